Background: an optimization exercise with open tools, aiming at small area, a short achievable clock period and few clock cycles per item. Do not read the settings as production practice. RTL that was checked went through simulation tests only; none was proved equivalent to the original. Order is by start time. A run may have started before the one above it ended, and the first run may already hold edits. Some runs may be left out. An edit can pass the tests and still lose a function that they never use. No functional check of the RTL was part of runs 3 to 8, 16, 19, 22, 25 and 33. Power figures rest on the tool's default switching activity, not on a simulated workload.

## config.mk

```make
export PLATFORM = sky130hd
export DESIGN_NAME = muldiv
export DESIGN_NICKNAME = muldiv
export VERILOG_FILES = /design/flow/design.v
export SDC_FILE = /design/flow/constraint.sdc
export NUM_CORES = 4
export LEC_CHECK = 0
export CAP_MARGIN = 20
export CORE_MARGIN = 2
export CORE_UTILIZATION = 40
export PLACE_DENSITY = 0.6
export SLEW_MARGIN = 20
```

## constraint.sdc

```tcl
create_clock -name core_clock -period 5.0 [get_ports {clk_i}]
set_input_delay 1.0000 -clock core_clock [delete_from_list [all_inputs] [get_ports {clk_i}]]
set_output_delay 1.0000 -clock core_clock [all_outputs]
set_load 0.01 [all_outputs]
```

## design.v

```verilog
`timescale 1ns / 1ps
module muldiv#(parameter DATA_WIDTH = 32)
(
    input                         clk_i,
    input                         rst_i,
    input                         stall_i,
    input  [DATA_WIDTH-1 : 0]     a_i,
    input  [DATA_WIDTH-1 : 0]     b_i,
    input                         req_i,
    input  [ 2 : 0]               operation_sel_i,
    output reg [DATA_WIDTH-1 : 0] muldiv_result_o,
    output reg                    ready_o
);
function [DATA_WIDTH-1 : 0] abs;
    input [DATA_WIDTH-1 : 0] num;
    abs = num[DATA_WIDTH-1] ? -num : num;
endfunction
wire operation_mul, operation_mulh, operation_mulhsu, operation_mulhu,
     operation_div, operation_divu, operation_rem, operation_remu;
assign operation_mul = (operation_sel_i == 3'b000);
assign operation_mulh = (operation_sel_i == 3'b001);
assign operation_mulhsu = (operation_sel_i == 3'b010);
assign operation_mulhu = (operation_sel_i == 3'b011);
assign operation_div = (operation_sel_i == 3'b100);
assign operation_divu = (operation_sel_i == 3'b101);
assign operation_rem = (operation_sel_i == 3'b110);
assign operation_remu = (operation_sel_i == 3'b111);
wire is_divider, is_a_zero, is_b_zero,
     is_a_neg, is_b_neg, signed_adjust, mul_overflow;
assign is_divider = operation_sel_i[2];
assign is_a_zero = (a_i == 32'b0);
assign is_b_zero = (b_i == 32'b0);
assign is_a_neg  = a_i[31] & (operation_mulh | operation_mulhsu | operation_div | operation_rem);
assign is_b_neg  = b_i[31] & (operation_mulh | operation_div | operation_rem);
assign signed_adjust = is_a_neg ^ is_b_neg;
assign mul_overflow   = (is_a_neg & (a_i[30: 0] == 31'b0));
wire [DATA_WIDTH-1 : 0] op_a, op_b;
assign op_a = ( | is_a_neg)? abs(a_i) : a_i;
assign op_b = ( | is_b_neg)? abs(b_i) : b_i;
wire                    is_calc_done;
reg  [DATA_WIDTH-1 : 0] reg32;
reg  [DATA_WIDTH*2 : 0] result;        
reg  [ 5 : 0]           cnt;
assign is_calc_done = ~|cnt;
wire [DATA_WIDTH-1 : 0] mull, mulh, quotient, remainder;
assign mull = result[31: 0];
assign mulh = result[63: 32];
assign quotient = result[31: 0];
assign remainder = result[64: 33];
localparam S_IDLE        = 3'b000,
           S_CALC        = 3'b001,
           S_SIGN_ADJUST = 3'b010,
           S_DONE        = 3'b011,
           S_STALL       = 3'b100;
reg [2 : 0] S, S_nxt;
always @(posedge clk_i)
begin
    if (rst_i)
        S <= S_IDLE;
    else
        S <= S_nxt;
end
always @(*)
begin
    case (S)
        S_IDLE:
            S_nxt = (| req_i)? (is_a_zero | is_b_zero)? S_DONE : S_CALC : S_IDLE;
        S_CALC:
            S_nxt = ( | is_calc_done)? S_SIGN_ADJUST : S_CALC;
        S_SIGN_ADJUST:
            S_nxt = S_DONE;
        S_DONE:
            S_nxt = (stall_i)? S_STALL : S_IDLE;
        S_STALL:
            S_nxt = (stall_i)? S_STALL : S_IDLE;
        default:
            S_nxt = S_IDLE;
    endcase
end
wire mul_add = ( | result[0]);
wire div_sub = (result[63: 32] >= reg32);
wire [32 : 0] adder_opa, adder_opb;
assign adder_opa = is_divider ? -reg32 : reg32;
assign adder_opb = result[63: 32];
wire [32 : 0] adder_tmp = adder_opa + adder_opb;
wire [64 : 0] result_tmp = {adder_tmp, result[31: 0]};
always @(posedge clk_i)
begin
    if ( (S == S_IDLE) & req_i)
    begin
        if ( | is_divider)
        begin                    
            if (is_b_zero)
            begin                    
                result[64: 33] <= a_i;
                result[32]  <= 1'b0;
                result[31: 0] <= {32{1'b1}};
            end
            else
            begin
                cnt <= 'd32;
                reg32 <= op_b;
                result <= {1'b0, 32'b0, op_a};   
            end
        end
        else
        begin                                
            if (is_a_zero | is_b_zero)
            begin
                result <= 65'b0;
            end
            else
            begin
                cnt <= 'd31;
                reg32 <= op_a;
                result <= {1'b0, 32'b0, op_b};   
            end
        end
    end
    else if (S == S_CALC)
    begin
        cnt <= cnt - 'd1;
        if ( | is_divider)
        begin
            result <= ( | div_sub)? {result_tmp[63 : 0], 1'b1} : {result[63 : 0], 1'b0};
        end
        else
        begin
            result <= ( | mul_add)? {1'b0, result_tmp[64 : 1]} : {1'b0, result[64 : 1]};
        end
    end
    else if (S == S_SIGN_ADJUST)
    begin
        if ( | is_divider)
        begin
            result[64: 33] <= ( | is_a_neg)? -remainder : remainder;
            result[31: 0] <= ( | signed_adjust)? -quotient : quotient;
        end
        else
        begin
            result <= (operation_mulh | operation_mulhu)? ( | signed_adjust)? -result : result
       : ( | operation_mulhsu)? ( | is_a_neg)? -result : result
       : result;
        end
    end
end
always @(posedge clk_i)
begin
    if (S == S_DONE || S == S_STALL)
        ready_o <= 1;
    else
        ready_o <= 0;
end
always @(posedge clk_i)
begin
    if (S == S_DONE)
        muldiv_result_o <= ( {32{operation_mul}} & mull)
                      | ( {32{operation_mulh | operation_mulhsu | operation_mulhu}} & mulh)
                      | ( {32{operation_div | operation_divu}} & quotient)
                      | ( {32{operation_rem | operation_remu}} & remainder)
                      ;
    else
        muldiv_result_o <= muldiv_result_o;
end
endmodule    
```

## run.sh

```bash
#!/bin/bash
# synth_recipe.tcl (not shown) runs the flow's synth.tcl, then flattens the netlist and writes it again
# the make line also repeats each setting of config.mk as NAME=value (left out here)
make -C /OpenROAD-flow-scripts/flow DESIGN_CONFIG=/design/flow/config.mk WORK_HOME=/design/flow/orfs CLKGATE_MAP_FILE= SYNTH_SCRIPT=/design/flow/synth_recipe.tcl finish
```

==> flow_metrics.tcl, run 1 <==
set metrics [dict create \
    design.core.area_sq_um 35300 \
    run_status "complete, no violations" \
    peakVddDrop_uv 281 \
    arr_time_crit_path_ps 4950 \
    synth_sequential_area_ratio_pct 29.0 \
    slew_headroom_pct 33.8 \
    worstSetupPathType "reg2reg" \
    place_inst 2179 \
    layout.nets 1884 \
    crit_chain "inv_2 -> nand4_1 -> or4_4 -> or3_1 -> nand2b_1 -> or4_4 -> nand2_1 -> xnor2_1 -> ha_1 -> buf_4 -> a21o_1 -> a211o_1 -> a211oi_1 -> a31oi_2 -> or3_1 -> a31oi_1 -> a211oi_1" \
    final_layout_size_suffix_gt1_share_pct 7.24 \
    asyncSetResetFlopFracSynth_pct 0 \
    dpl_cell_area_sq_um 15700 \
    fp.dieArea_sq_um 37000 \
    route.vias.total 14329 \
    antenna_left 0 \
    worst_path_dominant_cell_family "simple AND/OR/NAND/NOR gates" \
    setup_viols_final 0 \
    row_count 69 \
    syn_inst_count 1697 \
    final.setup_skew_ps 11.3 \
    synth_area_leader_cell "sky130_fd_sc_hd__edfxtp_1" \
    post_synth_num_cell_types 73 \
    fin_crit_sh_pct 95.5 \
    grt_antenna_before_repair 0 \
    maximum_clock_path_buffer_count 2 \
    rsz0062_at_grt "true" \
    num_io_pins 104 \
    postCtsHoldBufs 0 \
    post-dp-hpwl_um 41500 \
    global_route_usage_over_all_layers_pct 30.1 \
    synth_top_cell_area_share_pct 28.3 \
    maxClockFrequency_mhz 209 \
    htreeDepth 4 \
    diodes 0 \
    cts_made_buffers 17 \
    synth_top_cells_by_area "sky130_fd_sc_hd__edfxtp_1, sky130_fd_sc_hd__xnor2_1, sky130_fd_sc_hd__a21oi_1" \
    drt_pass1_iterations 6 \
    gp_congestion 0.969 \
    wirelength_um 55400 \
    timing.critical_path.fanout_max 6 \
    critical_path_buf_inv_count 2 \
    hold_violations 0 \
    avgViaCountPerCell 6.47 \
    yosys_most_used_dff "sky130_fd_sc_hd__edfxtp_1" \
    max_slew.worst_pin.slew_ps 990 \
    die_height_um 192 \
    critical_path.max_stage_delay_ps 560 \
    layout.cells.most_common_list "sky130_fd_sc_hd__a21oi_1, sky130_fd_sc_hd__nor2_1, sky130_fd_sc_hd__edfxtp_1" \
    floorplan.initialDensity_pct 40.2 \
    finalNonFillerCells 2215 \
    hold_path.class "reg2reg" \
    first_global_vias 13209 \
    clk-insertion-delay-late_ps 440 \
    leading_cell_type_in_the_layout_fill_and_taps_excluded "sky130_fd_sc_hd__a21oi_1" \
    drt_iter0_drc 1995 \
    critPathCaptureType "flop" \
    drc 0 \
    grt_remaining_overflow 0 \
    maxCapViolations 0 \
    die_x_um 192 \
    mapped_area_sq_um 14200 \
    area_growth_syn_to_layout_pct 15.5 \
    net_count_after_synthesis 1840 \
    io_buffer_count 103 \
    grt_first_pass_wirelength_um 82300 \
    cts_num_sinks 139 \
    final.fill_count 3416 \
    worstPathRequired_ps 5180 \
    fin_area_sq_um 16400 \
    average_cell_area_after_synthesis_sq_um 8.37 \
    cts_tree "done" \
    yosysWarnings 1 \
    setup-tns-final_ps 0 \
    leakagePower_nw 6.02 \
    synth-edff-count 134 \
    cts.reportedPaths.clkPinSlew_ps 70 \
    critical_path.slowest_cell "sky130_fd_sc_hd__or4_4" \
    clock-root-buffer "sky130_fd_sc_hd__clkbuf_16" \
    crit_path_start_kind "flop" \
    postSynthRegisterBits 139 \
    post_drt_wl_per_cell_um 25.0 \
    post-layout-total-power_w 0.00564 \
    drv_slew 0 \
    pwr_density_cell_nw_per_um2 344 \
    grt_max_degree 83 \
    layout_min_cycle_time_ps 4780 \
]
==> cells in the mapped netlist (19+ instances only) <==
| cell type | count |
|---|---|
| sky130_fd_sc_hd__a21oi_1 | 183 |
| sky130_fd_sc_hd__nor2_1 | 137 |
| sky130_fd_sc_hd__edfxtp_1 | 134 |
| sky130_fd_sc_hd__clkbuf_1 | 115 |
| sky130_fd_sc_hd__nand2_1 | 112 |
| sky130_fd_sc_hd__xnor2_1 | 112 |
| sky130_fd_sc_hd__o21ai_0 | 92 |
| sky130_fd_sc_hd__mux2i_1 | 90 |
| sky130_fd_sc_hd__ha_1 | 71 |
| sky130_fd_sc_hd__xor2_1 | 59 |
| sky130_fd_sc_hd__inv_1 | 54 |
| sky130_fd_sc_hd__nor3_1 | 50 |
| sky130_fd_sc_hd__o22ai_1 | 36 |
| sky130_fd_sc_hd__a211oi_1 | 34 |
| sky130_fd_sc_hd__a21o_1 | 28 |
| sky130_fd_sc_hd__or3_1 | 27 |
| sky130_fd_sc_hd__o31ai_1 | 26 |
| sky130_fd_sc_hd__nor4_1 | 25 |
| sky130_fd_sc_hd__o211ai_1 | 23 |
| sky130_fd_sc_hd__nand3_1 | 19 |
==> metal layers <==
metal | routed length [um] | track usage (%) | up-vias
met5 | 0 | 0 | -
met4 | 2770 | 14.7 | 0
met3 | 4770 | 4.44 | 118
met2 | 24300 | 46.0 | 823
met1 | 23600 | 41.5 | 6906
li1 | - | - | 6482
==> per-stage QoR <==
| stage | hold WS [ps] | util [%] | setup WS (ps) |
|---|---|---|---|
| floorplan | 573 | - | 11.7 |
| global placement | 594 | 44.6 | 131 |
| detailed placement | 598 | 44.6 | 52.9 |
| CTS | 605 | 46.2 | 29.1 |
| global route | 664 | 46.5 | -30.0 |
| finish | 605 | 46.5 | 223 |
==> path summary, 6_finish.rpt <==
| check | from | endpoint | slack, ps | depth (start not counted) |
|---|---|---|---|---|
| setup / recovery | reg32[3] | result[60] | 220 | 17 |
| hold / removal | cnt[0] | cnt[0] | 610 | 1 |
| setup reg to reg | reg32[3] | result[60] | 220 | 17 |
| hold reg to reg | cnt[0] | cnt[0] | 610 | 1 |
==> kinds of logic (layout without fill, tap and decap cells) <==
kind of cell | after synthesis | count (layout) | share of synthesized area (%)
compound gates | 549 | 549 | 24.7
xor+xnor | 171 | 171 | 10.5
fa+ha+maj | 72 | 72 | 6.39
buf+inv | 186 | 243 | 4.93
flops | 139 | 139 | 29.0
mux | 99 | 99 | 7.05
simple gates | 481 | 481 | 17.3
==> power by group <==
group	internal, W	switching (W)	total [W]
sequential	0.00149	0.000346	0.00184
clock	0.000744	0.000540	0.00128
combinational	0.00101	0.00151	0.00252
==> sequential cells by signal, summed over array words and instances (netlist names) <==
register and count:
result 65, muldiv_result_o 32, reg32 32, cnt 6, S 3, ready_o 1
==> cell type report <==
class	count	area, sq um	share of cell area (%)
inverter	55	206	1.26
multi-input combinational	1372	9450	57.6
timing repair buffer	156	1480	9.01
sequential	139	4120	25.1
clock buffer	20	447	2.72
tap	461	577	3.52
clock inverter	12	125	0.763
==> repair_timing <==
action	4_1_cts	5_1_grt
setup endpoints to repair	0	10
resized for setup	0	10
buffers inserted	0	2
Testbench counts, summed over its fixed seeds: cycles 70,150, ops 2,048.
==> run 2: changes to the inputs <==
==> design.v (replaced) <==
`timescale 1ns / 1ps
module muldiv#(parameter DATA_WIDTH = 32)
(
    input                         clk_i,
    input                         rst_i,
    input                         stall_i,
    input  [DATA_WIDTH-1 : 0]     a_i,
    input  [DATA_WIDTH-1 : 0]     b_i,
    input                         req_i,
    input  [ 2 : 0]               operation_sel_i,
    output reg [DATA_WIDTH-1 : 0] muldiv_result_o,
    output reg                    ready_o
);
wire is_div   = operation_sel_i[2];
wire is_rem   = operation_sel_i[2] & operation_sel_i[1];
wire a_signed = ~operation_sel_i[0] | (operation_sel_i == 3'b001);
wire b_signed = (operation_sel_i == 3'b000) | (operation_sel_i == 3'b001)
              | (operation_sel_i == 3'b100) | (operation_sel_i == 3'b110);
wire sa = a_i[31] & a_signed;
wire sb = b_i[31] & b_signed;
wire [31:0] ua = sa ? -a_i : a_i;
wire [31:0] ub = sb ? -b_i : b_i;
wire b_zero = ~|b_i;
reg  [4:0] lead;
integer i;
always @(*) begin
    lead = 5'd0;
    for (i = 0; i < 32; i = i + 1)
        if (ua[i]) lead = i;
end
wire a_zero    = ~|a_i;
wire div_zero  = is_div & b_zero;
wire [4:0] top = div_zero ? 5'd31 : lead;
reg  [31:0] R, Q;
reg  [4:0]  cnt;
reg         busy, ps;
reg         f_selq, f_neg, f_mh;
wire start = req_i & ~busy & ~ready_o;
wire bit_i = busy ? ua[cnt] : (div_zero ? ua[31] : 1'b1);
wire [32:0] rs   = {R, bit_i};
wire [33:0] dsub = {1'b0, rs} - {2'b0, ub};
wire        ge   = ~dsub[33];
wire [32:0] msum = {1'b0, R[30:0], 1'b0} + {1'b0, ub};
wire [31:0] qsh  = {Q[30:0], is_div ? ge : R[31]};
wire [31:0] qinc = qsh + 32'd1;
wire [31:0] R_step = is_div ? (ge ? dsub[31:0] : rs[31:0])
                            : (bit_i ? msum[31:0] : {R[30:0], 1'b0});
wire [31:0] Q_step = (~is_div & bit_i & msum[32]) ? qinc : qsh;
wire nz     = ~a_zero | div_zero;
wire step   = (start & nz) | busy;
wire finish = (start & (~nz | top == 5'd0)) | (busy & cnt == 5'd0);
always @(posedge clk_i)
begin
    ps <= stall_i;
    if (rst_i) begin
        busy    <= 1'b0;
        ready_o <= 1'b0;
    end else begin
        busy    <= (start & nz & top != 5'd0) | (busy & cnt != 5'd0);
        ready_o <= finish | (ready_o & ps);
    end
    if (start)
        cnt <= top - 5'd1;
    else if (busy)
        cnt <= cnt - 5'd1;
    if (step) begin
        R <= R_step;
        Q <= Q_step;
    end else if (~(ready_o & ps)) begin
        R <= 32'd0;
        Q <= 32'd0;
    end
    if (start) begin
        f_selq <= is_div ? ~is_rem : (operation_sel_i[1:0] != 2'b00);
        f_neg  <= is_rem ? sa : ((sa ^ sb) & ~div_zero);
        f_mh   <= ~is_div & (operation_sel_i[1:0] != 2'b00);
    end
end
wire [31:0] res_x = f_selq ? Q : R;
wire        res_c = f_mh ? (R == 32'd0) : 1'b1;
always @(*)
    muldiv_result_o = f_neg ? (~res_x + {31'd0, res_c}) : res_x;
endmodule    
==> run 2 against run 1 <==
  * The layout now fails its checks (setup timing)
  * Highest routed layer unchanged
  * Combinational power rose to 2.6 times the previous value
  * Utilization up 16 points
  * Final area rose by 17%
  * Sequential power fell by 46%
==> flow_metrics.tcl, run 2 <==
set metrics [dict create \
    synth_sequential_area_ratio_pct 18.0 \
    average_cell_area_after_synthesis_sq_um 7.37 \
    asyncSetResetFlopFracSynth_pct 0 \
    detailedPlace.worstSlack_ps -2930 \
    grt_max_degree 65 \
    num_io_pins 104 \
    drc 0 \
    route.vias.total 15588 \
    drt_iter0_drc 1180 \
    dpl_cell_area_sq_um 17600 \
    cts_tree "done" \
    post_synth_num_cell_types 89 \
    fp.dieArea_sq_um 32400 \
    biggestRegsByFlops "Q (32), R (32), cnt (5)" \
    io_buffer_count 103 \
    ys_top_cells_by_count "sky130_fd_sc_hd__nor2_1, sky130_fd_sc_hd__nand2_1, sky130_fd_sc_hd__a21oi_1" \
    htreeDepth 3 \
    worstPathRequired_ps 5110 \
    failed_layout_checks "setup timing" \
    die_x_um 180 \
    layout_min_cycle_time_ps 6850 \
    leakagePower_nw 8.34 \
    maxCapViolations 0 \
    cts_made_buffers 9 \
    worstSetupPathType "in2reg" \
    post-layout-total-power_w 0.00823 \
    wirelength_um 52500 \
    clk-insertion-delay-late_ps 360 \
    cts_num_sinks 75 \
    synth-edff-count 72 \
    fin_area_sq_um 19100 \
    peakVddDrop_uv 242 \
    slew_headroom_pct 30.7 \
    maxClockFrequency_mhz 146 \
    timing.critical_path.fanout_max 6 \
    post_drt_wl_per_cell_um 19.9 \
    critical_path.slowest_cell "sky130_fd_sc_hd__or4_4" \
    critical_path.max_stage_delay_ps 580 \
    drt_pass1_iterations 6 \
    grt_first_pass_wirelength_um 80100 \
    finished_core_util_pct 62.7 \
    max_slew.worst_pin.slew_ps 1040 \
    postLayoutSetupSlackWorst_ps -1850 \
    global_route_usage_over_all_layers_pct 30.9 \
    crit_path_start_kind "primary input" \
    net_count_after_synthesis 1822 \
    floorplan.initialDensity_pct 40.6 \
    synth_area_leader_cell "sky130_fd_sc_hd__edfxtp_1" \
    yosysWarnings 1 \
    hold_violations 0 \
    critPathCaptureType "flop" \
    drv_slew 0 \
    postSynthRegisterBits 75 \
    syn_inst_count 1679 \
    layout.cells.most_common_list "sky130_fd_sc_hd__buf_4, sky130_fd_sc_hd__nor2_1, sky130_fd_sc_hd__nand2_1" \
    layout.nets 2379 \
    rsz0062_at_grt "true" \
    avgViaCountPerCell 5.91 \
    mapped_area_sq_um 12400 \
    maximum_clock_path_buffer_count 2 \
    gp_congestion 0.957 \
    grt_antenna_before_repair 1 \
    design.core.area_sq_um 30500 \
    arr_time_crit_path_ps 6960 \
    first_global_vias 14681 \
    die_height_um 180 \
    antenna_left 0 \
    clock-root-buffer "sky130_fd_sc_hd__clkbuf_16" \
    synth_top_cell_area_share_pct 17.5 \
    cts.reportedPaths.clkPinSlew_ps 70 \
    setup_viols_final 64 \
    grt_remaining_overflow 0 \
    cp_common_cell "sky130_fd_sc_hd__or4_4" \
    synth.most_common_cell "sky130_fd_sc_hd__nor2_1" \
    run_status "failed layout checks" \
    post-dp-hpwl_um 40600 \
    hold_path.class "reg2reg" \
    pwr_density_cell_nw_per_um2 430 \
    final.setup_skew_ps 12.3 \
    area_growth_syn_to_layout_pct 54.5 \
    leading_cell_type_in_the_layout_fill_and_taps_excluded "sky130_fd_sc_hd__buf_4" \
    final_layout_size_suffix_gt1_share_pct 33.9 \
    synth_top_cells_by_area "sky130_fd_sc_hd__edfxtp_1, sky130_fd_sc_hd__ha_1, sky130_fd_sc_hd__xnor2_1" \
    yosys_most_used_dff "sky130_fd_sc_hd__edfxtp_1" \
    row_count 64 \
    fin_crit_sh_pct 137 \
    setup-tns-final_ps -87450 \
]
## run 2: cell types whose count changed in the layout (fill, tap and decap cells not counted), sizes merged, moves of 33 or more
| cell | before | now |
|---|---|---|
| buf | 55 | 555 |
| a21oi | 183 | 115 |
| edfxtp | 134 | 72 |
| clkdlybuf4s50 | 101 | 60 |
| mux2i | 90 | 49 |
| nand3 | 19 | 58 |
| nor2 | 137 | 171 |
| inv | 55 | 88 |
## run 2: report_power, final
group	switching, W	internal, W	total [W]
registers	0.000124	0.000876	0.000999
clock network	0.000300	0.000393	0.000693
logic	0.00345	0.00308	0.00654
## run 2: area by class of cell
class	count	area (sq um)
diodes	1	2.50
clock buffers	10	229
clock inverters	6	72.6
fillers	2735	11400
inverters	87	329
multi-input cells	1408	10400
flip-flops and latches	75	2220
well taps	396	495
repair buffers	655	5420
## run 2: timing repair
action	CTS	global route
endpoints found under the setup margin	74	73
gates cloned	1	3
pin swaps	54	74
setup buffers	36	18
resized for setup	124	132
hold buffers	0	0
hold endpoints to repair	0	0
## run 2: worst paths after layout
check             depth (start not counted)  slack [ps]      end  startpoint
hold / removal                            4         670  ready_o          ps
setup reg to reg                         25        -790    Q[10]      cnt[0]
hold reg to reg                           4         670  ready_o          ps
setup / recovery                         26       -1850    Q[10]      a_i[3]
## run 2: cell families (layout without fill, tap and decap cells)
| logic type | after synthesis | in the layout | synth area share (%) |
|---|---|---|---|
| compound gates | 480 | 480 | 26.6 |
| xor+xnor | 135 | 135 | 9.55 |
| fa+ha+maj | 72 | 72 | 7.40 |
| buf+inv | 196 | 758 | 6.24 |
| flops | 75 | 75 | 18.0 |
| mux | 54 | 54 | 4.42 |
| other cells | 0 | 1 | 0 |
| simple gates | 667 | 667 | 27.8 |
## run 2: metrics by stage
step	cells	hold slack, ps
finish	2638	669
floorplan	1679	548
detailed placement	2577	649
global route	2637	700
global placement	2577	637
CTS	2629	664
## run 2: metal layers
layer / up-vias / track usage (%) / part of all wire (%)
met5: - / 0 / 0
met4: 0 / 13.0 / 4.1
met3: 124 / 5.33 / 8.4
met2: 695 / 49.0 / 45
met1: 7333 / 41.3 / 43
li1: 7436 / - / -
## run 2: critical path, delay by kind of cell
| kind | cells | cell delay (ps) |
|---|---|---|
| adders and majority gates | 2 | 300 |
| buffers and inverters | 5 | 480 |
| AOI/OAI and AO/OA | 8 | 2190 |
| and+or+nand+nor | 11 | 2980 |
Testbench counts for the RTL of run 2, summed over its fixed seeds: cycles 33,944, ops 2,048.
==> run 3: changes to the inputs <==
==> design.v (replaced) <==
`timescale 1ns / 1ps
module muldiv#(parameter DATA_WIDTH = 32)
(
    input                         clk_i,
    input                         rst_i,
    input                         stall_i,
    input  [DATA_WIDTH-1 : 0]     a_i,
    input  [DATA_WIDTH-1 : 0]     b_i,
    input                         req_i,
    input  [ 2 : 0]               operation_sel_i,
    output reg [DATA_WIDTH-1 : 0] muldiv_result_o,
    output reg                    ready_o
);
wire is_div   = operation_sel_i[2];
wire is_rem   = operation_sel_i[2] & operation_sel_i[1];
wire b_zero   = ~|b_i;
wire a_zero   = ~|a_i;
wire div_zero = is_div & b_zero;
wire a_signed = (~operation_sel_i[0] | (operation_sel_i == 3'b001)) & ~div_zero;
wire b_signed = (operation_sel_i == 3'b000) | (operation_sel_i == 3'b001)
              | (operation_sel_i == 3'b100) | (operation_sel_i == 3'b110);
wire sa = a_i[31] & a_signed;
wire sb = b_i[31] & b_signed;
reg  [31:0] ua;
reg         low_nz;
integer i;
always @(*) begin
    low_nz = 1'b0;
    for (i = 0; i < 32; i = i + 1) begin
        ua[i]  = a_i[i] ^ (sa & low_nz);
        low_nz = low_nz | a_i[i];
    end
end
reg  [4:0] lead;
always @(*) begin
    lead = 5'd0;
    for (i = 0; i < 32; i = i + 1)
        if (ua[i]) lead = i;
    if (div_zero) lead = 5'd31;
end
reg  [31:0] R, Q;
reg  [4:0]  cnt;
reg         busy, ps, nb;
reg         f_selq, f_neg, f_mh;
wire start = req_i & ~busy & ~ready_o;
wire bit_i = busy ? nb : (div_zero ? a_i[31] : 1'b1);
wire        inv  = sb ^ is_div;
wire [31:0] Rg   = R & {32{busy}};
wire [31:0] Qg   = Q & {32{busy}};
wire [33:0] opa  = {1'b0, Rg, is_div & bit_i};
wire [33:0] opb  = {is_div, is_div, b_i ^ {32{inv}}};
wire [33:0] sum  = opa + opb + {33'd0, inv};
wire        ge   = ~sum[33];
wire [31:0] R_div = ge ? sum[31:0] : {Rg[30:0], bit_i};
wire [31:0] R_mul = bit_i ? sum[31:0] : {Rg[30:0], 1'b0};
wire        q_in  = is_div ? ge : (bit_i ? sum[32] : Rg[31]);
wire [31:0] qsh   = {Qg[30:0], q_in};
wire [31:0] Q_mul = {Qg[30:0] + {30'd0, bit_i & sum[33]}, q_in};
wire step   = (start & (~a_zero | div_zero)) | busy;
wire [4:0] idx = busy ? cnt : lead;
wire last   = (idx == 5'd0);
wire [32:0] ua_sh = {ua, 1'b0};
always @(posedge clk_i)
begin
    ps <= stall_i;
    if (rst_i) begin
        busy    <= 1'b0;
        ready_o <= 1'b0;
    end else begin
        busy    <= step & ~last;
        ready_o <= (start & ~step) | (step & last) | (ready_o & ps);
    end
    if (step) begin
        cnt <= idx - 5'd1;
        nb  <= ua_sh[idx];
        R   <= is_div ? R_div : R_mul;
        Q   <= is_div ? qsh : Q_mul;
    end else if (start) begin
        R   <= 32'd0;
        Q   <= 32'd0;
    end
    if (start) begin
        f_selq <= is_div ? ~is_rem : (operation_sel_i[1:0] != 2'b00);
        f_neg  <= is_rem ? sa : ((sa ^ sb) & ~div_zero);
        f_mh   <= ~is_div & (operation_sel_i[1:0] != 2'b00);
    end
end
wire [31:0] res_x = f_selq ? Q : R;
wire        r_nz  = f_mh & (|R);
reg  [31:0] res;
reg         x_nz;
always @(*) begin
    x_nz = r_nz;
    for (i = 0; i < 32; i = i + 1) begin
        res[i] = res_x[i] ^ (f_neg & x_nz);
        x_nz   = x_nz | res_x[i];
    end
    muldiv_result_o = res;
end
endmodule    
==> run 3 against run 2 <==
  * The layout still fails its checks (setup timing)
  * Die area is 25% lower
  * Global-route usage is 6.0 points lower
  * Hold slack worse by 170 ps
  * Worst setup slack better by 1600 ps
  * Routed wire length is 43% lower
  * Critical endpoint is now Q[27]
  * Largest power group unchanged
==> flow_metrics.tcl, run 3 <==
set metrics [dict create \
    synth_top_cell_area_share_pct 23.8 \
    wirelength_um 30000 \
    critical_path.reg2reg.endpoint "Q[27]" \
    slew_headroom_pct 48.7 \
    syn_inst_count 1206 \
    synth_sequential_area_ratio_pct 24.4 \
    global_route_usage_over_all_layers_pct 24.8 \
    clk-insertion-delay-late_ps 350 \
    cts_made_buffers 9 \
    yosys_most_used_dff "sky130_fd_sc_hd__edfxtp_1" \
    diodes 0 \
    net_count_after_synthesis 1314 \
    place_inst 1819 \
    cts_tree "done" \
    fp.dieArea_sq_um 24300 \
    worstSetupPathType "in2reg" \
    num_io_pins 104 \
    antenna_left 0 \
    yosysWarnings 1 \
    r2r.worst_path.cells 27 \
    ys_top_cells_by_count "sky130_fd_sc_hd__nand2_1, sky130_fd_sc_hd__nor2_1, sky130_fd_sc_hd__xnor2_1" \
    clock-root-buffer "sky130_fd_sc_hd__clkbuf_16" \
    hold_violations 0 \
    synth_area_leader_cell "sky130_fd_sc_hd__edfxtp_1" \
    pwr_density_cell_nw_per_um2 245 \
    failed_layout_checks "setup timing" \
    postLayoutSetupSlackWorst_ps -215 \
    setup.worst_path.end "Q[27]" \
    timing.critical_path.fanout_max 5 \
    drt_pass1_iterations 5 \
    peakVddDrop_uv 184 \
    crit_start "operation_sel_i[2]" \
    synth_top_cells_by_area "sky130_fd_sc_hd__edfxtp_1, sky130_fd_sc_hd__xnor2_1, sky130_fd_sc_hd__nand2_1" \
    worstPathRequired_ps 5090 \
    arr_time_crit_path_ps 5310 \
    critPathCaptureType "flop" \
    htreeDepth 3 \
    area_growth_syn_to_layout_pct 48.7 \
    drt_iter0_drc 614 \
    finalNonFillerCells 1876 \
    drv_slew 0 \
    grt_remaining_overflow 0 \
    synth-edff-count 73 \
    maxClockFrequency_mhz 192 \
    final_layout_size_suffix_gt1_share_pct 29.0 \
    layout.nets 1694 \
    floorplan.initialDensity_pct 40.8 \
    leading_cell_type_in_the_layout_fill_and_taps_excluded "sky130_fd_sc_hd__buf_4" \
    crit_path_start_kind "primary input" \
    post_synth_num_cell_types 80 \
    layout.cells.most_common_list "sky130_fd_sc_hd__buf_4, sky130_fd_sc_hd__nand2_1, sky130_fd_sc_hd__nor2_1" \
    post-dp-hpwl_um 23700 \
    avgViaCountPerCell 5.48 \
    reg2reg_from "R[0]" \
    gp_congestion 0.929 \
    postCtsHoldBufs 0 \
    maximum_clock_path_buffer_count 2 \
    average_cell_area_after_synthesis_sq_um 7.65 \
    final.setup_skew_ps 10.2 \
    mapped_area_sq_um 9230 \
    cts.reportedPaths.clkPinSlew_ps 60 \
    first_global_vias 9943 \
    io_buffer_count 103 \
    rsz0062_at_grt "true" \
    drc 0 \
    cts_num_sinks 76 \
    grt_max_degree 37 \
    min-delay-start "ps" \
    grt_antenna_before_repair 0 \
    grt_first_pass_wirelength_um 48600 \
    biggestRegsByFlops "Q (32), R (32), cnt (5)" \
    post_drt_wl_per_cell_um 16.0 \
    die_height_um 156 \
    design.core.area_sq_um 22600 \
    fin_crit_sh_pct 104 \
    route.vias.total 10286 \
    max_slew.worst_pin.slew_ps 766 \
    hold_path.class "reg2reg" \
    maxCapViolations 0 \
    row_count 55 \
    leakagePower_nw 6.12 \
    r2r_slack_ps 330 \
    asyncSetResetFlopFracSynth_pct 0 \
    synth.most_common_cell "sky130_fd_sc_hd__nand2_1" \
    layout_min_cycle_time_ps 5220 \
    run_status "failed layout checks" \
    setup_viols_final 13 \
    die_x_um 156 \
    detailedPlace.worstSlack_ps -1110 \
    postSynthRegisterBits 76 \
]
[run 3: stage by stage]
stage	area, sq um	total power, W	hold slack, ps	utilization, %	setup TNS [ps]
detailed placement	12800	0.00256	488	56.4	-27290
finish	13700	0.00336	500	60.6	-1110
global route	13700	0.00355	561	60.6	-5990
floorplan	9360	0.00179	461	-	-4330
global placement	12800	0.00254	467	56.4	-24690
CTS	13600	0.00333	503	59.9	-409
[run 3: area by class of cell]
type	count	area (sq um)
Fill cell	2058	8920
Multi-Input combinational cell	989	6810
Timing Repair Buffer	445	3740
Sequential cell	76	2250
Tap cell	285	357
Inverter	65	244
Clock buffer	9	225
Clock inverter	7	90.1
[run 3: worst min-delay path by stage]
stage / to / slack, ps / cells past startpoint
floorplan: ready_o / 460 / 2
global route: ready_o / 560 / 2
detailed placement: ready_o / 490 / 2
CTS: ready_o / 500 / 2
finish: ready_o / 500 / 2
global placement: ready_o / 470 / 2
[run 3: critical path, stage by stage]
cell and delay, ps:
sky130_fd_sc_hd__buf_8 100, sky130_fd_sc_hd__buf_6 110, sky130_fd_sc_hd__o22ai_4 220, sky130_fd_sc_hd__buf_12 170
sky130_fd_sc_hd__xnor2_2 60, sky130_fd_sc_hd__ha_1 340, sky130_fd_sc_hd__a21o_1 170, sky130_fd_sc_hd__a21oi_1 210
sky130_fd_sc_hd__nand3_2 120, sky130_fd_sc_hd__a211o_1 310, sky130_fd_sc_hd__nor2_1 120, sky130_fd_sc_hd__o21ai_2 100
sky130_fd_sc_hd__a21oi_2 150, sky130_fd_sc_hd__o211ai_1 90, sky130_fd_sc_hd__o21a_1 150, sky130_fd_sc_hd__o21ai_1 140
sky130_fd_sc_hd__ha_2 230, sky130_fd_sc_hd__ha_4 140, sky130_fd_sc_hd__nand3_2 80, sky130_fd_sc_hd__or3_4 390
sky130_fd_sc_hd__nor2_4 130, sky130_fd_sc_hd__nand2_2 90, sky130_fd_sc_hd__nor2_4 110, sky130_fd_sc_hd__and4_4 250
sky130_fd_sc_hd__nand4_1 100, sky130_fd_sc_hd__xor2_1 160, sky130_fd_sc_hd__nor2_1 60
[run 3: cell families (layout without fill, tap and decap cells)]
family | Yosys count | in the layout | synth area share, %
AND/OR/NAND/NOR | 483 | 483 | 26.2
XOR/XNOR | 133 | 133 | 12.6
buffers and inverters | 141 | 526 | 6.24
multiplexers | 49 | 49 | 5.44
AO/OA/AOI/OAI | 287 | 287 | 20.0
flip-flops | 76 | 76 | 24.4
adder cells (fa/ha/maj) | 37 | 37 | 5.10
[run 3: per-layer routing]
layer / up-vias / global-route usage, % / wire [um]
met5: - / 0 / 0
met4: 0 / 10.5 / 1100
met3: 55 / 1.83 / 1030
met2: 257 / 44.9 / 15000
met1: 4823 / 30.4 / 12900
li1: 5151 / - / -
[run 3: timing repair]
action / CTS / global route
gates resized for setup: 118 / 32
pin swaps: 61 / 23
buffers inserted: 30 / 13
cloned: 1 / 0
endpoints found under the setup margin: 44 / 40
[run 3: power by group]
group	total, W	internal, W	switching [W]
Sequential	0.000909	0.000829	0.0000799
Combinational	0.00173	0.000883	0.000846
Clock	0.000717	0.000436	0.000282
Total	0.00336	0.00215	0.00121
==> run 4: changes to the inputs <==
--- a/design.v
+++ b/design.v
@@ -38,28 +38,28 @@
         if (ua[i]) lead = i;
     if (div_zero) lead = 5'd31;
 end
-reg  [31:0] R, Q;
+reg  [31:0] R, Q, B;
 reg  [4:0]  cnt;
 reg         busy, ps, nb;
+reg         f_div, f_inv;
 reg         f_selq, f_neg, f_mh;
 wire start = req_i & ~busy & ~ready_o;
-wire bit_i = busy ? nb : (div_zero ? a_i[31] : 1'b1);
 wire        inv  = sb ^ is_div;
-wire [31:0] Rg   = R & {32{busy}};
-wire [31:0] Qg   = Q & {32{busy}};
-wire [33:0] opa  = {1'b0, Rg, is_div & bit_i};
-wire [33:0] opb  = {is_div, is_div, b_i ^ {32{inv}}};
-wire [33:0] sum  = opa + opb + {33'd0, inv};
-wire        ge   = ~sum[33];
-wire [31:0] R_div = ge ? sum[31:0] : {Rg[30:0], bit_i};
-wire [31:0] R_mul = bit_i ? sum[31:0] : {Rg[30:0], 1'b0};
-wire        q_in  = is_div ? ge : (bit_i ? sum[32] : Rg[31]);
-wire [31:0] qsh   = {Qg[30:0], q_in};
-wire [31:0] Q_mul = {Qg[30:0] + {30'd0, bit_i & sum[33]}, q_in};
-wire step   = (start & (~a_zero | div_zero)) | busy;
-wire [4:0] idx = busy ? cnt : lead;
-wire last   = (idx == 5'd0);
+wire [33:0] opa  = {1'b0, R, f_div & nb};
+wire [33:0] opb  = {f_div, f_div, B};
+wire [33:0] sum  = opa + opb + {33'd0, f_inv};
+wire        take  = f_div ? ~sum[33] : nb;
+wire [31:0] R_nxt = take ? sum[31:0] : {R[30:0], nb};
+wire        c_hi  = ~f_div & nb & sum[33];
+wire [30:0] q_inc = Q[30:0] + 31'd1;
+wire        q_in  = f_div ? ~sum[33] : (nb ? sum[32] : R[31]);
+wire [31:0] Q_nxt = {c_hi ? q_inc : Q[30:0], q_in};
+wire bit0   = div_zero ? a_i[31] : ~a_zero;
+wire b_one  = (b_i == 32'd1) | (sb & (&b_i));
+wire ge0    = b_zero | (b_one & bit0);
 wire [32:0] ua_sh = {ua, 1'b0};
+wire        last  = (cnt == 5'd0);
+wire        nz    = ~a_zero | div_zero;
 always @(posedge clk_i)
 begin
     ps <= stall_i;
@@ -67,22 +67,32 @@
         busy    <= 1'b0;
         ready_o <= 1'b0;
     end else begin
-        busy    <= step & ~last;
-        ready_o <= (start & ~step) | (step & last) | (ready_o & ps);
-    end
-    if (step) begin
-        cnt <= idx - 5'd1;
-        nb  <= ua_sh[idx];
-        R   <= is_div ? R_div : R_mul;
-        Q   <= is_div ? qsh : Q_mul;
-    end else if (start) begin
-        R   <= 32'd0;
-        Q   <= 32'd0;
+        busy    <= (start & nz & ~(is_div & lead == 5'd0)) | (busy & ~last);
+        ready_o <= (start & (~nz | (is_div & lead == 5'd0))) | (busy & last) | (ready_o & ps);
     end
     if (start) begin
+        B      <= b_i ^ {32{inv}};
+        f_div  <= is_div;
+        f_inv  <= inv;
         f_selq <= is_div ? ~is_rem : (operation_sel_i[1:0] != 2'b00);
         f_neg  <= is_rem ? sa : ((sa ^ sb) & ~div_zero);
         f_mh   <= ~is_div & (operation_sel_i[1:0] != 2'b00);
+        if (is_div) begin
+            R   <= {31'd0, bit0 & ~b_one};
+            Q   <= {31'd0, ge0};
+            cnt <= lead - 5'd1;
+            nb  <= ua_sh[lead];
+        end else begin
+            R   <= 32'd0;
+            Q   <= 32'd0;
+            cnt <= lead;
+            nb  <= 1'b1;
+        end
+    end else if (busy) begin
+        R   <= R_nxt;
+        Q   <= Q_nxt;
+        cnt <= cnt - 5'd1;
+        nb  <= ua_sh[cnt];
     end
 end
 wire [31:0] res_x = f_selq ? Q : R;
==> run 4 against run 3 <==
  * Now clean on timing, DRC and antenna
  * Power rose by 49%
  * Utilization fell by 7.1 points
  * Hold slack got worse by 28 ps
  * Critical path depth fell by 10
  * Critical path type unchanged
  * Critical endpoint is now nb
  * Largest cell class unchanged
  * Largest power group unchanged
  * Highest routed layer unchanged
==> flow_metrics.tcl, run 4 <==
set metrics [dict create \
    run_status "complete, no violations" \
    p_comb_share_pct 57.1 \
    grt_remaining_overflow 0 \
    finished_core_util_pct 53.5 \
    first_global_vias 10211 \
    fin_crit_sh_pct 97.0 \
    hold_violations 0 \
    asyncSetResetFlopFracSynth_pct 0 \
    layout_min_cycle_time_ps 4850 \
    share_seq_of_total_power_pct 28.9 \
    clock-root-buffer "sky130_fd_sc_hd__clkbuf_16" \
    synth_area_leader_cell "sky130_fd_sc_hd__edfxtp_1" \
    post_synth_num_cell_types 87 \
    cts.reportedPaths.clkPinSlew_ps 70 \
    worstPathRequired_ps 5100 \
    slew_headroom_pct 37.4 \
    yosysWarnings 1 \
    layout.cells.most_common_list "sky130_fd_sc_hd__buf_4, sky130_fd_sc_hd__nand2_1, sky130_fd_sc_hd__edfxtp_1" \
    critPathCaptureType "flop" \
    avgViaCountPerCell 5.73 \
    ys_top_cells_by_count "sky130_fd_sc_hd__nand2_1, sky130_fd_sc_hd__edfxtp_1, sky130_fd_sc_hd__a21oi_1" \
    final.setup_skew_ps 12.2 \
    cts_num_sinks 110 \
    layout.nets 1696 \
    pwr_density_cell_nw_per_um2 349 \
    biggestRegsByFlops "B (32), Q (32), R (32)" \
    switching_share_pct 41.4 \
    floorplan.initialDensity_pct 40.7 \
    maxClockFrequency_mhz 206 \
    max_slew.worst_pin.slew_ps 939 \
    timing.critical_path.fanout_max 14 \
    arr_time_crit_path_ps 4950 \
    mapped_area_sq_um 10900 \
    final_layout_size_suffix_gt1_share_pct 21.5 \
    average_cell_area_after_synthesis_sq_um 8.44 \
    cts_made_buffers 9 \
    design.core.area_sq_um 26900 \
    worstSetupPathType "in2reg" \
    rsz0062_at_grt "true" \
    post_drt_wl_per_cell_um 18.0 \
    power.switching_w 0.00208 \
    grt_first_pass_wirelength_um 54700 \
    post-dp-hpwl_um 27500 \
    synth_sequential_area_ratio_pct 29.9 \
    cts_tree "done" \
    yosys_most_used_dff "sky130_fd_sc_hd__edfxtp_1" \
    antenna_left 0 \
    synth_top_cells_by_area "sky130_fd_sc_hd__edfxtp_1, sky130_fd_sc_hd__xnor2_1, sky130_fd_sc_hd__nand2_1" \
    setup_viols_final 0 \
    synth_top_cell_area_share_pct 29.4 \
    postSynthRegisterBits 110 \
    critical_path.reg2reg.endpoint "R[31]" \
    row_count 60 \
    fin_area_sq_um 14400 \
    drv_slew 0 \
    grt_antenna_before_repair 0 \
    diodes 0 \
    whs_path_depth 2 \
    net_count_after_synthesis 1406 \
    fp.dieArea_sq_um 28700 \
    dpl_cell_area_sq_um 13900 \
    wirelength_um 34900 \
    clockPowerShare_pct 14.1 \
    gp_congestion 0.920 \
    crit_path_start_kind "primary input" \
    die_height_um 169 \
    maxCapViolations 0 \
    grt_max_degree 71 \
    drt_iter0_drc 1098 \
    syn_inst_count 1297 \
    r2r.worst_path.cells 16 \
    leading_cell_type_in_the_layout_fill_and_taps_excluded "sky130_fd_sc_hd__buf_4" \
    reg2reg_from "nb" \
    peakVddDrop_uv 220 \
    hold_path.class "reg2reg" \
    synth-edff-count 107 \
    route.vias.total 11083 \
    leakagePower_nw 5.61 \
    io_buffer_count 103 \
    die_x_um 169 \
    post-layout-total-power_w 0.00501 \
    r2r_slack_ps 550 \
    htreeDepth 3 \
    num_io_pins 104 \
    min-delay-start "ps" \
    timing.hold.worst_endpoint "ready_o" \
    area_growth_syn_to_layout_pct 31.3 \
    synth.most_common_cell "sky130_fd_sc_hd__nand2_1" \
    internal-power_w 0.00294 \
    maximum_clock_path_buffer_count 2 \
    drc 0 \
    postCtsHoldBufs 0 \
    global_route_usage_over_all_layers_pct 23.9 \
    drt_pass1_iterations 5 \
    clk-insertion-delay-late_ps 360 \
]
[run 4: cell types whose count changed in the layout (fill, tap and decap cells not counted), moves of 21 or more]
cell / delta
sky130_fd_sc_hd__clkdlybuf4s50_1: +29
sky130_fd_sc_hd__a21oi_1: +36
sky130_fd_sc_hd__edfxtp_1: +34
sky130_fd_sc_hd__inv_1: -30
sky130_fd_sc_hd__dlygate4sd2_1: -21
sky130_fd_sc_hd__nand3_1: -23
sky130_fd_sc_hd__buf_4: -73
[run 4: worst max path at each step]
stage | from | endpoint | slack (ps) | depth (start not counted)
2_1_floorplan | f_selq | muldiv_result_o[28] | 410 | 13
3_3_place_gp | b_i[2] | nb | -270 | 19
3_5_place_dp | b_i[2] | nb | -340 | 19
4_1_cts | b_i[2] | nb | 20 | 19
5_1_grt | b_i[2] | nb | -110 | 16
6_report | b_i[2] | nb | 150 | 17
[run 4: layout make-up]
type	instances	area, sq um
timing repair buffer	358	2930
multi-input combinational	1071	7310
tap	341	427
sequential	110	3270
inverter	37	139
clock buffer	10	229
clock inverter	6	57.6
fill	2542	12500
[run 4: through the flow]
step / worst slack, ps / std cells / hold slack (ps) / TNS (ps)
after floorplan: 407 / 1297 / 440 / 0
after global placement: -271 / 1905 / 460 / -779
after detailed placement: -344 / 1905 / 468 / -1110
after CTS: 15.2 / 1927 / 473 / 0
after global routing: -115 / 1933 / 492 / -338
final: 149 / 1933 / 473 / 0
[run 4: kinds of logic after synthesis]
logic type / share of synthesized area (%)
adders and majority gates: 4.48
DFF: 29.9
buffers and inverters: 4.41
xor gates and xnor gates: 10.1
and+or+nand+nor: 23.7
muxes: 5.92
AOI/OAI and AO/OA: 21.5
[run 4: critical path, cell delays in order]
cell and delay [ps]:
sky130_fd_sc_hd__clkdlybuf4s50_1 430, sky130_fd_sc_hd__nor4_2 340, sky130_fd_sc_hd__buf_4 170, sky130_fd_sc_hd__nand4_1 140, sky130_fd_sc_hd__o31a_2 540, sky130_fd_sc_hd__buf_4 220, sky130_fd_sc_hd__o32ai_1 280, sky130_fd_sc_hd__a21oi_1 130
sky130_fd_sc_hd__buf_4 170, sky130_fd_sc_hd__o31ai_4 350, sky130_fd_sc_hd__nor2_4 120, sky130_fd_sc_hd__buf_4 170, sky130_fd_sc_hd__buf_4 140, sky130_fd_sc_hd__nand2_1 50, sky130_fd_sc_hd__o221ai_1 110, sky130_fd_sc_hd__a2111oi_1 450
sky130_fd_sc_hd__a21oi_1 120
[run 4: power groups by stage]
| stage | Clock, W | Sequential, W | Combinational [W] |
|---|---|---|---|
| after floorplan | 0 | 0.00144 | 0.00169 |
| after global placement | 0 | 0.00145 | 0.00277 |
| after detailed placement | 0 | 0.00146 | 0.00280 |
| after CTS | 0.000714 | 0.00144 | 0.00280 |
| after global routing | 0.000742 | 0.00147 | 0.00313 |
| final | 0.000706 | 0.00145 | 0.00286 |
[run 4: what timing repair did]
action                     in CTS  in global routing
pin swaps                       2                  6
gates resized for setup        19                 32
cloned                          0                  1
setup endpoints to repair       8                 16
buffers inserted                6                  5
[run 4: per-layer routing]
metal / up-vias / share of wire [%] / global-route usage, %
li1: 5501 / - / -
met1: 5146 / 48 / 35.9
met2: 395 / 44 / 37.0
met3: 41 / 6.3 / 2.45
met4: 0 / 1.7 / 5.28
met5: - / 0 / 0
==> run 5: changes to the inputs <==
--- a/design.v
+++ b/design.v
@@ -16,7 +16,7 @@
 wire b_zero   = ~|b_i;
 wire a_zero   = ~|a_i;
 wire div_zero = is_div & b_zero;
-wire a_signed = (~operation_sel_i[0] | (operation_sel_i == 3'b001)) & ~div_zero;
+wire a_signed = ~operation_sel_i[0] | (operation_sel_i == 3'b001);
 wire b_signed = (operation_sel_i == 3'b000) | (operation_sel_i == 3'b001)
               | (operation_sel_i == 3'b100) | (operation_sel_i == 3'b110);
 wire sa = a_i[31] & a_signed;
@@ -54,9 +54,6 @@
 wire [30:0] q_inc = Q[30:0] + 31'd1;
 wire        q_in  = f_div ? ~sum[33] : (nb ? sum[32] : R[31]);
 wire [31:0] Q_nxt = {c_hi ? q_inc : Q[30:0], q_in};
-wire bit0   = div_zero ? a_i[31] : ~a_zero;
-wire b_one  = (b_i == 32'd1) | (sb & (&b_i));
-wire ge0    = b_zero | (b_one & bit0);
 wire [32:0] ua_sh = {ua, 1'b0};
 wire        last  = (cnt == 5'd0);
 wire        nz    = ~a_zero | div_zero;
@@ -67,8 +64,8 @@
         busy    <= 1'b0;
         ready_o <= 1'b0;
     end else begin
-        busy    <= (start & nz & ~(is_div & lead == 5'd0)) | (busy & ~last);
-        ready_o <= (start & (~nz | (is_div & lead == 5'd0))) | (busy & last) | (ready_o & ps);
+        busy    <= (start & nz) | (busy & ~last);
+        ready_o <= (start & ~nz) | (busy & last) | (ready_o & ps);
     end
     if (start) begin
         B      <= b_i ^ {32{inv}};
@@ -77,17 +74,10 @@
         f_selq <= is_div ? ~is_rem : (operation_sel_i[1:0] != 2'b00);
         f_neg  <= is_rem ? sa : ((sa ^ sb) & ~div_zero);
         f_mh   <= ~is_div & (operation_sel_i[1:0] != 2'b00);
-        if (is_div) begin
-            R   <= {31'd0, bit0 & ~b_one};
-            Q   <= {31'd0, ge0};
-            cnt <= lead - 5'd1;
-            nb  <= ua_sh[lead];
-        end else begin
-            R   <= 32'd0;
-            Q   <= 32'd0;
-            cnt <= lead;
-            nb  <= 1'b1;
-        end
+        R      <= 32'd0;
+        Q      <= 32'd0;
+        cnt    <= lead;
+        nb     <= ~div_zero | ua[31];
     end else if (busy) begin
         R   <= R_nxt;
         Q   <= Q_nxt;
--- a/config.mk
+++ b/config.mk
@@ -9,4 +9,5 @@
 export CORE_MARGIN = 2
 export CORE_UTILIZATION = 40
 export PLACE_DENSITY = 0.6
+export SETUP_SLACK_MARGIN = 1.5
 export SLEW_MARGIN = 20
==> run 5 against run 4 <==
  * Clock power rose by 3%
  * Synthesized area fell by 8.4%
  * Clock-buffer cell count rose by 1
  * Worst setup slack improved by 530 ps
  * Power fell by 17%
  * Hold slack improved by 14 ps
  * Sequential power fell by 16%
  * Die area fell by 8.2%
  * Critical path depth fell by 7
  * Combinational power fell by 23%
  * Sequential share of layout area fell by 1.7 points
  * Critical path type is now reg2out
  * Register-to-register slack improved by 1100 ps
==> flow_metrics.tcl, run 5 <==
set metrics [dict create \
    rsz0062_at_grt "true" \
    maxCapViolations 0 \
    hold_violations 0 \
    cts_num_sinks 110 \
    grt_first_pass_wirelength_um 49600 \
    synth.most_common_cell "sky130_fd_sc_hd__xnor2_1" \
    route.vias.total 9942 \
    fin_crit_sh_pct 86.3 \
    setup-tns-final_ps 0 \
    clock-root-buffer "sky130_fd_sc_hd__clkbuf_16" \
    seqCellArea_sq_um 2650 \
    num_io_pins 104 \
    p_comb_share_pct 53.0 \
    wirelength_um 31800 \
    worstSetupPathType "reg2out" \
    post_drt_wl_per_cell_um 19.3 \
    leakagePower_nw 4.85 \
    row_count 57 \
    leading_cell_type_in_the_layout_fill_and_taps_excluded "sky130_fd_sc_hd__xnor2_1" \
    final.setup_skew_ps 7.87 \
    antenna_left 0 \
    cts_tree "done" \
    average_cell_area_after_synthesis_sq_um 8.26 \
    cts_made_buffers 9 \
    yosys_most_used_dff "sky130_fd_sc_hd__dfxtp_1" \
    drv_slew 0 \
    grt_antenna_before_repair 0 \
    synth_top_cell_area_share_pct 13.4 \
    max_slew.worst_pin.slew_ps 1020 \
    drt_iter0_drc 874 \
    die_height_um 162 \
    global_route_usage_over_all_layers_pct 23.3 \
    synth-edff-count 43 \
    synth_area_leader_cell "sky130_fd_sc_hd__dfxtp_1" \
    avgViaCountPerCell 6.04 \
    postSynthRegisterBits 110 \
    critPathCaptureType "output pin" \
    arr_time_crit_path_ps 3320 \
    drc 0 \
    maximum_clock_path_buffer_count 2 \
    biggestRegsByFlops "B (32), Q (32), R (32)" \
    io_buffer_count 103 \
    layout.cells.most_common_list "sky130_fd_sc_hd__xnor2_1, sky130_fd_sc_hd__nand2_1, sky130_fd_sc_hd__buf_4" \
    slew_headroom_pct 31.8 \
    floorplan.initialDensity_pct 41.0 \
    grt_max_degree 76 \
    post-dp-hpwl_um 22500 \
    crit_path_start_kind "flop" \
    drt_pass1_iterations 5 \
    internal-power_w 0.00242 \
    clk-insertion-delay-late_ps 360 \
    post_synth_num_cell_types 87 \
    die_x_um 162 \
    synth_sequential_area_ratio_pct 26.3 \
    fp.dieArea_sq_um 26300 \
    peakVddDrop_uv 219 \
    htreeDepth 3 \
    yosysWarnings 1 \
    hold_path.class "reg2reg" \
    asyncSetResetFlopFracSynth_pct 0 \
    timing.critical_path.fanout_max 5 \
    first_global_vias 9192 \
    grt_remaining_overflow 0 \
    final_layout_size_suffix_gt1_share_pct 22.3 \
    worstPathRequired_ps 4000 \
    syn_inst_count 1213 \
    share_seq_of_total_power_pct 29.5 \
    ys_top_cells_by_count "sky130_fd_sc_hd__xnor2_1, sky130_fd_sc_hd__nand2_1, sky130_fd_sc_hd__o21ai_0" \
    run_status "complete, no violations" \
    layout_min_cycle_time_ps 4320 \
    design.core.area_sq_um 24500 \
    post-layout-total-power_w 0.00415 \
    switching_share_pct 41.5 \
    mapped_area_sq_um 10000 \
    layout.nets 1424 \
    area_growth_syn_to_layout_pct 25.7 \
    multi_input_area_sq_um 7580 \
    cts.reportedPaths.clkPinSlew_ps 80 \
    gp_congestion 0.915 \
    net_count_after_synthesis 1321 \
    final.fill_count 2270 \
    diodes 0 \
    synth_top_cells_by_area "sky130_fd_sc_hd__dfxtp_1, sky130_fd_sc_hd__edfxtp_1, sky130_fd_sc_hd__xnor2_1" \
    maxClockFrequency_mhz 232 \
    setup_viols_final 0 \
    power.switching_w 0.00172 \
    pwr_density_cell_nw_per_um2 329 \
    clockPowerShare_pct 17.5 \
]
==> run 5: cell types whose count changed in the layout (fill, tap and decap cells not counted), moves of 16 or more <==
cell	before	now
sky130_fd_sc_hd__edfxtp_1	107	43
sky130_fd_sc_hd__buf_2	0	32
sky130_fd_sc_hd__nor2_1	83	61
sky130_fd_sc_hd__nand2_1	142	87
sky130_fd_sc_hd__clkdlybuf4s50_1	91	54
sky130_fd_sc_hd__o21ai_0	70	54
sky130_fd_sc_hd__nand4_1	36	16
sky130_fd_sc_hd__dfxtp_1	3	55
sky130_fd_sc_hd__xor2_1	45	20
sky130_fd_sc_hd__or4_1	18	1
sky130_fd_sc_hd__a21oi_1	94	56
sky130_fd_sc_hd__a22o_1	2	50
sky130_fd_sc_hd__buf_4	253	67
==> run 5: cells by family (layout without fill, tap and decap cells) <==
logic type | count (synthesis) | in the layout | share of synthesized area [%]
buffers and inverters | 129 | 237 | 5.23
AO/OA/AOI/OAI | 392 | 392 | 27.8
adder cells (fa/ha/maj) | 37 | 37 | 4.77
multiplexers | 54 | 54 | 5.64
XOR/XNOR | 129 | 129 | 11.3
flip-flops | 110 | 110 | 26.3
AND/OR/NAND/NOR | 362 | 362 | 19.0
==> run 5: cell type report <==
class	instances	area share, %
clock buffer	11	2.02
clock inverter	5	0.238
inverter	38	1.13
multi-input combinational	974	60.2
sequential	110	21.1
tap	324	3.22
timing repair buffer	183	12.1
==> run 5: critical path: stages, from the launching register on <==
cell and delay [ps]:
sky130_fd_sc_hd__dfxtp_4 350, sky130_fd_sc_hd__or4_4 550, sky130_fd_sc_hd__o41ai_4 350, sky130_fd_sc_hd__and4_1 270, sky130_fd_sc_hd__nand4_1 160, sky130_fd_sc_hd__buf_4 200
sky130_fd_sc_hd__or2_4 290, sky130_fd_sc_hd__nor2_4 110, sky130_fd_sc_hd__a31o_2 180, sky130_fd_sc_hd__xor2_2 200, sky130_fd_sc_hd__dlygate4sd2_1 290
==> run 5: layer usage <==
layer  vias to the layer above  track usage, %  share of wire [%]
met5                         -               0                  0
met4                         0            5.43                1.7
met3                        38            2.94                5.4
met2                       301            37.7                 46
met1                      4779            33.2                 47
li1                       4824               -                  -
==> run 5: timing repair <==
| item | 4_1_cts | 5_1_grt |
|---|---|---|
| gates resized for setup | 234 | 106 |
| buffers inserted | 18 | 20 |
| endpoints found under the setup margin | 104 | 66 |
| hold buffers | 0 | 0 |
| pin swaps | 36 | 57 |
==> run 5: final timing paths <==
path	from	endpoint	slack, ps	cells after the start
setup / recovery	R[19]	muldiv_result_o[25]	680	10
hold / removal	Q[31]	Q[31]	490	1
setup reg to reg	nb	R[16]	1620	12
hold reg to reg	Q[31]	Q[31]	490	1
==> run 5: stage by stage <==
step	hold slack [ps]	utilization [%]	instances	instance area, sq um	setup slack [ps]
after detailed placement	470	47.2	1591	11500	387
after CTS	489	49.7	1625	12200	740
after global routing	502	51.5	1645	12600	583
after floorplan	449	-	1213	10100	1140
final	487	51.5	1645	12600	683
after global placement	463	47.2	1591	11500	445
==> run 5: power by group through the flow <==
stage                     Sequential, W  Combinational (W)  Clock, W
final                           0.00122            0.00220  0.000725
after global routing            0.00124            0.00239  0.000767
after CTS                       0.00122            0.00205  0.000735
after detailed placement        0.00123            0.00196         0
after global placement          0.00123            0.00195         0
after floorplan                 0.00117            0.00133         0
==> run 6: changes to the inputs <==
--- a/config.mk
+++ b/config.mk
@@ -9,5 +9,4 @@
 export CORE_MARGIN = 2
 export CORE_UTILIZATION = 40
 export PLACE_DENSITY = 0.6
-export SETUP_SLACK_MARGIN = 1.5
 export SLEW_MARGIN = 20
==> run 6 against run 5 <==
  * Clock-buffer cell count stayed put
  * Die area unchanged
  * Via count fell by 3.2%
  * Critical endpoint is now muldiv_result_o[30]
  * Highest routed layer unchanged
  * Sequential share of layout area rose by 1.2 points
  * Synthesized area did not move
==> flow_metrics.tcl, run 6 <==
set metrics [dict create \
    setup_viols_final 0 \
    design.core.area_sq_um 24500 \
    critical_path.slowest_cell "sky130_fd_sc_hd__or4_4" \
    synth_top_cells_by_area "sky130_fd_sc_hd__dfxtp_1, sky130_fd_sc_hd__edfxtp_1, sky130_fd_sc_hd__xnor2_1" \
    cts_num_sinks 110 \
    route.vias.total 9625 \
    io_buffer_count 103 \
    mapped_area_sq_um 10000 \
    cts_tree "done" \
    grt_remaining_overflow 0 \
    crit_chain "or4_4 -> o41ai_4 -> and4_1 -> nand4_1 -> or4_1 -> nand2b_2 -> o31ai_2 -> xnor2_1 -> clkdlybuf4s50_1" \
    maxCapViolations 0 \
    grt_antenna_before_repair 0 \
    final_layout_size_suffix_gt1_share_pct 8.48 \
    layout.nets 1388 \
    grt_max_degree 75 \
    leakagePower_nw 4.46 \
    clock-root-buffer "sky130_fd_sc_hd__clkbuf_16" \
    timing.critical_path.fanout_max 6 \
    synth.most_common_cell "sky130_fd_sc_hd__xnor2_1" \
    leading_cell_type_in_the_layout_fill_and_taps_excluded "sky130_fd_sc_hd__xnor2_1" \
    ys_top_cells_by_count "sky130_fd_sc_hd__xnor2_1, sky130_fd_sc_hd__nand2_1, sky130_fd_sc_hd__o21ai_0" \
    pwr_density_cell_nw_per_um2 334 \
    synth_compound_area_share_pct 27.8 \
    critPathCaptureType "output pin" \
    worstPathRequired_ps 4000 \
    die_x_um 162 \
    clk-insertion-delay-late_ps 370 \
    detailedPlace.worstSlack_ps 263 \
    floorplan.initialDensity_pct 41.0 \
    yosysWarnings 1 \
    asyncSetResetFlopFracSynth_pct 0 \
    synth_top_cell_area_share_pct 13.4 \
    hold_path.class "reg2reg" \
    fp.dieArea_sq_um 26300 \
    htreeDepth 3 \
    hold_violations 0 \
    drt_iter0_drc 715 \
    yosys_most_used_dff "sky130_fd_sc_hd__dfxtp_1" \
    syn_inst_count 1213 \
    net_count_after_synthesis 1321 \
    post_synth_num_cell_types 87 \
    gp_congestion 0.898 \
    post_drt_wl_per_cell_um 18.8 \
    peakVddDrop_uv 185 \
    postCtsHoldBufs 0 \
    postSynthRegisterBits 110 \
    biggestRegsByFlops "B (32), Q (32), R (32)" \
    critical_path.max_stage_delay_ps 580 \
    first_global_vias 9093 \
    synth_sequential_area_ratio_pct 26.3 \
    cts.reportedPaths.clkPinSlew_ps 80 \
    diodes 0 \
    fin_crit_sh_pct 97.8 \
    max_slew.worst_pin.slew_ps 1090 \
    synth_area_leader_cell "sky130_fd_sc_hd__dfxtp_1" \
    maxClockFrequency_mhz 204 \
    rsz0062_at_grt "false" \
    synth_top_family_by_area "compound AO/OA/AOI/OAI gates" \
    average_cell_area_after_synthesis_sq_um 8.26 \
    row_count 57 \
    avgViaCountPerCell 5.98 \
    crit_path_start_kind "flop" \
    grt_first_pass_wirelength_um 48500 \
    finished_core_util_pct 48.3 \
    yosys.area_share.xor_xnor_pct 11.3 \
    arr_time_crit_path_ps 3890 \
    synth-edff-count 43 \
    worstSetupPathType "reg2out" \
    num_io_pins 104 \
    postLayoutSetupSlackWorst_ps 110 \
    drt_pass1_iterations 5 \
    maximum_clock_path_buffer_count 2 \
    post-dp-hpwl_um 22500 \
    layout.cells.most_common_list "sky130_fd_sc_hd__xnor2_1, sky130_fd_sc_hd__clkdlybuf4s50_1, sky130_fd_sc_hd__nand2_1" \
    die_height_um 162 \
    slew_headroom_pct 27.2 \
    wirelength_um 30200 \
    run_status "complete, no violations" \
    global_route_usage_over_all_layers_pct 22.9 \
    antenna_left 0 \
    area_growth_syn_to_layout_pct 17.8 \
    synthSimpleGateAreaFrac_pct 19.0 \
    yosys.area_share.adder_pct 4.77 \
    drv_slew 0 \
    drc 0 \
    layout_min_cycle_time_ps 4890 \
    muxShareOfSynthArea_pct 5.64 \
    setup-tns-final_ps 0 \
    cts_made_buffers 9 \
    final.setup_skew_ps 9.36 \
]
[run 6: changes by cell type in the layout (fill, tap and decap cells not counted), sizes merged]
cell	change
buf	-72
clkinv	-3
clkdlybuf4s50	+48
inv	+2
dlymetal6s2s	-1
dlygate4sd2	-4
bufinv	+1
clkdlybuf4s15	-3
clkbuf	-4
[run 6: final timing paths]
kind                            startpoint             endpoint  slack, ps  cells after the start
worst max-delay path                 R[18]  muldiv_result_o[30]        110                      9
worst min register to register       Q[31]                Q[31]        490                      1
worst min-delay path                 Q[31]                Q[31]        490                      1
worst max register to register       f_div                R[16]        550                     12
[run 6: final cells by class]
type                       count  area (sq um)
clock buffer                  11           243
multi-input combinational    974          6940
sequential                   110          2630
inverter                      38           143
tap                          324           405
timing repair buffer         147          1390
fill                        2370         12700
clock inverter                 5          55.1
[run 6: cell families after synthesis]
kind of cell / count (synthesis)
AOI/OAI and AO/OA: 392
muxes: 54
xor gates and xnor gates: 129
and+or+nand+nor: 362
buffers and inverters: 129
DFF: 110
adders and majority gates: 37
[run 6: what timing repair did]
action | 4_1_cts | 5_1_grt
setup buffers | 0 | 1
resized for setup | 2 | 7
hold endpoints to repair | 0 | 0
setup endpoints to repair | 1 | 4
pin swaps | 5 | 3
[run 6: power by group]
group          leakage (nW)  switching [W]  internal (W)
clock network         0.152       0.000351      0.000404
logic                  3.36        0.00105      0.000919
registers             0.953       0.000160       0.00106
total                  4.46        0.00156       0.00238
[run 6: layer usage]
metal	up-vias	share of wire [%]	track usage, %
li1	4756	-	-
met1	4561	48	32.9
met2	277	44	36.3
met3	31	5.8	3.32
met4	0	1.6	5.31
met5	-	0	0
[run 6: stage by stage]
stage | total power, W | hold slack, ps | area [sq um] | instances
6_report | 0.00394 | 493 | 11800 | 1609
5_1_grt | 0.00420 | 519 | 11800 | 1609
4_1_cts | 0.00391 | 493 | 11800 | 1608
3_5_place_dp | 0.00315 | 470 | 11500 | 1592
3_3_place_gp | 0.00313 | 466 | 11500 | 1592
2_1_floorplan | 0.00247 | 449 | 10000 | 1213
[run 6: critical path: cells and delay by family, from the launching register on]
| kind | cells | cell delay (ps) |
|---|---|---|
| xor+xnor | 1 | 140 |
| buf+inv | 1 | 550 |
| compound gates | 2 | 670 |
| flops | 1 | 380 |
| simple gates | 5 | 1780 |
==> run 7: changes to the inputs <==
--- a/design.v
+++ b/design.v
@@ -11,6 +11,37 @@
     output reg [DATA_WIDTH-1 : 0] muldiv_result_o,
     output reg                    ready_o
 );
+function [31:0] prefix_or;
+    input [31:0] x;
+    integer l, k;
+    begin
+        prefix_or = x;
+        for (l = 0; l < 5; l = l + 1)
+            for (k = 0; k < 32; k = k + 1)
+                if (k[l])
+                    prefix_or[k] = prefix_or[k] | prefix_or[((k >> l) << l) - 1];
+    end
+endfunction
+function [33:0] add34;
+    input [33:0] x, y;
+    input        ci;
+    reg   [33:0] p, g, gg, pp;
+    integer l, k;
+    begin
+        p = x ^ y;
+        g = x & y;
+        g[0] = g[0] | (p[0] & ci);
+        gg = g;
+        pp = p;
+        for (l = 0; l < 6; l = l + 1)
+            for (k = 0; k < 34; k = k + 1)
+                if (k[l]) begin
+                    gg[k] = gg[k] | (pp[k] & gg[((k >> l) << l) - 1]);
+                    pp[k] = pp[k] & pp[((k >> l) << l) - 1];
+                end
+        add34 = p ^ {gg[32:0], ci};
+    end
+endfunction
 wire is_div   = operation_sel_i[2];
 wire is_rem   = operation_sel_i[2] & operation_sel_i[1];
 wire b_zero   = ~|b_i;
@@ -21,21 +52,32 @@
               | (operation_sel_i == 3'b100) | (operation_sel_i == 3'b110);
 wire sa = a_i[31] & a_signed;
 wire sb = b_i[31] & b_signed;
-reg  [31:0] ua;
-reg         low_nz;
-integer i;
+wire [31:0] a_pre = prefix_or(a_i);
+wire [31:0] ua    = a_i ^ ({32{sa}} & {a_pre[30:0], 1'b0});
+reg  [15:0] v1; reg [15:0] e1;
+reg  [7:0]  v2; reg [15:0] e2;
+reg  [3:0]  v3; reg [11:0] e3;
+reg  [1:0]  v4; reg [7:0]  e4;
+reg  [4:0]  lead;
+integer j;
 always @(*) begin
-    low_nz = 1'b0;
-    for (i = 0; i < 32; i = i + 1) begin
-        ua[i]  = a_i[i] ^ (sa & low_nz);
-        low_nz = low_nz | a_i[i];
+    for (j = 0; j < 16; j = j + 1) begin
+        v1[j] = ua[2*j+1] | ua[2*j];
+        e1[j] = ua[2*j+1];
     end
-end
-reg  [4:0] lead;
-always @(*) begin
-    lead = 5'd0;
-    for (i = 0; i < 32; i = i + 1)
-        if (ua[i]) lead = i;
+    for (j = 0; j < 8; j = j + 1) begin
+        v2[j]         = v1[2*j+1] | v1[2*j];
+        e2[2*j+:2]    = v1[2*j+1] ? {1'b1, e1[2*j+1]} : {1'b0, e1[2*j]};
+    end
+    for (j = 0; j < 4; j = j + 1) begin
+        v3[j]         = v2[2*j+1] | v2[2*j];
+        e3[3*j+:3]    = v2[2*j+1] ? {1'b1, e2[4*j+2+:2]} : {1'b0, e2[4*j+:2]};
+    end
+    for (j = 0; j < 2; j = j + 1) begin
+        v4[j]         = v3[2*j+1] | v3[2*j];
+        e4[4*j+:4]    = v3[2*j+1] ? {1'b1, e3[6*j+3+:3]} : {1'b0, e3[6*j+:3]};
+    end
+    lead = v4[1] ? {1'b1, e4[7:4]} : {1'b0, e4[3:0]};
     if (div_zero) lead = 5'd31;
 end
 reg  [31:0] R, Q, B;
@@ -45,9 +87,7 @@
 reg         f_selq, f_neg, f_mh;
 wire start = req_i & ~busy & ~ready_o;
 wire        inv  = sb ^ is_div;
-wire [33:0] opa  = {1'b0, R, f_div & nb};
-wire [33:0] opb  = {f_div, f_div, B};
-wire [33:0] sum  = opa + opb + {33'd0, f_inv};
+wire [33:0] sum  = add34({1'b0, R, f_div & nb}, {f_div, f_div, B}, f_inv);
 wire        take  = f_div ? ~sum[33] : nb;
 wire [31:0] R_nxt = take ? sum[31:0] : {R[30:0], nb};
 wire        c_hi  = ~f_div & nb & sum[33];
@@ -87,14 +127,7 @@
 end
 wire [31:0] res_x = f_selq ? Q : R;
 wire        r_nz  = f_mh & (|R);
-reg  [31:0] res;
-reg         x_nz;
-always @(*) begin
-    x_nz = r_nz;
-    for (i = 0; i < 32; i = i + 1) begin
-        res[i] = res_x[i] ^ (f_neg & x_nz);
-        x_nz   = x_nz | res_x[i];
-    end
-    muldiv_result_o = res;
-end
+wire [31:0] x_pre = prefix_or(res_x);
+always @(*)
+    muldiv_result_o = res_x ^ ({32{f_neg}} & ({x_pre[30:0], 1'b0} | {32{r_nz}}));
 endmodule    
--- a/config.mk
+++ b/config.mk
@@ -9,4 +9,5 @@
 export CORE_MARGIN = 2
 export CORE_UTILIZATION = 40
 export PLACE_DENSITY = 0.6
+export SETUP_SLACK_MARGIN = 1.0
 export SLEW_MARGIN = 20
==> run 7 against run 6 <==
  * Sequential share of layout area is 0.20 points lower
  * Combinational power fell by 16%
  * Critical endpoint is now Q[24]
  * First-iteration DRC count fell by 8.3%
  * Die area is 6.2% lower
  * Fmax grew 18%
  * Sequential cell count unchanged
  * Synthesized cell count down 3.4%
  * Via count down 5.8%
  * Register-to-register slack better by 290 ps
==> flow_metrics.tcl, run 7 <==
set metrics [dict create \
    run_status "complete, no violations" \
    gp_congestion 0.911 \
    worst_path_dominant_cell_family "simple AND/OR/NAND/NOR gates" \
    wirelength_um 28000 \
    drt_pass1_iterations 8 \
    hold_path.class "reg2reg" \
    synth.most_common_cell "sky130_fd_sc_hd__nand2_1" \
    post-dp-hpwl_um 20200 \
    fin_worst_hold_slack_ps 472 \
    place_inst 1538 \
    postSynthRegisterBits 110 \
    clk-insertion-delay-late_ps 360 \
    post_synth_num_cell_types 74 \
    global_route_usage_over_all_layers_pct 22.4 \
    critical_path.max_stage_delay_ps 410 \
    drc 0 \
    row_count 56 \
    muxShareOfSynthArea_pct 5.04 \
    fin_crit_sh_pct 83.2 \
    critical_path.slowest_cell "sky130_fd_sc_hd__edfxtp_1" \
    postCtsHoldBufs 0 \
    maxClockFrequency_mhz 240 \
    hold_violations 0 \
    leading_cell_type_in_the_layout_fill_and_taps_excluded "sky130_fd_sc_hd__nand2_1" \
    ys_top_cells_by_count "sky130_fd_sc_hd__nand2_1, sky130_fd_sc_hd__o21ai_0, sky130_fd_sc_hd__xnor2_1" \
    gr-usage-met2_pct 40.4 \
    yosys.area_share.adder_pct 5.89 \
    floorplan.initialDensity_pct 40.4 \
    die_x_um 157 \
    maximum_clock_path_buffer_count 2 \
    finalNonFillerCells 1602 \
    setup_viols_final 0 \
    biggestRegsByFlops "B (32), Q (32), R (32)" \
    layout.cells.most_common_list "sky130_fd_sc_hd__nand2_1, sky130_fd_sc_hd__xnor2_1, sky130_fd_sc_hd__nor2_1" \
    synthSimpleGateAreaFrac_pct 21.9 \
    clock-root-buffer "sky130_fd_sc_hd__clkbuf_16" \
    r2r.worst_path.cells 21 \
    grt_max_degree 97 \
    setup-tns-final_ps 0 \
    crit_chain "nand2_2 -> fa_2 -> inv_2 -> fa_2 -> a211oi_2 -> o211ai_1 -> a31o_2 -> nand3_2 -> a21oi_2 -> o31ai_2 -> a21boi_2 -> or2_4 -> fa_2 -> nand4b_1 -> nor3_4 -> and3_4 -> and3_4 -> and3_4 -> xor2_1 -> nand2_1 -> o21ai_1" \
    io_buffer_count 103 \
    groute.layer.met3.usage_pct 2.20 \
    grt_antenna_before_repair 1 \
    synth_sequential_area_ratio_pct 28.0 \
    antenna_left 0 \
    cts.reportedPaths.clkPinSlew_ps 80 \
    final.fill_count 2254 \
    yosys.area_share.xor_xnor_pct 11.9 \
    postLayoutSetupSlackWorst_ps 839 \
    cts_tree "done" \
    fp.dieArea_sq_um 24700 \
    cp_num_cells 21 \
    worstSetupPathType "reg2reg" \
    yosysWarnings 1 \
    worstPathRequired_ps 5220 \
    critical_path_buf_inv_count 1 \
    avgViaCountPerCell 5.66 \
    pwr_density_cell_nw_per_um2 309 \
    die_height_um 157 \
    htreeDepth 3 \
    globalRoute.busiestLayer "met2" \
    synth_compound_area_share_pct 22.4 \
    drv_slew 0 \
    crit_path_start_kind "flop" \
    arr_time_crit_path_ps 4380 \
    grt_remaining_overflow 0 \
    synth-edff-count 43 \
    met1_usage_pct 28.8 \
    drt_iter0_drc 656 \
    final_layout_size_suffix_gt1_share_pct 15.2 \
    whs_path_depth 2 \
    syn_inst_count 1172 \
    area_growth_syn_to_layout_pct 27.0 \
    synth_top_cell_area_share_pct 14.3 \
    finished_core_util_pct 51.2 \
    cts_made_buffers 9 \
    rsz0062_at_grt "true" \
    final.setup_skew_ps 12.6 \
    layout.nets 1389 \
    asyncSetResetFlopFracSynth_pct 0 \
    route.vias.total 9068 \
    peakVddDrop_uv 186 \
    timing.critical_path.fanout_max 6 \
    average_cell_area_after_synthesis_sq_um 8.01 \
    synth_top_family_by_area "compound AO/OA/AOI/OAI gates" \
    net_count_after_synthesis 1283 \
    layout_min_cycle_time_ps 4160 \
    mapped_area_sq_um 9390 \
    synth_area_leader_cell "sky130_fd_sc_hd__dfxtp_1" \
    post_drt_wl_per_cell_um 17.5 \
    grt_first_pass_wirelength_um 44100 \
    first_global_vias 8323 \
    critPathCaptureType "flop" \
    slew_headroom_pct 36.0 \
    cts_num_sinks 110 \
    synth_top_cells_by_area "sky130_fd_sc_hd__dfxtp_1, sky130_fd_sc_hd__edfxtp_1, sky130_fd_sc_hd__xnor2_1" \
    num_io_pins 104 \
    leakagePower_nw 4.69 \
    diodes 0 \
    yosys_most_used_dff "sky130_fd_sc_hd__dfxtp_1" \
    detailedPlace.worstSlack_ps 301 \
    maxCapViolations 0 \
    max_slew.worst_pin.slew_ps 959 \
    design.core.area_sq_um 23300 \
]
-- run 7: where the power goes --
| part | leakage (nW) | total (W) | switching [W] | internal (W) |
|---|---|---|---|---|
| registers | 0.956 | 0.00125 | 0.000192 | 0.00106 |
| clock network | 0.154 | 0.000769 | 0.000349 | 0.000420 |
| logic | 3.58 | 0.00166 | 0.000862 | 0.000801 |
-- run 7: logic make-up (layout without fill, tap and decap cells) --
group           count (synthesis)  after routing
xor+xnor                      128            128
fa+ha+maj                      40             40
simple gates                  416            416
flops                         110            110
mux                            46             46
compound gates                318            318
buf+inv                       114            225
-- run 7: final cells by class --
cell class              count  area (sq um)  area share (%)
inverters                  31           116           0.976
repair buffers            178          1750            14.7
flip-flops and latches    110          2640            22.1
multi-input cells         948          6710            56.3
well taps                 319           399            3.35
clock buffers              12           256            2.15
clock inverters             4          53.8           0.451
-- run 7: tightest hold or removal path, cell delays in order, from the launching register on --
cell                      delay [ps]
sky130_fd_sc_hd__dfxtp_1         330
sky130_fd_sc_hd__nand2_1          60
sky130_fd_sc_hd__o21ai_1          50
-- run 7: path summary, 6_finish.rpt --
| check | start | endpoint | slack [ps] |
|---|---|---|---|
| hold / removal | Q[29] | Q[29] | 470 |
| setup reg to reg | nb | Q[24] | 840 |
| hold reg to reg | Q[29] | Q[29] | 470 |
| setup / recovery | nb | Q[24] | 840 |
-- run 7: metal layers --
layer	routed length [um]	up-vias
li1	-	4522
met1	12000	4267
met2	14500	251
met3	1200	26
met4	359	2
met5	11	-
-- run 7: stage by stage --
stage                     instance area, sq um  power [W]
after floorplan                           9410    0.00221
after global placement                   10700    0.00272
after detailed placement                 10700    0.00273
after CTS                                11500    0.00357
after global routing                     11900    0.00391
final                                    11900    0.00368
-- run 7: repair_timing --
| item | CTS | global route |
|---|---|---|
| resized for setup | 85 | 80 |
| endpoints found under the setup margin | 86 | 87 |
| pin swaps | 23 | 33 |
| gates cloned | 2 | 2 |
| setup buffers | 21 | 23 |
==> run 8: changes to the inputs <==
--- a/config.mk
+++ b/config.mk
@@ -9,5 +9,5 @@
 export CORE_MARGIN = 2
 export CORE_UTILIZATION = 40
 export PLACE_DENSITY = 0.6
-export SETUP_SLACK_MARGIN = 1.0
+export SETUP_SLACK_MARGIN = 2.0
 export SLEW_MARGIN = 20
==> run 8 against run 7 <==
  * Hold slack worse by 0.77 ps
  * Power up 5.3%
  * Final area up 8.1%
  * Still clean
  * Sequential share of layout area down 1.5 points
  * Critical endpoint is now Q[26]
  * Highest routed layer is now met4
==> flow_metrics.tcl, run 8 <==
set metrics [dict create \
    io_buffer_count 103 \
    pwr_density_cell_nw_per_um2 301 \
    yosysWarnings 1 \
    yosys_most_used_dff "sky130_fd_sc_hd__dfxtp_1" \
    final.setup_skew_ps 13.1 \
    setup-tns-final_ps 0 \
    die_height_um 157 \
    cp_common_cell "sky130_fd_sc_hd__fa_2" \
    postSynthRegisterBits 110 \
    finished_core_util_pct 55.4 \
    floorplan.initialDensity_pct 40.4 \
    post-dp-hpwl_um 19900 \
    synth_area_leader_cell "sky130_fd_sc_hd__dfxtp_1" \
    syn_inst_count 1172 \
    drv_slew 0 \
    worstPathRequired_ps 5260 \
    gp_congestion 0.870 \
    min-delay-start "Q[29]" \
    critical_path.slowest_cell "sky130_fd_sc_hd__edfxtp_1" \
    multi_input_area_sq_um 7220 \
    clock-root-buffer "sky130_fd_sc_hd__clkbuf_16" \
    peakVddDrop_uv 180 \
    slew_headroom_pct 33.1 \
    ys_top_cells_by_count "sky130_fd_sc_hd__nand2_1, sky130_fd_sc_hd__o21ai_0, sky130_fd_sc_hd__xnor2_1" \
    die_x_um 157 \
    cts_made_buffers 9 \
    drt_pass1_iterations 5 \
    final_layout_size_suffix_gt1_share_pct 27.7 \
    reg2reg_from "nb" \
    timing.critical_path.fanout_max 6 \
    wirelength_um 29500 \
    biggestRegsByFlops "B (32), Q (32), R (32)" \
    mapped_area_sq_um 9390 \
    post_drt_wl_per_cell_um 17.6 \
    maximum_clock_path_buffer_count 2 \
    crit_chain "nand2_2 -> fa_2 -> inv_2 -> fa_2 -> a211oi_2 -> o211ai_1 -> a31o_2 -> nand3_2 -> a21oi_2 -> o31ai_2 -> a21boi_1 -> or2_4 -> fa_2 -> nand4b_1 -> nor3_4 -> and3_4 -> and3_4 -> and3_1 -> xor2_1 -> a22o_1" \
    place_inst 1540 \
    leading_cell_type_in_the_layout_fill_and_taps_excluded "sky130_fd_sc_hd__nand2_1" \
    antenna_left 0 \
    row_count 56 \
    cts_num_sinks 110 \
    cts.reportedPaths.clkPinSlew_ps 80 \
    diodes 0 \
    drt_iter0_drc 635 \
    avgViaCountPerCell 5.67 \
    layout.cells.most_common_list "sky130_fd_sc_hd__nand2_1, sky130_fd_sc_hd__buf_4, sky130_fd_sc_hd__xnor2_1" \
    num_io_pins 104 \
    setup_viols_final 0 \
    critPathCaptureType "flop" \
    area_growth_syn_to_layout_pct 37.3 \
    fin_worst_hold_slack_ps 472 \
    synth_top_cells_by_area "sky130_fd_sc_hd__dfxtp_1, sky130_fd_sc_hd__edfxtp_1, sky130_fd_sc_hd__xnor2_1" \
    layout.nets 1463 \
    dpl_cell_area_sq_um 10800 \
    finalNonFillerCells 1676 \
    fin_crit_sh_pct 83.9 \
    clk-insertion-delay-late_ps 360 \
    cts_tree "done" \
    grt_max_degree 97 \
    leakagePower_nw 5.07 \
    asyncSetResetFlopFracSynth_pct 0 \
    synth_top_cell_area_share_pct 14.3 \
    r2r_slack_ps 800 \
    hold_path.class "reg2reg" \
    timing.hold.worst_endpoint "Q[29]" \
    maxClockFrequency_mhz 238 \
    synth.most_common_cell "sky130_fd_sc_hd__nand2_1" \
    synth-edff-count 43 \
    layout_min_cycle_time_ps 4200 \
    whs_path_depth 2 \
    worst_path_dominant_cell_family "simple AND/OR/NAND/NOR gates" \
    route.vias.total 9511 \
    grt_antenna_before_repair 0 \
    max_slew.worst_pin.slew_ps 1000 \
    grt_first_pass_wirelength_um 45800 \
    average_cell_area_after_synthesis_sq_um 8.01 \
    drc 0 \
    design.core.area_sq_um 23300 \
    critical_path_buf_inv_count 1 \
    run_status "complete, no violations" \
    final.fill_count 2136 \
    global_route_usage_over_all_layers_pct 23.3 \
    maxCapViolations 0 \
    synth_sequential_area_ratio_pct 28.0 \
    post_synth_num_cell_types 74 \
    rsz0062_at_grt "true" \
    hold_violations 0 \
    fp.dieArea_sq_um 24700 \
    net_count_after_synthesis 1283 \
    seqCellArea_sq_um 2650 \
    fin_area_sq_um 12900 \
    arr_time_crit_path_ps 4450 \
    critical_path.reg2reg.endpoint "Q[26]" \
    r2r.worst_path.cells 20 \
    worstSetupPathType "reg2reg" \
    critical_path.max_stage_delay_ps 450 \
    grt_remaining_overflow 0 \
    htreeDepth 3 \
    first_global_vias 8767 \
    crit_path_start_kind "flop" \
    crit_start "nb" \
]
[run 8: cell counts after synthesis]
No cell type changed its count.
[run 8: worst reg2reg max path, delay by kind of cell (launching register included)]
family	cells	cell delay [ps]
buffers and inverters	1	40
AOI/OAI and AO/OA	7	1280
DFF	1	450
xor gates and xnor gates	1	140
adders and majority gates	3	920
and+or+nand+nor	8	1290
[run 8: cell type report]
| cell class | count | area share, % |
|---|---|---|
| Clock buffer | 12 | 2.00 |
| Multi-Input combinational cell | 948 | 56.0 |
| Timing Repair Buffer | 252 | 17.2 |
| Clock inverter | 4 | 0.165 |
| Sequential cell | 110 | 20.6 |
| Tap cell | 319 | 3.10 |
| Inverter | 31 | 0.903 |
[run 8: worst max path at each step]
stage | end | slack, ps | depth (start not counted)
floorplan | Q[26] | 920 | 20
global placement | cnt[1] | 410 | 9
detailed placement | Q[31] | 340 | 20
CTS | Q[24] | 900 | 21
global route | Q[23] | 560 | 21
finish | Q[26] | 800 | 20
[run 8: metrics by stage]
step	power (W)	setup slack, ps
final	0.00388	804
after global routing	0.00412	564
after CTS	0.00367	905
after detailed placement	0.00277	337
after global placement	0.00275	411
after floorplan	0.00225	922
[run 8: cells by family after synthesis]
| family | count (synthesis) | synth area share [%] |
|---|---|---|
| buf+inv | 114 | 4.75 |
| mux | 46 | 5.04 |
| compound gates | 318 | 22.4 |
| simple gates | 416 | 21.9 |
| fa+ha+maj | 40 | 5.89 |
| xor+xnor | 128 | 11.9 |
| flops | 110 | 28.0 |
[run 8: power breakdown]
group	leakage (nW)	total, W	internal, W	switching, W
Combinational	3.97	0.00192	0.000936	0.000986
Sequential	0.960	0.00125	0.00106	0.000188
Clock	0.142	0.000706	0.000368	0.000338
Total	5.07	0.00388	0.00237	0.00151
[run 8: repair_timing]
item | CTS | global route
endpoints found under the setup margin | 104 | 103
resized for setup | 344 | 104
endpoints found under the hold margin | 0 | 0
hold buffers | 0 | 0
gates cloned | 2 | 0
pin swaps | 78 | 61
buffers inserted | 79 | 39
[run 8: layer usage]
| layer | part of all wire (%) | GRT usage (%) | wire (um) | vias up |
|---|---|---|---|---|
| li1 | - | - | - | 4650 |
| met1 | 44 | 31.5 | 13100 | 4535 |
| met2 | 49 | 39.3 | 14500 | 290 |
| met4 | 1.9 | 7.36 | 546 | 0 |
| met5 | 0 | 0 | 0 | - |
| met3 | 4.5 | 2.26 | 1320 | 36 |
==> run 9: changes to the inputs <==
--- a/design.v
+++ b/design.v
@@ -22,24 +22,28 @@
                     prefix_or[k] = prefix_or[k] | prefix_or[((k >> l) << l) - 1];
     end
 endfunction
-function [33:0] add34;
-    input [33:0] x, y;
+function [33:0] add33;
+    input [32:0] x, y;
     input        ci;
-    reg   [33:0] p, g, gg, pp;
+    reg   [32:0] p, g, gg, pp, c;
+    reg          g0;
     integer l, k;
     begin
-        p = x ^ y;
-        g = x & y;
-        g[0] = g[0] | (p[0] & ci);
+        p  = x ^ y;
+        g  = x & y;
+        g0 = g[0] | (p[0] & ci);
         gg = g;
         pp = p;
-        for (l = 0; l < 6; l = l + 1)
-            for (k = 0; k < 34; k = k + 1)
-                if (k[l]) begin
-                    gg[k] = gg[k] | (pp[k] & gg[((k >> l) << l) - 1]);
-                    pp[k] = pp[k] & pp[((k >> l) << l) - 1];
+        for (l = 0; l < 5; l = l + 1)
+            for (k = 1; k < 33; k = k + 1)
+                if ((k - 1) & (1 << l)) begin
+                    gg[k] = gg[k] | (pp[k] & gg[(((k - 1) >> l) << l)]);
+                    pp[k] = pp[k] & pp[(((k - 1) >> l) << l)];
                 end
-        add34 = p ^ {gg[32:0], ci};
+        c[0] = g0;
+        for (k = 1; k < 33; k = k + 1)
+            c[k] = gg[k] | (pp[k] & g0);
+        add33 = {c[32], p ^ {c[31:0], ci}};
     end
 endfunction
 wire is_div   = operation_sel_i[2];
@@ -87,12 +91,12 @@
 reg         f_selq, f_neg, f_mh;
 wire start = req_i & ~busy & ~ready_o;
 wire        inv  = sb ^ is_div;
-wire [33:0] sum  = add34({1'b0, R, f_div & nb}, {f_div, f_div, B}, f_inv);
-wire        take  = f_div ? ~sum[33] : nb;
+wire [33:0] sum  = add33({R, f_div & nb}, {f_div, B}, f_inv);
+wire        take  = f_div ? sum[33] : nb;
 wire [31:0] R_nxt = take ? sum[31:0] : {R[30:0], nb};
 wire        c_hi  = ~f_div & nb & sum[33];
 wire [30:0] q_inc = Q[30:0] + 31'd1;
-wire        q_in  = f_div ? ~sum[33] : (nb ? sum[32] : R[31]);
+wire        q_in  = f_div ? sum[33] : (nb ? sum[32] : R[31]);
 wire [31:0] Q_nxt = {c_hi ? q_inc : Q[30:0], q_in};
 wire [32:0] ua_sh = {ua, 1'b0};
 wire        last  = (cnt == 5'd0);
--- a/config.mk
+++ b/config.mk
@@ -9,5 +9,4 @@
 export CORE_MARGIN = 2
 export CORE_UTILIZATION = 40
 export PLACE_DENSITY = 0.6
-export SETUP_SLACK_MARGIN = 2.0
 export SLEW_MARGIN = 20
==> run 9 against run 8 <==
  * Still clean on timing, DRC and antenna
  * Synthesized cell count is 0.17% higher
  * Worst setup slack got worse by 420 ps
  * Clock power about the same
  * Routed wire length down 4.6%
  * Synthesized area rose by 6.6%
  * Die area is 6.4% higher
  * Sequential share of layout area increased by 2.6 points
  * Clock skew is 6.2 ps lower
  * Hold slack got worse by 2.0 ps
  * Utilization down 8.9 points
  * Final area shrank 12%
  * Largest power group unchanged
==> flow_metrics.tcl, run 9 <==
set metrics [dict create \
    run_status "complete, no violations" \
    reg2reg_from "f_div" \
    crit_path_start_kind "flop" \
    synth_area_leader_cell "sky130_fd_sc_hd__dfxtp_1" \
    max_slew.worst_pin.slew_ps 1150 \
    cts.reportedPaths.clkPinSlew_ps 70 \
    maximum_clock_path_buffer_count 2 \
    fin_worst_hold_slack_ps 470 \
    layout.nets 1326 \
    pwr_density_cell_nw_per_um2 338 \
    leading_cell_type_in_the_layout_fill_and_taps_excluded "sky130_fd_sc_hd__clkdlybuf4s50_1" \
    min-delay-start "ps" \
    post_synth_num_cell_types 100 \
    design.core.area_sq_um 24500 \
    grt_remaining_overflow 0 \
    postCtsSetupRepairBufs 0 \
    num_io_pins 104 \
    synth_top_cells_by_area "sky130_fd_sc_hd__dfxtp_1, sky130_fd_sc_hd__edfxtp_1, sky130_fd_sc_hd__xnor2_1" \
    cts_tree "done" \
    seqCellArea_sq_um 2630 \
    synth_top_cell_area_share_pct 13.4 \
    worstSetupPathType "reg2out" \
    layout_min_cycle_time_ps 4620 \
    hold_violations 0 \
    crit_start "f_selq" \
    maxClockFrequency_mhz 217 \
    grt_first_pass_wirelength_um 45800 \
    post_drt_wl_per_cell_um 18.2 \
    leakagePower_nw 3.94 \
    diodes 0 \
    timing.critical_path.fanout_max 14 \
    r2r_slack_ps 1290 \
    antenna_left 0 \
    asyncSetResetFlopFracSynth_pct 0 \
    grt_antenna_before_repair 0 \
    post-dp-hpwl_um 20900 \
    final_layout_size_suffix_gt1_share_pct 8.75 \
    first_global_vias 8580 \
    setup-tns-final_ps 0 \
    biggestRegsByFlops "B (32), Q (32), R (32)" \
    final.fill_count 2374 \
    critical_path.slowest_cell "sky130_fd_sc_hd__edfxtp_1" \
    maxCapViolations 0 \
    slew_headroom_pct 23.4 \
    hold_path.class "reg2reg" \
    drc 0 \
    gp_congestion 0.862 \
    syn_inst_count 1174 \
    clk-insertion-delay-late_ps 360 \
    io_buffer_count 103 \
    critical_path.max_stage_delay_ps 750 \
    global_route_usage_over_all_layers_pct 21.3 \
    drt_pass1_iterations 5 \
    average_cell_area_after_synthesis_sq_um 8.52 \
    avgViaCountPerCell 6.00 \
    row_count 57 \
    cts_made_buffers 9 \
    synth_sequential_area_ratio_pct 26.3 \
    postCtsHoldBufs 0 \
    grt_max_degree 64 \
    wirelength_um 28100 \
    net_count_after_synthesis 1282 \
    yosys_most_used_dff "sky130_fd_sc_hd__dfxtp_1" \
    setup_viols_final 0 \
    synth.most_common_cell "sky130_fd_sc_hd__nand2_1" \
    critPathCaptureType "output pin" \
    floorplan.initialDensity_pct 40.9 \
    layout.cells.most_common_list "sky130_fd_sc_hd__clkdlybuf4s50_1, sky130_fd_sc_hd__nand2_1, sky130_fd_sc_hd__xnor2_1" \
    postSynthRegisterBits 110 \
    final.setup_skew_ps 6.86 \
    yosysWarnings 1 \
    fin_crit_sh_pct 92.3 \
    cp_common_cell "sky130_fd_sc_hd__nand3_1" \
    arr_time_crit_path_ps 3620 \
    drv_slew 0 \
    mapped_area_sq_um 10000 \
    area_growth_syn_to_layout_pct 13.7 \
    post-layout-total-power_w 0.00384 \
    worstPathRequired_ps 4000 \
    multi_input_area_sq_um 6770 \
    drt_iter0_drc 686 \
    peakVddDrop_uv 195 \
    fp.dieArea_sq_um 26300 \
    cts_repair_resize_count 0 \
    ys_top_cells_by_count "sky130_fd_sc_hd__nand2_1, sky130_fd_sc_hd__xnor2_1, sky130_fd_sc_hd__o21ai_0" \
    die_height_um 162 \
    cts_num_sinks 110 \
    clock-root-buffer "sky130_fd_sc_hd__clkbuf_16" \
    rsz0062_at_grt "false" \
    route.vias.total 9277 \
    crit_chain "buf_4 -> mux2i_1 -> nand3_1 -> nor2_1 -> nand3_1 -> nor4_4 -> nand3_1 -> o31ai_1 -> xor2_1 -> clkdlybuf4s50_1" \
    synth-edff-count 43 \
    die_x_um 162 \
    htreeDepth 3 \
]
[run 9: cell count changes after synthesis, sizes merged, moves of 11 or more]
| cell | before | now |
|---|---|---|
| a32oi | 4 | 22 |
| a22o | 20 | 1 |
| nor3 | 29 | 45 |
| nor4 | 18 | 29 |
| nand2 | 154 | 89 |
| a221o | 2 | 19 |
[run 9: metal layers]
metal,global-route usage (%),vias to the layer above,wire [um]
met2,32.3,300,12300
met4,4.75,0,342
met5,0,-,0
li1,-,4558,-
met1,32.2,4389,14100
met3,2.40,30,1390
[run 9: final cells by class]
| cell class | instances | share of cell area (%) |
|---|---|---|
| multi-input cells | 943 | 59.5 |
| flip-flops and latches | 110 | 23.2 |
| repair buffers | 120 | 10.2 |
| well taps | 324 | 3.56 |
| clock buffers | 12 | 2.17 |
| inverters | 34 | 1.12 |
| clock inverters | 4 | 0.297 |
[run 9: per-stage QoR]
step / cells / worst slack (ps) / utilization, % / area, sq um
after detailed placement: 1531 / 671 / 45.3 / 11100
after global routing: 1547 / 84.3 / 46.5 / 11400
after floorplan: 1174 / 1680 / - / 10000
after global placement: 1531 / 661 / 45.3 / 11100
after CTS: 1547 / 353 / 46.5 / 11400
final: 1547 / 384 / 46.5 / 11400
[run 9: kinds of logic after synthesis]
logic type      share of synthesized area, %
buf+inv                                 6.18
mux                                     5.52
flops                                   26.3
xor+xnor                                10.2
simple gates                            22.4
compound gates                          24.7
fa+ha+maj                               4.78
[run 9: critical path: cells and delay by family, from the launching register on]
family / cells / cell delay (ps)
buf+inv: 2 / 850
flops: 1 / 750
compound gates: 1 / 290
simple gates: 5 / 860
xor+xnor: 1 / 170
mux: 1 / 330
[run 9: path summary, 6_finish.rpt]
path	to	cells past startpoint
hold reg to reg	ready_o	2
setup / recovery	muldiv_result_o[29]	10
hold / removal	ready_o	2
setup reg to reg	Q[26]	10
[run 9: power by group]
group          switching, W  internal (W)  leakage, nW
sequential         0.000239       0.00108        0.952
combinational      0.000981      0.000839         2.86
clock              0.000350      0.000357        0.127
total               0.00157       0.00227         3.94
Testbench counts for the RTL of run 9, summed over its fixed seeds: cycles 35,912, ops 2,048.
==> run 10: changes to the inputs <==
--- a/config.mk
+++ b/config.mk
@@ -9,4 +9,5 @@
 export CORE_MARGIN = 2
 export CORE_UTILIZATION = 40
 export PLACE_DENSITY = 0.6
+export SETUP_SLACK_MARGIN = 1.5
 export SLEW_MARGIN = 20
==> run 10 against run 9 <==
  * Still clean
  * Fmax is 20% higher
  * Clock power increased by 0.6%
  * Synthesized cell count is the same
  * Largest cell class unchanged
==> flow_metrics.tcl, run 10 <==
set metrics [dict create \
    yosysWarnings 1 \
    route.vias.total 9578 \
    yosys_most_used_dff "sky130_fd_sc_hd__dfxtp_1" \
    max_slew.worst_pin.slew_ps 1100 \
    synthSimpleGateAreaFrac_pct 22.4 \
    asyncSetResetFlopFracSynth_pct 0 \
    htreeDepth 3 \
    synth_top_cell_area_share_pct 13.4 \
    setup_viols_final 0 \
    cts_made_buffers 9 \
    drt_iter0_drc 794 \
    maximum_clock_path_buffer_count 2 \
    setup-tns-final_ps 0 \
    worstSetupPathType "reg2out" \
    mapped_area_sq_um 10000 \
    synth_sequential_area_ratio_pct 26.3 \
    layout.nets 1381 \
    worstPathRequired_ps 4000 \
    grt_max_degree 64 \
    leading_cell_type_in_the_layout_fill_and_taps_excluded "sky130_fd_sc_hd__nand2_1" \
    synth-edff-count 43 \
    die_height_um 162 \
    io_buffer_count 103 \
    timing.critical_path.fanout_max 4 \
    wirelength_um 29800 \
    postSynthRegisterBits 110 \
    critPathCaptureType "output pin" \
    maxClockFrequency_mhz 260 \
    post_synth_num_cell_types 100 \
    biggestRegsByFlops "B (32), Q (32), R (32)" \
    syn_inst_count 1174 \
    postCtsHoldBufs 0 \
    drc 0 \
    net_count_after_synthesis 1282 \
    arr_time_crit_path_ps 2840 \
    design.core.area_sq_um 24500 \
    crit_path_start_kind "flop" \
    fp.dieArea_sq_um 26300 \
    clock-root-buffer "sky130_fd_sc_hd__clkbuf_16" \
    avgViaCountPerCell 5.98 \
    cts_tree "done" \
    synth_compound_area_share_pct 24.7 \
    cts.reportedPaths.clkPinSlew_ps 70 \
    drt_pass1_iterations 5 \
    dpl_cell_area_sq_um 11100 \
    synth_top_family_by_area "compound AO/OA/AOI/OAI gates" \
    hold_path.class "reg2reg" \
    grt_first_pass_wirelength_um 47000 \
    post-layout-total-power_w 0.00412 \
    antenna_left 0 \
    floorplan.initialDensity_pct 40.9 \
    fin_area_sq_um 12200 \
    layout_min_cycle_time_ps 3840 \
    fin_worst_hold_slack_ps 470 \
    synth_top_cells_by_area "sky130_fd_sc_hd__dfxtp_1, sky130_fd_sc_hd__edfxtp_1, sky130_fd_sc_hd__xnor2_1" \
    global_route_usage_over_all_layers_pct 21.9 \
    finished_core_util_pct 50.0 \
    slew_headroom_pct 26.9 \
    die_x_um 162 \
    final.fill_count 2308 \
    ys_top_cells_by_count "sky130_fd_sc_hd__nand2_1, sky130_fd_sc_hd__xnor2_1, sky130_fd_sc_hd__o21ai_0" \
    final.setup_skew_ps 8.57 \
    num_io_pins 104 \
    diodes 0 \
    clk-insertion-delay-late_ps 370 \
    maxCapViolations 0 \
    yosys.area_share.adder_pct 4.78 \
    hold_violations 0 \
    run_status "complete, no violations" \
    synth_area_leader_cell "sky130_fd_sc_hd__dfxtp_1" \
    area_growth_syn_to_layout_pct 22.3 \
    fin_crit_sh_pct 76.9 \
    rsz0062_at_grt "true" \
    yosys.area_share.xor_xnor_pct 10.2 \
    post-dp-hpwl_um 20900 \
    row_count 57 \
    post_drt_wl_per_cell_um 18.6 \
    gp_congestion 0.862 \
    leakagePower_nw 4.49 \
    pwr_density_cell_nw_per_um2 337 \
    drv_slew 0 \
    peakVddDrop_uv 193 \
    average_cell_area_after_synthesis_sq_um 8.52 \
    cts_num_sinks 110 \
    muxShareOfSynthArea_pct 5.52 \
    synth.most_common_cell "sky130_fd_sc_hd__nand2_1" \
    layout.cells.most_common_list "sky130_fd_sc_hd__nand2_1, sky130_fd_sc_hd__xnor2_1, sky130_fd_sc_hd__buf_4" \
    grt_remaining_overflow 0 \
    grt_antenna_before_repair 0 \
    first_global_vias 8769 \
    final_layout_size_suffix_gt1_share_pct 21.4 \
]
run 10: cell counts after synthesis:
No cell type changed its count.
run 10: worst paths after layout:
kind	slack, ps	depth (start not counted)	from	end
max	1160	10	R[28]	muldiv_result_o[5]
min	470	2	ps	ready_o
max reg2reg	1680	9	B[26]	Q[22]
min reg2reg	470	2	ps	ready_o
run 10: metrics by stage:
| step | std cells | setup WS [ps] |
|---|---|---|
| after CTS | 1568 | 1210 |
| after floorplan | 1174 | 1680 |
| final | 1602 | 1160 |
| after global routing | 1602 | 1040 |
| after detailed placement | 1531 | 671 |
| after global placement | 1531 | 661 |
run 10: critical path, stage by stage, from the launching register on:
cell	delay (ps)
sky130_fd_sc_hd__dfxtp_4	360
sky130_fd_sc_hd__nor4_4	300
sky130_fd_sc_hd__nand4_1	180
sky130_fd_sc_hd__o31ai_4	320
sky130_fd_sc_hd__buf_4	170
sky130_fd_sc_hd__buf_6	100
sky130_fd_sc_hd__nand2_2	80
sky130_fd_sc_hd__or2_4	310
sky130_fd_sc_hd__o31ai_2	260
sky130_fd_sc_hd__xor2_1	170
sky130_fd_sc_hd__clkdlybuf4s15_2	240
run 10: layout make-up:
cell class	instances	area [sq um]	area share, %
Clock inverter	4	33.8	0.276
Clock buffer	12	246	2.01
Timing Repair Buffer	174	1500	12.2
Tap cell	324	405	3.31
Sequential cell	110	2670	21.8
Multi-Input combinational cell	944	7250	59.3
Inverter	34	128	1.04
run 10: logic make-up after synthesis:
| logic type | Yosys count |
|---|---|
| simple gates | 399 |
| compound gates | 339 |
| buf+inv | 121 |
| xor+xnor | 116 |
| flops | 110 |
| mux | 52 |
| fa+ha+maj | 37 |
run 10: where the power goes:
part / internal [W] / switching [W]
sequential: 0.00109 / 0.000247
combinational: 0.000938 / 0.00113
clock: 0.000356 / 0.000354
run 10: what timing repair did:
item,in CTS,in global routing
pin swaps,31,36
setup endpoints to repair,61,73
resized for setup,172,104
setup buffers,21,33
endpoints found under the hold margin,0,0
cloned,0,1
run 10: per-layer routing:
layer | wire length (um) | part of all wire, % | vias up | GRT usage (%)
met5 | 0 | 0 | - | 0
met4 | 273 | 0.92 | 0 | 4.71
met3 | 1770 | 6.0 | 24 | 3.06
met2 | 13300 | 45 | 316 | 33.7
met1 | 14400 | 48 | 4571 | 32.6
li1 | - | - | 4667 | -
==> run 11: changes to the inputs <==
--- a/design.v
+++ b/design.v
@@ -84,14 +84,14 @@
     lead = v4[1] ? {1'b1, e4[7:4]} : {1'b0, e4[3:0]};
     if (div_zero) lead = 5'd31;
 end
-reg  [31:0] R, Q, B;
+reg  [31:0] R, Q;
 reg  [4:0]  cnt;
 reg         busy, ps, nb;
 reg         f_div, f_inv;
 reg         f_selq, f_neg, f_mh;
 wire start = req_i & ~busy & ~ready_o;
 wire        inv  = sb ^ is_div;
-wire [33:0] sum  = add33({R, f_div & nb}, {f_div, B}, f_inv);
+wire [33:0] sum  = add33({R, f_div & nb}, {f_div, b_i ^ {32{f_inv}}}, f_inv);
 wire        take  = f_div ? sum[33] : nb;
 wire [31:0] R_nxt = take ? sum[31:0] : {R[30:0], nb};
 wire        c_hi  = ~f_div & nb & sum[33];
@@ -112,7 +112,6 @@
         ready_o <= (start & ~nz) | (busy & last) | (ready_o & ps);
     end
     if (start) begin
-        B      <= b_i ^ {32{inv}};
         f_div  <= is_div;
         f_inv  <= inv;
         f_selq <= is_div ? ~is_rem : (operation_sel_i[1:0] != 2'b00);
==> run 11 against run 10 <==
  * Still clean
  * Sequential power shrank 28%
  * Final area rose by 1.8%
  * Sequential cell count decreased by 32
  * Via count is 7.9% higher
  * Synthesized cell count grew 2.0%
  * Combinational power increased by 19%
  * Register-to-register slack worse by 350 ps
  * Critical path depth increased by 2
  * Critical endpoint is now muldiv_result_o[31]
  * Largest cell class unchanged
  * Highest routed layer unchanged
==> flow_metrics.tcl, run 11 <==
set metrics [dict create \
    timing.critical_path.fanout_max 5 \
    die_height_um 152 \
    maxCapViolations 0 \
    r2r_slack_ps 1330 \
    maximum_clock_path_buffer_count 2 \
    synth_sequential_area_ratio_pct 19.2 \
    synth_top_cells_by_area "sky130_fd_sc_hd__dfxtp_1, sky130_fd_sc_hd__xor2_1, sky130_fd_sc_hd__nand2_1" \
    maxClockFrequency_mhz 235 \
    clk-insertion-delay-late_ps 360 \
    rsz0062_at_grt "true" \
    worstSetupPathType "reg2out" \
    average_cell_area_after_synthesis_sq_um 7.28 \
    fin_crit_sh_pct 85.1 \
    critPathCaptureType "output pin" \
    grt_first_pass_wirelength_um 49300 \
    setup-tns-final_ps 0 \
    cts_made_buffers 9 \
    row_count 53 \
    synth_top_cell_area_share_pct 15.4 \
    drc 0 \
    leading_cell_type_in_the_layout_fill_and_taps_excluded "sky130_fd_sc_hd__nand2_1" \
    final.setup_skew_ps 13.4 \
    floorplan.initialDensity_pct 41.0 \
    asyncSetResetFlopFracSynth_pct 0 \
    synth-edff-count 11 \
    slew_headroom_pct 42.0 \
    drt_pass1_iterations 7 \
    die_x_um 152 \
    drt_iter0_drc 809 \
    gp_congestion 0.914 \
    crit_start "R[26]" \
    finalNonFillerCells 1666 \
    critical_path.reg2reg.endpoint "R[4]" \
    ys_top_cells_by_count "sky130_fd_sc_hd__nand2_1, sky130_fd_sc_hd__a21oi_1, sky130_fd_sc_hd__o21ai_0" \
    fin_worst_hold_slack_ps 506 \
    leakagePower_nw 4.88 \
    grt_max_degree 65 \
    layout.nets 1493 \
    io_buffer_count 103 \
    mapped_area_sq_um 8710 \
    r2r.worst_path.cells 19 \
    cts_tree "done" \
    cts.reportedPaths.clkPinSlew_ps 70 \
    synth_area_leader_cell "sky130_fd_sc_hd__dfxtp_1" \
    syn_inst_count 1197 \
    design.core.area_sq_um 21200 \
    fp.dieArea_sq_um 23000 \
    route.vias.total 10332 \
    crit_path_start_kind "flop" \
    drv_slew 0 \
    first_global_vias 9320 \
    run_status "complete, no violations" \
    grt_antenna_before_repair 0 \
    layout_min_cycle_time_ps 4260 \
    post-dp-hpwl_um 21700 \
    postSynthRegisterBits 78 \
    setup.worst_path.end "muldiv_result_o[31]" \
    min-delay-start "Q[31]" \
    whs_path_depth 1 \
    arr_time_crit_path_ps 3260 \
    net_count_after_synthesis 1304 \
    clock-root-buffer "sky130_fd_sc_hd__clkbuf_16" \
    grt_remaining_overflow 0 \
    diodes 0 \
    layout.cells.most_common_list "sky130_fd_sc_hd__nand2_1, sky130_fd_sc_hd__buf_4, sky130_fd_sc_hd__xor2_1, sky130_fd_sc_hd__a21oi_1, sky130_fd_sc_hd__dfxtp_1" \
    biggestRegsByFlops "Q (32), R (32), cnt (5)" \
    reg2reg_from "f_inv" \
    yosys_most_used_dff "sky130_fd_sc_hd__dfxtp_1" \
    place_inst 1521 \
    post_drt_wl_per_cell_um 19.8 \
    num_io_pins 104 \
    post_synth_num_cell_types 82 \
    htreeDepth 3 \
    antenna_left 0 \
    setup_viols_final 0 \
    synth.most_common_cell "sky130_fd_sc_hd__nand2_1" \
    area_growth_syn_to_layout_pct 43.0 \
    worstPathRequired_ps 4000 \
    wirelength_um 32900 \
    pwr_density_cell_nw_per_um2 330 \
    global_route_usage_over_all_layers_pct 27.0 \
    cts_num_sinks 78 \
    max_slew.worst_pin.slew_ps 869 \
    peakVddDrop_uv 173 \
    final_layout_size_suffix_gt1_share_pct 30.9 \
    finished_core_util_pct 58.7 \
    yosysWarnings 1 \
    hold_path.class "reg2reg" \
    hold_violations 0 \
    avgViaCountPerCell 6.20 \
]
run 11: cell count changes after synthesis, moves of 12 or more:
cell and change:
sky130_fd_sc_hd__nand2_1 +66, sky130_fd_sc_hd__edfxtp_1 -32, sky130_fd_sc_hd__xor2_1 +30, sky130_fd_sc_hd__a21oi_1 +29, sky130_fd_sc_hd__xnor2_1 -27, sky130_fd_sc_hd__o311ai_0 +23, sky130_fd_sc_hd__a32oi_1 -17, sky130_fd_sc_hd__clkbuf_1 +16
sky130_fd_sc_hd__nand4_1 +14, sky130_fd_sc_hd__o21ai_1 -13, sky130_fd_sc_hd__a221o_1 -12
run 11: area by class of cell:
cell class	instances	area [sq um]
clock buffers	10	250
repair buffers	268	2380
clock inverters	6	47.5
inverters	31	116
multi-input cells	998	7630
fillers	1883	8760
well taps	275	344
flip-flops and latches	78	1690
run 11: worst min path at each step:
stage / to
floorplan: Q[25]
global placement: Q[31]
detailed placement: Q[31]
CTS: Q[31]
global route: Q[31]
finish: Q[31]
run 11: kinds of logic (layout without fill, tap and decap cells):
kind of cell | after synthesis | in the layout | share of synthesized area [%]
XOR/XNOR | 119 | 119 | 12.0
AND/OR/NAND/NOR | 469 | 469 | 27.1
multiplexers | 38 | 38 | 4.51
adder cells (fa/ha/maj) | 36 | 36 | 5.26
buffers and inverters | 121 | 315 | 5.69
flip-flops | 78 | 78 | 19.2
AO/OA/AOI/OAI | 336 | 336 | 26.3
run 11: timing repair:
item,4_1_cts,5_1_grt
setup endpoints to repair,101,98
resized for setup,292,209
pin swaps,89,88
hold buffers,0,0
setup buffers,95,28
cloned,3,2
run 11: stage by stage:
stage          worst slack (ps)  total power, W  area (sq um)
5_1_grt                     651         0.00433         12500
6_report                    743         0.00412         12500
2_1_floorplan              1360         0.00205          8830
3_3_place_gp                502         0.00267         10100
3_5_place_dp                438         0.00268         10100
4_1_cts                     982         0.00375         11600
run 11: report_power, final:
part	leakage (nW)	internal (W)	total (W)	switching, W
Clock	0.145	0.000373	0.000681	0.000309
Sequential	0.652	0.000742	0.000962	0.000220
Combinational	4.08	0.00118	0.00247	0.00129
run 11: worst max-delay path: stages, from the launching register on:
cell and delay [ps]:
sky130_fd_sc_hd__dfxtp_1 400, sky130_fd_sc_hd__nor4_2 370, sky130_fd_sc_hd__nand4_1 190, sky130_fd_sc_hd__o21a_1 250
sky130_fd_sc_hd__nor4b_2 240, sky130_fd_sc_hd__buf_4 190, sky130_fd_sc_hd__nand4_1 210, sky130_fd_sc_hd__nor3_2 290
sky130_fd_sc_hd__buf_4 170, sky130_fd_sc_hd__nand3_4 90, sky130_fd_sc_hd__o21a_1 230, sky130_fd_sc_hd__xnor2_2 130
sky130_fd_sc_hd__buf_2 140
run 11: layer usage:
layer	vias to the layer above	track usage, %	wire, um
li1	4858	-	-
met1	4882	36.4	14100
met2	497	41.9	14700
met3	95	6.44	2950
met4	0	10.3	1120
met5	-	0	0
Testbench counts for the RTL of run 11, summed over its fixed seeds: cycles 35,912, ops 2,048.
==> run 12: changes to the inputs <==
--- a/config.mk
+++ b/config.mk
@@ -9,5 +9,5 @@
 export CORE_MARGIN = 2
 export CORE_UTILIZATION = 40
 export PLACE_DENSITY = 0.6
-export SETUP_SLACK_MARGIN = 1.5
+export SETUP_SLACK_MARGIN = 1.0
 export SLEW_MARGIN = 20
==> run 12 against run 11 <==
  * Fmax up 3.8%
  * Global-route usage down 1.8 points
  * Sequential power up 0.4%
  * Largest cell class unchanged
  * Still clean on timing, DRC and antenna
  * Power down 10%
  * Sequential cell count unchanged
==> flow_metrics.tcl, run 12 <==
set metrics [dict create \
    hold_path.class "reg2reg" \
    asyncSetResetFlopFracSynth_pct 0 \
    cts_made_buffers 9 \
    critical_path.slowest_cell "sky130_fd_sc_hd__or3_1" \
    design.core.area_sq_um 21200 \
    synth_sequential_area_ratio_pct 19.2 \
    fin_worst_hold_slack_ps 511 \
    crit_chain "nor4_4 -> nand4_1 -> o21a_1 -> nor4b_2 -> buf_4 -> nand3_2 -> or3_1 -> o21ai_2 -> xor2_1 -> clkdlybuf4s15_2" \
    grt_antenna_before_repair 0 \
    maximum_clock_path_buffer_count 2 \
    worstSetupPathType "reg2out" \
    clk-insertion-delay-late_ps 350 \
    cts_num_sinks 78 \
    synth.most_common_cell "sky130_fd_sc_hd__nand2_1" \
    drt_iter0_drc 792 \
    grt_max_degree 58 \
    peakVddDrop_uv 148 \
    pwr_density_cell_nw_per_um2 334 \
    die_height_um 152 \
    crit_path_start_kind "flop" \
    post_synth_num_cell_types 82 \
    fp.dieArea_sq_um 23000 \
    antenna_left 0 \
    cts.reportedPaths.clkPinSlew_ps 70 \
    worstPathRequired_ps 4000 \
    slew_headroom_pct 48.2 \
    mapped_area_sq_um 8710 \
    drt_pass1_iterations 5 \
    die_x_um 152 \
    arr_time_crit_path_ps 3100 \
    cts_tree "done" \
    diodes 0 \
    final_layout_size_suffix_gt1_share_pct 16.1 \
    synth_area_leader_cell "sky130_fd_sc_hd__dfxtp_1" \
    run_status "complete, no violations" \
    row_count 53 \
    layout.cells.most_common_list "sky130_fd_sc_hd__nand2_1, sky130_fd_sc_hd__a21oi_1, sky130_fd_sc_hd__nor2_1" \
    rsz0062_at_grt "true" \
    setup-tns-final_ps 0 \
    leading_cell_type_in_the_layout_fill_and_taps_excluded "sky130_fd_sc_hd__nand2_1" \
    final.setup_skew_ps 11.2 \
    first_global_vias 8574 \
    fin_crit_sh_pct 82.0 \
    htreeDepth 3 \
    postSynthRegisterBits 78 \
    layout.nets 1403 \
    worst_path_dominant_cell_family "simple AND/OR/NAND/NOR gates" \
    drc 0 \
    leakagePower_nw 4.24 \
    biggestRegsByFlops "Q (32), R (32), cnt (5)" \
    grt_first_pass_wirelength_um 46000 \
    area_growth_syn_to_layout_pct 27.4 \
    hold_violations 0 \
    clock-root-buffer "sky130_fd_sc_hd__clkbuf_16" \
    syn_inst_count 1197 \
    ys_top_cells_by_count "sky130_fd_sc_hd__nand2_1, sky130_fd_sc_hd__a21oi_1, sky130_fd_sc_hd__o21ai_0" \
    net_count_after_synthesis 1304 \
    io_buffer_count 103 \
    synth_top_cell_area_share_pct 15.4 \
    grt_remaining_overflow 0 \
    critical_path_buf_inv_count 2 \
    wirelength_um 30000 \
    maxCapViolations 0 \
    critPathCaptureType "output pin" \
    critical_path.max_stage_delay_ps 410 \
    yosysWarnings 1 \
    average_cell_area_after_synthesis_sq_um 7.28 \
    place_inst 1526 \
    drv_slew 0 \
    post-dp-hpwl_um 21400 \
    global_route_usage_over_all_layers_pct 25.3 \
    timing.critical_path.fanout_max 7 \
    synth_top_cells_by_area "sky130_fd_sc_hd__dfxtp_1, sky130_fd_sc_hd__xor2_1, sky130_fd_sc_hd__nand2_1" \
    num_io_pins 104 \
    layout_min_cycle_time_ps 4100 \
    postCtsHoldBufs 0 \
    post_drt_wl_per_cell_um 19.1 \
    floorplan.initialDensity_pct 41.0 \
    maxClockFrequency_mhz 244 \
    gp_congestion 0.909 \
    max_slew.worst_pin.slew_ps 771 \
    finalNonFillerCells 1576 \
    setup_viols_final 0 \
    route.vias.total 9544 \
    avgViaCountPerCell 6.06 \
    synth-edff-count 11 \
    yosys_most_used_dff "sky130_fd_sc_hd__dfxtp_1" \
]
==> run 12: cell counts after synthesis <==
No cell type changed its count.
==> run 12: logic make-up after synthesis <==
group	share of synthesized area, %
buffers and inverters	5.69
flip-flops	19.2
AND/OR/NAND/NOR	27.1
AO/OA/AOI/OAI	26.3
XOR/XNOR	12.0
adder cells (fa/ha/maj)	5.26
multiplexers	4.51
==> run 12: routing by layer <==
| layer | up-vias | global-route usage [%] | wire [um] |
|---|---|---|---|
| met3 | 44 | 3.77 | 1830 |
| met4 | 0 | 6.76 | 644 |
| met5 | - | 0 | 0 |
| li1 | 4684 | - | - |
| met2 | 323 | 39.0 | 13300 |
| met1 | 4493 | 36.6 | 14200 |
==> run 12: path summary, 6_finish.rpt <==
kind | endpoint | depth (start not counted) | slack, ps | start
worst max-delay path | muldiv_result_o[20] | 10 | 900 | R[22]
worst max register to register | R[27] | 13 | 1370 | f_inv
worst min register to register | Q[31] | 1 | 510 | Q[31]
worst min-delay path | Q[31] | 1 | 510 | Q[31]
==> run 12: where the power goes <==
| part | switching [W] | internal, W |
|---|---|---|
| Combinational | 0.00106 | 0.000880 |
| Clock | 0.000291 | 0.000503 |
| Sequential | 0.000223 | 0.000742 |
| Total | 0.00158 | 0.00213 |
==> run 12: layout make-up <==
class	count	area [sq um]
clock inverters	5	106
multi-input cells	998	6940
repair buffers	178	1660
inverters	31	116
fillers	2033	10100
well taps	275	344
clock buffers	11	243
flip-flops and latches	78	1690
==> run 12: repair_timing <==
| item | CTS | global route |
|---|---|---|
| endpoints found under the setup margin | 79 | 83 |
| pin swaps | 18 | 33 |
| resized for setup | 97 | 94 |
| gates cloned | 2 | 2 |
| setup buffers | 13 | 17 |
==> run 12: stage by stage <==
stage / setup slack [ps] / area (sq um) / power, W / util (%)
after floorplan: 1310 / 8710 / 0.00200 / -
after global placement: 447 / 10000 / 0.00262 / 47.3
after detailed placement: 394 / 10000 / 0.00264 / 47.3
after CTS: 882 / 10700 / 0.00352 / 50.5
after global routing: 783 / 11100 / 0.00390 / 52.3
final: 900 / 11100 / 0.00370 / 52.3
==> run 13: changes to the inputs <==
==> flow/run.sh (new file) <==
#!/bin/bash
# The standard layout, with the ports buffered by sky130_fd_sc_hd__buf_4
# instead of the flow's default pick (a slow delay buffer).
set -e
bash standard.sh synth > synth.log 2>&1
bash standard.sh "BUFFER_PORTS_ARGS=-buffer_cell sky130_fd_sc_hd__buf_4" finish > layout.log 2>&1
==> standard.sh (new file) <==
#!/bin/bash
# synth_recipe.tcl (not shown) runs the flow's synth.tcl, then flattens the netlist and writes it again
# the make line also repeats each setting of config.mk as NAME=value (left out here)
make -C /OpenROAD-flow-scripts/flow DESIGN_CONFIG=/design/flow/config.mk WORK_HOME=/design/flow/orfs CLKGATE_MAP_FILE= SYNTH_SCRIPT=/design/flow/synth_recipe.tcl "${@:-finish}"
removed: run.sh
==> run 13 against run 12 <==
  * Non-clock buffer count down 33
  * Utilization down 4.0 points
  * First-iteration DRC count up 8.6%
==> flow_metrics.tcl, run 13 <==
set metrics [dict create \
    grt_antenna_before_repair 0 \
    post-dp-hpwl_um 21000 \
    slew_headroom_pct 28.1 \
    synth_sequential_area_ratio_pct 19.2 \
    antenna_left 0 \
    setup.worst_path.end "muldiv_result_o[31]" \
    design.core.area_sq_um 21200 \
    clk-insertion-delay-late_ps 360 \
    timing.critical_path.fanout_max 4 \
    area_growth_syn_to_layout_pct 17.7 \
    synth-edff-count 11 \
    synth_top_cell_area_share_pct 15.4 \
    final_layout_size_suffix_gt1_share_pct 17.7 \
    setup_viols_final 0 \
    grt_remaining_overflow 0 \
    critical_path.reg2reg.endpoint "R[27]" \
    average_cell_area_after_synthesis_sq_um 7.28 \
    final.setup_skew_ps 8.62 \
    drv_slew 0 \
    max_slew.worst_pin.slew_ps 1080 \
    yosys.area_share.adder_pct 5.26 \
    drc 0 \
    avgViaCountPerCell 6.06 \
    num_io_pins 104 \
    postCtsHoldBufs 0 \
    leading_cell_type_in_the_layout_fill_and_taps_excluded "sky130_fd_sc_hd__nand2_1" \
    mapped_area_sq_um 8710 \
    muxShareOfSynthArea_pct 4.51 \
    rsz0062_at_grt "true" \
    reg2reg_from "f_inv" \
    yosys.area_share.xor_xnor_pct 12.0 \
    row_count 53 \
    dpl_cell_area_sq_um 9640 \
    fp.dieArea_sq_um 23000 \
    die_x_um 152 \
    crit_path_start_kind "flop" \
    run_status "complete, no violations" \
    layout.cells.most_common_list "sky130_fd_sc_hd__nand2_1, sky130_fd_sc_hd__buf_4, sky130_fd_sc_hd__a21oi_1" \
    drt_iter0_drc 860 \
    ys_top_cells_by_count "sky130_fd_sc_hd__nand2_1, sky130_fd_sc_hd__a21oi_1, sky130_fd_sc_hd__o21ai_0" \
    layout.nets 1370 \
    cts_made_buffers 9 \
    asyncSetResetFlopFracSynth_pct 0 \
    peakVddDrop_uv 165 \
    global_route_usage_over_all_layers_pct 24.8 \
    maxCapViolations 0 \
    synth_area_leader_cell "sky130_fd_sc_hd__dfxtp_1" \
    finished_core_util_pct 48.3 \
    worstSetupPathType "reg2out" \
    r2r.worst_path.cells 13 \
    hold_path.class "reg2reg" \
    fin_area_sq_um 10200 \
    syn_inst_count 1197 \
    fin_crit_sh_pct 81.9 \
    clock-root-buffer "sky130_fd_sc_hd__clkbuf_16" \
    pwr_density_cell_nw_per_um2 326 \
    synth_top_family_by_area "simple AND/OR/NAND/NOR gates" \
    diodes 0 \
    drt_pass1_iterations 6 \
    r2r_slack_ps 1280 \
    io_buffer_count 103 \
    fin_worst_hold_slack_ps 502 \
    floorplan.initialDensity_pct 41.0 \
    net_count_after_synthesis 1304 \
    grt_max_degree 63 \
    hold_violations 0 \
    cts.reportedPaths.clkPinSlew_ps 60 \
    synthSimpleGateAreaFrac_pct 27.1 \
    crit_start "R[22]" \
    critPathCaptureType "output pin" \
    wirelength_um 28700 \
    leakagePower_nw 3.90 \
    synth_compound_area_share_pct 26.3 \
    gp_congestion 0.905 \
    maximum_clock_path_buffer_count 2 \
    first_global_vias 8350 \
    post_drt_wl_per_cell_um 18.6 \
    htreeDepth 3 \
    cts_tree "done" \
    grt_first_pass_wirelength_um 45200 \
    biggestRegsByFlops "Q (32), R (32), cnt (5)" \
    arr_time_crit_path_ps 3090 \
    worstPathRequired_ps 4000 \
    layout_min_cycle_time_ps 4090 \
    postSynthRegisterBits 78 \
    synth.most_common_cell "sky130_fd_sc_hd__nand2_1" \
    yosys_most_used_dff "sky130_fd_sc_hd__dfxtp_1" \
    die_height_um 152 \
    synth_top_cells_by_area "sky130_fd_sc_hd__dfxtp_1, sky130_fd_sc_hd__xor2_1, sky130_fd_sc_hd__nand2_1" \
    yosysWarnings 1 \
    cts_num_sinks 78 \
    maxClockFrequency_mhz 244 \
    route.vias.total 9349 \
    setup-tns-final_ps 0 \
    post_synth_num_cell_types 82 \
]
## run 13: changes by cell type in the layout (fill, tap and decap cells not counted), moves of 7 or more
cell,delta
sky130_fd_sc_hd__dlygate4sd2_1,-9
sky130_fd_sc_hd__clkdlybuf4s50_1,-64
sky130_fd_sc_hd__buf_4,+74
sky130_fd_sc_hd__buf_2,-9
sky130_fd_sc_hd__o21ai_1,-10
sky130_fd_sc_hd__dlymetal6s2s_1,-17
sky130_fd_sc_hd__nor4_1,+7
sky130_fd_sc_hd__o21ai_0,+16
## run 13: worst min path at each step
stage | startpoint | depth (start not counted) | end | slack (ps)
4_1_cts | Q[31] | 1 | Q[31] | 500
2_1_floorplan | Q[31] | 1 | Q[31] | 460
5_1_grt | Q[31] | 1 | Q[31] | 530
3_5_place_dp | Q[31] | 1 | Q[31] | 470
3_3_place_gp | Q[31] | 1 | Q[31] | 490
6_report | Q[31] | 1 | Q[31] | 500
## run 13: where the power goes
part | total (W) | internal, W | leakage [nW] | switching, W
Sequential | 0.000939 | 0.000741 | 0.651 | 0.000198
Clock | 0.000650 | 0.000353 | 0.139 | 0.000297
Combinational | 0.00175 | 0.000766 | 3.11 | 0.000981
## run 13: kinds of logic after synthesis
logic type               after synthesis
buffers and inverters                121
flip-flops                            78
XOR/XNOR                             119
AND/OR/NAND/NOR                      469
AO/OA/AOI/OAI                        336
adder cells (fa/ha/maj)               36
multiplexers                          38
## run 13: critical path: stages, from the launching register on
cell and delay [ps]:
sky130_fd_sc_hd__dfxtp_4 360, sky130_fd_sc_hd__nor4_4 360, sky130_fd_sc_hd__nand4_1 200, sky130_fd_sc_hd__o21a_1 280, sky130_fd_sc_hd__nor4b_4 310, sky130_fd_sc_hd__nand4_1 280
sky130_fd_sc_hd__nor3_4 280, sky130_fd_sc_hd__nand3_2 140, sky130_fd_sc_hd__o21a_1 220, sky130_fd_sc_hd__xnor2_1 160, sky130_fd_sc_hd__buf_4 150
## run 13: area by class of cell
type	instances	area (sq um)
multi-input cells	998	6680
inverters	31	116
repair buffers	145	1140
fillers	2134	11000
clock buffers	10	239
clock inverters	6	45.0
flip-flops and latches	78	1680
well taps	275	344
## run 13: through the flow
| step | setup WS, ps | total power, W | instances |
|---|---|---|---|
| detailed placement | 462 | 0.00255 | 1509 |
| CTS | 963 | 0.00329 | 1539 |
| finish | 905 | 0.00334 | 1543 |
| global placement | 616 | 0.00253 | 1509 |
| floorplan | 1310 | 0.00200 | 1197 |
| global route | 774 | 0.00355 | 1543 |
## run 13: what timing repair did
action / 4_1_cts / 5_1_grt
pin swaps: 14 / 14
setup endpoints to repair: 47 / 24
gates resized for setup: 31 / 15
setup buffers: 14 / 4
## run 13: per-layer routing
metal  routed length, um  track usage [%]  up-vias  share of wire [%]
met4                 446             6.06        0                1.6
met1               13400             35.7     4359                 47
met3                2060             4.43       36                7.2
met5                   0                0        -                  0
met2               12800             38.4      336                 45
li1                    -                -     4618                  -
==> run 14: changes to the inputs <==
==> flow/run.sh (replaced) <==
#!/bin/bash
# The standard layout, with the ports buffered by sky130_fd_sc_hd__buf_2
# instead of the flow's default pick (a slow delay buffer).
set -e
bash standard.sh synth > synth.log 2>&1
bash standard.sh "BUFFER_PORTS_ARGS=-buffer_cell sky130_fd_sc_hd__buf_2" finish > layout.log 2>&1
==> run 14 against run 13 <==
  * Still clean
  * Power is 1.4% higher
  * Sequential cell count stayed put
  * Critical path depth stayed put
  * Sequential share of layout area is 0.24 points higher
  * Clock-buffer cell count is 1 higher
  * Cell count is 0.13% lower
  * Fmax is 0.12% lower
  * Combinational power hardly changed
  * Critical path type unchanged
  * Highest routed layer unchanged
==> flow_metrics.tcl, run 14 <==
set metrics [dict create \
    run_status "complete, no violations" \
    slew_headroom_pct 29.9 \
    grt_remaining_overflow 0 \
    die_x_um 152 \
    synth_compound_area_share_pct 26.3 \
    ys_top_cells_by_count "sky130_fd_sc_hd__nand2_1, sky130_fd_sc_hd__a21oi_1, sky130_fd_sc_hd__o21ai_0" \
    layout.cells.most_common_list "sky130_fd_sc_hd__nand2_1, sky130_fd_sc_hd__buf_2, sky130_fd_sc_hd__a21oi_1" \
    pwr_density_cell_nw_per_um2 335 \
    cts_tree "done" \
    crit_path_start_kind "flop" \
    drt_pass1_iterations 7 \
    drv_slew 0 \
    avgViaCountPerCell 6.08 \
    maxCapViolations 0 \
    finished_core_util_pct 47.5 \
    diodes 0 \
    global_route_usage_over_all_layers_pct 24.5 \
    grt_max_degree 63 \
    yosys.area_share.xor_xnor_pct 12.0 \
    maximum_clock_path_buffer_count 2 \
    area_growth_syn_to_layout_pct 15.8 \
    leakagePower_nw 3.82 \
    setup-tns-final_ps 0 \
    mapped_area_sq_um 8710 \
    postLayoutSetupSlackWorst_ps 900 \
    yosysWarnings 1 \
    hold_path.class "reg2reg" \
    layout_min_cycle_time_ps 4100 \
    seqCellArea_sq_um 1680 \
    synth-edff-count 11 \
    maxClockFrequency_mhz 244 \
    timing.critical_path.fanout_max 5 \
    final_layout_size_suffix_gt1_share_pct 18.3 \
    grt_antenna_before_repair 0 \
    fin_crit_sh_pct 82.0 \
    post-dp-hpwl_um 20800 \
    cts.reportedPaths.clkPinSlew_ps 70 \
    wirelength_um 28600 \
    die_height_um 152 \
    net_count_after_synthesis 1304 \
    fin_worst_hold_slack_ps 512 \
    setup_viols_final 0 \
    postCtsHoldBufs 0 \
    arr_time_crit_path_ps 3100 \
    detailedPlace.worstSlack_ps 626 \
    muxShareOfSynthArea_pct 4.51 \
    biggestRegsByFlops "Q (32), R (32), cnt (5)" \
    num_io_pins 104 \
    row_count 53 \
    hold_violations 0 \
    yosys.area_share.adder_pct 5.26 \
    htreeDepth 3 \
    synth.most_common_cell "sky130_fd_sc_hd__nand2_1" \
    post_drt_wl_per_cell_um 18.6 \
    final.setup_skew_ps 15.1 \
    gp_congestion 0.920 \
    post_synth_num_cell_types 82 \
    design.core.area_sq_um 21200 \
    r2r_slack_ps 1210 \
    peakVddDrop_uv 184 \
    yosys_most_used_dff "sky130_fd_sc_hd__dfxtp_1" \
    drt_iter0_drc 834 \
    average_cell_area_after_synthesis_sq_um 7.28 \
    clk-insertion-delay-late_ps 360 \
    rsz0062_at_grt "true" \
    cts_made_buffers 9 \
    synthSimpleGateAreaFrac_pct 27.1 \
    critical_path.max_stage_delay_ps 400 \
    floorplan.initialDensity_pct 41.0 \
    synth_top_cells_by_area "sky130_fd_sc_hd__dfxtp_1, sky130_fd_sc_hd__xor2_1, sky130_fd_sc_hd__nand2_1" \
    max_slew.worst_pin.slew_ps 1040 \
    critPathCaptureType "output pin" \
    first_global_vias 8449 \
    grt_first_pass_wirelength_um 44900 \
    fp.dieArea_sq_um 23000 \
    synth_top_cell_area_share_pct 15.4 \
    route.vias.total 9376 \
    leading_cell_type_in_the_layout_fill_and_taps_excluded "sky130_fd_sc_hd__nand2_1" \
    cts_num_sinks 78 \
    antenna_left 0 \
    io_buffer_count 103 \
    asyncSetResetFlopFracSynth_pct 0 \
    drc 0 \
    synth_sequential_area_ratio_pct 19.2 \
    synth_area_leader_cell "sky130_fd_sc_hd__dfxtp_1" \
    syn_inst_count 1197 \
    crit_chain "nor4_2 -> nand4_1 -> o21a_1 -> nor4b_4 -> nand4_1 -> nor3_4 -> nand3_2 -> o21a_1 -> xnor2_1 -> buf_2" \
    synth_top_family_by_area "simple AND/OR/NAND/NOR gates" \
    critical_path.slowest_cell "sky130_fd_sc_hd__dfxtp_1" \
    final.fill_count 2135 \
    layout.nets 1368 \
    postSynthRegisterBits 78 \
    clock-root-buffer "sky130_fd_sc_hd__clkbuf_16" \
    multi_input_area_sq_um 6750 \
    worstPathRequired_ps 4000 \
    worstSetupPathType "reg2out" \
]
## run 14: final cells by class
cell class,instances,area share (%)
clock buffer,11,2.51
clock inverter,5,0.633
inverter,31,1.15
multi-input combinational,998,67.0
sequential,78,16.7
tap,275,3.41
timing repair buffer,143,8.65
## run 14: report_power, final
group          internal [W]  total, W  leakage (nW)  switching, W
clock              0.000419  0.000713         0.153      0.000295
sequential         0.000740  0.000947         0.651      0.000207
combinational      0.000728   0.00172          3.02      0.000994
## run 14: final timing paths
check	startpoint	end	cells past startpoint
max	R[26]	muldiv_result_o[31]	10
min	Q[31]	Q[31]	1
max reg2reg	f_inv	Q[28]	13
min reg2reg	Q[31]	Q[31]	1
## run 14: layer usage
metal	vias to the layer above	GRT usage, %	routed length (um)
li1	4602	-	-
met5	-	0	0
met2	356	38.1	12700
met3	33	3.86	2050
met1	4385	35.3	13400
met4	0	6.25	437
## run 14: kinds of logic (layout without fill, tap and decap cells)
kind of cell / after synthesis / in the layout
mux: 38 / 38
xor+xnor: 119 / 119
fa+ha+maj: 36 / 36
compound gates: 336 / 336
simple gates: 469 / 469
flops: 78 / 78
buf+inv: 121 / 190
## run 14: timing repair
action                                  4_1_cts  5_1_grt
pin swaps                                     8        5
gates resized for setup                      26       26
gates cloned                                  1        0
buffers inserted                             10        5
endpoints found under the setup margin       24       20
## run 14: worst max-delay path, delay by kind of cell (launching register included)
family | cells | cell delay, ps
AOI/OAI and AO/OA | 2 | 470
xor gates and xnor gates | 1 | 120
buffers and inverters | 1 | 150
DFF | 1 | 400
and+or+nand+nor | 6 | 1610
## run 14: per-stage QoR
stage	area, sq um	std cells	total power, W
after floorplan	8710	1197	0.00200
after global placement	9380	1509	0.00249
after detailed placement	9380	1509	0.00251
after CTS	9930	1536	0.00329
after global routing	10100	1541	0.00359
final	10100	1541	0.00338
==> run 15: changes to the inputs <==
--- a/config.mk
+++ b/config.mk
@@ -7,7 +7,7 @@
 export LEC_CHECK = 0
 export CAP_MARGIN = 20
 export CORE_MARGIN = 2
-export CORE_UTILIZATION = 40
-export PLACE_DENSITY = 0.6
+export CORE_UTILIZATION = 60
+export PLACE_DENSITY = 0.75
 export SETUP_SLACK_MARGIN = 1.0
 export SLEW_MARGIN = 20
==> run 15 against run 14 <==
  * Synthesized area did not move
  * Synthesized cell count unchanged
  * Final area down 1.8%
  * Register-to-register slack gained 70 ps
  * First-iteration DRC count is 18% higher
  * Clock-buffer cell count is 2 lower
  * Clock skew decreased by 3.0 ps
  * Sequential cell count is the same
  * Largest cell class unchanged
  * Critical endpoint unchanged
  * Highest routed layer unchanged
  * Clock power shrank 4.2%
  * Sequential share of layout area grew 0.22 points
  * Hold slack worse by 17 ps
==> flow_metrics.tcl, run 15 <==
set metrics [dict create \
    synth_top_cells_by_area "sky130_fd_sc_hd__dfxtp_1, sky130_fd_sc_hd__xor2_1, sky130_fd_sc_hd__nand2_1" \
    p_comb_share_pct 49.5 \
    finalNonFillerCells 1450 \
    cts_made_buffers 9 \
    cts_num_sinks 78 \
    crit_path_start_kind "flop" \
    share_seq_of_total_power_pct 29.5 \
    syn_inst_count 1197 \
    worstPathRequired_ps 4000 \
    post-dp-hpwl_um 19100 \
    diodes 0 \
    global_route_usage_over_all_layers_pct 33.0 \
    arr_time_crit_path_ps 3240 \
    gp_congestion 0.916 \
    route.vias.total 9522 \
    finished_core_util_pct 68.9 \
    wirelength_um 26700 \
    yosys_most_used_dff "sky130_fd_sc_hd__dfxtp_1" \
    final.setup_skew_ps 12.1 \
    grt_antenna_before_repair 0 \
    synth_compound_area_share_pct 26.3 \
    postSynthRegisterBits 78 \
    postCtsHoldBufs 0 \
    first_global_vias 8494 \
    max_slew.worst_pin.slew_ps 1020 \
    layout.cells.most_common_list "sky130_fd_sc_hd__nand2_1, sky130_fd_sc_hd__buf_2, sky130_fd_sc_hd__a21oi_1" \
    setup-tns-final_ps 0 \
    biggestRegsByFlops "Q (32), R (32), cnt (5)" \
    drv_slew 0 \
    yosys.area_share.xor_xnor_pct 12.0 \
    synth.most_common_cell "sky130_fd_sc_hd__nand2_1" \
    ys_top_cells_by_count "sky130_fd_sc_hd__nand2_1, sky130_fd_sc_hd__a21oi_1, sky130_fd_sc_hd__o21ai_0" \
    fin_worst_hold_slack_ps 495 \
    synth_area_leader_cell "sky130_fd_sc_hd__dfxtp_1" \
    layout_min_cycle_time_ps 4240 \
    cts_tree "done" \
    synth_sequential_area_ratio_pct 19.2 \
    place_inst 1413 \
    grt_max_degree 65 \
    pwr_density_cell_nw_per_um2 328 \
    clockPowerShare_pct 21.0 \
    switching_share_pct 44.0 \
    design.core.area_sq_um 14400 \
    internal-power_w 0.00182 \
    layout.nets 1368 \
    met1_usage_pct 47.8 \
    drc 0 \
    muxShareOfSynthArea_pct 4.51 \
    r2r_slack_ps 1280 \
    io_buffer_count 103 \
    final_layout_size_suffix_gt1_share_pct 17.1 \
    power.switching_w 0.00143 \
    critPathCaptureType "output pin" \
    floorplan.initialDensity_pct 60.6 \
    net_count_after_synthesis 1304 \
    clk-insertion-delay-late_ps 350 \
    synth_top_cell_area_share_pct 15.4 \
    hold_path.class "reg2reg" \
    rsz0062_at_grt "true" \
    leading_cell_type_in_the_layout_fill_and_taps_excluded "sky130_fd_sc_hd__nand2_1" \
    die_height_um 124 \
    peakVddDrop_uv 218 \
    groute.layer.met3.usage_pct 4.90 \
    maxClockFrequency_mhz 236 \
    drt_iter0_drc 986 \
    yosysWarnings 1 \
    avgViaCountPerCell 6.57 \
    leakagePower_nw 3.80 \
    fp.dieArea_sq_um 15500 \
    globalRoute.busiestLayer "met2" \
    worstSetupPathType "reg2out" \
    mapped_area_sq_um 8710 \
    maximum_clock_path_buffer_count 2 \
    run_status "complete, no violations" \
    post_drt_wl_per_cell_um 18.4 \
    antenna_left 0 \
    area_growth_syn_to_layout_pct 13.7 \
    gr-usage-met2_pct 50.8 \
    grt_remaining_overflow 0 \
    hold_violations 0 \
    cts.reportedPaths.clkPinSlew_ps 60 \
    die_x_um 124 \
    clock-root-buffer "sky130_fd_sc_hd__clkbuf_16" \
    num_io_pins 104 \
    setup_viols_final 0 \
    synth-edff-count 11 \
    average_cell_area_after_synthesis_sq_um 7.28 \
    row_count 44 \
    grt_first_pass_wirelength_um 42800 \
    slew_headroom_pct 31.9 \
    synthSimpleGateAreaFrac_pct 27.1 \
    post_synth_num_cell_types 82 \
    yosys.area_share.adder_pct 5.26 \
    asyncSetResetFlopFracSynth_pct 0 \
    maxCapViolations 0 \
    htreeDepth 3 \
    synth_top_family_by_area "simple AND/OR/NAND/NOR gates" \
    drt_pass1_iterations 6 \
    timing.critical_path.fanout_max 5 \
    fin_crit_sh_pct 84.8 \
]
==> run 15: final timing paths <==
path	cells past startpoint	startpoint	to
setup / recovery	11	f_selq	muldiv_result_o[31]
hold / removal	1	Q[31]	Q[31]
setup reg to reg	15	f_inv	Q[28]
hold reg to reg	1	Q[31]	Q[31]
==> run 15: area by class of cell <==
| cell class | instances | area (sq um) |
|---|---|---|
| multi-input combinational | 998 | 6680 |
| fill | 1251 | 4470 |
| sequential | 78 | 1670 |
| timing repair buffer | 143 | 900 |
| tap | 184 | 230 |
| clock buffer | 9 | 225 |
| inverter | 31 | 116 |
| clock inverter | 7 | 77.6 |
==> run 15: timing repair <==
action                                  in CTS  in global routing
pin swaps                                    2                 11
endpoints found under the hold margin        0                  0
buffers inserted                            11                  9
gates resized for setup                     12                 21
endpoints found under the setup margin      79                 27
gates cloned                                 0                  1
==> run 15: power groups by stage <==
stage	logic [W]	registers (W)	clock network (W)
after floorplan	0.00116	0.000839	0
after global placement	0.00145	0.000951	0
final	0.00161	0.000957	0.000683
after CTS	0.00154	0.000939	0.000683
after detailed placement	0.00148	0.000956	0
after global routing	0.00176	0.000967	0.000706
==> run 15: critical path, cell delays in order (launching register included) <==
cell                       delay, ps
sky130_fd_sc_hd__edfxtp_1        520
sky130_fd_sc_hd__buf_12          180
sky130_fd_sc_hd__nor3b_1         360
sky130_fd_sc_hd__o21ai_1         150
sky130_fd_sc_hd__or3_4           370
sky130_fd_sc_hd__nor3_4          120
sky130_fd_sc_hd__nand4_1         230
sky130_fd_sc_hd__nor3_2          320
sky130_fd_sc_hd__nand3_2         150
sky130_fd_sc_hd__o21a_1          210
sky130_fd_sc_hd__xnor2_1         140
sky130_fd_sc_hd__buf_2           140
==> run 15: layer usage <==
layer	part of all wire, %	wire length, um
met5	0	0
met4	1.9	520
met3	8.7	2320
met2	44	11900
met1	45	12000
==> run 15: stage by stage <==
step                instance area [sq um]  worst slack (ps)  power [W]
finish                               9900               762    0.00325
global route                         9900               642    0.00343
CTS                                  9730               997    0.00316
detailed placement                   9240               510    0.00243
global placement                     9240               616    0.00240
floorplan                            8710              1310    0.00200
==> run 15: kinds of logic (layout without fill, tap and decap cells) <==
logic type,Yosys count,in the layout
AND/OR/NAND/NOR,469,469
AO/OA/AOI/OAI,336,336
buffers and inverters,121,190
XOR/XNOR,119,119
flip-flops,78,78
multiplexers,38,38
adder cells (fa/ha/maj),36,36
==> run 16: changes to the inputs <==
--- a/design.v
+++ b/design.v
@@ -22,10 +22,10 @@
                     prefix_or[k] = prefix_or[k] | prefix_or[((k >> l) << l) - 1];
     end
 endfunction
-function [33:0] add33;
-    input [32:0] x, y;
+function [34:0] add35;
+    input [34:0] x, y;
     input        ci;
-    reg   [32:0] p, g, gg, pp, c;
+    reg   [34:0] p, g, gg, pp, c;
     reg          g0;
     integer l, k;
     begin
@@ -34,16 +34,16 @@
         g0 = g[0] | (p[0] & ci);
         gg = g;
         pp = p;
-        for (l = 0; l < 5; l = l + 1)
-            for (k = 1; k < 33; k = k + 1)
+        for (l = 0; l < 6; l = l + 1)
+            for (k = 1; k < 35; k = k + 1)
                 if ((k - 1) & (1 << l)) begin
                     gg[k] = gg[k] | (pp[k] & gg[(((k - 1) >> l) << l)]);
                     pp[k] = pp[k] & pp[(((k - 1) >> l) << l)];
                 end
         c[0] = g0;
-        for (k = 1; k < 33; k = k + 1)
+        for (k = 1; k < 35; k = k + 1)
             c[k] = gg[k] | (pp[k] & g0);
-        add33 = {c[32], p ^ {c[31:0], ci}};
+        add35 = p ^ {c[33:0], ci};
     end
 endfunction
 wire is_div   = operation_sel_i[2];
@@ -87,17 +87,22 @@
 reg  [31:0] R, Q;
 reg  [4:0]  cnt;
 reg         busy, ps, nb;
-reg         f_div, f_inv;
-reg         f_selq, f_neg, f_mh;
+reg         f_div, f_inv, f_s, f_nq;
+reg         f_selq, f_neg;
 wire start = req_i & ~busy & ~ready_o;
-wire        inv  = sb ^ is_div;
-wire [33:0] sum  = add33({R, f_div & nb}, {f_div, b_i ^ {32{f_inv}}}, f_inv);
-wire        take  = f_div ? sum[33] : nb;
+wire        inv  = is_div ? ~sb : sa;
+wire [34:0] sum  = add35({2'b00, R, f_div & nb},
+                         {~f_div & f_s, ~f_div & f_s, f_div | f_s, b_i ^ {32{f_inv}}},
+                         f_inv);
+wire        ge    = sum[33];
+wire        take  = f_div ? ge : nb;
 wire [31:0] R_nxt = take ? sum[31:0] : {R[30:0], nb};
-wire        c_hi  = ~f_div & nb & sum[33];
+wire        q_in  = f_div ? ge : (nb ? sum[32] : R[31]);
+wire        q_up  = ~f_div & nb & ~sum[34] & sum[33];
+wire        q_dn  = f_div ? (f_nq & ge) : (nb & sum[34]);
 wire [30:0] q_inc = Q[30:0] + 31'd1;
-wire        q_in  = f_div ? sum[33] : (nb ? sum[32] : R[31]);
-wire [31:0] Q_nxt = {c_hi ? q_inc : Q[30:0], q_in};
+wire [30:0] q_dec = Q[30:0] - 31'd1;
+wire [31:0] Q_nxt = {q_up ? q_inc : (q_dn ? q_dec : Q[30:0]), q_in};
 wire [32:0] ua_sh = {ua, 1'b0};
 wire        last  = (cnt == 5'd0);
 wire        nz    = ~a_zero | div_zero;
@@ -114,9 +119,10 @@
     if (start) begin
         f_div  <= is_div;
         f_inv  <= inv;
+        f_s    <= sa ^ sb;
+        f_nq   <= (sa ^ sb) & ~div_zero;
         f_selq <= is_div ? ~is_rem : (operation_sel_i[1:0] != 2'b00);
-        f_neg  <= is_rem ? sa : ((sa ^ sb) & ~div_zero);
-        f_mh   <= ~is_div & (operation_sel_i[1:0] != 2'b00);
+        f_neg  <= is_rem & sa;
         R      <= 32'd0;
         Q      <= 32'd0;
         cnt    <= lead;
@@ -128,9 +134,8 @@
         nb  <= ua_sh[cnt];
     end
 end
-wire [31:0] res_x = f_selq ? Q : R;
-wire        r_nz  = f_mh & (|R);
-wire [31:0] x_pre = prefix_or(res_x);
+wire [31:0] r_pre = prefix_or(R);
+wire [31:0] res_r = R ^ ({32{f_neg}} & {r_pre[30:0], 1'b0});
 always @(*)
-    muldiv_result_o = res_x ^ ({32{f_neg}} & ({x_pre[30:0], 1'b0} | {32{r_nz}}));
+    muldiv_result_o = f_selq ? Q : res_r;
 endmodule    
--- a/config.mk
+++ b/config.mk
@@ -5,9 +5,10 @@
 export SDC_FILE = /design/flow/constraint.sdc
 export NUM_CORES = 4
 export LEC_CHECK = 0
+export ABC_AREA = 1
 export CAP_MARGIN = 20
 export CORE_MARGIN = 2
-export CORE_UTILIZATION = 60
-export PLACE_DENSITY = 0.75
+export CORE_UTILIZATION = 40
+export PLACE_DENSITY = 0.6
 export SETUP_SLACK_MARGIN = 1.0
 export SLEW_MARGIN = 20
==> run 16 against run 15 <==
  * Clock skew fell by 4.8 ps
  * Synthesized cell count rose by 49%
  * Critical endpoint is now muldiv_result_o[30]
  * Hold slack got worse by 42 ps
  * Power rose by 15%
  * Register-to-register slack improved by 100 ps
  * Non-clock buffer count fell by 27
  * Die area rose by 70%
  * Routed wire length rose by 22%
  * First-iteration DRC count fell by 17%
  * Largest power group unchanged
  * Final area rose by 11%
  * Combinational power rose by 29%
  * Largest cell class unchanged
  * Worst setup slack improved by 490 ps
==> flow_metrics.tcl, run 16 <==
set metrics [dict create \
    setup-tns-final_ps 0 \
    whs_path_depth 2 \
    cts.reportedPaths.clkPinSlew_ps 60 \
    maximum_clock_path_buffer_count 2 \
    htreeDepth 3 \
    leakagePower_nw 5.44 \
    synth_area_leader_cell "sky130_fd_sc_hd__nand2_1" \
    mapped_area_sq_um 10000 \
    worst_path_dominant_cell_family "simple AND/OR/NAND/NOR gates" \
    grt_antenna_before_repair 0 \
    biggestRegsByFlops "Q (32), R (32), cnt (5)" \
    average_cell_area_after_synthesis_sq_um 5.62 \
    final.fill_count 2722 \
    gp_congestion 0.935 \
    synth_sequential_area_ratio_pct 17.0 \
    post_synth_num_cell_types 47 \
    leading_cell_type_in_the_layout_fill_and_taps_excluded "sky130_fd_sc_hd__nand2_1" \
    first_global_vias 10330 \
    r2r_slack_ps 1380 \
    fin_worst_hold_slack_ps 453 \
    wirelength_um 32600 \
    num_io_pins 104 \
    diodes 0 \
    critical_path_buf_inv_count 1 \
    finalNonFillerCells 2167 \
    timing.critical_path.fanout_max 9 \
    floorplan.initialDensity_pct 41.0 \
    ys_top_cells_by_count "sky130_fd_sc_hd__nand2_1, sky130_fd_sc_hd__nand3_1, sky130_fd_sc_hd__inv_1" \
    min-delay-start "Q[31]" \
    syn_inst_count 1785 \
    max_slew.worst_pin.slew_ps 1030 \
    cp_common_cell "sky130_fd_sc_hd__nor2_4" \
    synth-edff-count 12 \
    drv_slew 0 \
    hold_path.class "reg2reg" \
    antenna_left 0 \
    synth_top_cell_area_share_pct 20.3 \
    worstSetupPathType "reg2out" \
    asyncSetResetFlopFracSynth_pct 0 \
    global_route_usage_over_all_layers_pct 24.4 \
    layout.cells.most_common_list "sky130_fd_sc_hd__nand2_1, sky130_fd_sc_hd__nand3_1, sky130_fd_sc_hd__inv_1" \
    arr_time_crit_path_ps 2750 \
    synth.most_common_cell "sky130_fd_sc_hd__nand2_1" \
    cts_tree "done" \
    finished_core_util_pct 45.1 \
    drc 0 \
    postCtsHoldBufs 0 \
    pwr_density_cell_nw_per_um2 339 \
    reg2reg_from "f_inv" \
    final.setup_skew_ps 7.28 \
    detailedPlace.worstSlack_ps 642 \
    maxClockFrequency_mhz 267 \
    yosysWarnings 1 \
    cts_made_buffers 9 \
    critical_path.max_stage_delay_ps 370 \
    layout_min_cycle_time_ps 3750 \
    synth_top_cells_by_area "sky130_fd_sc_hd__nand2_1, sky130_fd_sc_hd__dfxtp_1, sky130_fd_sc_hd__nand3_1" \
    critPathCaptureType "output pin" \
    layout.nets 1946 \
    post_drt_wl_per_cell_um 15.0 \
    maxCapViolations 0 \
    net_count_after_synthesis 1893 \
    run_status "complete, no violations" \
    die_height_um 162 \
    avgViaCountPerCell 5.25 \
    crit_path_start_kind "flop" \
    yosys_most_used_dff "sky130_fd_sc_hd__dfxtp_1" \
    grt_max_degree 63 \
    row_count 57 \
    fin_crit_sh_pct 74.9 \
    setup_viols_final 0 \
    peakVddDrop_uv 179 \
    crit_chain "nor2_2 -> nand2_1 -> nor2_4 -> nand3_1 -> nor2_4 -> nand3_4 -> nor2_4 -> nand3_2 -> o21ai_4 -> or2_2 -> nand3_1 -> o21ai_0 -> buf_2" \
    final_layout_size_suffix_gt1_share_pct 10.7 \
    timing.hold.worst_endpoint "Q[31]" \
    route.vias.total 11384 \
    worstPathRequired_ps 4000 \
    critical_path.slowest_cell "sky130_fd_sc_hd__dfxtp_1" \
    design.core.area_sq_um 24500 \
    place_inst 2148 \
    grt_first_pass_wirelength_um 52000 \
    fp.dieArea_sq_um 26400 \
    grt_remaining_overflow 0 \
    area_growth_syn_to_layout_pct 9.93 \
    clk-insertion-delay-late_ps 360 \
    r2r.worst_path.cells 15 \
    critical_path.reg2reg.endpoint "R[11]" \
    slew_headroom_pct 31.5 \
    clock-root-buffer "sky130_fd_sc_hd__clkbuf_16" \
    cts_num_sinks 79 \
    post-dp-hpwl_um 24900 \
    hold_violations 0 \
    drt_iter0_drc 816 \
    rsz0062_at_grt "false" \
    drt_pass1_iterations 5 \
    postLayoutSetupSlackWorst_ps 1250 \
    io_buffer_count 103 \
    postSynthRegisterBits 79 \
    die_x_um 162 \
]
## run 16: area by class of cell
class	count	area [sq um]	area share, %
repair buffers	116	623	5.65
multi-input cells	1405	7140	64.7
flip-flops and latches	79	1700	15.4
well taps	324	405	3.67
clock buffers	11	264	2.39
inverters	227	861	7.80
clock inverters	5	40.0	0.363
## run 16: where the power goes
| group | leakage [nW] | total [W] | internal, W | switching (W) |
|---|---|---|---|---|
| clock | 0.139 | 0.000688 | 0.000382 | 0.000305 |
| combinational | 4.64 | 0.00208 | 0.000724 | 0.00136 |
| sequential | 0.661 | 0.000967 | 0.000759 | 0.000208 |
| total | 5.44 | 0.00374 | 0.00187 | 0.00187 |
## run 16: metrics by stage
stage	instance area, sq um	power (W)
CTS	11000	0.00370
detailed placement	10700	0.00301
floorplan	10000	0.00248
global placement	10700	0.00298
finish	11000	0.00374
global route	11000	0.00407
## run 16: what timing repair did
item / 4_1_cts / 5_1_grt
resized for setup: 1 / 8
setup buffers: 0 / 3
setup endpoints to repair: 6 / 46
pin swaps: 0 / 3
## run 16: layer usage
layer / vias up / GRT usage, % / part of all wire (%)
li1: 5919 / - / -
met4: 0 / 4.02 / 1.0
met2: 279 / 42.1 / 47
met1: 5162 / 32.4 / 47
met5: - / 0 / 0
met3: 24 / 4.15 / 5.5
## run 16: cell families after synthesis
group | count (synthesis) | share of synthesized area [%]
AND/OR/NAND/NOR | 1042 | 46.3
buffers and inverters | 301 | 12.3
AO/OA/AOI/OAI | 255 | 13.6
flip-flops | 79 | 17.0
XOR/XNOR | 71 | 6.20
adder cells (fa/ha/maj) | 37 | 4.69
## run 16: worst max-delay path by stage
stage | depth (start not counted) | from | endpoint | slack [ps]
final | 13 | R[0] | muldiv_result_o[30] | 1250
after global routing | 14 | R[0] | muldiv_result_o[31] | 1010
after CTS | 7 | f_neg | muldiv_result_o[12] | 1080
after detailed placement | 15 | b_i[14] | Q[21] | 640
after global placement | 15 | b_i[14] | Q[19] | 780
after floorplan | 16 | b_i[19] | R[23] | 1940
## run 16: tightest hold or removal path, stage by stage, from the launching register on
cell and delay [ps]:
sky130_fd_sc_hd__dfxtp_1 310, sky130_fd_sc_hd__nand2_1 60, sky130_fd_sc_hd__nand2_1 40
==> run 17: changes to the inputs <==
==> design.v: back to that of run 11 <==
==> run 17 against run 16 <==
  * Cell count down 1.9%
  * Sequential power down 18%
  * Highest routed layer is now met5
  * Largest power group unchanged
  * Hold slack better by 2.9 ps
  * Largest cell class unchanged
==> flow_metrics.tcl, run 17 <==
set metrics [dict create \
    avgViaCountPerCell 5.23 \
    switching_share_pct 43.7 \
    critical_path.slowest_cell "sky130_fd_sc_hd__edfxtp_1" \
    maxClockFrequency_mhz 260 \
    postLayoutSetupSlackWorst_ps 1160 \
    route.vias.total 11124 \
    synth_sequential_area_ratio_pct 17.1 \
    floorplan.initialDensity_pct 40.4 \
    power.switching_w 0.00129 \
    clk-insertion-delay-late_ps 350 \
    ys_top_cells_by_count "sky130_fd_sc_hd__nand2_1, sky130_fd_sc_hd__nand3_1, sky130_fd_sc_hd__inv_1" \
    drt_iter0_drc 729 \
    post-dp-hpwl_um 24200 \
    rsz0062_at_grt "false" \
    postSynthRegisterBits 78 \
    clockPowerShare_pct 24.9 \
    grt_first_pass_wirelength_um 49800 \
    r2r_slack_ps 1420 \
    drv_slew 0 \
    num_io_pins 104 \
    setup_viols_final 0 \
    first_global_vias 10053 \
    leakagePower_nw 5.37 \
    synth_area_leader_cell "sky130_fd_sc_hd__nand2_1" \
    syn_inst_count 1716 \
    peakVddDrop_uv 172 \
    antenna_left 0 \
    p_comb_share_pct 48.2 \
    slew_headroom_pct 29.3 \
    pwr_density_cell_nw_per_um2 267 \
    synth_top_cells_by_area "sky130_fd_sc_hd__nand2_1, sky130_fd_sc_hd__dfxtp_1, sky130_fd_sc_hd__nand3_1" \
    cp_common_cell "sky130_fd_sc_hd__nand2_1" \
    leading_cell_type_in_the_layout_fill_and_taps_excluded "sky130_fd_sc_hd__nand2_1" \
    grt_antenna_before_repair 2 \
    net_count_after_synthesis 1823 \
    crit_path_start_kind "flop" \
    worstSetupPathType "reg2out" \
    grt_remaining_overflow 0 \
    finished_core_util_pct 45.6 \
    layout.nets 1902 \
    critPathCaptureType "output pin" \
    yosys_most_used_dff "sky130_fd_sc_hd__dfxtp_1" \
    layout_min_cycle_time_ps 3840 \
    wirelength_um 31200 \
    die_x_um 160 \
    run_status "complete, no violations" \
    synth.most_common_cell "sky130_fd_sc_hd__nand2_1" \
    hold_path.class "reg2reg" \
    mapped_area_sq_um 9780 \
    r2r.worst_path.cells 16 \
    reg2reg_from "f_inv" \
    cts.reportedPaths.clkPinSlew_ps 70 \
    final.setup_skew_ps 9.29 \
    share_seq_of_total_power_pct 26.9 \
    maxCapViolations 0 \
    post_drt_wl_per_cell_um 14.7 \
    setup-tns-final_ps 0 \
    asyncSetResetFlopFracSynth_pct 0 \
    row_count 57 \
    detailedPlace.worstSlack_ps 858 \
    area_growth_syn_to_layout_pct 12.8 \
    design.core.area_sq_um 24200 \
    hold_violations 0 \
    cts_made_buffers 9 \
    drc 0 \
    internal-power_w 0.00166 \
    fp.dieArea_sq_um 25700 \
    io_buffer_count 103 \
    arr_time_crit_path_ps 2840 \
    grt_max_degree 66 \
    maximum_clock_path_buffer_count 2 \
    layout.cells.most_common_list "sky130_fd_sc_hd__nand2_1, sky130_fd_sc_hd__nand3_1, sky130_fd_sc_hd__inv_1" \
    drt_pass1_iterations 5 \
    gp_congestion 0.901 \
    worstPathRequired_ps 4000 \
    crit_chain "buf_4 -> buf_12 -> nand2_1 -> o21ai_2 -> nor2_1 -> buf_4 -> nand2_1 -> nor3_2 -> and2_4 -> nand2_2 -> inv_4 -> nand2_4 -> nor2_4 -> nand2_1 -> nand2_1 -> xor2_1 -> buf_2" \
    biggestRegsByFlops "Q (32), R (32), cnt (5)" \
    cts_num_sinks 78 \
    synth_top_cell_area_share_pct 18.7 \
    final_layout_size_suffix_gt1_share_pct 11.8 \
    cts_tree "done" \
    critical_path.max_stage_delay_ps 360 \
    crit_start "f_selq" \
    critical_path.reg2reg.endpoint "R[22]" \
    yosysWarnings 1 \
    die_height_um 160 \
    global_route_usage_over_all_layers_pct 23.5 \
    clock-root-buffer "sky130_fd_sc_hd__clkbuf_16" \
    average_cell_area_after_synthesis_sq_um 5.70 \
    synth-edff-count 11 \
    setup.worst_path.end "muldiv_result_o[26]" \
    post_synth_num_cell_types 46 \
    timing.critical_path.fanout_max 8 \
    htreeDepth 3 \
    max_slew.worst_pin.slew_ps 1060 \
    fin_crit_sh_pct 76.8 \
]
## run 17: cell types whose count changed in the layout (fill, tap and decap cells not counted), moves of 7 or more
cell and delta:
sky130_fd_sc_hd__o21ai_1 +26, sky130_fd_sc_hd__buf_4 +10, sky130_fd_sc_hd__xor2_1 +13, sky130_fd_sc_hd__o21ai_0 -15, sky130_fd_sc_hd__a21oi_1 -44, sky130_fd_sc_hd__inv_1 -16
sky130_fd_sc_hd__nand4_1 +8, sky130_fd_sc_hd__nand3_1 +43, sky130_fd_sc_hd__o211ai_1 -14, sky130_fd_sc_hd__or2_1 -7, sky130_fd_sc_hd__nand2_1 -57
## run 17: through the flow
step	instances	instance area, sq um	hold WS (ps)	power [W]
after global routing	2124	11000	486	0.00316
final	2125	11000	455	0.00294
after global placement	2094	10500	447	0.00216
after CTS	2110	10800	460	0.00291
after detailed placement	2094	10500	453	0.00218
after floorplan	1716	9780	432	0.00179
## run 17: worst min-delay path by stage
stage               start      end  slack [ps]  cells past startpoint
floorplan              ps  ready_o         430                      2
global placement       ps  ready_o         450                      2
global route           ps  ready_o         490                      2
CTS                    ps  ready_o         460                      2
detailed placement     ps  ready_o         450                      2
finish                 ps  ready_o         460                      2
## run 17: cell families (layout without fill, tap and decap cells)
| family | after synthesis | in the layout | share of synthesized area (%) |
|---|---|---|---|
| DFF | 78 | 78 | 17.1 |
| and+or+nand+nor | 1023 | 1023 | 47.1 |
| adders and majority gates | 36 | 36 | 4.68 |
| buffers and inverters | 277 | 361 | 11.7 |
| other | 0 | 1 | 0 |
| AOI/OAI and AO/OA | 214 | 214 | 11.6 |
| xor gates and xnor gates | 88 | 88 | 7.88 |
## run 17: routing by layer
layer | part of all wire, % | track usage [%] | vias up
li1 | - | - | 5763
met1 | 45 | 30.2 | 5060
met2 | 48 | 40.8 | 263
met3 | 5.0 | 2.97 | 36
met4 | 2.4 | 7.49 | 2
met5 | 0.042 | 0 | -
## run 17: cell type report
cell class | instances | area, sq um
clock buffers | 11 | 264
flip-flops and latches | 78 | 1670
multi-input cells | 1361 | 6980
repair buffers | 132 | 842
inverters | 213 | 802
diodes | 1 | 2.50
well taps | 324 | 405
fillers | 2573 | 13100
clock inverters | 5 | 63.8
## run 17: critical path: cells and delay by family, from the launching register on
family / cells / cell delay [ps]
AND/OR/NAND/NOR: 10 / 1110
buffers and inverters: 5 / 730
flip-flops: 1 / 360
XOR/XNOR: 1 / 170
AO/OA/AOI/OAI: 1 / 100
## run 17: what timing repair did
item                                    CTS  global route
setup buffers                             0            11
pin swaps                                 0             3
endpoints found under the setup margin   13            61
hold buffers                              0             0
gates cloned                              0             2
gates resized for setup                   6            10
## run 17: power groups by stage
stage	clock network (W)	logic, W	registers (W)
2_1_floorplan	0	0.00104	0.000753
3_3_place_gp	0	0.00135	0.000810
3_5_place_dp	0	0.00136	0.000810
4_1_cts	0.000737	0.00137	0.000796
5_1_grt	0.000762	0.00160	0.000801
6_report	0.000733	0.00142	0.000793
Testbench counts for the RTL of run 17, summed over its fixed seeds: cycles 35,912, ops 2,048.
==> run 18: changes to the inputs <==
--- a/config.mk
+++ b/config.mk
@@ -10,5 +10,5 @@
 export CORE_MARGIN = 2
 export CORE_UTILIZATION = 40
 export PLACE_DENSITY = 0.6
-export SETUP_SLACK_MARGIN = 1.0
+export SETUP_SLACK_MARGIN = 0.5
 export SLEW_MARGIN = 20
==> run 18 against run 17 <==
  * Critical path depth is 1 lower
  * Global-route usage hardly changed
  * Fmax is 9.4% lower
  * Critical path type unchanged
  * Largest power group unchanged
  * Largest cell class unchanged
  * Sequential share of layout area is 0.27 points higher
  * Sequential power is 0.5% higher
==> flow_metrics.tcl, run 18 <==
set metrics [dict create \
    postCtsHoldBufs 0 \
    hold_violations 0 \
    cts_tree "done" \
    final.fill_count 2596 \
    cts_num_sinks 78 \
    yosys.area_share.xor_xnor_pct 7.88 \
    layout_min_cycle_time_ps 4240 \
    crit_path_start_kind "flop" \
    post_synth_num_cell_types 46 \
    arr_time_crit_path_ps 3240 \
    synth-edff-count 11 \
    setup-tns-final_ps 0 \
    run_status "complete, no violations" \
    drt_iter0_drc 714 \
    worstSetupPathType "reg2out" \
    num_io_pins 104 \
    net_count_after_synthesis 1823 \
    grt_remaining_overflow 0 \
    max_slew.worst_pin.slew_ps 1040 \
    critPathCaptureType "output pin" \
    pwr_density_cell_nw_per_um2 268 \
    maxClockFrequency_mhz 236 \
    first_global_vias 10044 \
    fin_crit_sh_pct 84.7 \
    avgViaCountPerCell 5.20 \
    clock-root-buffer "sky130_fd_sc_hd__clkbuf_16" \
    setup_viols_final 0 \
    synth_top_cells_by_area "sky130_fd_sc_hd__nand2_1, sky130_fd_sc_hd__dfxtp_1, sky130_fd_sc_hd__nand3_1" \
    clk-insertion-delay-late_ps 350 \
    ys_top_cells_by_count "sky130_fd_sc_hd__nand2_1, sky130_fd_sc_hd__nand3_1, sky130_fd_sc_hd__inv_1" \
    drc 0 \
    crit_start "f_selq" \
    synth_area_leader_cell "sky130_fd_sc_hd__nand2_1" \
    synth_sequential_area_ratio_pct 17.1 \
    yosysWarnings 1 \
    area_growth_syn_to_layout_pct 10.8 \
    biggestRegsByFlops "Q (32), R (32), cnt (5)" \
    cts.reportedPaths.clkPinSlew_ps 60 \
    synth.most_common_cell "sky130_fd_sc_hd__nand2_1" \
    htreeDepth 3 \
    groute.layer.met3.usage_pct 2.97 \
    peakVddDrop_uv 173 \
    leading_cell_type_in_the_layout_fill_and_taps_excluded "sky130_fd_sc_hd__nand2_1" \
    layout.nets 1889 \
    postSynthRegisterBits 78 \
    cts_repair_resize_count 0 \
    rsz0062_at_grt "false" \
    reg2reg_from "f_inv" \
    synth_top_family_by_area "simple AND/OR/NAND/NOR gates" \
    synth_compound_area_share_pct 11.6 \
    gr-usage-met2_pct 40.7 \
    gp_congestion 0.901 \
    design.core.area_sq_um 24200 \
    hold_path.class "reg2reg" \
    postCtsSetupRepairBufs 0 \
    die_x_um 160 \
    grt_antenna_before_repair 2 \
    io_buffer_count 103 \
    r2r_slack_ps 1110 \
    slew_headroom_pct 30.8 \
    fp.dieArea_sq_um 25700 \
    wirelength_um 30600 \
    mapped_area_sq_um 9780 \
    timing.critical_path.fanout_max 33 \
    fin_worst_hold_slack_ps 456 \
    worstPathRequired_ps 4000 \
    post-dp-hpwl_um 24200 \
    syn_inst_count 1716 \
    drt_pass1_iterations 5 \
    met1_usage_pct 30.2 \
    globalRoute.busiestLayer "met2" \
    cts_made_buffers 9 \
    final_layout_size_suffix_gt1_share_pct 10.9 \
    final.setup_skew_ps 7.90 \
    min-delay-start "ps" \
    grt_max_degree 66 \
    synth_top_cell_area_share_pct 18.7 \
    asyncSetResetFlopFracSynth_pct 0 \
    die_height_um 160 \
    grt_first_pass_wirelength_um 49700 \
    muxShareOfSynthArea_pct 0 \
    maxCapViolations 0 \
    global_route_usage_over_all_layers_pct 23.4 \
    floorplan.initialDensity_pct 40.4 \
    yosys_most_used_dff "sky130_fd_sc_hd__dfxtp_1" \
    row_count 57 \
    maximum_clock_path_buffer_count 2 \
    antenna_left 0 \
    yosys.area_share.adder_pct 4.68 \
    average_cell_area_after_synthesis_sq_um 5.70 \
    leakagePower_nw 5.26 \
    layout.cells.most_common_list "sky130_fd_sc_hd__nand2_1, sky130_fd_sc_hd__nand3_1, sky130_fd_sc_hd__inv_1" \
    post_drt_wl_per_cell_um 14.5 \
    route.vias.total 10985 \
    synthSimpleGateAreaFrac_pct 47.1 \
    drv_slew 0 \
]
-- run 18: cell counts after synthesis --
No cell type changed its count.
-- run 18: logic make-up (layout without fill, tap and decap cells) --
family | count (synthesis) | count (layout)
AND/OR/NAND/NOR | 1023 | 1023
XOR/XNOR | 88 | 88
buffers and inverters | 277 | 348
other | 0 | 1
adder cells (fa/ha/maj) | 36 | 36
flip-flops | 78 | 78
AO/OA/AOI/OAI | 214 | 214
-- run 18: path summary, 6_finish.rpt --
kind | cells past startpoint | end
setup / recovery | 16 | muldiv_result_o[28]
hold / removal | 2 | ready_o
setup reg to reg | 12 | R[10]
hold reg to reg | 2 | ready_o
-- run 18: critical path, cell delays in order, from the launching register on --
cell and delay (ps):
sky130_fd_sc_hd__edfxtp_1 480, sky130_fd_sc_hd__buf_4 280, sky130_fd_sc_hd__nand2_1 100, sky130_fd_sc_hd__o21ai_0 220, sky130_fd_sc_hd__nor2_1 150, sky130_fd_sc_hd__buf_4 150, sky130_fd_sc_hd__nand2_1 60, sky130_fd_sc_hd__nor3_2 120
sky130_fd_sc_hd__and2_2 220, sky130_fd_sc_hd__nand2_1 180, sky130_fd_sc_hd__inv_2 130, sky130_fd_sc_hd__nand2_2 130, sky130_fd_sc_hd__nor2_4 180, sky130_fd_sc_hd__nand2_1 70, sky130_fd_sc_hd__nand2_1 70, sky130_fd_sc_hd__xor2_1 170
sky130_fd_sc_hd__buf_2 150
-- run 18: cell type report --
class                   instances  area [sq um]  share of cell area [%]
multi-input cells            1361          6960                    64.2
flip-flops and latches         78          1670                    15.4
inverters                     213           800                    7.38
repair buffers                119           668                    6.16
well taps                     324           405                    3.74
clock buffers                  11           264                    2.44
clock inverters                 5          63.8                   0.589
diodes                          1          2.50                  0.0231
-- run 18: stage by stage --
| step | total power, W | setup slack (ps) | cell area, sq um | utilization (%) | cells |
|---|---|---|---|---|---|
| after floorplan | 0.00179 | 1980 | 9780 | - | 1716 |
| after global placement | 0.00216 | 956 | 10500 | 43.3 | 2094 |
| after detailed placement | 0.00218 | 858 | 10500 | 43.3 | 2094 |
| after CTS | 0.00290 | 778 | 10800 | 44.7 | 2110 |
| after global routing | 0.00313 | 515 | 10800 | 44.8 | 2111 |
| final | 0.00291 | 764 | 10800 | 44.8 | 2112 |
-- run 18: where the power goes --
group	switching (W)	total [W]	internal (W)
clock	0.000296	0.000731	0.000435
sequential	0.0000993	0.000797	0.000698
combinational	0.000881	0.00138	0.000500
total	0.00128	0.00291	0.00163
-- run 18: per-layer routing --
metal  vias to the layer above  routed length, um
met5                         -                 13
met4                         2                785
met3                        41               1480
met2                       265              14400
met1                      4934              14000
li1                       5743                  -
==> run 19: changes to the inputs <==
==> design.v: back to that of run 16 <==
--- a/config.mk
+++ b/config.mk
@@ -5,10 +5,9 @@
 export SDC_FILE = /design/flow/constraint.sdc
 export NUM_CORES = 4
 export LEC_CHECK = 0
-export ABC_AREA = 1
 export CAP_MARGIN = 20
 export CORE_MARGIN = 2
 export CORE_UTILIZATION = 40
 export PLACE_DENSITY = 0.6
-export SETUP_SLACK_MARGIN = 0.5
+export SETUP_SLACK_MARGIN = 1.0
 export SLEW_MARGIN = 20
==> run 19 against run 18 <==
  * Via count down 8.0%
  * Largest cell class unchanged
  * Final area down 4.2%
  * Clock-buffer cell count up 3
  * Still clean
  * Largest power group unchanged
  * Fmax up 2.2%
  * Sequential share of layout area up 1.0 points
  * Hold slack better by 38 ps
==> flow_metrics.tcl, run 19 <==
set metrics [dict create \
    cts_made_buffers 9 \
    hold_path.class "reg2reg" \
    area_growth_syn_to_layout_pct 13.9 \
    floorplan.initialDensity_pct 40.5 \
    syn_inst_count 1279 \
    critical_path.slowest_cell "sky130_fd_sc_hd__or4_4" \
    maxCapViolations 0 \
    post_synth_num_cell_types 79 \
    slew_headroom_pct 26.6 \
    cp_common_cell "sky130_fd_sc_hd__or4_4" \
    route.vias.total 10111 \
    fin_crit_sh_pct 82.9 \
    layout_min_cycle_time_ps 4140 \
    setup_viols_final 0 \
    multi_input_area_sq_um 7100 \
    cts_num_sinks 79 \
    postSynthRegisterBits 79 \
    final.fill_count 2297 \
    grt_antenna_before_repair 0 \
    peakVddDrop_uv 217 \
    grt_max_degree 60 \
    crit_path_start_kind "flop" \
    first_global_vias 9212 \
    synth_sequential_area_ratio_pct 18.7 \
    diodes 0 \
    cts_tree "done" \
    layout.cells.most_common_list "sky130_fd_sc_hd__nand2_1, sky130_fd_sc_hd__o21ai_0, sky130_fd_sc_hd__buf_2" \
    grt_first_pass_wirelength_um 49100 \
    cts.reportedPaths.clkPinSlew_ps 70 \
    fp.dieArea_sq_um 24000 \
    drt_pass1_iterations 5 \
    rsz0062_at_grt "true" \
    final.setup_skew_ps 15.7 \
    postCtsHoldBufs 0 \
    row_count 55 \
    post-dp-hpwl_um 21900 \
    clock-root-buffer "sky130_fd_sc_hd__clkbuf_16" \
    die_height_um 155 \
    crit_chain "buf_4 -> or4_4 -> or3_4 -> or4_4 -> o31ai_1 -> xnor2_1 -> mux2_2 -> buf_2" \
    design.core.area_sq_um 22500 \
    maxClockFrequency_mhz 241 \
    leading_cell_type_in_the_layout_fill_and_taps_excluded "sky130_fd_sc_hd__nand2_1" \
    critical_path.max_stage_delay_ps 540 \
    synth_area_leader_cell "sky130_fd_sc_hd__dfxtp_1" \
    yosysWarnings 1 \
    synth_compound_area_share_pct 31.0 \
    antenna_left 0 \
    synthSimpleGateAreaFrac_pct 27.8 \
    final_layout_size_suffix_gt1_share_pct 16.3 \
    timing.critical_path.fanout_max 6 \
    synth_top_cells_by_area "sky130_fd_sc_hd__dfxtp_1, sky130_fd_sc_hd__o21ai_0, sky130_fd_sc_hd__xor2_1" \
    num_io_pins 104 \
    ys_top_cells_by_count "sky130_fd_sc_hd__nand2_1, sky130_fd_sc_hd__o21ai_0, sky130_fd_sc_hd__clkbuf_1" \
    drv_slew 0 \
    setup-tns-final_ps 0 \
    htreeDepth 3 \
    finalNonFillerCells 1619 \
    average_cell_area_after_synthesis_sq_um 7.13 \
    hold_violations 0 \
    clk-insertion-delay-late_ps 360 \
    leakagePower_nw 4.00 \
    biggestRegsByFlops "Q (32), R (32), cnt (5)" \
    critPathCaptureType "output pin" \
    gp_congestion 0.872 \
    net_count_after_synthesis 1387 \
    yosys.area_share.adder_pct 5.16 \
    grt_remaining_overflow 0 \
    synth_top_cell_area_share_pct 14.7 \
    worstSetupPathType "reg2out" \
    avgViaCountPerCell 6.25 \
    yosys_most_used_dff "sky130_fd_sc_hd__dfxtp_1" \
    synth_top_family_by_area "compound AO/OA/AOI/OAI gates" \
    synth.most_common_cell "sky130_fd_sc_hd__nand2_1" \
    drc 0 \
    seqCellArea_sq_um 1710 \
    asyncSetResetFlopFracSynth_pct 0 \
    pwr_density_cell_nw_per_um2 475 \
    arr_time_crit_path_ps 3140 \
    critical_path_buf_inv_count 2 \
    worst_path_dominant_cell_family "simple AND/OR/NAND/NOR gates" \
    place_inst 1588 \
    muxShareOfSynthArea_pct 1.96 \
    drt_iter0_drc 883 \
    run_status "complete, no violations" \
    worstPathRequired_ps 4000 \
    global_route_usage_over_all_layers_pct 25.0 \
    maximum_clock_path_buffer_count 2 \
    io_buffer_count 103 \
    layout.nets 1437 \
    wirelength_um 30800 \
    mapped_area_sq_um 9120 \
    die_x_um 155 \
    synth-edff-count 12 \
    max_slew.worst_pin.slew_ps 1100 \
    yosys.area_share.xor_xnor_pct 9.70 \
    post_drt_wl_per_cell_um 19.0 \
]
## run 19: cell count changes after synthesis, sizes merged, moves of 19 or more
cell    change
nand2b     +20
nand2     -369
nor2       -70
inv       -186
or4        +19
or3        +25
clkbuf     +64
buf        -25
nand3     -229
o31ai      +26
## run 19: worst paths after layout
path	startpoint	endpoint	slack (ps)	cells after the start
setup / recovery	R[18]	muldiv_result_o[26]	860	8
hold / removal	Q[31]	Q[31]	490	2
setup reg to reg	f_inv	Q[29]	1060	13
hold reg to reg	Q[31]	Q[31]	490	2
## run 19: report_power, final
group	leakage (nW)	internal (W)	total, W	switching (W)
Combinational	3.20	0.00125	0.00298	0.00173
Clock	0.143	0.000378	0.000657	0.000278
Sequential	0.662	0.000859	0.00130	0.000437
Total	4.00	0.00249	0.00493	0.00244
## run 19: through the flow
step	hold slack [ps]	setup slack, ps	total power [W]	cell area, sq um	util (%)
2_1_floorplan	452	1020	0.00320	9130	-
3_3_place_gp	486	391	0.00400	9800	43.5
3_5_place_dp	486	268	0.00402	9800	43.5
4_1_cts	506	957	0.00478	10200	45.2
5_1_grt	529	798	0.00533	10400	46.1
6_report	493	856	0.00493	10400	46.1
## run 19: layout make-up
| type | instances | area share [%] |
|---|---|---|
| Clock buffer | 14 | 2.64 |
| Clock inverter | 2 | 0.133 |
| Inverter | 30 | 1.08 |
| Multi-Input combinational cell | 1067 | 68.4 |
| Sequential cell | 79 | 16.4 |
| Tap cell | 285 | 3.43 |
| Timing Repair Buffer | 142 | 7.90 |
## run 19: kinds of logic (layout without fill, tap and decap cells)
kind of cell | after synthesis | in the layout
simple gates | 489 | 489
mux | 17 | 17
fa+ha+maj | 37 | 37
flops | 79 | 79
compound gates | 423 | 423
buf+inv | 133 | 188
xor+xnor | 101 | 101
## run 19: timing repair
item                                    CTS  global route
pin swaps                                 4             5
setup buffers                             3            12
gates resized for setup                  21            30
cloned                                    0             0
endpoints found under the setup margin   27            29
## run 19: worst reg2reg max path, delay by kind of cell (launching register included)
kind	cells	cell delay, ps
AO/OA/AOI/OAI	6	1950
AND/OR/NAND/NOR	3	350
adder cells (fa/ha/maj)	1	350
flip-flops	1	410
buffers and inverters	2	430
XOR/XNOR	1	350
## run 19: metal layers
metal	GRT usage, %	vias to the layer above	wire length [um]
li1	-	4942	-
met1	34.0	4746	13900
met2	40.6	365	14000
met3	3.37	58	1920
met4	8.77	0	884
met5	0	-	0
==> run 20: changes to the inputs <==
==> design.v: back to that of run 9 <==
==> run 20 against run 19 <==
  * Combinational power is 41% lower
  * Largest power group unchanged
  * Power is 22% lower
  * Synthesized cell count down 8.2%
  * Highest routed layer unchanged
  * Utilization shrank 1.0 points
  * Final area increased by 6.3%
  * Synthesized area grew 9.7%
  * Hold slack got worse by 22 ps
  * Clock-buffer cell count down 5
==> flow_metrics.tcl, run 20 <==
set metrics [dict create \
    die_x_um 162 \
    syn_inst_count 1174 \
    diodes 0 \
    pwr_density_cell_nw_per_um2 347 \
    cts_tree "done" \
    post_drt_wl_per_cell_um 18.1 \
    antenna_left 0 \
    post-layout-total-power_w 0.00384 \
    hold_violations 0 \
    rsz0062_at_grt "true" \
    maximum_clock_path_buffer_count 2 \
    first_global_vias 8234 \
    crit_path_start_kind "flop" \
    route.vias.total 9223 \
    drc 0 \
    post-dp-hpwl_um 20500 \
    average_cell_area_after_synthesis_sq_um 8.52 \
    leading_cell_type_in_the_layout_fill_and_taps_excluded "sky130_fd_sc_hd__buf_2" \
    layout_min_cycle_time_ps 3910 \
    grt_remaining_overflow 0 \
    design.core.area_sq_um 24500 \
    drv_slew 0 \
    asyncSetResetFlopFracSynth_pct 0 \
    maxCapViolations 0 \
    arr_time_crit_path_ps 2910 \
    floorplan.initialDensity_pct 40.9 \
    setup_viols_final 0 \
    final_layout_size_suffix_gt1_share_pct 19.1 \
    fp.dieArea_sq_um 26300 \
    cts_made_buffers 9 \
    slew_headroom_pct 26.6 \
    synth_top_cells_by_area "sky130_fd_sc_hd__dfxtp_1, sky130_fd_sc_hd__edfxtp_1, sky130_fd_sc_hd__xnor2_1" \
    mapped_area_sq_um 10000 \
    clk-insertion-delay-late_ps 360 \
    layout.nets 1326 \
    global_route_usage_over_all_layers_pct 21.2 \
    die_height_um 162 \
    synth_area_leader_cell "sky130_fd_sc_hd__dfxtp_1" \
    synth_sequential_area_ratio_pct 26.3 \
    synth-edff-count 43 \
    setup-tns-final_ps 0 \
    max_slew.worst_pin.slew_ps 1100 \
    area_growth_syn_to_layout_pct 10.4 \
    drt_pass1_iterations 5 \
    ys_top_cells_by_count "sky130_fd_sc_hd__nand2_1, sky130_fd_sc_hd__xnor2_1, sky130_fd_sc_hd__o21ai_0" \
    peakVddDrop_uv 177 \
    row_count 57 \
    postSynthRegisterBits 110 \
    hold_path.class "reg2reg" \
    postCtsHoldBufs 0 \
    drt_iter0_drc 687 \
    net_count_after_synthesis 1282 \
    layout.cells.most_common_list "sky130_fd_sc_hd__buf_2, sky130_fd_sc_hd__nand2_1, sky130_fd_sc_hd__xnor2_1" \
    timing.critical_path.fanout_max 5 \
    clock-root-buffer "sky130_fd_sc_hd__clkbuf_16" \
    num_io_pins 104 \
    avgViaCountPerCell 5.96 \
    biggestRegsByFlops "B (32), Q (32), R (32)" \
    dpl_cell_area_sq_um 10500 \
    yosysWarnings 1 \
    worstSetupPathType "reg2out" \
    leakagePower_nw 4.00 \
    io_buffer_count 103 \
    run_status "complete, no violations" \
    post_synth_num_cell_types 100 \
    cts.reportedPaths.clkPinSlew_ps 80 \
    wirelength_um 28000 \
    htreeDepth 3 \
    postLayoutSetupSlackWorst_ps 1090 \
    maxClockFrequency_mhz 256 \
    critPathCaptureType "output pin" \
    cts_num_sinks 110 \
    synth.most_common_cell "sky130_fd_sc_hd__nand2_1" \
    grt_max_degree 64 \
    gp_congestion 0.899 \
    fin_area_sq_um 11000 \
    grt_antenna_before_repair 0 \
    fin_crit_sh_pct 78.2 \
    yosys_most_used_dff "sky130_fd_sc_hd__dfxtp_1" \
    final.setup_skew_ps 8.96 \
    worstPathRequired_ps 4000 \
    detailedPlace.worstSlack_ps 1270 \
    synth_top_cell_area_share_pct 13.4 \
    grt_first_pass_wirelength_um 45400 \
]
-- run 20: kinds of logic after synthesis --
logic type	after synthesis	share of synthesized area, %
xor gates and xnor gates	116	10.2
adders and majority gates	37	4.78
buffers and inverters	121	6.18
and+or+nand+nor	399	22.4
AOI/OAI and AO/OA	339	24.7
muxes	52	5.52
DFF	110	26.3
-- run 20: worst max-delay path: stages, from the launching register on --
cell and delay, ps:
sky130_fd_sc_hd__dfxtp_1 390, sky130_fd_sc_hd__nor4_1 370, sky130_fd_sc_hd__nand3_1 170, sky130_fd_sc_hd__o31ai_4 300, sky130_fd_sc_hd__nand4_4 140, sky130_fd_sc_hd__or3_4 410, sky130_fd_sc_hd__nand3b_4 200, sky130_fd_sc_hd__o31ai_4 250
sky130_fd_sc_hd__xor2_1 170, sky130_fd_sc_hd__buf_2 150
-- run 20: final cells by class --
class / instances / area (sq um)
well taps: 324 / 405
repair buffers: 120 / 681
flip-flops and latches: 110 / 2650
inverters: 34 / 128
clock buffers: 9 / 225
multi-input cells: 943 / 6880
clock inverters: 7 / 72.6
fillers: 2418 / 13400
-- run 20: metal layers --
metal  wire [um]  vias up  track usage [%]
met2       12400      289             31.9
met3        1440       13             2.02
met4         241        0             3.70
met5           0        -                0
li1            -     4567                -
met1       13900     4354             32.9
-- run 20: final timing paths --
check	from	endpoint	slack (ps)	depth (start not counted)
setup / recovery	R[17]	muldiv_result_o[21]	1090	9
hold / removal	ps	ready_o	470	2
setup reg to reg	f_div	Q[31]	1350	11
hold reg to reg	ps	ready_o	470	2
-- run 20: timing repair --
item                                    in CTS  in global routing
endpoints found under the setup margin       4                 14
cloned                                       0                  1
pin swaps                                    1                  6
gates resized for setup                      3                 32
buffers inserted                             1                  3
-- run 20: power by group --
| group | internal (W) | switching (W) |
|---|---|---|
| Sequential | 0.00108 | 0.000253 |
| Clock | 0.000390 | 0.000351 |
| Combinational | 0.000761 | 0.00100 |
-- run 20: metrics by stage --
step	hold WS (ps)	cells	utilization [%]
6_report	471	1547	45.1
5_1_grt	496	1547	45.1
4_1_cts	486	1543	44.4
3_5_place_dp	468	1526	43.1
3_3_place_gp	470	1526	43.1
2_1_floorplan	432	1174	-
Testbench counts for the RTL of run 20, summed over its fixed seeds: cycles 35,912, ops 2,048.
==> run 21: changes to the inputs <==
--- a/config.mk
+++ b/config.mk
@@ -9,5 +9,5 @@
 export CORE_MARGIN = 2
 export CORE_UTILIZATION = 40
 export PLACE_DENSITY = 0.6
-export SETUP_SLACK_MARGIN = 1.0
+export SETUP_SLACK_MARGIN = 1.5
 export SLEW_MARGIN = 20
==> run 21 against run 20 <==
  * Utilization grew 1.8 points
  * Synthesized cell count unchanged
  * Synthesized area stayed put
  * Fmax up 3.4%
  * Register-to-register slack better by 350 ps
  * Clock skew grew 3.3 ps
  * Cell count rose by 1.6%
  * Critical path depth did not move
  * Critical path type unchanged
  * Critical endpoint unchanged
  * Largest power group unchanged
==> flow_metrics.tcl, run 21 <==
set metrics [dict create \
    cts_tree "done" \
    net_count_after_synthesis 1282 \
    maxCapViolations 0 \
    min-delay-start "ps" \
    asyncSetResetFlopFracSynth_pct 0 \
    hold_violations 0 \
    hold_path.class "reg2reg" \
    die_x_um 162 \
    rsz0062_at_grt "true" \
    layout.nets 1351 \
    setup_viols_final 0 \
    row_count 57 \
    post-layout-total-power_w 0.00403 \
    num_io_pins 104 \
    run_status "complete, no violations" \
    crit_start "R[28]" \
    leakagePower_nw 4.18 \
    wirelength_um 28600 \
    fp.dieArea_sq_um 26300 \
    gp_congestion 0.899 \
    worstPathRequired_ps 4000 \
    synth_sequential_area_ratio_pct 26.3 \
    synth_area_leader_cell "sky130_fd_sc_hd__dfxtp_1" \
    average_cell_area_after_synthesis_sq_um 8.52 \
    syn_inst_count 1174 \
    layout_min_cycle_time_ps 3780 \
    layout.cells.most_common_list "sky130_fd_sc_hd__buf_2, sky130_fd_sc_hd__nand2_1, sky130_fd_sc_hd__xnor2_1" \
    drt_iter0_drc 766 \
    antenna_left 0 \
    clk-insertion-delay-late_ps 360 \
    cp_common_cell "sky130_fd_sc_hd__o31ai_4" \
    final.setup_skew_ps 12.2 \
    clock-root-buffer "sky130_fd_sc_hd__clkbuf_16" \
    synth.most_common_cell "sky130_fd_sc_hd__nand2_1" \
    mapped_area_sq_um 10000 \
    grt_max_degree 64 \
    critPathCaptureType "output pin" \
    drv_slew 0 \
    grt_first_pass_wirelength_um 46400 \
    maximum_clock_path_buffer_count 2 \
    worstSetupPathType "reg2out" \
    timing.critical_path.fanout_max 5 \
    crit_chain "nor4_4 -> nand4_1 -> o31ai_4 -> nand4_4 -> or3_4 -> nand3b_4 -> o31ai_4 -> xor2_1 -> buf_2" \
    synth-edff-count 43 \
    pwr_density_cell_nw_per_um2 351 \
    cts_made_buffers 9 \
    fin_worst_hold_slack_ps 470 \
    cts.reportedPaths.clkPinSlew_ps 80 \
    die_height_um 162 \
    diodes 0 \
    post_synth_num_cell_types 100 \
    maxClockFrequency_mhz 264 \
    synth_top_cell_area_share_pct 13.4 \
    design.core.area_sq_um 24500 \
    avgViaCountPerCell 5.96 \
    peakVddDrop_uv 164 \
    global_route_usage_over_all_layers_pct 21.7 \
    leading_cell_type_in_the_layout_fill_and_taps_excluded "sky130_fd_sc_hd__buf_2" \
    yosys_most_used_dff "sky130_fd_sc_hd__dfxtp_1" \
    reg2reg_from "nb" \
    final_layout_size_suffix_gt1_share_pct 23.3 \
    critical_path.max_stage_delay_ps 410 \
    grt_antenna_before_repair 0 \
    postSynthRegisterBits 110 \
    io_buffer_count 103 \
    max_slew.worst_pin.slew_ps 999 \
    setup-tns-final_ps 0 \
    arr_time_crit_path_ps 2780 \
    drt_pass1_iterations 5 \
    first_global_vias 8484 \
    htreeDepth 3 \
    crit_path_start_kind "flop" \
    floorplan.initialDensity_pct 40.9 \
    biggestRegsByFlops "B (32), Q (32), R (32)" \
    route.vias.total 9370 \
    post-dp-hpwl_um 20500 \
    critical_path.slowest_cell "sky130_fd_sc_hd__or3_4" \
    yosysWarnings 1 \
    drc 0 \
    post_drt_wl_per_cell_um 18.2 \
    grt_remaining_overflow 0 \
    synth_top_cells_by_area "sky130_fd_sc_hd__dfxtp_1, sky130_fd_sc_hd__edfxtp_1, sky130_fd_sc_hd__xnor2_1" \
    cts_num_sinks 110 \
    fin_crit_sh_pct 75.7 \
    area_growth_syn_to_layout_pct 14.8 \
    ys_top_cells_by_count "sky130_fd_sc_hd__nand2_1, sky130_fd_sc_hd__xnor2_1, sky130_fd_sc_hd__o21ai_0" \
    slew_headroom_pct 33.4 \
]
[run 21: final cells by class]
class | instances | area (sq um)
clock buffer | 9 | 225
inverter | 34 | 128
fill | 2368 | 13000
multi-input combinational | 943 | 7090
sequential | 110 | 2660
timing repair buffer | 145 | 900
tap | 324 | 405
clock inverter | 7 | 72.6
[run 21: cell families after synthesis]
logic type                 synth area share, %
DFF                                       26.3
buffers and inverters                     6.18
xor gates and xnor gates                  10.2
adders and majority gates                 4.78
muxes                                     5.52
and+or+nand+nor                           22.4
AOI/OAI and AO/OA                         24.7
[run 21: per-layer routing]
layer / up-vias / GRT usage [%] / share of wire [%]
met4: 0 / 4.59 / 1.2
met2: 306 / 32.8 / 44
met1: 4400 / 33.2 / 49
li1: 4640 / - / -
met3: 24 / 2.04 / 5.3
met5: - / 0 / 0
[run 21: path summary, 6_finish.rpt]
check | end | slack, ps | depth (start not counted)
setup reg to reg | Q[26] | 1700 | 11
setup / recovery | muldiv_result_o[21] | 1220 | 9
hold reg to reg | ready_o | 470 | 2
hold / removal | ready_o | 470 | 2
[run 21: stage by stage]
stage,cells,setup WS (ps),instance area [sq um],util [%]
6_report,1572,1220,11500,46.9
3_3_place_gp,1526,1290,10500,43.1
5_1_grt,1572,1120,11500,46.9
4_1_cts,1559,1240,11300,46.2
2_1_floorplan,1174,1680,10000,-
3_5_place_dp,1526,1270,10500,43.1
[run 21: report_power, final]
part	internal, W	switching [W]	total, W
combinational	0.000864	0.00108	0.00194
sequential	0.00109	0.000259	0.00135
clock	0.000390	0.000353	0.000743
[run 21: worst max-delay path, delay by kind of cell (launching register included)]
family                 cells  cell delay, ps
buffers and inverters      1             150
AND/OR/NAND/NOR            5            1240
AO/OA/AOI/OAI              2             530
flip-flops                 1             360
XOR/XNOR                   1             170
[run 21: timing repair]
action,in CTS,in global routing
hold buffers,0,0
buffers inserted,16,12
cloned,1,0
resized for setup,78,14
setup endpoints to repair,47,53
pin swaps,20,13
hold endpoints to repair,0,0
==> run 22: changes to the inputs <==
==> design.v: back to that of run 16 <==
--- a/config.mk
+++ b/config.mk
@@ -8,6 +8,7 @@
 export CAP_MARGIN = 20
 export CORE_MARGIN = 2
 export CORE_UTILIZATION = 40
+export CTS_BUF_LIST = sky130_fd_sc_hd__clkbuf_8
 export PLACE_DENSITY = 0.6
-export SETUP_SLACK_MARGIN = 1.5
+export SETUP_SLACK_MARGIN = 1.0
 export SLEW_MARGIN = 20
==> run 22 against run 21 <==
  * Synthesized area is 8.8% lower
  * Sequential cell count is 31 lower
  * Non-clock buffer count is 4 lower
  * Still clean
  * Cell count is 2.9% higher
  * Routed wire length is 6.6% higher
  * Sequential power is 4% lower
  * Critical endpoint is now muldiv_result_o[27]
  * Register-to-register slack worse by 600 ps
  * Clock power is 36% lower
  * Utilization is 1.3 points lower
  * Clock skew is 8.5 ps higher
  * Combinational power is 54% higher
==> flow_metrics.tcl, run 22 <==
set metrics [dict create \
    crit_path_start_kind "flop" \
    max_slew.worst_pin.slew_ps 1120 \
    synth-edff-count 12 \
    net_count_after_synthesis 1387 \
    area_growth_syn_to_layout_pct 12.6 \
    hold_violations 0 \
    post-dp-hpwl_um 21900 \
    layout.nets 1436 \
    grt_first_pass_wirelength_um 49100 \
    syn_inst_count 1279 \
    leading_cell_type_in_the_layout_fill_and_taps_excluded "sky130_fd_sc_hd__nand2_1" \
    htreeDepth 3 \
    finished_core_util_pct 45.6 \
    route.vias.total 10096 \
    cp_common_cell "sky130_fd_sc_hd__or4_4" \
    timing.critical_path.fanout_max 4 \
    clock-root-buffer "sky130_fd_sc_hd__clkbuf_8" \
    arr_time_crit_path_ps 3260 \
    drv_slew 0 \
    postSynthRegisterBits 79 \
    critical_path.max_stage_delay_ps 590 \
    biggestRegsByFlops "Q (32), R (32), cnt (5)" \
    critical_path.slowest_cell "sky130_fd_sc_hd__or4_4" \
    maxCapViolations 0 \
    fin_crit_sh_pct 85.3 \
    peakVddDrop_uv 166 \
    maximum_clock_path_buffer_count 2 \
    synth.most_common_cell "sky130_fd_sc_hd__nand2_1" \
    grt_max_degree 60 \
    postCtsHoldBufs 0 \
    asyncSetResetFlopFracSynth_pct 0 \
    ys_top_cells_by_count "sky130_fd_sc_hd__nand2_1, sky130_fd_sc_hd__o21ai_0, sky130_fd_sc_hd__clkbuf_1" \
    worstPathRequired_ps 4000 \
    slew_headroom_pct 25.0 \
    layout.cells.most_common_list "sky130_fd_sc_hd__nand2_1, sky130_fd_sc_hd__o21ai_0, sky130_fd_sc_hd__buf_2" \
    clk-insertion-delay-late_ps 390 \
    drt_pass1_iterations 6 \
    yosysWarnings 1 \
    cts.reportedPaths.clkPinSlew_ps 90 \
    crit_chain "or4_4 -> nor4_4 -> nand4b_1 -> or4_4 -> o41ai_1 -> xnor2_1 -> mux2_2 -> buf_2" \
    avgViaCountPerCell 6.24 \
    yosys_most_used_dff "sky130_fd_sc_hd__dfxtp_1" \
    cts_tree "done" \
    cts_made_buffers 9 \
    grt_remaining_overflow 0 \
    layout_min_cycle_time_ps 4260 \
    first_global_vias 9197 \
    grt_antenna_before_repair 0 \
    synth_area_leader_cell "sky130_fd_sc_hd__dfxtp_1" \
    synth_top_cells_by_area "sky130_fd_sc_hd__dfxtp_1, sky130_fd_sc_hd__o21ai_0, sky130_fd_sc_hd__xor2_1" \
    run_status "complete, no violations" \
    hold_path.class "reg2reg" \
    leakagePower_nw 3.92 \
    post_synth_num_cell_types 79 \
    die_x_um 155 \
    cts_num_sinks 79 \
    pwr_density_cell_nw_per_um2 464 \
    num_io_pins 104 \
    wirelength_um 30500 \
    synth_sequential_area_ratio_pct 18.7 \
    setup-tns-final_ps 0 \
    worstSetupPathType "reg2out" \
    rsz0062_at_grt "true" \
    average_cell_area_after_synthesis_sq_um 7.13 \
    synth_top_cell_area_share_pct 14.7 \
    antenna_left 0 \
    die_height_um 155 \
    drt_iter0_drc 849 \
    final_layout_size_suffix_gt1_share_pct 16.1 \
    fp.dieArea_sq_um 24000 \
    io_buffer_count 103 \
    floorplan.initialDensity_pct 40.5 \
    global_route_usage_over_all_layers_pct 25.0 \
    maxClockFrequency_mhz 235 \
    drc 0 \
    critPathCaptureType "output pin" \
    setup_viols_final 0 \
    design.core.area_sq_um 22500 \
    final.setup_skew_ps 20.8 \
    gp_congestion 0.872 \
    row_count 55 \
    mapped_area_sq_um 9120 \
    post_drt_wl_per_cell_um 18.9 \
    diodes 0 \
]
run 22: final timing paths:
| check | start | to | slack, ps | cells after the start |
|---|---|---|---|---|
| max | R[2] | muldiv_result_o[27] | 740 | 8 |
| min | Q[31] | Q[31] | 500 | 2 |
| max reg2reg | f_inv | Q[29] | 1100 | 13 |
| min reg2reg | Q[31] | Q[31] | 500 | 2 |
run 22: power breakdown:
part / switching, W / internal (W)
clock network: 0.000259 / 0.000218
registers: 0.000440 / 0.000858
logic: 0.00172 / 0.00126
total: 0.00242 / 0.00234
run 22: kinds of logic (layout without fill, tap and decap cells):
kind of cell	count (synthesis)	count (layout)	synth area share, %
simple gates	489	489	27.8
compound gates	423	423	31.0
buf+inv	133	187	5.72
xor+xnor	101	101	9.70
flops	79	79	18.7
fa+ha+maj	37	37	5.16
mux	17	17	1.96
run 22: layout make-up:
cell class	count	area (sq um)
clock buffer	12	165
clock inverter	4	21.3
fill	2304	12200
inverter	30	113
multi-input combinational	1067	7080
sequential	79	1710
tap	285	357
timing repair buffer	141	823
run 22: worst max-delay path: cells and delay by family (launching register included):
family                    cells  cell delay [ps]
xor gates and xnor gates      1              130
buffers and inverters         1              150
muxes                         1              310
DFF                           1              320
AOI/OAI and AO/OA             1              390
and+or+nand+nor               4             1570
run 22: repair_timing:
action	4_1_cts	5_1_grt
cloned	0	0
setup endpoints to repair	26	28
pin swaps	4	7
buffers inserted	5	9
resized for setup	21	29
hold endpoints to repair	0	0
run 22: per-layer routing:
metal	vias up	track usage (%)	part of all wire [%]
met4	0	9.08	2.9
met1	4728	34.2	46
li1	4951	-	-
met5	-	0	0
met2	360	40.4	46
met3	57	3.26	6.0
run 22: metrics by stage:
stage / total power (W) / hold slack, ps / cells / instance area, sq um / setup WS [ps]
after floorplan: 0.00320 / 452 / 1279 / 9130 / 1020
after global placement: 0.00400 / 486 / 1588 / 9800 / 391
after detailed placement: 0.00402 / 486 / 1588 / 9800 / 268
after CTS: 0.00460 / 512 / 1609 / 10100 / 892
after global routing: 0.00515 / 530 / 1618 / 10300 / 682
final: 0.00476 / 500 / 1618 / 10300 / 737
==> run 23: changes to the inputs <==
==> design.v: back to that of run 11 <==
==> run 23 against run 22 <==
  * Combinational power fell by 42%
  * Worst setup slack improved by 230 ps
  * Cell count fell by 4.7%
  * Critical path depth rose by 3
==> flow_metrics.tcl, run 23 <==
set metrics [dict create \
    clk-insertion-delay-late_ps 390 \
    syn_inst_count 1197 \
    leading_cell_type_in_the_layout_fill_and_taps_excluded "sky130_fd_sc_hd__nand2_1" \
    post-dp-hpwl_um 20800 \
    hold_violations 0 \
    synth.most_common_cell "sky130_fd_sc_hd__nand2_1" \
    asyncSetResetFlopFracSynth_pct 0 \
    peakVddDrop_uv 158 \
    critical_path.slowest_cell "sky130_fd_sc_hd__edfxtp_1" \
    rsz0062_at_grt "true" \
    maxClockFrequency_mhz 248 \
    fp.dieArea_sq_um 23000 \
    layout_min_cycle_time_ps 4030 \
    r2r.worst_path.cells 14 \
    layout.nets 1369 \
    setup.worst_path.end "muldiv_result_o[31]" \
    diodes 0 \
    design.core.area_sq_um 21200 \
    seqCellArea_sq_um 1690 \
    muxShareOfSynthArea_pct 4.51 \
    cts.reportedPaths.clkPinSlew_ps 90 \
    slew_headroom_pct 27.6 \
    htreeDepth 3 \
    floorplan.initialDensity_pct 41.0 \
    max_slew.worst_pin.slew_ps 1080 \
    synth_area_leader_cell "sky130_fd_sc_hd__dfxtp_1" \
    post_synth_num_cell_types 82 \
    cts_tree "done" \
    mapped_area_sq_um 8710 \
    worstPathRequired_ps 4000 \
    crit_start "f_selq" \
    yosys.area_share.xor_xnor_pct 12.0 \
    global_route_usage_over_all_layers_pct 24.4 \
    synth_sequential_area_ratio_pct 19.2 \
    num_io_pins 104 \
    fin_crit_sh_pct 80.6 \
    drt_pass1_iterations 5 \
    wirelength_um 28600 \
    maxCapViolations 0 \
    synth_top_family_by_area "simple AND/OR/NAND/NOR gates" \
    pwr_density_cell_nw_per_um2 322 \
    yosys.area_share.adder_pct 5.26 \
    crit_path_start_kind "flop" \
    cts_num_sinks 78 \
    critical_path.reg2reg.endpoint "Q[28]" \
    clock-root-buffer "sky130_fd_sc_hd__clkbuf_8" \
    synthSimpleGateAreaFrac_pct 27.1 \
    route.vias.total 9350 \
    hold_path.class "reg2reg" \
    antenna_left 0 \
    post_drt_wl_per_cell_um 18.5 \
    yosys_most_used_dff "sky130_fd_sc_hd__dfxtp_1" \
    run_status "complete, no violations" \
    place_inst 1509 \
    finalNonFillerCells 1542 \
    timing.critical_path.fanout_max 11 \
    yosysWarnings 1 \
    grt_first_pass_wirelength_um 44800 \
    ys_top_cells_by_count "sky130_fd_sc_hd__nand2_1, sky130_fd_sc_hd__a21oi_1, sky130_fd_sc_hd__o21ai_0" \
    drt_iter0_drc 773 \
    drv_slew 0 \
    arr_time_crit_path_ps 3030 \
    grt_remaining_overflow 0 \
    worstSetupPathType "reg2out" \
    cts_made_buffers 9 \
    area_growth_syn_to_layout_pct 15.0 \
    gp_congestion 0.920 \
    setup_viols_final 0 \
    io_buffer_count 103 \
    final.setup_skew_ps 20.4 \
    critical_path.max_stage_delay_ps 460 \
    net_count_after_synthesis 1304 \
    layout.cells.most_common_list "sky130_fd_sc_hd__nand2_1, sky130_fd_sc_hd__buf_2, sky130_fd_sc_hd__a21oi_1" \
    postSynthRegisterBits 78 \
    reg2reg_from "f_inv" \
    worst_path_dominant_cell_family "simple AND/OR/NAND/NOR gates" \
    average_cell_area_after_synthesis_sq_um 7.28 \
    biggestRegsByFlops "Q (32), R (32), cnt (5)" \
    crit_chain "buf_12 -> mux2_2 -> or3_4 -> nor3_2 -> nand4_1 -> buf_4 -> nor3_4 -> nand3_2 -> o21a_1 -> xnor2_1 -> buf_2" \
    r2r_slack_ps 1240 \
    critPathCaptureType "output pin" \
    final.fill_count 2135 \
    row_count 53 \
    first_global_vias 8393 \
    synth_top_cell_area_share_pct 15.4 \
    avgViaCountPerCell 6.06 \
    leakagePower_nw 3.79 \
    cp_num_cells 11 \
    critical_path_buf_inv_count 3 \
    setup-tns-final_ps 0 \
    die_height_um 152 \
    final_layout_size_suffix_gt1_share_pct 18.7 \
    multi_input_area_sq_um 6770 \
    drc 0 \
    grt_antenna_before_repair 0 \
    maximum_clock_path_buffer_count 2 \
    die_x_um 152 \
    synth-edff-count 11 \
    synth_top_cells_by_area "sky130_fd_sc_hd__dfxtp_1, sky130_fd_sc_hd__xor2_1, sky130_fd_sc_hd__nand2_1" \
    synth_compound_area_share_pct 26.3 \
    grt_max_degree 63 \
]
==> run 23: cell types whose count changed after synthesis, moves of 12 or more <==
cell / delta
sky130_fd_sc_hd__clkbuf_1: -22
sky130_fd_sc_hd__mux2i_1: +18
sky130_fd_sc_hd__a21o_1: +12
sky130_fd_sc_hd__or4_1: -13
sky130_fd_sc_hd__xnor2_1: +20
sky130_fd_sc_hd__nand2_1: +15
sky130_fd_sc_hd__o31ai_1: -14
sky130_fd_sc_hd__or3_1: -16
sky130_fd_sc_hd__o311ai_0: +20
sky130_fd_sc_hd__o21ai_0: -56
sky130_fd_sc_hd__a32oi_1: -12
==> run 23: layout make-up <==
cell class | instances | share of cell area (%)
timing repair buffer | 144 | 8.78
tap | 275 | 3.44
multi-input combinational | 998 | 67.6
clock buffer | 11 | 1.51
inverter | 31 | 1.16
clock inverter | 5 | 0.637
sequential | 78 | 16.9
==> run 23: metal layers <==
layer  part of all wire, %  vias to the layer above  global-route usage [%]
li1                      -                     4606                       -
met1                    47                     4362                    35.6
met2                    45                      347                    38.3
met3                   6.8                       35                    3.23
met4                   1.2                        0                    5.05
met5                     0                        -                       0
==> run 23: where the power goes <==
group	switching (W)	leakage (nW)	internal (W)
registers	0.000210	0.653	0.000742
logic	0.000996	3.03	0.000743
clock network	0.000269	0.107	0.000262
==> run 23: repair_timing <==
action / in CTS / in global routing
endpoints found under the setup margin: 23 / 21
cloned: 1 / 0
pin swaps: 9 / 6
hold buffers: 0 / 0
buffers inserted: 12 / 4
resized for setup: 35 / 25
==> run 23: worst min-delay path by stage <==
stage / slack, ps / end / cells past startpoint / startpoint
final: 510 / Q[31] / 1 / Q[31]
after global routing: 530 / Q[31] / 1 / Q[31]
after CTS: 510 / Q[31] / 1 / Q[31]
after detailed placement: 480 / Q[31] / 1 / Q[31]
after global placement: 480 / Q[31] / 1 / Q[31]
after floorplan: 460 / Q[31] / 1 / Q[31]
==> run 23: logic make-up after synthesis <==
group | after synthesis
adders and majority gates | 36
buffers and inverters | 121
muxes | 38
xor gates and xnor gates | 119
AOI/OAI and AO/OA | 336
and+or+nand+nor | 469
DFF | 78
==> run 23: per-stage QoR <==
| stage | cell area, sq um | hold slack [ps] | setup WS (ps) | util [%] | power [W] |
|---|---|---|---|---|---|
| 2_1_floorplan | 8710 | 456 | 1310 | - | 0.00200 |
| 3_3_place_gp | 9380 | 475 | 700 | 44.2 | 0.00249 |
| 3_5_place_dp | 9380 | 482 | 626 | 44.2 | 0.00251 |
| 4_1_cts | 9890 | 508 | 998 | 46.6 | 0.00313 |
| 5_1_grt | 10000 | 526 | 837 | 47.2 | 0.00344 |
| 6_report | 10000 | 513 | 968 | 47.2 | 0.00322 |
Testbench counts for the RTL of run 23, summed over its fixed seeds: cycles 35,912, ops 2,048.
==> run 24: changes to the inputs <==
--- a/design.v
+++ b/design.v
@@ -95,9 +95,9 @@
 wire        take  = f_div ? sum[33] : nb;
 wire [31:0] R_nxt = take ? sum[31:0] : {R[30:0], nb};
 wire        c_hi  = ~f_div & nb & sum[33];
-wire [30:0] q_inc = Q[30:0] + 31'd1;
 wire        q_in  = f_div ? sum[33] : (nb ? sum[32] : R[31]);
-wire [31:0] Q_nxt = {c_hi ? q_inc : Q[30:0], q_in};
+wire [31:0] q_all = ~prefix_or(~{1'b1, Q[30:0]});
+wire [31:0] Q_nxt = {Q[30:0] ^ ({31{c_hi}} & {q_all[29:0], 1'b1}), q_in};
 wire [32:0] ua_sh = {ua, 1'b0};
 wire        last  = (cnt == 5'd0);
 wire        nz    = ~a_zero | div_zero;
==> run 24 against run 23 <==
  * Highest routed layer unchanged
  * Still clean on timing, DRC and antenna
  * Clock skew shrank 12 ps
  * Largest power group unchanged
  * Sequential share of layout area up 0.23 points
  * Synthesized cell count fell by 5.8%
  * Critical path type unchanged
  * Global-route usage is 0.73 points lower
  * Non-clock buffer count down 11
  * Clock power decreased by about 10%
  * Largest cell class unchanged
==> flow_metrics.tcl, run 24 <==
set metrics [dict create \
    cts_tree "done" \
    maxCapViolations 0 \
    critical_path.max_stage_delay_ps 440 \
    post_synth_num_cell_types 89 \
    mapped_area_sq_um 8620 \
    floorplan.initialDensity_pct 40.9 \
    layout.nets 1300 \
    fp.dieArea_sq_um 22700 \
    asyncSetResetFlopFracSynth_pct 0 \
    run_status "complete, no violations" \
    wl_met1_um 12800 \
    crit_path_start_kind "flop" \
    cp_common_cell "sky130_fd_sc_hd__buf_12" \
    leading_cell_type_in_the_layout_fill_and_taps_excluded "sky130_fd_sc_hd__nand2_1" \
    timing.hold.worst_endpoint "ready_o" \
    pwr_density_cell_nw_per_um2 307 \
    die_height_um 151 \
    synth_sequential_area_ratio_pct 19.4 \
    route.vias.total 8752 \
    final_layout_size_suffix_gt1_share_pct 18.5 \
    r2r.worst_path.cells 11 \
    critPathCaptureType "output pin" \
    leakagePower_nw 3.68 \
    row_count 53 \
    biggestRegsByFlops "Q (32), R (32), cnt (5)" \
    highest_layer "met4" \
    cts.reportedPaths.clkPinSlew_ps 90 \
    crit_chain "buf_12 -> buf_4 -> buf_12 -> nand3b_1 -> a21oi_2 -> nand4_1 -> buf_6 -> or3_1 -> o21ai_1 -> xnor2_1 -> buf_2" \
    layout_min_cycle_time_ps 4050 \
    r2r_slack_ps 1210 \
    io_buffer_count 103 \
    min-delay-start "ps" \
    design.core.area_sq_um 21100 \
    grt_max_degree 56 \
    net_count_after_synthesis 1234 \
    average_cell_area_after_synthesis_sq_um 7.64 \
    dpl_cell_area_sq_um 9270 \
    synth_area_leader_cell "sky130_fd_sc_hd__dfxtp_1" \
    postSynthRegisterBits 78 \
    setup-tns-final_ps 0 \
    rsz0062_at_grt "true" \
    drc 0 \
    synth.most_common_cell "sky130_fd_sc_hd__nand2_1" \
    layout.cells.most_common_list "sky130_fd_sc_hd__nand2_1, sky130_fd_sc_hd__buf_2, sky130_fd_sc_hd__o21ai_0" \
    hold_violations 0 \
    avgViaCountPerCell 5.94 \
    area_growth_syn_to_layout_pct 13.5 \
    maximum_clock_path_buffer_count 2 \
    setup_viols_final 0 \
    grt_remaining_overflow 0 \
    htreeDepth 3 \
    wirelength_um 27500 \
    gp_congestion 0.898 \
    die_x_um 151 \
    fin_area_sq_um 9780 \
    peakVddDrop_uv 90.2 \
    antenna_left 0 \
    clk-insertion-delay-late_ps 380 \
    critical_path.slowest_cell "sky130_fd_sc_hd__edfxtp_1" \
    timing.critical_path.fanout_max 16 \
    worstPathRequired_ps 4000 \
    diodes 0 \
    synth-edff-count 11 \
    num_io_pins 104 \
    slew_headroom_pct 38.3 \
    drt_pass1_iterations 6 \
    synth_top_cell_area_share_pct 15.6 \
    worstSetupPathType "reg2out" \
    clock-root-buffer "sky130_fd_sc_hd__clkbuf_8" \
    critical_path.reg2reg.endpoint "Q[14]" \
    arr_time_crit_path_ps 3050 \
    crit_start "f_selq" \
    drt_iter0_drc 820 \
    syn_inst_count 1128 \
    post-dp-hpwl_um 19900 \
    grt_first_pass_wirelength_um 42800 \
    first_global_vias 7991 \
    global_route_usage_over_all_layers_pct 23.6 \
    max_slew.worst_pin.slew_ps 918 \
    fin_crit_sh_pct 80.9 \
    grt_antenna_before_repair 0 \
    post_drt_wl_per_cell_um 18.6 \
    maxClockFrequency_mhz 247 \
    reg2reg_from "f_inv" \
    finished_core_util_pct 46.4 \
    final.setup_skew_ps 8.06 \
    ys_top_cells_by_count "sky130_fd_sc_hd__nand2_1, sky130_fd_sc_hd__o21ai_0, sky130_fd_sc_hd__dfxtp_1" \
    met2_length_um 12700 \
    cts_num_sinks 78 \
    drv_slew 0 \
    postCtsHoldBufs 0 \
    detailroute.wirelength.met3_um 1300 \
    yosys_most_used_dff "sky130_fd_sc_hd__dfxtp_1" \
    whs_path_depth 2 \
    post-layout-total-power_w 0.00300 \
    cts_made_buffers 9 \
    hold_path.class "reg2reg" \
    yosysWarnings 1 \
    synth_top_cells_by_area "sky130_fd_sc_hd__dfxtp_1, sky130_fd_sc_hd__xnor2_1, sky130_fd_sc_hd__xor2_1" \
]
## run 24: cell families (layout without fill, tap and decap cells)
kind of cell,count (synthesis),in the layout,share of synthesized area [%]
muxes,60,60,7.10
and+or+nand+nor,396,396,23.2
buffers and inverters,110,180,5.18
xor gates and xnor gates,132,132,13.4
AOI/OAI and AO/OA,317,318,26.6
DFF,78,78,19.4
adders and majority gates,35,35,5.17
## run 24: power by group
part	switching (W)	internal, W	total, W
logic	0.000915	0.000694	0.00161
registers	0.000189	0.000729	0.000918
clock network	0.000278	0.000198	0.000476
total	0.00138	0.00162	0.00300
## run 24: how the worst max path moves through the flow
stage	slack [ps]	endpoint	depth (start not counted)
after global routing	850	muldiv_result_o[31]	12
after floorplan	1320	Q[1]	11
final	950	muldiv_result_o[23]	11
after detailed placement	640	muldiv_result_o[31]	8
after global placement	660	muldiv_result_o[31]	8
after CTS	970	muldiv_result_o[31]	10
## run 24: layout make-up
type	instances	area, sq um
inverter	31	116
clock buffer	10	138
tap	275	344
timing repair buffer	133	781
fill	2120	11300
clock inverter	6	43.8
sequential	78	1670
multi-input combinational	941	6690
## run 24: stage by stage
| step | hold WS [ps] | worst slack (ps) | std cells |
|---|---|---|---|
| floorplan | 453 | 1320 | 1128 |
| global placement | 476 | 665 | 1442 |
| detailed placement | 475 | 640 | 1442 |
| CTS | 494 | 971 | 1466 |
| global route | 542 | 848 | 1474 |
| finish | 499 | 955 | 1474 |
## run 24: timing repair
| action | CTS | global route |
|---|---|---|
| pin swaps | 10 | 12 |
| buffers inserted | 8 | 7 |
| endpoints found under the setup margin | 25 | 54 |
| resized for setup | 16 | 24 |
| gates cloned | 0 | 1 |
## run 24: critical path: cells and delay by family (launching register included)
family / cells / cell delay, ps
xor gates and xnor gates: 1 / 220
AOI/OAI and AO/OA: 2 / 390
buffers and inverters: 5 / 860
and+or+nand+nor: 3 / 750
DFF: 1 / 440
## run 24: routing by layer
| layer | vias up | global-route usage (%) |
|---|---|---|
| li1 | 4334 | - |
| met1 | 4147 | 32.7 |
| met2 | 236 | 38.9 |
| met3 | 35 | 1.90 |
| met4 | 0 | 7.90 |
| met5 | - | 0 |
Testbench counts for the RTL of run 24, summed over its fixed seeds: cycles 35,912, ops 2,048.
==> run 25: changes to the inputs <==
--- a/design.v
+++ b/design.v
@@ -56,8 +56,7 @@
               | (operation_sel_i == 3'b100) | (operation_sel_i == 3'b110);
 wire sa = a_i[31] & a_signed;
 wire sb = b_i[31] & b_signed;
-wire [31:0] a_pre = prefix_or(a_i);
-wire [31:0] ua    = a_i ^ ({32{sa}} & {a_pre[30:0], 1'b0});
+wire [31:0] ua    = sa ? -a_i : a_i;
 reg  [15:0] v1; reg [15:0] e1;
 reg  [7:0]  v2; reg [15:0] e2;
 reg  [3:0]  v3; reg [11:0] e3;
@@ -128,9 +127,11 @@
         nb  <= ua_sh[cnt];
     end
 end
-wire [31:0] res_x = f_selq ? Q : R;
-wire        r_nz  = f_mh & (|R);
-wire [31:0] x_pre = prefix_or(res_x);
+wire [31:0] r_pre = prefix_or(R);
+wire [31:0] q_pre = prefix_or(Q);
+wire        r_nz  = f_mh & r_pre[31];
+wire [31:0] res_r = R ^ ({32{f_neg}} & {r_pre[30:0], 1'b0});
+wire [31:0] res_q = Q ^ ({32{f_neg}} & ({q_pre[30:0], 1'b0} | {32{r_nz}}));
 always @(*)
-    muldiv_result_o = res_x ^ ({32{f_neg}} & ({x_pre[30:0], 1'b0} | {32{r_nz}}));
+    muldiv_result_o = f_selq ? res_q : res_r;
 endmodule    
==> run 25 against run 24 <==
  * Now fails the layout checks on setup timing
  * Synthesized area shrank 3.0%
  * Clock power shrank 2%
  * Worst setup slack lost 960 ps
  * Clock-buffer cell count grew 1
  * Routed wire length shrank 4.4%
  * Synthesized cell count grew 0.62%
  * Non-clock buffer count grew 23
  * First-iteration DRC count shrank 26%
  * Critical endpoint is now muldiv_result_o[28]
  * Largest cell class unchanged
  * Largest power group unchanged
==> flow_metrics.tcl, run 25 <==
set metrics [dict create \
    run_status "failed layout checks" \
    failed_layout_checks "setup timing" \
    htreeDepth 3 \
    synth_sequential_area_ratio_pct 20.0 \
    grt_max_degree 66 \
    rsz0062_at_grt "true" \
    hold_violations 0 \
    cts_tree "done" \
    crit_path_start_kind "flop" \
    synth-edff-count 11 \
    synth_top_cell_area_share_pct 16.0 \
    design.core.area_sq_um 20400 \
    clockPowerShare_pct 13.1 \
    drv_slew 0 \
    synth_area_leader_cell "sky130_fd_sc_hd__dfxtp_1" \
    post-layout-total-power_w 0.00355 \
    net_count_after_synthesis 1243 \
    layout.cells.most_common_list "sky130_fd_sc_hd__nand2_1, sky130_fd_sc_hd__buf_2, sky130_fd_sc_hd__xor2_1" \
    cts_made_buffers 9 \
    setup_viols_final 1 \
    critPathCaptureType "output pin" \
    internal-power_w 0.00191 \
    postSynthRegisterBits 78 \
    hold_path.class "reg2reg" \
    arr_time_crit_path_ps 4000 \
    max_slew.worst_pin.slew_ps 755 \
    biggestRegsByFlops "Q (32), R (32), cnt (5)" \
    post-dp-hpwl_um 19900 \
    clock-root-buffer "sky130_fd_sc_hd__clkbuf_8" \
    drt_pass1_iterations 5 \
    cts.reportedPaths.clkPinSlew_ps 80 \
    gp_congestion 0.895 \
    fin_crit_sh_pct 100 \
    yosys_most_used_dff "sky130_fd_sc_hd__dfxtp_1" \
    worstSetupPathType "reg2out" \
    leakagePower_nw 3.99 \
    wirelength_um 26300 \
    place_inst 1464 \
    area_growth_syn_to_layout_pct 18.3 \
    timing.critical_path.fanout_max 6 \
    final_layout_size_suffix_gt1_share_pct 21.2 \
    maxCapViolations 0 \
    grt_antenna_before_repair 0 \
    peakVddDrop_uv 161 \
    maximum_clock_path_buffer_count 2 \
    syn_inst_count 1135 \
    antenna_left 0 \
    grt_remaining_overflow 0 \
    setup-tns-final_ps -2.37 \
    post_synth_num_cell_types 75 \
    drt_iter0_drc 606 \
    floorplan.initialDensity_pct 41.0 \
    die_height_um 149 \
    ys_top_cells_by_count "sky130_fd_sc_hd__nand2_1, sky130_fd_sc_hd__xor2_1, sky130_fd_sc_hd__o21ai_0" \
    route.vias.total 8544 \
    asyncSetResetFlopFracSynth_pct 0 \
    clk-insertion-delay-late_ps 380 \
    postCtsHoldBufs 0 \
    maxClockFrequency_mhz 200 \
    layout.nets 1335 \
    fin_area_sq_um 9890 \
    io_buffer_count 103 \
    worstPathRequired_ps 4000 \
    diodes 0 \
    finalNonFillerCells 1502 \
    cts_num_sinks 78 \
    synth.most_common_cell "sky130_fd_sc_hd__nand2_1" \
    layout_min_cycle_time_ps 5000 \
    p_comb_share_pct 61.6 \
    leading_cell_type_in_the_layout_fill_and_taps_excluded "sky130_fd_sc_hd__nand2_1" \
    yosysWarnings 1 \
    slew_headroom_pct 49.7 \
    avgViaCountPerCell 5.69 \
    share_seq_of_total_power_pct 25.3 \
    switching_share_pct 46.2 \
    num_io_pins 104 \
    final.fill_count 2033 \
    power.switching_w 0.00164 \
    average_cell_area_after_synthesis_sq_um 7.36 \
    synth_top_cells_by_area "sky130_fd_sc_hd__dfxtp_1, sky130_fd_sc_hd__xor2_1, sky130_fd_sc_hd__xnor2_1" \
    global_route_usage_over_all_layers_pct 23.7 \
    fp.dieArea_sq_um 22100 \
    fin_worst_hold_slack_ps 498 \
    die_x_um 149 \
    grt_first_pass_wirelength_um 42100 \
    pwr_density_cell_nw_per_um2 359 \
    dpl_cell_area_sq_um 9240 \
    post_drt_wl_per_cell_um 17.5 \
    row_count 52 \
    mapped_area_sq_um 8360 \
    postLayoutSetupSlackWorst_ps -2.37 \
    drc 0 \
    final.setup_skew_ps 15.4 \
    first_global_vias 7837 \
]
==> run 25: cell count changes after synthesis, moves of 22 or more <==
cell	previous run	this run
sky130_fd_sc_hd__xor2_1	66	103
sky130_fd_sc_hd__nor2_1	58	85
sky130_fd_sc_hd__mux2i_1	51	24
sky130_fd_sc_hd__a21oi_1	46	79
sky130_fd_sc_hd__o21ai_0	70	92
sky130_fd_sc_hd__o21ai_1	24	1
==> run 25: worst max-delay path: stages (launching register included) <==
cell and delay [ps]:
sky130_fd_sc_hd__dfxtp_4 350, sky130_fd_sc_hd__or4_4 550, sky130_fd_sc_hd__nor4_4 180, sky130_fd_sc_hd__or4b_4 510, sky130_fd_sc_hd__o31a_1 280, sky130_fd_sc_hd__or4b_4 500, sky130_fd_sc_hd__nand2b_4 160, sky130_fd_sc_hd__or4_4 490
sky130_fd_sc_hd__o21ai_2 150, sky130_fd_sc_hd__xor2_1 230, sky130_fd_sc_hd__a21oi_2 80, sky130_fd_sc_hd__buf_2 160
==> run 25: layout make-up <==
cell class	count	area, sq um	area share (%)
multi-input combinational	951	6640	67.1
sequential	78	1680	17.0
timing repair buffer	156	931	9.41
tap	270	338	3.42
clock buffer	11	151	1.53
inverter	31	119	1.20
clock inverter	5	33.8	0.342
==> run 25: kinds of logic (layout without fill, tap and decap cells) <==
family | after synthesis | after routing | synth area share [%]
simple gates | 390 | 390 | 22.8
mux | 31 | 31 | 4.22
xor+xnor | 178 | 178 | 18.6
flops | 78 | 78 | 20.0
compound gates | 315 | 315 | 23.8
fa+ha+maj | 37 | 37 | 5.63
buf+inv | 106 | 203 | 4.92
==> run 25: timing repair <==
item / in CTS / in global routing
gates resized for setup: 38 / 29
gates cloned: 0 / 0
pin swaps: 19 / 15
endpoints found under the setup margin: 31 / 66
setup buffers: 11 / 11
==> run 25: power by group through the flow <==
stage                     Sequential [W]  Clock [W]  Combinational (W)
after floorplan                 0.000879          0            0.00143
after global placement          0.000908          0            0.00198
after detailed placement        0.000911          0            0.00199
after CTS                       0.000893   0.000473            0.00209
after global routing            0.000919   0.000499            0.00239
final                           0.000899   0.000465            0.00218
==> run 25: path summary, 6_finish.rpt <==
| check | cells past startpoint | slack, ps | to | startpoint |
|---|---|---|---|---|
| hold reg to reg | 2 | 500 | Q[31] | Q[31] |
| setup reg to reg | 15 | 1320 | R[9] | f_inv |
| hold / removal | 2 | 500 | Q[31] | Q[31] |
| setup / recovery | 11 | -2 | muldiv_result_o[28] | R[3] |
==> run 25: routing by layer <==
layer	global-route usage [%]	share of wire [%]	wire length (um)
met1	34.8	48	12600
met3	3.10	5.8	1520
met5	0	0	0
met2	36.5	44	11700
met4	6.57	2.0	526
==> run 25: per-stage QoR <==
| step | setup WS, ps | util (%) |
|---|---|---|
| 2_1_floorplan | 410 | - |
| 3_3_place_gp | 257 | 45.4 |
| 3_5_place_dp | 173 | 45.4 |
| 4_1_cts | 31.3 | 47.4 |
| 5_1_grt | -116 | 48.6 |
| 6_report | -2.37 | 48.6 |
==> run 26: changes to the inputs <==
--- a/design.v
+++ b/design.v
@@ -127,11 +127,9 @@
         nb  <= ua_sh[cnt];
     end
 end
-wire [31:0] r_pre = prefix_or(R);
-wire [31:0] q_pre = prefix_or(Q);
-wire        r_nz  = f_mh & r_pre[31];
-wire [31:0] res_r = R ^ ({32{f_neg}} & {r_pre[30:0], 1'b0});
-wire [31:0] res_q = Q ^ ({32{f_neg}} & ({q_pre[30:0], 1'b0} | {32{r_nz}}));
+wire [31:0] res_x = f_selq ? Q : R;
+wire        r_nz  = f_mh & (|R);
+wire [31:0] x_pre = prefix_or(res_x);
 always @(*)
-    muldiv_result_o = f_selq ? res_q : res_r;
+    muldiv_result_o = res_x ^ ({32{f_neg}} & ({x_pre[30:0], 1'b0} | {32{r_nz}}));
 endmodule    
==> run 26 against run 25 <==
  * Now clean on timing, DRC and antenna
  * Sequential cell count is the same
  * Synthesized area shrank 1.7%
  * Die area shrank 1.6%
  * Final area shrank 4.2%
  * Largest power group unchanged
  * Worst setup slack gained 990 ps
  * Via count shrank 3.1%
  * Clock skew shrank 3.1 ps
==> flow_metrics.tcl, run 26 <==
set metrics [dict create \
    layout.cells.most_common_list "sky130_fd_sc_hd__nand2_1, sky130_fd_sc_hd__buf_2, sky130_fd_sc_hd__xor2_1" \
    leakagePower_nw 3.78 \
    yosys_most_used_dff "sky130_fd_sc_hd__dfxtp_1" \
    yosysWarnings 1 \
    critical_path.slowest_cell "sky130_fd_sc_hd__or4_4" \
    synth_sequential_area_ratio_pct 20.3 \
    average_cell_area_after_synthesis_sq_um 7.81 \
    design.core.area_sq_um 20200 \
    multi_input_area_sq_um 6330 \
    clock-root-buffer "sky130_fd_sc_hd__clkbuf_8" \
    fin_crit_sh_pct 80.3 \
    synth_area_leader_cell "sky130_fd_sc_hd__dfxtp_1" \
    drt_iter0_drc 378 \
    synth.most_common_cell "sky130_fd_sc_hd__nand2_1" \
    pwr_density_cell_nw_per_um2 331 \
    timing.critical_path.fanout_max 5 \
    setup_viols_final 0 \
    rsz0062_at_grt "true" \
    io_buffer_count 103 \
    num_io_pins 104 \
    worstSetupPathType "reg2out" \
    final_layout_size_suffix_gt1_share_pct 19.7 \
    drc 0 \
    maxCapViolations 0 \
    hold_violations 0 \
    seqCellArea_sq_um 1690 \
    biggestRegsByFlops "Q (32), R (32), cnt (5)" \
    place_inst 1384 \
    critical_path_buf_inv_count 1 \
    area_growth_syn_to_layout_pct 15.3 \
    arr_time_crit_path_ps 3010 \
    net_count_after_synthesis 1161 \
    gp_congestion 0.940 \
    critical_path.max_stage_delay_ps 530 \
    global_route_usage_over_all_layers_pct 23.8 \
    grt_remaining_overflow 0 \
    diodes 0 \
    route.vias.total 8283 \
    post_synth_num_cell_types 94 \
    final.setup_skew_ps 12.2 \
    grt_antenna_before_repair 0 \
    grt_first_pass_wirelength_um 41300 \
    post-dp-hpwl_um 19300 \
    postLayoutSetupSlackWorst_ps 985 \
    crit_chain "or4_4 -> nor3_2 -> nand4_1 -> o21ai_2 -> nand3_4 -> nor3_4 -> nand4_4 -> o41ai_4 -> xor2_2 -> buf_2" \
    avgViaCountPerCell 5.86 \
    cts.reportedPaths.clkPinSlew_ps 80 \
    crit_path_start_kind "flop" \
    drv_slew 0 \
    floorplan.initialDensity_pct 40.8 \
    ys_top_cells_by_count "sky130_fd_sc_hd__nand2_1, sky130_fd_sc_hd__xor2_1, sky130_fd_sc_hd__o21ai_0" \
    clk-insertion-delay-late_ps 380 \
    die_x_um 147 \
    mapped_area_sq_um 8220 \
    slew_headroom_pct 28.9 \
    finalNonFillerCells 1414 \
    cts_made_buffers 9 \
    worst_path_dominant_cell_family "simple AND/OR/NAND/NOR gates" \
    max_slew.worst_pin.slew_ps 1070 \
    synth_top_cells_by_area "sky130_fd_sc_hd__dfxtp_1, sky130_fd_sc_hd__xor2_1, sky130_fd_sc_hd__xnor2_1" \
    asyncSetResetFlopFracSynth_pct 0 \
    postSynthRegisterBits 78 \
    critPathCaptureType "output pin" \
    antenna_left 0 \
    setup-tns-final_ps 0 \
    synth-edff-count 11 \
    detailedPlace.worstSlack_ps 611 \
    run_status "complete, no violations" \
    cts_tree "done" \
    syn_inst_count 1053 \
    drt_pass1_iterations 5 \
    wirelength_um 25900 \
    maximum_clock_path_buffer_count 2 \
    htreeDepth 3 \
    die_height_um 147 \
    maxClockFrequency_mhz 249 \
    peakVddDrop_uv 151 \
    worstPathRequired_ps 4000 \
    layout_min_cycle_time_ps 4010 \
    layout.nets 1247 \
    leading_cell_type_in_the_layout_fill_and_taps_excluded "sky130_fd_sc_hd__nand2_1" \
    hold_path.class "reg2reg" \
    fp.dieArea_sq_um 21700 \
    grt_max_degree 52 \
    cts_num_sinks 78 \
    post_drt_wl_per_cell_um 18.3 \
    final.fill_count 2063 \
    first_global_vias 7721 \
    synth_top_cell_area_share_pct 16.3 \
    row_count 52 \
]
-- run 26: what timing repair did --
action	4_1_cts	5_1_grt
resized for setup	28	16
hold buffers	0	0
cloned	2	0
buffers inserted	12	0
pin swaps	11	3
endpoints found under the setup margin	21	31
-- run 26: cells by family (layout without fill, tap and decap cells) --
family	count (synthesis)	count (layout)	share of synthesized area, %
fa+ha+maj	37	37	5.72
compound gates	304	304	25.3
buf+inv	87	178	4.55
xor+xnor	149	149	15.9
mux	43	43	5.84
simple gates	355	355	22.4
flops	78	78	20.3
-- run 26: power by group --
part	internal, W	total (W)	leakage [nW]	switching, W
clock	0.000218	0.000471	0.102	0.000253
sequential	0.000754	0.000944	0.655	0.000190
combinational	0.000744	0.00172	3.03	0.000978
total	0.00172	0.00314	3.78	0.00142
-- run 26: final timing paths --
kind / start / end / slack (ps) / cells after the start
worst min register to register: Q[31] / Q[31] / 470 / 2
worst max-delay path: R[10] / muldiv_result_o[31] / 990 / 10
worst min-delay path: Q[31] / Q[31] / 470 / 2
worst max register to register: f_inv / Q[20] / 1290 / 12
-- run 26: worst reg2reg max path, cell delays in order, from the launching register on --
cell                        delay, ps
sky130_fd_sc_hd__edfxtp_1         340
sky130_fd_sc_hd__buf_6            320
sky130_fd_sc_hd__xor2_1           170
sky130_fd_sc_hd__ha_1             380
sky130_fd_sc_hd__a21oi_1          100
sky130_fd_sc_hd__o21a_1           210
sky130_fd_sc_hd__a211oi_4         290
sky130_fd_sc_hd__o2111ai_2        260
sky130_fd_sc_hd__a211o_1          450
sky130_fd_sc_hd__a2111o_1         550
sky130_fd_sc_hd__nor3_1           270
sky130_fd_sc_hd__xnor2_1          150
sky130_fd_sc_hd__o22ai_1           90
-- run 26: layout make-up --
| cell class | instances | share of cell area, % |
|---|---|---|
| clock buffer | 12 | 1.74 |
| multi-input combinational | 888 | 66.8 |
| tap | 270 | 3.56 |
| inverter | 27 | 1.07 |
| clock inverter | 4 | 0.211 |
| sequential | 78 | 17.9 |
| timing repair buffer | 135 | 8.71 |
-- run 26: metrics by stage --
stage	hold slack [ps]	utilization [%]	total power (W)	instance area [sq um]
floorplan	425	-	0.00206	8220
CTS	472	46.7	0.00311	9410
detailed placement	452	44.4	0.00256	8960
global route	488	47.0	0.00336	9480
finish	466	47.0	0.00314	9480
global placement	442	44.4	0.00256	8960
-- run 26: layer usage --
layer	track usage [%]	wire [um]
met1	31.0	11400
met2	40.9	12400
met3	2.20	1320
met4	8.89	794
met5	0	0
Testbench counts for the RTL of run 26, summed over its fixed seeds: cycles 35,912, ops 2,048.
==> run 27: changes to the inputs <==
--- a/config.mk
+++ b/config.mk
@@ -10,5 +10,5 @@
 export CORE_UTILIZATION = 40
 export CTS_BUF_LIST = sky130_fd_sc_hd__clkbuf_8
 export PLACE_DENSITY = 0.6
-export SETUP_SLACK_MARGIN = 1.0
+export SETUP_SLACK_MARGIN = 1.3
 export SLEW_MARGIN = 20
==> run 27 against run 26 <==
  * Largest cell class unchanged
  * Fmax is 4.7% lower
  * Critical path type unchanged
  * Final area is 5.0% higher
  * Non-clock buffer count is 28 higher
==> flow_metrics.tcl, run 27 <==
set metrics [dict create \
    max_slew.worst_pin.slew_ps 958 \
    htreeDepth 3 \
    peakVddDrop_uv 143 \
    cts.reportedPaths.clkPinSlew_ps 90 \
    final.fill_count 2006 \
    global_route_usage_over_all_layers_pct 23.7 \
    yosys_most_used_dff "sky130_fd_sc_hd__dfxtp_1" \
    drc 0 \
    synth-edff-count 11 \
    critical_path.reg2reg.endpoint "Q[31]" \
    maxCapViolations 0 \
    place_inst 1387 \
    postSynthRegisterBits 78 \
    reg2reg_from "f_inv" \
    timing.hold.worst_endpoint "Q[31]" \
    r2r_slack_ps 1350 \
    grt_max_degree 52 \
    crit_path_start_kind "flop" \
    clk-insertion-delay-late_ps 380 \
    fin_worst_hold_slack_ps 475 \
    drv_slew 0 \
    layout.nets 1275 \
    drt_iter0_drc 502 \
    die_height_um 147 \
    mapped_area_sq_um 8220 \
    rsz0062_at_grt "true" \
    synth_sequential_area_ratio_pct 20.3 \
    worstSetupPathType "reg2out" \
    post-dp-hpwl_um 19400 \
    power.switching_w 0.00147 \
    io_buffer_count 103 \
    min-delay-start "Q[31]" \
    pwr_density_cell_nw_per_um2 329 \
    cts_tree "done" \
    setup_viols_final 0 \
    worstPathRequired_ps 4000 \
    layout_min_cycle_time_ps 4210 \
    route.vias.total 8460 \
    floorplan.initialDensity_pct 40.8 \
    maxClockFrequency_mhz 237 \
    clock-root-buffer "sky130_fd_sc_hd__clkbuf_8" \
    synth.most_common_cell "sky130_fd_sc_hd__nand2_1" \
    fin_crit_sh_pct 84.3 \
    ys_top_cells_by_count "sky130_fd_sc_hd__nand2_1, sky130_fd_sc_hd__xor2_1, sky130_fd_sc_hd__o21ai_0" \
    seqCellArea_sq_um 1690 \
    final.setup_skew_ps 10.1 \
    synth_top_cell_area_share_pct 16.3 \
    detailedPlace.worstSlack_ps 680 \
    slew_headroom_pct 36.0 \
    die_x_um 147 \
    final_layout_size_suffix_gt1_share_pct 24.5 \
    post_drt_wl_per_cell_um 18.5 \
    wirelength_um 26600 \
    hold_violations 0 \
    share_seq_of_total_power_pct 28.7 \
    p_comb_share_pct 55.2 \
    grt_antenna_before_repair 0 \
    row_count 52 \
    syn_inst_count 1053 \
    num_io_pins 104 \
    clockPowerShare_pct 16.0 \
    yosysWarnings 1 \
    cts_made_buffers 9 \
    fp.dieArea_sq_um 21700 \
    asyncSetResetFlopFracSynth_pct 0 \
    biggestRegsByFlops "Q (32), R (32), cnt (5)" \
    post_synth_num_cell_types 94 \
    hold_path.class "reg2reg" \
    design.core.area_sq_um 20200 \
    average_cell_area_after_synthesis_sq_um 7.81 \
    r2r.worst_path.cells 14 \
    run_status "complete, no violations" \
    grt_first_pass_wirelength_um 41500 \
    whs_path_depth 2 \
    leakagePower_nw 4.01 \
    area_growth_syn_to_layout_pct 21.0 \
    grt_remaining_overflow 0 \
    net_count_after_synthesis 1161 \
    diodes 0 \
    antenna_left 0 \
    leading_cell_type_in_the_layout_fill_and_taps_excluded "sky130_fd_sc_hd__buf_2" \
    multi_input_area_sq_um 6600 \
    timing.critical_path.fanout_max 3 \
    first_global_vias 7706 \
    gp_congestion 0.914 \
    postLayoutSetupSlackWorst_ps 786 \
    critPathCaptureType "output pin" \
    layout.cells.most_common_list "sky130_fd_sc_hd__buf_2, sky130_fd_sc_hd__nand2_1, sky130_fd_sc_hd__xor2_1" \
    post-layout-total-power_w 0.00328 \
    synth_top_cells_by_area "sky130_fd_sc_hd__dfxtp_1, sky130_fd_sc_hd__xor2_1, sky130_fd_sc_hd__xnor2_1" \
    synth_area_leader_cell "sky130_fd_sc_hd__dfxtp_1" \
    drt_pass1_iterations 5 \
    internal-power_w 0.00181 \
    switching_share_pct 44.8 \
    arr_time_crit_path_ps 3210 \
    avgViaCountPerCell 5.87 \
    maximum_clock_path_buffer_count 2 \
    cts_num_sinks 78 \
    setup-tns-final_ps 0 \
    finalNonFillerCells 1441 \
]
==> run 27: worst max-delay path by stage <==
stage	start	endpoint	slack (ps)	depth (start not counted)
floorplan	b_i[2]	Q[16]	1280	12
global placement	R[10]	muldiv_result_o[31]	620	10
detailed placement	a_i[0]	cnt[1]	680	12
CTS	R[10]	muldiv_result_o[31]	890	10
global route	R[31]	muldiv_result_o[31]	670	10
finish	R[17]	muldiv_result_o[31]	790	10
==> run 27: metrics by stage <==
stage               instance area (sq um)  util, %
detailed placement                   8990     44.6
CTS                                  9530     47.2
global route                         9950     49.3
floorplan                            8240        -
global placement                     8990     44.6
finish                               9950     49.3
==> run 27: cell families after synthesis <==
logic type | synth area share (%)
compound gates | 25.3
xor+xnor | 15.9
fa+ha+maj | 5.72
buf+inv | 4.55
flops | 20.3
mux | 5.84
simple gates | 22.4
==> run 27: critical path: stages (launching register included) <==
cell,delay (ps)
sky130_fd_sc_hd__dfxtp_4,360
sky130_fd_sc_hd__or4_4,540
sky130_fd_sc_hd__nor3_4,110
sky130_fd_sc_hd__nand4_1,120
sky130_fd_sc_hd__o21ai_2,240
sky130_fd_sc_hd__nand3_4,130
sky130_fd_sc_hd__nor3_4,300
sky130_fd_sc_hd__nand4_4,140
sky130_fd_sc_hd__o41ai_4,460
sky130_fd_sc_hd__xor2_2,240
sky130_fd_sc_hd__buf_2,170
==> run 27: area by class of cell <==
class                           instances  share of cell area, %
Sequential cell                        78                   17.0
Clock inverter                          3                  0.415
Multi-Input combinational cell        888                   66.3
Clock buffer                           12                   1.66
Tap cell                              270                   3.40
Timing Repair Buffer                  163                   10.2
Inverter                               27                   1.02
==> run 27: repair_timing <==
| action | 4_1_cts | 5_1_grt |
|---|---|---|
| setup buffers | 18 | 19 |
| resized for setup | 46 | 62 |
| pin swaps | 21 | 42 |
| endpoints found under the setup margin | 83 | 59 |
| hold buffers | 0 | 0 |
| gates cloned | 0 | 2 |
==> run 27: power groups by stage <==
stage	clock network (W)	registers (W)	logic [W]
floorplan	0	0.000853	0.00121
global placement	0	0.000955	0.00160
global route	0.000557	0.000955	0.00199
CTS	0.000530	0.000935	0.00170
finish	0.000526	0.000941	0.00181
detailed placement	0	0.000953	0.00160
==> run 27: layer usage <==
layer,track usage [%],wire (um),part of all wire [%],vias up
met3,2.33,1200,4.5,34
met2,41.1,13100,49,243
met1,31.4,11900,45,4044
met5,0,0,0,-
met4,6.78,471,1.8,0
li1,-,-,-,4139
==> run 28: changes to the inputs <==
--- a/config.mk
+++ b/config.mk
@@ -7,8 +7,8 @@
 export LEC_CHECK = 0
 export CAP_MARGIN = 20
 export CORE_MARGIN = 2
-export CORE_UTILIZATION = 40
+export CORE_UTILIZATION = 50
 export CTS_BUF_LIST = sky130_fd_sc_hd__clkbuf_8
-export PLACE_DENSITY = 0.6
-export SETUP_SLACK_MARGIN = 1.3
+export PLACE_DENSITY = 0.7
+export SETUP_SLACK_MARGIN = 1.0
 export SLEW_MARGIN = 20
==> run 28 against run 27 <==
  * Clock skew grew 1.4 ps
  * Die area fell by 19%
  * Final area decreased by 5.8%
  * Register-to-register slack lost 50 ps
  * First-iteration DRC count is 57% higher
  * Fmax rose by 4.3%
  * Sequential cell count unchanged
  * Utilization grew 9.2 points
  * Combinational power fell by 6%
  * Critical path type unchanged
  * Critical endpoint unchanged
==> flow_metrics.tcl, run 28 <==
set metrics [dict create \
    run_status "complete, no violations" \
    asyncSetResetFlopFracSynth_pct 0 \
    drv_slew 0 \
    maxClockFrequency_mhz 247 \
    synth_area_leader_cell "sky130_fd_sc_hd__dfxtp_1" \
    clock-root-buffer "sky130_fd_sc_hd__clkbuf_8" \
    worstPathRequired_ps 4000 \
    critPathCaptureType "output pin" \
    leading_cell_type_in_the_layout_fill_and_taps_excluded "sky130_fd_sc_hd__nand2_1" \
    synth-edff-count 11 \
    setup-tns-final_ps 0 \
    average_cell_area_after_synthesis_sq_um 7.81 \
    worst_path_dominant_cell_family "simple AND/OR/NAND/NOR gates" \
    grt_remaining_overflow 0 \
    biggestRegsByFlops "Q (32), R (32), cnt (5)" \
    synthSimpleGateAreaFrac_pct 22.4 \
    yosys.area_share.adder_pct 5.72 \
    clockPowerShare_pct 15.9 \
    synth_top_cells_by_area "sky130_fd_sc_hd__dfxtp_1, sky130_fd_sc_hd__xor2_1, sky130_fd_sc_hd__xnor2_1" \
    muxShareOfSynthArea_pct 5.84 \
    hold_path.class "reg2reg" \
    met2_length_um 11000 \
    peakVddDrop_uv 167 \
    synth_top_family_by_area "compound AO/OA/AOI/OAI gates" \
    drt_iter0_drc 788 \
    max_slew.worst_pin.slew_ps 977 \
    fp.dieArea_sq_um 17500 \
    slew_headroom_pct 34.9 \
    area_growth_syn_to_layout_pct 14.0 \
    post_synth_num_cell_types 94 \
    die_x_um 132 \
    post_drt_wl_per_cell_um 18.3 \
    crit_path_start_kind "flop" \
    whs_path_depth 2 \
    die_height_um 132 \
    post-layout-total-power_w 0.00316 \
    net_count_after_synthesis 1161 \
    grt_antenna_before_repair 0 \
    arr_time_crit_path_ps 3040 \
    synth_top_cell_area_share_pct 16.3 \
    synth_compound_area_share_pct 25.3 \
    route.vias.total 8531 \
    global_route_usage_over_all_layers_pct 27.4 \
    final_layout_size_suffix_gt1_share_pct 19.9 \
    io_buffer_count 103 \
    setup_viols_final 0 \
    worstSetupPathType "reg2out" \
    htreeDepth 3 \
    yosys_most_used_dff "sky130_fd_sc_hd__dfxtp_1" \
    row_count 46 \
    hold_violations 0 \
    cts_num_sinks 78 \
    ys_top_cells_by_count "sky130_fd_sc_hd__nand2_1, sky130_fd_sc_hd__xor2_1, sky130_fd_sc_hd__o21ai_0" \
    gp_congestion 0.904 \
    mapped_area_sq_um 8220 \
    clk-insertion-delay-late_ps 380 \
    synth_sequential_area_ratio_pct 20.3 \
    crit_chain "or4_4 -> nor2_4 -> nand4_1 -> o21ai_2 -> nand3_4 -> nor3_4 -> nand4_4 -> o41ai_2 -> xor2_1 -> buf_2" \
    internal-power_w 0.00175 \
    yosysWarnings 1 \
    cts.reportedPaths.clkPinSlew_ps 80 \
    layout.cells.most_common_list "sky130_fd_sc_hd__nand2_1, sky130_fd_sc_hd__buf_2, sky130_fd_sc_hd__xor2_1" \
    pwr_density_cell_nw_per_um2 338 \
    floorplan.initialDensity_pct 51.4 \
    wirelength_um 24900 \
    critical_path.slowest_cell "sky130_fd_sc_hd__or4_4" \
    critical_path.max_stage_delay_ps 540 \
    cts_tree "done" \
    critical_path_buf_inv_count 1 \
    p_comb_share_pct 53.7 \
    leakagePower_nw 3.75 \
    cp_num_cells 10 \
    wl_met1_um 11100 \
    syn_inst_count 1053 \
    rsz0062_at_grt "true" \
    power.switching_w 0.00142 \
    avgViaCountPerCell 6.26 \
    first_global_vias 7548 \
    grt_first_pass_wirelength_um 39400 \
    r2r_slack_ps 1300 \
    post-dp-hpwl_um 18900 \
    layout.nets 1250 \
    postSynthRegisterBits 78 \
    antenna_left 0 \
    synth.most_common_cell "sky130_fd_sc_hd__nand2_1" \
    diodes 0 \
    switching_share_pct 44.8 \
    maxCapViolations 0 \
    highest_layer "met4" \
    timing.critical_path.fanout_max 5 \
    detailroute.wirelength.met3_um 1930 \
    num_io_pins 104 \
    final.setup_skew_ps 11.4 \
    drt_pass1_iterations 5 \
    maximum_clock_path_buffer_count 2 \
    layout_min_cycle_time_ps 4040 \
    r2r.worst_path.cells 13 \
    cts_made_buffers 9 \
    grt_max_degree 52 \
    share_seq_of_total_power_pct 30.4 \
    design.core.area_sq_um 16000 \
    fin_crit_sh_pct 80.8 \
    drc 0 \
    yosys.area_share.xor_xnor_pct 15.9 \
]
## run 28: changes by cell type in the layout (fill, tap and decap cells not counted), sizes merged
cell / previous run / this run
clkbuf: 12 / 11
clkinv: 2 / 3
buf: 163 / 138
## run 28: per-layer routing
metal	up-vias	track usage, %
met1	3995	38.3
li1	4101	-
met3	65	4.27
met4	0	10.9
met5	-	0
met2	370	42.4
## run 28: path summary, 6_finish.rpt
path               from                  end
setup / recovery  R[19]  muldiv_result_o[31]
hold / removal    Q[31]                Q[31]
setup reg to reg  f_inv                Q[28]
hold reg to reg   Q[31]                Q[31]
## run 28: cell type report
| class | instances | area, sq um |
|---|---|---|
| Clock buffer | 11 | 151 |
| Clock inverter | 4 | 47.5 |
| Fill cell | 1518 | 6630 |
| Inverter | 27 | 101 |
| Multi-Input combinational cell | 888 | 6330 |
| Sequential cell | 78 | 1680 |
| Tap cell | 216 | 270 |
| Timing Repair Buffer | 138 | 790 |
## run 28: power groups by stage
stage | clock network, W | logic (W) | registers [W]
2_1_floorplan | 0 | 0.00121 | 0.000853
3_3_place_gp | 0 | 0.00155 | 0.000959
3_5_place_dp | 0 | 0.00156 | 0.000962
4_1_cts | 0.000506 | 0.00161 | 0.000946
5_1_grt | 0.000529 | 0.00186 | 0.000970
6_report | 0.000503 | 0.00170 | 0.000960
## run 28: timing repair
item	in CTS	in global routing
hold endpoints to repair	0	0
buffers inserted	8	8
resized for setup	15	28
setup endpoints to repair	21	11
hold buffers	0	0
pin swaps	8	8
## run 28: tightest hold or removal path, stage by stage (launching register included)
cell                      delay, ps
sky130_fd_sc_hd__dfxtp_1        330
sky130_fd_sc_hd__nand2_1         40
sky130_fd_sc_hd__o21ai_0         60
## run 28: kinds of logic after synthesis
kind of cell               Yosys count
DFF                                 78
and+or+nand+nor                    355
AOI/OAI and AO/OA                  304
muxes                               43
xor gates and xnor gates           149
adders and majority gates           37
buffers and inverters               87
## run 28: metrics by stage
stage          hold slack [ps]  setup WS, ps  instances  instance area (sq um)  util [%]
2_1_floorplan              425          1190       1053                   8220         -
3_3_place_gp               451           807       1331                   8890      55.5
3_5_place_dp               450           831       1331                   8890      55.5
4_1_cts                    469           987       1354                   9210      57.6
5_1_grt                    492           906       1362                   9370      58.5
6_report                   468           958       1362                   9370      58.5
==> run 29: changes to the inputs <==
==> flow/run.sh (replaced) <==
#!/bin/bash
# The standard layout, with the ports buffered by sky130_fd_sc_hd__buf_1
# instead of the flow's default pick (a slow delay buffer).
set -e
bash standard.sh synth > synth.log 2>&1
bash standard.sh "BUFFER_PORTS_ARGS=-buffer_cell sky130_fd_sc_hd__buf_1" finish > layout.log 2>&1
--- a/config.mk
+++ b/config.mk
@@ -7,8 +7,8 @@
 export LEC_CHECK = 0
 export CAP_MARGIN = 20
 export CORE_MARGIN = 2
-export CORE_UTILIZATION = 50
+export CORE_UTILIZATION = 40
 export CTS_BUF_LIST = sky130_fd_sc_hd__clkbuf_8
-export PLACE_DENSITY = 0.7
+export PLACE_DENSITY = 0.6
 export SETUP_SLACK_MARGIN = 1.0
 export SLEW_MARGIN = 20
==> run 29 against run 28 <==
  * Still clean on timing, DRC and antenna
  * Worst setup slack improved by 7.7 ps
  * Die area increased by 24%
  * Routed wire length increased by 6.3%
  * Sequential share of layout area decreased by 0.11 points
  * Register-to-register slack got worse by 40 ps
  * Sequential cell count unchanged
  * Critical path depth increased by 1
==> flow_metrics.tcl, run 29 <==
set metrics [dict create \
    run_status "complete, no violations" \
    drv_slew 0 \
    synth-edff-count 11 \
    final_layout_size_suffix_gt1_share_pct 11.9 \
    gp_congestion 0.919 \
    peakVddDrop_uv 150 \
    hold_path.class "reg2reg" \
    asyncSetResetFlopFracSynth_pct 0 \
    setup-tns-final_ps 0 \
    fin_crit_sh_pct 80.7 \
    layout.cells.most_common_list "sky130_fd_sc_hd__nand2_1, sky130_fd_sc_hd__buf_1, sky130_fd_sc_hd__xor2_1" \
    row_count 52 \
    dpl_cell_area_sq_um 8820 \
    yosys.area_share.xor_xnor_pct 15.9 \
    leading_cell_type_in_the_layout_fill_and_taps_excluded "sky130_fd_sc_hd__nand2_1" \
    die_height_um 147 \
    maxCapViolations 0 \
    layout.nets 1250 \
    io_buffer_count 103 \
    cts_num_sinks 78 \
    worstSetupPathType "reg2out" \
    critPathCaptureType "output pin" \
    synth_top_family_by_area "compound AO/OA/AOI/OAI gates" \
    synth_sequential_area_ratio_pct 20.3 \
    diodes 0 \
    layout_min_cycle_time_ps 4030 \
    grt_antenna_before_repair 0 \
    floorplan.initialDensity_pct 40.8 \
    postSynthRegisterBits 78 \
    timing.critical_path.fanout_max 5 \
    clock-root-buffer "sky130_fd_sc_hd__clkbuf_8" \
    clk-insertion-delay-late_ps 390 \
    avgViaCountPerCell 5.84 \
    design.core.area_sq_um 20200 \
    fin_area_sq_um 9460 \
    post-dp-hpwl_um 19300 \
    grt_remaining_overflow 0 \
    num_io_pins 104 \
    ys_top_cells_by_count "sky130_fd_sc_hd__nand2_1, sky130_fd_sc_hd__xor2_1, sky130_fd_sc_hd__o21ai_0" \
    yosys.area_share.adder_pct 5.72 \
    grt_max_degree 52 \
    post_synth_num_cell_types 94 \
    synthSimpleGateAreaFrac_pct 22.4 \
    net_count_after_synthesis 1161 \
    setup_viols_final 0 \
    synth_compound_area_share_pct 25.3 \
    wirelength_um 26500 \
    max_slew.worst_pin.slew_ps 1150 \
    htreeDepth 3 \
    worstPathRequired_ps 4000 \
    drt_iter0_drc 513 \
    synth_top_cell_area_share_pct 16.3 \
    final.setup_skew_ps 12.0 \
    cts_tree "done" \
    average_cell_area_after_synthesis_sq_um 7.81 \
    post_drt_wl_per_cell_um 18.7 \
    pwr_density_cell_nw_per_um2 345 \
    fp.dieArea_sq_um 21700 \
    maximum_clock_path_buffer_count 2 \
    synth.most_common_cell "sky130_fd_sc_hd__nand2_1" \
    die_x_um 147 \
    route.vias.total 8276 \
    antenna_left 0 \
    synth_area_leader_cell "sky130_fd_sc_hd__dfxtp_1" \
    mapped_area_sq_um 8220 \
    muxShareOfSynthArea_pct 5.84 \
    leakagePower_nw 3.57 \
    global_route_usage_over_all_layers_pct 24.3 \
    area_growth_syn_to_layout_pct 15.1 \
    drt_pass1_iterations 5 \
    grt_first_pass_wirelength_um 42300 \
    rsz0062_at_grt "true" \
    biggestRegsByFlops "Q (32), R (32), cnt (5)" \
    syn_inst_count 1053 \
    synth_top_cells_by_area "sky130_fd_sc_hd__dfxtp_1, sky130_fd_sc_hd__xor2_1, sky130_fd_sc_hd__xnor2_1" \
    first_global_vias 7766 \
    yosys_most_used_dff "sky130_fd_sc_hd__dfxtp_1" \
    cts_made_buffers 9 \
    yosysWarnings 1 \
    drc 0 \
    slew_headroom_pct 23.4 \
    hold_violations 0 \
    arr_time_crit_path_ps 3030 \
    crit_path_start_kind "flop" \
    cts.reportedPaths.clkPinSlew_ps 90 \
    r2r_slack_ps 1260 \
    maxClockFrequency_mhz 248 \
]
run 29: cell counts after synthesis:
Identical to the previous run, type by type.
run 29: worst max-delay path, stage by stage, from the launching register on:
cell and delay (ps):
sky130_fd_sc_hd__dfxtp_4 380, sky130_fd_sc_hd__or4_4 530, sky130_fd_sc_hd__nor3_2 120, sky130_fd_sc_hd__nand4_1 110
sky130_fd_sc_hd__o21ai_2 230, sky130_fd_sc_hd__nand3_4 140, sky130_fd_sc_hd__nor3_4 320, sky130_fd_sc_hd__nand4_4 180
sky130_fd_sc_hd__buf_4 180, sky130_fd_sc_hd__o21ai_2 150, sky130_fd_sc_hd__xnor2_2 140, sky130_fd_sc_hd__buf_2 160
run 29: final cells by class:
cell class	instances	area, sq um
clock inverter	6	103
fill	2061	10700
timing repair buffer	138	736
clock buffer	10	138
tap	270	338
inverter	27	101
sequential	78	1690
multi-input combinational	888	6360
run 29: path summary, 6_finish.rpt:
| path | to | depth (start not counted) | from |
|---|---|---|---|
| setup / recovery | muldiv_result_o[29] | 11 | R[10] |
| setup reg to reg | Q[21] | 12 | f_inv |
| hold reg to reg | Q[31] | 2 | Q[31] |
| hold / removal | Q[31] | 2 | Q[31] |
run 29: through the flow:
step	setup slack (ps)	hold WS [ps]	util, %	std cells	power (W)
final	966	472	46.9	1417	0.00327
after global routing	835	525	46.9	1417	0.00349
after CTS	1000	464	45.9	1406	0.00319
after detailed placement	684	443	43.7	1382	0.00253
after global placement	725	441	43.7	1382	0.00253
after floorplan	1190	425	-	1053	0.00206
run 29: where the power goes:
part,switching [W],internal (W)
logic,0.000972,0.000730
registers,0.000202,0.000752
clock network,0.000269,0.000341
total,0.00144,0.00182
run 29: what timing repair did:
item / in CTS / in global routing
resized for setup: 24 / 40
setup endpoints to repair: 22 / 60
gates cloned: 2 / 0
hold buffers: 0 / 0
pin swaps: 11 / 15
setup buffers: 6 / 11
run 29: metal layers:
layer  vias up  wire [um]  global-route usage, %
li1       4090          -                      -
met1      3883      11600                   31.6
met5         -          0                      0
met4         0        664                   8.99
met3        33       1450                   2.24
met2       270      12800                   41.9
run 29: logic make-up after synthesis:
kind of cell | Yosys count
multiplexers | 43
AND/OR/NAND/NOR | 355
AO/OA/AOI/OAI | 304
buffers and inverters | 87
adder cells (fa/ha/maj) | 37
flip-flops | 78
XOR/XNOR | 149
==> run 30: changes to the inputs <==
==> flow/run.sh (replaced) <==
#!/bin/bash
# The standard layout, with the ports buffered by sky130_fd_sc_hd__buf_2
# instead of the flow's default pick (a slow delay buffer).
set -e
bash standard.sh synth > synth.log 2>&1
bash standard.sh "BUFFER_PORTS_ARGS=-buffer_cell sky130_fd_sc_hd__buf_2" finish > layout.log 2>&1
--- a/config.mk
+++ b/config.mk
@@ -10,5 +10,5 @@
 export CORE_UTILIZATION = 40
 export CTS_BUF_LIST = sky130_fd_sc_hd__clkbuf_8
 export PLACE_DENSITY = 0.6
-export SETUP_SLACK_MARGIN = 1.0
+export SETUP_SLACK_MARGIN = 0.7
 export SLEW_MARGIN = 20
==> run 30 against run 29 <==
  * Sequential power is 0.6% lower
  * Combinational power hardly changed
  * Sequential share of layout area is 0.19 points higher
  * Die area stayed put
  * Clock-buffer cell count is 2 higher
  * Sequential cell count stayed put
  * Global-route usage is 0.89 points lower
  * Fmax is 3.3% lower
  * Non-clock buffer count is 11 lower
  * Synthesized cell count stayed put
  * Register-to-register slack worse by 110 ps
  * Cell count is 0.78% lower
  * Highest routed layer unchanged
==> flow_metrics.tcl, run 30 <==
set metrics [dict create \
    fp.dieArea_sq_um 21700 \
    die_height_um 147 \
    cts_num_sinks 78 \
    critical_path.reg2reg.endpoint "R[22]" \
    muxShareOfSynthArea_pct 5.84 \
    place_inst 1384 \
    route.vias.total 8202 \
    postLayoutSetupSlackWorst_ps 830 \
    drc 0 \
    net_count_after_synthesis 1161 \
    syn_inst_count 1053 \
    drt_iter0_drc 428 \
    arr_time_crit_path_ps 3170 \
    multi_input_area_sq_um 6280 \
    drt_pass1_iterations 5 \
    post-dp-hpwl_um 19300 \
    reg2reg_from "f_inv" \
    maxClockFrequency_mhz 240 \
    biggestRegsByFlops "Q (32), R (32), cnt (5)" \
    dpl_cell_area_sq_um 8960 \
    groute.layer.met3.usage_pct 2.08 \
    synthSimpleGateAreaFrac_pct 22.4 \
    htreeDepth 3 \
    design.core.area_sq_um 20200 \
    worstSetupPathType "reg2out" \
    timing.hold.worst_endpoint "Q[31]" \
    maximum_clock_path_buffer_count 2 \
    clk-insertion-delay-late_ps 390 \
    mapped_area_sq_um 8220 \
    drv_slew 0 \
    yosysWarnings 1 \
    synth_area_leader_cell "sky130_fd_sc_hd__dfxtp_1" \
    r2r_slack_ps 1150 \
    synth_compound_area_share_pct 25.3 \
    grt_antenna_before_repair 0 \
    seqCellArea_sq_um 1680 \
    globalRoute.busiestLayer "met2" \
    slew_headroom_pct 34.0 \
    yosys.area_share.xor_xnor_pct 15.9 \
    max_slew.worst_pin.slew_ps 990 \
    antenna_left 0 \
    whs_path_depth 2 \
    setup_viols_final 0 \
    cts.reportedPaths.clkPinSlew_ps 80 \
    yosys_most_used_dff "sky130_fd_sc_hd__dfxtp_1" \
    hold_violations 0 \
    leakagePower_nw 3.72 \
    finalNonFillerCells 1406 \
    crit_start "R[24]" \
    yosys.area_share.adder_pct 5.72 \
    layout.cells.most_common_list "sky130_fd_sc_hd__nand2_1, sky130_fd_sc_hd__buf_2, sky130_fd_sc_hd__xor2_1" \
    cts_made_buffers 9 \
    final.setup_skew_ps 11.7 \
    hold_path.class "reg2reg" \
    grt_remaining_overflow 0 \
    synth.most_common_cell "sky130_fd_sc_hd__nand2_1" \
    synth_top_family_by_area "compound AO/OA/AOI/OAI gates" \
    avgViaCountPerCell 5.83 \
    floorplan.initialDensity_pct 40.8 \
    average_cell_area_after_synthesis_sq_um 7.81 \
    cts_tree "done" \
    io_buffer_count 103 \
    detailedPlace.worstSlack_ps 611 \
    rsz0062_at_grt "false" \
    fin_area_sq_um 9320 \
    setup-tns-final_ps 0 \
    row_count 52 \
    layout_min_cycle_time_ps 4170 \
    final.fill_count 2073 \
    postCtsHoldBufs 0 \
    gp_congestion 0.940 \
    post_drt_wl_per_cell_um 18.3 \
    maxCapViolations 0 \
    postSynthRegisterBits 78 \
    peakVddDrop_uv 132 \
    min-delay-start "Q[31]" \
    r2r.worst_path.cells 11 \
    synth_top_cells_by_area "sky130_fd_sc_hd__dfxtp_1, sky130_fd_sc_hd__xor2_1, sky130_fd_sc_hd__xnor2_1" \
    worstPathRequired_ps 4000 \
    leading_cell_type_in_the_layout_fill_and_taps_excluded "sky130_fd_sc_hd__nand2_1" \
    fin_crit_sh_pct 83.4 \
    grt_first_pass_wirelength_um 40700 \
    asyncSetResetFlopFracSynth_pct 0 \
    synth_top_cell_area_share_pct 16.3 \
    wirelength_um 25700 \
    clock-root-buffer "sky130_fd_sc_hd__clkbuf_8" \
    synth_sequential_area_ratio_pct 20.3 \
    global_route_usage_over_all_layers_pct 23.4 \
    fin_worst_hold_slack_ps 465 \
    pwr_density_cell_nw_per_um2 331 \
    timing.critical_path.fanout_max 5 \
    grt_max_degree 52 \
    crit_path_start_kind "flop" \
    met1_usage_pct 30.5 \
    post_synth_num_cell_types 94 \
    critPathCaptureType "output pin" \
    gr-usage-met2_pct 40.7 \
    run_status "complete, no violations" \
    final_layout_size_suffix_gt1_share_pct 18.2 \
    diodes 0 \
    die_x_um 147 \
    first_global_vias 7616 \
    area_growth_syn_to_layout_pct 13.3 \
    layout.nets 1239 \
    ys_top_cells_by_count "sky130_fd_sc_hd__nand2_1, sky130_fd_sc_hd__xor2_1, sky130_fd_sc_hd__o21ai_0" \
    num_io_pins 104 \
    synth-edff-count 11 \
]
[run 30: cell counts after synthesis]
No cell type changed its count.
[run 30: worst max-delay path, stage by stage, from the launching register on]
cell and delay, ps:
sky130_fd_sc_hd__dfxtp_1 370, sky130_fd_sc_hd__or4_1 530, sky130_fd_sc_hd__nor2_2 130, sky130_fd_sc_hd__nand4_1 160, sky130_fd_sc_hd__o21ai_4 260, sky130_fd_sc_hd__nand3_4 140, sky130_fd_sc_hd__nor3_4 300, sky130_fd_sc_hd__nand4_4 170
sky130_fd_sc_hd__o41ai_4 300, sky130_fd_sc_hd__xor2_2 240, sky130_fd_sc_hd__buf_2 170
[run 30: cells by family after synthesis]
logic type,Yosys count
compound gates,304
xor+xnor,149
fa+ha+maj,37
buf+inv,87
flops,78
mux,43
simple gates,355
[run 30: worst max path at each step]
stage | endpoint | slack, ps | cells past startpoint
2_1_floorplan | Q[16] | 1190 | 12
3_3_place_gp | muldiv_result_o[31] | 660 | 10
3_5_place_dp | muldiv_result_o[31] | 610 | 10
4_1_cts | muldiv_result_o[31] | 610 | 10
5_1_grt | muldiv_result_o[31] | 660 | 10
6_report | muldiv_result_o[31] | 830 | 10
[run 30: timing repair]
| item | CTS | global route |
|---|---|---|
| endpoints found under the setup margin | 7 | 7 |
| cloned | 1 | 0 |
| gates resized for setup | 7 | 15 |
| setup buffers | 2 | 3 |
| pin swaps | 2 | 7 |
[run 30: where the power goes]
| group | total, W | internal (W) | switching, W |
|---|---|---|---|
| combinational | 0.00167 | 0.000714 | 0.000952 |
| clock | 0.000473 | 0.000218 | 0.000255 |
| sequential | 0.000948 | 0.000749 | 0.000199 |
| total | 0.00309 | 0.00168 | 0.00141 |
[run 30: layout make-up]
type                       instances  share of cell area (%)
multi-input combinational        888                    67.4
inverter                          27                    1.09
timing repair buffer             127                    7.87
clock inverter                     4                   0.215
clock buffer                      12                    1.77
sequential                        78                    18.0
tap                              270                    3.63
[run 30: metal layers]
layer | vias up | part of all wire, %
li1 | 4070 | -
met1 | 3828 | 44
met2 | 268 | 48
met3 | 36 | 4.8
met4 | 0 | 2.4
met5 | - | 0
[run 30: through the flow]
| stage | util, % | total power (W) |
|---|---|---|
| floorplan | - | 0.00206 |
| global placement | 44.4 | 0.00256 |
| detailed placement | 44.4 | 0.00256 |
| CTS | 45.7 | 0.00305 |
| global route | 46.2 | 0.00331 |
| finish | 46.2 | 0.00309 |
==> run 31: changes to the inputs <==
--- a/config.mk
+++ b/config.mk
@@ -5,10 +5,11 @@
 export SDC_FILE = /design/flow/constraint.sdc
 export NUM_CORES = 4
 export LEC_CHECK = 0
+export ABC_AREA = 1
 export CAP_MARGIN = 20
 export CORE_MARGIN = 2
 export CORE_UTILIZATION = 40
 export CTS_BUF_LIST = sky130_fd_sc_hd__clkbuf_8
 export PLACE_DENSITY = 0.6
-export SETUP_SLACK_MARGIN = 0.7
+export SETUP_SLACK_MARGIN = 1.0
 export SLEW_MARGIN = 20
==> run 31 against run 30 <==
  * Utilization decreased by 1.3 points
  * Sequential share of layout area decreased by 1.6 points
  * Fmax increased by 13%
  * Synthesized cell count increased by 52%
  * Routed wire length increased by 10%
  * Combinational power decreased by 16%
  * Largest cell class unchanged
  * Clock-buffer cell count decreased by 3
  * Critical path depth increased by 8
  * First-iteration DRC count increased by 92%
  * Clock skew increased by 2.8 ps
==> flow_metrics.tcl, run 31 <==
set metrics [dict create \
    share_seq_of_total_power_pct 30.9 \
    biggestRegsByFlops "Q (32), R (32), cnt (5)" \
    postSynthRegisterBits 78 \
    maxCapViolations 0 \
    detailedPlace.worstSlack_ps 1010 \
    average_cell_area_after_synthesis_sq_um 5.81 \
    net_count_after_synthesis 1708 \
    syn_inst_count 1600 \
    hold_violations 0 \
    reg2reg_from "f_inv" \
    critical_path_buf_inv_count 4 \
    setup_viols_final 0 \
    internal-power_w 0.00144 \
    wirelength_um 28300 \
    row_count 55 \
    finalNonFillerCells 1969 \
    design.core.area_sq_um 22700 \
    grt_remaining_overflow 0 \
    cts.reportedPaths.clkPinSlew_ps 90 \
    layout_min_cycle_time_ps 3690 \
    critical_path.slowest_cell "sky130_fd_sc_hd__edfxtp_1" \
    asyncSetResetFlopFracSynth_pct 0 \
    peakVddDrop_uv 133 \
    cp_common_cell "sky130_fd_sc_hd__nand2_1" \
    cts_tree "done" \
    run_status "complete, no violations" \
    post-layout-total-power_w 0.00272 \
    synth_top_cell_area_share_pct 19.9 \
    grt_max_degree 65 \
    critPathCaptureType "output pin" \
    final.setup_skew_ps 14.5 \
    max_slew.worst_pin.slew_ps 758 \
    crit_chain "buf_4 -> nand2_1 -> o21ai_0 -> inv_1 -> nand2_1 -> nor2_2 -> nand2_2 -> nor2_8 -> nand3_4 -> nor2_4 -> buf_12 -> nand2_2 -> nand2_2 -> nand2_1 -> nand2_1 -> nand2_1 -> nand2_1 -> buf_2" \
    io_buffer_count 103 \
    rsz0062_at_grt "false" \
    drt_iter0_drc 823 \
    timing.critical_path.fanout_max 11 \
    avgViaCountPerCell 5.24 \
    cts_num_sinks 78 \
    post_synth_num_cell_types 51 \
    switching_share_pct 47.1 \
    worstSetupPathType "reg2out" \
    r2r.worst_path.cells 15 \
    drv_slew 0 \
    diodes 0 \
    cp_num_cells 18 \
    antenna_left 0 \
    synth_sequential_area_ratio_pct 18.0 \
    yosysWarnings 1 \
    worstPathRequired_ps 4000 \
    min-delay-start "Q[26]" \
    synth.most_common_cell "sky130_fd_sc_hd__nand2_1" \
    die_x_um 156 \
    place_inst 1950 \
    maximum_clock_path_buffer_count 2 \
    fp.dieArea_sq_um 24500 \
    synth-edff-count 11 \
    mapped_area_sq_um 9300 \
    worst_path_dominant_cell_family "simple AND/OR/NAND/NOR gates" \
    post_drt_wl_per_cell_um 14.4 \
    die_height_um 156 \
    clockPowerShare_pct 17.5 \
    maxClockFrequency_mhz 271 \
    grt_first_pass_wirelength_um 46800 \
    synth_area_leader_cell "sky130_fd_sc_hd__nand2_1" \
    whs_path_depth 2 \
    area_growth_syn_to_layout_pct 9.62 \
    num_io_pins 104 \
    drt_pass1_iterations 5 \
    global_route_usage_over_all_layers_pct 23.6 \
    gp_congestion 0.904 \
    postLayoutSetupSlackWorst_ps 1310 \
    cts_made_buffers 9 \
    power.switching_w 0.00128 \
    clock-root-buffer "sky130_fd_sc_hd__clkbuf_8" \
    leakagePower_nw 4.97 \
    clk-insertion-delay-late_ps 370 \
    final_layout_size_suffix_gt1_share_pct 12.3 \
    leading_cell_type_in_the_layout_fill_and_taps_excluded "sky130_fd_sc_hd__nand2_1" \
    setup-tns-final_ps 0 \
    route.vias.total 10309 \
    layout.cells.most_common_list "sky130_fd_sc_hd__nand2_1, sky130_fd_sc_hd__inv_1, sky130_fd_sc_hd__nand3_1" \
    pwr_density_cell_nw_per_um2 267 \
    htreeDepth 3 \
    crit_start "f_selq" \
    post-dp-hpwl_um 22100 \
    fin_crit_sh_pct 73.7 \
    drc 0 \
    slew_headroom_pct 49.4 \
    grt_antenna_before_repair 0 \
    ys_top_cells_by_count "sky130_fd_sc_hd__nand2_1, sky130_fd_sc_hd__inv_1, sky130_fd_sc_hd__nand3_1" \
    crit_path_start_kind "flop" \
    hold_path.class "reg2reg" \
    arr_time_crit_path_ps 2690 \
    synth_top_cells_by_area "sky130_fd_sc_hd__nand2_1, sky130_fd_sc_hd__dfxtp_1, sky130_fd_sc_hd__nand3_1" \
    critical_path.max_stage_delay_ps 520 \
    layout.nets 1787 \
    p_comb_share_pct 51.6 \
    first_global_vias 9335 \
    floorplan.initialDensity_pct 40.9 \
    yosys_most_used_dff "sky130_fd_sc_hd__dfxtp_1" \
]
[run 31: cell type report]
class                      instances  area [sq um]
multi-input combinational       1272          6570
timing repair buffer             119           656
fill                            2497         12500
clock buffer                       9           124
inverter                         199           754
tap                              285           357
clock inverter                     7          60.1
sequential                        78          1670
[run 31: logic make-up (layout without fill, tap and decap cells)]
logic type,count (synthesis),after routing,synth area share (%)
compound gates,189,189,11.5
simple gates,953,953,45.2
buf+inv,250,334,11.5
fa+ha+maj,37,37,5.06
xor+xnor,93,93,8.76
flops,78,78,18.0
[run 31: routing by layer]
metal	up-vias	wire (um)	global-route usage, %
met2	269	12100	36.8
met5	-	0	0
met3	23	1730	2.35
li1	5305	-	-
met4	0	262	4.59
met1	4712	14300	35.3
[run 31: final timing paths]
path,to,slack [ps]
worst max-delay path,muldiv_result_o[25],1310
worst min-delay path,Q[26],450
worst max register to register,R[24],1490
worst min register to register,Q[26],450
[run 31: timing repair]
item | 4_1_cts | 5_1_grt
setup buffers | 2 | 1
setup endpoints to repair | 3 | 44
resized for setup | 0 | 4
gates cloned | 0 | 0
hold buffers | 0 | 0
pin swaps | 0 | 1
[run 31: through the flow]
step | instance area [sq um] | util (%) | hold WS (ps)
final | 10200 | 44.9 | 454
after floorplan | 9300 | - | 426
after detailed placement | 9970 | 43.9 | 441
after global routing | 10200 | 44.9 | 482
after global placement | 9950 | 43.8 | 438
after CTS | 10200 | 44.8 | 458
[run 31: worst register-to-register path, cell delays in order (launching register included)]
cell,delay (ps)
sky130_fd_sc_hd__edfxtp_1,320
sky130_fd_sc_hd__buf_4,450
sky130_fd_sc_hd__xor2_1,290
sky130_fd_sc_hd__ha_1,320
sky130_fd_sc_hd__a21oi_1,260
sky130_fd_sc_hd__o21ai_0,210
sky130_fd_sc_hd__nand3_1,120
sky130_fd_sc_hd__nand2_1,50
sky130_fd_sc_hd__nor2_1,180
sky130_fd_sc_hd__nand2_4,160
sky130_fd_sc_hd__nand2_2,120
sky130_fd_sc_hd__nand2_4,240
sky130_fd_sc_hd__inv_4,390
sky130_fd_sc_hd__nand2_1,100
sky130_fd_sc_hd__nand3_1,90
sky130_fd_sc_hd__a21oi_1,70
[run 31: power by group through the flow]
stage	combinational (W)	clock (W)	sequential [W]
floorplan	0.00109	0	0.000776
global placement	0.00137	0	0.000853
detailed placement	0.00139	0	0.000850
CTS	0.00139	0.000489	0.000834
global route	0.00160	0.000510	0.000846
finish	0.00140	0.000475	0.000838
==> run 32: changes to the inputs <==
--- a/config.mk
+++ b/config.mk
@@ -11,5 +11,5 @@
 export CORE_UTILIZATION = 40
 export CTS_BUF_LIST = sky130_fd_sc_hd__clkbuf_8
 export PLACE_DENSITY = 0.6
-export SETUP_SLACK_MARGIN = 1.0
+export SETUP_SLACK_MARGIN = 1.4
 export SLEW_MARGIN = 20
==> run 32 against run 31 <==
  * Still clean
  * Clock power up 0.8%
  * Combinational power is 4% higher
  * Non-clock buffer count rose by 19
  * Critical path depth is 2 lower
  * Register-to-register slack improved by 240 ps
  * Via count up 1.3%
  * Power rose by 2.8%
==> flow_metrics.tcl, run 32 <==
set metrics [dict create \
    fp.dieArea_sq_um 24500 \
    synthSimpleGateAreaFrac_pct 45.2 \
    layout_min_cycle_time_ps 3570 \
    synth-edff-count 11 \
    share_seq_of_total_power_pct 30.4 \
    drv_slew 0 \
    max_slew.worst_pin.slew_ps 771 \
    hold_path.class "reg2reg" \
    drt_iter0_drc 831 \
    groute.layer.met3.usage_pct 2.77 \
    synth_top_cells_by_area "sky130_fd_sc_hd__nand2_1, sky130_fd_sc_hd__dfxtp_1, sky130_fd_sc_hd__nand3_1" \
    globalRoute.busiestLayer "met2" \
    setup_viols_final 0 \
    seqCellArea_sq_um 1680 \
    cts_num_sinks 78 \
    leading_cell_type_in_the_layout_fill_and_taps_excluded "sky130_fd_sc_hd__nand2_1" \
    first_global_vias 9361 \
    cts_made_buffers 9 \
    global_route_usage_over_all_layers_pct 23.7 \
    arr_time_crit_path_ps 2570 \
    yosys.area_share.xor_xnor_pct 8.76 \
    final.fill_count 2435 \
    num_io_pins 104 \
    p_comb_share_pct 52.4 \
    synth_top_cell_area_share_pct 19.9 \
    timing.critical_path.fanout_max 23 \
    met1_usage_pct 35.2 \
    synth_area_leader_cell "sky130_fd_sc_hd__nand2_1" \
    wirelength_um 28800 \
    internal-power_w 0.00148 \
    layout.nets 1806 \
    maxCapViolations 0 \
    post_drt_wl_per_cell_um 14.5 \
    cts_tree "done" \
    drt_pass1_iterations 5 \
    grt_remaining_overflow 0 \
    setup-tns-final_ps 0 \
    multi_input_area_sq_um 6720 \
    pwr_density_cell_nw_per_um2 265 \
    route.vias.total 10442 \
    yosys_most_used_dff "sky130_fd_sc_hd__dfxtp_1" \
    hold_violations 0 \
    worstSetupPathType "reg2out" \
    clockPowerShare_pct 17.2 \
    power.switching_w 0.00132 \
    leakagePower_nw 5.11 \
    dpl_cell_area_sq_um 9970 \
    clock-root-buffer "sky130_fd_sc_hd__clkbuf_8" \
    post-layout-total-power_w 0.00279 \
    yosys.area_share.adder_pct 5.06 \
    mapped_area_sq_um 9300 \
    cts.reportedPaths.clkPinSlew_ps 90 \
    layout.cells.most_common_list "sky130_fd_sc_hd__nand2_1, sky130_fd_sc_hd__inv_1, sky130_fd_sc_hd__nand3_1" \
    design.core.area_sq_um 22700 \
    area_growth_syn_to_layout_pct 13.5 \
    gp_congestion 0.904 \
    net_count_after_synthesis 1708 \
    grt_first_pass_wirelength_um 46900 \
    floorplan.initialDensity_pct 40.9 \
    crit_path_start_kind "flop" \
    syn_inst_count 1600 \
    antenna_left 0 \
    fin_area_sq_um 10600 \
    final_layout_size_suffix_gt1_share_pct 14.6 \
    synth_compound_area_share_pct 11.5 \
    post_synth_num_cell_types 51 \
    avgViaCountPerCell 5.25 \
    diodes 0 \
    asyncSetResetFlopFracSynth_pct 0 \
    synth_top_family_by_area "simple AND/OR/NAND/NOR gates" \
    drc 0 \
    average_cell_area_after_synthesis_sq_um 5.81 \
    htreeDepth 3 \
    maximum_clock_path_buffer_count 2 \
    gr-usage-met2_pct 36.9 \
    biggestRegsByFlops "Q (32), R (32), cnt (5)" \
    synth_sequential_area_ratio_pct 18.0 \
    ys_top_cells_by_count "sky130_fd_sc_hd__nand2_1, sky130_fd_sc_hd__inv_1, sky130_fd_sc_hd__nand3_1" \
    grt_antenna_before_repair 0 \
    final.setup_skew_ps 15.1 \
    maxClockFrequency_mhz 280 \
    rsz0062_at_grt "true" \
    io_buffer_count 103 \
    clk-insertion-delay-late_ps 380 \
    peakVddDrop_uv 135 \
    synth.most_common_cell "sky130_fd_sc_hd__nand2_1" \
    switching_share_pct 47.2 \
    fin_worst_hold_slack_ps 454 \
    die_height_um 156 \
    die_x_um 156 \
    r2r_slack_ps 1730 \
    post-dp-hpwl_um 22100 \
    run_status "complete, no violations" \
    fin_crit_sh_pct 71.5 \
    row_count 55 \
    yosysWarnings 1 \
    grt_max_degree 65 \
    slew_headroom_pct 48.6 \
    postSynthRegisterBits 78 \
    worstPathRequired_ps 4000 \
    critPathCaptureType "output pin" \
    muxShareOfSynthArea_pct 0 \
]
-- run 32: cell types whose count changed in the layout (fill, tap and decap cells not counted), sizes merged --
cell    delta
buf       +18
clkbuf     +1
-- run 32: cell type report --
class,count,area share (%)
clock inverter,7,0.569
clock buffer,9,1.17
multi-input combinational,1272,63.7
tap,285,3.38
timing repair buffer,138,8.08
sequential,78,16.0
inverter,199,7.18
-- run 32: cell families after synthesis --
family                   after synthesis
adder cells (fa/ha/maj)               37
AO/OA/AOI/OAI                        189
buffers and inverters                250
AND/OR/NAND/NOR                      953
flip-flops                            78
XOR/XNOR                              93
-- run 32: through the flow --
step | setup slack [ps] | utilization [%] | cells
after detailed placement | 1010 | 43.9 | 1950
final | 1430 | 46.5 | 1988
after CTS | 1340 | 45.1 | 1972
after global placement | 922 | 43.8 | 1949
after global routing | 1280 | 46.5 | 1988
after floorplan | 1860 | - | 1600
-- run 32: worst max-delay path: stages, from the launching register on --
cell	delay, ps
sky130_fd_sc_hd__edfxtp_1	370
sky130_fd_sc_hd__buf_6	130
sky130_fd_sc_hd__buf_12	180
sky130_fd_sc_hd__nand2_1	110
sky130_fd_sc_hd__o21ai_4	80
sky130_fd_sc_hd__nand2_1	100
sky130_fd_sc_hd__nor2_2	140
sky130_fd_sc_hd__nand2_4	90
sky130_fd_sc_hd__nor2_8	120
sky130_fd_sc_hd__nand3_4	80
sky130_fd_sc_hd__nor2_4	150
sky130_fd_sc_hd__buf_6	120
sky130_fd_sc_hd__clkbuf_16	120
sky130_fd_sc_hd__nand3_1	60
sky130_fd_sc_hd__nand2_1	80
sky130_fd_sc_hd__xor2_1	130
sky130_fd_sc_hd__buf_2	140
-- run 32: path summary, 6_finish.rpt --
| path | from | to | cells past startpoint |
|---|---|---|---|
| max | f_selq | muldiv_result_o[18] | 16 |
| min | Q[26] | Q[26] | 2 |
| max reg2reg | f_inv | R[28] | 15 |
| min reg2reg | Q[26] | Q[26] | 2 |
-- run 32: repair_timing --
action / CTS / global route
setup buffers: 6 / 15
hold buffers: 0 / 0
endpoints found under the setup margin: 54 / 54
resized for setup: 9 / 52
pin swaps: 3 / 12
gates cloned: 0 / 1
-- run 32: power by group through the flow --
stage / sequential [W] / combinational [W] / clock [W]
3_3_place_gp: 0.000853 / 0.00137 / 0
3_5_place_dp: 0.000850 / 0.00139 / 0
4_1_cts: 0.000835 / 0.00141 / 0.000489
6_report: 0.000849 / 0.00146 / 0.000479
5_1_grt: 0.000857 / 0.00166 / 0.000511
2_1_floorplan: 0.000776 / 0.00109 / 0
-- run 32: routing by layer --
| layer | vias to the layer above | wire length (um) |
|---|---|---|
| li1 | 5351 | - |
| met1 | 4790 | 14500 |
| met2 | 277 | 12400 |
| met3 | 24 | 1620 |
| met4 | 0 | 312 |
| met5 | - | 0 |
==> run 33: changes to the inputs <==
--- a/design.v
+++ b/design.v
@@ -86,11 +86,14 @@
 reg  [31:0] R, Q;
 reg  [4:0]  cnt;
 reg         busy, ps, nb;
-reg         f_div, f_inv;
-reg         f_selq, f_neg, f_mh;
+reg         f_div;
+reg  [3:0]  f_inv;      
+reg  [3:0]  f_selq;     
+reg         f_neg, f_mh;
 wire start = req_i & ~busy & ~ready_o;
 wire        inv  = sb ^ is_div;
-wire [33:0] sum  = add33({R, f_div & nb}, {f_div, b_i ^ {32{f_inv}}}, f_inv);
+wire [31:0] b_x  = b_i ^ {{8{f_inv[3]}}, {8{f_inv[2]}}, {8{f_inv[1]}}, {8{f_inv[0]}}};
+wire [33:0] sum  = add33({R, f_div & nb}, {f_div, b_x}, f_inv[0]);
 wire        take  = f_div ? sum[33] : nb;
 wire [31:0] R_nxt = take ? sum[31:0] : {R[30:0], nb};
 wire        c_hi  = ~f_div & nb & sum[33];
@@ -112,8 +115,14 @@
     end
     if (start) begin
         f_div  <= is_div;
-        f_inv  <= inv;
-        f_selq <= is_div ? ~is_rem : (operation_sel_i[1:0] != 2'b00);
+        f_inv[0]  <= inv;
+        f_inv[1]  <= is_div ? ~sb : sb;
+        f_inv[2]  <= (sb & ~is_div) | (~sb & is_div);
+        f_inv[3]  <= (b_i[31] & b_signed) ^ operation_sel_i[2];
+        f_selq[0] <= is_div ? ~is_rem : (operation_sel_i[1:0] != 2'b00);
+        f_selq[1] <= operation_sel_i[2] ? ~operation_sel_i[1] : (operation_sel_i[0] | operation_sel_i[1]);
+        f_selq[2] <= (is_div & ~is_rem) | (~is_div & |operation_sel_i[1:0]);
+        f_selq[3] <= ~((operation_sel_i[2] & operation_sel_i[1]) | (~operation_sel_i[2] & ~operation_sel_i[1] & ~operation_sel_i[0]));
         f_neg  <= is_rem ? sa : ((sa ^ sb) & ~div_zero);
         f_mh   <= ~is_div & (operation_sel_i[1:0] != 2'b00);
         R      <= 32'd0;
@@ -127,7 +136,8 @@
         nb  <= ua_sh[cnt];
     end
 end
-wire [31:0] res_x = f_selq ? Q : R;
+wire [31:0] res_x = {f_selq[3] ? Q[31:24] : R[31:24], f_selq[2] ? Q[23:16] : R[23:16],
+                     f_selq[1] ? Q[15:8]  : R[15:8],  f_selq[0] ? Q[7:0]   : R[7:0]};
 wire        r_nz  = f_mh & (|R);
 wire [31:0] x_pre = prefix_or(res_x);
 always @(*)
--- a/config.mk
+++ b/config.mk
@@ -11,5 +11,5 @@
 export CORE_UTILIZATION = 40
 export CTS_BUF_LIST = sky130_fd_sc_hd__clkbuf_8
 export PLACE_DENSITY = 0.6
-export SETUP_SLACK_MARGIN = 1.4
+export SETUP_SLACK_MARGIN = 1.0
 export SLEW_MARGIN = 20
==> run 33 against run 32 <==
  * Clock skew shrank 5.0 ps
  * Largest power group unchanged
  * Non-clock buffer count shrank 21
  * Critical path depth shrank 5
  * Combinational power is essentially flat
  * Sequential power shrank 1%
  * Register-to-register slack lost 270 ps
  * Final area shrank 3.4%
  * Sequential share of layout area grew 0.76 points
  * Largest cell class unchanged
  * Worst setup slack lost 260 ps
  * First-iteration DRC count shrank 12%
  * Synthesized cell count shrank 1.3%
  * Highest routed layer is now met5
==> flow_metrics.tcl, run 33 <==
set metrics [dict create \
    run_status "complete, no violations" \
    slew_headroom_pct 29.2 \
    hold_path.class "reg2reg" \
    postCtsHoldBufs 0 \
    r2r.worst_path.cells 16 \
    crit_chain "inv_1 -> nand4_1 -> nor4_1 -> nand2_1 -> nand2_1 -> inv_1 -> nor2_2 -> nor2_1 -> a21oi_1 -> xor2_1 -> buf_2" \
    grt_max_degree 67 \
    post_synth_num_cell_types 49 \
    rsz0062_at_grt "true" \
    layout.cells.most_common_list "sky130_fd_sc_hd__nand2_1, sky130_fd_sc_hd__inv_1, sky130_fd_sc_hd__nand3_1" \
    antenna_left 0 \
    clk-insertion-delay-late_ps 380 \
    cts.reportedPaths.clkPinSlew_ps 90 \
    detailedPlace.worstSlack_ps 1220 \
    postLayoutSetupSlackWorst_ps 1170 \
    ys_top_cells_by_count "sky130_fd_sc_hd__nand2_1, sky130_fd_sc_hd__inv_1, sky130_fd_sc_hd__nand3_1" \
    die_height_um 156 \
    route.vias.total 10132 \
    timing.critical_path.fanout_max 9 \
    worstSetupPathType "reg2out" \
    htreeDepth 3 \
    synth_top_cell_area_share_pct 19.6 \
    net_count_after_synthesis 1687 \
    critPathCaptureType "output pin" \
    grt_first_pass_wirelength_um 47100 \
    yosys_most_used_dff "sky130_fd_sc_hd__dfxtp_1" \
    setup-tns-final_ps 0 \
    leakagePower_nw 4.89 \
    r2r_slack_ps 1460 \
    dpl_cell_area_sq_um 9950 \
    critical_path_buf_inv_count 3 \
    drt_pass1_iterations 5 \
    average_cell_area_after_synthesis_sq_um 5.85 \
    maximum_clock_path_buffer_count 2 \
    maxClockFrequency_mhz 261 \
    fin_area_sq_um 10200 \
    num_io_pins 104 \
    arr_time_crit_path_ps 2830 \
    final_layout_size_suffix_gt1_share_pct 12.5 \
    wirelength_um 28700 \
    leading_cell_type_in_the_layout_fill_and_taps_excluded "sky130_fd_sc_hd__nand2_1" \
    die_x_um 156 \
    avgViaCountPerCell 5.20 \
    cp_num_cells 11 \
    pwr_density_cell_nw_per_um2 272 \
    first_global_vias 9305 \
    peakVddDrop_uv 139 \
    layout_min_cycle_time_ps 3830 \
    reg2reg_from "f_inv[2]" \
    floorplan.initialDensity_pct 40.8 \
    fin_crit_sh_pct 76.7 \
    gp_congestion 0.897 \
    io_buffer_count 103 \
    synth_top_cells_by_area "sky130_fd_sc_hd__nand2_1, sky130_fd_sc_hd__dfxtp_1, sky130_fd_sc_hd__nand3_1" \
    area_growth_syn_to_layout_pct 10.4 \
    design.core.area_sq_um 22600 \
    drv_slew 0 \
    synth-edff-count 12 \
    critical_path.reg2reg.endpoint "R[23]" \
    grt_antenna_before_repair 2 \
    crit_path_start_kind "flop" \
    asyncSetResetFlopFracSynth_pct 0 \
    min-delay-start "Q[30]" \
    maxCapViolations 0 \
    synth_area_leader_cell "sky130_fd_sc_hd__nand2_1" \
    whs_path_depth 2 \
    clock-root-buffer "sky130_fd_sc_hd__clkbuf_8" \
    final.setup_skew_ps 10.0 \
    drc 0 \
    yosysWarnings 1 \
    global_route_usage_over_all_layers_pct 23.9 \
    grt_remaining_overflow 0 \
    setup_viols_final 0 \
    postSynthRegisterBits 79 \
    critical_path.max_stage_delay_ps 470 \
    cts_num_sinks 79 \
    hold_violations 0 \
    drt_iter0_drc 729 \
    cts_made_buffers 9 \
    layout.nets 1765 \
    mapped_area_sq_um 9230 \
    worst_path_dominant_cell_family "simple AND/OR/NAND/NOR gates" \
    crit_start "R[0]" \
    fp.dieArea_sq_um 24300 \
    critical_path.slowest_cell "sky130_fd_sc_hd__nor4_1" \
    timing.hold.worst_endpoint "Q[30]" \
    syn_inst_count 1579 \
    biggestRegsByFlops "Q (32), R (32), cnt (5)" \
    post_drt_wl_per_cell_um 14.8 \
    post-dp-hpwl_um 22900 \
    synth_sequential_area_ratio_pct 18.4 \
    synth.most_common_cell "sky130_fd_sc_hd__nand2_1" \
    worstPathRequired_ps 4000 \
    row_count 55 \
    max_slew.worst_pin.slew_ps 1060 \
    cts_tree "done" \
]
## run 33: logic make-up (layout without fill, tap and decap cells)
kind of cell | after synthesis | count (layout) | synth area share (%)
and+or+nand+nor | 918 | 918 | 44.4
buffers and inverters | 249 | 332 | 11.1
AOI/OAI and AO/OA | 197 | 197 | 11.6
xor gates and xnor gates | 99 | 99 | 9.39
DFF | 79 | 79 | 18.4
adders and majority gates | 37 | 37 | 5.10
other | 0 | 1 | 0
## run 33: worst reg2reg max path, cell delays in order, from the launching register on
cell and delay [ps]:
sky130_fd_sc_hd__edfxtp_1 810, sky130_fd_sc_hd__buf_12 270, sky130_fd_sc_hd__xor2_1 100, sky130_fd_sc_hd__ha_1 340
sky130_fd_sc_hd__nand2_1 80, sky130_fd_sc_hd__inv_1 90, sky130_fd_sc_hd__nand2_1 130, sky130_fd_sc_hd__inv_1 110
sky130_fd_sc_hd__nand2_1 220, sky130_fd_sc_hd__nor3_2 250, sky130_fd_sc_hd__nand2_4 90, sky130_fd_sc_hd__nand3_2 90
sky130_fd_sc_hd__nand2_2 60, sky130_fd_sc_hd__inv_2 440, sky130_fd_sc_hd__nand2_1 140, sky130_fd_sc_hd__nand3_1 110
sky130_fd_sc_hd__a21oi_1 70
## run 33: routing by layer
layer	vias to the layer above	global-route usage (%)	routed length, um
met4	2	3.71	246
met1	4551	33.2	13800
met2	271	40.4	13100
li1	5286	-	-
met5	-	0	13
met3	22	3.14	1520
## run 33: cell type report
class / count / area, sq um
fillers: 2494 / 12500
multi-input cells: 1251 / 6540
flip-flops and latches: 79 / 1700
inverters: 199 / 752
repair buffers: 117 / 641
well taps: 285 / 357
clock buffers: 9 / 124
clock inverters: 7 / 72.6
diodes: 1 / 2.50
## run 33: through the flow
step / instances / power, W / util (%) / hold slack [ps]
global route: 1947 / 0.00300 / 45.0 / 484
CTS: 1947 / 0.00276 / 44.9 / 461
finish: 1948 / 0.00277 / 45.0 / 458
detailed placement: 1929 / 0.00226 / 43.9 / 445
floorplan: 1579 / 0.00186 / - / 426
global placement: 1929 / 0.00225 / 43.9 / 437
## run 33: worst max-delay path by stage
stage | endpoint | slack, ps
after global routing | muldiv_result_o[25] | 950
after floorplan | Q[1] | 1810
after global placement | muldiv_result_o[25] | 1300
after CTS | muldiv_result_o[25] | 1180
after detailed placement | muldiv_result_o[25] | 1220
final | muldiv_result_o[19] | 1170
## run 33: power by group
| group | switching (W) | leakage (nW) | internal (W) | total, W |
|---|---|---|---|---|
| registers | 0.000120 | 0.660 | 0.000718 | 0.000838 |
| logic | 0.000918 | 4.14 | 0.000512 | 0.00143 |
| clock network | 0.000272 | 0.0918 | 0.000231 | 0.000502 |
| total | 0.00131 | 4.89 | 0.00146 | 0.00277 |
## run 33: what timing repair did
action / 4_1_cts / 5_1_grt
pin swaps: 0 / 2
buffers inserted: 2 / 0
endpoints found under the setup margin: 10 / 8
resized for setup: 0 / 9

==> afterwards: timing with drivers on the ports <==
How much do the figures lean on ideal ports? The routed layouts below were timed once more, with nothing changed but the port constraints. Step 1 assumes that a clkbuf_16 drives the clock port and a buf_2 every other input. Step 2 moves the port delays by t, midway between the first and last clock arrival at a register: inputs arrive t later, outputs are due t later. That takes back most of the time a late clock gives input paths. a / b / c = ideal / step 1 / step 2; a / b = the first two.
| run | t (ns) | setup WS [ns] | hold slack, ns |
|---|---|---|---|
| run 1 | 0.496 | 0.223 / 0.223 / 0.121 | 0.605 / 0.605 / 0.605 |
| run 2 | 0.395 | -1.845 / -1.834 / -2.229 | 0.669 / 0.669 / 0.669 |
| run 3 | 0.392 | -0.215 / -0.207 / -0.598 | 0.500 / 0.500 / 0.500 |
| run 4 | 0.405 | 0.149 / 0.119 / -0.234 | 0.473 / 0.473 / 0.473 |
| run 5 | 0.403 | 0.683 / 0.640 / 0.965 | 0.487 / 0.487 / 0.487 |
| run 6 | 0.405 | 0.110 / 0.066 / 0.263 | 0.493 / 0.493 / 0.493 |
| run 7 | 0.401 | 0.839 / 0.839 / 0.718 | 0.472 / 0.472 / 0.472 |
| run 8 | 0.399 | 0.804 / 0.804 / 0.804 | 0.472 / 0.472 / 0.472 |
| run 9 | 0.403 | 0.384 / 0.338 / 0.585 | 0.470 / 0.470 / 0.470 |
| run 10 | 0.411 | 1.155 / 1.110 / 1.223 | 0.470 / 0.471 / 0.471 |
| run 11 | 0.395 | 0.743 / 0.699 / 0.846 | 0.506 / 0.506 / 0.506 |
| run 12 | 0.389 | 0.900 / 0.854 / 0.677 | 0.511 / 0.511 / 0.511 |
| run 13 | 0.398 | 0.905 / 0.861 / 0.813 | 0.502 / 0.502 / 0.502 |
| run 14 | 0.399 | 0.900 / 0.852 / 0.741 | 0.512 / 0.512 / 0.512 |
| run 15 | 0.388 | 0.762 / 0.719 / 0.787 | 0.495 / 0.495 / 0.495 |
| run 16 | 0.402 | 1.255 / 1.207 / 0.948 | 0.453 / 0.453 / 0.453 |
| run 17 | 0.395 | 1.160 / 1.112 / 0.920 | 0.455 / 0.455 / 0.455 |
| run 18 | 0.393 | 0.764 / 0.716 / 0.799 | 0.456 / 0.456 / 0.456 |
| run 19 | 0.395 | 0.856 / 0.809 / 0.601 | 0.493 / 0.493 / 0.493 |
| run 20 | 0.400 | 1.088 / 1.041 / 1.264 | 0.471 / 0.471 / 0.471 |
| run 21 | 0.400 | 1.215 / 1.169 / 1.318 | 0.470 / 0.470 / 0.470 |
| run 22 | 0.419 | 0.737 / 0.695 / 0.623 | 0.500 / 0.500 / 0.500 |
| run 23 | 0.419 | 0.968 / 0.925 / 0.769 | 0.513 / 0.513 / 0.513 |
| run 24 | 0.419 | 0.955 / 0.916 / 0.762 | 0.499 / 0.499 / 0.499 |
| run 25 | 0.411 | -0.002 / -0.043 / 0.369 | 0.498 / 0.498 / 0.498 |
| run 26 | 0.416 | 0.985 / 0.947 / 0.808 | 0.466 / 0.466 / 0.466 |
| run 27 | 0.419 | 0.786 / 0.746 / 0.890 | 0.475 / 0.475 / 0.475 |
| run 28 | 0.411 | 0.958 / 0.924 / 0.842 | 0.468 / 0.468 / 0.468 |
| run 29 | 0.420 | 0.966 / 0.928 / 0.801 | 0.472 / 0.472 / 0.472 |
| run 30 | 0.418 | 0.830 / 0.793 / 0.780 | 0.465 / 0.465 / 0.465 |
| run 31 | 0.405 | 1.315 / 1.277 / 1.135 | 0.454 / 0.454 / 0.454 |
| run 32 | 0.412 | 1.425 / 1.386 / 1.307 | 0.454 / 0.454 / 0.454 |
| run 33 | 0.418 | 1.167 / 1.128 / 1.070 | 0.458 / 0.458 / 0.458 |
With both steps, setup timing fails in run 4, where it was met with ideal ports. The setup slack of run 2, which loses most, moves by +0.011 ns with the drivers and by -0.384 ns with both steps.
